From an optimization exercise on the open Yosys and OpenROAD flow, aimed at small area; shortcuts taken in it are not production practice. RTL that was checked went through simulation tests only; none was proved equivalent to the original. The runs stand in the order in which they began. Some may have run side by side, so a run need not build on the results above it, and the first need not be the original design. The series may have gaps, and a smaller design here may also do less where the tests do not look. No functional check of the RTL was part of runs 2 to 4 and 8.

===== run.sh =====
#!/bin/bash
# synth_recipe.tcl (not shown) runs the flow's synth.tcl, then flattens the netlist and writes it again
# the make line also repeats each setting of config.mk as NAME=value (left out here)
make -C /OpenROAD-flow-scripts/flow DESIGN_CONFIG=/design/flow/config.mk WORK_HOME=/design/flow/orfs CLKGATE_MAP_FILE= SYNTH_SCRIPT=/design/flow/synth_recipe.tcl finish

===== config.mk =====
export PLATFORM = sky130hd
export DESIGN_NAME = iir_top
export DESIGN_NICKNAME = iir_top
export VERILOG_FILES = /design/flow/design.v
export SDC_FILE = /design/flow/constraint.sdc
export NUM_CORES = 4
export LEC_CHECK = 0
export CAP_MARGIN = 20
export CORE_MARGIN = 2
export CORE_UTILIZATION = 40
export SLEW_MARGIN = 20

===== constraint.sdc =====
create_clock -name core_clock -period 45.0 [get_ports {clock}]
set_input_delay 9.0000 -clock core_clock [delete_from_list [all_inputs] [get_ports {clock}]]
set_output_delay 9.0000 -clock core_clock [all_outputs]
set_load 0.01 [all_outputs]

===== design.v =====
module iir_filter
    #(
        parameter NB_SAMPLE     = 9,   
        parameter NBF_SAMPLE    = 7,   
        parameter NB_COEFF      = 15,  
        parameter NBF_COEFF     = 13,  
        parameter N_COEFFS      = 3    
    )
    ( 
        output signed [NB_SAMPLE - 1 : 0]     o_sample,   
        input signed [NB_SAMPLE - 1 : 0] 	    i_sample,   
        input [NB_COEFF*N_COEFFS - 1 : 0]     i_coeffsB,  
        input [NB_COEFF*(N_COEFFS-1) - 1 : 0] i_coeffsA,  
        input 				                i_reset,    
        input 				                clock       
    );
    localparam NB_DOTB  = NB_SAMPLE  + NB_COEFF;    
    localparam NBF_DOTB = NBF_SAMPLE + NBF_COEFF;   
    localparam NB_ADDB  = NB_DOTB   + 2;            
    localparam NBF_ADDB = NBF_DOTB;                 
    localparam NB_DOTA  = NB_ADDB  + NB_COEFF;      
    localparam NBF_DOTA = NBF_ADDB + NBF_COEFF;     
    localparam NB_ADDA  = NB_DOTA  + 2;             
    localparam NBF_ADDA = NBF_DOTA;                 
    localparam NBI_ADDA = NB_ADDA - NBF_ADDA;       
    localparam NB_SAMPLEA  = NB_ADDB;               
    localparam NBF_SAMPLEA = NBF_ADDB;              
    localparam NBI_SAMPLEA = NB_SAMPLEA - NBF_SAMPLEA;  
    localparam NB_SAT     = NBI_ADDA-NBI_SAMPLEA;    
    localparam NBI_SAMPLE = NB_SAMPLE - NBF_SAMPLE;  
    localparam NB_SAT_OUT = NBI_ADDA-NBI_SAMPLE;     
    wire signed [NB_COEFF   - 1 : 0] coeffa [N_COEFFS - 1 : 1];     
    wire signed [NB_COEFF   - 1 : 0] coeffb [N_COEFFS - 1 : 0];     
    wire signed [NB_DOTB    - 1 : 0] dotb   [N_COEFFS - 1 : 0];     
    wire signed [NB_DOTA    - 1 : 0] dota   [N_COEFFS - 1 : 1];     
    wire signed [NB_ADDB    - 1 : 0] addb;                          
    wire signed [NB_ADDA    - 1 : 0] adda;                          
    wire signed [NB_SAMPLEA - 1 : 0] adda_trunc;                    
    wire signed [NB_DOTA    - 1 : 0] addbExpand;                    
    reg signed [NB_SAMPLE  - 1 : 0] r_sampleb [N_COEFFS - 1 : 1];   
    reg signed [NB_SAMPLEA - 1 : 0] r_samplea [N_COEFFS - 1 : 1];   
    generate
        genvar 			    ptrCoeffa;
        genvar 			    ptrCoeffb;
        for(ptrCoeffb=0;ptrCoeffb<N_COEFFS;ptrCoeffb=ptrCoeffb+1)begin:cb
	        assign coeffb[ptrCoeffb] = i_coeffsB[(ptrCoeffb+1)*NB_COEFF -1 -: NB_COEFF];
        end
        for(ptrCoeffa=0;ptrCoeffa<N_COEFFS-1;ptrCoeffa=ptrCoeffa+1)begin:ca
	        assign coeffa[ptrCoeffa+1] = i_coeffsA[(ptrCoeffa+1)*NB_COEFF -1 -: NB_COEFF];
        end
    endgenerate
    assign dotb[0] = coeffb[0] * i_sample;
    assign dotb[1] = coeffb[1] * r_sampleb[1];
    assign dotb[2] = coeffb[2] * r_sampleb[2];
    assign addb = dotb[0] + dotb[1] + dotb[2];
    always @(posedge clock) begin: regB
        if(i_reset) begin
            r_sampleb[1] <= {NB_SAMPLE{1'b0}};
            r_sampleb[2] <= {NB_SAMPLE{1'b0}};
        end
        else begin
            r_sampleb[1] <= i_sample;
            r_sampleb[2] <= r_sampleb[1];
        end       
    end
    assign dota[1] = coeffa[1] * r_samplea[1];
    assign dota[2] = coeffa[2] * r_samplea[2];
    assign addbExpand = $signed({{NBI_ADDA-NBI_SAMPLEA{addb[NB_ADDB-1]}},addb,{NBF_ADDA-NBF_SAMPLEA{1'b0}}});
    assign adda       = addbExpand - dota[1] - dota[2];
    assign adda_trunc = ( ~|adda[NB_ADDA-1 -: NB_SAT+1] || &adda[NB_ADDA-1 -: NB_SAT+1]) ? adda[NB_ADDA-(NBI_ADDA-NBI_SAMPLEA) - 1 -: NB_SAMPLEA] :
                        (adda[NB_ADDA-1]) ? {{1'b1},{NB_SAMPLEA-1{1'b0}}} : {{1'b0},{NB_SAMPLEA-1{1'b1}}};
    always @(posedge clock) begin: regA
        if(i_reset) begin
            r_samplea[1] <= {NB_SAMPLEA{1'b0}};
            r_samplea[2] <= {NB_SAMPLEA{1'b0}};
        end
        else begin
            r_samplea[1] <= adda_trunc;
            r_samplea[2] <= r_samplea[1];
        end       
    end
    assign o_sample   = ( ~|adda[NB_ADDA-1 -: NB_SAT_OUT+1] || &adda[NB_ADDA-1 -: NB_SAT+1]) ? adda[NB_ADDA-(NBI_ADDA-NBI_SAMPLE) - 1 -: NB_SAMPLE] :
                        (adda[NB_ADDA-1]) ? {{1'b1},{NB_SAMPLE-1{1'b0}}} : {{1'b0},{NB_SAMPLE-1{1'b1}}};
endmodule
module iir_top
    #(
        parameter NB_SAMPLE     = 9,   
        parameter NBF_SAMPLE    = 7,   
        parameter NB_COEFF      = 15,  
        parameter NBF_COEFF     = 13,  
        parameter N_COEFFS      = 3    
    )
    (
        output signed [NB_SAMPLE - 1 : 0] o_sample,  
        input signed  [NB_SAMPLE - 1 : 0] i_sample,  
        input                             i_reset,   
        input                             clock      
    );
   wire signed [NB_SAMPLE - 1 : 0] 	  w_sec1_to_sec2;  
   wire signed [NB_SAMPLE - 1 : 0] 	  w_sec2_to_sec3;  
   wire [NB_COEFF*N_COEFFS - 1 : 0] 	  coeffSec1B;  
   wire [NB_COEFF*(N_COEFFS-1) - 1 : 0]   coeffSec1A;  
   wire [NB_COEFF*N_COEFFS - 1 : 0] 	  coeffSec2B;  
   wire [NB_COEFF*(N_COEFFS-1) - 1 : 0]   coeffSec2A;  
   wire [NB_COEFF*N_COEFFS - 1 : 0] 	  coeffSec3B;  
   wire [NB_COEFF*(N_COEFFS-1) - 1 : 0]   coeffSec3A;  
assign coeffSec1B = {15'h002B,15'h0056,15'h002B};
assign coeffSec1A = {15'h1DA6,15'h4306};
assign coeffSec2B = {15'h0028,15'h0050,15'h0028};
assign coeffSec2A = {15'h19F6,15'h46AB};
assign coeffSec3B = {15'h0027,15'h004E,15'h0027};
assign coeffSec3A = {15'h1807,15'h4895};
    iir_filter
        #(
            .NB_SAMPLE     (NB_SAMPLE),
            .NBF_SAMPLE    (NBF_SAMPLE),
            .NB_COEFF      (NB_COEFF),
            .NBF_COEFF     (NBF_COEFF),
            .N_COEFFS      (N_COEFFS)
        )
        u_iir_filter_sec1
        ( 
            .o_sample (w_sec1_to_sec2),
            .i_sample (i_sample),
            .i_coeffsB(coeffSec1B),
            .i_coeffsA(coeffSec1A),
            .i_reset  (i_reset),
            .clock    (clock)
        );
    iir_filter
        #(
            .NB_SAMPLE     (NB_SAMPLE),
            .NBF_SAMPLE    (NBF_SAMPLE),
            .NB_COEFF      (NB_COEFF),
            .NBF_COEFF     (NBF_COEFF),
            .N_COEFFS      (N_COEFFS)
        )
        u_iir_filter_sec2
        ( 
            .o_sample (w_sec2_to_sec3),
            .i_sample (w_sec1_to_sec2),
	        .i_coeffsB(coeffSec2B),
	        .i_coeffsA(coeffSec2A),
            .i_reset  (i_reset),
            .clock    (clock)
        );
    iir_filter
        #(
            .NB_SAMPLE     (NB_SAMPLE),
            .NBF_SAMPLE    (NBF_SAMPLE),
            .NB_COEFF      (NB_COEFF),
            .NBF_COEFF     (NBF_COEFF),
            .N_COEFFS      (N_COEFFS)
        )
        u_iir_filter_sec3
        ( 
            .o_sample (o_sample),
            .i_sample (w_sec2_to_sec3),
            .i_coeffsB(coeffSec3B),
            .i_coeffsA(coeffSec3A),
            .i_reset  (i_reset),
            .clock    (clock)
        );
endmodule

==> summary.txt, run 1 <==
status=complete, no violations; Worst Path Max Fanout=7; minimum clock period=43.74 ns; DRT Wirelength=139.2 mm; GR Util All Layers=18.61%; xor and xnor fraction of the mapped netlist area=4.925%; final std cells w/o fill=8867; vias per inst=4.777; Die H=396.4 µm; gr ovfl total=0; largest net degree at the start of global routing=85; leading area contributor after synthesis=fa_1; syn_area_per_cell=9.462 µm²; Distinct cells, synth=93; Starting Density=40.40%; max incr delay on CP=0.54 ns; P&R area growth vs syn=10.55%; initial antenna violation count=0; crit share post-route=97.20%; 1st-pass router iterations=7; simple-gate area share of the yosys netlist=5.748%; Final Skew=0.01681 ns; Max-Cap Viols=0; Max-slew headroom=28.95%; post-DP HPWL=123.7 mm; Synth Area in Adders=61.14%; final hold violations=0; commonest cells in the netlist=inv_1, ha_1, fa_1; cts bufs inserted=31; worst-margin pin slew=1.039 ns; Post-synth EDFFs=0; # DRC=0; most common cell in the netlist=inv_1; Clk pin slew, worst setup/hold paths=0.07 ns; placed cells=8800; CP arrival=34.74 ns; cell area after synthesis=0.06158 mm²; setup_tns=0 ns; fillers=14754; Fmax=22.86 MHz; CTS Sinks=210; critical path's slowest cell=fa_1; Setup crit end kind=output port; fin. max-slew vios=0; ys flop type=dfxtp_1; layout cell share with drive strength beyond 1=7.606%; top cells by area, synth=fa_1, ha_1, inv_1, dfxtp_1, xnor2_1; Setup CP Type=in2out; register area=0.004204 mm²; clock tree from TritonCTS=built; # rows=143; Core Box Area=0.1524 mm²; Post-Synthesis Cells=6508; Post-Syn Nets=8875; CP dominant cell by count=fa_1; clk root buf=clkbuf_16; fin area=0.06808 mm²; Multi-input gate area=0.05047 mm²; Post-Place Cell Area=0.06636 mm²; Vias=42362; worst hold-check path type=reg2reg; I/O Buffers=19; Die Area=0.1571 mm²; crit path launch type=input port; final setup violation count=0; post-route ant nets=0; clk buf depth=3; WL/cell=15.70 µm; hold buffers post-CTS=0; Clock Latency Late Sink=0.64 ns; first-pass GRT wire length=238.0 mm; Yosys top cell area share=35.40%; FFs w/ async S/R, synth=0%; R2R depth=116; antenna cell count=0; mux contribution to synthesized area=0.4368%; starting DRC count in detailed routing=1768; largest family of logic cells by synthesized area=adder cells; Syn. warnings=3; H-tree depth=1; complex-gate fraction of the synthesized area=8.763%; # IOs=20; cell count of the worst hold path=1; chip width=396.4 µm; Seq/Total Area, Yosys=6.827%; synthesized flop and latch total=210; fin util=44.66%; CP required=36.00 ns; vias in the first global route=46498; Nets=9182; Placer Congestion=0.8987
timing repair:
item                                    CTS  global route
endpoints found under the setup margin    9             9
pin swaps                                 4            50
setup buffers                             2            10
resized for setup                        26           110
gates cloned                              0             0
critical path: cells and delay by family:
| kind | cells | cell delay [ns] |
|---|---|---|
| fa+ha+maj | 33 | 13.98 |
| mux | 1 | 0.30 |
| buf+inv | 30 | 3.51 |
| compound gates | 35 | 6.07 |
| xor+xnor | 4 | 0.59 |
| simple gates | 9 | 1.24 |
routing by layer:
metal	vias up	wire length, µm	global-route usage [%]
met5	-	0	0
li1	20830	-	-
met3	124	4446	1.603
met2	513	64020	30.34
met4	0	2629	3.571
met1	20895	68130	27.05
metrics by stage:
step / setup WS, ns / hold WS, ns
after floorplan: 1.333 / 0.4571
after global routing: -0.1700 / 0.5126
after global placement: -0.06488 / 0.4912
after detailed placement: -0.4997 / 0.4976
after CTS: 0.008200 / 0.5027
final: 1.259 / 0.5014
sequential cells by signal (all words and copies together) (netlist names):
signal,count
u_iir_filter_sec1.r_samplea,52
u_iir_filter_sec2.r_samplea,52
u_iir_filter_sec3.r_samplea,52
u_iir_filter_sec1.r_sampleb,18
u_iir_filter_sec2.r_sampleb,18
u_iir_filter_sec3.r_sampleb,18
path summary, 6_finish.rpt:
check	startpoint	end	slack, ns
setup / recovery	i_sample[6]	o_sample[5]	1.26
hold / removal	u_iir_filter_sec2.r_sampleb[1][7]	u_iir_filter_sec2.r_sampleb[2][7]	0.50
setup reg to reg	u_iir_filter_sec1.r_sampleb[1][5]	u_iir_filter_sec3.r_samplea[1][2]	16.18
hold reg to reg	u_iir_filter_sec2.r_sampleb[1][7]	u_iir_filter_sec2.r_sampleb[2][7]	0.50
logic make-up (layout without fill, tap and decap cells):
group | count (synthesis) | in the layout
fa+ha+maj | 2356 | 2356
buf+inv | 1989 | 2318
compound gates | 840 | 840
simple gates | 745 | 745
xor+xnor | 342 | 342
flops | 210 | 210
mux | 26 | 26
cell type report:
class,count,share of cell area (%)
clock buffers,40,1.263
clock inverters,15,0.2830
inverters,1929,10.64
multi-input cells,4309,74.13
flip-flops and latches,210,6.175
well taps,2030,3.731
repair buffers,334,3.782
placed cells by master, fill, tap and decap left out, drive strengths merged, types with 8 or more instances in the layout:
cell	synthesis	routed
o211ai	19	19
a21boi	17	17
a2111oi	13	13
o21bai	55	55
a31oi	14	14
xnor2	231	231
nor2	258	258
fa	1089	1089
a211o	14	14
inv	1927	1931
and2	12	12
ha	1267	1267
a31o	8	8
or2	16	16
o21a	32	32
nor3	39	39
dlymetal6s2s	0	9
nand2	172	172
a21oi	275	275
nand2b	31	31
nor2b	67	67
buf	18	316
a211oi	23	23
clkbuf	42	42
a21o	93	93
dfxtp	210	210
xor2	111	111
and3	22	22
o22ai	10	10
nand3	62	62
mux2i	19	19
o31ai	9	9
nand4	20	20
o21ai	192	192
or3	14	14
Power of run 1 is left out: the tool's default activity adds up to more than one toggle a clock period on the data nets, which glitch-free logic cannot reach.
==> run 2: too many edits to list; what changed since run 1 <==
design.v: 164 -> 1993 lines; modules unchanged: 0
  iir_sec1: new, 735 lines, shown in part
  iir_sec2: new, 627 lines, not shown
  iir_sec3: new, 597 lines, not shown
  iir_top: edited, 80 -> 34 lines
  removed: iir_filter
==> module iir_sec1 as of run 2, first 9 of 735 lines <==
module iir_sec1 (
    input  [8:0]   x0,
    input  [8:0]   x1,
    input  [8:0]   x2,
    input  [23:0]  y1,
    input  [23:0]  y2,
    output [23:0]  y0,
    output [8:0]   o
);
==> module iir_top as of run 2 <==
module iir_top
    (
        output signed [8:0] o_sample,
        input  signed [8:0] i_sample,
        input               i_reset,
        input               clock
    );
    reg  [8:0]  x1, x2;
    reg  [23:0] ya1, ya2;
    reg  [22:0] yb1, yb2, yc1, yc2;
    wire [23:0] ya0;
    wire [22:0] yb0, yc0;
    wire [8:0]  oa, ob;
    wire [8:0]  oa1 = (~ya1[23] & |ya1[22:21]) ? 9'h0FF : ya1[21:13];
    wire [8:0]  oa2 = (~ya2[23] & |ya2[22:21]) ? 9'h0FF : ya2[21:13];
    wire [8:0]  ob1 = (~yb1[22] & yb1[21]) ? 9'h0FF : yb1[21:13];
    wire [8:0]  ob2 = (~yb2[22] & yb2[21]) ? 9'h0FF : yb2[21:13];
    iir_sec1 u_sec1 (.x0(i_sample), .x1(x1),  .x2(x2),  .y1(ya1), .y2(ya2), .y0(ya0), .o(oa));
    iir_sec2 u_sec2 (.x0(oa),       .x1(oa1), .x2(oa2), .y1(yb1), .y2(yb2), .y0(yb0), .o(ob));
    iir_sec3 u_sec3 (.x0(ob),       .x1(ob1), .x2(ob2), .y1(yc1), .y2(yc2), .y0(yc0), .o(o_sample));
    always @(posedge clock) begin
        if (i_reset) begin
            x1  <= 9'd0;  x2  <= 9'd0;
            ya1 <= 24'd0; ya2 <= 24'd0;
            yb1 <= 23'd0; yb2 <= 23'd0;
            yc1 <= 23'd0; yc2 <= 23'd0;
        end else begin
            x1  <= i_sample; x2 <= x1;
            ya1 <= ya0; ya2 <= ya1;
            yb1 <= yb0; yb2 <= yb1;
            yc1 <= yc0; yc2 <= yc1;
        end
    end
endmodule
==> summary.txt, run 2 <==
status=complete, no violations; final hold violations=0 (unchanged); hold buffers post-CTS=0 (unchanged); initial antenna violation count=0 (unchanged); most frequent cells in the layout=inv_1, fa_1, dfxtp_1, nor2_1, ha_1; Max-slew headroom=44.56% (+16 points); Distinct cells, synth=40 (-57%); CTS Sinks=158 (-25%); worst hold-check path type=reg2reg; P&R area growth vs syn=6.767%; post-route ant nets=0 (unchanged); Clk pin slew, worst setup/hold paths=0.07 ns (about the same); hold_sp=ya1[23]; max incr delay on CP=0.59 ns (+0.05 ns); hold_ws=0.5936 ns (+0.09222 ns); first-pass GRT wire length=98.12 mm (-59%); PostCTS Resize Cnt=0 (-100%); crit path launch type=input port; Die Area=0.06756 mm² (-57%); R2R depth=115 (-0.86%); Max-Cap Viols=0 (unchanged); minimum clock period=39.63 ns (-4.113 ns); Setup crit end kind=output port; CP arrival=30.63 ns (-4.11 ns); M1 wire length=24.77 mm (-64%); Post-Synthesis Cells=2275 (-65%); largest net degree at the start of global routing=95 (+12%); post-DP HPWL=54.05 mm (-56%); WL/cell=19.02 µm (+21%); synthesized flop and latch total=158 (-25%); Bufs and invs on worst path=29 (-3.3%); Post-CTS Setup Repair Bufs=0 (-2); Vias=14479 (-66%); antenna cell count=0 (unchanged); # IOs=20 (unchanged); gr ovfl total=0 (unchanged); Crit path depth=104 (-7.1%); chip width=259.9 µm (-34%); Starting Density=40.57% (+0.17 points); FFs w/ async S/R, synth=0% (unchanged); I/O Buffers=19 (unchanged); layout cell share with drive strength beyond 1=1.861% (-5.7 points); # rows=93 (-35%); Worst Path Max Fanout=9 (+2); GR Util All Layers=19.78% (+1.2 points); Fmax=25.23 MHz (+10%); top cells by area, synth=fa_1, inv_1, dfxtp_1, ha_1, nor2_1; Seq/Total Area, Yosys=12.07% (+5.2 points); Yosys top cell area share=65.79% (+30 points); fin. max-slew vios=0 (unchanged); setup slack, reg-to-reg=20.95 ns (+4.77 ns); CP dominant cell by count=fa_1; Nets=3248 (-65%); Placer Congestion=0.9019 (+0.36%); cts bufs inserted=17 (-45%); setup_tns=0 ns (unchanged); RSZ-0062 raised after global routing=no; final setup violation count=0 (unchanged); worst r2r src=ya2[0]; Die H=259.9 µm (-34%); metal2 WL=31.63 mm (-51%); DRT Wirelength=60.20 mm (-57%); critical path launch point=i_sample[1]; most common cell in the netlist=inv_1; leading area contributor after synthesis=fa_1; starting DRC count in detailed routing=759 (-57%); vias per inst=4.575 (-4.2%); Setup CP Type=in2out; clk buf depth=2 (-1); clock tree from TritonCTS=built; fillers=6088 (-59%); vias in the first global route=17434 (-63%); 1st-pass router iterations=4 (-3); syn_area_per_cell=11.52 µm² (+22%); ys flop type=dfxtp_1; critical path's top delay family=adder cells; cell count of the worst hold path=2 (+1); Clock Latency Late Sink=0.50 ns (-0.14 ns); fin util=43.31% (-1.3 points); Final Skew=0.01625 ns (-0.0005573 ns); worst-margin pin slew=0.8316 ns (-0.2072 ns); top flop regs=ya1 x24, ya2 x24; H-tree depth=4 (+3); cell area after synthesis=0.02620 mm² (-57%); most common cell after layout, fill and taps aside=inv_1; Post-Syn Nets=3226 (-64%); Syn. warnings=1 (-2); Core Box Area=0.06458 mm² (-58%); Post-synth EDFFs=0 (unchanged); DR top layer=met4; # DRC=0 (unchanged); CP required=36.00 ns (about the same); met3 WL post-DR=2.915 mm (-34%); clk root buf=clkbuf_16; critical path's slowest cell=clkdlybuf4s50_1; crit share post-route=88.06% (-9.1 points); commonest cells in the netlist=inv_1, fa_1, dfxtp_1
## run 2: final timing paths
check	end
worst max-delay path	o_sample[0]
worst min-delay path	ya2[23]
worst max register to register	yc1[21]
worst min register to register	ya2[23]
## run 2: worst min-delay path: stages (launching register included)
cell and delay [ns]:
dfxtp_1 0.38, inv_1 0.12, nor2_1 0.05
## run 2: kinds of logic after synthesis
family / after synthesis / share of synthesized area [%]
flops: 158 / 12.07
compound gates: 31 / 0.7976
xor+xnor: 12 / 0.4585
simple gates: 246 / 4.255
buf+inv: 883 / 12.66
fa+ha+maj: 945 / 69.76
## run 2: routing by layer
layer  up-vias  track usage [%]
li1       6142                -
met1      7983            26.24
met2       301            34.19
met3        53            3.294
met4         0            4.342
met5         -                0
## run 2: stage by stage
step                area [µm²]  worst slack [ns]  cells
finish                   27970             5.372   3165
global route             27970             3.960   3165
CTS                      27970             5.177   3165
detailed placement       27400             5.246   3133
global placement         27400             5.570   3133
floorplan                26200             7.832   2275
## run 2: area by class of cell
cell class                      count  area (µm²)  area share [%]
Tap cell                          855        1070           3.824
Sequential cell                   158        3163           11.31
Clock inverter                     12       112.6          0.4026
Timing Repair Buffer               20       198.9          0.7112
Multi-Input combinational cell   1234       19720           70.50
Inverter                          866        3251           11.62
Clock buffer                       20       456.7           1.633
Power of run 2 is left out for the same reason.
==> run 3: too many edits to list; what changed since run 2 <==
design.v: 1993 -> 1143 lines; modules unchanged: 0
  iir_fa: new, 4 lines
  iir_sec1: edited, 735 -> 390 lines, shown in part
  iir_sec2: edited, 627 -> 340 lines, not shown
  iir_sec3: edited, 597 -> 370 lines, not shown
  iir_top: edited, 34 -> 39 lines
==> module iir_fa as of run 3 <==
module iir_fa (input a, input b, input c, output s, output co);
    assign s = a ^ b ^ c;
    assign co = (a & b) | (c & (a ^ b));
endmodule
==> module iir_sec1 as of run 3, first 27 of 390 lines <==
module iir_sec1 (
    input  [8:0]   x0,
    input  [8:0]   x1,
    input  [8:0]   x2,
    input  [23:0]  y1,
    input  [23:0]  y2,
    output [23:0]  y0,
    output [8:0]   o
);
    wire [10:0] t;
    wire [24:0] v1;
    wire [27:0] v2;
    wire n1, n2, n3, n4, n5, n6, n7, n8, n9, n10, n11, n12, n13, n14, n15, n16;
    wire n17, n18, n19, n20, n21, n22, n23, n24, n25, n26, n27, n28, n29, n30, n31, n32;
    wire n33, n34, n35, n36, n37, n38, n39, n40, n41, n42, n43, n44, n45, n46, n47, n48;
    wire n49, n50, n51, n52, n53, n54, n55, n56, n57, n58, n59, n60, n61, n62, n63, n64;
    wire n65, n66, n67, n68, n69, n70, n71, n72, n73, n74, n75, n76, n77, n78, n79, n80;
    wire n81, n82, n83, n84, n85, n86, n87, n88, n89, n90, n91, n92, n93, n94, n95, n96;
    wire n97, n98, n99, n100, n101, n102, n103, n104, n105, n106, n107, n108, n109, n110, n111, n112;
    wire n113, n114, n115, n116, n117, n118, n119, n120, n121, n122, n123, n124, n125, n126, n127, n128;
    wire n129, n130, n131, n132, n133, n134, n135, n136, n137, n138, n139, n140, n141, n142, n143, n144;
    wire n145, n146, n147, n148, n149, n150, n151, n152, n153, n154, n155, n156, n157, n158, n159, n160;
    wire n161, n162, n163, n164, n165, n166, n167, n168, n169, n170, n171, n172, n173, n174, n175, n176;
    wire n177, n178, n179, n180, n181, n182, n183, n184, n185, n186, n187, n188, n189, n190, n191, n192;
    wire n193, n194, n195, n196, n197, n198, n199, n200, n201, n202, n203, n204, n205, n206, n207, n208;
    wire n209, n210, n211, n212, n213, n214, n215, n216, n217, n218, n219, n220, n221, n222, n223, n224;
    wire n225, n226, n227, n228, n229, n230, n231, n232, n233, n234, n235, n236, n237, n238, n239, n240;
==> module iir_top as of run 3 <==
module iir_top
    (
        output signed [8:0] o_sample,
        input  signed [8:0] i_sample,
        input               i_reset,
        input               clock
    );
    reg  [8:0]  x1, x2;
    reg  [23:0] ya1;
    reg  [23:0] ya2;
    wire [23:0] ya0;
    reg  [22:0] yb1;
    reg  [22:0] yb2;
    wire [22:0] yb0;
    reg  [22:0] yc1;
    reg  [22:0] yc2;
    wire [22:0] yc0;
    wire [8:0]  oa, ob;
    wire [8:0]  oa1 = (~ya1[23] & |ya1[22:21]) ? 9'h0FF : ya1[21:13];
    wire [8:0]  oa2 = (~ya2[23] & |ya2[22:21]) ? 9'h0FF : ya2[21:13];
    wire [8:0]  ob1 = (~yb1[22] & |yb1[21:21]) ? 9'h0FF : yb1[21:13];
    wire [8:0]  ob2 = (~yb2[22] & |yb2[21:21]) ? 9'h0FF : yb2[21:13];
    iir_sec1 u_sec1 (.x0(i_sample), .x1(x1), .x2(x2), .y1(ya1), .y2(ya2), .y0(ya0), .o(oa));
    iir_sec2 u_sec2 (.x0(oa), .x1(oa1), .x2(oa2), .y1(yb1), .y2(yb2), .y0(yb0), .o(ob));
    iir_sec3 u_sec3 (.x0(ob), .x1(ob1), .x2(ob2), .y1(yc1), .y2(yc2), .y0(yc0), .o(o_sample));
    always @(posedge clock) begin
        if (i_reset) begin
            x1 <= 9'd0; x2 <= 9'd0;
            ya1 <= 24'd0; ya2 <= 24'd0;
            yb1 <= 23'd0; yb2 <= 23'd0;
            yc1 <= 23'd0; yc2 <= 23'd0;
        end else begin
            x1 <= i_sample; x2 <= x1;
            ya1 <= ya0; ya2 <= ya1;
            yb1 <= yb0; yb2 <= yb1;
            yc1 <= yc0; yc2 <= yc1;
        end
    end
endmodule
--- a/config.mk
+++ b/config.mk
@@ -9,3 +9,5 @@
 export CORE_MARGIN = 2
 export CORE_UTILIZATION = 40
 export SLEW_MARGIN = 20
+export SYNTH_HIERARCHICAL = 1
+export SYNTH_MINIMUM_KEEP_SIZE = 0
==> summary.txt, run 3 <==
fillers=4632 (-24%); Die Area=0.05525 mm² (-18%); max incr delay on CP=0.54 ns (-0.05 ns); synthesized flop and latch total=158 (unchanged); largest net degree at the start of global routing=80 (-16%); final hold violations=0 (unchanged); top flop regs=ya1 x24, ya2 x24; final worst setup slack=-3.421 ns (-8.792 ns); crit share post-route=107.6% (+20 points); WL/cell=18.81 µm (-1.1%); syn_area_per_cell=14.12 µm² (+23%); top cells by area, synth=fa_1, dfxtp_1, ha_1, nor2b_1, inv_1; antenna cell count=0 (unchanged); Max-Cap Viols=0 (unchanged); Multi-input gate area=0.01758 mm² (-11%); RSZ-0062 raised after global routing=yes; # DRC=0 (unchanged); clk buf depth=2 (unchanged); Die H=235.1 µm (-9.6%); Seq/Total Area, Yosys=14.81% (+2.7 points); ys flop type=dfxtp_1; register area=0.003163 mm² (unchanged); vias per inst=4.715 (+3.1%); most common cell after layout, fill and taps aside=fa_1; Syn. warnings=7 (+6); worst hold-check path type=reg2reg; Post-Syn Nets=2316 (-28%); Bufs and invs on worst path=14 (-52%); DRT Wirelength=44.03 mm (-27%); Post-Synthesis Cells=1512 (-34%); CTS Sinks=158 (unchanged); leading area contributor after synthesis=fa_1; chip width=235.1 µm (-9.6%); critical path's slowest cell=fa_2; I/O Buffers=19 (unchanged); hold_ws=0.4667 ns (-0.1269 ns); Vias=11037 (-24%); status=failed layout checks; Placer Congestion=0.8637 (-4.2%); Violated Checks=setup timing; most frequent cells in the layout=fa_1, inv_1, nor2b_1, dfxtp_1, buf_4; critical path's top delay family=adder cells; 1st-pass router iterations=7 (+3); Starting Density=40.55% (about the same); fin. max-slew vios=0 (unchanged); most common cell in the netlist=fa_1; FFs w/ async S/R, synth=0% (unchanged); starting DRC count in detailed routing=474 (-38%); minimum clock period=48.42 ns (+8.792 ns); Fmax=20.65 MHz (-18%); Setup CP Type=in2out; # rows=84 (-9.7%); cell area after synthesis=0.02135 mm² (-18%); gr ovfl total=0 (unchanged); clock tree from TritonCTS=built; post-DP HPWL=40.25 mm (-26%); Max-slew headroom=35.68% (-8.9 points); clk root buf=clkbuf_16; Yosys top cell area share=64.87% (-0.92 points); Setup crit end kind=output port; CP dominant cell by count=fa_2; initial antenna violation count=0 (unchanged); final setup violation count=9 (+9); Worst Path Max Fanout=5 (-4); Nets=2444 (-25%); commonest cells in the netlist=fa_1, inv_1, nor2b_1; Core Box Area=0.05266 mm² (-18%); Clock Latency Late Sink=0.46 ns (-0.04 ns); Distinct cells, synth=47 (+18%); Post-synth EDFFs=0 (unchanged); P&R area growth vs syn=12.99%; first-pass GRT wire length=74.35 mm (-24%); H-tree depth=4 (unchanged); vias in the first global route=13221 (-24%); cts bufs inserted=17 (unchanged); post-route ant nets=0 (unchanged); # IOs=20 (unchanged); CP required=36.00 ns (about the same); layout cell share with drive strength beyond 1=17.36% (+16 points); Final Skew=0.01324 ns (-0.003014 ns); crit path launch type=input port; Clk pin slew, worst setup/hold paths=0.06 ns (about the same); GR Util All Layers=17.69% (-2.1 points); CP arrival=39.42 ns (+8.79 ns); worst-margin pin slew=0.9648 ns (+0.1332 ns)
[run 3: cell count changes in the layout (fill, tap and decap cells not counted), sizes merged, moves of 22 or more]
| cell | before | now |
|---|---|---|
| inv | 868 | 235 |
| fa | 861 | 692 |
| nor2 | 124 | 3 |
| buf | 2 | 119 |
| nor2b | 50 | 166 |
| nand2b | 8 | 59 |
| nand2 | 49 | 5 |
| ha | 79 | 101 |
[run 3: cells by family after synthesis]
family / Yosys count / synth area share [%]
AO/OA/AOI/OAI: 34 / 1.365
flip-flops: 158 / 14.81
XOR/XNOR: 12 / 0.4922
buffers and inverters: 250 / 4.541
AND/OR/NAND/NOR: 254 / 7.441
adder cells (fa/ha/maj): 804 / 71.35
[run 3: per-module statistics from Yosys, one instance, submodules excluded]
module | copies in the design | cells | cell area (µm²)
iir_top | 1 | 373 | 4502
iir_sec3 | 1 | 155 | 1066
iir_sec1 | 1 | 179 | 1189
iir_sec2 | 1 | 116 | 804.5
iir_fa | 689 | 1 | 20.02
[run 3: metrics by stage]
stage,utilization [%],cell area [µm²],instances,TNS (ns),worst slack [ns]
after global placement,44.22,23290,2292,-38.06,-4.253
after global routing,45.82,24130,2341,-37.02,-4.191
after floorplan,-,21650,1512,-25.07,-2.805
after detailed placement,44.22,23290,2292,-41.45,-4.637
final,45.82,24130,2341,-30.10,-3.421
after CTS,45.65,24040,2337,-30.94,-3.505
[run 3: worst reg2reg max path: cells and delay by family (launching register included)]
family,cells,cell delay [ns]
adders and majority gates,92,35.24
buffers and inverters,13,0.85
and+or+nand+nor,6,0.83
xor gates and xnor gates,4,0.69
DFF,1,0.32
[run 3: final timing paths]
check / from / slack [ns] / depth (start not counted) / end
max: i_sample[1] / -3.42 / 100 / o_sample[4]
min: x1[7] / 0.47 / 1 / x2[7]
max reg2reg: ya1[0] / 6.93 / 115 / yc1[22]
min reg2reg: x1[7] / 0.47 / 1 / x2[7]
[run 3: timing repair]
action	4_1_cts	5_1_grt
buffers inserted	13	5
pin swaps	22	3
setup endpoints to repair	9	9
hold endpoints to repair	0	0
gates resized for setup	62	11
hold buffers	0	0
[run 3: cell type report]
cell class	instances	share of cell area [%]
timing repair buffer	126	4.211
multi-input combinational	1104	72.84
tap	688	3.568
clock inverter	15	0.8608
sequential	158	13.11
inverter	233	3.646
clock buffer	17	1.763
[run 3: routing by layer]
| metal | vias up | global-route usage [%] | share of wire, % |
|---|---|---|---|
| met5 | - | 0 | 0 |
| met2 | 136 | 28.16 | 49 |
| met1 | 6099 | 25.99 | 47 |
| li1 | 4761 | - | - |
| met3 | 41 | 1.962 | 2.9 |
| met4 | 0 | 4.680 | 1.7 |
Power of run 3 is left out for the same reason.
==> run 4: too many edits to list; what changed since run 3 <==
design.v: 1143 -> 1201 lines; modules unchanged: 1
  iir_sec1: edited, 390 -> 413 lines, shown in part
  iir_sec2: edited, 340 -> 360 lines, not shown
  iir_sec3: edited, 370 -> 391 lines, not shown
  iir_top: edited, 39 -> 33 lines
==> module iir_sec1 as of run 4, first 25 of 413 lines <==
module iir_sec1 (
    input  [8:0]   x0,
    input  [8:0]   x1,
    input  [8:0]   x2,
    input  [23:0]  y1,
    input  [23:0]  y2,
    output [23:0]  y0,
    output [8:0]   o
);
    wire n1, n2, n3, n4, n5, n6, n7, n8, n9, n10, n11, n12, n13, n14, n15, n16;
    wire n17, n18, n19, n20, n21, n22, n23, n24, n25, n26, n27, n28, n29, n30, n31, n32;
    wire n33, n34, n35, n36, n37, n38, n39, n40, n41, n42, n43, n44, n45, n46, n47, n48;
    wire n49, n50, n51, n52, n53, n54, n55, n56, n57, n58, n59, n60, n61, n62, n63, n64;
    wire n65, n66, n67, n68, n69, n70, n71, n72, n73, n74, n75, n76, n77, n78, n79, n80;
    wire n81, n82, n83, n84, n85, n86, n87, n88, n89, n90, n91, n92, n93, n94, n95, n96;
    wire n97, n98, n99, n100, n101, n102, n103, n104, n105, n106, n107, n108, n109, n110, n111, n112;
    wire n113, n114, n115, n116, n117, n118, n119, n120, n121, n122, n123, n124, n125, n126, n127, n128;
    wire n129, n130, n131, n132, n133, n134, n135, n136, n137, n138, n139, n140, n141, n142, n143, n144;
    wire n145, n146, n147, n148, n149, n150, n151, n152, n153, n154, n155, n156, n157, n158, n159, n160;
    wire n161, n162, n163, n164, n165, n166, n167, n168, n169, n170, n171, n172, n173, n174, n175, n176;
    wire n177, n178, n179, n180, n181, n182, n183, n184, n185, n186, n187, n188, n189, n190, n191, n192;
    wire n193, n194, n195, n196, n197, n198, n199, n200, n201, n202, n203, n204, n205, n206, n207, n208;
    wire n209, n210, n211, n212, n213, n214, n215, n216, n217, n218, n219, n220, n221, n222, n223, n224;
    wire n225, n226, n227, n228, n229, n230, n231, n232, n233, n234, n235, n236, n237, n238, n239, n240;
    wire n241, n242, n243, n244, n245, n246, n247, n248, n249, n250, n251, n252, n253, n254, n255, n256;
==> module iir_top as of run 4 <==
module iir_top
    (
        output signed [8:0] o_sample,
        input  signed [8:0] i_sample,
        input               i_reset,
        input               clock
    );
    reg  [8:0]  x1n, x2;
    reg  [23:0] ya1, ya2;
    wire [23:0] ya0;
    reg  [22:0] yb1, yb2;
    wire [22:0] yb0;
    reg  [22:0] yc1, yc2;
    wire [22:0] yc0;
    wire [8:0]  oa, ob, oa1, oa2, ob1, ob2;
    assign oa1 = (~~ya1[23] & (~ya1[21] | ya1[22])) ? 9'h0FF : {~ya1[21], ~ya1[20], ya1[19], ya1[18], ya1[17], ya1[16], ya1[15], ya1[14], ~ya1[13]};
    assign oa2 = (~ya2[23] & (ya2[21] | ~ya2[22])) ? 9'h0FF : {ya2[21], ya2[20], ~ya2[19], ~ya2[18], ~ya2[17], ~ya2[16], ~ya2[15], ~ya2[14], ya2[13]};
    assign ob1 = (~yb1[22] & (~yb1[21])) ? 9'h0FF : {~yb1[21], ~yb1[20], ~yb1[19], ~yb1[18], yb1[17], yb1[16], yb1[15], yb1[14], yb1[13]};
    assign ob2 = (~~yb2[22] & (yb2[21])) ? 9'h0FF : {yb2[21], yb2[20], yb2[19], yb2[18], ~yb2[17], ~yb2[16], ~yb2[15], ~yb2[14], ~yb2[13]};
    iir_sec1 u_sec1 (.x0(i_sample), .x1(x1n), .x2(x2), .y1(ya1), .y2(ya2), .y0(ya0), .o(oa));
    iir_sec2 u_sec2 (.x0(oa), .x1(oa1), .x2(oa2), .y1(yb1), .y2(yb2), .y0(yb0), .o(ob));
    iir_sec3 u_sec3 (.x0(ob), .x1(ob1), .x2(ob2), .y1(yc1), .y2(yc2), .y0(yc0), .o(o_sample));
    always @(posedge clock) begin
        x1n <= i_reset ? 9'h1FF : ~i_sample;
        x2  <= i_reset ? 9'h000 : ~x1n;
        ya1 <= i_reset ? 24'b101100000011101110000010 : (ya0 ^ 24'b101011111111111111111111);
        ya2 <= i_reset ? 24'b010011111100010001111101 : ~ya1;
        yb1 <= i_reset ? 23'b01111000001111111111111 : (yb0 ^ 23'b00001011101111111111101);
        yb2 <= i_reset ? 23'b10000111110000000000000 : ~yb1;
        yc1 <= i_reset ? 23'b11000100011110101010000 : (yc0 ^ 23'b11111101111111111111110);
        yc2 <= i_reset ? 23'b00111011100001010101111 : ~yc1;
    end
endmodule
==> summary.txt, run 4 <==
chip width=239.4 µm (+1.8%); Distinct cells, synth=46 (-2.1%); final worst setup slack=6.604 ns (+10.02 ns); clk buf depth=2 (unchanged); crit path launch type=input port; 1st-pass router iterations=5 (-2); layout cell share with drive strength beyond 1=3.333% (-14 points); worst-margin pin slew=0.9549 ns (-0.009869 ns); Setup CP Type=in2out; setup slack, reg-to-reg=16.95 ns (+10.02 ns); Starting Density=40.37% (-0.18 points); initial antenna violation count=0 (unchanged); RSZ-0062 raised after global routing=no; Nets=2479 (+1.4%); P&R area growth vs syn=4.642%; Max-slew headroom=36.34% (+0.66 points); hold buffers post-CTS=0 (unchanged); final setup violation count=0 (-9); setup_tns=0 ns (+30.10 ns); post-route ant nets=0 (unchanged); final hold violations=0 (unchanged); CP dominant cell by count=fa_1; CTS Sinks=158 (unchanged); fin. max-slew vios=0 (unchanged); # rows=86 (+2.4%); status=complete, no violations; DRT Wirelength=44.82 mm (+1.8%); Yosys top cell area share=62.89% (-2.0 points); clock tree from TritonCTS=built; hold_ws=0.4102 ns (-0.05657 ns); cell area after synthesis=0.02216 mm² (+3.8%); Placer Congestion=0.8700 (+0.73%); Fmax=26.04 MHz (+26%); CP required=36.00 ns (about the same); syn_area_per_cell=12.91 µm² (-8.6%); Post-Syn Nets=2528 (+9.2%); Worst Path Max Fanout=8 (+3); met2 usage in global routing=33.33% (+5.2 points); max incr delay on CP=0.65 ns (+0.11 ns); Max-Cap Viols=0 (unchanged); fillers=5110 (+10%); antenna cell count=0 (unchanged); met1 usage=21.48% (-4.5 points); # DRC=0 (unchanged); most frequent cells in the layout=fa_1, inv_1, dfxtp_1, ha_1, nand2b_1; Die Area=0.05729 mm² (+3.7%); H-tree depth=4 (unchanged); Final Skew=0.01150 ns (-0.001734 ns); Post-CTS Setup Repair Bufs=0 (-13); Clk pin slew, worst setup/hold paths=0.07 ns (about the same); vias per inst=4.731 (+0.35%); worst hold-check path type=reg2reg; Post-Synthesis Cells=1716 (+13%); Setup crit end kind=output port; critical path's slowest cell=clkdlybuf4s50_1; CP arrival=29.40 ns (-10.02 ns); GR Util All Layers=18.09% (+0.40 points); commonest cells in the netlist=fa_1, inv_1, dfxtp_1; largest net degree at the start of global routing=98 (+23%); cts bufs inserted=17 (unchanged); synthesized flop and latch total=158 (unchanged); crit share post-route=85.32% (-22 points); starting DRC count in detailed routing=414 (-13%); Die H=239.4 µm (+1.8%); Core Box Area=0.05488 mm² (+4.2%); gr ovfl total=0 (unchanged); Post-synth EDFFs=0 (unchanged); GR Layer Usage met3=2.847% (+0.88 points); # IOs=20 (unchanged); busiest layer in global routing=met2; critical path's top delay family=adder cells; top flop regs=ya1 x24, ya2 x24; minimum clock period=38.40 ns (-10.02 ns); FFs w/ async S/R, synth=0% (unchanged); most common cell after layout, fill and taps aside=fa_1; Seq/Total Area, Yosys=14.28% (-0.54 points); Clock Latency Late Sink=0.48 ns (+0.02 ns); vias in the first global route=14349 (+8.5%); WL/cell=18.80 µm (about the same); top cells by area, synth=fa_1, dfxtp_1, inv_1, ha_1, nand2b_1; I/O Buffers=19 (unchanged); Syn. warnings=7 (unchanged); leading area contributor after synthesis=fa_1; PostCTS Resize Cnt=0 (-100%); DP Worst Slack=6.498 ns (+11.13 ns); clk root buf=clkbuf_16; most common cell in the netlist=fa_1; first-pass GRT wire length=76.74 mm (+3.2%); post-DP HPWL=40.43 mm (+0.45%); Bufs and invs on worst path=19 (+5); ys flop type=dfxtp_1; Vias=11279 (+2.2%)
-- run 4: cell count changes in the layout (fill, tap and decap cells not counted), moves of 11 or more --
cell and change:
fa_2 -79, nor2_1 +78, buf_4 -101, buf_6 -11, nand2_1 +24, fa_1 +83
nor2b_1 -151, clkdlybuf4s50_1 +12, inv_1 +139, nand2b_1 +46
-- run 4: metrics by stage --
step | utilization (%) | instance area [µm²] | cells
final | 42.25 | 23180 | 2384
after floorplan | - | 22160 | 1716
after detailed placement | 41.19 | 22600 | 2352
after global placement | 41.19 | 22600 | 2352
after CTS | 42.25 | 23180 | 2384
after global routing | 42.25 | 23180 | 2384
-- run 4: layout make-up --
class	count	area (µm²)	share of cell area [%]
Clock inverter	13	130.1	0.5613
Clock buffer	19	452.9	1.954
Inverter	362	1359	5.861
Multi-Input combinational cell	1108	17000	73.34
Tap cell	704	880.8	3.799
Sequential cell	158	3163	13.64
Timing Repair Buffer	20	195.2	0.8419
-- run 4: worst reg2reg max path, delay by kind of cell, from the launching register on --
family / cells / cell delay, ns
adder cells (fa/ha/maj): 84 / 24.99
buffers and inverters: 19 / 1.13
AND/OR/NAND/NOR: 4 / 0.71
flip-flops: 1 / 0.46
XOR/XNOR: 2 / 0.35
AO/OA/AOI/OAI: 1 / 0.32
-- run 4: logic make-up after synthesis --
family,count (synthesis),synth area share (%)
AO/OA/AOI/OAI,54,1.739
AND/OR/NAND/NOR,240,5.602
flip-flops,158,14.28
buffers and inverters,450,8.979
adder cells (fa/ha/maj),809,69.21
XOR/XNOR,5,0.1977
-- run 4: Yosys stat by module, one instance, submodules excluded --
| module | cell area, µm² | flops+latches |
|---|---|---|
| iir_top | 4304 | 158 |
| iir_sec3 | 1418 | 0 |
| iir_sec1 | 1476 | 0 |
| iir_fa | 20.02 | 0 |
| iir_sec2 | 1025 | 0 |
-- run 4: final timing paths --
kind / startpoint / to / depth (start not counted)
worst max-delay path: i_sample[2] / o_sample[6] / 89
worst min-delay path: x1n[2] / x2[2] / 1
worst max register to register: ya2[0] / yc1[22] / 110
worst min register to register: x1n[2] / x2[2] / 1
-- run 4: per-layer routing --
layer | part of all wire [%] | wire length [µm] | up-vias
met4 | 2.5 | 1134 | 0
met3 | 2.7 | 1227 | 62
met5 | 0 | 0 | -
li1 | - | - | 4837
met2 | 56 | 24940 | 145
met1 | 39 | 17520 | 6235
Power of run 4 is left out for the same reason.
--- run 5: outline of the changes from run 4 ---
design.v: 1201 -> 1131 lines; modules unchanged: 1
  iir_inv: new, 3 lines
  iir_sec1: edited, 413 -> 387 lines, shown in part
  iir_sec2: edited, 360 -> 336 lines, not shown
  iir_sec3: edited, 391 -> 366 lines
  iir_top: edited, 33 -> 35 lines
==> module iir_inv as of run 5 <==
module iir_inv (input a, output y);
    assign y = ~a;
endmodule
==> module iir_sec1, changes in run 5, first 30 of 512 lines <==
@@ -40,10 +40,8 @@
     wire n481, n482, n483, n484, n485, n486, n487, n488, n489, n490, n491, n492, n493, n494, n495, n496;
     wire n497, n498, n499, n500, n501, n502, n503, n504, n505, n506, n507, n508, n509, n510, n511, n512;
     wire n513, n514, n515, n516, n517, n518, n519, n520, n521, n522, n523, n524, n525, n526, n527, n528;
-    wire n529, n530, n531, n532, n533, n534, n535, n536, n537, n538, n539, n540, n541, n542, n543, n544;
-    wire n545, n546, n547, n548, n549, n550, n551, n552, n553, n554, n555, n556, n557, n558, n559, n560;
-    wire n561, n562, n563, n564, n565, n566, n567, n568, n569, n570, n571, n572, n573, n574, n575, n576;
-    wire n577, n578;
+    wire n529, n530, n532, n534, n536, n538, n540, n542, n544, n546, n548, n550, n552, n554, n556, n558;
+    wire n560, n562, n564, n566, n568, n570, n572, n574, n576, n578;
     assign n1 = x1[7] ^ x2[8];
     assign n2 = x1[7] & x2[8];
     assign n3 = x1[0] ^ x2[1];
@@ -57,8 +55,8 @@
     assign n17 = n1 ^ n16;
     assign n18 = ~n1 & n16;
     iir_fa un20 (.a(x1[8]), .b(~n2), .c(n18), .s(n19), .co(n20));
-    assign n21 = y1[22] ^ y1[23];
-    assign n22 = y1[22] | y1[23];
+    assign n21 = y1[23] ^ y1[22];
+    assign n22 = y1[23] | ~y1[22];
     assign n23 = y1[0] ^ y1[1];
     assign n24 = y1[0] & ~y1[1];
     iir_fa un26 (.a(~y1[1]), .b(y1[2]), .c(n24), .s(n25), .co(n26));
@@ -69,9 +67,9 @@
     iir_fa un36 (.a(y1[6]), .b(~y1[7]), .c(n34), .s(n35), .co(n36));
     iir_fa un38 (.a(y1[7]), .b(y1[8]), .c(~n36), .s(n37), .co(n38));
     iir_fa un40 (.a(y1[8]), .b(y1[9]), .c(n38), .s(n39), .co(n40));
-    iir_fa un42 (.a(y1[9]), .b(~y1[10]), .c(n40), .s(n41), .co(n42));
-    iir_fa un44 (.a(~y1[10]), .b(y1[11]), .c(n42), .s(n43), .co(n44));
==> module iir_sec3, changes in run 5 <==
@@ -38,10 +38,8 @@
     wire n449, n450, n451, n452, n453, n454, n455, n456, n457, n458, n459, n460, n461, n462, n463, n464;
     wire n465, n466, n467, n468, n469, n470, n471, n472, n473, n474, n475, n476, n477, n478, n479, n480;
     wire n481, n482, n483, n484, n485, n486, n487, n488, n489, n490, n491, n492, n493, n494, n495, n496;
-    wire n497, n498, n499, n500, n501, n502, n503, n504, n505, n506, n507, n508, n509, n510, n511, n512;
-    wire n513, n514, n515, n516, n517, n518, n519, n520, n521, n522, n523, n524, n525, n526, n527, n528;
-    wire n529, n530, n531, n532, n533, n534, n535, n536, n537, n538, n539, n540, n541, n542, n543, n544;
-    wire n545, n546, n547, n548;
+    wire n497, n498, n499, n500, n501, n502, n504, n506, n508, n510, n512, n514, n516, n518, n520, n522;
+    wire n524, n526, n528, n530, n532, n534, n536, n538, n540, n542, n544, n546, n548;
     assign n1 = x1[7] ^ x2[8];
     assign n2 = x1[7] | ~x2[8];
     assign n3 = x1[0] ^ x2[1];
@@ -328,64 +326,41 @@
     assign n500 = (n160 & ~n162) | (n499 & (n160 | ~n162));
     assign n501 = ~n172 & n500;
     assign n502 = (n180 & ~n182) | (n501 & (n180 | ~n182));
-    iir_fa un504 (.a(n194), .b(~x0[0]), .c(n502), .s(n503), .co(n504));
-    iir_fa un506 (.a(n208), .b(x0[1]), .c(~n504), .s(n505), .co(n506));
-    iir_fa un508 (.a(n222), .b(x0[2]), .c(n506), .s(n507), .co(n508));
-    iir_fa un510 (.a(n436), .b(~x0[0]), .c(n508), .s(n509), .co(n510));
-    assign n511 = n458 ^ n510;
+    iir_fa un504 (.a(n194), .b(~x0[0]), .c(n502), .s(y0[0]), .co(n504));
+    iir_fa un506 (.a(n208), .b(x0[1]), .c(~n504), .s(y0[1]), .co(n506));
+    iir_fa un508 (.a(n222), .b(x0[2]), .c(n506), .s(y0[2]), .co(n508));
+    iir_fa un510 (.a(n436), .b(~x0[0]), .c(n508), .s(y0[3]), .co(n510));
+    assign y0[4] = n458 ^ n510;
     assign n512 = n458 | n510;
-    iir_fa un514 (.a(n459), .b(n460), .c(n512), .s(n513), .co(n514));
-    assign n515 = n470 ^ n514;
+    iir_fa un514 (.a(n459), .b(n460), .c(n512), .s(y0[5]), .co(n514));
+    assign y0[6] = n470 ^ n514;
     assign n516 = n470 | n514;
-    iir_fa un518 (.a(n471), .b(n472), .c(n516), .s(n517), .co(n518));
-    assign n519 = n478 ^ n518;
+    iir_fa un518 (.a(n471), .b(n472), .c(n516), .s(y0[7]), .co(n518));
+    assign y0[8] = n478 ^ n518;
     assign n520 = n478 | n518;
-    iir_fa un522 (.a(n479), .b(~n474), .c(n520), .s(n521), .co(n522));
-    iir_fa un524 (.a(n475), .b(n468), .c(~n522), .s(n523), .co(n524));
-    assign n525 = n476 ^ n524;
+    iir_fa un522 (.a(n479), .b(~n474), .c(n520), .s(y0[9]), .co(n522));
+    iir_fa un524 (.a(n475), .b(n468), .c(~n522), .s(y0[10]), .co(n524));
+    assign y0[11] = n476 ^ n524;
     assign n526 = n476 & n524;
-    assign n527 = n480 ^ n526;
+    assign y0[12] = n480 ^ n526;
     assign n528 = n480 & n526;
-    assign n529 = n482 ^ n528;
+    assign y0[13] = n482 ^ n528;
     assign n530 = n482 & n528;
-    assign n531 = n484 ^ n530;
+    assign y0[14] = n484 ^ n530;
     assign n532 = ~n484 & n530;
-    assign n533 = n486 ^ n532;
+    assign y0[15] = n486 ^ n532;
     assign n534 = ~n486 & n532;
-    assign n535 = n488 ^ n534;
+    assign y0[16] = n488 ^ n534;
     assign n536 = n488 & n534;
-    iir_fa un538 (.a(n489), .b(n420), .c(n536), .s(n537), .co(n538));
-    assign n539 = n424 ^ n538;
+    iir_fa un538 (.a(n489), .b(n420), .c(n536), .s(y0[17]), .co(n538));
+    assign y0[18] = n424 ^ n538;
     assign n540 = ~n424 & n538;
-    assign n541 = n428 ^ n540;
+    assign y0[19] = n428 ^ n540;
     assign n542 = ~n428 & n540;
-    assign n543 = n432 ^ n542;
+    assign y0[20] = n432 ^ n542;
     assign n544 = ~n432 & n542;
-    iir_fa un546 (.a(~n433), .b(n434), .c(n544), .s(n545), .co(n546));
-    iir_fa un548 (.a(~n73), .b(n435), .c(n546), .s(n547), .co(n548));
-    assign y0[0] = n503;
-    assign y0[1] = n505;
-    assign y0[2] = n507;
-    assign y0[3] = n509;
-    assign y0[4] = n511;
-    assign y0[5] = n513;
-    assign y0[6] = n515;
-    assign y0[7] = n517;
-    assign y0[8] = n519;
-    assign y0[9] = n521;
-    assign y0[10] = n523;
-    assign y0[11] = n525;
-    assign y0[12] = n527;
-    assign y0[13] = n529;
-    assign y0[14] = n531;
-    assign y0[15] = n533;
-    assign y0[16] = n535;
-    assign y0[17] = n537;
-    assign y0[18] = n539;
-    assign y0[19] = n541;
-    assign y0[20] = n543;
-    assign y0[21] = n545;
-    assign y0[22] = n547;
+    iir_fa un546 (.a(~n433), .b(n434), .c(n544), .s(y0[21]), .co(n546));
+    iir_fa un548 (.a(~n73), .b(n435), .c(n546), .s(y0[22]), .co(n548));
     wire sat = (~y0[22] & (y0[21]));
     assign o = sat ? 9'h0FF : {y0[21], ~y0[20], ~y0[19], ~y0[18], y0[17], y0[16], ~y0[15], ~y0[14], y0[13]};
 endmodule
==> module iir_top as of run 5 <==
module iir_top
    (
        output signed [8:0] o_sample,
        input  signed [8:0] i_sample,
        input               i_reset,
        input               clock
    );
    reg  [8:0]  x1n, x2;
    reg  [23:0] ya1, ya2;
    wire [23:0] ya0;
    reg  [22:0] yb1, yb2;
    wire [22:0] yb0;
    reg  [22:0] yc1, yc2;
    wire [22:0] yc0;
    wire [8:0]  oa, ob, oa1, oa2, ob1, ob2;
    assign oa1 = (~~ya1[23] & (~ya1[21] | ~ya1[22])) ? 9'h0FF : {~ya1[21], ya1[20], ya1[19], ya1[18], ya1[17], ya1[16], ya1[15], ya1[14], ~ya1[13]};
    assign oa2 = (~ya2[23] & (ya2[21] | ya2[22])) ? 9'h0FF : {ya2[21], ~ya2[20], ~ya2[19], ~ya2[18], ~ya2[17], ~ya2[16], ~ya2[15], ~ya2[14], ya2[13]};
    assign ob1 = (~yb1[22] & (yb1[21])) ? 9'h0FF : {yb1[21], yb1[20], yb1[19], yb1[18], yb1[17], yb1[16], yb1[15], yb1[14], yb1[13]};
    assign ob2 = (~~yb2[22] & (~yb2[21])) ? 9'h0FF : {~yb2[21], ~yb2[20], ~yb2[19], ~yb2[18], ~yb2[17], ~yb2[16], ~yb2[15], ~yb2[14], ~yb2[13]};
    iir_sec1 u_sec1 (.x0(i_sample), .x1(x1n), .x2(x2), .y1(ya1), .y2(ya2), .y0(ya0), .o(oa));
    iir_sec2 u_sec2 (.x0(oa), .x1(oa1), .x2(oa2), .y1(yb1), .y2(yb2), .y0(yb0), .o(ob));
    iir_sec3 u_sec3 (.x0(ob), .x1(ob1), .x2(ob2), .y1(yc1), .y2(yc2), .y0(yc0), .o(o_sample));
    wire rstn;
    iir_inv u_rstn (.a(i_reset), .y(rstn));
    always @(posedge clock) begin
        x1n <= ~({9{rstn}} & i_sample);
        x2  <= ~({9{i_reset}} | x1n);
        ya1 <= (24'b111000000011011110000010 & ~({24{rstn}} & ~(ya0 ^ 24'b111111111111001111111111))) | (~24'b111000000011011110000010 & ~({24{i_reset}} | ~(ya0 ^ 24'b111111111111001111111111)));
        ya2 <= (24'b000111111100100001111101 & ~({24{rstn}} & ya1)) | (~24'b000111111100100001111101 & ~({24{i_reset}} | ya1));
        yb1 <= (23'b00000000000000000000000 & ~({23{rstn}} & ~(yb0 ^ 23'b10000111100000000000000))) | (~23'b00000000000000000000000 & ~({23{i_reset}} | ~(yb0 ^ 23'b10000111100000000000000)));
        yb2 <= (23'b11111111111111111111111 & ~({23{rstn}} & yb1)) | (~23'b11111111111111111111111 & ~({23{i_reset}} | yb1));
        yc1 <= (23'b11000100011110101010000 & ~({23{rstn}} & ~(yc0 ^ 23'b11111101111111111111110))) | (~23'b11000100011110101010000 & ~({23{i_reset}} | ~(yc0 ^ 23'b11111101111111111111110)));
        yc2 <= (23'b00111011100001010101111 & ~({23{rstn}} & yc1)) | (~23'b00111011100001010101111 & ~({23{i_reset}} | yc1));
    end
endmodule
==> summary.txt, run 5 <==
fin. max-slew vios=0 (unchanged); hold_sp=x1n[4]; simple-gate area share of the yosys netlist=5.510% (-0.092 points); gr ovfl total=0 (unchanged); # rows=84 (-2.3%); Seq/Total Area, Yosys=14.74% (+0.46 points); first-pass GRT wire length=78.54 mm (+2.3%); mux contribution to synthesized area=0% (unchanged); post-route ant nets=0 (unchanged); CP required=36.00 ns (about the same); ys flop type=dfxtp_1; status=complete, no violations; most common cell after layout, fill and taps aside=fa_1; Syn. warnings=7 (unchanged); chip width=235.6 µm (-1.6%); most common cell in the netlist=fa_1; Clk pin slew, worst setup/hold paths=0.07 ns (about the same); clk buf depth=2 (unchanged); clock tree from TritonCTS=built; commonest cells in the netlist=fa_1, inv_1, dfxtp_1; complex-gate fraction of the synthesized area=1.417% (-0.32 points); R2R depth=113 (+2.7%); vias per inst=4.762 (+0.65%); minimum clock period=39.46 ns (+1.066 ns); synthesized flop and latch total=158 (unchanged); I/O Buffers=19 (unchanged); cell count of the worst hold path=1 (unchanged); Nets=2470 (-0.36%); Yosys top cell area share=64.93% (+2.0 points); worst hold-check path type=reg2reg; most frequent cells in the layout=fa_1, inv_1, dfxtp_1, nand2_1, ha_1; Core Box Area=0.05276 mm² (-3.9%); syn_area_per_cell=13.11 µm² (+1.5%); Fmax=25.34 MHz (-2.7%); largest family of logic cells by synthesized area=adder cells; Post-Syn Nets=2449 (-3.1%); top cells by area, synth=fa_1, dfxtp_1, inv_1, ha_1, nand2_1; placed cells=2327 (-1.1%); Vias=11233 (-0.41%); Starting Density=40.67% (+0.30 points); PostCTS Resize Cnt=0 (unchanged); GR Util All Layers=18.81% (+0.72 points); layout cell share with drive strength beyond 1=3.232% (-0.10 points); Crit path depth=115 (+29%); DRT Wirelength=46.48 mm (+3.7%); vias in the first global route=14202 (-1.0%); Placer Congestion=0.8619 (-0.93%); RSZ-0062 raised after global routing=no; starting DRC count in detailed routing=424 (+2.4%); CP dominant cell by count=fa_1; initial antenna violation count=0 (unchanged); CTS Sinks=158 (unchanged); Post-synth EDFFs=0 (unchanged); H-tree depth=4 (unchanged); Setup CP Type=reg2out; Worst Path Max Fanout=8 (unchanged); Die H=235.6 µm (-1.6%); Max-slew headroom=45.33% (+9.0 points); FFs w/ async S/R, synth=0% (unchanged); clk root buf=clkbuf_16; Max-Cap Viols=0 (unchanged); WL/cell=19.70 µm (+4.8%); P&R area growth vs syn=7.196%; Clock Latency Late Sink=0.45 ns (-0.03 ns); final setup violation count=0 (unchanged); worst r2r src=ya1[1]; setup slack, reg-to-reg=15.68 ns (-1.27 ns); # DRC=0 (unchanged); Post-Place Cell Area=0.02239 mm² (-0.94%); critical path's top delay family=adder cells; critical path's slowest cell=clkdlybuf4s50_1; Distinct cells, synth=50 (+8.7%); # IOs=20 (unchanged); cell area after synthesis=0.02146 mm² (-3.2%); largest net degree at the start of global routing=65 (-34%); antenna cell count=0 (unchanged); post-DP HPWL=41.47 mm (+2.6%); crit share post-route=87.69% (+2.4 points); Synth Area in Adders=71.35% (+2.1 points); setup_tns=0 ns (unchanged); fin area=0.02300 mm² (-0.79%); final std cells w/o fill=2359 (-1.0%); hold buffers post-CTS=0 (unchanged); cts bufs inserted=17 (unchanged); Post-Synthesis Cells=1637 (-4.6%); Post-CTS Setup Repair Bufs=0 (unchanged); max incr delay on CP=0.54 ns (-0.11 ns); hold path endpoint=x2[4]; CP arrival=30.46 ns (+1.06 ns); 1st-pass router iterations=4 (-1); RR Endpoint=yc1[22]; xor and xnor fraction of the mapped netlist area=0.2041% (+0.0064 points); leading area contributor after synthesis=fa_1; worst-margin pin slew=0.8200 ns (-0.1349 ns); Die Area=0.05551 mm² (-3.1%); crit path launch type=flip-flop; Setup crit end kind=output port; top flop regs=ya1 x24, ya2 x24; final hold violations=0 (unchanged); Bufs and invs on worst path=22 (+3); Final Skew=0.01472 ns (+0.003211 ns)
[run 5: worst reg2reg max path: cells and delay by family, from the launching register on]
kind                       cells  cell delay (ns)
buffers and inverters         21             1.26
and+or+nand+nor                4             0.63
DFF                            1             0.39
AOI/OAI and AO/OA              1             0.34
adders and majority gates     85            26.06
xor gates and xnor gates       2             0.45
[run 5: cell type report]
cell class	instances	area [µm²]
flip-flops and latches	158	3163
inverters	352	1321
well taps	688	860.8
fillers	4856	29760
repair buffers	21	202.7
clock inverters	14	183.9
multi-input cells	1108	16840
clock buffers	18	429.2
[run 5: cells by family after synthesis]
| kind of cell | after synthesis |
|---|---|
| XOR/XNOR | 5 |
| buffers and inverters | 371 |
| AND/OR/NAND/NOR | 261 |
| adder cells (fa/ha/maj) | 807 |
| flip-flops | 158 |
| AO/OA/AOI/OAI | 35 |
[run 5: metrics by stage]
step | setup WS (ns) | utilization, % | hold slack, ns
global route | 4.118 | 43.60 | 0.4292
finish | 5.538 | 43.60 | 0.4013
detailed placement | 5.606 | 42.44 | 0.3942
global placement | 6.215 | 42.44 | 0.3911
CTS | 5.312 | 43.60 | 0.4052
floorplan | 8.234 | - | 0.3833
[run 5: per-module statistics from Yosys, one instance, submodules excluded]
module    cell area (µm²)  flip-flops and latches
iir_fa              20.02                       0
iir_inv             3.754                       0
iir_sec1             1300                       0
iir_sec2            819.5                       0
iir_sec3             1244                       0
iir_top              4158                     158
[run 5: metal layers]
| metal | routed length, µm | up-vias | GRT usage (%) | part of all wire [%] |
|---|---|---|---|---|
| li1 | - | 4813 | - | - |
| met4 | 1081 | 0 | 5.096 | 2.3 |
| met5 | 0 | - | 0 | 0 |
| met3 | 1282 | 56 | 2.498 | 2.8 |
| met2 | 26310 | 188 | 35.01 | 57 |
| met1 | 17810 | 6176 | 22.84 | 38 |
[run 5: how the worst max path moves through the flow]
stage	slack (ns)	to	from
after global routing	4.12	o_sample[7]	ya1[1]
final	5.54	o_sample[7]	ya1[1]
after CTS	5.31	o_sample[7]	ya1[1]
after detailed placement	5.61	o_sample[7]	i_sample[2]
after floorplan	8.23	o_sample[0]	ya1[1]
after global placement	6.21	o_sample[7]	i_sample[2]
Power of run 5 is left out for the same reason.
==> run 6: changes to the inputs <==
--- a/config.mk
+++ b/config.mk
@@ -8,6 +8,7 @@
 export CAP_MARGIN = 20
 export CORE_MARGIN = 2
 export CORE_UTILIZATION = 40
+export CTS_BUF_LIST = sky130_fd_sc_hd__clkbuf_8
 export SLEW_MARGIN = 20
 export SYNTH_HIERARCHICAL = 1
 export SYNTH_MINIMUM_KEEP_SIZE = 0
==> summary.txt, run 6 <==
Worst Setup EP=o_sample[7]; R2R depth=113 (unchanged); worst-margin pin slew=0.8407 ns (+0.02068 ns); simple-gate area share of the yosys netlist=5.510% (unchanged); Clk pin slew, worst setup/hold paths=0.10 ns (+0.03 ns); most frequent cells in the layout=fa_1, inv_1, dfxtp_1, nand2_1, ha_1; antenna cell count=0 (unchanged); Setup crit end kind=output port; Post-synth EDFFs=0 (unchanged); Syn. warnings=7 (unchanged); P&R area growth vs syn=6.303%; final worst setup slack=5.482 ns (-0.05559 ns); DRT Wirelength=46.06 mm (-0.91%); CTS Sinks=158 (unchanged); critical path launch point=ya1[1]; hold_ws=0.4060 ns (+0.004688 ns); clk root buf=clkbuf_8; post-DP HPWL=41.47 mm (unchanged); setup_tns=0 ns (unchanged); hold buffers post-CTS=0 (unchanged); synthesized flop and latch total=158 (unchanged); RR Endpoint=yc1[22]; Setup CP Type=reg2out; # IOs=20 (unchanged); gr ovfl total=0 (unchanged); fin. max-slew vios=0 (unchanged); Synth Area in Adders=71.35% (unchanged); DP Worst Slack=5.606 ns (unchanged); Worst Path Max Fanout=8 (unchanged); largest family of logic cells by synthesized area=adder cells; ys flop type=dfxtp_1; vias per inst=4.742 (-0.42%); 1st-pass router iterations=5 (+1); cell area after synthesis=0.02146 mm² (unchanged); complex-gate fraction of the synthesized area=1.417% (unchanged); Starting Density=40.67% (unchanged); Post-Syn Nets=2449 (unchanged); FFs w/ async S/R, synth=0% (unchanged); crit path launch type=flip-flop; Post-CTS Setup Repair Bufs=0 (unchanged); Die Area=0.05551 mm² (unchanged); CP required=36.00 ns (about the same); register area=0.003163 mm² (unchanged); layout cell share with drive strength beyond 1=3.232% (unchanged); mux contribution to synthesized area=0% (unchanged); PostCTS Resize Cnt=0 (unchanged); # rows=84 (unchanged); Multi-input gate area=0.01684 mm² (unchanged); GR Util All Layers=18.65% (-0.15 points); WL/cell=19.52 µm (-0.91%); most common cell after layout, fill and taps aside=fa_1; top cells by area, synth=fa_1, dfxtp_1, inv_1, ha_1, nand2_1; initial antenna violation count=0 (unchanged); final setup violation count=0 (unchanged); most common cell in the netlist=fa_1; Yosys top cell area share=64.93% (unchanged); top flop regs=ya1 x24, ya2 x24; syn_area_per_cell=13.11 µm² (unchanged); xor and xnor fraction of the mapped netlist area=0.2041% (unchanged); Seq/Total Area, Yosys=14.74% (unchanged); setup slack, reg-to-reg=15.68 ns (about the same); status=complete, no violations; CP dominant cell by count=fa_1; minimum clock period=39.52 ns (+0.05559 ns); Nets=2470 (unchanged); vias in the first global route=14139 (-0.44%); largest net degree at the start of global routing=65 (unchanged); worst r2r src=ya1[1]; I/O Buffers=19 (unchanged); chip width=235.6 µm (unchanged); final hold violations=0 (unchanged); leading area contributor after synthesis=fa_1; crit share post-route=87.82% (+0.12 points); critical path's slowest cell=clkdlybuf4s50_1; # DRC=0 (unchanged); Final Skew=0.01722 ns (+0.002500 ns); max incr delay on CP=0.54 ns (about the same); Max-Cap Viols=0 (unchanged); Post-Synthesis Cells=1637 (unchanged); CP arrival=30.52 ns (+0.06 ns); H-tree depth=4 (unchanged); Distinct cells, synth=50 (unchanged); Core Box Area=0.05276 mm² (unchanged); cts bufs inserted=17 (unchanged); starting DRC count in detailed routing=522 (+23%); Fmax=25.31 MHz (-0.14%); worst hold-check path type=reg2reg; Max-slew headroom=43.95% (-1.4 points); RSZ-0062 raised after global routing=no; Placer Congestion=0.8619 (unchanged); Clock Latency Late Sink=0.50 ns (+0.05 ns); Die H=235.6 µm (unchanged); commonest cells in the netlist=fa_1, inv_1, dfxtp_1; post-route ant nets=0 (unchanged); clock tree from TritonCTS=built; first-pass GRT wire length=78.01 mm (-0.68%); clk buf depth=2 (unchanged); Vias=11186 (-0.42%); fillers=4879 (+0.47%)
-- run 6: worst min-delay path by stage --
stage               cells past startpoint       to  slack [ns]    start
floorplan                               1  yc2[19]        0.38  yc1[19]
finish                                  1    x2[4]        0.41   x1n[4]
global placement                        1    x2[5]        0.39   x1n[5]
global route                            1    x2[3]        0.43   x1n[3]
CTS                                     1    x2[4]        0.41   x1n[4]
detailed placement                      1    x2[4]        0.39   x1n[4]
-- run 6: cell type report --
class                           instances  share of cell area [%]
Timing Repair Buffer                   21                  0.8886
Clock buffer                           17                   1.026
Sequential cell                       158                   13.87
Inverter                              352                   5.792
Tap cell                              688                   3.774
Clock inverter                         15                  0.8228
Multi-Input combinational cell       1108                   73.83
-- run 6: cell families after synthesis --
group,count (synthesis)
DFF,158
and+or+nand+nor,261
xor gates and xnor gates,5
AOI/OAI and AO/OA,35
buffers and inverters,371
adders and majority gates,807
-- run 6: worst max-delay path, delay by kind of cell, from the launching register on --
kind | cells | cell delay [ns]
DFF | 1 | 0.40
AOI/OAI and AO/OA | 1 | 0.34
xor gates and xnor gates | 2 | 0.45
buffers and inverters | 22 | 1.83
adders and majority gates | 85 | 26.03
and+or+nand+nor | 5 | 0.97
-- run 6: per-stage QoR --
stage	instances	area, µm²	util, %
6_report	2359	22810	43.23
5_1_grt	2359	22810	43.23
4_1_cts	2359	22810	43.23
3_5_place_dp	2327	22390	42.44
3_3_place_gp	2327	22390	42.44
2_1_floorplan	1637	21460	-
-- run 6: Yosys stat by module, one instance, submodules excluded --
module / area (µm²) / times used / flops+latches / cells inside
iir_top: 4158 / 1 / 158 / 375
iir_sec3: 1244 / 1 / 0 / 210
iir_sec2: 819.5 / 1 / 0 / 133
iir_fa: 20.02 / 696 / 0 / 1
iir_inv: 3.754 / 1 / 0 / 1
iir_sec1: 1300 / 1 / 0 / 222
-- run 6: layer usage --
layer  routed length, µm  up-vias  track usage [%]
met5                   0        -                0
met4                1077        0            4.825
met3                1130       61            2.533
met2               25900      161            34.71
met1               17950     6158            22.73
li1                    -     4806                -
Power of run 6 is left out for the same reason.
## Run 7: large edit since run 6, in outline
design.v: 1131 -> 1095 lines; modules unchanged: 2
  iir_sec1: edited, 387 -> 358 lines, shown in part
  iir_sec2: edited, 336 -> 336 lines, not shown
  iir_sec3: edited, 366 -> 359 lines, not shown
  iir_top: edited, 35 -> 35 lines
==> module iir_sec1, changes in run 7, first 29 of 617 lines <==
@@ -37,11 +37,8 @@
     wire n433, n434, n435, n436, n437, n438, n439, n440, n441, n442, n443, n444, n445, n446, n447, n448;
     wire n449, n450, n451, n452, n453, n454, n455, n456, n457, n458, n459, n460, n461, n462, n463, n464;
     wire n465, n466, n467, n468, n469, n470, n471, n472, n473, n474, n475, n476, n477, n478, n479, n480;
-    wire n481, n482, n483, n484, n485, n486, n487, n488, n489, n490, n491, n492, n493, n494, n495, n496;
-    wire n497, n498, n499, n500, n501, n502, n503, n504, n505, n506, n507, n508, n509, n510, n511, n512;
-    wire n513, n514, n515, n516, n517, n518, n519, n520, n521, n522, n523, n524, n525, n526, n527, n528;
-    wire n529, n530, n532, n534, n536, n538, n540, n542, n544, n546, n548, n550, n552, n554, n556, n558;
-    wire n560, n562, n564, n566, n568, n570, n572, n574, n576, n578;
+    wire n482, n484, n486, n488, n490, n492, n494, n496, n498, n500, n502, n504, n506, n508, n510, n512;
+    wire n514, n516, n518, n520, n522, n524, n526, n528;
     assign n1 = x1[7] ^ x2[8];
     assign n2 = x1[7] & x2[8];
     assign n3 = x1[0] ^ x2[1];
@@ -55,333 +52,307 @@
     assign n17 = n1 ^ n16;
     assign n18 = ~n1 & n16;
     iir_fa un20 (.a(x1[8]), .b(~n2), .c(n18), .s(n19), .co(n20));
-    assign n21 = y1[23] ^ y1[22];
-    assign n22 = y1[23] | ~y1[22];
+    assign n21 = y1[22] ^ y1[23];
+    assign n22 = y1[22] | ~y1[23];
     assign n23 = y1[0] ^ y1[1];
-    assign n24 = y1[0] & ~y1[1];
-    iir_fa un26 (.a(~y1[1]), .b(y1[2]), .c(n24), .s(n25), .co(n26));
+    assign n24 = y1[0] & y1[1];
+    iir_fa un26 (.a(y1[1]), .b(y1[2]), .c(n24), .s(n25), .co(n26));
     iir_fa un28 (.a(y1[2]), .b(y1[3]), .c(n26), .s(n27), .co(n28));
     iir_fa un30 (.a(y1[3]), .b(y1[4]), .c(n28), .s(n29), .co(n30));
==> module iir_top as of run 7 <==
module iir_top
    (
        output signed [8:0] o_sample,
        input  signed [8:0] i_sample,
        input               i_reset,
        input               clock
    );
    reg  [8:0]  x1n, x2;
    reg  [23:0] ya1, ya2;
    wire [23:0] ya0;
    reg  [22:0] yb1, yb2;
    wire [22:0] yb0;
    reg  [22:0] yc1, yc2;
    wire [22:0] yc0;
    wire [8:0]  oa, ob, oa1, oa2, ob1, ob2;
    assign oa1 = (~ya1[23] & (ya1[21] | ya1[22])) ? 9'h0FF : {ya1[21], ya1[20], ya1[19], ya1[18], ya1[17], ya1[16], ya1[15], ya1[14], ya1[13]};
    assign oa2 = (~~ya2[23] & (~ya2[21] | ~ya2[22])) ? 9'h0FF : {~ya2[21], ~ya2[20], ~ya2[19], ~ya2[18], ~ya2[17], ~ya2[16], ~ya2[15], ~ya2[14], ~ya2[13]};
    assign ob1 = (~yb1[22] & (~yb1[21])) ? 9'h0FF : {~yb1[21], ~yb1[20], ~yb1[19], yb1[18], ~yb1[17], ~yb1[16], ~yb1[15], ~yb1[14], ~yb1[13]};
    assign ob2 = (~~yb2[22] & (yb2[21])) ? 9'h0FF : {yb2[21], yb2[20], yb2[19], ~yb2[18], yb2[17], yb2[16], yb2[15], yb2[14], yb2[13]};
    iir_sec1 u_sec1 (.x0(i_sample), .x1(x1n), .x2(x2), .y1(ya1), .y2(ya2), .y0(ya0), .o(oa));
    iir_sec2 u_sec2 (.x0(oa), .x1(oa1), .x2(oa2), .y1(yb1), .y2(yb2), .y0(yb0), .o(ob));
    iir_sec3 u_sec3 (.x0(ob), .x1(ob1), .x2(ob2), .y1(yc1), .y2(yc2), .y0(yc0), .o(o_sample));
    wire rstn;
    iir_inv u_rstn (.a(i_reset), .y(rstn));
    always @(posedge clock) begin
        x1n <= ~({9{rstn}} & i_sample);
        x2  <= ~({9{i_reset}} | x1n);
        ya1 <= (24'b000000000000000000000000 & ~({24{rstn}} & ~(ya0 ^ 24'b011100110011011110111101))) | (~24'b000000000000000000000000 & ~({24{i_reset}} | ~(ya0 ^ 24'b011100110011011110111101)));
        ya2 <= (24'b111111111111111111111111 & ~({24{rstn}} & ya1)) | (~24'b111111111111111111111111 & ~({24{i_reset}} | ya1));
        yb1 <= (23'b01110111111111111111101 & ~({23{rstn}} & ~(yb0 ^ 23'b00111100011111111111111))) | (~23'b01110111111111111111101 & ~({23{i_reset}} | ~(yb0 ^ 23'b00111100011111111111111)));
        yb2 <= (23'b10001000000000000000010 & ~({23{rstn}} & yb1)) | (~23'b10001000000000000000010 & ~({23{i_reset}} | yb1));
        yc1 <= (23'b11011111111111111001000 & ~({23{rstn}} & ~(yc0 ^ 23'b00100111111111110011111))) | (~23'b11011111111111111001000 & ~({23{i_reset}} | ~(yc0 ^ 23'b00100111111111110011111)));
        yc2 <= (23'b00100000000000000110111 & ~({23{rstn}} & yc1)) | (~23'b00100000000000000110111 & ~({23{i_reset}} | yc1));
    end
endmodule
--- a/config.mk
+++ b/config.mk
@@ -7,7 +7,7 @@
 export LEC_CHECK = 0
 export CAP_MARGIN = 20
 export CORE_MARGIN = 2
-export CORE_UTILIZATION = 40
+export CORE_UTILIZATION = 65
 export CTS_BUF_LIST = sky130_fd_sc_hd__clkbuf_8
 export SLEW_MARGIN = 20
 export SYNTH_HIERARCHICAL = 1
==> summary.txt, run 7 <==
minimum clock period=43.85 ns (+4.328 ns); most frequent cells in the layout=fa_1, inv_1, dfxtp_1, ha_1, nand2_1; CP required=36.00 ns (about the same); Clk pin slew, worst setup/hold paths=0.09 ns (about the same); status=complete, no violations; top flop regs=ya1 x24, ya2 x24; # rows=65 (-23%); hold path endpoint=x2[0]; Setup CP Type=in2out; cell count of the worst hold path=1 (unchanged); Seq/Total Area, Yosys=15.34% (+0.60 points); RSZ-0062 raised after global routing=no; post-DP HPWL=37.61 mm (-9.3%); setup_tns=0 ns (unchanged); FFs w/ async S/R, synth=0% (unchanged); RR Endpoint=yc1[22]; Core Box Area=0.03139 mm² (-40%); layout cell share with drive strength beyond 1=3.945% (+0.71 points); first-pass GRT wire length=71.42 mm (-8.4%); Max-slew headroom=27.42% (-17 points); post-route ant nets=0 (unchanged); Max-Cap Viols=0 (unchanged); clk buf depth=2 (unchanged); ys flop type=dfxtp_1; clock tree from TritonCTS=built; setup slack, reg-to-reg=12.97 ns (-2.71 ns); initial antenna violation count=1 (+1); Vias=10781 (-3.6%); Final Skew=0.02464 ns (+0.007423 ns); antenna cell count=0 (unchanged); Die Area=0.03316 mm² (-40%); Nets=2362 (-4.4%); WL/cell=20.95 µm (+7.3%); top cells by area, synth=fa_1, dfxtp_1, ha_1, inv_1, nand2_1; # DRC=0 (unchanged); largest net degree at the start of global routing=80 (+23%); Distinct cells, synth=50 (unchanged); leading area contributor after synthesis=fa_1; commonest cells in the netlist=fa_1, inv_1, dfxtp_1; Placer Congestion=0.9017 (+4.6%); Worst Path Max Fanout=8 (unchanged); hold_ws=0.4094 ns (+0.003436 ns); Post-synth EDFFs=0 (unchanged); most common cell in the netlist=fa_1; gr ovfl total=0 (unchanged); CP dominant cell by count=fa_1; Clock Latency Late Sink=0.50 ns (about the same); CTS Sinks=158 (unchanged); P&R area growth vs syn=4.672%; Die H=182.1 µm (-23%); CP arrival=34.85 ns (+4.33 ns); synthesized flop and latch total=158 (unchanged); Post-Syn Nets=2341 (-4.4%); Syn. warnings=7 (unchanged); starting DRC count in detailed routing=678 (+30%); most common cell after layout, fill and taps aside=fa_1; DRT Wirelength=41.88 mm (-9.1%); Post-Synthesis Cells=1563 (-4.5%); cell area after synthesis=0.02062 mm² (-3.9%); syn_area_per_cell=13.19 µm² (+0.64%); crit path launch type=input port; cts bufs inserted=17 (unchanged); Post-CTS Setup Repair Bufs=0 (unchanged); final setup violation count=0 (unchanged); hold_sp=x1n[0]; Setup crit end kind=output port; I/O Buffers=19 (unchanged); fin. max-slew vios=0 (unchanged); worst hold-check path type=reg2reg; worst r2r src=ya2[0]; final hold violations=0 (unchanged); chip width=182.1 µm (-23%); max incr delay on CP=0.67 ns (+0.13 ns); vias in the first global route=12798 (-9.5%); clk root buf=clkbuf_8; H-tree depth=4 (unchanged); worst-margin pin slew=1.089 ns (+0.2480 ns); critical path's slowest cell=fa_1; GR Util All Layers=29.54% (+11 points); Fmax=22.81 MHz (-9.9%); # IOs=20 (unchanged); vias per inst=5.393 (+14%); crit share post-route=97.43% (+9.6 points); 1st-pass router iterations=5 (unchanged); Starting Density=65.68% (+25 points); R2R depth=103 (-8.8%); Yosys top cell area share=63.69% (-1.2 points)
-- run 7: cell types whose count changed in the layout (fill, tap and decap cells not counted), sizes merged, moves of 6 or more --
cell    before  now
inv        358  313
fa         696  656
nand2b      31   43
nand2      115  105
o21ai        2    9
ha         105  111
or2          7    1
-- run 7: Yosys stat by module, one instance, submodules excluded --
module	flops+latches	times used	cells inside	cell area (µm²)
iir_top	158	1	375	4218
iir_sec1	0	1	204	1247
iir_inv	0	1	1	3.754
iir_sec2	0	1	137	828.3
iir_sec3	0	1	190	1190
iir_fa	0	656	1	20.02
-- run 7: critical path, delay by kind of cell --
kind                       cells  cell delay [ns]
xor gates and xnor gates       2             0.27
buffers and inverters         12             1.56
AOI/OAI and AO/OA              1             0.32
adders and majority gates     72            22.89
and+or+nand+nor                5             0.76
-- run 7: how the worst max path moves through the flow --
stage / startpoint / endpoint / slack [ns]
3_3_place_gp: i_sample[0] / o_sample[2] / 1.15
2_1_floorplan: i_sample[0] / o_sample[0] / 3.24
3_5_place_dp: i_sample[0] / o_sample[2] / 0.67
4_1_cts: i_sample[0] / o_sample[2] / 0.65
6_report: i_sample[0] / o_sample[2] / 1.15
5_1_grt: i_sample[0] / o_sample[2] / 0.02
-- run 7: cell families after synthesis --
group,count (synthesis),share of synthesized area [%]
AND/OR/NAND/NOR,256,5.850
adder cells (fa/ha/maj),771,70.64
flip-flops,158,15.34
AO/OA/AOI/OAI,43,1.505
buffers and inverters,331,6.499
XOR/XNOR,4,0.1699
-- run 7: repair_timing --
| action | CTS | global route |
|---|---|---|
| gates resized for setup | 0 | 3 |
| hold buffers | 0 | 0 |
| setup endpoints to repair | 0 | 9 |
-- run 7: layer usage --
layer / up-vias / share of wire (%) / GRT usage [%] / routed length [µm]
li1: 4629 / - / - / -
met1: 5879 / 46 / 46.47 / 19470
met2: 240 / 46 / 43.25 / 19210
met3: 33 / 6.5 / 7.264 / 2737
met4: 0 / 1.1 / 5.355 / 461
met5: - / 0 / 0 / 0
-- run 7: final cells by class --
type | count | area (µm²)
timing repair buffer | 21 | 202.7
tap | 402 | 503.0
multi-input combinational | 1074 | 16130
inverter | 312 | 1172
clock buffer | 18 | 247.7
clock inverter | 14 | 168.9
sequential | 158 | 3163
fill | 2318 | 9809
-- run 7: through the flow --
step / setup slack [ns] / instances / area [µm²] / util [%]
final: 1.155 / 1999 / 21580 / 68.75
after global routing: 0.01749 / 1999 / 21580 / 68.75
after CTS: 0.6512 / 1999 / 21570 / 68.72
after detailed placement: 0.6662 / 1967 / 21160 / 67.40
after global placement: 1.150 / 1967 / 21160 / 67.40
after floorplan: 3.242 / 1563 / 20620 / -
Power of run 7 is left out for the same reason.
==> run 8: changes to the inputs <==
==> design.v (replaced) <==
module iir_inv (input a, output y);
    assign y = ~a;
endmodule
module iir_fa (input a, input b, input c, output s, output co);
    assign s = a ^ b ^ c;
    assign co = (a & b) | (c & (a ^ b));
endmodule
module iir_sec1 (
    input  [8:0]   x0,
    input  [8:0]   x1,
    input  [8:0]   x2,
    input  [23:0]  y1,
    input  [23:0]  y2,
    output [23:0]  y0,
    output [8:0]   o
);
    wire n1, n2, n3, n4, n5, n6, n7, n8, n9, n10, n11, n12, n13, n14, n15, n16;
    wire n17, n18, n19, n20, n21, n22, n23, n24, n25, n26, n27, n28, n29, n30, n31, n32;
    wire n33, n34, n35, n36, n37, n38, n39, n40, n41, n42, n43, n44, n45, n46, n47, n48;
    wire n49, n50, n51, n52, n53, n54, n55, n56, n57, n58, n59, n60, n61, n62, n63, n64;
    wire n65, n66, n67, n68, n69, n70, n71, n72, n73, n74, n75, n76, n77, n78, n79, n80;
    wire n81, n82, n83, n84, n85, n86, n87, n88, n89, n90, n91, n92, n93, n94, n95, n96;
    wire n97, n98, n99, n100, n101, n102, n103, n104, n105, n106, n107, n108, n109, n110, n111, n112;
    wire n113, n114, n115, n116, n117, n118, n119, n120, n121, n122, n123, n124, n125, n126, n127, n128;
    wire n129, n130, n131, n132, n133, n134, n135, n136, n137, n138, n139, n140, n141, n142, n143, n144;
    wire n145, n146, n147, n148, n149, n150, n151, n152, n153, n154, n155, n156, n157, n158, n159, n160;
    wire n161, n162, n163, n164, n165, n166, n167, n168, n169, n170, n171, n172, n173, n174, n175, n176;
    wire n177, n178, n179, n180, n181, n182, n183, n184, n185, n186, n187, n188, n189, n190, n191, n192;
    wire n193, n194, n195, n196, n197, n198, n199, n200, n201, n202, n203, n204, n205, n206, n207, n208;
    wire n209, n210, n211, n212, n213, n214, n215, n216, n217, n218, n219, n220, n221, n222, n223, n224;
    wire n225, n226, n227, n228, n229, n230, n231, n232, n233, n234, n235, n236, n237, n238, n239, n240;
    wire n241, n242, n243, n244, n245, n246, n247, n248, n249, n250, n251, n252, n253, n254, n255, n256;
    wire n257, n258, n259, n260, n261, n262, n263, n264, n265, n266, n267, n268, n269, n270, n271, n272;
    wire n273, n274, n275, n276, n277, n278, n279, n280, n281, n282, n283, n284, n285, n286, n287, n288;
    wire n289, n290, n291, n292, n293, n294, n295, n296, n297, n298, n299, n300, n301, n302, n303, n304;
    wire n305, n306, n307, n308, n309, n310, n311, n312, n313, n314, n315, n316, n317, n318, n319, n320;
    wire n321, n322, n323, n324, n325, n326, n327, n328, n329, n330, n331, n332, n333, n334, n335, n336;
    wire n337, n338, n339, n340, n341, n342, n343, n344, n345, n346, n347, n348, n349, n350, n351, n352;
    wire n353, n354, n355, n356, n357, n358, n359, n360, n361, n362, n363, n364, n365, n366, n367, n368;
    wire n369, n370, n371, n372, n373, n374, n375, n376, n377, n378, n379, n380, n381, n382, n383, n384;
    wire n385, n386, n387, n388, n389, n390, n391, n392, n393, n394, n395, n396, n397, n398, n399, n400;
    wire n401, n402, n403, n404, n405, n406, n407, n408, n409, n410, n411, n412, n413, n414, n415, n416;
    wire n417, n418, n419, n420, n421, n422, n423, n424, n425, n426, n427, n428, n429, n430, n431, n432;
    wire n433, n434, n435, n436, n437, n438, n439, n440, n441, n442, n443, n444, n445, n446, n447, n448;
    wire n449, n450, n451, n452, n453, n454, n455, n456, n457, n458, n459, n460, n461, n462, n463, n464;
    wire n465, n466, n467, n468, n469, n470, n471, n472, n473, n474, n475, n476, n477, n478, n479, n480;
    wire n482, n484, n486, n488, n490, n492, n494, n496, n498, n500, n502, n504, n506, n508, n510, n512;
    wire n514, n516, n518, n520, n522, n524, n526, n528;
    assign n1 = x1[7] ^ x2[8];
    assign n2 = x1[7] & x2[8];
    assign n3 = x1[0] ^ x2[1];
    assign n4 = ~x1[0] & x2[1];
    iir_fa un6 (.a(~x1[1]), .b(x2[2]), .c(n4), .s(n5), .co(n6));
    iir_fa un8 (.a(~x1[2]), .b(x2[3]), .c(n6), .s(n7), .co(n8));
    iir_fa un10 (.a(~x1[3]), .b(x2[4]), .c(n8), .s(n9), .co(n10));
    iir_fa un12 (.a(~x1[4]), .b(x2[5]), .c(n10), .s(n11), .co(n12));
    iir_fa un14 (.a(~x1[5]), .b(x2[6]), .c(n12), .s(n13), .co(n14));
    iir_fa un16 (.a(~x1[6]), .b(x2[7]), .c(n14), .s(n15), .co(n16));
    assign n17 = n1 ^ n16;
    assign n18 = ~n1 & n16;
    iir_fa un20 (.a(x1[8]), .b(~n2), .c(n18), .s(n19), .co(n20));
    assign n21 = y1[22] ^ y1[23];
    assign n22 = y1[22] | ~y1[23];
    assign n23 = y1[0] ^ y1[1];
    assign n24 = y1[0] & y1[1];
    iir_fa un26 (.a(y1[1]), .b(y1[2]), .c(n24), .s(n25), .co(n26));
    iir_fa un28 (.a(y1[2]), .b(y1[3]), .c(n26), .s(n27), .co(n28));
    iir_fa un30 (.a(y1[3]), .b(y1[4]), .c(n28), .s(n29), .co(n30));
    iir_fa un32 (.a(y1[4]), .b(y1[5]), .c(n30), .s(n31), .co(n32));
    iir_fa un34 (.a(y1[5]), .b(y1[6]), .c(n32), .s(n33), .co(n34));
    iir_fa un36 (.a(y1[6]), .b(y1[7]), .c(n34), .s(n35), .co(n36));
    iir_fa un38 (.a(y1[7]), .b(y1[8]), .c(n36), .s(n37), .co(n38));
    iir_fa un40 (.a(y1[8]), .b(y1[9]), .c(n38), .s(n39), .co(n40));
    iir_fa un42 (.a(y1[9]), .b(y1[10]), .c(n40), .s(n41), .co(n42));
    iir_fa un44 (.a(y1[10]), .b(y1[11]), .c(n42), .s(n43), .co(n44));
    iir_fa un46 (.a(y1[11]), .b(y1[12]), .c(n44), .s(n45), .co(n46));
    iir_fa un48 (.a(y1[12]), .b(y1[13]), .c(n46), .s(n47), .co(n48));
    iir_fa un50 (.a(y1[13]), .b(y1[14]), .c(n48), .s(n49), .co(n50));
    iir_fa un52 (.a(y1[14]), .b(y1[15]), .c(n50), .s(n51), .co(n52));
    iir_fa un54 (.a(y1[15]), .b(y1[16]), .c(n52), .s(n53), .co(n54));
    iir_fa un56 (.a(y1[16]), .b(y1[17]), .c(n54), .s(n55), .co(n56));
    iir_fa un58 (.a(y1[17]), .b(y1[18]), .c(n56), .s(n57), .co(n58));
    iir_fa un60 (.a(y1[18]), .b(y1[19]), .c(n58), .s(n59), .co(n60));
    iir_fa un62 (.a(y1[19]), .b(y1[20]), .c(n60), .s(n61), .co(n62));
    iir_fa un64 (.a(y1[20]), .b(y1[21]), .c(n62), .s(n63), .co(n64));
    iir_fa un66 (.a(y1[21]), .b(y1[22]), .c(n64), .s(n65), .co(n66));
    assign n67 = n21 ^ n66;
    assign n68 = n21 & n66;
    iir_fa un70 (.a(~y1[23]), .b(n22), .c(n68), .s(n69), .co(n70));
    assign n71 = y2[19] ^ y2[23];
    assign n72 = y2[19] & y2[23];
    assign n73 = y2[20] ^ n72;
    assign n74 = y2[20] & n72;
    assign n75 = y2[21] ^ n74;
    assign n76 = y2[21] & n74;
    assign n77 = y2[22] ^ n76;
    assign n78 = y2[22] & n76;
    assign n79 = y2[1] ^ y2[0];
    assign n80 = y2[1] & y2[0];
    assign n81 = y2[2] ^ n80;
    assign n82 = y2[2] & n80;
    assign n83 = y2[3] ^ n82;
    assign n84 = y2[3] & n82;
    iir_fa un86 (.a(~y2[0]), .b(y2[4]), .c(n84), .s(n85), .co(n86));
    iir_fa un88 (.a(~y2[1]), .b(y2[5]), .c(n86), .s(n87), .co(n88));
    iir_fa un90 (.a(~y2[2]), .b(y2[6]), .c(n88), .s(n89), .co(n90));
    iir_fa un92 (.a(~y2[3]), .b(y2[7]), .c(n90), .s(n91), .co(n92));
    iir_fa un94 (.a(~y2[4]), .b(y2[8]), .c(n92), .s(n93), .co(n94));
    iir_fa un96 (.a(~y2[5]), .b(y2[9]), .c(n94), .s(n95), .co(n96));
    iir_fa un98 (.a(~y2[6]), .b(y2[10]), .c(n96), .s(n97), .co(n98));
    iir_fa un100 (.a(~y2[7]), .b(y2[11]), .c(n98), .s(n99), .co(n100));
    iir_fa un102 (.a(~y2[8]), .b(y2[12]), .c(n100), .s(n101), .co(n102));
    iir_fa un104 (.a(~y2[9]), .b(y2[13]), .c(n102), .s(n103), .co(n104));
    iir_fa un106 (.a(~y2[10]), .b(y2[14]), .c(n104), .s(n105), .co(n106));
    iir_fa un108 (.a(~y2[11]), .b(y2[15]), .c(n106), .s(n107), .co(n108));
    iir_fa un110 (.a(~y2[12]), .b(y2[16]), .c(n108), .s(n109), .co(n110));
    iir_fa un112 (.a(~y2[13]), .b(y2[17]), .c(n110), .s(n111), .co(n112));
    iir_fa un114 (.a(~y2[14]), .b(y2[18]), .c(n112), .s(n113), .co(n114));
    iir_fa un116 (.a(~y2[15]), .b(y2[19]), .c(n114), .s(n115), .co(n116));
    iir_fa un118 (.a(~y2[16]), .b(y2[20]), .c(n116), .s(n117), .co(n118));
    iir_fa un120 (.a(~y2[17]), .b(y2[21]), .c(n118), .s(n119), .co(n120));
    iir_fa un122 (.a(~y2[18]), .b(y2[22]), .c(n120), .s(n121), .co(n122));
    assign n123 = n71 ^ n122;
    assign n124 = ~n71 & n122;
    assign n125 = n73 ^ n124;
    assign n126 = ~n73 & n124;
    assign n127 = n75 ^ n126;
    assign n128 = ~n75 & n126;
    assign n129 = n77 ^ n128;
    assign n130 = ~n77 & n128;
    iir_fa un132 (.a(y2[23]), .b(~n78), .c(n130), .s(n131), .co(n132));
    assign n133 = n17 ^ x0[8];
    assign n134 = n17 & x0[8];
    assign n135 = n19 ^ n134;
    assign n136 = n19 | ~n134;
    assign n137 = x2[0] ^ x0[0];
    assign n138 = x2[0] & x0[0];
    iir_fa un140 (.a(~n3), .b(x0[1]), .c(n138), .s(n139), .co(n140));
    iir_fa un142 (.a(n5), .b(x0[2]), .c(n140), .s(n141), .co(n142));
    iir_fa un144 (.a(n7), .b(x0[3]), .c(n142), .s(n143), .co(n144));
    iir_fa un146 (.a(n9), .b(x0[4]), .c(n144), .s(n145), .co(n146));
    iir_fa un148 (.a(n11), .b(x0[5]), .c(n146), .s(n147), .co(n148));
    iir_fa un150 (.a(n13), .b(x0[6]), .c(n148), .s(n149), .co(n150));
    iir_fa un152 (.a(n15), .b(x0[7]), .c(n150), .s(n151), .co(n152));
    assign n153 = n133 ^ n152;
    assign n154 = ~n133 & n152;
    assign n155 = n135 ^ n154;
    assign n156 = n135 & n154;
    iir_fa un158 (.a(n20), .b(n136), .c(n156), .s(n157), .co(n158));
    assign n159 = n23 ^ n79;
    assign n160 = n23 & n79;
    iir_fa un162 (.a(y2[0]), .b(n81), .c(n160), .s(n161), .co(n162));
    iir_fa un164 (.a(n83), .b(n162), .c(n27), .s(n163), .co(n164));
    iir_fa un166 (.a(n85), .b(n164), .c(n29), .s(n165), .co(n166));
    iir_fa un168 (.a(n87), .b(n31), .c(n166), .s(n167), .co(n168));
    iir_fa un170 (.a(n89), .b(n33), .c(n168), .s(n169), .co(n170));
    assign n171 = y1[0] ^ n91;
    assign n172 = y1[0] & n91;
    iir_fa un174 (.a(n171), .b(n35), .c(n170), .s(n173), .co(n174));
    assign n175 = n23 ^ n172;
    assign n176 = n23 & n172;
    iir_fa un178 (.a(n93), .b(n175), .c(n37), .s(n177), .co(n178));
    iir_fa un180 (.a(y2[0]), .b(n89), .c(~n174), .s(n179), .co(n180));
    iir_fa un182 (.a(n79), .b(n25), .c(n176), .s(n181), .co(n182));
    iir_fa un184 (.a(n95), .b(n181), .c(n39), .s(n183), .co(n184));
    iir_fa un186 (.a(n91), .b(~n178), .c(n180), .s(n185), .co(n186));
    iir_fa un188 (.a(n81), .b(n27), .c(n182), .s(n187), .co(n188));
    iir_fa un190 (.a(n97), .b(n187), .c(n41), .s(n189), .co(n190));
    iir_fa un192 (.a(n93), .b(~n184), .c(n186), .s(n191), .co(n192));
    iir_fa un194 (.a(n83), .b(n29), .c(n188), .s(n193), .co(n194));
    iir_fa un196 (.a(n99), .b(n193), .c(n43), .s(n195), .co(n196));
    iir_fa un198 (.a(n95), .b(~n190), .c(n192), .s(n197), .co(n198));
    assign n199 = n85 ^ n31;
    assign n200 = n85 & n31;
    iir_fa un202 (.a(n199), .b(n194), .c(n101), .s(n201), .co(n202));
    iir_fa un204 (.a(n45), .b(n196), .c(n201), .s(n203), .co(n204));
    iir_fa un206 (.a(n97), .b(n198), .c(~n203), .s(n205), .co(n206));
    iir_fa un208 (.a(n87), .b(n200), .c(n33), .s(n207), .co(n208));
    iir_fa un210 (.a(n207), .b(n103), .c(n202), .s(n209), .co(n210));
    iir_fa un212 (.a(n47), .b(n204), .c(n209), .s(n211), .co(n212));
    iir_fa un214 (.a(y1[0]), .b(n99), .c(n206), .s(n213), .co(n214));
    assign n215 = n89 ^ n35;
    assign n216 = n89 & n35;
    iir_fa un218 (.a(n208), .b(n215), .c(n105), .s(n217), .co(n218));
    iir_fa un220 (.a(n210), .b(n49), .c(n212), .s(n219), .co(n220));
    iir_fa un222 (.a(y1[1]), .b(n101), .c(n214), .s(n221), .co(n222));
    iir_fa un224 (.a(n217), .b(n219), .c(~n221), .s(n223), .co(n224));
    iir_fa un226 (.a(n91), .b(n216), .c(n37), .s(n225), .co(n226));
    iir_fa un228 (.a(n225), .b(n107), .c(n218), .s(n227), .co(n228));
    iir_fa un230 (.a(n51), .b(n220), .c(n227), .s(n229), .co(n230));
    iir_fa un232 (.a(y1[2]), .b(n103), .c(n222), .s(n231), .co(n232));
    iir_fa un234 (.a(n229), .b(~n231), .c(n224), .s(n233), .co(n234));
    assign n235 = n93 ^ n39;
    assign n236 = n93 & n39;
    iir_fa un238 (.a(n226), .b(n235), .c(n109), .s(n237), .co(n238));
    iir_fa un240 (.a(n228), .b(n53), .c(n230), .s(n239), .co(n240));
    iir_fa un242 (.a(y1[3]), .b(n105), .c(n232), .s(n241), .co(n242));
    iir_fa un244 (.a(n237), .b(n239), .c(n234), .s(n243), .co(n244));
    iir_fa un246 (.a(n95), .b(n236), .c(n41), .s(n245), .co(n246));
    iir_fa un248 (.a(n245), .b(n111), .c(n238), .s(n247), .co(n248));
    iir_fa un250 (.a(n55), .b(n240), .c(n247), .s(n249), .co(n250));
    iir_fa un252 (.a(y1[4]), .b(n107), .c(n242), .s(n251), .co(n252));
    iir_fa un254 (.a(n249), .b(~n251), .c(n244), .s(n253), .co(n254));
    iir_fa un256 (.a(n97), .b(n43), .c(n246), .s(n255), .co(n256));
    iir_fa un258 (.a(n255), .b(n113), .c(n248), .s(n257), .co(n258));
    iir_fa un260 (.a(n57), .b(n250), .c(n257), .s(n259), .co(n260));
    iir_fa un262 (.a(y1[5]), .b(n109), .c(n252), .s(n261), .co(n262));
    iir_fa un264 (.a(n259), .b(~n261), .c(n254), .s(n263), .co(n264));
    iir_fa un266 (.a(n99), .b(n45), .c(n256), .s(n265), .co(n266));
    iir_fa un268 (.a(n265), .b(n115), .c(n258), .s(n267), .co(n268));
    iir_fa un270 (.a(n59), .b(n260), .c(n267), .s(n269), .co(n270));
    iir_fa un272 (.a(y1[6]), .b(n111), .c(n262), .s(n271), .co(n272));
    iir_fa un274 (.a(n269), .b(~n271), .c(n264), .s(n273), .co(n274));
    iir_fa un276 (.a(n101), .b(n47), .c(n266), .s(n275), .co(n276));
    iir_fa un278 (.a(n275), .b(n117), .c(n268), .s(n277), .co(n278));
    iir_fa un280 (.a(n61), .b(n270), .c(n277), .s(n279), .co(n280));
    iir_fa un282 (.a(y1[7]), .b(n113), .c(n272), .s(n281), .co(n282));
    iir_fa un284 (.a(n279), .b(~n281), .c(n274), .s(n283), .co(n284));
    iir_fa un286 (.a(n103), .b(n49), .c(n276), .s(n285), .co(n286));
    iir_fa un288 (.a(n285), .b(n119), .c(n278), .s(n287), .co(n288));
    iir_fa un290 (.a(n63), .b(n287), .c(n280), .s(n289), .co(n290));
    iir_fa un292 (.a(y1[8]), .b(n115), .c(n282), .s(n291), .co(n292));
    iir_fa un294 (.a(n289), .b(~n291), .c(n284), .s(n293), .co(n294));
    iir_fa un296 (.a(n105), .b(n51), .c(n286), .s(n295), .co(n296));
    iir_fa un298 (.a(n295), .b(n121), .c(n288), .s(n297), .co(n298));
    iir_fa un300 (.a(n65), .b(n297), .c(n290), .s(n299), .co(n300));
    iir_fa un302 (.a(y1[9]), .b(n117), .c(n292), .s(n301), .co(n302));
    iir_fa un304 (.a(n299), .b(~n301), .c(n294), .s(n303), .co(n304));
    assign n305 = n107 ^ n53;
    assign n306 = n107 & n53;
    iir_fa un308 (.a(y1[10]), .b(n119), .c(n123), .s(n307), .co(n308));
    iir_fa un310 (.a(n296), .b(n305), .c(n298), .s(n309), .co(n310));
    iir_fa un312 (.a(n67), .b(n309), .c(n300), .s(n311), .co(n312));
    iir_fa un314 (.a(n307), .b(~n311), .c(n302), .s(n313), .co(n314));
    iir_fa un316 (.a(n109), .b(n306), .c(n55), .s(n315), .co(n316));
    iir_fa un318 (.a(y1[11]), .b(n121), .c(n125), .s(n317), .co(n318));
    iir_fa un320 (.a(n308), .b(n317), .c(n69), .s(n319), .co(n320));
    iir_fa un322 (.a(n315), .b(n310), .c(n312), .s(n321), .co(n322));
    iir_fa un324 (.a(n319), .b(~n321), .c(n314), .s(n323), .co(n324));
    iir_fa un326 (.a(n111), .b(n57), .c(n316), .s(n325), .co(n326));
    iir_fa un328 (.a(y1[12]), .b(n127), .c(n318), .s(n327), .co(n328));
    iir_fa un330 (.a(n325), .b(n123), .c(n322), .s(n329), .co(n330));
    iir_fa un332 (.a(n327), .b(n320), .c(n324), .s(n331), .co(n332));
    assign n333 = n113 ^ n59;
    assign n334 = n113 & n59;
    iir_fa un336 (.a(n326), .b(n333), .c(n125), .s(n335), .co(n336));
    iir_fa un338 (.a(y1[13]), .b(n129), .c(n328), .s(n337), .co(n338));
    iir_fa un340 (.a(n335), .b(~n337), .c(n330), .s(n339), .co(n340));
    assign n341 = n115 ^ n334;
    assign n342 = n115 & n334;
    iir_fa un344 (.a(n61), .b(n341), .c(n127), .s(n343), .co(n344));
    iir_fa un346 (.a(y1[14]), .b(n131), .c(n338), .s(n345), .co(n346));
    iir_fa un348 (.a(n336), .b(n343), .c(n340), .s(n347), .co(n348));
    iir_fa un350 (.a(n117), .b(n342), .c(n63), .s(n349), .co(n350));
    iir_fa un352 (.a(n349), .b(n129), .c(n344), .s(n351), .co(n352));
    iir_fa un354 (.a(y1[15]), .b(~n351), .c(n346), .s(n353), .co(n354));
    assign n355 = n119 ^ n65;
    assign n356 = n119 & n65;
    iir_fa un358 (.a(n350), .b(n355), .c(n131), .s(n357), .co(n358));
    iir_fa un360 (.a(~y1[16]), .b(n352), .c(n357), .s(n359), .co(n360));
    iir_fa un362 (.a(n121), .b(n67), .c(n356), .s(n361), .co(n362));
    iir_fa un364 (.a(n361), .b(n358), .c(n360), .s(n363), .co(n364));
    iir_fa un366 (.a(y1[18]), .b(n123), .c(n69), .s(n365), .co(n366));
    iir_fa un368 (.a(n362), .b(~n365), .c(n364), .s(n367), .co(n368));
    assign n369 = y1[19] ^ n125;
    assign n370 = y1[19] | n125;
    iir_fa un372 (.a(n369), .b(~n366), .c(n368), .s(n371), .co(n372));
    assign n373 = y1[20] ^ n127;
    assign n374 = y1[20] | n127;
    iir_fa un376 (.a(~n370), .b(n373), .c(n372), .s(n375), .co(n376));
    assign n377 = y1[21] ^ n129;
    assign n378 = y1[21] | n129;
    iir_fa un380 (.a(~n374), .b(n377), .c(n376), .s(n379), .co(n380));
    iir_fa un382 (.a(y1[22]), .b(n378), .c(n131), .s(n381), .co(n382));
    iir_fa un384 (.a(n211), .b(~n213), .c(n139), .s(n383), .co(n384));
    iir_fa un386 (.a(n223), .b(n137), .c(n141), .s(n385), .co(n386));
    iir_fa un388 (.a(n233), .b(n139), .c(n143), .s(n387), .co(n388));
    iir_fa un390 (.a(n243), .b(n137), .c(n141), .s(n389), .co(n390));
    iir_fa un392 (.a(n253), .b(n139), .c(n143), .s(n391), .co(n392));
    iir_fa un394 (.a(n263), .b(n141), .c(n145), .s(n393), .co(n394));
    iir_fa un396 (.a(n273), .b(n143), .c(n147), .s(n395), .co(n396));
    iir_fa un398 (.a(n283), .b(n145), .c(n149), .s(n397), .co(n398));
    iir_fa un400 (.a(n293), .b(n147), .c(n151), .s(n399), .co(n400));
    iir_fa un402 (.a(n303), .b(n149), .c(n157), .s(n401), .co(n402));
    iir_fa un404 (.a(n304), .b(n151), .c(n155), .s(n403), .co(n404));
    iir_fa un406 (.a(n313), .b(n147), .c(~n158), .s(n405), .co(n406));
    iir_fa un408 (.a(n323), .b(n149), .c(n153), .s(n407), .co(n408));
    iir_fa un410 (.a(n329), .b(n155), .c(n158), .s(n409), .co(n410));
    iir_fa un412 (.a(n339), .b(n153), .c(n157), .s(n411), .co(n412));
    iir_fa un414 (.a(n345), .b(~n347), .c(n155), .s(n413), .co(n414));
    iir_fa un416 (.a(n353), .b(~n348), .c(n157), .s(n415), .co(n416));
    iir_fa un418 (.a(~n359), .b(n354), .c(n158), .s(n417), .co(n418));
    iir_fa un420 (.a(n389), .b(n388), .c(n145), .s(n419), .co(n420));
    iir_fa un422 (.a(n390), .b(n391), .c(n147), .s(n421), .co(n422));
    iir_fa un424 (.a(n392), .b(n393), .c(n149), .s(n423), .co(n424));
    iir_fa un426 (.a(n394), .b(n395), .c(n151), .s(n425), .co(n426));
    iir_fa un428 (.a(~n141), .b(n396), .c(n397), .s(n427), .co(n428));
    iir_fa un430 (.a(n398), .b(n155), .c(n399), .s(n429), .co(n430));
    iir_fa un432 (.a(n145), .b(n153), .c(~n400), .s(n431), .co(n432));
    iir_fa un434 (.a(n403), .b(n402), .c(~n405), .s(n433), .co(n434));
    iir_fa un436 (.a(~n407), .b(n404), .c(n157), .s(n435), .co(n436));
    iir_fa un438 (.a(n331), .b(n151), .c(n408), .s(n437), .co(n438));
    iir_fa un440 (.a(~n332), .b(n410), .c(n411), .s(n439), .co(n440));
    iir_fa un442 (.a(n158), .b(~n413), .c(n412), .s(n441), .co(n442));
    iir_fa un444 (.a(y1[17]), .b(~n363), .c(n418), .s(n443), .co(n444));
    iir_fa un446 (.a(~n137), .b(n422), .c(n423), .s(n445), .co(n446));
    iir_fa un448 (.a(~n139), .b(n424), .c(n425), .s(n447), .co(n448));
    iir_fa un450 (.a(~n153), .b(n426), .c(n427), .s(n449), .co(n450));
    iir_fa un452 (.a(~n143), .b(n428), .c(n429), .s(n451), .co(n452));
    iir_fa un454 (.a(n430), .b(~n431), .c(n401), .s(n453), .co(n454));
    iir_fa un456 (.a(~n406), .b(n435), .c(n434), .s(n455), .co(n456));
    iir_fa un458 (.a(~n437), .b(n436), .c(n409), .s(n457), .co(n458));
    iir_fa un460 (.a(n414), .b(n415), .c(~n442), .s(n459), .co(n460));
    iir_fa un462 (.a(~n432), .b(n454), .c(n433), .s(n461), .co(n462));
    iir_fa un464 (.a(~n438), .b(n458), .c(n439), .s(n463), .co(n464));
    iir_fa un466 (.a(n416), .b(n417), .c(n460), .s(n465), .co(n466));
    iir_fa un468 (.a(n440), .b(n441), .c(n464), .s(n467), .co(n468));
    assign n469 = ~y1[0] & y2[0];
    assign n470 = ~n159 & n469;
    assign n471 = (n25 & n161) | (~n470 & (n25 | n161));
    assign n472 = (~n79 & n163) | (n471 & (~n79 | n163));
    assign n473 = (~n81 & n165) | (n472 & (~n81 | n165));
    assign n474 = (~n83 & n167) | (n473 & (~n83 | n167));
    assign n475 = (~n85 & n169) | (n474 & (~n85 | n169));
    assign n476 = (~n87 & n173) | (n475 & (~n87 | n173));
    assign n477 = (n177 & ~n179) | (n476 & (n177 | ~n179));
    assign n478 = (n183 & ~n185) | (n477 & (n183 | ~n185));
    assign n479 = (n189 & ~n191) | (n478 & (n189 | ~n191));
    assign n480 = (n195 & ~n197) | (n479 & (n195 | ~n197));
    iir_fa un482 (.a(~n205), .b(n137), .c(n480), .s(y0[0]), .co(n482));
    assign y0[1] = n383 ^ n482;
    assign n484 = n383 | n482;
    iir_fa un486 (.a(n384), .b(n385), .c(n484), .s(y0[2]), .co(n486));
    iir_fa un488 (.a(n386), .b(n387), .c(n486), .s(y0[3]), .co(n488));
    iir_fa un490 (.a(n419), .b(~n241), .c(n488), .s(y0[4]), .co(n490));
    iir_fa un492 (.a(n420), .b(n421), .c(n490), .s(y0[5]), .co(n492));
    assign y0[6] = n445 ^ n492;
    assign n494 = n445 | n492;
    iir_fa un496 (.a(n446), .b(n447), .c(n494), .s(y0[7]), .co(n496));
    iir_fa un498 (.a(n448), .b(n449), .c(n496), .s(y0[8]), .co(n498));
    iir_fa un500 (.a(n450), .b(n451), .c(n498), .s(y0[9]), .co(n500));
    iir_fa un502 (.a(n452), .b(n453), .c(n500), .s(y0[10]), .co(n502));
    assign y0[11] = n461 ^ n502;
    assign n504 = n461 | n502;
    iir_fa un506 (.a(n462), .b(n455), .c(n504), .s(y0[12]), .co(n506));
    iir_fa un508 (.a(n456), .b(n457), .c(n506), .s(y0[13]), .co(n508));
    assign y0[14] = n463 ^ n508;
    assign n510 = n463 | n508;
    assign y0[15] = n467 ^ n510;
    assign n512 = n467 | n510;
    iir_fa un514 (.a(n468), .b(~n459), .c(n512), .s(y0[16]), .co(n514));
    assign y0[17] = n465 ^ n514;
    assign n516 = n465 & ~n514;
    iir_fa un518 (.a(n466), .b(n443), .c(n516), .s(y0[18]), .co(n518));
    iir_fa un520 (.a(n444), .b(~n367), .c(n518), .s(y0[19]), .co(n520));
    assign y0[20] = n371 ^ n520;
    assign n522 = ~n371 & n520;
    assign y0[21] = n375 ^ n522;
    assign n524 = ~n375 & n522;
    assign y0[22] = n379 ^ n524;
    assign n526 = ~n379 & n524;
    iir_fa un528 (.a(~n380), .b(n381), .c(n526), .s(y0[23]), .co(n528));
    wire sat = (~y0[23] & (~y0[21] | ~y0[22]));
    assign o = sat ? 9'h0FF : {~y0[21], ~y0[20], y0[19], y0[18], ~y0[17], ~y0[16], y0[15], y0[14], ~y0[13]};
endmodule
module iir_sec2 (
    input  [8:0]   x0,
    input  [8:0]   x1,
    input  [8:0]   x2,
    input  [22:0]  y1,
    input  [22:0]  y2,
    output [22:0]  y0,
    output [8:0]   o
);
    wire n1, n2, n3, n4, n5, n6, n7, n8, n9, n10, n11, n12, n13, n14, n15, n16;
    wire n17, n18, n19, n20, n21, n22, n23, n24, n25, n26, n27, n28, n29, n30, n31, n32;
    wire n33, n34, n35, n36, n37, n38, n39, n40, n41, n42, n43, n44, n45, n46, n47, n48;
    wire n49, n50, n51, n52, n53, n54, n55, n56, n57, n58, n59, n60, n61, n62, n63, n64;
    wire n65, n66, n67, n68, n69, n70, n71, n72, n73, n74, n75, n76, n77, n78, n79, n80;
    wire n81, n82, n83, n84, n85, n86, n87, n88, n89, n90, n91, n92, n93, n94, n95, n96;
    wire n97, n98, n99, n100, n101, n102, n103, n104, n105, n106, n107, n108, n109, n110, n111, n112;
    wire n113, n114, n115, n116, n117, n118, n119, n120, n121, n122, n123, n124, n125, n126, n127, n128;
    wire n129, n130, n131, n132, n133, n134, n135, n136, n137, n138, n139, n140, n141, n142, n143, n144;
    wire n145, n146, n147, n148, n149, n150, n151, n152, n153, n154, n155, n156, n157, n158, n159, n160;
    wire n161, n162, n163, n164, n165, n166, n167, n168, n169, n170, n171, n172, n173, n174, n175, n176;
    wire n177, n178, n179, n180, n181, n182, n183, n184, n185, n186, n187, n188, n189, n190, n191, n192;
    wire n193, n194, n195, n196, n197, n198, n199, n200, n201, n202, n203, n204, n205, n206, n207, n208;
    wire n209, n210, n211, n212, n213, n214, n215, n216, n217, n218, n219, n220, n221, n222, n223, n224;
    wire n225, n226, n227, n228, n229, n230, n231, n232, n233, n234, n235, n236, n237, n238, n239, n240;
    wire n241, n242, n243, n244, n245, n246, n247, n248, n249, n250, n251, n252, n253, n254, n255, n256;
    wire n257, n258, n259, n260, n261, n262, n263, n264, n265, n266, n267, n268, n269, n270, n271, n272;
    wire n273, n274, n275, n276, n277, n278, n279, n280, n281, n282, n283, n284, n285, n286, n287, n288;
    wire n289, n290, n291, n292, n293, n294, n295, n296, n297, n298, n299, n300, n301, n302, n303, n304;
    wire n305, n306, n307, n308, n309, n310, n311, n312, n313, n314, n315, n316, n317, n318, n319, n320;
    wire n321, n322, n323, n324, n325, n326, n327, n328, n329, n330, n331, n332, n333, n334, n335, n336;
    wire n337, n338, n339, n340, n341, n342, n343, n344, n345, n346, n347, n348, n349, n350, n351, n352;
    wire n353, n354, n355, n356, n357, n358, n359, n360, n361, n362, n363, n364, n365, n366, n367, n368;
    wire n369, n370, n371, n372, n373, n374, n375, n376, n377, n378, n379, n380, n381, n382, n383, n384;
    wire n385, n386, n387, n388, n389, n390, n391, n392, n393, n394, n395, n396, n397, n398, n399, n400;
    wire n401, n402, n403, n404, n405, n406, n407, n408, n409, n410, n411, n412, n413, n414, n415, n416;
    wire n417, n418, n419, n420, n421, n422, n423, n424, n425, n426, n427, n428, n429, n430, n431, n432;
    wire n433, n434, n435, n436, n437, n438, n439, n440, n441, n442, n443, n444, n445, n446, n447, n448;
    wire n449, n450, n451, n452, n453, n454, n455, n456, n457, n458, n459, n460, n461, n462, n463, n464;
    wire n465, n466, n467, n468, n469, n470, n471, n472, n473, n474, n475, n476, n477, n478, n479, n480;
    wire n482, n484, n486, n488, n490, n492, n494, n496, n498, n500, n502, n504, n506, n508, n510, n512;
    wire n514, n516, n518, n520, n522, n524;
    assign n1 = x1[7] ^ x2[8];
    assign n2 = x1[7] | ~x2[8];
    assign n3 = x1[0] ^ x2[1];
    assign n4 = x1[0] & x2[1];
    iir_fa un6 (.a(x1[1]), .b(x2[2]), .c(n4), .s(n5), .co(n6));
    iir_fa un8 (.a(x1[2]), .b(x2[3]), .c(n6), .s(n7), .co(n8));
    iir_fa un10 (.a(x1[3]), .b(x2[4]), .c(n8), .s(n9), .co(n10));
    iir_fa un12 (.a(x1[4]), .b(x2[5]), .c(n10), .s(n11), .co(n12));
    iir_fa un14 (.a(x1[5]), .b(x2[6]), .c(n12), .s(n13), .co(n14));
    iir_fa un16 (.a(x1[6]), .b(x2[7]), .c(n14), .s(n15), .co(n16));
    assign n17 = n1 ^ n16;
    assign n18 = n1 & n16;
    iir_fa un20 (.a(~x1[8]), .b(n2), .c(n18), .s(n19), .co(n20));
    assign n21 = y1[21] ^ y1[22];
    assign n22 = y1[21] & y1[22];
    assign n23 = y1[0] ^ y1[1];
    assign n24 = y1[0] | y1[1];
    iir_fa un26 (.a(y1[1]), .b(y1[2]), .c(n24), .s(n25), .co(n26));
    iir_fa un28 (.a(y1[2]), .b(y1[3]), .c(n26), .s(n27), .co(n28));
    iir_fa un30 (.a(y1[3]), .b(y1[4]), .c(n28), .s(n29), .co(n30));
    iir_fa un32 (.a(y1[4]), .b(y1[5]), .c(n30), .s(n31), .co(n32));
    iir_fa un34 (.a(y1[5]), .b(y1[6]), .c(n32), .s(n33), .co(n34));
    iir_fa un36 (.a(y1[6]), .b(y1[7]), .c(n34), .s(n35), .co(n36));
    iir_fa un38 (.a(y1[7]), .b(y1[8]), .c(n36), .s(n37), .co(n38));
    iir_fa un40 (.a(y1[8]), .b(y1[9]), .c(n38), .s(n39), .co(n40));
    iir_fa un42 (.a(y1[9]), .b(y1[10]), .c(n40), .s(n41), .co(n42));
    iir_fa un44 (.a(y1[10]), .b(y1[11]), .c(n42), .s(n43), .co(n44));
    iir_fa un46 (.a(y1[11]), .b(y1[12]), .c(n44), .s(n45), .co(n46));
    iir_fa un48 (.a(y1[12]), .b(y1[13]), .c(n46), .s(n47), .co(n48));
    iir_fa un50 (.a(y1[13]), .b(y1[14]), .c(n48), .s(n49), .co(n50));
    iir_fa un52 (.a(y1[14]), .b(y1[15]), .c(n50), .s(n51), .co(n52));
    iir_fa un54 (.a(y1[15]), .b(y1[16]), .c(n52), .s(n53), .co(n54));
    iir_fa un56 (.a(y1[16]), .b(y1[17]), .c(n54), .s(n55), .co(n56));
    iir_fa un58 (.a(y1[17]), .b(y1[18]), .c(n56), .s(n57), .co(n58));
    iir_fa un60 (.a(y1[18]), .b(y1[19]), .c(n58), .s(n59), .co(n60));
    iir_fa un62 (.a(y1[19]), .b(y1[20]), .c(n60), .s(n61), .co(n62));
    iir_fa un64 (.a(y1[20]), .b(y1[21]), .c(n62), .s(n63), .co(n64));
    assign n65 = n21 ^ n64;
    assign n66 = n21 | n64;
    iir_fa un68 (.a(y1[22]), .b(n22), .c(n66), .s(n67), .co(n68));
    assign n69 = y2[20] ^ y2[22];
    assign n70 = y2[20] | y2[22];
    assign n71 = y2[21] ^ n70;
    assign n72 = y2[21] | n70;
    assign n73 = y2[0] ^ y2[2];
    assign n74 = y2[0] & y2[2];
    iir_fa un76 (.a(y2[1]), .b(y2[3]), .c(n74), .s(n75), .co(n76));
    iir_fa un78 (.a(y2[2]), .b(y2[4]), .c(n76), .s(n77), .co(n78));
    iir_fa un80 (.a(y2[3]), .b(y2[5]), .c(n78), .s(n79), .co(n80));
    iir_fa un82 (.a(y2[4]), .b(y2[6]), .c(n80), .s(n81), .co(n82));
    iir_fa un84 (.a(y2[5]), .b(y2[7]), .c(n82), .s(n83), .co(n84));
    iir_fa un86 (.a(y2[6]), .b(y2[8]), .c(n84), .s(n85), .co(n86));
    iir_fa un88 (.a(y2[7]), .b(y2[9]), .c(n86), .s(n87), .co(n88));
    iir_fa un90 (.a(y2[8]), .b(y2[10]), .c(n88), .s(n89), .co(n90));
    iir_fa un92 (.a(y2[9]), .b(y2[11]), .c(n90), .s(n91), .co(n92));
    iir_fa un94 (.a(y2[10]), .b(y2[12]), .c(n92), .s(n93), .co(n94));
    iir_fa un96 (.a(y2[11]), .b(y2[13]), .c(n94), .s(n95), .co(n96));
    iir_fa un98 (.a(y2[12]), .b(y2[14]), .c(n96), .s(n97), .co(n98));
    iir_fa un100 (.a(y2[13]), .b(y2[15]), .c(n98), .s(n99), .co(n100));
    iir_fa un102 (.a(y2[14]), .b(y2[16]), .c(n100), .s(n101), .co(n102));
    iir_fa un104 (.a(y2[15]), .b(y2[17]), .c(n102), .s(n103), .co(n104));
    iir_fa un106 (.a(y2[16]), .b(y2[18]), .c(n104), .s(n105), .co(n106));
    iir_fa un108 (.a(y2[17]), .b(y2[19]), .c(n106), .s(n107), .co(n108));
    iir_fa un110 (.a(y2[18]), .b(y2[20]), .c(n108), .s(n109), .co(n110));
    iir_fa un112 (.a(y2[19]), .b(y2[21]), .c(n110), .s(n111), .co(n112));
    assign n113 = n69 ^ n112;
    assign n114 = ~n69 & n112;
    assign n115 = n71 ^ n114;
    assign n116 = ~n71 & n114;
    iir_fa un118 (.a(y2[22]), .b(n72), .c(n116), .s(n117), .co(n118));
    assign n119 = n17 ^ x0[8];
    assign n120 = n17 | ~x0[8];
    assign n121 = n19 ^ n120;
    assign n122 = n19 | n120;
    assign n123 = x2[0] ^ x0[0];
    assign n124 = x2[0] & x0[0];
    iir_fa un126 (.a(n3), .b(x0[1]), .c(n124), .s(n125), .co(n126));
    iir_fa un128 (.a(n5), .b(x0[2]), .c(n126), .s(n127), .co(n128));
    iir_fa un130 (.a(n7), .b(x0[3]), .c(n128), .s(n129), .co(n130));
    iir_fa un132 (.a(n9), .b(x0[4]), .c(n130), .s(n131), .co(n132));
    iir_fa un134 (.a(n11), .b(x0[5]), .c(n132), .s(n133), .co(n134));
    iir_fa un136 (.a(n13), .b(x0[6]), .c(n134), .s(n135), .co(n136));
    iir_fa un138 (.a(n15), .b(x0[7]), .c(n136), .s(n137), .co(n138));
    assign n139 = n119 ^ n138;
    assign n140 = n119 & n138;
    assign n141 = n121 ^ n140;
    assign n142 = ~n121 & n140;
    iir_fa un144 (.a(n20), .b(n122), .c(n142), .s(n143), .co(n144));
    iir_fa un146 (.a(~y1[0]), .b(n73), .c(n27), .s(n145), .co(n146));
    iir_fa un148 (.a(n23), .b(n75), .c(n146), .s(n147), .co(n148));
    iir_fa un150 (.a(n77), .b(n148), .c(n31), .s(n149), .co(n150));
    assign n151 = y1[0] ^ n79;
    assign n152 = y1[0] | n79;
    iir_fa un154 (.a(n27), .b(n151), .c(~n33), .s(n153), .co(n154));
    iir_fa un156 (.a(n152), .b(n81), .c(n35), .s(n155), .co(n156));
    iir_fa un158 (.a(n23), .b(n29), .c(n154), .s(n157), .co(n158));
    iir_fa un160 (.a(n25), .b(n83), .c(n37), .s(n159), .co(n160));
    iir_fa un162 (.a(n31), .b(~n156), .c(n158), .s(n161), .co(n162));
    iir_fa un164 (.a(y1[0]), .b(n27), .c(n85), .s(n163), .co(n164));
    iir_fa un166 (.a(n163), .b(n39), .c(n160), .s(n165), .co(n166));
    iir_fa un168 (.a(y2[0]), .b(n33), .c(n162), .s(n167), .co(n168));
    assign n169 = y2[1] ^ n23;
    assign n170 = y2[1] & n23;
    iir_fa un172 (.a(n29), .b(n87), .c(n164), .s(n171), .co(n172));
    iir_fa un174 (.a(n171), .b(n41), .c(n166), .s(n173), .co(n174));
    iir_fa un176 (.a(n169), .b(n35), .c(n168), .s(n175), .co(n176));
    iir_fa un178 (.a(n73), .b(n170), .c(n37), .s(n177), .co(n178));
    iir_fa un180 (.a(n25), .b(n31), .c(n89), .s(n179), .co(n180));
    iir_fa un182 (.a(n172), .b(n179), .c(n43), .s(n181), .co(n182));
    iir_fa un184 (.a(n177), .b(~n174), .c(n176), .s(n183), .co(n184));
    assign n185 = y2[0] ^ n75;
    assign n186 = y2[0] & n75;
    iir_fa un188 (.a(n185), .b(n39), .c(n178), .s(n187), .co(n188));
    iir_fa un190 (.a(n27), .b(n33), .c(n91), .s(n189), .co(n190));
    iir_fa un192 (.a(n180), .b(n189), .c(n45), .s(n191), .co(n192));
    iir_fa un194 (.a(n187), .b(~n182), .c(n184), .s(n193), .co(n194));
    iir_fa un196 (.a(y2[1]), .b(n186), .c(n77), .s(n195), .co(n196));
    iir_fa un198 (.a(n195), .b(n41), .c(n188), .s(n197), .co(n198));
    iir_fa un200 (.a(n29), .b(n35), .c(n93), .s(n199), .co(n200));
    iir_fa un202 (.a(n190), .b(n199), .c(n47), .s(n201), .co(n202));
    iir_fa un204 (.a(n197), .b(~n192), .c(n194), .s(n203), .co(n204));
    iir_fa un206 (.a(y1[0]), .b(y2[2]), .c(n196), .s(n205), .co(n206));
    iir_fa un208 (.a(n79), .b(n205), .c(n43), .s(n207), .co(n208));
    iir_fa un210 (.a(n31), .b(n37), .c(n95), .s(n209), .co(n210));
    iir_fa un212 (.a(n200), .b(n209), .c(n49), .s(n211), .co(n212));
    iir_fa un214 (.a(n198), .b(n207), .c(n204), .s(n213), .co(n214));
    iir_fa un216 (.a(n202), .b(n211), .c(~n213), .s(n215), .co(n216));
    iir_fa un218 (.a(y1[1]), .b(y2[3]), .c(n206), .s(n217), .co(n218));
    iir_fa un220 (.a(n81), .b(n217), .c(n45), .s(n219), .co(n220));
    iir_fa un222 (.a(n33), .b(n39), .c(n97), .s(n221), .co(n222));
    iir_fa un224 (.a(n210), .b(n221), .c(n51), .s(n223), .co(n224));
    iir_fa un226 (.a(n208), .b(n219), .c(n214), .s(n225), .co(n226));
    iir_fa un228 (.a(n212), .b(n223), .c(n216), .s(n227), .co(n228));
    iir_fa un230 (.a(y1[2]), .b(y2[4]), .c(n218), .s(n229), .co(n230));
    iir_fa un232 (.a(n83), .b(n229), .c(n47), .s(n231), .co(n232));
    iir_fa un234 (.a(n35), .b(n41), .c(n99), .s(n233), .co(n234));
    iir_fa un236 (.a(n222), .b(n233), .c(n53), .s(n235), .co(n236));
    iir_fa un238 (.a(n220), .b(n231), .c(n226), .s(n237), .co(n238));
    iir_fa un240 (.a(n224), .b(n235), .c(n228), .s(n239), .co(n240));
    iir_fa un242 (.a(y1[3]), .b(y2[5]), .c(n230), .s(n241), .co(n242));
    iir_fa un244 (.a(n85), .b(n241), .c(n49), .s(n243), .co(n244));
    iir_fa un246 (.a(n37), .b(n43), .c(n101), .s(n245), .co(n246));
    iir_fa un248 (.a(n234), .b(n245), .c(n55), .s(n247), .co(n248));
    iir_fa un250 (.a(n232), .b(n243), .c(n238), .s(n249), .co(n250));
    iir_fa un252 (.a(n236), .b(n247), .c(n240), .s(n251), .co(n252));
    iir_fa un254 (.a(y1[4]), .b(y2[6]), .c(n242), .s(n253), .co(n254));
    iir_fa un256 (.a(n87), .b(n253), .c(n51), .s(n255), .co(n256));
    iir_fa un258 (.a(n39), .b(n45), .c(n103), .s(n257), .co(n258));
    iir_fa un260 (.a(n246), .b(n257), .c(n57), .s(n259), .co(n260));
    iir_fa un262 (.a(n244), .b(n255), .c(n250), .s(n261), .co(n262));
    iir_fa un264 (.a(n248), .b(n259), .c(n252), .s(n263), .co(n264));
    iir_fa un266 (.a(y1[5]), .b(y2[7]), .c(n254), .s(n265), .co(n266));
    iir_fa un268 (.a(n89), .b(n265), .c(n53), .s(n267), .co(n268));
    iir_fa un270 (.a(n41), .b(n47), .c(n105), .s(n269), .co(n270));
    iir_fa un272 (.a(n258), .b(n269), .c(n59), .s(n271), .co(n272));
    iir_fa un274 (.a(n256), .b(n267), .c(n262), .s(n273), .co(n274));
    iir_fa un276 (.a(n260), .b(n271), .c(n264), .s(n275), .co(n276));
    iir_fa un278 (.a(y1[6]), .b(y2[8]), .c(n91), .s(n277), .co(n278));
    iir_fa un280 (.a(n266), .b(n277), .c(n55), .s(n279), .co(n280));
    iir_fa un282 (.a(n43), .b(n49), .c(n107), .s(n281), .co(n282));
    iir_fa un284 (.a(n270), .b(n281), .c(n61), .s(n283), .co(n284));
    iir_fa un286 (.a(n268), .b(n279), .c(n274), .s(n285), .co(n286));
    iir_fa un288 (.a(n272), .b(n283), .c(n276), .s(n287), .co(n288));
    iir_fa un290 (.a(y1[7]), .b(y2[9]), .c(n93), .s(n289), .co(n290));
    iir_fa un292 (.a(n278), .b(n289), .c(n57), .s(n291), .co(n292));
    iir_fa un294 (.a(n45), .b(n51), .c(n109), .s(n293), .co(n294));
    iir_fa un296 (.a(n282), .b(n293), .c(n63), .s(n295), .co(n296));
    iir_fa un298 (.a(n280), .b(n291), .c(n286), .s(n297), .co(n298));
    iir_fa un300 (.a(n284), .b(n295), .c(n288), .s(n299), .co(n300));
    iir_fa un302 (.a(y1[8]), .b(y2[10]), .c(n95), .s(n301), .co(n302));
    iir_fa un304 (.a(n290), .b(n301), .c(n59), .s(n303), .co(n304));
    iir_fa un306 (.a(n47), .b(n53), .c(n111), .s(n305), .co(n306));
    iir_fa un308 (.a(n292), .b(n303), .c(n65), .s(n307), .co(n308));
    iir_fa un310 (.a(n294), .b(n305), .c(n296), .s(n309), .co(n310));
    iir_fa un312 (.a(n298), .b(n307), .c(~n309), .s(n311), .co(n312));
    assign n313 = y1[9] ^ y2[11];
    assign n314 = y1[9] & y2[11];
    iir_fa un316 (.a(n313), .b(n97), .c(n302), .s(n315), .co(n316));
    iir_fa un318 (.a(n315), .b(n61), .c(n304), .s(n317), .co(n318));
    iir_fa un320 (.a(n49), .b(n55), .c(n306), .s(n319), .co(n320));
    iir_fa un322 (.a(n113), .b(n317), .c(n308), .s(n321), .co(n322));
    iir_fa un324 (.a(n67), .b(n321), .c(n312), .s(n323), .co(n324));
    iir_fa un326 (.a(n319), .b(n310), .c(~n323), .s(n325), .co(n326));
    assign n327 = y1[10] ^ y2[12];
    assign n328 = y1[10] & y2[12];
    iir_fa un330 (.a(n314), .b(n327), .c(n99), .s(n329), .co(n330));
    iir_fa un332 (.a(n316), .b(n329), .c(n63), .s(n331), .co(n332));
    iir_fa un334 (.a(n51), .b(n57), .c(n320), .s(n333), .co(n334));
    iir_fa un336 (.a(n115), .b(n318), .c(n331), .s(n335), .co(n336));
    iir_fa un338 (.a(n335), .b(n322), .c(n324), .s(n337), .co(n338));
    iir_fa un340 (.a(n333), .b(~n337), .c(n326), .s(n339), .co(n340));
    iir_fa un342 (.a(y1[11]), .b(y2[13]), .c(n328), .s(n341), .co(n342));
    iir_fa un344 (.a(n341), .b(n101), .c(n330), .s(n343), .co(n344));
    iir_fa un346 (.a(n53), .b(n59), .c(n65), .s(n345), .co(n346));
    iir_fa un348 (.a(n343), .b(n332), .c(n117), .s(n347), .co(n348));
    iir_fa un350 (.a(n336), .b(n347), .c(n338), .s(n349), .co(n350));
    iir_fa un352 (.a(n345), .b(n334), .c(n340), .s(n351), .co(n352));
    iir_fa un354 (.a(y1[12]), .b(y2[14]), .c(n342), .s(n353), .co(n354));
    iir_fa un356 (.a(n353), .b(n103), .c(n344), .s(n355), .co(n356));
    iir_fa un358 (.a(n55), .b(n61), .c(n346), .s(n357), .co(n358));
    iir_fa un360 (.a(n355), .b(n348), .c(n350), .s(n359), .co(n360));
    iir_fa un362 (.a(n67), .b(n357), .c(n352), .s(n361), .co(n362));
    iir_fa un364 (.a(y1[13]), .b(y2[15]), .c(n354), .s(n363), .co(n364));
    iir_fa un366 (.a(n363), .b(n105), .c(n356), .s(n365), .co(n366));
    iir_fa un368 (.a(n57), .b(n63), .c(n358), .s(n367), .co(n368));
    iir_fa un370 (.a(n365), .b(~n367), .c(n360), .s(n369), .co(n370));
    assign n371 = y1[14] ^ y2[16];
    assign n372 = y1[14] & y2[16];
    iir_fa un374 (.a(n371), .b(n364), .c(n107), .s(n373), .co(n374));
    iir_fa un376 (.a(n366), .b(n373), .c(n65), .s(n375), .co(n376));
    iir_fa un378 (.a(n59), .b(~n375), .c(n368), .s(n377), .co(n378));
    assign n379 = y1[15] ^ y2[17];
    assign n380 = y1[15] & y2[17];
    iir_fa un382 (.a(n372), .b(n379), .c(n109), .s(n381), .co(n382));
    iir_fa un384 (.a(n374), .b(n381), .c(n376), .s(n383), .co(n384));
    iir_fa un386 (.a(~n61), .b(n67), .c(n383), .s(n385), .co(n386));
    iir_fa un388 (.a(y1[16]), .b(y2[18]), .c(n380), .s(n387), .co(n388));
    iir_fa un390 (.a(n387), .b(n111), .c(n382), .s(n389), .co(n390));
    iir_fa un392 (.a(n389), .b(n384), .c(n386), .s(n391), .co(n392));
    assign n393 = y1[17] ^ y2[19];
    assign n394 = y1[17] & y2[19];
    iir_fa un396 (.a(n393), .b(n388), .c(n390), .s(n395), .co(n396));
    iir_fa un398 (.a(n65), .b(n395), .c(n392), .s(n397), .co(n398));
    iir_fa un400 (.a(y1[18]), .b(y2[20]), .c(n394), .s(n399), .co(n400));
    iir_fa un402 (.a(n399), .b(n396), .c(n67), .s(n401), .co(n402));
    iir_fa un404 (.a(~n115), .b(n401), .c(n398), .s(n403), .co(n404));
    iir_fa un406 (.a(y1[19]), .b(y2[21]), .c(n400), .s(n405), .co(n406));
    iir_fa un408 (.a(n405), .b(n402), .c(n404), .s(n407), .co(n408));
    iir_fa un410 (.a(y1[20]), .b(y2[22]), .c(n406), .s(n409), .co(n410));
    assign n411 = y1[21] ^ n410;
    assign n412 = y1[21] & n410;
    iir_fa un414 (.a(~n237), .b(n239), .c(n123), .s(n413), .co(n414));
    iir_fa un416 (.a(~n249), .b(n251), .c(n125), .s(n415), .co(n416));
    iir_fa un418 (.a(n263), .b(n123), .c(n127), .s(n417), .co(n418));
    iir_fa un420 (.a(n275), .b(n125), .c(n129), .s(n419), .co(n420));
    iir_fa un422 (.a(n287), .b(n127), .c(n131), .s(n421), .co(n422));
    iir_fa un424 (.a(n299), .b(n129), .c(n133), .s(n423), .co(n424));
    iir_fa un426 (.a(n300), .b(n131), .c(n135), .s(n425), .co(n426));
    iir_fa un428 (.a(n325), .b(n133), .c(n137), .s(n427), .co(n428));
    iir_fa un430 (.a(n339), .b(n135), .c(n139), .s(n429), .co(n430));
    iir_fa un432 (.a(~n349), .b(n351), .c(n137), .s(n431), .co(n432));
    iir_fa un434 (.a(n361), .b(n139), .c(n143), .s(n433), .co(n434));
    iir_fa un436 (.a(n369), .b(~n362), .c(n141), .s(n435), .co(n436));
    iir_fa un438 (.a(n377), .b(~n370), .c(n143), .s(n437), .co(n438));
    iir_fa un440 (.a(~n385), .b(n378), .c(n144), .s(n439), .co(n440));
    iir_fa un442 (.a(~n261), .b(n416), .c(n417), .s(n441), .co(n442));
    iir_fa un444 (.a(~n273), .b(n418), .c(n419), .s(n443), .co(n444));
    iir_fa un446 (.a(~n285), .b(n420), .c(n421), .s(n445), .co(n446));
    iir_fa un448 (.a(~n297), .b(n422), .c(n423), .s(n447), .co(n448));
    iir_fa un450 (.a(~n311), .b(n424), .c(n425), .s(n449), .co(n450));
    iir_fa un452 (.a(~n141), .b(n431), .c(n430), .s(n451), .co(n452));
    iir_fa un454 (.a(~n359), .b(n432), .c(n433), .s(n453), .co(n454));
    iir_fa un456 (.a(n144), .b(~n435), .c(n434), .s(n455), .co(n456));
    iir_fa un458 (.a(n63), .b(~n391), .c(n440), .s(n457), .co(n458));
    iir_fa un460 (.a(n426), .b(n450), .c(n427), .s(n459), .co(n460));
    iir_fa un462 (.a(~n436), .b(n437), .c(n456), .s(n461), .co(n462));
    iir_fa un464 (.a(n113), .b(~n397), .c(n458), .s(n463), .co(n464));
    iir_fa un466 (.a(n428), .b(n429), .c(n460), .s(n465), .co(n466));
    iir_fa un468 (.a(n438), .b(n439), .c(n462), .s(n467), .co(n468));
    assign n469 = (~n23 & y2[0]) | (y1[0] & (~n23 | y2[0]));
    assign n470 = (n25 & y2[1]) | (n469 & (n25 | y2[1]));
    assign n471 = n145 & n470;
    assign n472 = (n29 & n147) | (n471 & (n29 | n147));
    assign n473 = (~n25 & n149) | (n472 & (~n25 | n149));
    assign n474 = (n150 & ~n153) | (n473 & (n150 | ~n153));
    assign n475 = (n155 & ~n157) | (n474 & (n155 | ~n157));
    assign n476 = (n159 & ~n161) | (n475 & (n159 | ~n161));
    assign n477 = (n165 & ~n167) | (n476 & (n165 | ~n167));
    assign n478 = (n173 & ~n175) | (n477 & (n173 | ~n175));
    assign n479 = (n181 & ~n183) | (n478 & (n181 | ~n183));
    assign n480 = (n191 & ~n193) | (n479 & (n191 | ~n193));
    iir_fa un482 (.a(n201), .b(~n203), .c(n480), .s(y0[0]), .co(n482));
    assign y0[1] = n215 ^ n482;
    assign n484 = n215 & n482;
    iir_fa un486 (.a(~n225), .b(n227), .c(n484), .s(y0[2]), .co(n486));
    assign y0[3] = n413 ^ n486;
    assign n488 = n413 & n486;
    iir_fa un490 (.a(n414), .b(n415), .c(n488), .s(y0[4]), .co(n490));
    assign y0[5] = n441 ^ n490;
    assign n492 = n441 & n490;
    iir_fa un494 (.a(n442), .b(n443), .c(n492), .s(y0[6]), .co(n494));
    iir_fa un496 (.a(n444), .b(n445), .c(n494), .s(y0[7]), .co(n496));
    iir_fa un498 (.a(n446), .b(n447), .c(n496), .s(y0[8]), .co(n498));
    iir_fa un500 (.a(n448), .b(n449), .c(n498), .s(y0[9]), .co(n500));
    assign y0[10] = n459 ^ n500;
    assign n502 = n459 & n500;
    assign y0[11] = n465 ^ n502;
    assign n504 = n465 & n502;
    iir_fa un506 (.a(n466), .b(n451), .c(n504), .s(y0[12]), .co(n506));
    iir_fa un508 (.a(n452), .b(n453), .c(n506), .s(y0[13]), .co(n508));
    iir_fa un510 (.a(n454), .b(n455), .c(n508), .s(y0[14]), .co(n510));
    assign y0[15] = n461 ^ n510;
    assign n512 = n461 & n510;
    assign y0[16] = n467 ^ n512;
    assign n514 = n467 & n512;
    iir_fa un516 (.a(n468), .b(n457), .c(n514), .s(y0[17]), .co(n516));
    assign y0[18] = n463 ^ n516;
    assign n518 = n463 & n516;
    iir_fa un520 (.a(n464), .b(~n403), .c(n518), .s(y0[19]), .co(n520));
    iir_fa un522 (.a(n117), .b(~n407), .c(n520), .s(y0[20]), .co(n522));
    iir_fa un524 (.a(n408), .b(n409), .c(~n522), .s(y0[21]), .co(n524));
    assign y0[22] = n411 ^ n524;
    wire sat = (~y0[22] & (~y0[21]));
    assign o = sat ? 9'h0FF : {~y0[21], y0[20], y0[19], y0[18], y0[17], y0[16], y0[15], y0[14], y0[13]};
endmodule
module iir_sec3 (
    input  [8:0]   x0,
    input  [8:0]   x1,
    input  [8:0]   x2,
    input  [22:0]  y1,
    input  [22:0]  y2,
    output [22:0]  y0,
    output [8:0]   o
);
    wire n1, n2, n3, n4, n5, n6, n7, n8, n9, n10, n11, n12, n13, n14, n15, n16;
    wire n17, n18, n19, n20, n21, n22, n23, n24, n25, n26, n27, n28, n29, n30, n31, n32;
    wire n33, n34, n35, n36, n37, n38, n39, n40, n41, n42, n43, n44, n45, n46, n47, n48;
    wire n49, n50, n51, n52, n53, n54, n55, n56, n57, n58, n59, n60, n61, n62, n63, n64;
    wire n65, n66, n67, n68, n69, n70, n71, n72, n73, n74, n75, n76, n77, n78, n79, n80;
    wire n81, n82, n83, n84, n85, n86, n87, n88, n89, n90, n91, n92, n93, n94, n95, n96;
    wire n97, n98, n99, n100, n101, n102, n103, n104, n105, n106, n107, n108, n109, n110, n111, n112;
    wire n113, n114, n115, n116, n117, n118, n119, n120, n121, n122, n123, n124, n125, n126, n127, n128;
    wire n129, n130, n131, n132, n133, n134, n135, n136, n137, n138, n139, n140, n141, n142, n143, n144;
    wire n145, n146, n147, n148, n149, n150, n151, n152, n153, n154, n155, n156, n157, n158, n159, n160;
    wire n161, n162, n163, n164, n165, n166, n167, n168, n169, n170, n171, n172, n173, n174, n175, n176;
    wire n177, n178, n179, n180, n181, n182, n183, n184, n185, n186, n187, n188, n189, n190, n191, n192;
    wire n193, n194, n195, n196, n197, n198, n199, n200, n201, n202, n203, n204, n205, n206, n207, n208;
    wire n209, n210, n211, n212, n213, n214, n215, n216, n217, n218, n219, n220, n221, n222, n223, n224;
    wire n225, n226, n227, n228, n229, n230, n231, n232, n233, n234, n235, n236, n237, n238, n239, n240;
    wire n241, n242, n243, n244, n245, n246, n247, n248, n249, n250, n251, n252, n253, n254, n255, n256;
    wire n257, n258, n259, n260, n261, n262, n263, n264, n265, n266, n267, n268, n269, n270, n271, n272;
    wire n273, n274, n275, n276, n277, n278, n279, n280, n281, n282, n283, n284, n285, n286, n287, n288;
    wire n289, n290, n291, n292, n293, n294, n295, n296, n297, n298, n299, n300, n301, n302, n303, n304;
    wire n305, n306, n307, n308, n309, n310, n311, n312, n313, n314, n315, n316, n317, n318, n319, n320;
    wire n321, n322, n323, n324, n325, n326, n327, n328, n329, n330, n331, n332, n333, n334, n335, n336;
    wire n337, n338, n339, n340, n341, n342, n343, n344, n345, n346, n347, n348, n349, n350, n351, n352;
    wire n353, n354, n355, n356, n357, n358, n359, n360, n361, n362, n363, n364, n365, n366, n367, n368;
    wire n369, n370, n371, n372, n373, n374, n375, n376, n377, n378, n379, n380, n381, n382, n383, n384;
    wire n385, n386, n387, n388, n389, n390, n391, n392, n393, n394, n395, n396, n397, n398, n399, n400;
    wire n401, n402, n403, n404, n405, n406, n407, n408, n409, n410, n411, n412, n413, n414, n415, n416;
    wire n417, n418, n419, n420, n421, n422, n423, n424, n425, n426, n427, n428, n429, n430, n431, n432;
    wire n433, n434, n435, n436, n437, n438, n439, n440, n441, n442, n443, n444, n445, n446, n447, n448;
    wire n449, n450, n451, n452, n453, n454, n455, n456, n457, n458, n459, n460, n461, n462, n463, n464;
    wire n465, n466, n467, n468, n469, n470, n471, n472, n473, n474, n476, n478, n480, n482, n484, n486;
    wire n488, n490, n492, n494, n496, n498, n500, n502, n504, n506, n508, n510, n512, n514, n516, n518;
    assign n1 = x1[7] ^ x2[8];
    assign n2 = x1[7] | ~x2[8];
    assign n3 = x1[0] ^ x2[1];
    assign n4 = x1[0] & x2[1];
    iir_fa un6 (.a(x1[1]), .b(x2[2]), .c(n4), .s(n5), .co(n6));
    iir_fa un8 (.a(x1[2]), .b(x2[3]), .c(n6), .s(n7), .co(n8));
    iir_fa un10 (.a(x1[3]), .b(x2[4]), .c(n8), .s(n9), .co(n10));
    iir_fa un12 (.a(x1[4]), .b(x2[5]), .c(n10), .s(n11), .co(n12));
    iir_fa un14 (.a(x1[5]), .b(x2[6]), .c(n12), .s(n13), .co(n14));
    iir_fa un16 (.a(x1[6]), .b(x2[7]), .c(n14), .s(n15), .co(n16));
    assign n17 = n1 ^ n16;
    assign n18 = n1 & n16;
    iir_fa un20 (.a(~x1[8]), .b(n2), .c(n18), .s(n19), .co(n20));
    assign n21 = y1[19] ^ y1[22];
    assign n22 = y1[19] & y1[22];
    assign n23 = y1[20] ^ n22;
    assign n24 = y1[20] & n22;
    assign n25 = y1[21] ^ n24;
    assign n26 = y1[21] & n24;
    assign n27 = y1[1] ^ y1[0];
    assign n28 = ~y1[1] & y1[0];
    assign n29 = y1[2] ^ n28;
    assign n30 = ~y1[2] & n28;
    iir_fa un32 (.a(~y1[0]), .b(y1[3]), .c(n30), .s(n31), .co(n32));
    iir_fa un34 (.a(y1[1]), .b(~y1[4]), .c(n32), .s(n33), .co(n34));
    iir_fa un36 (.a(y1[2]), .b(y1[5]), .c(n34), .s(n35), .co(n36));
    iir_fa un38 (.a(y1[3]), .b(y1[6]), .c(~n36), .s(n37), .co(n38));
    iir_fa un40 (.a(y1[4]), .b(y1[7]), .c(~n38), .s(n39), .co(n40));
    iir_fa un42 (.a(~y1[5]), .b(y1[8]), .c(n40), .s(n41), .co(n42));
    iir_fa un44 (.a(y1[6]), .b(y1[9]), .c(n42), .s(n43), .co(n44));
    iir_fa un46 (.a(~y1[7]), .b(y1[10]), .c(n44), .s(n45), .co(n46));
    iir_fa un48 (.a(~y1[8]), .b(y1[11]), .c(n46), .s(n47), .co(n48));
    iir_fa un50 (.a(~y1[9]), .b(y1[12]), .c(n48), .s(n49), .co(n50));
    iir_fa un52 (.a(~y1[10]), .b(y1[13]), .c(n50), .s(n51), .co(n52));
    iir_fa un54 (.a(~y1[11]), .b(y1[14]), .c(n52), .s(n53), .co(n54));
    iir_fa un56 (.a(~y1[12]), .b(y1[15]), .c(n54), .s(n55), .co(n56));
    iir_fa un58 (.a(~y1[13]), .b(y1[16]), .c(n56), .s(n57), .co(n58));
    iir_fa un60 (.a(~y1[14]), .b(y1[17]), .c(n58), .s(n59), .co(n60));
    iir_fa un62 (.a(~y1[15]), .b(y1[18]), .c(n60), .s(n61), .co(n62));
    iir_fa un64 (.a(~y1[16]), .b(y1[19]), .c(n62), .s(n63), .co(n64));
    iir_fa un66 (.a(~y1[17]), .b(y1[20]), .c(n64), .s(n65), .co(n66));
    iir_fa un68 (.a(~y1[18]), .b(y1[21]), .c(n66), .s(n67), .co(n68));
    assign n69 = n21 ^ n68;
    assign n70 = ~n21 & n68;
    assign n71 = n23 ^ n70;
    assign n72 = ~n23 & n70;
    assign n73 = n25 ^ n72;
    assign n74 = n17 ^ x0[8];
    assign n75 = n17 | ~x0[8];
    assign n76 = n19 ^ n75;
    assign n77 = n19 | n75;
    assign n78 = x2[0] ^ x0[0];
    assign n79 = x2[0] & x0[0];
    iir_fa un81 (.a(n3), .b(x0[1]), .c(n79), .s(n80), .co(n81));
    iir_fa un83 (.a(n5), .b(x0[2]), .c(n81), .s(n82), .co(n83));
    iir_fa un85 (.a(n7), .b(x0[3]), .c(n83), .s(n84), .co(n85));
    iir_fa un87 (.a(n9), .b(x0[4]), .c(n85), .s(n86), .co(n87));
    iir_fa un89 (.a(n11), .b(x0[5]), .c(n87), .s(n88), .co(n89));
    iir_fa un91 (.a(n13), .b(x0[6]), .c(n89), .s(n90), .co(n91));
    iir_fa un93 (.a(n15), .b(x0[7]), .c(n91), .s(n92), .co(n93));
    assign n94 = n74 ^ n93;
    assign n95 = n74 & n93;
    assign n96 = n76 ^ n95;
    assign n97 = ~n76 & n95;
    iir_fa un99 (.a(n20), .b(n77), .c(n97), .s(n98), .co(n99));
    assign n100 = y2[2] ^ n29;
    assign n101 = y2[2] & n29;
    assign n102 = y2[0] ^ n101;
    assign n103 = y2[0] & n101;
    iir_fa un105 (.a(y2[3]), .b(n27), .c(n31), .s(n104), .co(n105));
    iir_fa un107 (.a(y2[1]), .b(n29), .c(n33), .s(n106), .co(n107));
    iir_fa un109 (.a(y2[4]), .b(n103), .c(~n105), .s(n108), .co(n109));
    iir_fa un111 (.a(y2[5]), .b(y2[2]), .c(n35), .s(n110), .co(n111));
    iir_fa un113 (.a(n31), .b(~n107), .c(n109), .s(n112), .co(n113));
    iir_fa un115 (.a(y2[6]), .b(y2[3]), .c(n33), .s(n114), .co(n115));
    iir_fa un117 (.a(n114), .b(n37), .c(n113), .s(n116), .co(n117));
    iir_fa un119 (.a(y1[0]), .b(y2[7]), .c(y2[4]), .s(n118), .co(n119));
    assign n120 = n35 ^ n115;
    assign n121 = n35 & n115;
    iir_fa un123 (.a(~n118), .b(n120), .c(n117), .s(n122), .co(n123));
    iir_fa un125 (.a(y1[1]), .b(y2[5]), .c(n121), .s(n124), .co(n125));
    iir_fa un127 (.a(y2[8]), .b(n119), .c(n37), .s(n126), .co(n127));
    iir_fa un129 (.a(n124), .b(~n126), .c(n123), .s(n128), .co(n129));
    iir_fa un131 (.a(y2[9]), .b(y2[6]), .c(n127), .s(n130), .co(n131));
    iir_fa un133 (.a(y1[2]), .b(n125), .c(n39), .s(n132), .co(n133));
    iir_fa un135 (.a(~n130), .b(n132), .c(n129), .s(n134), .co(n135));
    iir_fa un137 (.a(y1[3]), .b(y2[10]), .c(n131), .s(n136), .co(n137));
    iir_fa un139 (.a(y2[7]), .b(n41), .c(n133), .s(n138), .co(n139));
    iir_fa un141 (.a(~n136), .b(n138), .c(n135), .s(n140), .co(n141));
    iir_fa un143 (.a(y1[4]), .b(y1[0]), .c(y2[8]), .s(n142), .co(n143));
    iir_fa un145 (.a(y2[11]), .b(y2[0]), .c(n137), .s(n144), .co(n145));
    iir_fa un147 (.a(n142), .b(n43), .c(n139), .s(n146), .co(n147));
    iir_fa un149 (.a(~n144), .b(n146), .c(n141), .s(n148), .co(n149));
    iir_fa un151 (.a(y2[9]), .b(y2[1]), .c(n27), .s(n150), .co(n151));
    iir_fa un153 (.a(y1[5]), .b(y2[12]), .c(n145), .s(n152), .co(n153));
    iir_fa un155 (.a(n143), .b(n150), .c(n45), .s(n154), .co(n155));
    iir_fa un157 (.a(n147), .b(n154), .c(n149), .s(n156), .co(n157));
    iir_fa un159 (.a(n152), .b(n49), .c(~n156), .s(n158), .co(n159));
    iir_fa un161 (.a(y1[6]), .b(y2[10]), .c(y2[2]), .s(n160), .co(n161));
    iir_fa un163 (.a(y2[0]), .b(n29), .c(n160), .s(n162), .co(n163));
    iir_fa un165 (.a(n151), .b(n162), .c(n155), .s(n164), .co(n165));
    iir_fa un167 (.a(n47), .b(n164), .c(n157), .s(n166), .co(n167));
    iir_fa un169 (.a(y2[13]), .b(n153), .c(n51), .s(n168), .co(n169));
    iir_fa un171 (.a(~n166), .b(n159), .c(n168), .s(n170), .co(n171));
    iir_fa un173 (.a(y1[7]), .b(y2[14]), .c(y2[3]), .s(n172), .co(n173));
    assign n174 = y2[11] ^ n161;
    assign n175 = y2[11] & n161;
    iir_fa un177 (.a(y2[1]), .b(n172), .c(n31), .s(n176), .co(n177));
    iir_fa un179 (.a(n174), .b(n163), .c(n165), .s(n178), .co(n179));
    iir_fa un181 (.a(n49), .b(n178), .c(n167), .s(n180), .co(n181));
    iir_fa un183 (.a(n176), .b(n53), .c(n169), .s(n182), .co(n183));
    iir_fa un185 (.a(~n180), .b(n171), .c(n182), .s(n184), .co(n185));
    iir_fa un187 (.a(y1[8]), .b(y2[15]), .c(y2[2]), .s(n186), .co(n187));
    iir_fa un189 (.a(y2[12]), .b(y2[4]), .c(n175), .s(n188), .co(n189));
    iir_fa un191 (.a(n173), .b(n186), .c(n33), .s(n190), .co(n191));
    iir_fa un193 (.a(n188), .b(n179), .c(n51), .s(n192), .co(n193));
    iir_fa un195 (.a(n177), .b(n190), .c(n55), .s(n194), .co(n195));
    iir_fa un197 (.a(n183), .b(n185), .c(n194), .s(n196), .co(n197));
    iir_fa un199 (.a(n192), .b(n181), .c(~n196), .s(n198), .co(n199));
    iir_fa un201 (.a(y1[9]), .b(y2[16]), .c(y2[5]), .s(n200), .co(n201));
    iir_fa un203 (.a(y2[13]), .b(y2[3]), .c(n189), .s(n202), .co(n203));
    iir_fa un205 (.a(n187), .b(n200), .c(n35), .s(n204), .co(n205));
    iir_fa un207 (.a(n202), .b(n53), .c(n193), .s(n206), .co(n207));
    iir_fa un209 (.a(n191), .b(n204), .c(n57), .s(n208), .co(n209));
    iir_fa un211 (.a(n195), .b(n197), .c(n208), .s(n210), .co(n211));
    iir_fa un213 (.a(n206), .b(~n210), .c(n199), .s(n212), .co(n213));
    iir_fa un215 (.a(y1[10]), .b(y2[17]), .c(y2[4]), .s(n214), .co(n215));
    iir_fa un217 (.a(y2[14]), .b(y2[6]), .c(n203), .s(n216), .co(n217));
    iir_fa un219 (.a(n201), .b(n214), .c(n205), .s(n218), .co(n219));
    iir_fa un221 (.a(n216), .b(n37), .c(n55), .s(n220), .co(n221));
    iir_fa un223 (.a(n218), .b(n59), .c(n209), .s(n222), .co(n223));
    iir_fa un225 (.a(n207), .b(n220), .c(n213), .s(n224), .co(n225));
    iir_fa un227 (.a(n211), .b(n222), .c(~n224), .s(n226), .co(n227));
    iir_fa un229 (.a(y1[11]), .b(y2[18]), .c(y2[7]), .s(n228), .co(n229));
    iir_fa un231 (.a(y2[15]), .b(y2[5]), .c(n217), .s(n230), .co(n231));
    iir_fa un233 (.a(n215), .b(n228), .c(n219), .s(n232), .co(n233));
    iir_fa un235 (.a(n230), .b(n57), .c(n221), .s(n234), .co(n235));
    iir_fa un237 (.a(n39), .b(n232), .c(n61), .s(n236), .co(n237));
    iir_fa un239 (.a(n223), .b(n236), .c(n227), .s(n238), .co(n239));
    iir_fa un241 (.a(n234), .b(n225), .c(~n238), .s(n240), .co(n241));
    iir_fa un243 (.a(y1[12]), .b(y2[19]), .c(y2[8]), .s(n242), .co(n243));
    iir_fa un245 (.a(y2[6]), .b(n229), .c(n242), .s(n244), .co(n245));
    iir_fa un247 (.a(n244), .b(n233), .c(n41), .s(n246), .co(n247));
    iir_fa un249 (.a(y2[16]), .b(n231), .c(n59), .s(n248), .co(n249));
    iir_fa un251 (.a(n246), .b(n63), .c(n237), .s(n250), .co(n251));
    iir_fa un253 (.a(n235), .b(n248), .c(n241), .s(n252), .co(n253));
    iir_fa un255 (.a(n250), .b(n239), .c(~n252), .s(n254), .co(n255));
    iir_fa un257 (.a(y1[13]), .b(y2[20]), .c(y2[9]), .s(n256), .co(n257));
    iir_fa un259 (.a(n243), .b(n256), .c(n245), .s(n258), .co(n259));
    iir_fa un261 (.a(n258), .b(n43), .c(n247), .s(n260), .co(n261));
    iir_fa un263 (.a(y2[17]), .b(y2[7]), .c(n61), .s(n262), .co(n263));
    iir_fa un265 (.a(n260), .b(n65), .c(n251), .s(n264), .co(n265));
    iir_fa un267 (.a(n249), .b(n262), .c(n253), .s(n266), .co(n267));
    iir_fa un269 (.a(n264), .b(~n266), .c(n255), .s(n268), .co(n269));
    iir_fa un271 (.a(y1[14]), .b(y2[21]), .c(y2[10]), .s(n270), .co(n271));
    iir_fa un273 (.a(n257), .b(n270), .c(n259), .s(n272), .co(n273));
    iir_fa un275 (.a(n272), .b(n45), .c(n261), .s(n274), .co(n275));
    iir_fa un277 (.a(y2[18]), .b(y2[8]), .c(n63), .s(n276), .co(n277));
    iir_fa un279 (.a(n274), .b(n67), .c(n265), .s(n278), .co(n279));
    iir_fa un281 (.a(n263), .b(n276), .c(n267), .s(n280), .co(n281));
    iir_fa un283 (.a(n278), .b(~n280), .c(n269), .s(n282), .co(n283));
    assign n284 = y2[22] ^ y2[19];
    assign n285 = y2[22] & y2[19];
    iir_fa un287 (.a(y1[15]), .b(y2[11]), .c(n271), .s(n286), .co(n287));
    iir_fa un289 (.a(n286), .b(n273), .c(n47), .s(n288), .co(n289));
    iir_fa un291 (.a(y2[9]), .b(n284), .c(n65), .s(n290), .co(n291));
    iir_fa un293 (.a(n277), .b(n290), .c(n69), .s(n292), .co(n293));
    iir_fa un295 (.a(n275), .b(n288), .c(n279), .s(n294), .co(n295));
    iir_fa un297 (.a(n292), .b(~n294), .c(n281), .s(n296), .co(n297));
    assign n298 = y2[20] ^ y2[10];
    assign n299 = y2[20] & y2[10];
    iir_fa un301 (.a(y1[16]), .b(y2[12]), .c(n287), .s(n300), .co(n301));
    iir_fa un303 (.a(n300), .b(n49), .c(n289), .s(n302), .co(n303));
    iir_fa un305 (.a(n285), .b(n298), .c(n67), .s(n304), .co(n305));
    iir_fa un307 (.a(n291), .b(n71), .c(n304), .s(n306), .co(n307));
    iir_fa un309 (.a(n293), .b(n306), .c(n297), .s(n308), .co(n309));
    iir_fa un311 (.a(n302), .b(n295), .c(~n308), .s(n310), .co(n311));
    assign n312 = y2[21] ^ y2[11];
    assign n313 = y2[21] & y2[11];
    iir_fa un315 (.a(y1[17]), .b(y2[13]), .c(n301), .s(n314), .co(n315));
    iir_fa un317 (.a(n314), .b(n51), .c(n303), .s(n316), .co(n317));
    iir_fa un319 (.a(n299), .b(n312), .c(n305), .s(n318), .co(n319));
    iir_fa un321 (.a(n316), .b(n69), .c(n73), .s(n320), .co(n321));
    iir_fa un323 (.a(n307), .b(n318), .c(n309), .s(n322), .co(n323));
    iir_fa un325 (.a(n320), .b(~n322), .c(n311), .s(n324), .co(n325));
    iir_fa un327 (.a(y1[18]), .b(y2[22]), .c(y2[14]), .s(n326), .co(n327));
    assign n328 = y2[12] ^ n313;
    assign n329 = y2[12] & n313;
    iir_fa un331 (.a(n326), .b(n315), .c(n53), .s(n330), .co(n331));
    iir_fa un333 (.a(n317), .b(n330), .c(n71), .s(n332), .co(n333));
    iir_fa un335 (.a(n328), .b(n319), .c(n323), .s(n334), .co(n335));
    iir_fa un337 (.a(n332), .b(n321), .c(n325), .s(n336), .co(n337));
    iir_fa un339 (.a(y1[19]), .b(y2[15]), .c(n327), .s(n338), .co(n339));
    assign n340 = y2[13] ^ n329;
    assign n341 = y2[13] & n329;
    iir_fa un343 (.a(n338), .b(n55), .c(n331), .s(n342), .co(n343));
    iir_fa un345 (.a(n340), .b(n73), .c(n335), .s(n344), .co(n345));
    iir_fa un347 (.a(n342), .b(n333), .c(n337), .s(n346), .co(n347));
    assign n348 = y2[14] ^ n341;
    assign n349 = y2[14] & n341;
    iir_fa un351 (.a(y1[20]), .b(y2[16]), .c(n339), .s(n350), .co(n351));
    iir_fa un353 (.a(n350), .b(n57), .c(n343), .s(n352), .co(n353));
    iir_fa un355 (.a(n348), .b(~n352), .c(n345), .s(n354), .co(n355));
    iir_fa un357 (.a(y1[21]), .b(y2[17]), .c(n351), .s(n356), .co(n357));
    iir_fa un359 (.a(n356), .b(n59), .c(n353), .s(n358), .co(n359));
    iir_fa un361 (.a(y2[15]), .b(n349), .c(n355), .s(n360), .co(n361));
    assign n362 = y1[22] ^ y2[16];
    assign n363 = y1[22] & y2[16];
    iir_fa un365 (.a(y2[18]), .b(n357), .c(n61), .s(n364), .co(n365));
    iir_fa un367 (.a(~n362), .b(n359), .c(n364), .s(n366), .co(n367));
    iir_fa un369 (.a(y2[19]), .b(n63), .c(n365), .s(n368), .co(n369));
    iir_fa un371 (.a(y2[17]), .b(n363), .c(~n367), .s(n370), .co(n371));
    iir_fa un373 (.a(y2[20]), .b(n65), .c(n369), .s(n372), .co(n373));
    assign n374 = y2[18] ^ n371;
    assign n375 = y2[18] & n371;
    iir_fa un377 (.a(y2[21]), .b(n67), .c(n373), .s(n376), .co(n377));
    assign n378 = y2[19] ^ n375;
    assign n379 = y2[19] & n375;
    iir_fa un381 (.a(y2[22]), .b(y2[20]), .c(n69), .s(n380), .co(n381));
    iir_fa un383 (.a(~n377), .b(n380), .c(n379), .s(n382), .co(n383));
    assign n384 = y2[21] ^ n71;
    assign n385 = y2[21] & n71;
    iir_fa un387 (.a(n381), .b(n384), .c(n383), .s(n386), .co(n387));
    assign n388 = n385 ^ n387;
    assign n389 = n385 & n387;
    iir_fa un391 (.a(y2[22]), .b(n73), .c(~n388), .s(n390), .co(n391));
    iir_fa un393 (.a(n212), .b(~n78), .c(n84), .s(n392), .co(n393));
    iir_fa un395 (.a(n226), .b(n80), .c(~n86), .s(n394), .co(n395));
    iir_fa un397 (.a(~n240), .b(n78), .c(n82), .s(n396), .co(n397));
    iir_fa un399 (.a(n254), .b(n80), .c(n84), .s(n398), .co(n399));
    iir_fa un401 (.a(n268), .b(n82), .c(n86), .s(n400), .co(n401));
    iir_fa un403 (.a(n282), .b(n84), .c(n88), .s(n402), .co(n403));
    iir_fa un405 (.a(n283), .b(n86), .c(n90), .s(n404), .co(n405));
    iir_fa un407 (.a(n310), .b(n88), .c(n92), .s(n406), .co(n407));
    iir_fa un409 (.a(n324), .b(n90), .c(n94), .s(n408), .co(n409));
    iir_fa un411 (.a(~n334), .b(n336), .c(n92), .s(n410), .co(n411));
    iir_fa un413 (.a(n346), .b(n94), .c(n98), .s(n412), .co(n413));
    iir_fa un415 (.a(n354), .b(~n347), .c(n96), .s(n414), .co(n415));
    iir_fa un417 (.a(n358), .b(~n360), .c(n98), .s(n416), .co(n417));
    iir_fa un419 (.a(n366), .b(~n361), .c(n99), .s(n418), .co(n419));
    iir_fa un421 (.a(n396), .b(~n88), .c(n395), .s(n420), .co(n421));
    iir_fa un423 (.a(n397), .b(n398), .c(~n90), .s(n422), .co(n423));
    iir_fa un425 (.a(n399), .b(n400), .c(~n92), .s(n424), .co(n425));
    iir_fa un427 (.a(n401), .b(n402), .c(~n94), .s(n426), .co(n427));
    iir_fa un429 (.a(n403), .b(n404), .c(n96), .s(n428), .co(n429));
    iir_fa un431 (.a(n405), .b(n406), .c(~n98), .s(n430), .co(n431));
    iir_fa un433 (.a(n407), .b(n408), .c(~n99), .s(n432), .co(n433));
    iir_fa un435 (.a(~n96), .b(n410), .c(n409), .s(n434), .co(n435));
    iir_fa un437 (.a(~n344), .b(n411), .c(n412), .s(n436), .co(n437));
    iir_fa un439 (.a(n99), .b(~n414), .c(n413), .s(n438), .co(n439));
    iir_fa un441 (.a(n368), .b(~n370), .c(n419), .s(n440), .co(n441));
    iir_fa un443 (.a(~n296), .b(n427), .c(n428), .s(n442), .co(n443));
    iir_fa un445 (.a(~n415), .b(n416), .c(n439), .s(n444), .co(n445));
    iir_fa un447 (.a(n372), .b(~n374), .c(n441), .s(n446), .co(n447));
    iir_fa un449 (.a(n429), .b(n443), .c(n430), .s(n448), .co(n449));
    iir_fa un451 (.a(n417), .b(n418), .c(n445), .s(n450), .co(n451));
    iir_fa un453 (.a(n376), .b(~n378), .c(n447), .s(n452), .co(n453));
    iir_fa un455 (.a(n431), .b(n432), .c(n449), .s(n454), .co(n455));
    iir_fa un457 (.a(n434), .b(n433), .c(n455), .s(n456), .co(n457));
    iir_fa un459 (.a(n435), .b(n436), .c(n457), .s(n458), .co(n459));
    iir_fa un461 (.a(n437), .b(n438), .c(n459), .s(n460), .co(n461));
    assign n462 = ~y1[0] & y2[0];
    assign n463 = (n27 & y2[1]) | (~n462 & (n27 | y2[1]));
    assign n464 = (~y1[0] & n100) | (n463 & (~y1[0] | n100));
    assign n465 = (n102 & ~n104) | (n464 & (n102 | ~n104));
    assign n466 = (~n106 & n108) | (n465 & (~n106 | n108));
    assign n467 = (~n110 & n112) | (n466 & (~n110 | n112));
    assign n468 = (~n111 & n116) | (n467 & (~n111 | n116));
    assign n469 = (~n39 & n122) | (n468 & (~n39 | n122));
    assign n470 = (~n41 & n128) | (n469 & (~n41 | n128));
    assign n471 = (~n43 & n134) | (n470 & (~n43 | n134));
    assign n472 = (~n45 & n140) | (n471 & (~n45 | n140));
    assign n473 = (~n47 & n148) | (n472 & (~n47 | n148));
    assign n474 = n158 & ~n473;
    iir_fa un476 (.a(n170), .b(~n78), .c(n474), .s(y0[0]), .co(n476));
    iir_fa un478 (.a(n184), .b(~n80), .c(n476), .s(y0[1]), .co(n478));
    iir_fa un480 (.a(n198), .b(n82), .c(~n478), .s(y0[2]), .co(n480));
    assign y0[3] = n392 ^ n480;
    assign n482 = n392 | n480;
    iir_fa un484 (.a(n393), .b(~n394), .c(n482), .s(y0[4]), .co(n484));
    assign y0[5] = n420 ^ n484;
    assign n486 = n420 & ~n484;
    iir_fa un488 (.a(n421), .b(n422), .c(n486), .s(y0[6]), .co(n488));
    iir_fa un490 (.a(n423), .b(n424), .c(n488), .s(y0[7]), .co(n490));
    iir_fa un492 (.a(n425), .b(n426), .c(n490), .s(y0[8]), .co(n492));
    assign y0[9] = n442 ^ n492;
    assign n494 = n442 & n492;
    assign y0[10] = n448 ^ n494;
    assign n496 = n448 & n494;
    assign y0[11] = n454 ^ n496;
    assign n498 = n454 & n496;
    assign y0[12] = n456 ^ n498;
    assign n500 = n456 & n498;
    assign y0[13] = n458 ^ n500;
    assign n502 = n458 & n500;
    assign y0[14] = n460 ^ n502;
    assign n504 = n460 & n502;
    iir_fa un506 (.a(n461), .b(n444), .c(n504), .s(y0[15]), .co(n506));
    assign y0[16] = n450 ^ n506;
    assign n508 = n450 & n506;
    iir_fa un510 (.a(n451), .b(n440), .c(n508), .s(y0[17]), .co(n510));
    assign y0[18] = n446 ^ n510;
    assign n512 = n446 & n510;
    assign y0[19] = n452 ^ n512;
    assign n514 = n452 & n512;
    iir_fa un516 (.a(n453), .b(~n382), .c(n514), .s(y0[20]), .co(n516));
    assign y0[21] = n386 ^ n516;
    assign n518 = ~n386 & n516;
    assign y0[22] = n390 ^ n518;
    wire sat = (~y0[22] & (~y0[21]));
    assign o = sat ? 9'h0FF : {~y0[21], y0[20], y0[19], y0[18], y0[17], y0[16], y0[15], y0[14], y0[13]};
endmodule
module iir_top
    (
        output signed [8:0] o_sample,
        input  signed [8:0] i_sample,
        input               i_reset,
        input               clock
    );
    reg  [8:0]  x1n, x2;
    reg  [23:0] ya1, ya2;
    wire [23:0] ya0;
    reg  [22:0] yb1, yb2;
    wire [22:0] yb0;
    reg  [22:0] yc1, yc2;
    wire [22:0] yc0;
    wire [8:0]  oa, ob, oa1, oa2, ob1, ob2;
    assign oa1 = (~ya1[23] & (ya1[21] | ya1[22])) ? 9'h0FF : {ya1[21], ya1[20], ya1[19], ya1[18], ya1[17], ya1[16], ya1[15], ya1[14], ya1[13]};
    assign oa2 = (~~ya2[23] & (~ya2[21] | ~ya2[22])) ? 9'h0FF : {~ya2[21], ~ya2[20], ~ya2[19], ~ya2[18], ~ya2[17], ~ya2[16], ~ya2[15], ~ya2[14], ~ya2[13]};
    assign ob1 = (~yb1[22] & (~yb1[21])) ? 9'h0FF : {~yb1[21], ~yb1[20], ~yb1[19], ~yb1[18], ~yb1[17], ~yb1[16], ~yb1[15], ~yb1[14], ~yb1[13]};
    assign ob2 = (~~yb2[22] & (yb2[21])) ? 9'h0FF : {yb2[21], yb2[20], yb2[19], yb2[18], yb2[17], yb2[16], yb2[15], yb2[14], yb2[13]};
    iir_sec1 u_sec1 (.x0(i_sample), .x1(x1n), .x2(x2), .y1(ya1), .y2(ya2), .y0(ya0), .o(oa));
    iir_sec2 u_sec2 (.x0(oa), .x1(oa1), .x2(oa2), .y1(yb1), .y2(yb2), .y0(yb0), .o(ob));
    iir_sec3 u_sec3 (.x0(ob), .x1(ob1), .x2(ob2), .y1(yc1), .y2(yc2), .y0(yc0), .o(o_sample));
    wire rstn;
    iir_inv u_rstn (.a(i_reset), .y(rstn));
    always @(posedge clock) begin
        x1n <= ~({9{rstn}} & i_sample);
        x2  <= ~({9{i_reset}} | x1n);
        ya1 <= (24'b000000000000000000000000 & ~({24{rstn}} & ~(ya0 ^ 24'b011100110011011110111101))) | (~24'b000000000000000000000000 & ~({24{i_reset}} | ~(ya0 ^ 24'b011100110011011110111101)));
        ya2 <= (24'b111111111111111111111111 & ~({24{rstn}} & ya1)) | (~24'b111111111111111111111111 & ~({24{i_reset}} | ya1));
        yb1 <= (23'b01111111111111111111111 & ~({23{rstn}} & ~(yb0 ^ 23'b00111111111111111111111))) | (~23'b01111111111111111111111 & ~({23{i_reset}} | ~(yb0 ^ 23'b00111111111111111111111)));
        yb2 <= (23'b10000000000000000000000 & ~({23{rstn}} & yb1)) | (~23'b10000000000000000000000 & ~({23{i_reset}} | yb1));
        yc1 <= (23'b11111111111111110101001 & ~({23{rstn}} & ~(yc0 ^ 23'b10111111111111110011101))) | (~23'b11111111111111110101001 & ~({23{i_reset}} | ~(yc0 ^ 23'b10111111111111110011101)));
        yc2 <= (23'b00000000000000001010110 & ~({23{rstn}} & yc1)) | (~23'b00000000000000001010110 & ~({23{i_reset}} | yc1));
    end
endmodule
==> summary.txt, run 8 <==
status=complete, no violations; final hold violations=0 (unchanged); gr ovfl total=0 (unchanged); cell area after synthesis=0.02039 mm² (-1.1%); clock tree from TritonCTS=built; hold buffers post-CTS=0 (unchanged); Clk pin slew, worst setup/hold paths=0.09 ns (about the same); crit share post-route=97.84% (+0.40 points); # DRC=0 (unchanged); DRT Wirelength=42.90 mm (+2.4%); initial antenna violation count=0 (-1); clk buf depth=2 (unchanged); WL/cell=21.58 µm (+3.0%); most common cell in the netlist=fa_1; final setup violation count=0 (unchanged); Max-Cap Viols=0 (unchanged); Die Area=0.03280 mm² (-1.1%); commonest cells in the netlist=fa_1, inv_1, dfxtp_1; setup_tns=0 ns (unchanged); Multi-input gate area=0.01606 mm² (-0.38%); cts bufs inserted=17 (unchanged); antenna cell count=0 (unchanged); Vias=10788 (+0.065%); Post-Syn Nets=2314 (-1.2%); Die H=181.1 µm (-0.54%); Setup CP Type=in2out; syn_area_per_cell=13.24 µm² (+0.37%); clk root buf=clkbuf_8; Max-slew headroom=33.17% (+5.8 points); FFs w/ async S/R, synth=0% (unchanged); CP required=36.00 ns (about the same); Clock Latency Late Sink=0.49 ns (about the same); Yosys top cell area share=63.52% (-0.17 points); worst hold-check path type=reg2reg; Distinct cells, synth=48 (-4.0%); top flop regs=ya1 x24, ya2 x24; fin. max-slew vios=0 (unchanged); Starting Density=66.32% (+0.63 points); starting DRC count in detailed routing=554 (-18%); I/O Buffers=19 (unchanged); largest net degree at the start of global routing=80 (unchanged); leading area contributor after synthesis=fa_1; layout cell share with drive strength beyond 1=6.784% (+2.8 points); minimum clock period=44.03 ns (+0.1819 ns); Syn. warnings=7 (unchanged); Post-Synthesis Cells=1540 (-1.5%); max incr delay on CP=0.55 ns (-0.12 ns); Nets=2354 (-0.34%); Core Box Area=0.03075 mm² (-2.0%); vias per inst=5.427 (+0.62%); ys flop type=dfxtp_1; critical path's slowest cell=fa_1; Seq/Total Area, Yosys=15.51% (+0.17 points); Setup crit end kind=output port; crit path launch type=input port; # rows=64 (-1.5%); CP arrival=35.03 ns (+0.18 ns); post-route ant nets=0 (unchanged); fillers=2269 (-2.1%); post-DP HPWL=38.06 mm (+1.2%); P&R area growth vs syn=5.485%; Worst Path Max Fanout=8 (unchanged); synthesized flop and latch total=158 (unchanged); GR Util All Layers=30.13% (+0.59 points); Final Skew=0.01294 ns (-0.01170 ns); Placer Congestion=0.9146 (+1.4%); Post-synth EDFFs=0 (unchanged); Fmax=22.71 MHz (-0.41%); CP dominant cell by count=fa_1; # IOs=20 (unchanged); most frequent cells in the layout=fa_1, inv_1, dfxtp_1, ha_1, nand2_1; vias in the first global route=12790 (-0.063%); most common cell after layout, fill and taps aside=fa_1; H-tree depth=4 (unchanged); first-pass GRT wire length=72.37 mm (+1.3%); top cells by area, synth=fa_1, dfxtp_1, ha_1, inv_1, nand2_1; worst-margin pin slew=1.002 ns (-0.08638 ns); 1st-pass router iterations=5 (unchanged); chip width=181.1 µm (-0.54%); CTS Sinks=158 (unchanged); register area=0.003163 mm² (unchanged)
run 8: cell types whose count changed after synthesis, sizes merged, moves of 3 or more:
cell and change:
a22oi -5, fa -9, ha +5, inv -19, maj3 +3, nand2b -7
nor2b +6, or2 +8, or2b -3
run 8: logic make-up (layout without fill, tap and decap cells):
| kind of cell | Yosys count | after routing | synth area share [%] |
|---|---|---|---|
| flip-flops | 158 | 158 | 15.51 |
| AO/OA/AOI/OAI | 39 | 39 | 1.307 |
| buffers and inverters | 313 | 365 | 6.136 |
| AND/OR/NAND/NOR | 253 | 253 | 5.737 |
| multiplexers | 1 | 1 | 0.04909 |
| XOR/XNOR | 6 | 6 | 0.2577 |
| adder cells (fa/ha/maj) | 770 | 770 | 71.00 |
run 8: final timing paths:
check	endpoint	cells after the start	start	slack (ns)
worst min-delay path	x2[6]	1	x1n[6]	0.41
worst min register to register	x2[6]	1	x1n[6]	0.41
worst max register to register	yc1[21]	103	ya2[0]	11.81
worst max-delay path	o_sample[6]	93	i_sample[0]	0.97
run 8: metal layers:
metal / track usage [%] / vias to the layer above / share of wire (%)
li1: - / 4608 / -
met1: 42.86 / 5859 / 41
met2: 49.20 / 270 / 51
met3: 5.866 / 51 / 5.4
met4: 7.024 / 0 / 1.9
met5: 0 / - / 0
run 8: critical path: cells and delay by family:
kind            cells  cell delay [ns]
simple gates        5             0.65
xor+xnor            3             0.48
buf+inv            10             1.25
fa+ha+maj          74            23.45
compound gates      1             0.14
run 8: per-stage QoR:
stage	cell area, µm²	hold slack, ns	std cells	utilization [%]	setup slack [ns]
after floorplan	20390	0.3856	1540	-	1.428
after global placement	21040	0.3886	1950	68.41	0.1605
after detailed placement	21040	0.3919	1950	68.41	-0.4715
after CTS	21400	0.4064	1983	69.60	0.01415
after global routing	21510	0.4245	1988	69.95	-0.02498
final	21510	0.4069	1988	69.95	0.9727
run 8: cell type report:
type,instances,share of cell area (%)
Tap cell,396,2.303
Timing Repair Buffer,41,1.576
Clock inverter,12,0.4014
Inverter,293,5.119
Clock buffer,19,1.216
Sequential cell,158,14.70
Multi-Input combinational cell,1069,74.68
run 8: Yosys stat by module, one instance, submodules excluded:
module / cell area, µm² / copies in the design / cells inside
iir_top: 4155 / 1 / 376
iir_sec1: 1247 / 1 / 204
iir_sec3: 1150 / 1 / 180
iir_sec2: 883.3 / 1 / 132
iir_fa: 20.02 / 647 / 1
iir_inv: 3.754 / 1 / 1
run 8: timing repair:
| item | 4_1_cts | 5_1_grt |
|---|---|---|
| resized for setup | 14 | 29 |
| hold endpoints to repair | 0 | 0 |
| gates cloned | 0 | 0 |
| setup endpoints to repair | 9 | 9 |
| buffers inserted | 2 | 5 |
| pin swaps | 3 | 12 |
Power of run 8 is left out for the same reason.
==> run 9: changes to the inputs <==
--- a/design.v
+++ b/design.v
@@ -401,9 +401,9 @@
     wire n417, n418, n419, n420, n421, n422, n423, n424, n425, n426, n427, n428, n429, n430, n431, n432;
     wire n433, n434, n435, n436, n437, n438, n439, n440, n441, n442, n443, n444, n445, n446, n447, n448;
     wire n449, n450, n451, n452, n453, n454, n455, n456, n457, n458, n459, n460, n461, n462, n463, n464;
-    wire n465, n466, n467, n468, n469, n470, n471, n472, n473, n474, n475, n476, n477, n478, n479, n480;
-    wire n482, n484, n486, n488, n490, n492, n494, n496, n498, n500, n502, n504, n506, n508, n510, n512;
-    wire n514, n516, n518, n520, n522, n524;
+    wire n465, n466, n467, n468, n469, n470, n471, n472, n473, n474, n475, n476, n477, n478, n480, n482;
+    wire n484, n486, n488, n490, n492, n494, n496, n498, n500, n502, n504, n506, n508, n510, n512, n514;
+    wire n516, n518, n520, n522;
     assign n1 = x1[7] ^ x2[8];
     assign n2 = x1[7] | ~x2[8];
     assign n3 = x1[0] ^ x2[1];
@@ -420,9 +420,9 @@
     assign n21 = y1[21] ^ y1[22];
     assign n22 = y1[21] & y1[22];
     assign n23 = y1[0] ^ y1[1];
-    assign n24 = y1[0] | y1[1];
-    iir_fa un26 (.a(y1[1]), .b(y1[2]), .c(n24), .s(n25), .co(n26));
-    iir_fa un28 (.a(y1[2]), .b(y1[3]), .c(n26), .s(n27), .co(n28));
+    assign n24 = ~y1[0] & y1[1];
+    iir_fa un26 (.a(y1[1]), .b(~y1[2]), .c(n24), .s(n25), .co(n26));
+    iir_fa un28 (.a(y1[2]), .b(y1[3]), .c(~n26), .s(n27), .co(n28));
     iir_fa un30 (.a(y1[3]), .b(y1[4]), .c(n28), .s(n29), .co(n30));
     iir_fa un32 (.a(y1[4]), .b(y1[5]), .c(n30), .s(n31), .co(n32));
     iir_fa un34 (.a(y1[5]), .b(y1[6]), .c(n32), .s(n33), .co(n34));
@@ -437,8 +437,8 @@
     iir_fa un52 (.a(y1[14]), .b(y1[15]), .c(n50), .s(n51), .co(n52));
     iir_fa un54 (.a(y1[15]), .b(y1[16]), .c(n52), .s(n53), .co(n54));
     iir_fa un56 (.a(y1[16]), .b(y1[17]), .c(n54), .s(n55), .co(n56));
-    iir_fa un58 (.a(y1[17]), .b(y1[18]), .c(n56), .s(n57), .co(n58));
-    iir_fa un60 (.a(y1[18]), .b(y1[19]), .c(n58), .s(n59), .co(n60));
+    iir_fa un58 (.a(y1[17]), .b(~y1[18]), .c(n56), .s(n57), .co(n58));
+    iir_fa un60 (.a(~y1[18]), .b(y1[19]), .c(n58), .s(n59), .co(n60));
     iir_fa un62 (.a(y1[19]), .b(y1[20]), .c(n60), .s(n61), .co(n62));
     iir_fa un64 (.a(y1[20]), .b(y1[21]), .c(n62), .s(n63), .co(n64));
     assign n65 = n21 ^ n64;
@@ -450,7 +450,7 @@
     assign n72 = y2[21] | n70;
     assign n73 = y2[0] ^ y2[2];
     assign n74 = y2[0] & y2[2];
-    iir_fa un76 (.a(y2[1]), .b(y2[3]), .c(n74), .s(n75), .co(n76));
+    iir_fa un76 (.a(~y2[1]), .b(y2[3]), .c(n74), .s(n75), .co(n76));
     iir_fa un78 (.a(y2[2]), .b(y2[4]), .c(n76), .s(n77), .co(n78));
     iir_fa un80 (.a(y2[3]), .b(y2[5]), .c(n78), .s(n79), .co(n80));
     iir_fa un82 (.a(y2[4]), .b(y2[6]), .c(n80), .s(n81), .co(n82));
@@ -465,249 +465,239 @@
     iir_fa un100 (.a(y2[13]), .b(y2[15]), .c(n98), .s(n99), .co(n100));
     iir_fa un102 (.a(y2[14]), .b(y2[16]), .c(n100), .s(n101), .co(n102));
     iir_fa un104 (.a(y2[15]), .b(y2[17]), .c(n102), .s(n103), .co(n104));
-    iir_fa un106 (.a(y2[16]), .b(y2[18]), .c(n104), .s(n105), .co(n106));
+    iir_fa un106 (.a(y2[16]), .b(~y2[18]), .c(n104), .s(n105), .co(n106));
     iir_fa un108 (.a(y2[17]), .b(y2[19]), .c(n106), .s(n107), .co(n108));
-    iir_fa un110 (.a(y2[18]), .b(y2[20]), .c(n108), .s(n109), .co(n110));
+    iir_fa un110 (.a(~y2[18]), .b(y2[20]), .c(n108), .s(n109), .co(n110));
     iir_fa un112 (.a(y2[19]), .b(y2[21]), .c(n110), .s(n111), .co(n112));
     assign n113 = n69 ^ n112;
     assign n114 = ~n69 & n112;
     assign n115 = n71 ^ n114;
     assign n116 = ~n71 & n114;
     iir_fa un118 (.a(y2[22]), .b(n72), .c(n116), .s(n117), .co(n118));
-    assign n119 = n17 ^ x0[8];
-    assign n120 = n17 | ~x0[8];
-    assign n121 = n19 ^ n120;
-    assign n122 = n19 | n120;
-    assign n123 = x2[0] ^ x0[0];
-    assign n124 = x2[0] & x0[0];
-    iir_fa un126 (.a(n3), .b(x0[1]), .c(n124), .s(n125), .co(n126));
-    iir_fa un128 (.a(n5), .b(x0[2]), .c(n126), .s(n127), .co(n128));
-    iir_fa un130 (.a(n7), .b(x0[3]), .c(n128), .s(n129), .co(n130));
-    iir_fa un132 (.a(n9), .b(x0[4]), .c(n130), .s(n131), .co(n132));
-    iir_fa un134 (.a(n11), .b(x0[5]), .c(n132), .s(n133), .co(n134));
-    iir_fa un136 (.a(n13), .b(x0[6]), .c(n134), .s(n135), .co(n136));
-    iir_fa un138 (.a(n15), .b(x0[7]), .c(n136), .s(n137), .co(n138));
-    assign n139 = n119 ^ n138;
-    assign n140 = n119 & n138;
-    assign n141 = n121 ^ n140;
-    assign n142 = ~n121 & n140;
-    iir_fa un144 (.a(n20), .b(n122), .c(n142), .s(n143), .co(n144));
-    iir_fa un146 (.a(~y1[0]), .b(n73), .c(n27), .s(n145), .co(n146));
-    iir_fa un148 (.a(n23), .b(n75), .c(n146), .s(n147), .co(n148));
-    iir_fa un150 (.a(n77), .b(n148), .c(n31), .s(n149), .co(n150));
-    assign n151 = y1[0] ^ n79;
-    assign n152 = y1[0] | n79;
-    iir_fa un154 (.a(n27), .b(n151), .c(~n33), .s(n153), .co(n154));
-    iir_fa un156 (.a(n152), .b(n81), .c(n35), .s(n155), .co(n156));
-    iir_fa un158 (.a(n23), .b(n29), .c(n154), .s(n157), .co(n158));
-    iir_fa un160 (.a(n25), .b(n83), .c(n37), .s(n159), .co(n160));
-    iir_fa un162 (.a(n31), .b(~n156), .c(n158), .s(n161), .co(n162));
-    iir_fa un164 (.a(y1[0]), .b(n27), .c(n85), .s(n163), .co(n164));
-    iir_fa un166 (.a(n163), .b(n39), .c(n160), .s(n165), .co(n166));
-    iir_fa un168 (.a(y2[0]), .b(n33), .c(n162), .s(n167), .co(n168));
-    assign n169 = y2[1] ^ n23;
-    assign n170 = y2[1] & n23;
-    iir_fa un172 (.a(n29), .b(n87), .c(n164), .s(n171), .co(n172));
-    iir_fa un174 (.a(n171), .b(n41), .c(n166), .s(n173), .co(n174));
-    iir_fa un176 (.a(n169), .b(n35), .c(n168), .s(n175), .co(n176));
-    iir_fa un178 (.a(n73), .b(n170), .c(n37), .s(n177), .co(n178));
-    iir_fa un180 (.a(n25), .b(n31), .c(n89), .s(n179), .co(n180));
-    iir_fa un182 (.a(n172), .b(n179), .c(n43), .s(n181), .co(n182));
-    iir_fa un184 (.a(n177), .b(~n174), .c(n176), .s(n183), .co(n184));
-    assign n185 = y2[0] ^ n75;
-    assign n186 = y2[0] & n75;
-    iir_fa un188 (.a(n185), .b(n39), .c(n178), .s(n187), .co(n188));
-    iir_fa un190 (.a(n27), .b(n33), .c(n91), .s(n189), .co(n190));
-    iir_fa un192 (.a(n180), .b(n189), .c(n45), .s(n191), .co(n192));
-    iir_fa un194 (.a(n187), .b(~n182), .c(n184), .s(n193), .co(n194));
-    iir_fa un196 (.a(y2[1]), .b(n186), .c(n77), .s(n195), .co(n196));
-    iir_fa un198 (.a(n195), .b(n41), .c(n188), .s(n197), .co(n198));
-    iir_fa un200 (.a(n29), .b(n35), .c(n93), .s(n199), .co(n200));
-    iir_fa un202 (.a(n190), .b(n199), .c(n47), .s(n201), .co(n202));
-    iir_fa un204 (.a(n197), .b(~n192), .c(n194), .s(n203), .co(n204));
-    iir_fa un206 (.a(y1[0]), .b(y2[2]), .c(n196), .s(n205), .co(n206));
-    iir_fa un208 (.a(n79), .b(n205), .c(n43), .s(n207), .co(n208));
-    iir_fa un210 (.a(n31), .b(n37), .c(n95), .s(n209), .co(n210));
-    iir_fa un212 (.a(n200), .b(n209), .c(n49), .s(n211), .co(n212));
-    iir_fa un214 (.a(n198), .b(n207), .c(n204), .s(n213), .co(n214));
-    iir_fa un216 (.a(n202), .b(n211), .c(~n213), .s(n215), .co(n216));
-    iir_fa un218 (.a(y1[1]), .b(y2[3]), .c(n206), .s(n217), .co(n218));
-    iir_fa un220 (.a(n81), .b(n217), .c(n45), .s(n219), .co(n220));
-    iir_fa un222 (.a(n33), .b(n39), .c(n97), .s(n221), .co(n222));
-    iir_fa un224 (.a(n210), .b(n221), .c(n51), .s(n223), .co(n224));
-    iir_fa un226 (.a(n208), .b(n219), .c(n214), .s(n225), .co(n226));
-    iir_fa un228 (.a(n212), .b(n223), .c(n216), .s(n227), .co(n228));
-    iir_fa un230 (.a(y1[2]), .b(y2[4]), .c(n218), .s(n229), .co(n230));
-    iir_fa un232 (.a(n83), .b(n229), .c(n47), .s(n231), .co(n232));
-    iir_fa un234 (.a(n35), .b(n41), .c(n99), .s(n233), .co(n234));
-    iir_fa un236 (.a(n222), .b(n233), .c(n53), .s(n235), .co(n236));
-    iir_fa un238 (.a(n220), .b(n231), .c(n226), .s(n237), .co(n238));
-    iir_fa un240 (.a(n224), .b(n235), .c(n228), .s(n239), .co(n240));
-    iir_fa un242 (.a(y1[3]), .b(y2[5]), .c(n230), .s(n241), .co(n242));
-    iir_fa un244 (.a(n85), .b(n241), .c(n49), .s(n243), .co(n244));
-    iir_fa un246 (.a(n37), .b(n43), .c(n101), .s(n245), .co(n246));
-    iir_fa un248 (.a(n234), .b(n245), .c(n55), .s(n247), .co(n248));
-    iir_fa un250 (.a(n232), .b(n243), .c(n238), .s(n249), .co(n250));
-    iir_fa un252 (.a(n236), .b(n247), .c(n240), .s(n251), .co(n252));
-    iir_fa un254 (.a(y1[4]), .b(y2[6]), .c(n242), .s(n253), .co(n254));
-    iir_fa un256 (.a(n87), .b(n253), .c(n51), .s(n255), .co(n256));
-    iir_fa un258 (.a(n39), .b(n45), .c(n103), .s(n257), .co(n258));
-    iir_fa un260 (.a(n246), .b(n257), .c(n57), .s(n259), .co(n260));
-    iir_fa un262 (.a(n244), .b(n255), .c(n250), .s(n261), .co(n262));
-    iir_fa un264 (.a(n248), .b(n259), .c(n252), .s(n263), .co(n264));
-    iir_fa un266 (.a(y1[5]), .b(y2[7]), .c(n254), .s(n265), .co(n266));
-    iir_fa un268 (.a(n89), .b(n265), .c(n53), .s(n267), .co(n268));
-    iir_fa un270 (.a(n41), .b(n47), .c(n105), .s(n269), .co(n270));
-    iir_fa un272 (.a(n258), .b(n269), .c(n59), .s(n271), .co(n272));
-    iir_fa un274 (.a(n256), .b(n267), .c(n262), .s(n273), .co(n274));
-    iir_fa un276 (.a(n260), .b(n271), .c(n264), .s(n275), .co(n276));
-    iir_fa un278 (.a(y1[6]), .b(y2[8]), .c(n91), .s(n277), .co(n278));
-    iir_fa un280 (.a(n266), .b(n277), .c(n55), .s(n279), .co(n280));
-    iir_fa un282 (.a(n43), .b(n49), .c(n107), .s(n281), .co(n282));
-    iir_fa un284 (.a(n270), .b(n281), .c(n61), .s(n283), .co(n284));
-    iir_fa un286 (.a(n268), .b(n279), .c(n274), .s(n285), .co(n286));
-    iir_fa un288 (.a(n272), .b(n283), .c(n276), .s(n287), .co(n288));
-    iir_fa un290 (.a(y1[7]), .b(y2[9]), .c(n93), .s(n289), .co(n290));
-    iir_fa un292 (.a(n278), .b(n289), .c(n57), .s(n291), .co(n292));
-    iir_fa un294 (.a(n45), .b(n51), .c(n109), .s(n293), .co(n294));
-    iir_fa un296 (.a(n282), .b(n293), .c(n63), .s(n295), .co(n296));
-    iir_fa un298 (.a(n280), .b(n291), .c(n286), .s(n297), .co(n298));
-    iir_fa un300 (.a(n284), .b(n295), .c(n288), .s(n299), .co(n300));
-    iir_fa un302 (.a(y1[8]), .b(y2[10]), .c(n95), .s(n301), .co(n302));
-    iir_fa un304 (.a(n290), .b(n301), .c(n59), .s(n303), .co(n304));
-    iir_fa un306 (.a(n47), .b(n53), .c(n111), .s(n305), .co(n306));
-    iir_fa un308 (.a(n292), .b(n303), .c(n65), .s(n307), .co(n308));
-    iir_fa un310 (.a(n294), .b(n305), .c(n296), .s(n309), .co(n310));
-    iir_fa un312 (.a(n298), .b(n307), .c(~n309), .s(n311), .co(n312));
-    assign n313 = y1[9] ^ y2[11];
-    assign n314 = y1[9] & y2[11];
-    iir_fa un316 (.a(n313), .b(n97), .c(n302), .s(n315), .co(n316));
-    iir_fa un318 (.a(n315), .b(n61), .c(n304), .s(n317), .co(n318));
-    iir_fa un320 (.a(n49), .b(n55), .c(n306), .s(n319), .co(n320));
-    iir_fa un322 (.a(n113), .b(n317), .c(n308), .s(n321), .co(n322));
-    iir_fa un324 (.a(n67), .b(n321), .c(n312), .s(n323), .co(n324));
-    iir_fa un326 (.a(n319), .b(n310), .c(~n323), .s(n325), .co(n326));
-    assign n327 = y1[10] ^ y2[12];
-    assign n328 = y1[10] & y2[12];
-    iir_fa un330 (.a(n314), .b(n327), .c(n99), .s(n329), .co(n330));
-    iir_fa un332 (.a(n316), .b(n329), .c(n63), .s(n331), .co(n332));
-    iir_fa un334 (.a(n51), .b(n57), .c(n320), .s(n333), .co(n334));
-    iir_fa un336 (.a(n115), .b(n318), .c(n331), .s(n335), .co(n336));
-    iir_fa un338 (.a(n335), .b(n322), .c(n324), .s(n337), .co(n338));
-    iir_fa un340 (.a(n333), .b(~n337), .c(n326), .s(n339), .co(n340));
-    iir_fa un342 (.a(y1[11]), .b(y2[13]), .c(n328), .s(n341), .co(n342));
-    iir_fa un344 (.a(n341), .b(n101), .c(n330), .s(n343), .co(n344));
-    iir_fa un346 (.a(n53), .b(n59), .c(n65), .s(n345), .co(n346));
-    iir_fa un348 (.a(n343), .b(n332), .c(n117), .s(n347), .co(n348));
-    iir_fa un350 (.a(n336), .b(n347), .c(n338), .s(n349), .co(n350));
-    iir_fa un352 (.a(n345), .b(n334), .c(n340), .s(n351), .co(n352));
-    iir_fa un354 (.a(y1[12]), .b(y2[14]), .c(n342), .s(n353), .co(n354));
-    iir_fa un356 (.a(n353), .b(n103), .c(n344), .s(n355), .co(n356));
-    iir_fa un358 (.a(n55), .b(n61), .c(n346), .s(n357), .co(n358));
-    iir_fa un360 (.a(n355), .b(n348), .c(n350), .s(n359), .co(n360));
-    iir_fa un362 (.a(n67), .b(n357), .c(n352), .s(n361), .co(n362));
-    iir_fa un364 (.a(y1[13]), .b(y2[15]), .c(n354), .s(n363), .co(n364));
-    iir_fa un366 (.a(n363), .b(n105), .c(n356), .s(n365), .co(n366));
-    iir_fa un368 (.a(n57), .b(n63), .c(n358), .s(n367), .co(n368));
-    iir_fa un370 (.a(n365), .b(~n367), .c(n360), .s(n369), .co(n370));
-    assign n371 = y1[14] ^ y2[16];
-    assign n372 = y1[14] & y2[16];
-    iir_fa un374 (.a(n371), .b(n364), .c(n107), .s(n373), .co(n374));
-    iir_fa un376 (.a(n366), .b(n373), .c(n65), .s(n375), .co(n376));
-    iir_fa un378 (.a(n59), .b(~n375), .c(n368), .s(n377), .co(n378));
-    assign n379 = y1[15] ^ y2[17];
-    assign n380 = y1[15] & y2[17];
-    iir_fa un382 (.a(n372), .b(n379), .c(n109), .s(n381), .co(n382));
-    iir_fa un384 (.a(n374), .b(n381), .c(n376), .s(n383), .co(n384));
-    iir_fa un386 (.a(~n61), .b(n67), .c(n383), .s(n385), .co(n386));
-    iir_fa un388 (.a(y1[16]), .b(y2[18]), .c(n380), .s(n387), .co(n388));
-    iir_fa un390 (.a(n387), .b(n111), .c(n382), .s(n389), .co(n390));
-    iir_fa un392 (.a(n389), .b(n384), .c(n386), .s(n391), .co(n392));
-    assign n393 = y1[17] ^ y2[19];
-    assign n394 = y1[17] & y2[19];
-    iir_fa un396 (.a(n393), .b(n388), .c(n390), .s(n395), .co(n396));
-    iir_fa un398 (.a(n65), .b(n395), .c(n392), .s(n397), .co(n398));
-    iir_fa un400 (.a(y1[18]), .b(y2[20]), .c(n394), .s(n399), .co(n400));
-    iir_fa un402 (.a(n399), .b(n396), .c(n67), .s(n401), .co(n402));
-    iir_fa un404 (.a(~n115), .b(n401), .c(n398), .s(n403), .co(n404));
-    iir_fa un406 (.a(y1[19]), .b(y2[21]), .c(n400), .s(n405), .co(n406));
-    iir_fa un408 (.a(n405), .b(n402), .c(n404), .s(n407), .co(n408));
-    iir_fa un410 (.a(y1[20]), .b(y2[22]), .c(n406), .s(n409), .co(n410));
-    assign n411 = y1[21] ^ n410;
-    assign n412 = y1[21] & n410;
-    iir_fa un414 (.a(~n237), .b(n239), .c(n123), .s(n413), .co(n414));
-    iir_fa un416 (.a(~n249), .b(n251), .c(n125), .s(n415), .co(n416));
-    iir_fa un418 (.a(n263), .b(n123), .c(n127), .s(n417), .co(n418));
-    iir_fa un420 (.a(n275), .b(n125), .c(n129), .s(n419), .co(n420));
-    iir_fa un422 (.a(n287), .b(n127), .c(n131), .s(n421), .co(n422));
-    iir_fa un424 (.a(n299), .b(n129), .c(n133), .s(n423), .co(n424));
-    iir_fa un426 (.a(n300), .b(n131), .c(n135), .s(n425), .co(n426));
-    iir_fa un428 (.a(n325), .b(n133), .c(n137), .s(n427), .co(n428));
-    iir_fa un430 (.a(n339), .b(n135), .c(n139), .s(n429), .co(n430));
-    iir_fa un432 (.a(~n349), .b(n351), .c(n137), .s(n431), .co(n432));
-    iir_fa un434 (.a(n361), .b(n139), .c(n143), .s(n433), .co(n434));
-    iir_fa un436 (.a(n369), .b(~n362), .c(n141), .s(n435), .co(n436));
-    iir_fa un438 (.a(n377), .b(~n370), .c(n143), .s(n437), .co(n438));
-    iir_fa un440 (.a(~n385), .b(n378), .c(n144), .s(n439), .co(n440));
-    iir_fa un442 (.a(~n261), .b(n416), .c(n417), .s(n441), .co(n442));
-    iir_fa un444 (.a(~n273), .b(n418), .c(n419), .s(n443), .co(n444));
-    iir_fa un446 (.a(~n285), .b(n420), .c(n421), .s(n445), .co(n446));
-    iir_fa un448 (.a(~n297), .b(n422), .c(n423), .s(n447), .co(n448));
-    iir_fa un450 (.a(~n311), .b(n424), .c(n425), .s(n449), .co(n450));
-    iir_fa un452 (.a(~n141), .b(n431), .c(n430), .s(n451), .co(n452));
-    iir_fa un454 (.a(~n359), .b(n432), .c(n433), .s(n453), .co(n454));
-    iir_fa un456 (.a(n144), .b(~n435), .c(n434), .s(n455), .co(n456));
-    iir_fa un458 (.a(n63), .b(~n391), .c(n440), .s(n457), .co(n458));
-    iir_fa un460 (.a(n426), .b(n450), .c(n427), .s(n459), .co(n460));
-    iir_fa un462 (.a(~n436), .b(n437), .c(n456), .s(n461), .co(n462));
-    iir_fa un464 (.a(n113), .b(~n397), .c(n458), .s(n463), .co(n464));
-    iir_fa un466 (.a(n428), .b(n429), .c(n460), .s(n465), .co(n466));
-    iir_fa un468 (.a(n438), .b(n439), .c(n462), .s(n467), .co(n468));
-    assign n469 = (~n23 & y2[0]) | (y1[0] & (~n23 | y2[0]));
-    assign n470 = (n25 & y2[1]) | (n469 & (n25 | y2[1]));
-    assign n471 = n145 & n470;
-    assign n472 = (n29 & n147) | (n471 & (n29 | n147));
-    assign n473 = (~n25 & n149) | (n472 & (~n25 | n149));
-    assign n474 = (n150 & ~n153) | (n473 & (n150 | ~n153));
-    assign n475 = (n155 & ~n157) | (n474 & (n155 | ~n157));
-    assign n476 = (n159 & ~n161) | (n475 & (n159 | ~n161));
-    assign n477 = (n165 & ~n167) | (n476 & (n165 | ~n167));
-    assign n478 = (n173 & ~n175) | (n477 & (n173 | ~n175));
-    assign n479 = (n181 & ~n183) | (n478 & (n181 | ~n183));
-    assign n480 = (n191 & ~n193) | (n479 & (n191 | ~n193));
-    iir_fa un482 (.a(n201), .b(~n203), .c(n480), .s(y0[0]), .co(n482));
-    assign y0[1] = n215 ^ n482;
-    assign n484 = n215 & n482;
-    iir_fa un486 (.a(~n225), .b(n227), .c(n484), .s(y0[2]), .co(n486));
-    assign y0[3] = n413 ^ n486;
-    assign n488 = n413 & n486;
-    iir_fa un490 (.a(n414), .b(n415), .c(n488), .s(y0[4]), .co(n490));
-    assign y0[5] = n441 ^ n490;
-    assign n492 = n441 & n490;
-    iir_fa un494 (.a(n442), .b(n443), .c(n492), .s(y0[6]), .co(n494));
-    iir_fa un496 (.a(n444), .b(n445), .c(n494), .s(y0[7]), .co(n496));
-    iir_fa un498 (.a(n446), .b(n447), .c(n496), .s(y0[8]), .co(n498));
-    iir_fa un500 (.a(n448), .b(n449), .c(n498), .s(y0[9]), .co(n500));
-    assign y0[10] = n459 ^ n500;
-    assign n502 = n459 & n500;
-    assign y0[11] = n465 ^ n502;
-    assign n504 = n465 & n502;
-    iir_fa un506 (.a(n466), .b(n451), .c(n504), .s(y0[12]), .co(n506));
-    iir_fa un508 (.a(n452), .b(n453), .c(n506), .s(y0[13]), .co(n508));
-    iir_fa un510 (.a(n454), .b(n455), .c(n508), .s(y0[14]), .co(n510));
-    assign y0[15] = n461 ^ n510;
-    assign n512 = n461 & n510;
-    assign y0[16] = n467 ^ n512;
-    assign n514 = n467 & n512;
-    iir_fa un516 (.a(n468), .b(n457), .c(n514), .s(y0[17]), .co(n516));
-    assign y0[18] = n463 ^ n516;
-    assign n518 = n463 & n516;
-    iir_fa un520 (.a(n464), .b(~n403), .c(n518), .s(y0[19]), .co(n520));
-    iir_fa un522 (.a(n117), .b(~n407), .c(n520), .s(y0[20]), .co(n522));
-    iir_fa un524 (.a(n408), .b(n409), .c(~n522), .s(y0[21]), .co(n524));
-    assign y0[22] = n411 ^ n524;
+    iir_fa un120 (.a(~y1[0]), .b(n73), .c(n27), .s(n119), .co(n120));
+    iir_fa un122 (.a(n75), .b(n120), .c(n29), .s(n121), .co(n122));
+    iir_fa un124 (.a(n25), .b(n77), .c(n31), .s(n123), .co(n124));
+    assign n125 = y1[0] ^ n79;
+    assign n126 = y1[0] | n79;
+    iir_fa un128 (.a(n27), .b(n125), .c(~n33), .s(n127), .co(n128));
+    iir_fa un130 (.a(n23), .b(n126), .c(n81), .s(n129), .co(n130));
+    iir_fa un132 (.a(~n29), .b(n129), .c(n35), .s(n131), .co(n132));
+    iir_fa un134 (.a(n83), .b(n130), .c(n37), .s(n133), .co(n134));
+    iir_fa un136 (.a(n25), .b(n31), .c(~n132), .s(n135), .co(n136));
+    iir_fa un138 (.a(y1[0]), .b(n27), .c(n85), .s(n137), .co(n138));
+    iir_fa un140 (.a(n137), .b(n39), .c(n134), .s(n139), .co(n140));
+    iir_fa un142 (.a(y2[0]), .b(n33), .c(n136), .s(n141), .co(n142));
+    iir_fa un144 (.a(y2[1]), .b(n23), .c(n29), .s(n143), .co(n144));
+    iir_fa un146 (.a(n143), .b(n87), .c(n138), .s(n145), .co(n146));
+    iir_fa un148 (.a(n145), .b(n41), .c(n140), .s(n147), .co(n148));
+    assign n149 = n35 ^ n142;
+    assign n150 = n35 & n142;
+    iir_fa un152 (.a(n73), .b(n25), .c(n37), .s(n151), .co(n152));
+    iir_fa un154 (.a(n31), .b(n144), .c(n89), .s(n153), .co(n154));
+    iir_fa un156 (.a(n146), .b(n153), .c(n43), .s(n155), .co(n156));
+    iir_fa un158 (.a(n151), .b(n150), .c(~n148), .s(n157), .co(n158));
+    assign n159 = y2[0] ^ n75;
+    assign n160 = y2[0] & n75;
+    iir_fa un162 (.a(n159), .b(n39), .c(n152), .s(n161), .co(n162));
+    iir_fa un164 (.a(n27), .b(n33), .c(n91), .s(n163), .co(n164));
+    iir_fa un166 (.a(n154), .b(n163), .c(n45), .s(n165), .co(n166));
+    iir_fa un168 (.a(n161), .b(~n156), .c(n158), .s(n167), .co(n168));
+    iir_fa un170 (.a(y2[1]), .b(n29), .c(n35), .s(n169), .co(n170));
+    iir_fa un172 (.a(n160), .b(n77), .c(n41), .s(n171), .co(n172));
+    iir_fa un174 (.a(n169), .b(n93), .c(n164), .s(n173), .co(n174));
+    iir_fa un176 (.a(n173), .b(n47), .c(n166), .s(n175), .co(n176));
+    iir_fa un178 (.a(n162), .b(n171), .c(n168), .s(n177), .co(n178));
+    iir_fa un180 (.a(y1[0]), .b(y2[2]), .c(n79), .s(n179), .co(n180));
+    iir_fa un182 (.a(n31), .b(n37), .c(n170), .s(n181), .co(n182));
+    iir_fa un184 (.a(n179), .b(n172), .c(n43), .s(n183), .co(n184));
+    iir_fa un186 (.a(n181), .b(n95), .c(n174), .s(n185), .co(n186));
+    iir_fa un188 (.a(n185), .b(n49), .c(n176), .s(n187), .co(n188));
+    iir_fa un190 (.a(n183), .b(n178), .c(~n187), .s(n189), .co(n190));
+    iir_fa un192 (.a(y2[3]), .b(n81), .c(n180), .s(n191), .co(n192));
+    iir_fa un194 (.a(y1[1]), .b(n33), .c(n39), .s(n193), .co(n194));
+    iir_fa un196 (.a(n191), .b(n45), .c(n184), .s(n195), .co(n196));
+    iir_fa un198 (.a(n182), .b(n193), .c(n97), .s(n197), .co(n198));
+    iir_fa un200 (.a(n186), .b(n197), .c(n51), .s(n199), .co(n200));
+    iir_fa un202 (.a(~n195), .b(n188), .c(n199), .s(n201), .co(n202));
+    iir_fa un204 (.a(y1[2]), .b(y2[4]), .c(n83), .s(n203), .co(n204));
+    iir_fa un206 (.a(x2[0]), .b(n35), .c(n41), .s(n205), .co(n206));
+    iir_fa un208 (.a(n192), .b(n203), .c(n47), .s(n207), .co(n208));
+    iir_fa un210 (.a(n194), .b(n205), .c(n99), .s(n209), .co(n210));
+    iir_fa un212 (.a(n198), .b(n209), .c(n53), .s(n211), .co(n212));
+    iir_fa un214 (.a(n200), .b(n202), .c(n211), .s(n213), .co(n214));
+    iir_fa un216 (.a(n196), .b(n207), .c(~n213), .s(n215), .co(n216));
+    iir_fa un218 (.a(y1[3]), .b(y2[5]), .c(n85), .s(n217), .co(n218));
+    iir_fa un220 (.a(n3), .b(n37), .c(n206), .s(n219), .co(n220));
+    iir_fa un222 (.a(n204), .b(n217), .c(n49), .s(n221), .co(n222));
+    iir_fa un224 (.a(n43), .b(n219), .c(n101), .s(n223), .co(n224));
+    iir_fa un226 (.a(n210), .b(n223), .c(n55), .s(n225), .co(n226));
+    iir_fa un228 (.a(n212), .b(n214), .c(n225), .s(n227), .co(n228));
+    iir_fa un230 (.a(n208), .b(n221), .c(n216), .s(n229), .co(n230));
+    iir_fa un232 (.a(y1[4]), .b(y2[6]), .c(n87), .s(n231), .co(n232));
+    iir_fa un234 (.a(x2[0]), .b(n5), .c(n39), .s(n233), .co(n234));
+    iir_fa un236 (.a(n233), .b(n220), .c(n45), .s(n235), .co(n236));
+    iir_fa un238 (.a(n218), .b(n231), .c(n51), .s(n237), .co(n238));
+    iir_fa un240 (.a(n235), .b(n103), .c(n224), .s(n239), .co(n240));
+    iir_fa un242 (.a(n239), .b(n57), .c(n226), .s(n241), .co(n242));
+    iir_fa un244 (.a(n222), .b(n237), .c(n230), .s(n243), .co(n244));
+    iir_fa un246 (.a(n228), .b(n241), .c(~n243), .s(n245), .co(n246));
+    iir_fa un248 (.a(y1[5]), .b(y2[7]), .c(n89), .s(n247), .co(n248));
+    iir_fa un250 (.a(n3), .b(n7), .c(n41), .s(n249), .co(n250));
+    iir_fa un252 (.a(n234), .b(n249), .c(n47), .s(n251), .co(n252));
+    iir_fa un254 (.a(n232), .b(n247), .c(n53), .s(n253), .co(n254));
+    iir_fa un256 (.a(n236), .b(n251), .c(n105), .s(n255), .co(n256));
+    iir_fa un258 (.a(n240), .b(n255), .c(n59), .s(n257), .co(n258));
+    iir_fa un260 (.a(n238), .b(n253), .c(n244), .s(n259), .co(n260));
+    iir_fa un262 (.a(n242), .b(n257), .c(n246), .s(n261), .co(n262));
+    iir_fa un264 (.a(y1[6]), .b(y2[8]), .c(n91), .s(n263), .co(n264));
+    iir_fa un266 (.a(n5), .b(n9), .c(n250), .s(n265), .co(n266));
+    iir_fa un268 (.a(n43), .b(n265), .c(n49), .s(n267), .co(n268));
+    iir_fa un270 (.a(n248), .b(n263), .c(n55), .s(n269), .co(n270));
+    iir_fa un272 (.a(n252), .b(n267), .c(n107), .s(n271), .co(n272));
+    iir_fa un274 (.a(n256), .b(n271), .c(n61), .s(n273), .co(n274));
+    iir_fa un276 (.a(n254), .b(n269), .c(n260), .s(n275), .co(n276));
+    iir_fa un278 (.a(n258), .b(n273), .c(n262), .s(n277), .co(n278));
+    iir_fa un280 (.a(y1[7]), .b(y2[9]), .c(n93), .s(n279), .co(n280));
+    iir_fa un282 (.a(n7), .b(n11), .c(n266), .s(n281), .co(n282));
+    iir_fa un284 (.a(n45), .b(n281), .c(n51), .s(n283), .co(n284));
+    iir_fa un286 (.a(n264), .b(n279), .c(n57), .s(n285), .co(n286));
+    iir_fa un288 (.a(n268), .b(n283), .c(n109), .s(n287), .co(n288));
+    iir_fa un290 (.a(n272), .b(n287), .c(n63), .s(n289), .co(n290));
+    iir_fa un292 (.a(n270), .b(n285), .c(n276), .s(n291), .co(n292));
+    iir_fa un294 (.a(n274), .b(n289), .c(n278), .s(n293), .co(n294));
+    iir_fa un296 (.a(y1[8]), .b(y2[10]), .c(n95), .s(n295), .co(n296));
+    iir_fa un298 (.a(n9), .b(n13), .c(n282), .s(n297), .co(n298));
+    iir_fa un300 (.a(n47), .b(n297), .c(n53), .s(n299), .co(n300));
+    iir_fa un302 (.a(n280), .b(n295), .c(n59), .s(n301), .co(n302));
+    iir_fa un304 (.a(n284), .b(n299), .c(n111), .s(n303), .co(n304));
+    iir_fa un306 (.a(n286), .b(n301), .c(n65), .s(n305), .co(n306));
+    iir_fa un308 (.a(n288), .b(n303), .c(n290), .s(n307), .co(n308));
+    iir_fa un310 (.a(n305), .b(~n307), .c(n292), .s(n309), .co(n310));
+    assign n311 = y1[9] ^ y2[11];
+    assign n312 = y1[9] & y2[11];
+    iir_fa un314 (.a(n311), .b(n97), .c(n296), .s(n313), .co(n314));
+    iir_fa un316 (.a(n11), .b(n15), .c(n298), .s(n315), .co(n316));
+    iir_fa un318 (.a(n49), .b(n315), .c(n55), .s(n317), .co(n318));
+    iir_fa un320 (.a(n313), .b(n61), .c(n302), .s(n319), .co(n320));
+    iir_fa un322 (.a(n300), .b(n317), .c(n304), .s(n321), .co(n322));
+    iir_fa un324 (.a(n113), .b(n319), .c(n306), .s(n323), .co(n324));
+    iir_fa un326 (.a(n67), .b(n323), .c(n310), .s(n325), .co(n326));
+    iir_fa un328 (.a(n321), .b(n308), .c(~n325), .s(n327), .co(n328));
+    iir_fa un330 (.a(y1[10]), .b(y2[12]), .c(n312), .s(n329), .co(n330));
+    iir_fa un332 (.a(n329), .b(n99), .c(n314), .s(n331), .co(n332));
+    iir_fa un334 (.a(n13), .b(n17), .c(n316), .s(n333), .co(n334));
+    iir_fa un336 (.a(n51), .b(n333), .c(n57), .s(n335), .co(n336));
+    iir_fa un338 (.a(n331), .b(n115), .c(n63), .s(n337), .co(n338));
+    iir_fa un340 (.a(n318), .b(n335), .c(n322), .s(n339), .co(n340));
+    iir_fa un342 (.a(n320), .b(n337), .c(n324), .s(n341), .co(n342));
+    iir_fa un344 (.a(~n339), .b(n341), .c(n326), .s(n343), .co(n344));
+    iir_fa un346 (.a(y1[11]), .b(y2[13]), .c(n330), .s(n345), .co(n346));
+    iir_fa un348 (.a(n345), .b(n101), .c(n332), .s(n347), .co(n348));
+    iir_fa un350 (.a(n15), .b(n19), .c(n334), .s(n349), .co(n350));
+    iir_fa un352 (.a(n53), .b(n349), .c(n59), .s(n351), .co(n352));
+    iir_fa un354 (.a(n336), .b(n351), .c(n65), .s(n353), .co(n354));
+    iir_fa un356 (.a(n347), .b(n117), .c(n338), .s(n355), .co(n356));
+    iir_fa un358 (.a(n355), .b(n342), .c(n344), .s(n357), .co(n358));
+    iir_fa un360 (.a(n353), .b(n340), .c(~n357), .s(n359), .co(n360));
+    iir_fa un362 (.a(y1[12]), .b(y2[14]), .c(n346), .s(n361), .co(n362));
+    iir_fa un364 (.a(n361), .b(n103), .c(n348), .s(n363), .co(n364));
+    iir_fa un366 (.a(n17), .b(n20), .c(n350), .s(n365), .co(n366));
+    iir_fa un368 (.a(n55), .b(n365), .c(n61), .s(n367), .co(n368));
+    iir_fa un370 (.a(n352), .b(n367), .c(n354), .s(n369), .co(n370));
+    iir_fa un372 (.a(n363), .b(n356), .c(n358), .s(n371), .co(n372));
+    iir_fa un374 (.a(n67), .b(n369), .c(n360), .s(n373), .co(n374));
+    iir_fa un376 (.a(y1[13]), .b(y2[15]), .c(n362), .s(n375), .co(n376));
+    iir_fa un378 (.a(n375), .b(n105), .c(n364), .s(n377), .co(n378));
+    iir_fa un380 (.a(n19), .b(n366), .c(n57), .s(n379), .co(n380));
+    iir_fa un382 (.a(n379), .b(n63), .c(n368), .s(n381), .co(n382));
+    iir_fa un384 (.a(n381), .b(n370), .c(n374), .s(n383), .co(n384));
+    iir_fa un386 (.a(n377), .b(n372), .c(~n383), .s(n385), .co(n386));
+    iir_fa un388 (.a(y1[14]), .b(y2[16]), .c(n376), .s(n387), .co(n388));
+    iir_fa un390 (.a(n387), .b(n107), .c(n378), .s(n389), .co(n390));
+    iir_fa un392 (.a(n20), .b(n59), .c(n380), .s(n391), .co(n392));
+    iir_fa un394 (.a(n391), .b(n382), .c(n384), .s(n393), .co(n394));
+    iir_fa un396 (.a(n389), .b(n65), .c(n386), .s(n395), .co(n396));
+    iir_fa un398 (.a(y1[15]), .b(y2[17]), .c(n388), .s(n397), .co(n398));
+    iir_fa un400 (.a(n397), .b(n109), .c(n390), .s(n399), .co(n400));
+    iir_fa un402 (.a(n61), .b(n392), .c(n394), .s(n401), .co(n402));
+    iir_fa un404 (.a(n399), .b(n67), .c(n396), .s(n403), .co(n404));
+    assign n405 = y1[16] ^ n398;
+    assign n406 = y1[16] & n398;
+    iir_fa un408 (.a(n405), .b(n111), .c(n400), .s(n407), .co(n408));
+    iir_fa un410 (.a(y2[18]), .b(n63), .c(n402), .s(n409), .co(n410));
+    iir_fa un412 (.a(n407), .b(~n409), .c(n404), .s(n411), .co(n412));
+    assign n413 = y1[17] ^ y2[19];
+    assign n414 = y1[17] & y2[19];
+    iir_fa un416 (.a(n413), .b(n406), .c(n408), .s(n415), .co(n416));
+    iir_fa un418 (.a(n65), .b(n415), .c(n412), .s(n417), .co(n418));
+    iir_fa un420 (.a(n113), .b(n410), .c(~n417), .s(n419), .co(n420));
+    iir_fa un422 (.a(y2[20]), .b(n414), .c(n416), .s(n421), .co(n422));
+    iir_fa un424 (.a(n67), .b(n421), .c(n418), .s(n423), .co(n424));
+    iir_fa un426 (.a(y1[18]), .b(n115), .c(n420), .s(n425), .co(n426));
+    iir_fa un428 (.a(y1[19]), .b(y2[21]), .c(n422), .s(n427), .co(n428));
+    iir_fa un430 (.a(~n117), .b(n427), .c(n424), .s(n429), .co(n430));
+    iir_fa un432 (.a(y1[20]), .b(y2[22]), .c(n428), .s(n431), .co(n432));
+    assign n433 = y1[21] ^ n432;
+    assign n434 = y1[21] & n432;
+    iir_fa un436 (.a(n227), .b(~n229), .c(x0[1]), .s(n435), .co(n436));
+    iir_fa un438 (.a(n245), .b(x0[2]), .c(x0[0]), .s(n437), .co(n438));
+    iir_fa un440 (.a(n261), .b(x0[3]), .c(x0[1]), .s(n439), .co(n440));
+    iir_fa un442 (.a(n277), .b(x0[4]), .c(x0[2]), .s(n441), .co(n442));
+    iir_fa un444 (.a(n293), .b(x0[5]), .c(x0[3]), .s(n443), .co(n444));
+    iir_fa un446 (.a(n294), .b(x0[6]), .c(x0[4]), .s(n445), .co(n446));
+    iir_fa un448 (.a(n327), .b(x0[7]), .c(x0[5]), .s(n447), .co(n448));
+    iir_fa un450 (.a(n343), .b(~n328), .c(x0[8]), .s(n449), .co(n450));
+    iir_fa un452 (.a(n371), .b(~n373), .c(x0[8]), .s(n451), .co(n452));
+    iir_fa un454 (.a(~n259), .b(n438), .c(n439), .s(n453), .co(n454));
+    iir_fa un456 (.a(~n275), .b(n440), .c(n441), .s(n455), .co(n456));
+    iir_fa un458 (.a(~n291), .b(n442), .c(n443), .s(n457), .co(n458));
+    iir_fa un460 (.a(~n309), .b(n444), .c(n445), .s(n459), .co(n460));
+    iir_fa un462 (.a(x0[6]), .b(n448), .c(~n449), .s(n461), .co(n462));
+    iir_fa un464 (.a(n359), .b(x0[7]), .c(~n450), .s(n463), .co(n464));
+    iir_fa un466 (.a(n446), .b(n447), .c(n460), .s(n465), .co(n466));
+    assign n467 = (n23 & y2[0]) | (y1[0] & (n23 | y2[0]));
+    assign n468 = (n25 & y2[1]) | (~n467 & (n25 | y2[1]));
+    assign n469 = n119 & ~n468;
+    assign n470 = (~n23 & n121) | (n469 & (~n23 | n121));
+    assign n471 = (n122 & n123) | (n470 & (n122 | n123));
+    assign n472 = (n124 & ~n127) | (n471 & (n124 | ~n127));
+    assign n473 = (~n128 & n131) | (n472 & (~n128 | n131));
+    assign n474 = (n133 & ~n135) | (n473 & (n133 | ~n135));
+    assign n475 = (n139 & ~n141) | (n474 & (n139 | ~n141));
+    assign n476 = (n147 & ~n149) | (n475 & (n147 | ~n149));
+    assign n477 = (n155 & ~n157) | (n476 & (n155 | ~n157));
+    assign n478 = (n165 & ~n167) | (n477 & (n165 | ~n167));
+    iir_fa un480 (.a(n175), .b(~n177), .c(n478), .s(y0[0]), .co(n480));
+    assign y0[1] = n189 ^ n480;
+    assign n482 = ~n189 & n480;
+    iir_fa un484 (.a(~n190), .b(n201), .c(n482), .s(y0[2]), .co(n484));
+    iir_fa un486 (.a(~n215), .b(x0[0]), .c(n484), .s(y0[3]), .co(n486));
+    assign y0[4] = n435 ^ n486;
+    assign n488 = n435 & n486;
+    iir_fa un490 (.a(n436), .b(n437), .c(n488), .s(y0[5]), .co(n490));
+    assign y0[6] = n453 ^ n490;
+    assign n492 = n453 & n490;
+    iir_fa un494 (.a(n454), .b(n455), .c(n492), .s(y0[7]), .co(n494));
+    iir_fa un496 (.a(n456), .b(n457), .c(n494), .s(y0[8]), .co(n496));
+    iir_fa un498 (.a(n458), .b(n459), .c(n496), .s(y0[9]), .co(n498));
+    assign y0[10] = n465 ^ n498;
+    assign n500 = n465 & n498;
+    iir_fa un502 (.a(n466), .b(n461), .c(n500), .s(y0[11]), .co(n502));
+    iir_fa un504 (.a(n462), .b(n463), .c(n502), .s(y0[12]), .co(n504));
+    iir_fa un506 (.a(n464), .b(~n451), .c(n504), .s(y0[13]), .co(n506));
+    iir_fa un508 (.a(n452), .b(n385), .c(~n506), .s(y0[14]), .co(n508));
+    iir_fa un510 (.a(~n393), .b(n395), .c(n508), .s(y0[15]), .co(n510));
+    iir_fa un512 (.a(~n401), .b(n403), .c(n510), .s(y0[16]), .co(n512));
+    assign y0[17] = n411 ^ n512;
+    assign n514 = n411 | n512;
+    assign y0[18] = n419 ^ n514;
+    assign n516 = n419 & ~n514;
+    iir_fa un518 (.a(~n423), .b(n425), .c(n516), .s(y0[19]), .co(n518));
+    iir_fa un520 (.a(n426), .b(~n429), .c(n518), .s(y0[20]), .co(n520));
+    iir_fa un522 (.a(n430), .b(n431), .c(~n520), .s(y0[21]), .co(n522));
+    assign y0[22] = n433 ^ n522;
     wire sat = (~y0[22] & (~y0[21]));
-    assign o = sat ? 9'h0FF : {~y0[21], y0[20], y0[19], y0[18], y0[17], y0[16], y0[15], y0[14], y0[13]};
+    assign o = sat ? 9'h0FF : {~y0[21], y0[20], y0[19], ~y0[18], y0[17], ~y0[16], ~y0[15], ~y0[14], y0[13]};
 endmodule
 module iir_sec3 (
     input  [8:0]   x0,
@@ -1078,8 +1068,8 @@
     wire [8:0]  oa, ob, oa1, oa2, ob1, ob2;
     assign oa1 = (~ya1[23] & (ya1[21] | ya1[22])) ? 9'h0FF : {ya1[21], ya1[20], ya1[19], ya1[18], ya1[17], ya1[16], ya1[15], ya1[14], ya1[13]};
     assign oa2 = (~~ya2[23] & (~ya2[21] | ~ya2[22])) ? 9'h0FF : {~ya2[21], ~ya2[20], ~ya2[19], ~ya2[18], ~ya2[17], ~ya2[16], ~ya2[15], ~ya2[14], ~ya2[13]};
-    assign ob1 = (~yb1[22] & (~yb1[21])) ? 9'h0FF : {~yb1[21], ~yb1[20], ~yb1[19], ~yb1[18], ~yb1[17], ~yb1[16], ~yb1[15], ~yb1[14], ~yb1[13]};
-    assign ob2 = (~~yb2[22] & (yb2[21])) ? 9'h0FF : {yb2[21], yb2[20], yb2[19], yb2[18], yb2[17], yb2[16], yb2[15], yb2[14], yb2[13]};
+    assign ob1 = (~yb1[22] & (~yb1[21])) ? 9'h0FF : {~yb1[21], ~yb1[20], ~yb1[19], yb1[18], ~yb1[17], ~yb1[16], ~yb1[15], ~yb1[14], ~yb1[13]};
+    assign ob2 = (~~yb2[22] & (yb2[21])) ? 9'h0FF : {yb2[21], yb2[20], yb2[19], ~yb2[18], yb2[17], yb2[16], yb2[15], yb2[14], yb2[13]};
     iir_sec1 u_sec1 (.x0(i_sample), .x1(x1n), .x2(x2), .y1(ya1), .y2(ya2), .y0(ya0), .o(oa));
     iir_sec2 u_sec2 (.x0(oa), .x1(oa1), .x2(oa2), .y1(yb1), .y2(yb2), .y0(yb0), .o(ob));
     iir_sec3 u_sec3 (.x0(ob), .x1(ob1), .x2(ob2), .y1(yc1), .y2(yc2), .y0(yc0), .o(o_sample));
@@ -1090,8 +1080,8 @@
         x2  <= ~({9{i_reset}} | x1n);
         ya1 <= (24'b000000000000000000000000 & ~({24{rstn}} & ~(ya0 ^ 24'b011100110011011110111101))) | (~24'b000000000000000000000000 & ~({24{i_reset}} | ~(ya0 ^ 24'b011100110011011110111101)));
         ya2 <= (24'b111111111111111111111111 & ~({24{rstn}} & ya1)) | (~24'b111111111111111111111111 & ~({24{i_reset}} | ya1));
-        yb1 <= (23'b01111111111111111111111 & ~({23{rstn}} & ~(yb0 ^ 23'b00111111111111111111111))) | (~23'b01111111111111111111111 & ~({23{i_reset}} | ~(yb0 ^ 23'b00111111111111111111111)));
-        yb2 <= (23'b10000000000000000000000 & ~({23{rstn}} & yb1)) | (~23'b10000000000000000000000 & ~({23{i_reset}} | yb1));
+        yb1 <= (23'b01110111111111111111101 & ~({23{rstn}} & ~(yb0 ^ 23'b00111100011111111111111))) | (~23'b01110111111111111111101 & ~({23{i_reset}} | ~(yb0 ^ 23'b00111100011111111111111)));
+        yb2 <= (23'b10001000000000000000010 & ~({23{rstn}} & yb1)) | (~23'b10001000000000000000010 & ~({23{i_reset}} | yb1));
         yc1 <= (23'b11111111111111110101001 & ~({23{rstn}} & ~(yc0 ^ 23'b10111111111111110011101))) | (~23'b11111111111111110101001 & ~({23{i_reset}} | ~(yc0 ^ 23'b10111111111111110011101)));
         yc2 <= (23'b00000000000000001010110 & ~({23{rstn}} & yc1)) | (~23'b00000000000000001010110 & ~({23{i_reset}} | yc1));
     end
==> summary.txt, run 9 <==
final setup violation count=0 (unchanged); CP dominant cell by count=fa_1; met1 usage=37.73% (-5.1 points); top cells by area, synth=fa_1, dfxtp_1, ha_1, inv_1, nand2_1; top flop regs=ya1 x24, ya2 x24; Post-synth EDFFs=0 (unchanged); Distinct cells, synth=47 (-2.1%); I/O Buffers=19 (unchanged); Post-Place Cell Area=0.02106 mm² (about the same); Yosys top cell area share=63.91% (+0.40 points); Vias=10664 (-1.1%); final hold violations=0 (unchanged); initial antenna violation count=0 (unchanged); Final Skew=0.01444 ns (+0.001506 ns); met2 usage in global routing=51.16% (+2.0 points); Max-Cap Viols=0 (unchanged); chip width=181.7 µm (+0.30%); most common cell after layout, fill and taps aside=fa_1; crit share post-route=96.86% (-0.98 points); layout cell share with drive strength beyond 1=3.357% (-3.4 points); H-tree depth=4 (unchanged); # rows=65 (+1.6%); leading area contributor after synthesis=fa_1; DRT Wirelength=40.49 mm (-5.6%); worst r2r src=ya2[0]; CP arrival=34.58 ns (-0.45 ns); Clock Latency Late Sink=0.49 ns (about the same); worst hold-check path type=reg2reg; status=complete, no violations; GR Util All Layers=28.88% (-1.3 points); P&R area growth vs syn=4.653%; GR Layer Usage met3=4.091% (-1.8 points); cts bufs inserted=17 (unchanged); worst-margin pin slew=0.8265 ns (-0.1759 ns); ys flop type=dfxtp_1; Die Area=0.03300 mm² (+0.60%); commonest cells in the netlist=fa_1, inv_1, dfxtp_1; max incr delay on CP=0.63 ns (+0.08 ns); # DRC=0 (unchanged); CP required=36.00 ns (about the same); DP Worst Slack=1.088 ns (+1.559 ns); vias in the first global route=13244 (+3.5%); minimum clock period=43.58 ns (-0.4424 ns); Placer Congestion=0.8698 (-4.9%); 1st-pass router iterations=4 (-1); fin area=0.02147 mm² (-0.19%); clk root buf=clkbuf_8; Max-slew headroom=44.90% (+12 points); WL/cell=20.44 µm (-5.3%); Post-Synthesis Cells=1548 (+0.52%); Syn. warnings=7 (unchanged); most common cell in the netlist=fa_1; Seq/Total Area, Yosys=15.42% (-0.094 points); Core Box Area=0.03131 mm² (+1.8%); crit path launch type=input port; CTS Sinks=158 (unchanged); # IOs=20 (unchanged); largest net degree at the start of global routing=56 (-30%); synthesized flop and latch total=158 (unchanged); FFs w/ async S/R, synth=0% (unchanged); gr ovfl total=0 (unchanged); Starting Density=65.52% (-0.79 points); final worst setup slack=1.415 ns (+0.4424 ns); clock tree from TritonCTS=built; cell area after synthesis=0.02052 mm² (+0.61%); Post-Syn Nets=2321 (+0.30%); Setup CP Type=in2out; critical path's slowest cell=fa_2; busiest layer in global routing=met2; first-pass GRT wire length=70.19 mm (-3.0%); fin. max-slew vios=0 (unchanged); antenna cell count=0 (unchanged); critical path launch point=i_sample[0]; most frequent cells in the layout=fa_1, inv_1, dfxtp_1, ha_1, nand2_1; Clk pin slew, worst setup/hold paths=0.08 ns (about the same); clk buf depth=2 (unchanged); Nets=2342 (-0.51%); Die H=181.7 µm (+0.30%); Fmax=22.94 MHz (+1.0%); Worst Path Max Fanout=8 (unchanged); hold buffers post-CTS=0 (unchanged); Setup crit end kind=output port; RSZ-0062 raised after global routing=no; fillers=2328 (+2.6%); vias per inst=5.383 (-0.80%); syn_area_per_cell=13.25 µm² (about the same); starting DRC count in detailed routing=404 (-27%); post-DP HPWL=36.63 mm (-3.7%); hold_sp=x1n[0]; setup_tns=0 ns (unchanged); post-route ant nets=0 (unchanged)
-- run 9: kinds of logic (layout without fill, tap and decap cells) --
group | after synthesis | after routing | share of synthesized area, %
buffers and inverters | 319 | 350 | 6.294
adders and majority gates | 770 | 770 | 70.86
AOI/OAI and AO/OA | 40 | 40 | 1.476
xor gates and xnor gates | 6 | 6 | 0.2561
DFF | 158 | 158 | 15.42
and+or+nand+nor | 255 | 255 | 5.696
-- run 9: worst max-delay path: cells and delay by family --
family,cells,cell delay (ns)
compound gates,1,0.29
xor+xnor,3,0.43
fa+ha+maj,71,22.47
buf+inv,12,1.63
simple gates,5,0.71
-- run 9: repair_timing --
| item | 4_1_cts | 5_1_grt |
|---|---|---|
| gates resized for setup | 0 | 3 |
| endpoints found under the setup margin | 0 | 9 |
| setup buffers | 0 | 0 |
-- run 9: layer usage --
| metal | vias to the layer above | part of all wire, % |
|---|---|---|
| li1 | 4598 | - |
| met1 | 5881 | 40 |
| met2 | 126 | 55 |
| met3 | 59 | 2.5 |
| met4 | 0 | 2.7 |
| met5 | - | 0 |
-- run 9: worst paths after layout --
path                 end  slack [ns]  cells past startpoint
max reg2reg      yc1[22]       13.02                    102
max          o_sample[0]        1.42                     92
min                x2[0]        0.40                      1
min reg2reg        x2[0]        0.40                      1
-- run 9: Yosys stat by module, one instance, submodules excluded --
| module | copies in the design | flip-flops and latches | cells inside | area, µm² |
|---|---|---|---|---|
| iir_inv | 1 | 0 | 1 | 3.754 |
| iir_top | 1 | 158 | 375 | 4180 |
| iir_sec1 | 1 | 0 | 204 | 1247 |
| iir_sec3 | 1 | 0 | 176 | 1144 |
| iir_sec2 | 1 | 0 | 137 | 828.3 |
| iir_fa | 655 | 0 | 1 | 20.02 |
-- run 9: final cells by class --
type / count / area (µm²) / share of cell area (%)
inverter: 300 / 1127 / 5.251
multi-input combinational: 1071 / 16070 / 74.85
clock inverter: 12 / 172.7 / 0.8042
sequential: 158 / 3163 / 14.73
tap: 402 / 503.0 / 2.343
clock buffer: 17 / 234.0 / 1.090
timing repair buffer: 21 / 200.2 / 0.9324
-- run 9: metrics by stage --
step           hold WS, ns  util (%)  cells
4_1_cts             0.4042     68.54   1981
5_1_grt             0.4155     68.57   1981
2_1_floorplan       0.3856         -   1548
6_report            0.4015     68.57   1981
3_5_place_dp        0.3935     67.24   1952
3_3_place_gp        0.3891     67.24   1952
Power of run 9 is left out for the same reason.
==> run 10: changes to the inputs <==
==> design.v (replaced) <==
module iir_inv (input a, output y);
    assign y = ~a;
endmodule
module iir_fa (input a, input b, input c, output s, output co);
    assign s = a ^ b ^ c;
    assign co = (a & b) | (c & (a ^ b));
endmodule
module iir_sec1 (
    input  [8:0]   x0,
    input  [8:0]   x1,
    input  [8:0]   x2,
    input  [23:0]  y1,
    input  [23:0]  y2,
    output [23:0]  y0,
    output [8:0]   o
);
    wire n1, n2, n3, n4, n5, n6, n7, n8, n9, n10, n11, n12, n13, n14, n15, n16;
    wire n17, n18, n19, n20, n21, n22, n23, n24, n25, n26, n27, n28, n29, n30, n31, n32;
    wire n33, n34, n35, n36, n37, n38, n39, n40, n41, n42, n43, n44, n45, n46, n47, n48;
    wire n49, n50, n51, n52, n53, n54, n55, n56, n57, n58, n59, n60, n61, n62, n63, n64;
    wire n65, n66, n67, n68, n69, n70, n71, n72, n73, n74, n75, n76, n77, n78, n79, n80;
    wire n81, n82, n83, n84, n85, n86, n87, n88, n89, n90, n91, n92, n93, n94, n95, n96;
    wire n97, n98, n99, n100, n101, n102, n103, n104, n105, n106, n107, n108, n109, n110, n111, n112;
    wire n113, n114, n115, n116, n117, n118, n119, n120, n121, n122, n123, n124, n125, n126, n127, n128;
    wire n129, n130, n131, n132, n133, n134, n135, n136, n137, n138, n139, n140, n141, n142, n143, n144;
    wire n145, n146, n147, n148, n149, n150, n151, n152, n153, n154, n155, n156, n157, n158, n159, n160;
    wire n161, n162, n163, n164, n165, n166, n167, n168, n169, n170, n171, n172, n173, n174, n175, n176;
    wire n177, n178, n179, n180, n181, n182, n183, n184, n185, n186, n187, n188, n189, n190, n191, n192;
    wire n193, n194, n195, n196, n197, n198, n199, n200, n201, n202, n203, n204, n205, n206, n207, n208;
    wire n209, n210, n211, n212, n213, n214, n215, n216, n217, n218, n219, n220, n221, n222, n223, n224;
    wire n225, n226, n227, n228, n229, n230, n231, n232, n233, n234, n235, n236, n237, n238, n239, n240;
    wire n241, n242, n243, n244, n245, n246, n247, n248, n249, n250, n251, n252, n253, n254, n255, n256;
    wire n257, n258, n259, n260, n261, n262, n263, n264, n265, n266, n267, n268, n269, n270, n271, n272;
    wire n273, n274, n275, n276, n277, n278, n279, n280, n281, n282, n283, n284, n285, n286, n287, n288;
    wire n289, n290, n291, n292, n293, n294, n295, n296, n297, n298, n299, n300, n301, n302, n303, n304;
    wire n305, n306, n307, n308, n309, n310, n311, n312, n313, n314, n315, n316, n317, n318, n319, n320;
    wire n321, n322, n323, n324, n325, n326, n327, n328, n329, n330, n331, n332, n333, n334, n335, n336;
    wire n337, n338, n339, n340, n341, n342, n343, n344, n345, n346, n347, n348, n349, n350, n351, n352;
    wire n353, n354, n355, n356, n357, n358, n359, n360, n361, n362, n363, n364, n365, n366, n367, n368;
    wire n369, n370, n371, n372, n373, n374, n375, n376, n377, n378, n379, n380, n381, n382, n383, n384;
    wire n385, n386, n387, n388, n389, n390, n391, n392, n393, n394, n395, n396, n397, n398, n399, n400;
    wire n401, n402, n403, n404, n405, n406, n407, n408, n409, n410, n411, n412, n413, n414, n415, n416;
    wire n417, n418, n419, n420, n421, n422, n423, n424, n425, n426, n427, n428, n429, n430, n431, n432;
    wire n433, n434, n435, n436, n437, n438, n439, n440, n441, n442, n443, n444, n445, n446, n447, n448;
    wire n449, n450, n451, n452, n453, n454, n455, n456, n457, n458, n459, n460, n461, n462, n463, n464;
    wire n465, n466, n467, n468, n469, n470, n471, n472, n473, n474, n475, n476, n477, n478, n479, n480;
    wire n482, n484, n486, n488, n490, n492, n494, n496, n498, n500, n502, n504, n506, n508, n510, n512;
    wire n514, n516, n518, n520, n522, n524, n526, n528;
    assign n1 = x1[7] ^ x2[8];
    assign n2 = x1[7] & x2[8];
    assign n3 = x1[0] ^ x2[1];
    assign n4 = ~x1[0] & x2[1];
    iir_fa un6 (.a(~x1[1]), .b(x2[2]), .c(n4), .s(n5), .co(n6));
    iir_fa un8 (.a(~x1[2]), .b(x2[3]), .c(n6), .s(n7), .co(n8));
    iir_fa un10 (.a(~x1[3]), .b(x2[4]), .c(n8), .s(n9), .co(n10));
    iir_fa un12 (.a(~x1[4]), .b(x2[5]), .c(n10), .s(n11), .co(n12));
    iir_fa un14 (.a(~x1[5]), .b(x2[6]), .c(n12), .s(n13), .co(n14));
    iir_fa un16 (.a(~x1[6]), .b(x2[7]), .c(n14), .s(n15), .co(n16));
    assign n17 = n1 ^ n16;
    assign n18 = ~n1 & n16;
    iir_fa un20 (.a(x1[8]), .b(~n2), .c(n18), .s(n19), .co(n20));
    assign n21 = y1[22] ^ y1[23];
    assign n22 = y1[22] | ~y1[23];
    assign n23 = y1[0] ^ y1[1];
    assign n24 = y1[0] & y1[1];
    iir_fa un26 (.a(y1[1]), .b(y1[2]), .c(n24), .s(n25), .co(n26));
    iir_fa un28 (.a(y1[2]), .b(y1[3]), .c(n26), .s(n27), .co(n28));
    iir_fa un30 (.a(y1[3]), .b(y1[4]), .c(n28), .s(n29), .co(n30));
    iir_fa un32 (.a(y1[4]), .b(y1[5]), .c(n30), .s(n31), .co(n32));
    iir_fa un34 (.a(y1[5]), .b(y1[6]), .c(n32), .s(n33), .co(n34));
    iir_fa un36 (.a(y1[6]), .b(y1[7]), .c(n34), .s(n35), .co(n36));
    iir_fa un38 (.a(y1[7]), .b(y1[8]), .c(n36), .s(n37), .co(n38));
    iir_fa un40 (.a(y1[8]), .b(y1[9]), .c(n38), .s(n39), .co(n40));
    iir_fa un42 (.a(y1[9]), .b(y1[10]), .c(n40), .s(n41), .co(n42));
    iir_fa un44 (.a(y1[10]), .b(y1[11]), .c(n42), .s(n43), .co(n44));
    iir_fa un46 (.a(y1[11]), .b(y1[12]), .c(n44), .s(n45), .co(n46));
    iir_fa un48 (.a(y1[12]), .b(y1[13]), .c(n46), .s(n47), .co(n48));
    iir_fa un50 (.a(y1[13]), .b(y1[14]), .c(n48), .s(n49), .co(n50));
    iir_fa un52 (.a(y1[14]), .b(y1[15]), .c(n50), .s(n51), .co(n52));
    iir_fa un54 (.a(y1[15]), .b(y1[16]), .c(n52), .s(n53), .co(n54));
    iir_fa un56 (.a(y1[16]), .b(y1[17]), .c(n54), .s(n55), .co(n56));
    iir_fa un58 (.a(y1[17]), .b(y1[18]), .c(n56), .s(n57), .co(n58));
    iir_fa un60 (.a(y1[18]), .b(y1[19]), .c(n58), .s(n59), .co(n60));
    iir_fa un62 (.a(y1[19]), .b(y1[20]), .c(n60), .s(n61), .co(n62));
    iir_fa un64 (.a(y1[20]), .b(y1[21]), .c(n62), .s(n63), .co(n64));
    iir_fa un66 (.a(y1[21]), .b(y1[22]), .c(n64), .s(n65), .co(n66));
    assign n67 = n21 ^ n66;
    assign n68 = n21 & n66;
    iir_fa un70 (.a(~y1[23]), .b(n22), .c(n68), .s(n69), .co(n70));
    assign n71 = y2[19] ^ y2[23];
    assign n72 = y2[19] & y2[23];
    assign n73 = y2[20] ^ n72;
    assign n74 = y2[20] & n72;
    assign n75 = y2[21] ^ n74;
    assign n76 = y2[21] & n74;
    assign n77 = y2[22] ^ n76;
    assign n78 = y2[22] & n76;
    assign n79 = y2[0] ^ y2[4];
    assign n80 = ~y2[0] & y2[4];
    iir_fa un82 (.a(~y2[1]), .b(y2[5]), .c(n80), .s(n81), .co(n82));
    iir_fa un84 (.a(~y2[2]), .b(y2[6]), .c(n82), .s(n83), .co(n84));
    iir_fa un86 (.a(~y2[3]), .b(y2[7]), .c(n84), .s(n85), .co(n86));
    iir_fa un88 (.a(~y2[4]), .b(y2[8]), .c(n86), .s(n87), .co(n88));
    iir_fa un90 (.a(~y2[5]), .b(y2[9]), .c(n88), .s(n89), .co(n90));
    iir_fa un92 (.a(~y2[6]), .b(y2[10]), .c(n90), .s(n91), .co(n92));
    iir_fa un94 (.a(~y2[7]), .b(y2[11]), .c(n92), .s(n93), .co(n94));
    iir_fa un96 (.a(~y2[8]), .b(y2[12]), .c(n94), .s(n95), .co(n96));
    iir_fa un98 (.a(~y2[9]), .b(y2[13]), .c(n96), .s(n97), .co(n98));
    iir_fa un100 (.a(~y2[10]), .b(y2[14]), .c(n98), .s(n99), .co(n100));
    iir_fa un102 (.a(~y2[11]), .b(y2[15]), .c(n100), .s(n101), .co(n102));
    iir_fa un104 (.a(~y2[12]), .b(y2[16]), .c(n102), .s(n103), .co(n104));
    iir_fa un106 (.a(~y2[13]), .b(y2[17]), .c(n104), .s(n105), .co(n106));
    iir_fa un108 (.a(~y2[14]), .b(y2[18]), .c(n106), .s(n107), .co(n108));
    iir_fa un110 (.a(~y2[15]), .b(y2[19]), .c(n108), .s(n109), .co(n110));
    iir_fa un112 (.a(~y2[16]), .b(y2[20]), .c(n110), .s(n111), .co(n112));
    iir_fa un114 (.a(~y2[17]), .b(y2[21]), .c(n112), .s(n113), .co(n114));
    iir_fa un116 (.a(~y2[18]), .b(y2[22]), .c(n114), .s(n115), .co(n116));
    assign n117 = n71 ^ n116;
    assign n118 = ~n71 & n116;
    assign n119 = n73 ^ n118;
    assign n120 = ~n73 & n118;
    assign n121 = n75 ^ n120;
    assign n122 = ~n75 & n120;
    assign n123 = n77 ^ n122;
    assign n124 = ~n77 & n122;
    iir_fa un126 (.a(y2[23]), .b(~n78), .c(n124), .s(n125), .co(n126));
    assign n127 = n17 ^ x0[8];
    assign n128 = n17 & x0[8];
    assign n129 = n19 ^ n128;
    assign n130 = n19 | ~n128;
    assign n131 = x2[0] ^ x0[0];
    assign n132 = x2[0] & x0[0];
    iir_fa un134 (.a(~n3), .b(x0[1]), .c(n132), .s(n133), .co(n134));
    iir_fa un136 (.a(n5), .b(x0[2]), .c(n134), .s(n135), .co(n136));
    iir_fa un138 (.a(n7), .b(x0[3]), .c(n136), .s(n137), .co(n138));
    iir_fa un140 (.a(n9), .b(x0[4]), .c(n138), .s(n139), .co(n140));
    iir_fa un142 (.a(n11), .b(x0[5]), .c(n140), .s(n141), .co(n142));
    iir_fa un144 (.a(n13), .b(x0[6]), .c(n142), .s(n143), .co(n144));
    iir_fa un146 (.a(n15), .b(x0[7]), .c(n144), .s(n145), .co(n146));
    assign n147 = n127 ^ n146;
    assign n148 = ~n127 & n146;
    assign n149 = n129 ^ n148;
    assign n150 = n129 & n148;
    iir_fa un152 (.a(n20), .b(n130), .c(n150), .s(n151), .co(n152));
    assign n153 = y1[0] ^ y2[0];
    assign n154 = y1[0] & y2[0];
    iir_fa un156 (.a(y2[1]), .b(n23), .c(n154), .s(n155), .co(n156));
    assign n157 = y2[2] ^ n156;
    assign n158 = y2[2] & n156;
    iir_fa un160 (.a(~y2[0]), .b(n25), .c(n157), .s(n159), .co(n160));
    iir_fa un162 (.a(y2[3]), .b(n158), .c(n27), .s(n161), .co(n162));
    iir_fa un164 (.a(~y2[1]), .b(n160), .c(n161), .s(n163), .co(n164));
    iir_fa un166 (.a(n162), .b(n29), .c(n164), .s(n165), .co(n166));
    iir_fa un168 (.a(y2[2]), .b(n79), .c(~n165), .s(n167), .co(n168));
    iir_fa un170 (.a(n81), .b(n31), .c(n166), .s(n169), .co(n170));
    iir_fa un172 (.a(y2[3]), .b(~n169), .c(n168), .s(n171), .co(n172));
    iir_fa un174 (.a(n79), .b(n83), .c(n33), .s(n173), .co(n174));
    iir_fa un176 (.a(n170), .b(n173), .c(~n172), .s(n175), .co(n176));
    assign n177 = y1[0] ^ n85;
    assign n178 = y1[0] & n85;
    iir_fa un180 (.a(n177), .b(n35), .c(n174), .s(n179), .co(n180));
    iir_fa un182 (.a(~n81), .b(n179), .c(n176), .s(n181), .co(n182));
    iir_fa un184 (.a(y2[0]), .b(n23), .c(n178), .s(n183), .co(n184));
    iir_fa un186 (.a(n87), .b(n183), .c(n37), .s(n185), .co(n186));
    iir_fa un188 (.a(n180), .b(n185), .c(n182), .s(n187), .co(n188));
    iir_fa un190 (.a(y2[1]), .b(n25), .c(n184), .s(n189), .co(n190));
    iir_fa un192 (.a(n89), .b(n189), .c(n39), .s(n191), .co(n192));
    iir_fa un194 (.a(n186), .b(n191), .c(n188), .s(n193), .co(n194));
    iir_fa un196 (.a(y2[2]), .b(n27), .c(n190), .s(n195), .co(n196));
    iir_fa un198 (.a(n91), .b(n195), .c(n41), .s(n197), .co(n198));
    iir_fa un200 (.a(n192), .b(n197), .c(n194), .s(n199), .co(n200));
    iir_fa un202 (.a(y2[3]), .b(n29), .c(n196), .s(n201), .co(n202));
    iir_fa un204 (.a(n93), .b(n201), .c(n43), .s(n203), .co(n204));
    iir_fa un206 (.a(n198), .b(n203), .c(n200), .s(n205), .co(n206));
    assign n207 = n31 ^ n202;
    assign n208 = n31 & n202;
    iir_fa un210 (.a(n95), .b(n207), .c(n45), .s(n209), .co(n210));
    iir_fa un212 (.a(n204), .b(n209), .c(n206), .s(n211), .co(n212));
    iir_fa un214 (.a(n79), .b(n91), .c(~n211), .s(n213), .co(n214));
    iir_fa un216 (.a(n81), .b(n33), .c(n208), .s(n215), .co(n216));
    iir_fa un218 (.a(n97), .b(n215), .c(n47), .s(n217), .co(n218));
    iir_fa un220 (.a(n210), .b(n217), .c(n212), .s(n219), .co(n220));
    iir_fa un222 (.a(y1[0]), .b(n93), .c(n214), .s(n221), .co(n222));
    assign n223 = n83 ^ n35;
    assign n224 = n83 & n35;
    iir_fa un226 (.a(n223), .b(n216), .c(n99), .s(n225), .co(n226));
    iir_fa un228 (.a(n225), .b(n49), .c(n218), .s(n227), .co(n228));
    iir_fa un230 (.a(y1[1]), .b(n95), .c(n222), .s(n229), .co(n230));
    iir_fa un232 (.a(n227), .b(n220), .c(~n229), .s(n231), .co(n232));
    iir_fa un234 (.a(n85), .b(n224), .c(n37), .s(n233), .co(n234));
    iir_fa un236 (.a(n233), .b(n101), .c(n226), .s(n235), .co(n236));
    iir_fa un238 (.a(n235), .b(n51), .c(n228), .s(n237), .co(n238));
    iir_fa un240 (.a(y1[2]), .b(n97), .c(n230), .s(n239), .co(n240));
    iir_fa un242 (.a(n237), .b(~n239), .c(n232), .s(n241), .co(n242));
    assign n243 = n87 ^ n39;
    assign n244 = n87 & n39;
    iir_fa un246 (.a(n234), .b(n243), .c(n103), .s(n245), .co(n246));
    iir_fa un248 (.a(n236), .b(n245), .c(n53), .s(n247), .co(n248));
    iir_fa un250 (.a(y1[3]), .b(n99), .c(n240), .s(n249), .co(n250));
    iir_fa un252 (.a(n238), .b(n247), .c(n242), .s(n251), .co(n252));
    iir_fa un254 (.a(n89), .b(n244), .c(n41), .s(n253), .co(n254));
    iir_fa un256 (.a(n253), .b(n105), .c(n246), .s(n255), .co(n256));
    iir_fa un258 (.a(n255), .b(n55), .c(n248), .s(n257), .co(n258));
    iir_fa un260 (.a(y1[4]), .b(n101), .c(n250), .s(n259), .co(n260));
    iir_fa un262 (.a(n257), .b(~n259), .c(n252), .s(n261), .co(n262));
    iir_fa un264 (.a(n91), .b(n43), .c(n254), .s(n263), .co(n264));
    iir_fa un266 (.a(n263), .b(n107), .c(n256), .s(n265), .co(n266));
    iir_fa un268 (.a(n265), .b(n57), .c(n258), .s(n267), .co(n268));
    iir_fa un270 (.a(y1[5]), .b(n103), .c(n260), .s(n269), .co(n270));
    iir_fa un272 (.a(n267), .b(~n269), .c(n262), .s(n271), .co(n272));
    iir_fa un274 (.a(n93), .b(n45), .c(n264), .s(n273), .co(n274));
    iir_fa un276 (.a(n273), .b(n109), .c(n266), .s(n275), .co(n276));
    iir_fa un278 (.a(n275), .b(n59), .c(n268), .s(n277), .co(n278));
    iir_fa un280 (.a(y1[6]), .b(n105), .c(n270), .s(n279), .co(n280));
    iir_fa un282 (.a(n277), .b(~n279), .c(n272), .s(n281), .co(n282));
    iir_fa un284 (.a(n95), .b(n47), .c(n274), .s(n283), .co(n284));
    iir_fa un286 (.a(n283), .b(n111), .c(n276), .s(n285), .co(n286));
    iir_fa un288 (.a(n285), .b(n61), .c(n278), .s(n287), .co(n288));
    iir_fa un290 (.a(y1[7]), .b(n107), .c(n280), .s(n289), .co(n290));
    iir_fa un292 (.a(n287), .b(~n289), .c(n282), .s(n291), .co(n292));
    iir_fa un294 (.a(n97), .b(n49), .c(n284), .s(n293), .co(n294));
    iir_fa un296 (.a(n293), .b(n113), .c(n286), .s(n295), .co(n296));
    iir_fa un298 (.a(n295), .b(n63), .c(n288), .s(n297), .co(n298));
    iir_fa un300 (.a(y1[8]), .b(n109), .c(n290), .s(n299), .co(n300));
    iir_fa un302 (.a(n297), .b(~n299), .c(n292), .s(n301), .co(n302));
    iir_fa un304 (.a(n99), .b(n51), .c(n294), .s(n303), .co(n304));
    iir_fa un306 (.a(n303), .b(n115), .c(n296), .s(n305), .co(n306));
    iir_fa un308 (.a(n305), .b(n65), .c(n298), .s(n307), .co(n308));
    iir_fa un310 (.a(y1[9]), .b(n111), .c(n300), .s(n309), .co(n310));
    iir_fa un312 (.a(n307), .b(~n309), .c(n302), .s(n311), .co(n312));
    assign n313 = n101 ^ n53;
    assign n314 = n101 & n53;
    iir_fa un316 (.a(y1[10]), .b(n113), .c(n117), .s(n315), .co(n316));
    iir_fa un318 (.a(n304), .b(n313), .c(n306), .s(n317), .co(n318));
    iir_fa un320 (.a(n317), .b(n67), .c(n308), .s(n319), .co(n320));
    iir_fa un322 (.a(n315), .b(~n319), .c(n310), .s(n321), .co(n322));
    iir_fa un324 (.a(n103), .b(n314), .c(n55), .s(n323), .co(n324));
    iir_fa un326 (.a(y1[11]), .b(n115), .c(n119), .s(n325), .co(n326));
    iir_fa un328 (.a(n316), .b(n325), .c(n69), .s(n327), .co(n328));
    iir_fa un330 (.a(n323), .b(n318), .c(n320), .s(n329), .co(n330));
    iir_fa un332 (.a(n327), .b(~n329), .c(n322), .s(n331), .co(n332));
    iir_fa un334 (.a(n105), .b(n57), .c(n324), .s(n333), .co(n334));
    iir_fa un336 (.a(y1[12]), .b(n121), .c(n326), .s(n335), .co(n336));
    iir_fa un338 (.a(n333), .b(n117), .c(n330), .s(n337), .co(n338));
    iir_fa un340 (.a(n335), .b(n328), .c(n332), .s(n339), .co(n340));
    assign n341 = n107 ^ n59;
    assign n342 = n107 & n59;
    iir_fa un344 (.a(n334), .b(n341), .c(n119), .s(n343), .co(n344));
    iir_fa un346 (.a(y1[13]), .b(n123), .c(n336), .s(n345), .co(n346));
    iir_fa un348 (.a(n343), .b(~n345), .c(n338), .s(n347), .co(n348));
    assign n349 = n109 ^ n342;
    assign n350 = n109 & n342;
    iir_fa un352 (.a(n61), .b(n349), .c(n121), .s(n351), .co(n352));
    iir_fa un354 (.a(y1[14]), .b(n125), .c(n346), .s(n353), .co(n354));
    iir_fa un356 (.a(n344), .b(n351), .c(n348), .s(n355), .co(n356));
    iir_fa un358 (.a(n111), .b(n350), .c(n63), .s(n357), .co(n358));
    iir_fa un360 (.a(n123), .b(n352), .c(n357), .s(n359), .co(n360));
    iir_fa un362 (.a(y1[15]), .b(~n359), .c(n354), .s(n361), .co(n362));
    assign n363 = n113 ^ n65;
    assign n364 = n113 & n65;
    iir_fa un366 (.a(n358), .b(n125), .c(n363), .s(n365), .co(n366));
    iir_fa un368 (.a(~y1[16]), .b(n360), .c(n365), .s(n367), .co(n368));
    iir_fa un370 (.a(n115), .b(n67), .c(n364), .s(n369), .co(n370));
    iir_fa un372 (.a(n366), .b(n369), .c(n368), .s(n371), .co(n372));
    iir_fa un374 (.a(y1[18]), .b(n117), .c(n69), .s(n373), .co(n374));
    iir_fa un376 (.a(n370), .b(~n373), .c(n372), .s(n375), .co(n376));
    assign n377 = y1[19] ^ n119;
    assign n378 = y1[19] | n119;
    iir_fa un380 (.a(n377), .b(~n374), .c(n376), .s(n379), .co(n380));
    assign n381 = y1[20] ^ n121;
    assign n382 = y1[20] | n121;
    iir_fa un384 (.a(~n378), .b(n381), .c(n380), .s(n383), .co(n384));
    assign n385 = y1[21] ^ n123;
    assign n386 = y1[21] | n123;
    iir_fa un388 (.a(~n382), .b(n385), .c(n384), .s(n387), .co(n388));
    iir_fa un390 (.a(y1[22]), .b(n386), .c(n125), .s(n389), .co(n390));
    iir_fa un392 (.a(n219), .b(~n221), .c(n133), .s(n391), .co(n392));
    iir_fa un394 (.a(n231), .b(n131), .c(n135), .s(n393), .co(n394));
    iir_fa un396 (.a(n241), .b(n133), .c(n137), .s(n395), .co(n396));
    iir_fa un398 (.a(n251), .b(n131), .c(n135), .s(n397), .co(n398));
    iir_fa un400 (.a(n261), .b(n133), .c(n137), .s(n399), .co(n400));
    iir_fa un402 (.a(n271), .b(n135), .c(n139), .s(n401), .co(n402));
    iir_fa un404 (.a(n281), .b(n137), .c(n141), .s(n403), .co(n404));
    iir_fa un406 (.a(n291), .b(n139), .c(n143), .s(n405), .co(n406));
    iir_fa un408 (.a(n301), .b(n141), .c(n145), .s(n407), .co(n408));
    iir_fa un410 (.a(n311), .b(n143), .c(n151), .s(n409), .co(n410));
    iir_fa un412 (.a(n312), .b(n145), .c(n149), .s(n411), .co(n412));
    iir_fa un414 (.a(n321), .b(n141), .c(~n152), .s(n413), .co(n414));
    iir_fa un416 (.a(n331), .b(n143), .c(n147), .s(n415), .co(n416));
    iir_fa un418 (.a(n337), .b(n149), .c(n152), .s(n417), .co(n418));
    iir_fa un420 (.a(n347), .b(n147), .c(n151), .s(n419), .co(n420));
    iir_fa un422 (.a(n353), .b(~n355), .c(n149), .s(n421), .co(n422));
    iir_fa un424 (.a(n361), .b(~n356), .c(n151), .s(n423), .co(n424));
    iir_fa un426 (.a(n362), .b(~n367), .c(n152), .s(n425), .co(n426));
    iir_fa un428 (.a(n397), .b(n396), .c(n139), .s(n427), .co(n428));
    iir_fa un430 (.a(n398), .b(n399), .c(n141), .s(n429), .co(n430));
    iir_fa un432 (.a(n400), .b(n401), .c(n143), .s(n431), .co(n432));
    iir_fa un434 (.a(n402), .b(n403), .c(n145), .s(n433), .co(n434));
    iir_fa un436 (.a(~n135), .b(n404), .c(n405), .s(n435), .co(n436));
    iir_fa un438 (.a(n406), .b(n149), .c(n407), .s(n437), .co(n438));
    iir_fa un440 (.a(n139), .b(n147), .c(~n408), .s(n439), .co(n440));
    iir_fa un442 (.a(n411), .b(n410), .c(~n413), .s(n441), .co(n442));
    iir_fa un444 (.a(~n415), .b(n412), .c(n151), .s(n443), .co(n444));
    iir_fa un446 (.a(n339), .b(n145), .c(n416), .s(n445), .co(n446));
    iir_fa un448 (.a(~n340), .b(n418), .c(n419), .s(n447), .co(n448));
    iir_fa un450 (.a(n152), .b(~n421), .c(n420), .s(n449), .co(n450));
    iir_fa un452 (.a(y1[17]), .b(~n371), .c(n426), .s(n451), .co(n452));
    iir_fa un454 (.a(~n131), .b(n430), .c(n431), .s(n453), .co(n454));
    iir_fa un456 (.a(~n133), .b(n432), .c(n433), .s(n455), .co(n456));
    iir_fa un458 (.a(~n147), .b(n434), .c(n435), .s(n457), .co(n458));
    iir_fa un460 (.a(~n137), .b(n436), .c(n437), .s(n459), .co(n460));
    iir_fa un462 (.a(n438), .b(~n439), .c(n409), .s(n461), .co(n462));
    iir_fa un464 (.a(~n414), .b(n443), .c(n442), .s(n463), .co(n464));
    iir_fa un466 (.a(~n445), .b(n444), .c(n417), .s(n465), .co(n466));
    iir_fa un468 (.a(n422), .b(n423), .c(~n450), .s(n467), .co(n468));
    iir_fa un470 (.a(~n440), .b(n462), .c(n441), .s(n469), .co(n470));
    iir_fa un472 (.a(~n446), .b(n466), .c(n447), .s(n471), .co(n472));
    iir_fa un474 (.a(n424), .b(n425), .c(n468), .s(n473), .co(n474));
    iir_fa un476 (.a(n448), .b(n449), .c(n472), .s(n475), .co(n476));
    assign n477 = n83 & ~n187;
    assign n478 = (n85 & ~n193) | (n477 & (n85 | ~n193));
    assign n479 = (n87 & ~n199) | (n478 & (n87 | ~n199));
    assign n480 = (n89 & ~n205) | (n479 & (n89 | ~n205));
    iir_fa un482 (.a(n213), .b(~n131), .c(n480), .s(y0[0]), .co(n482));
    assign y0[1] = n391 ^ n482;
    assign n484 = ~n391 & n482;
    iir_fa un486 (.a(n392), .b(n393), .c(~n484), .s(y0[2]), .co(n486));
    iir_fa un488 (.a(n394), .b(n395), .c(n486), .s(y0[3]), .co(n488));
    iir_fa un490 (.a(n427), .b(~n249), .c(n488), .s(y0[4]), .co(n490));
    iir_fa un492 (.a(n428), .b(n429), .c(n490), .s(y0[5]), .co(n492));
    assign y0[6] = n453 ^ n492;
    assign n494 = n453 | n492;
    iir_fa un496 (.a(n454), .b(n455), .c(n494), .s(y0[7]), .co(n496));
    iir_fa un498 (.a(n456), .b(n457), .c(n496), .s(y0[8]), .co(n498));
    iir_fa un500 (.a(n458), .b(n459), .c(n498), .s(y0[9]), .co(n500));
    iir_fa un502 (.a(n460), .b(n461), .c(n500), .s(y0[10]), .co(n502));
    assign y0[11] = n469 ^ n502;
    assign n504 = n469 | n502;
    iir_fa un506 (.a(n470), .b(n463), .c(n504), .s(y0[12]), .co(n506));
    iir_fa un508 (.a(n464), .b(n465), .c(n506), .s(y0[13]), .co(n508));
    assign y0[14] = n471 ^ n508;
    assign n510 = n471 | n508;
    assign y0[15] = n475 ^ n510;
    assign n512 = n475 | n510;
    iir_fa un514 (.a(n476), .b(~n467), .c(n512), .s(y0[16]), .co(n514));
    assign y0[17] = n473 ^ n514;
    assign n516 = n473 & ~n514;
    iir_fa un518 (.a(n474), .b(n451), .c(n516), .s(y0[18]), .co(n518));
    iir_fa un520 (.a(n452), .b(~n375), .c(n518), .s(y0[19]), .co(n520));
    assign y0[20] = n379 ^ n520;
    assign n522 = ~n379 & n520;
    assign y0[21] = n383 ^ n522;
    assign n524 = ~n383 & n522;
    assign y0[22] = n387 ^ n524;
    assign n526 = ~n387 & n524;
    iir_fa un528 (.a(~n388), .b(n389), .c(n526), .s(y0[23]), .co(n528));
    wire sat = (~y0[23] & (~y0[21] | ~y0[22]));
    assign o = sat ? 9'h0FF : {~y0[21], ~y0[20], y0[19], y0[18], ~y0[17], ~y0[16], y0[15], y0[14], ~y0[13]};
endmodule
module iir_sec2 (
    input  [8:0]   x0,
    input  [8:0]   x1,
    input  [8:0]   x2,
    input  [22:0]  y1,
    input  [22:0]  y2,
    output [22:0]  y0,
    output [8:0]   o
);
    wire n1, n2, n3, n4, n5, n6, n7, n8, n9, n10, n11, n12, n13, n14, n15, n16;
    wire n17, n18, n19, n20, n21, n22, n23, n24, n25, n26, n27, n28, n29, n30, n31, n32;
    wire n33, n34, n35, n36, n37, n38, n39, n40, n41, n42, n43, n44, n45, n46, n47, n48;
    wire n49, n50, n51, n52, n53, n54, n55, n56, n57, n58, n59, n60, n61, n62, n63, n64;
    wire n65, n66, n67, n68, n69, n70, n71, n72, n73, n74, n75, n76, n77, n78, n79, n80;
    wire n81, n82, n83, n84, n85, n86, n87, n88, n89, n90, n91, n92, n93, n94, n95, n96;
    wire n97, n98, n99, n100, n101, n102, n103, n104, n105, n106, n107, n108, n109, n110, n111, n112;
    wire n113, n114, n115, n116, n117, n118, n119, n120, n121, n122, n123, n124, n125, n126, n127, n128;
    wire n129, n130, n131, n132, n133, n134, n135, n136, n137, n138, n139, n140, n141, n142, n143, n144;
    wire n145, n146, n147, n148, n149, n150, n151, n152, n153, n154, n155, n156, n157, n158, n159, n160;
    wire n161, n162, n163, n164, n165, n166, n167, n168, n169, n170, n171, n172, n173, n174, n175, n176;
    wire n177, n178, n179, n180, n181, n182, n183, n184, n185, n186, n187, n188, n189, n190, n191, n192;
    wire n193, n194, n195, n196, n197, n198, n199, n200, n201, n202, n203, n204, n205, n206, n207, n208;
    wire n209, n210, n211, n212, n213, n214, n215, n216, n217, n218, n219, n220, n221, n222, n223, n224;
    wire n225, n226, n227, n228, n229, n230, n231, n232, n233, n234, n235, n236, n237, n238, n239, n240;
    wire n241, n242, n243, n244, n245, n246, n247, n248, n249, n250, n251, n252, n253, n254, n255, n256;
    wire n257, n258, n259, n260, n261, n262, n263, n264, n265, n266, n267, n268, n269, n270, n271, n272;
    wire n273, n274, n275, n276, n277, n278, n279, n280, n281, n282, n283, n284, n285, n286, n287, n288;
    wire n289, n290, n291, n292, n293, n294, n295, n296, n297, n298, n299, n300, n301, n302, n303, n304;
    wire n305, n306, n307, n308, n309, n310, n311, n312, n313, n314, n315, n316, n317, n318, n319, n320;
    wire n321, n322, n323, n324, n325, n326, n327, n328, n329, n330, n331, n332, n333, n334, n335, n336;
    wire n337, n338, n339, n340, n341, n342, n343, n344, n345, n346, n347, n348, n349, n350, n351, n352;
    wire n353, n354, n355, n356, n357, n358, n359, n360, n361, n362, n363, n364, n365, n366, n367, n368;
    wire n369, n370, n371, n372, n373, n374, n375, n376, n377, n378, n379, n380, n381, n382, n383, n384;
    wire n385, n386, n387, n388, n389, n390, n391, n392, n393, n394, n395, n396, n397, n398, n399, n400;
    wire n401, n402, n403, n404, n405, n406, n407, n408, n409, n410, n411, n412, n413, n414, n415, n416;
    wire n417, n418, n419, n420, n421, n422, n423, n424, n425, n426, n427, n428, n429, n430, n431, n432;
    wire n433, n434, n435, n436, n437, n438, n439, n440, n441, n442, n443, n444, n445, n446, n447, n448;
    wire n449, n450, n451, n452, n453, n454, n455, n456, n457, n458, n459, n460, n461, n462, n463, n464;
    wire n465, n466, n467, n468, n469, n470, n471, n472, n473, n474, n475, n476, n477, n478, n480, n482;
    wire n484, n486, n488, n490, n492, n494, n496, n498, n500, n502, n504, n506, n508, n510, n512, n514;
    wire n516, n518, n520, n522;
    assign n1 = x1[7] ^ x2[8];
    assign n2 = x1[7] | ~x2[8];
    assign n3 = x1[0] ^ x2[1];
    assign n4 = x1[0] & x2[1];
    iir_fa un6 (.a(x1[1]), .b(x2[2]), .c(n4), .s(n5), .co(n6));
    iir_fa un8 (.a(x1[2]), .b(x2[3]), .c(n6), .s(n7), .co(n8));
    iir_fa un10 (.a(x1[3]), .b(x2[4]), .c(n8), .s(n9), .co(n10));
    iir_fa un12 (.a(x1[4]), .b(x2[5]), .c(n10), .s(n11), .co(n12));
    iir_fa un14 (.a(x1[5]), .b(x2[6]), .c(n12), .s(n13), .co(n14));
    iir_fa un16 (.a(x1[6]), .b(x2[7]), .c(n14), .s(n15), .co(n16));
    assign n17 = n1 ^ n16;
    assign n18 = n1 & n16;
    iir_fa un20 (.a(~x1[8]), .b(n2), .c(n18), .s(n19), .co(n20));
    assign n21 = y1[21] ^ y1[22];
    assign n22 = y1[21] & y1[22];
    assign n23 = y1[0] ^ y1[1];
    assign n24 = ~y1[0] & y1[1];
    iir_fa un26 (.a(y1[1]), .b(~y1[2]), .c(n24), .s(n25), .co(n26));
    iir_fa un28 (.a(y1[2]), .b(y1[3]), .c(~n26), .s(n27), .co(n28));
    iir_fa un30 (.a(y1[3]), .b(y1[4]), .c(n28), .s(n29), .co(n30));
    iir_fa un32 (.a(y1[4]), .b(y1[5]), .c(n30), .s(n31), .co(n32));
    iir_fa un34 (.a(y1[5]), .b(y1[6]), .c(n32), .s(n33), .co(n34));
    iir_fa un36 (.a(y1[6]), .b(y1[7]), .c(n34), .s(n35), .co(n36));
    iir_fa un38 (.a(y1[7]), .b(y1[8]), .c(n36), .s(n37), .co(n38));
    iir_fa un40 (.a(y1[8]), .b(y1[9]), .c(n38), .s(n39), .co(n40));
    iir_fa un42 (.a(y1[9]), .b(y1[10]), .c(n40), .s(n41), .co(n42));
    iir_fa un44 (.a(y1[10]), .b(y1[11]), .c(n42), .s(n43), .co(n44));
    iir_fa un46 (.a(y1[11]), .b(y1[12]), .c(n44), .s(n45), .co(n46));
    iir_fa un48 (.a(y1[12]), .b(y1[13]), .c(n46), .s(n47), .co(n48));
    iir_fa un50 (.a(y1[13]), .b(y1[14]), .c(n48), .s(n49), .co(n50));
    iir_fa un52 (.a(y1[14]), .b(y1[15]), .c(n50), .s(n51), .co(n52));
    iir_fa un54 (.a(y1[15]), .b(y1[16]), .c(n52), .s(n53), .co(n54));
    iir_fa un56 (.a(y1[16]), .b(y1[17]), .c(n54), .s(n55), .co(n56));
    iir_fa un58 (.a(y1[17]), .b(~y1[18]), .c(n56), .s(n57), .co(n58));
    iir_fa un60 (.a(~y1[18]), .b(y1[19]), .c(n58), .s(n59), .co(n60));
    iir_fa un62 (.a(y1[19]), .b(y1[20]), .c(n60), .s(n61), .co(n62));
    iir_fa un64 (.a(y1[20]), .b(y1[21]), .c(n62), .s(n63), .co(n64));
    assign n65 = n21 ^ n64;
    assign n66 = n21 | n64;
    iir_fa un68 (.a(y1[22]), .b(n22), .c(n66), .s(n67), .co(n68));
    assign n69 = y2[20] ^ y2[22];
    assign n70 = y2[20] | y2[22];
    assign n71 = y2[21] ^ n70;
    assign n72 = y2[21] | n70;
    assign n73 = y2[0] ^ y2[2];
    assign n74 = y2[0] & y2[2];
    iir_fa un76 (.a(~y2[1]), .b(y2[3]), .c(n74), .s(n75), .co(n76));
    iir_fa un78 (.a(y2[2]), .b(y2[4]), .c(n76), .s(n77), .co(n78));
    iir_fa un80 (.a(y2[3]), .b(y2[5]), .c(n78), .s(n79), .co(n80));
    iir_fa un82 (.a(y2[4]), .b(y2[6]), .c(n80), .s(n81), .co(n82));
    iir_fa un84 (.a(y2[5]), .b(y2[7]), .c(n82), .s(n83), .co(n84));
    iir_fa un86 (.a(y2[6]), .b(y2[8]), .c(n84), .s(n85), .co(n86));
    iir_fa un88 (.a(y2[7]), .b(y2[9]), .c(n86), .s(n87), .co(n88));
    iir_fa un90 (.a(y2[8]), .b(y2[10]), .c(n88), .s(n89), .co(n90));
    iir_fa un92 (.a(y2[9]), .b(y2[11]), .c(n90), .s(n91), .co(n92));
    iir_fa un94 (.a(y2[10]), .b(y2[12]), .c(n92), .s(n93), .co(n94));
    iir_fa un96 (.a(y2[11]), .b(y2[13]), .c(n94), .s(n95), .co(n96));
    iir_fa un98 (.a(y2[12]), .b(y2[14]), .c(n96), .s(n97), .co(n98));
    iir_fa un100 (.a(y2[13]), .b(y2[15]), .c(n98), .s(n99), .co(n100));
    iir_fa un102 (.a(y2[14]), .b(y2[16]), .c(n100), .s(n101), .co(n102));
    iir_fa un104 (.a(y2[15]), .b(y2[17]), .c(n102), .s(n103), .co(n104));
    iir_fa un106 (.a(y2[16]), .b(~y2[18]), .c(n104), .s(n105), .co(n106));
    iir_fa un108 (.a(y2[17]), .b(y2[19]), .c(n106), .s(n107), .co(n108));
    iir_fa un110 (.a(~y2[18]), .b(y2[20]), .c(n108), .s(n109), .co(n110));
    iir_fa un112 (.a(y2[19]), .b(y2[21]), .c(n110), .s(n111), .co(n112));
    assign n113 = n69 ^ n112;
    assign n114 = ~n69 & n112;
    assign n115 = n71 ^ n114;
    assign n116 = ~n71 & n114;
    iir_fa un118 (.a(y2[22]), .b(n72), .c(n116), .s(n117), .co(n118));
    iir_fa un120 (.a(~y1[0]), .b(n73), .c(n27), .s(n119), .co(n120));
    iir_fa un122 (.a(n75), .b(n120), .c(n29), .s(n121), .co(n122));
    iir_fa un124 (.a(n25), .b(n77), .c(n31), .s(n123), .co(n124));
    assign n125 = y1[0] ^ n79;
    assign n126 = y1[0] | n79;
    iir_fa un128 (.a(n27), .b(n125), .c(~n33), .s(n127), .co(n128));
    iir_fa un130 (.a(n23), .b(n126), .c(n81), .s(n129), .co(n130));
    iir_fa un132 (.a(~n29), .b(n129), .c(n35), .s(n131), .co(n132));
    iir_fa un134 (.a(n83), .b(n130), .c(n37), .s(n133), .co(n134));
    iir_fa un136 (.a(n25), .b(n31), .c(~n132), .s(n135), .co(n136));
    iir_fa un138 (.a(y1[0]), .b(n27), .c(n85), .s(n137), .co(n138));
    iir_fa un140 (.a(n137), .b(n39), .c(n134), .s(n139), .co(n140));
    iir_fa un142 (.a(y2[0]), .b(n33), .c(n136), .s(n141), .co(n142));
    iir_fa un144 (.a(y2[1]), .b(n23), .c(n29), .s(n143), .co(n144));
    iir_fa un146 (.a(n143), .b(n87), .c(n138), .s(n145), .co(n146));
    iir_fa un148 (.a(n145), .b(n41), .c(n140), .s(n147), .co(n148));
    assign n149 = n35 ^ n142;
    assign n150 = n35 & n142;
    iir_fa un152 (.a(n73), .b(n25), .c(n37), .s(n151), .co(n152));
    iir_fa un154 (.a(n31), .b(n144), .c(n89), .s(n153), .co(n154));
    iir_fa un156 (.a(n146), .b(n153), .c(n43), .s(n155), .co(n156));
    iir_fa un158 (.a(n151), .b(n150), .c(~n148), .s(n157), .co(n158));
    assign n159 = y2[0] ^ n75;
    assign n160 = y2[0] & n75;
    iir_fa un162 (.a(n159), .b(n39), .c(n152), .s(n161), .co(n162));
    iir_fa un164 (.a(n27), .b(n33), .c(n91), .s(n163), .co(n164));
    iir_fa un166 (.a(n154), .b(n163), .c(n45), .s(n165), .co(n166));
    iir_fa un168 (.a(n161), .b(~n156), .c(n158), .s(n167), .co(n168));
    iir_fa un170 (.a(y2[1]), .b(n29), .c(n35), .s(n169), .co(n170));
    iir_fa un172 (.a(n160), .b(n77), .c(n41), .s(n171), .co(n172));
    iir_fa un174 (.a(n169), .b(n93), .c(n164), .s(n173), .co(n174));
    iir_fa un176 (.a(n173), .b(n47), .c(n166), .s(n175), .co(n176));
    iir_fa un178 (.a(n162), .b(n171), .c(n168), .s(n177), .co(n178));
    iir_fa un180 (.a(y1[0]), .b(y2[2]), .c(n79), .s(n179), .co(n180));
    iir_fa un182 (.a(n31), .b(n37), .c(n170), .s(n181), .co(n182));
    iir_fa un184 (.a(n179), .b(n172), .c(n43), .s(n183), .co(n184));
    iir_fa un186 (.a(n181), .b(n95), .c(n174), .s(n185), .co(n186));
    iir_fa un188 (.a(n185), .b(n49), .c(n176), .s(n187), .co(n188));
    iir_fa un190 (.a(n183), .b(n178), .c(~n187), .s(n189), .co(n190));
    iir_fa un192 (.a(y2[3]), .b(n81), .c(n180), .s(n191), .co(n192));
    iir_fa un194 (.a(y1[1]), .b(n33), .c(n39), .s(n193), .co(n194));
    iir_fa un196 (.a(n191), .b(n45), .c(n184), .s(n195), .co(n196));
    iir_fa un198 (.a(n182), .b(n193), .c(n97), .s(n197), .co(n198));
    iir_fa un200 (.a(n186), .b(n197), .c(n51), .s(n199), .co(n200));
    iir_fa un202 (.a(~n195), .b(n188), .c(n199), .s(n201), .co(n202));
    iir_fa un204 (.a(y1[2]), .b(y2[4]), .c(n83), .s(n203), .co(n204));
    iir_fa un206 (.a(x2[0]), .b(n35), .c(n41), .s(n205), .co(n206));
    iir_fa un208 (.a(n192), .b(n203), .c(n47), .s(n207), .co(n208));
    iir_fa un210 (.a(n194), .b(n205), .c(n99), .s(n209), .co(n210));
    iir_fa un212 (.a(n198), .b(n209), .c(n53), .s(n211), .co(n212));
    iir_fa un214 (.a(n200), .b(n202), .c(n211), .s(n213), .co(n214));
    iir_fa un216 (.a(n196), .b(n207), .c(~n213), .s(n215), .co(n216));
    iir_fa un218 (.a(y1[3]), .b(y2[5]), .c(n85), .s(n217), .co(n218));
    iir_fa un220 (.a(n3), .b(n37), .c(n206), .s(n219), .co(n220));
    iir_fa un222 (.a(n204), .b(n217), .c(n49), .s(n221), .co(n222));
    iir_fa un224 (.a(n43), .b(n219), .c(n101), .s(n223), .co(n224));
    iir_fa un226 (.a(n210), .b(n223), .c(n55), .s(n225), .co(n226));
    iir_fa un228 (.a(n212), .b(n214), .c(n225), .s(n227), .co(n228));
    iir_fa un230 (.a(n208), .b(n221), .c(n216), .s(n229), .co(n230));
    iir_fa un232 (.a(y1[4]), .b(y2[6]), .c(n87), .s(n231), .co(n232));
    iir_fa un234 (.a(x2[0]), .b(n5), .c(n39), .s(n233), .co(n234));
    iir_fa un236 (.a(n233), .b(n220), .c(n45), .s(n235), .co(n236));
    iir_fa un238 (.a(n218), .b(n231), .c(n51), .s(n237), .co(n238));
    iir_fa un240 (.a(n235), .b(n103), .c(n224), .s(n239), .co(n240));
    iir_fa un242 (.a(n239), .b(n57), .c(n226), .s(n241), .co(n242));
    iir_fa un244 (.a(n222), .b(n237), .c(n230), .s(n243), .co(n244));
    iir_fa un246 (.a(n228), .b(n241), .c(~n243), .s(n245), .co(n246));
    iir_fa un248 (.a(y1[5]), .b(y2[7]), .c(n89), .s(n247), .co(n248));
    iir_fa un250 (.a(n3), .b(n7), .c(n41), .s(n249), .co(n250));
    iir_fa un252 (.a(n234), .b(n249), .c(n47), .s(n251), .co(n252));
    iir_fa un254 (.a(n232), .b(n247), .c(n53), .s(n253), .co(n254));
    iir_fa un256 (.a(n236), .b(n251), .c(n105), .s(n255), .co(n256));
    iir_fa un258 (.a(n240), .b(n255), .c(n59), .s(n257), .co(n258));
    iir_fa un260 (.a(n238), .b(n253), .c(n244), .s(n259), .co(n260));
    iir_fa un262 (.a(n242), .b(n257), .c(n246), .s(n261), .co(n262));
    iir_fa un264 (.a(y1[6]), .b(y2[8]), .c(n91), .s(n263), .co(n264));
    iir_fa un266 (.a(n5), .b(n9), .c(n250), .s(n265), .co(n266));
    iir_fa un268 (.a(n43), .b(n265), .c(n49), .s(n267), .co(n268));
    iir_fa un270 (.a(n248), .b(n263), .c(n55), .s(n269), .co(n270));
    iir_fa un272 (.a(n252), .b(n267), .c(n107), .s(n271), .co(n272));
    iir_fa un274 (.a(n256), .b(n271), .c(n61), .s(n273), .co(n274));
    iir_fa un276 (.a(n254), .b(n269), .c(n260), .s(n275), .co(n276));
    iir_fa un278 (.a(n258), .b(n273), .c(n262), .s(n277), .co(n278));
    iir_fa un280 (.a(y1[7]), .b(y2[9]), .c(n93), .s(n279), .co(n280));
    iir_fa un282 (.a(n7), .b(n11), .c(n266), .s(n281), .co(n282));
    iir_fa un284 (.a(n45), .b(n281), .c(n51), .s(n283), .co(n284));
    iir_fa un286 (.a(n264), .b(n279), .c(n57), .s(n285), .co(n286));
    iir_fa un288 (.a(n268), .b(n283), .c(n109), .s(n287), .co(n288));
    iir_fa un290 (.a(n272), .b(n287), .c(n63), .s(n289), .co(n290));
    iir_fa un292 (.a(n270), .b(n285), .c(n276), .s(n291), .co(n292));
    iir_fa un294 (.a(n274), .b(n289), .c(n278), .s(n293), .co(n294));
    iir_fa un296 (.a(y1[8]), .b(y2[10]), .c(n95), .s(n295), .co(n296));
    iir_fa un298 (.a(n9), .b(n13), .c(n282), .s(n297), .co(n298));
    iir_fa un300 (.a(n47), .b(n297), .c(n53), .s(n299), .co(n300));
    iir_fa un302 (.a(n280), .b(n295), .c(n59), .s(n301), .co(n302));
    iir_fa un304 (.a(n284), .b(n299), .c(n111), .s(n303), .co(n304));
    iir_fa un306 (.a(n286), .b(n301), .c(n65), .s(n305), .co(n306));
    iir_fa un308 (.a(n288), .b(n303), .c(n290), .s(n307), .co(n308));
    iir_fa un310 (.a(n305), .b(~n307), .c(n292), .s(n309), .co(n310));
    assign n311 = y1[9] ^ y2[11];
    assign n312 = y1[9] & y2[11];
    iir_fa un314 (.a(n311), .b(n97), .c(n296), .s(n313), .co(n314));
    iir_fa un316 (.a(n11), .b(n15), .c(n298), .s(n315), .co(n316));
    iir_fa un318 (.a(n49), .b(n315), .c(n55), .s(n317), .co(n318));
    iir_fa un320 (.a(n313), .b(n61), .c(n302), .s(n319), .co(n320));
    iir_fa un322 (.a(n300), .b(n317), .c(n304), .s(n321), .co(n322));
    iir_fa un324 (.a(n113), .b(n319), .c(n306), .s(n323), .co(n324));
    iir_fa un326 (.a(n67), .b(n323), .c(n310), .s(n325), .co(n326));
    iir_fa un328 (.a(n321), .b(n308), .c(~n325), .s(n327), .co(n328));
    iir_fa un330 (.a(y1[10]), .b(y2[12]), .c(n312), .s(n329), .co(n330));
    iir_fa un332 (.a(n329), .b(n99), .c(n314), .s(n331), .co(n332));
    iir_fa un334 (.a(n13), .b(n17), .c(n316), .s(n333), .co(n334));
    iir_fa un336 (.a(n51), .b(n333), .c(n57), .s(n335), .co(n336));
    iir_fa un338 (.a(n331), .b(n115), .c(n63), .s(n337), .co(n338));
    iir_fa un340 (.a(n318), .b(n335), .c(n322), .s(n339), .co(n340));
    iir_fa un342 (.a(n320), .b(n337), .c(n324), .s(n341), .co(n342));
    iir_fa un344 (.a(~n339), .b(n341), .c(n326), .s(n343), .co(n344));
    iir_fa un346 (.a(y1[11]), .b(y2[13]), .c(n330), .s(n345), .co(n346));
    iir_fa un348 (.a(n345), .b(n101), .c(n332), .s(n347), .co(n348));
    iir_fa un350 (.a(n15), .b(n19), .c(n334), .s(n349), .co(n350));
    iir_fa un352 (.a(n53), .b(n349), .c(n59), .s(n351), .co(n352));
    iir_fa un354 (.a(n336), .b(n351), .c(n65), .s(n353), .co(n354));
    iir_fa un356 (.a(n347), .b(n117), .c(n338), .s(n355), .co(n356));
    iir_fa un358 (.a(n355), .b(n342), .c(n344), .s(n357), .co(n358));
    iir_fa un360 (.a(n353), .b(n340), .c(~n357), .s(n359), .co(n360));
    iir_fa un362 (.a(y1[12]), .b(y2[14]), .c(n346), .s(n361), .co(n362));
    iir_fa un364 (.a(n361), .b(n103), .c(n348), .s(n363), .co(n364));
    iir_fa un366 (.a(n17), .b(n20), .c(n350), .s(n365), .co(n366));
    iir_fa un368 (.a(n55), .b(n365), .c(n61), .s(n367), .co(n368));
    iir_fa un370 (.a(n352), .b(n367), .c(n354), .s(n369), .co(n370));
    iir_fa un372 (.a(n363), .b(n356), .c(n358), .s(n371), .co(n372));
    iir_fa un374 (.a(n67), .b(n369), .c(n360), .s(n373), .co(n374));
    iir_fa un376 (.a(y1[13]), .b(y2[15]), .c(n362), .s(n375), .co(n376));
    iir_fa un378 (.a(n375), .b(n105), .c(n364), .s(n377), .co(n378));
    iir_fa un380 (.a(n19), .b(n366), .c(n57), .s(n379), .co(n380));
    iir_fa un382 (.a(n379), .b(n63), .c(n368), .s(n381), .co(n382));
    iir_fa un384 (.a(n381), .b(n370), .c(n374), .s(n383), .co(n384));
    iir_fa un386 (.a(n377), .b(n372), .c(~n383), .s(n385), .co(n386));
    iir_fa un388 (.a(y1[14]), .b(y2[16]), .c(n376), .s(n387), .co(n388));
    iir_fa un390 (.a(n387), .b(n107), .c(n378), .s(n389), .co(n390));
    iir_fa un392 (.a(n20), .b(n59), .c(n380), .s(n391), .co(n392));
    iir_fa un394 (.a(n391), .b(n382), .c(n384), .s(n393), .co(n394));
    iir_fa un396 (.a(n389), .b(n65), .c(n386), .s(n395), .co(n396));
    iir_fa un398 (.a(y1[15]), .b(y2[17]), .c(n388), .s(n397), .co(n398));
    iir_fa un400 (.a(n397), .b(n109), .c(n390), .s(n399), .co(n400));
    iir_fa un402 (.a(n61), .b(n392), .c(n394), .s(n401), .co(n402));
    iir_fa un404 (.a(n399), .b(n67), .c(n396), .s(n403), .co(n404));
    assign n405 = y1[16] ^ n398;
    assign n406 = y1[16] & n398;
    iir_fa un408 (.a(n405), .b(n111), .c(n400), .s(n407), .co(n408));
    iir_fa un410 (.a(y2[18]), .b(n63), .c(n402), .s(n409), .co(n410));
    iir_fa un412 (.a(n407), .b(~n409), .c(n404), .s(n411), .co(n412));
    assign n413 = y1[17] ^ y2[19];
    assign n414 = y1[17] & y2[19];
    iir_fa un416 (.a(n413), .b(n406), .c(n408), .s(n415), .co(n416));
    iir_fa un418 (.a(n65), .b(n415), .c(n412), .s(n417), .co(n418));
    iir_fa un420 (.a(n113), .b(n410), .c(~n417), .s(n419), .co(n420));
    iir_fa un422 (.a(y2[20]), .b(n414), .c(n416), .s(n421), .co(n422));
    iir_fa un424 (.a(n67), .b(n421), .c(n418), .s(n423), .co(n424));
    iir_fa un426 (.a(y1[18]), .b(n115), .c(n420), .s(n425), .co(n426));
    iir_fa un428 (.a(y1[19]), .b(y2[21]), .c(n422), .s(n427), .co(n428));
    iir_fa un430 (.a(~n117), .b(n427), .c(n424), .s(n429), .co(n430));
    iir_fa un432 (.a(y1[20]), .b(y2[22]), .c(n428), .s(n431), .co(n432));
    assign n433 = y1[21] ^ n432;
    assign n434 = y1[21] & n432;
    iir_fa un436 (.a(n227), .b(~n229), .c(x0[1]), .s(n435), .co(n436));
    iir_fa un438 (.a(n245), .b(x0[2]), .c(x0[0]), .s(n437), .co(n438));
    iir_fa un440 (.a(n261), .b(x0[3]), .c(x0[1]), .s(n439), .co(n440));
    iir_fa un442 (.a(n277), .b(x0[4]), .c(x0[2]), .s(n441), .co(n442));
    iir_fa un444 (.a(n293), .b(x0[5]), .c(x0[3]), .s(n443), .co(n444));
    iir_fa un446 (.a(n294), .b(x0[6]), .c(x0[4]), .s(n445), .co(n446));
    iir_fa un448 (.a(n327), .b(x0[7]), .c(x0[5]), .s(n447), .co(n448));
    iir_fa un450 (.a(n343), .b(~n328), .c(x0[8]), .s(n449), .co(n450));
    iir_fa un452 (.a(n371), .b(~n373), .c(x0[8]), .s(n451), .co(n452));
    iir_fa un454 (.a(~n259), .b(n438), .c(n439), .s(n453), .co(n454));
    iir_fa un456 (.a(~n275), .b(n440), .c(n441), .s(n455), .co(n456));
    iir_fa un458 (.a(~n291), .b(n442), .c(n443), .s(n457), .co(n458));
    iir_fa un460 (.a(~n309), .b(n444), .c(n445), .s(n459), .co(n460));
    iir_fa un462 (.a(x0[6]), .b(n448), .c(~n449), .s(n461), .co(n462));
    iir_fa un464 (.a(n359), .b(x0[7]), .c(~n450), .s(n463), .co(n464));
    iir_fa un466 (.a(n446), .b(n447), .c(n460), .s(n465), .co(n466));
    assign n467 = (n23 & y2[0]) | (y1[0] & (n23 | y2[0]));
    assign n468 = (n25 & y2[1]) | (~n467 & (n25 | y2[1]));
    assign n469 = n119 & ~n468;
    assign n470 = (~n23 & n121) | (n469 & (~n23 | n121));
    assign n471 = (n122 & n123) | (n470 & (n122 | n123));
    assign n472 = (n124 & ~n127) | (n471 & (n124 | ~n127));
    assign n473 = (~n128 & n131) | (n472 & (~n128 | n131));
    assign n474 = (n133 & ~n135) | (n473 & (n133 | ~n135));
    assign n475 = (n139 & ~n141) | (n474 & (n139 | ~n141));
    assign n476 = (n147 & ~n149) | (n475 & (n147 | ~n149));
    assign n477 = (n155 & ~n157) | (n476 & (n155 | ~n157));
    assign n478 = (n165 & ~n167) | (n477 & (n165 | ~n167));
    iir_fa un480 (.a(n175), .b(~n177), .c(n478), .s(y0[0]), .co(n480));
    assign y0[1] = n189 ^ n480;
    assign n482 = ~n189 & n480;
    iir_fa un484 (.a(~n190), .b(n201), .c(n482), .s(y0[2]), .co(n484));
    iir_fa un486 (.a(~n215), .b(x0[0]), .c(n484), .s(y0[3]), .co(n486));
    assign y0[4] = n435 ^ n486;
    assign n488 = n435 & n486;
    iir_fa un490 (.a(n436), .b(n437), .c(n488), .s(y0[5]), .co(n490));
    assign y0[6] = n453 ^ n490;
    assign n492 = n453 & n490;
    iir_fa un494 (.a(n454), .b(n455), .c(n492), .s(y0[7]), .co(n494));
    iir_fa un496 (.a(n456), .b(n457), .c(n494), .s(y0[8]), .co(n496));
    iir_fa un498 (.a(n458), .b(n459), .c(n496), .s(y0[9]), .co(n498));
    assign y0[10] = n465 ^ n498;
    assign n500 = n465 & n498;
    iir_fa un502 (.a(n466), .b(n461), .c(n500), .s(y0[11]), .co(n502));
    iir_fa un504 (.a(n462), .b(n463), .c(n502), .s(y0[12]), .co(n504));
    iir_fa un506 (.a(n464), .b(~n451), .c(n504), .s(y0[13]), .co(n506));
    iir_fa un508 (.a(n452), .b(n385), .c(~n506), .s(y0[14]), .co(n508));
    iir_fa un510 (.a(~n393), .b(n395), .c(n508), .s(y0[15]), .co(n510));
    iir_fa un512 (.a(~n401), .b(n403), .c(n510), .s(y0[16]), .co(n512));
    assign y0[17] = n411 ^ n512;
    assign n514 = n411 | n512;
    assign y0[18] = n419 ^ n514;
    assign n516 = n419 & ~n514;
    iir_fa un518 (.a(~n423), .b(n425), .c(n516), .s(y0[19]), .co(n518));
    iir_fa un520 (.a(n426), .b(~n429), .c(n518), .s(y0[20]), .co(n520));
    iir_fa un522 (.a(n430), .b(n431), .c(~n520), .s(y0[21]), .co(n522));
    assign y0[22] = n433 ^ n522;
    wire sat = (~y0[22] & (~y0[21]));
    assign o = sat ? 9'h0FF : {~y0[21], y0[20], y0[19], ~y0[18], y0[17], ~y0[16], ~y0[15], ~y0[14], y0[13]};
endmodule
module iir_sec3 (
    input  [8:0]   x0,
    input  [8:0]   x1,
    input  [8:0]   x2,
    input  [22:0]  y1,
    input  [22:0]  y2,
    output [22:0]  y0,
    output [8:0]   o
);
    wire n1, n2, n3, n4, n5, n6, n7, n8, n9, n10, n11, n12, n13, n14, n15, n16;
    wire n17, n18, n19, n20, n21, n22, n23, n24, n25, n26, n27, n28, n29, n30, n31, n32;
    wire n33, n34, n35, n36, n37, n38, n39, n40, n41, n42, n43, n44, n45, n46, n47, n48;
    wire n49, n50, n51, n52, n53, n54, n55, n56, n57, n58, n59, n60, n61, n62, n63, n64;
    wire n65, n66, n67, n68, n69, n70, n71, n72, n73, n74, n75, n76, n77, n78, n79, n80;
    wire n81, n82, n83, n84, n85, n86, n87, n88, n89, n90, n91, n92, n93, n94, n95, n96;
    wire n97, n98, n99, n100, n101, n102, n103, n104, n105, n106, n107, n108, n109, n110, n111, n112;
    wire n113, n114, n115, n116, n117, n118, n119, n120, n121, n122, n123, n124, n125, n126, n127, n128;
    wire n129, n130, n131, n132, n133, n134, n135, n136, n137, n138, n139, n140, n141, n142, n143, n144;
    wire n145, n146, n147, n148, n149, n150, n151, n152, n153, n154, n155, n156, n157, n158, n159, n160;
    wire n161, n162, n163, n164, n165, n166, n167, n168, n169, n170, n171, n172, n173, n174, n175, n176;
    wire n177, n178, n179, n180, n181, n182, n183, n184, n185, n186, n187, n188, n189, n190, n191, n192;
    wire n193, n194, n195, n196, n197, n198, n199, n200, n201, n202, n203, n204, n205, n206, n207, n208;
    wire n209, n210, n211, n212, n213, n214, n215, n216, n217, n218, n219, n220, n221, n222, n223, n224;
    wire n225, n226, n227, n228, n229, n230, n231, n232, n233, n234, n235, n236, n237, n238, n239, n240;
    wire n241, n242, n243, n244, n245, n246, n247, n248, n249, n250, n251, n252, n253, n254, n255, n256;
    wire n257, n258, n259, n260, n261, n262, n263, n264, n265, n266, n267, n268, n269, n270, n271, n272;
    wire n273, n274, n275, n276, n277, n278, n279, n280, n281, n282, n283, n284, n285, n286, n287, n288;
    wire n289, n290, n291, n292, n293, n294, n295, n296, n297, n298, n299, n300, n301, n302, n303, n304;
    wire n305, n306, n307, n308, n309, n310, n311, n312, n313, n314, n315, n316, n317, n318, n319, n320;
    wire n321, n322, n323, n324, n325, n326, n327, n328, n329, n330, n331, n332, n333, n334, n335, n336;
    wire n337, n338, n339, n340, n341, n342, n343, n344, n345, n346, n347, n348, n349, n350, n351, n352;
    wire n353, n354, n355, n356, n357, n358, n359, n360, n361, n362, n363, n364, n365, n366, n367, n368;
    wire n369, n370, n371, n372, n373, n374, n375, n376, n377, n378, n379, n380, n381, n382, n383, n384;
    wire n385, n386, n387, n388, n389, n390, n391, n392, n393, n394, n395, n396, n397, n398, n399, n400;
    wire n401, n402, n403, n404, n405, n406, n407, n408, n409, n410, n411, n412, n413, n414, n415, n416;
    wire n417, n418, n419, n420, n421, n422, n423, n424, n425, n426, n427, n428, n429, n430, n431, n432;
    wire n433, n434, n435, n436, n437, n438, n439, n440, n441, n442, n443, n444, n445, n446, n447, n448;
    wire n449, n450, n451, n452, n453, n454, n455, n456, n457, n458, n459, n460, n461, n462, n463, n464;
    wire n465, n466, n467, n468, n469, n470, n471, n472, n473, n474, n476, n478, n480, n482, n484, n486;
    wire n488, n490, n492, n494, n496, n498, n500, n502, n504, n506, n508, n510, n512, n514, n516, n518;
    assign n1 = x1[7] ^ x2[8];
    assign n2 = x1[7] | ~x2[8];
    assign n3 = x1[0] ^ x2[1];
    assign n4 = x1[0] & x2[1];
    iir_fa un6 (.a(x1[1]), .b(x2[2]), .c(n4), .s(n5), .co(n6));
    iir_fa un8 (.a(x1[2]), .b(x2[3]), .c(n6), .s(n7), .co(n8));
    iir_fa un10 (.a(x1[3]), .b(x2[4]), .c(n8), .s(n9), .co(n10));
    iir_fa un12 (.a(x1[4]), .b(x2[5]), .c(n10), .s(n11), .co(n12));
    iir_fa un14 (.a(x1[5]), .b(x2[6]), .c(n12), .s(n13), .co(n14));
    iir_fa un16 (.a(x1[6]), .b(x2[7]), .c(n14), .s(n15), .co(n16));
    assign n17 = n1 ^ n16;
    assign n18 = n1 & n16;
    iir_fa un20 (.a(~x1[8]), .b(n2), .c(n18), .s(n19), .co(n20));
    assign n21 = y1[22] ^ y1[19];
    assign n22 = y1[22] | ~y1[19];
    assign n23 = y1[20] ^ n22;
    assign n24 = ~y1[20] | n22;
    assign n25 = y1[21] ^ n24;
    assign n26 = ~y1[21] | n24;
    assign n27 = y1[0] ^ y1[3];
    assign n28 = y1[0] & ~y1[3];
    iir_fa un30 (.a(y1[1]), .b(y1[4]), .c(n28), .s(n29), .co(n30));
    iir_fa un32 (.a(y1[2]), .b(y1[5]), .c(n30), .s(n31), .co(n32));
    iir_fa un34 (.a(y1[3]), .b(y1[6]), .c(n32), .s(n33), .co(n34));
    iir_fa un36 (.a(~y1[4]), .b(y1[7]), .c(n34), .s(n35), .co(n36));
    iir_fa un38 (.a(~y1[5]), .b(y1[8]), .c(n36), .s(n37), .co(n38));
    iir_fa un40 (.a(~y1[6]), .b(y1[9]), .c(n38), .s(n39), .co(n40));
    iir_fa un42 (.a(~y1[7]), .b(y1[10]), .c(n40), .s(n41), .co(n42));
    iir_fa un44 (.a(~y1[8]), .b(y1[11]), .c(n42), .s(n43), .co(n44));
    iir_fa un46 (.a(~y1[9]), .b(y1[12]), .c(n44), .s(n45), .co(n46));
    iir_fa un48 (.a(~y1[10]), .b(y1[13]), .c(n46), .s(n47), .co(n48));
    iir_fa un50 (.a(~y1[11]), .b(y1[14]), .c(n48), .s(n49), .co(n50));
    iir_fa un52 (.a(~y1[12]), .b(y1[15]), .c(n50), .s(n51), .co(n52));
    iir_fa un54 (.a(~y1[13]), .b(y1[16]), .c(n52), .s(n53), .co(n54));
    iir_fa un56 (.a(~y1[14]), .b(y1[17]), .c(n54), .s(n55), .co(n56));
    iir_fa un58 (.a(~y1[15]), .b(y1[18]), .c(n56), .s(n57), .co(n58));
    iir_fa un60 (.a(~y1[16]), .b(y1[19]), .c(n58), .s(n59), .co(n60));
    iir_fa un62 (.a(~y1[17]), .b(y1[20]), .c(n60), .s(n61), .co(n62));
    iir_fa un64 (.a(~y1[18]), .b(y1[21]), .c(n62), .s(n63), .co(n64));
    assign n65 = n21 ^ n64;
    assign n66 = n21 & n64;
    assign n67 = n23 ^ n66;
    assign n68 = n23 & n66;
    assign n69 = n25 ^ n68;
    assign n70 = n17 ^ x0[8];
    assign n71 = n17 | ~x0[8];
    assign n72 = n19 ^ n71;
    assign n73 = n19 | n71;
    assign n74 = x2[0] ^ x0[0];
    assign n75 = x2[0] & x0[0];
    iir_fa un77 (.a(n3), .b(x0[1]), .c(n75), .s(n76), .co(n77));
    iir_fa un79 (.a(n5), .b(x0[2]), .c(n77), .s(n78), .co(n79));
    iir_fa un81 (.a(n7), .b(x0[3]), .c(n79), .s(n80), .co(n81));
    iir_fa un83 (.a(n9), .b(x0[4]), .c(n81), .s(n82), .co(n83));
    iir_fa un85 (.a(n11), .b(x0[5]), .c(n83), .s(n84), .co(n85));
    iir_fa un87 (.a(n13), .b(x0[6]), .c(n85), .s(n86), .co(n87));
    iir_fa un89 (.a(n15), .b(x0[7]), .c(n87), .s(n88), .co(n89));
    assign n90 = n70 ^ n89;
    assign n91 = n70 & n89;
    assign n92 = n72 ^ n91;
    assign n93 = ~n72 & n91;
    iir_fa un95 (.a(n20), .b(n73), .c(n93), .s(n94), .co(n95));
    assign n96 = y1[0] ^ y2[0];
    assign n97 = y1[0] & y2[0];
    iir_fa un99 (.a(y1[1]), .b(y2[1]), .c(n97), .s(n98), .co(n99));
    iir_fa un101 (.a(y1[2]), .b(y2[2]), .c(n99), .s(n100), .co(n101));
    assign n102 = y2[3] ^ n27;
    assign n103 = y2[3] & n27;
    iir_fa un105 (.a(y1[1]), .b(y2[0]), .c(~n102), .s(n104), .co(n105));
    iir_fa un107 (.a(y1[2]), .b(y2[4]), .c(y2[1]), .s(n106), .co(n107));
    iir_fa un109 (.a(n106), .b(n29), .c(n105), .s(n108), .co(n109));
    iir_fa un111 (.a(y2[5]), .b(y2[2]), .c(n27), .s(n110), .co(n111));
    iir_fa un113 (.a(n107), .b(n110), .c(n31), .s(n112), .co(n113));
    iir_fa un115 (.a(y2[6]), .b(y2[3]), .c(n111), .s(n114), .co(n115));
    iir_fa un117 (.a(n114), .b(n113), .c(n33), .s(n116), .co(n117));
    assign n118 = y1[0] ^ y2[4];
    assign n119 = y1[0] & y2[4];
    iir_fa un121 (.a(y2[7]), .b(n115), .c(n35), .s(n120), .co(n121));
    iir_fa un123 (.a(n118), .b(n31), .c(~n117), .s(n122), .co(n123));
    iir_fa un125 (.a(y1[1]), .b(y2[5]), .c(n119), .s(n124), .co(n125));
    iir_fa un127 (.a(y2[8]), .b(n37), .c(n121), .s(n126), .co(n127));
    iir_fa un129 (.a(n124), .b(n33), .c(n123), .s(n128), .co(n129));
    iir_fa un131 (.a(y1[2]), .b(y2[6]), .c(n125), .s(n130), .co(n131));
    iir_fa un133 (.a(y2[9]), .b(n39), .c(n127), .s(n132), .co(n133));
    iir_fa un135 (.a(n130), .b(n35), .c(n129), .s(n134), .co(n135));
    iir_fa un137 (.a(y1[3]), .b(y2[7]), .c(n131), .s(n136), .co(n137));
    iir_fa un139 (.a(y2[10]), .b(n41), .c(n133), .s(n138), .co(n139));
    iir_fa un141 (.a(n136), .b(n37), .c(n135), .s(n140), .co(n141));
    assign n142 = y1[0] ^ y2[8];
    assign n143 = y1[0] & y2[8];
    iir_fa un145 (.a(y2[0]), .b(n142), .c(n137), .s(n144), .co(n145));
    iir_fa un147 (.a(y1[4]), .b(y2[11]), .c(n43), .s(n146), .co(n147));
    iir_fa un149 (.a(n144), .b(n39), .c(n141), .s(n148), .co(n149));
    iir_fa un151 (.a(n139), .b(n146), .c(~n148), .s(n150), .co(n151));
    iir_fa un153 (.a(y1[1]), .b(y2[9]), .c(y2[1]), .s(n152), .co(n153));
    iir_fa un155 (.a(n143), .b(n152), .c(n145), .s(n154), .co(n155));
    iir_fa un157 (.a(y1[5]), .b(y2[12]), .c(n45), .s(n156), .co(n157));
    iir_fa un159 (.a(n154), .b(n41), .c(n149), .s(n158), .co(n159));
    iir_fa un161 (.a(n147), .b(n156), .c(n151), .s(n160), .co(n161));
    iir_fa un163 (.a(y1[6]), .b(y2[13]), .c(y2[0]), .s(n162), .co(n163));
    iir_fa un165 (.a(y1[2]), .b(y2[10]), .c(y2[2]), .s(n164), .co(n165));
    iir_fa un167 (.a(n153), .b(n164), .c(n155), .s(n166), .co(n167));
    iir_fa un169 (.a(n162), .b(n47), .c(n157), .s(n168), .co(n169));
    iir_fa un171 (.a(n166), .b(n43), .c(n159), .s(n170), .co(n171));
    iir_fa un173 (.a(n168), .b(~n170), .c(n161), .s(n172), .co(n173));
    assign n174 = y2[11] ^ y2[3];
    assign n175 = y2[11] & y2[3];
    iir_fa un177 (.a(y1[7]), .b(y2[14]), .c(y2[1]), .s(n176), .co(n177));
    iir_fa un179 (.a(n27), .b(n174), .c(n165), .s(n178), .co(n179));
    iir_fa un181 (.a(n178), .b(n167), .c(n45), .s(n180), .co(n181));
    iir_fa un183 (.a(n163), .b(n176), .c(n49), .s(n182), .co(n183));
    iir_fa un185 (.a(n169), .b(n182), .c(n173), .s(n184), .co(n185));
    iir_fa un187 (.a(n180), .b(n171), .c(~n184), .s(n186), .co(n187));
    iir_fa un189 (.a(y1[8]), .b(y2[15]), .c(y2[4]), .s(n188), .co(n189));
    iir_fa un191 (.a(y2[2]), .b(n177), .c(n188), .s(n190), .co(n191));
    iir_fa un193 (.a(y2[12]), .b(n175), .c(n179), .s(n192), .co(n193));
    iir_fa un195 (.a(n192), .b(n47), .c(n181), .s(n194), .co(n195));
    iir_fa un197 (.a(n29), .b(n190), .c(n51), .s(n196), .co(n197));
    iir_fa un199 (.a(n183), .b(n196), .c(n185), .s(n198), .co(n199));
    iir_fa un201 (.a(n194), .b(~n198), .c(n187), .s(n200), .co(n201));
    iir_fa un203 (.a(y1[9]), .b(y2[16]), .c(y2[5]), .s(n202), .co(n203));
    iir_fa un205 (.a(y2[3]), .b(n189), .c(n202), .s(n204), .co(n205));
    iir_fa un207 (.a(n191), .b(n204), .c(n31), .s(n206), .co(n207));
    iir_fa un209 (.a(y2[13]), .b(n193), .c(n49), .s(n208), .co(n209));
    iir_fa un211 (.a(n206), .b(n53), .c(n197), .s(n210), .co(n211));
    iir_fa un213 (.a(n195), .b(n208), .c(n201), .s(n212), .co(n213));
    iir_fa un215 (.a(n210), .b(n199), .c(~n212), .s(n214), .co(n215));
    iir_fa un217 (.a(y1[10]), .b(y2[17]), .c(y2[6]), .s(n216), .co(n217));
    iir_fa un219 (.a(n203), .b(n216), .c(n205), .s(n218), .co(n219));
    iir_fa un221 (.a(n218), .b(n207), .c(n33), .s(n220), .co(n221));
    iir_fa un223 (.a(y2[14]), .b(y2[4]), .c(n51), .s(n222), .co(n223));
    iir_fa un225 (.a(n220), .b(n55), .c(n211), .s(n224), .co(n225));
    iir_fa un227 (.a(n209), .b(n222), .c(n213), .s(n226), .co(n227));
    iir_fa un229 (.a(n224), .b(~n226), .c(n215), .s(n228), .co(n229));
    iir_fa un231 (.a(y1[11]), .b(y2[18]), .c(y2[7]), .s(n230), .co(n231));
    iir_fa un233 (.a(n217), .b(n230), .c(n219), .s(n232), .co(n233));
    iir_fa un235 (.a(n232), .b(n35), .c(n221), .s(n234), .co(n235));
    iir_fa un237 (.a(y2[15]), .b(y2[5]), .c(n53), .s(n236), .co(n237));
    iir_fa un239 (.a(n234), .b(n57), .c(n225), .s(n238), .co(n239));
    iir_fa un241 (.a(n223), .b(n236), .c(n227), .s(n240), .co(n241));
    iir_fa un243 (.a(n238), .b(~n240), .c(n229), .s(n242), .co(n243));
    iir_fa un245 (.a(y1[12]), .b(y2[19]), .c(y2[8]), .s(n244), .co(n245));
    iir_fa un247 (.a(n231), .b(n244), .c(n233), .s(n246), .co(n247));
    iir_fa un249 (.a(n246), .b(n37), .c(n235), .s(n248), .co(n249));
    iir_fa un251 (.a(y2[16]), .b(y2[6]), .c(n55), .s(n250), .co(n251));
    iir_fa un253 (.a(n248), .b(n59), .c(n239), .s(n252), .co(n253));
    iir_fa un255 (.a(n237), .b(n250), .c(n241), .s(n254), .co(n255));
    iir_fa un257 (.a(n252), .b(~n254), .c(n243), .s(n256), .co(n257));
    iir_fa un259 (.a(y1[13]), .b(y2[20]), .c(y2[9]), .s(n258), .co(n259));
    iir_fa un261 (.a(n245), .b(n258), .c(n247), .s(n260), .co(n261));
    iir_fa un263 (.a(n260), .b(n39), .c(n249), .s(n262), .co(n263));
    iir_fa un265 (.a(y2[17]), .b(y2[7]), .c(n57), .s(n264), .co(n265));
    iir_fa un267 (.a(n262), .b(n61), .c(n253), .s(n266), .co(n267));
    iir_fa un269 (.a(n251), .b(n264), .c(n255), .s(n268), .co(n269));
    iir_fa un271 (.a(n266), .b(~n268), .c(n257), .s(n270), .co(n271));
    iir_fa un273 (.a(y1[14]), .b(y2[21]), .c(y2[10]), .s(n272), .co(n273));
    iir_fa un275 (.a(n259), .b(n272), .c(n261), .s(n274), .co(n275));
    iir_fa un277 (.a(n274), .b(n41), .c(n263), .s(n276), .co(n277));
    iir_fa un279 (.a(y2[18]), .b(y2[8]), .c(n59), .s(n278), .co(n279));
    iir_fa un281 (.a(n276), .b(n63), .c(n267), .s(n280), .co(n281));
    iir_fa un283 (.a(n265), .b(n278), .c(n269), .s(n282), .co(n283));
    iir_fa un285 (.a(n280), .b(~n282), .c(n271), .s(n284), .co(n285));
    assign n286 = y2[19] ^ y2[9];
    assign n287 = y2[19] & y2[9];
    iir_fa un289 (.a(y1[15]), .b(y2[22]), .c(y2[11]), .s(n288), .co(n289));
    iir_fa un291 (.a(n273), .b(n288), .c(n275), .s(n290), .co(n291));
    iir_fa un293 (.a(n290), .b(n43), .c(n277), .s(n292), .co(n293));
    iir_fa un295 (.a(n286), .b(n61), .c(n279), .s(n294), .co(n295));
    iir_fa un297 (.a(n292), .b(n65), .c(n281), .s(n296), .co(n297));
    iir_fa un299 (.a(n294), .b(~n296), .c(n283), .s(n298), .co(n299));
    assign n300 = y2[20] ^ y2[10];
    assign n301 = y2[20] & y2[10];
    iir_fa un303 (.a(y1[16]), .b(y2[12]), .c(n289), .s(n302), .co(n303));
    iir_fa un305 (.a(n302), .b(n291), .c(n45), .s(n304), .co(n305));
    iir_fa un307 (.a(n287), .b(n300), .c(n63), .s(n306), .co(n307));
    iir_fa un309 (.a(n293), .b(n304), .c(n67), .s(n308), .co(n309));
    iir_fa un311 (.a(n295), .b(n306), .c(n299), .s(n310), .co(n311));
    iir_fa un313 (.a(n297), .b(n308), .c(~n310), .s(n312), .co(n313));
    assign n314 = y2[21] ^ y2[11];
    assign n315 = y2[21] & y2[11];
    iir_fa un317 (.a(y1[17]), .b(y2[13]), .c(n303), .s(n316), .co(n317));
    iir_fa un319 (.a(n316), .b(n47), .c(n305), .s(n318), .co(n319));
    iir_fa un321 (.a(n301), .b(n314), .c(n65), .s(n320), .co(n321));
    iir_fa un323 (.a(n307), .b(n69), .c(n320), .s(n322), .co(n323));
    iir_fa un325 (.a(n318), .b(n309), .c(n313), .s(n324), .co(n325));
    iir_fa un327 (.a(n322), .b(n311), .c(~n324), .s(n326), .co(n327));
    assign n328 = y2[22] ^ y2[12];
    assign n329 = y2[22] & y2[12];
    iir_fa un331 (.a(y1[18]), .b(y2[14]), .c(n317), .s(n330), .co(n331));
    iir_fa un333 (.a(n330), .b(n49), .c(n319), .s(n332), .co(n333));
    iir_fa un335 (.a(n315), .b(n328), .c(n67), .s(n334), .co(n335));
    iir_fa un337 (.a(n321), .b(n334), .c(n323), .s(n336), .co(n337));
    iir_fa un339 (.a(n332), .b(~n336), .c(n325), .s(n338), .co(n339));
    assign n340 = y2[13] ^ n329;
    assign n341 = y2[13] & n329;
    iir_fa un343 (.a(y1[19]), .b(y2[15]), .c(n331), .s(n342), .co(n343));
    iir_fa un345 (.a(n342), .b(n51), .c(n333), .s(n344), .co(n345));
    iir_fa un347 (.a(n340), .b(n335), .c(n337), .s(n346), .co(n347));
    iir_fa un349 (.a(n344), .b(n69), .c(n339), .s(n348), .co(n349));
    assign n350 = y2[14] ^ n341;
    assign n351 = y2[14] & n341;
    iir_fa un353 (.a(y1[20]), .b(y2[16]), .c(n343), .s(n352), .co(n353));
    iir_fa un355 (.a(n352), .b(n53), .c(n345), .s(n354), .co(n355));
    iir_fa un357 (.a(n350), .b(~n354), .c(n347), .s(n356), .co(n357));
    iir_fa un359 (.a(y1[21]), .b(y2[17]), .c(n353), .s(n358), .co(n359));
    iir_fa un361 (.a(n358), .b(n55), .c(n355), .s(n360), .co(n361));
    iir_fa un363 (.a(y2[15]), .b(n351), .c(n357), .s(n362), .co(n363));
    iir_fa un365 (.a(y1[22]), .b(y2[18]), .c(n359), .s(n364), .co(n365));
    iir_fa un367 (.a(n364), .b(n57), .c(n361), .s(n366), .co(n367));
    assign n368 = y2[16] ^ n363;
    assign n369 = y2[16] & n363;
    iir_fa un371 (.a(y2[19]), .b(n365), .c(n59), .s(n370), .co(n371));
    iir_fa un373 (.a(~y2[17]), .b(n367), .c(n370), .s(n372), .co(n373));
    assign n374 = y2[20] ^ n61;
    assign n375 = y2[20] | n61;
    iir_fa un377 (.a(y2[18]), .b(~n371), .c(n374), .s(n376), .co(n377));
    iir_fa un379 (.a(y2[21]), .b(n375), .c(n63), .s(n378), .co(n379));
    assign n380 = y2[19] ^ n377;
    assign n381 = y2[19] & n377;
    iir_fa un383 (.a(y2[22]), .b(n65), .c(n379), .s(n382), .co(n383));
    iir_fa un385 (.a(y2[20]), .b(n381), .c(~n382), .s(n384), .co(n385));
    assign n386 = y2[21] ^ n385;
    assign n387 = y2[21] & n385;
    iir_fa un389 (.a(n67), .b(n383), .c(~n386), .s(n388), .co(n389));
    assign n390 = y2[22] ^ n69;
    assign n391 = y2[22] & n69;
    iir_fa un393 (.a(n390), .b(n387), .c(~n389), .s(n392), .co(n393));
    iir_fa un395 (.a(n214), .b(n74), .c(~n80), .s(n394), .co(n395));
    iir_fa un397 (.a(n228), .b(n76), .c(~n82), .s(n396), .co(n397));
    iir_fa un399 (.a(n242), .b(n74), .c(n78), .s(n398), .co(n399));
    iir_fa un401 (.a(n256), .b(n76), .c(n80), .s(n400), .co(n401));
    iir_fa un403 (.a(n270), .b(n78), .c(n82), .s(n402), .co(n403));
    iir_fa un405 (.a(n284), .b(n80), .c(n84), .s(n404), .co(n405));
    iir_fa un407 (.a(n285), .b(n82), .c(n86), .s(n406), .co(n407));
    iir_fa un409 (.a(n312), .b(n84), .c(n88), .s(n408), .co(n409));
    iir_fa un411 (.a(~n326), .b(n86), .c(n90), .s(n410), .co(n411));
    iir_fa un413 (.a(n338), .b(~n327), .c(n88), .s(n412), .co(n413));
    iir_fa un415 (.a(n348), .b(n90), .c(n94), .s(n414), .co(n415));
    iir_fa un417 (.a(n356), .b(~n349), .c(n92), .s(n416), .co(n417));
    iir_fa un419 (.a(n360), .b(~n362), .c(n94), .s(n418), .co(n419));
    iir_fa un421 (.a(n366), .b(~n368), .c(n95), .s(n420), .co(n421));
    iir_fa un423 (.a(n398), .b(~n84), .c(n397), .s(n422), .co(n423));
    iir_fa un425 (.a(n399), .b(n400), .c(~n86), .s(n424), .co(n425));
    iir_fa un427 (.a(n401), .b(n402), .c(~n88), .s(n426), .co(n427));
    iir_fa un429 (.a(n403), .b(n404), .c(~n90), .s(n428), .co(n429));
    iir_fa un431 (.a(n405), .b(n406), .c(n92), .s(n430), .co(n431));
    iir_fa un433 (.a(n407), .b(n408), .c(~n94), .s(n432), .co(n433));
    iir_fa un435 (.a(n409), .b(n410), .c(~n95), .s(n434), .co(n435));
    iir_fa un437 (.a(~n92), .b(n412), .c(n411), .s(n436), .co(n437));
    iir_fa un439 (.a(~n346), .b(n413), .c(n414), .s(n438), .co(n439));
    iir_fa un441 (.a(n95), .b(~n416), .c(n415), .s(n440), .co(n441));
    iir_fa un443 (.a(n372), .b(~n369), .c(n421), .s(n442), .co(n443));
    iir_fa un445 (.a(~n298), .b(n429), .c(n430), .s(n444), .co(n445));
    iir_fa un447 (.a(~n417), .b(n418), .c(n441), .s(n446), .co(n447));
    iir_fa un449 (.a(n373), .b(~n376), .c(n443), .s(n448), .co(n449));
    iir_fa un451 (.a(n431), .b(n445), .c(n432), .s(n450), .co(n451));
    iir_fa un453 (.a(n419), .b(n420), .c(n447), .s(n452), .co(n453));
    iir_fa un455 (.a(n378), .b(~n380), .c(n449), .s(n454), .co(n455));
    iir_fa un457 (.a(n433), .b(n434), .c(n451), .s(n456), .co(n457));
    iir_fa un459 (.a(n436), .b(n435), .c(n457), .s(n458), .co(n459));
    iir_fa un461 (.a(n437), .b(n438), .c(n459), .s(n460), .co(n461));
    iir_fa un463 (.a(n439), .b(n440), .c(n461), .s(n462), .co(n463));
    assign n464 = y1[0] & ~n100;
    assign n465 = (~n101 & n104) | (n464 & (~n101 | n104));
    assign n466 = (~n103 & n108) | (n465 & (~n103 | n108));
    assign n467 = (n109 & n112) | (n466 & (n109 | n112));
    assign n468 = (~n29 & n116) | (n467 & (~n29 | n116));
    assign n469 = (n120 & ~n122) | (n468 & (n120 | ~n122));
    assign n470 = (n126 & ~n128) | (n469 & (n126 | ~n128));
    assign n471 = (n132 & ~n134) | (n470 & (n132 | ~n134));
    assign n472 = (n138 & ~n140) | (n471 & (n138 | ~n140));
    assign n473 = n150 & n472;
    assign n474 = (~n158 & n160) | (n473 & (~n158 | n160));
    iir_fa un476 (.a(n172), .b(~n74), .c(n474), .s(y0[0]), .co(n476));
    iir_fa un478 (.a(n186), .b(n76), .c(~n476), .s(y0[1]), .co(n478));
    iir_fa un480 (.a(n200), .b(n78), .c(n478), .s(y0[2]), .co(n480));
    assign y0[3] = n394 ^ n480;
    assign n482 = n394 & ~n480;
    iir_fa un484 (.a(n395), .b(n396), .c(n482), .s(y0[4]), .co(n484));
    assign y0[5] = n422 ^ n484;
    assign n486 = n422 & n484;
    iir_fa un488 (.a(n423), .b(n424), .c(n486), .s(y0[6]), .co(n488));
    iir_fa un490 (.a(n425), .b(n426), .c(n488), .s(y0[7]), .co(n490));
    iir_fa un492 (.a(n427), .b(n428), .c(n490), .s(y0[8]), .co(n492));
    assign y0[9] = n444 ^ n492;
    assign n494 = n444 & n492;
    assign y0[10] = n450 ^ n494;
    assign n496 = n450 & n494;
    assign y0[11] = n456 ^ n496;
    assign n498 = n456 & n496;
    assign y0[12] = n458 ^ n498;
    assign n500 = n458 & n498;
    assign y0[13] = n460 ^ n500;
    assign n502 = n460 & n500;
    assign y0[14] = n462 ^ n502;
    assign n504 = n462 & n502;
    iir_fa un506 (.a(n463), .b(n446), .c(n504), .s(y0[15]), .co(n506));
    assign y0[16] = n452 ^ n506;
    assign n508 = n452 & n506;
    iir_fa un510 (.a(n453), .b(n442), .c(n508), .s(y0[17]), .co(n510));
    assign y0[18] = n448 ^ n510;
    assign n512 = n448 & n510;
    assign y0[19] = n454 ^ n512;
    assign n514 = n454 & n512;
    iir_fa un516 (.a(n455), .b(~n384), .c(n514), .s(y0[20]), .co(n516));
    assign y0[21] = n388 ^ n516;
    assign n518 = n388 & n516;
    assign y0[22] = n392 ^ n518;
    wire sat = (~~y0[22] & (y0[21]));
    assign o = sat ? 9'h0FF : {y0[21], y0[20], y0[19], y0[18], y0[17], y0[16], y0[15], y0[14], y0[13]};
endmodule
module iir_top
    (
        output signed [8:0] o_sample,
        input  signed [8:0] i_sample,
        input               i_reset,
        input               clock
    );
    reg  [8:0]  x1n, x2;
    reg  [23:0] ya1, ya2;
    wire [23:0] ya0;
    reg  [22:0] yb1, yb2;
    wire [22:0] yb0;
    reg  [22:0] yc1, yc2;
    wire [22:0] yc0;
    wire [8:0]  oa, ob, oa1, oa2, ob1, ob2;
    assign oa1 = (~ya1[23] & (ya1[21] | ya1[22])) ? 9'h0FF : {ya1[21], ya1[20], ya1[19], ya1[18], ya1[17], ya1[16], ya1[15], ya1[14], ya1[13]};
    assign oa2 = (~~ya2[23] & (~ya2[21] | ~ya2[22])) ? 9'h0FF : {~ya2[21], ~ya2[20], ~ya2[19], ~ya2[18], ~ya2[17], ~ya2[16], ~ya2[15], ~ya2[14], ~ya2[13]};
    assign ob1 = (~yb1[22] & (~yb1[21])) ? 9'h0FF : {~yb1[21], ~yb1[20], ~yb1[19], yb1[18], ~yb1[17], ~yb1[16], ~yb1[15], ~yb1[14], ~yb1[13]};
    assign ob2 = (~~yb2[22] & (yb2[21])) ? 9'h0FF : {yb2[21], yb2[20], yb2[19], ~yb2[18], yb2[17], yb2[16], yb2[15], yb2[14], yb2[13]};
    iir_sec1 u_sec1 (.x0(i_sample), .x1(x1n), .x2(x2), .y1(ya1), .y2(ya2), .y0(ya0), .o(oa));
    iir_sec2 u_sec2 (.x0(oa), .x1(oa1), .x2(oa2), .y1(yb1), .y2(yb2), .y0(yb0), .o(ob));
    iir_sec3 u_sec3 (.x0(ob), .x1(ob1), .x2(ob2), .y1(yc1), .y2(yc2), .y0(yc0), .o(o_sample));
    wire rstn;
    iir_inv u_rstn (.a(i_reset), .y(rstn));
    always @(posedge clock) begin
        x1n <= ~({9{rstn}} & i_sample);
        x2  <= ~({9{i_reset}} | x1n);
        ya1 <= (24'b000000000000000000000000 & ~({24{rstn}} & ~(ya0 ^ 24'b011100110011011110111110))) | (~24'b000000000000000000000000 & ~({24{i_reset}} | ~(ya0 ^ 24'b011100110011011110111110)));
        ya2 <= (24'b111111111111111111111111 & ~({24{rstn}} & ya1)) | (~24'b111111111111111111111111 & ~({24{i_reset}} | ya1));
        yb1 <= (23'b01110111111111111111101 & ~({23{rstn}} & ~(yb0 ^ 23'b00111100011111111111111))) | (~23'b01110111111111111111101 & ~({23{i_reset}} | ~(yb0 ^ 23'b00111100011111111111111)));
        yb2 <= (23'b10001000000000000000010 & ~({23{rstn}} & yb1)) | (~23'b10001000000000000000010 & ~({23{i_reset}} | yb1));
        yc1 <= (23'b01111111111111111110000 & ~({23{rstn}} & ~(yc0 ^ 23'b11111111111111111111110))) | (~23'b01111111111111111110000 & ~({23{i_reset}} | ~(yc0 ^ 23'b11111111111111111111110)));
        yc2 <= (23'b10000000000000000001111 & ~({23{rstn}} & yc1)) | (~23'b10000000000000000001111 & ~({23{i_reset}} | yc1));
    end
endmodule
==> summary.txt, run 10 <==
Setup CP Type=in2out; fin area=0.02133 mm² (-0.65%); Final Skew=0.01501 ns (+0.0005686 ns); max incr delay on CP=0.64 ns (about the same); 1st-pass router iterations=6 (+2); cts bufs inserted=17 (unchanged); FFs w/ async S/R, synth=0% (unchanged); Setup crit end kind=output port; crit share post-route=97.07% (+0.21 points); Post-Syn Nets=2286 (-1.5%); GR Util All Layers=29.00% (+0.13 points); cell area after synthesis=0.02040 mm² (-0.54%); gr ovfl total=0 (unchanged); busiest layer in global routing=met2; Post-synth EDFFs=0 (unchanged); final setup violation count=0 (unchanged); synthesized flop and latch total=158 (unchanged); Syn. warnings=7 (unchanged); GR Layer Usage met3=5.080% (+0.99 points); H-tree depth=4 (unchanged); vias per inst=5.431 (+0.88%); clk buf depth=2 (unchanged); most common cell after layout, fill and taps aside=fa_1; Fmax=22.89 MHz (-0.22%); Distinct cells, synth=49 (+4.3%); clk root buf=clkbuf_8; # rows=64 (-1.5%); crit path launch type=input port; Die H=181.2 µm (-0.27%); CP dominant cell by count=fa_1; top cells by area, synth=fa_1, dfxtp_1, ha_1, inv_1, nand2_1; top flop regs=ya1 x24, ya2 x24; vias in the first global route=12960 (-2.1%); Clock Latency Late Sink=0.47 ns (-0.02 ns); Die Area=0.03282 mm² (-0.53%); met2 usage in global routing=50.62% (-0.54 points); # IOs=20 (unchanged); chip width=181.2 µm (-0.27%); I/O Buffers=19 (unchanged); clock tree from TritonCTS=built; critical path's slowest cell=fa_2; final hold violations=0 (unchanged); first-pass GRT wire length=69.89 mm (-0.42%); layout cell share with drive strength beyond 1=3.764% (+0.41 points); largest net degree at the start of global routing=81 (+45%); DRT Wirelength=40.50 mm (about the same); RSZ-0062 raised after global routing=no; syn_area_per_cell=13.51 µm² (+2.0%); worst-margin pin slew=1.003 ns (+0.1769 ns); status=complete, no violations; Nets=2307 (-1.5%); Placer Congestion=0.8555 (-1.6%); post-DP HPWL=36.42 mm (-0.58%); minimum clock period=43.68 ns (+0.09581 ns); CP required=36.00 ns (about the same); fin. max-slew vios=0 (unchanged); Yosys top cell area share=64.95% (+1.0 points); Max-Cap Viols=0 (unchanged); CP arrival=34.68 ns (+0.10 ns); antenna cell count=0 (unchanged); P&R area growth vs syn=4.544%; ys flop type=dfxtp_1; Max-slew headroom=33.11% (-12 points); met1 usage=37.89% (+0.16 points); most common cell in the netlist=fa_1; Post-Place Cell Area=0.02095 mm² (-0.51%); # DRC=0 (unchanged); commonest cells in the netlist=fa_1, inv_1, dfxtp_1; Clk pin slew, worst setup/hold paths=0.08 ns (about the same); fillers=2310 (-0.77%); Core Box Area=0.03075 mm² (-1.8%); WL/cell=20.91 µm (+2.3%); Vias=10519 (-1.4%); Worst Path Max Fanout=8 (unchanged); post-route ant nets=0 (unchanged); starting DRC count in detailed routing=414 (+2.5%); Starting Density=66.36% (+0.83 points); CTS Sinks=158 (unchanged); most frequent cells in the layout=fa_1, inv_1, dfxtp_1, ha_1, nand2_1; Post-Synthesis Cells=1510 (-2.5%); hold_ws=0.4087 ns (+0.007257 ns); Seq/Total Area, Yosys=15.50% (+0.084 points); initial antenna violation count=0 (unchanged); setup_tns=0 ns (unchanged); leading area contributor after synthesis=fa_1; worst hold-check path type=reg2reg
run 10: final cells by class:
class / instances / area, µm² / share of cell area, %
clock inverters: 11 / 120.1 / 0.5631
clock buffers: 18 / 247.7 / 1.161
multi-input cells: 1051 / 16050 / 75.22
inverters: 282 / 1059 / 4.962
well taps: 396 / 495.5 / 2.323
repair buffers: 21 / 200.2 / 0.9385
flip-flops and latches: 158 / 3163 / 14.83
run 10: logic make-up (layout without fill, tap and decap cells):
logic type	after synthesis	after routing	share of synthesized area, %
buffers and inverters	301	332	5.930
and+or+nand+nor	245	245	5.439
xor gates and xnor gates	6	6	0.2575
adders and majority gates	771	771	71.59
DFF	158	158	15.50
AOI/OAI and AO/OA	28	28	1.226
muxes	1	1	0.05518
run 10: through the flow:
| stage | setup slack (ns) | utilization [%] | std cells |
|---|---|---|---|
| after floorplan | 3.297 | - | 1510 |
| after global placement | 1.456 | 68.13 | 1908 |
| after detailed placement | 0.9359 | 68.13 | 1908 |
| after CTS | 0.8976 | 69.32 | 1937 |
| after global routing | 0.05200 | 69.37 | 1937 |
| final | 1.319 | 69.37 | 1937 |
run 10: per-layer routing:
layer | up-vias | wire length, µm
met3 | 73 | 1793
li1 | 4457 | -
met4 | 0 | 1135
met1 | 5815 | 15330
met5 | - | 0
met2 | 174 | 22230
run 10: Yosys stat by module (local to each module, per instance):
module / cells / times used
iir_top: 375 / 1
iir_sec2: 132 / 1
iir_sec3: 163 / 1
iir_sec1: 177 / 1
iir_fa: 1 / 662
iir_inv: 1 / 1
run 10: worst max-delay path, delay by kind of cell:
kind / cells / cell delay (ns)
buf+inv: 11 / 1.60
fa+ha+maj: 71 / 22.55
compound gates: 1 / 0.33
simple gates: 5 / 0.72
xor+xnor: 3 / 0.48
run 10: worst paths after layout:
| check | startpoint | endpoint | slack, ns | depth (start not counted) |
|---|---|---|---|---|
| setup / recovery | i_sample[0] | o_sample[0] | 1.32 | 91 |
| setup reg to reg | ya1[0] | yc1[22] | 12.50 | 105 |
| hold / removal | x1n[4] | x2[4] | 0.41 | 1 |
| hold reg to reg | x1n[4] | x2[4] | 0.41 | 1 |
run 10: what timing repair did:
| action | CTS | global route |
|---|---|---|
| endpoints found under the hold margin | 0 | 0 |
| endpoints found under the setup margin | 0 | 8 |
| hold buffers | 0 | 0 |
| buffers inserted | 0 | 0 |
| gates resized for setup | 0 | 4 |
Power of run 10 is left out for the same reason.
==> run 11: changes to the inputs <==
--- a/design.v
+++ b/design.v
@@ -49,8 +49,8 @@
     assign n1 = x1[7] ^ x2[8];
     assign n2 = x1[7] & x2[8];
     assign n3 = x1[0] ^ x2[1];
-    assign n4 = ~x1[0] & x2[1];
-    iir_fa un6 (.a(~x1[1]), .b(x2[2]), .c(n4), .s(n5), .co(n6));
+    assign n4 = x1[0] | x2[1];
+    iir_fa un6 (.a(x1[1]), .b(x2[2]), .c(~n4), .s(n5), .co(n6));
     iir_fa un8 (.a(~x1[2]), .b(x2[3]), .c(n6), .s(n7), .co(n8));
     iir_fa un10 (.a(~x1[3]), .b(x2[4]), .c(n8), .s(n9), .co(n10));
     iir_fa un12 (.a(~x1[4]), .b(x2[5]), .c(n10), .s(n11), .co(n12));
@@ -60,7 +60,7 @@
     assign n18 = ~n1 & n16;
     iir_fa un20 (.a(x1[8]), .b(~n2), .c(n18), .s(n19), .co(n20));
     assign n21 = y1[22] ^ y1[23];
-    assign n22 = y1[22] | ~y1[23];
+    assign n22 = y1[22] | y1[23];
     assign n23 = y1[0] ^ y1[1];
     assign n24 = y1[0] & y1[1];
     iir_fa un26 (.a(y1[1]), .b(y1[2]), .c(n24), .s(n25), .co(n26));
@@ -85,8 +85,8 @@
     iir_fa un64 (.a(y1[20]), .b(y1[21]), .c(n62), .s(n63), .co(n64));
     iir_fa un66 (.a(y1[21]), .b(y1[22]), .c(n64), .s(n65), .co(n66));
     assign n67 = n21 ^ n66;
-    assign n68 = n21 & n66;
-    iir_fa un70 (.a(~y1[23]), .b(n22), .c(n68), .s(n69), .co(n70));
+    assign n68 = ~n21 & n66;
+    iir_fa un70 (.a(y1[23]), .b(n22), .c(n68), .s(n69), .co(n70));
     assign n71 = y2[19] ^ y2[23];
     assign n72 = y2[19] & y2[23];
     assign n73 = y2[20] ^ n72;
@@ -98,8 +98,8 @@
     assign n79 = y2[0] ^ y2[4];
     assign n80 = ~y2[0] & y2[4];
     iir_fa un82 (.a(~y2[1]), .b(y2[5]), .c(n80), .s(n81), .co(n82));
-    iir_fa un84 (.a(~y2[2]), .b(y2[6]), .c(n82), .s(n83), .co(n84));
-    iir_fa un86 (.a(~y2[3]), .b(y2[7]), .c(n84), .s(n85), .co(n86));
+    iir_fa un84 (.a(y2[2]), .b(y2[6]), .c(n82), .s(n83), .co(n84));
+    iir_fa un86 (.a(y2[3]), .b(y2[7]), .c(n84), .s(n85), .co(n86));
     iir_fa un88 (.a(~y2[4]), .b(y2[8]), .c(n86), .s(n87), .co(n88));
     iir_fa un90 (.a(~y2[5]), .b(y2[9]), .c(n88), .s(n89), .co(n90));
     iir_fa un92 (.a(~y2[6]), .b(y2[10]), .c(n90), .s(n91), .co(n92));
@@ -130,7 +130,7 @@
     assign n130 = n19 | ~n128;
     assign n131 = x2[0] ^ x0[0];
     assign n132 = x2[0] & x0[0];
-    iir_fa un134 (.a(~n3), .b(x0[1]), .c(n132), .s(n133), .co(n134));
+    iir_fa un134 (.a(n3), .b(x0[1]), .c(n132), .s(n133), .co(n134));
     iir_fa un136 (.a(n5), .b(x0[2]), .c(n134), .s(n135), .co(n136));
     iir_fa un138 (.a(n7), .b(x0[3]), .c(n136), .s(n137), .co(n138));
     iir_fa un140 (.a(n9), .b(x0[4]), .c(n138), .s(n139), .co(n140));
@@ -145,17 +145,17 @@
     assign n153 = y1[0] ^ y2[0];
     assign n154 = y1[0] & y2[0];
     iir_fa un156 (.a(y2[1]), .b(n23), .c(n154), .s(n155), .co(n156));
-    assign n157 = y2[2] ^ n156;
-    assign n158 = y2[2] & n156;
-    iir_fa un160 (.a(~y2[0]), .b(n25), .c(n157), .s(n159), .co(n160));
-    iir_fa un162 (.a(y2[3]), .b(n158), .c(n27), .s(n161), .co(n162));
-    iir_fa un164 (.a(~y2[1]), .b(n160), .c(n161), .s(n163), .co(n164));
-    iir_fa un166 (.a(n162), .b(n29), .c(n164), .s(n165), .co(n166));
-    iir_fa un168 (.a(y2[2]), .b(n79), .c(~n165), .s(n167), .co(n168));
-    iir_fa un170 (.a(n81), .b(n31), .c(n166), .s(n169), .co(n170));
-    iir_fa un172 (.a(y2[3]), .b(~n169), .c(n168), .s(n171), .co(n172));
+    assign n157 = n156 ^ n25;
+    assign n158 = n156 & n25;
+    iir_fa un160 (.a(y2[2]), .b(y2[0]), .c(~n157), .s(n159), .co(n160));
+    iir_fa un162 (.a(y2[3]), .b(y2[1]), .c(n160), .s(n161), .co(n162));
+    iir_fa un164 (.a(n158), .b(n27), .c(~n161), .s(n163), .co(n164));
+    iir_fa un166 (.a(y2[2]), .b(n29), .c(n164), .s(n165), .co(n166));
+    iir_fa un168 (.a(n79), .b(n162), .c(~n165), .s(n167), .co(n168));
+    iir_fa un170 (.a(y2[3]), .b(n81), .c(n31), .s(n169), .co(n170));
+    iir_fa un172 (.a(n169), .b(n166), .c(~n168), .s(n171), .co(n172));
     iir_fa un174 (.a(n79), .b(n83), .c(n33), .s(n173), .co(n174));
-    iir_fa un176 (.a(n170), .b(n173), .c(~n172), .s(n175), .co(n176));
+    iir_fa un176 (.a(n170), .b(n173), .c(n172), .s(n175), .co(n176));
     assign n177 = y1[0] ^ n85;
     assign n178 = y1[0] & n85;
     iir_fa un180 (.a(n177), .b(n35), .c(n174), .s(n179), .co(n180));
@@ -166,27 +166,27 @@
     iir_fa un190 (.a(y2[1]), .b(n25), .c(n184), .s(n189), .co(n190));
     iir_fa un192 (.a(n89), .b(n189), .c(n39), .s(n191), .co(n192));
     iir_fa un194 (.a(n186), .b(n191), .c(n188), .s(n193), .co(n194));
-    iir_fa un196 (.a(y2[2]), .b(n27), .c(n190), .s(n195), .co(n196));
-    iir_fa un198 (.a(n91), .b(n195), .c(n41), .s(n197), .co(n198));
-    iir_fa un200 (.a(n192), .b(n197), .c(n194), .s(n199), .co(n200));
-    iir_fa un202 (.a(y2[3]), .b(n29), .c(n196), .s(n201), .co(n202));
-    iir_fa un204 (.a(n93), .b(n201), .c(n43), .s(n203), .co(n204));
-    iir_fa un206 (.a(n198), .b(n203), .c(n200), .s(n205), .co(n206));
-    assign n207 = n31 ^ n202;
-    assign n208 = n31 & n202;
-    iir_fa un210 (.a(n95), .b(n207), .c(n45), .s(n209), .co(n210));
-    iir_fa un212 (.a(n204), .b(n209), .c(n206), .s(n211), .co(n212));
-    iir_fa un214 (.a(n79), .b(n91), .c(~n211), .s(n213), .co(n214));
+    iir_fa un196 (.a(n27), .b(n190), .c(n91), .s(n195), .co(n196));
+    iir_fa un198 (.a(n195), .b(n41), .c(n192), .s(n197), .co(n198));
+    iir_fa un200 (.a(y2[2]), .b(n87), .c(~n197), .s(n199), .co(n200));
+    iir_fa un202 (.a(n29), .b(n93), .c(n196), .s(n201), .co(n202));
+    iir_fa un204 (.a(n201), .b(n43), .c(n198), .s(n203), .co(n204));
+    iir_fa un206 (.a(y2[3]), .b(n89), .c(n200), .s(n205), .co(n206));
+    assign n207 = n31 ^ n95;
+    assign n208 = n31 & n95;
+    iir_fa un210 (.a(n202), .b(n207), .c(n45), .s(n209), .co(n210));
+    iir_fa un212 (.a(n79), .b(n91), .c(n206), .s(n211), .co(n212));
+    iir_fa un214 (.a(n204), .b(n209), .c(~n211), .s(n213), .co(n214));
     iir_fa un216 (.a(n81), .b(n33), .c(n208), .s(n215), .co(n216));
     iir_fa un218 (.a(n97), .b(n215), .c(n47), .s(n217), .co(n218));
-    iir_fa un220 (.a(n210), .b(n217), .c(n212), .s(n219), .co(n220));
-    iir_fa un222 (.a(y1[0]), .b(n93), .c(n214), .s(n221), .co(n222));
+    iir_fa un220 (.a(y1[0]), .b(n93), .c(n212), .s(n219), .co(n220));
+    iir_fa un222 (.a(n210), .b(n217), .c(n214), .s(n221), .co(n222));
     assign n223 = n83 ^ n35;
     assign n224 = n83 & n35;
     iir_fa un226 (.a(n223), .b(n216), .c(n99), .s(n225), .co(n226));
     iir_fa un228 (.a(n225), .b(n49), .c(n218), .s(n227), .co(n228));
-    iir_fa un230 (.a(y1[1]), .b(n95), .c(n222), .s(n229), .co(n230));
-    iir_fa un232 (.a(n227), .b(n220), .c(~n229), .s(n231), .co(n232));
+    iir_fa un230 (.a(y1[1]), .b(n95), .c(n220), .s(n229), .co(n230));
+    iir_fa un232 (.a(n227), .b(~n229), .c(n222), .s(n231), .co(n232));
     iir_fa un234 (.a(n85), .b(n224), .c(n37), .s(n233), .co(n234));
     iir_fa un236 (.a(n233), .b(n101), .c(n226), .s(n235), .co(n236));
     iir_fa un238 (.a(n235), .b(n51), .c(n228), .s(n237), .co(n238));
@@ -232,13 +232,13 @@
     assign n314 = n101 & n53;
     iir_fa un316 (.a(y1[10]), .b(n113), .c(n117), .s(n315), .co(n316));
     iir_fa un318 (.a(n304), .b(n313), .c(n306), .s(n317), .co(n318));
-    iir_fa un320 (.a(n317), .b(n67), .c(n308), .s(n319), .co(n320));
-    iir_fa un322 (.a(n315), .b(~n319), .c(n310), .s(n321), .co(n322));
+    iir_fa un320 (.a(n315), .b(n67), .c(n310), .s(n319), .co(n320));
+    iir_fa un322 (.a(n317), .b(n308), .c(n312), .s(n321), .co(n322));
     iir_fa un324 (.a(n103), .b(n314), .c(n55), .s(n323), .co(n324));
     iir_fa un326 (.a(y1[11]), .b(n115), .c(n119), .s(n325), .co(n326));
     iir_fa un328 (.a(n316), .b(n325), .c(n69), .s(n327), .co(n328));
-    iir_fa un330 (.a(n323), .b(n318), .c(n320), .s(n329), .co(n330));
-    iir_fa un332 (.a(n327), .b(~n329), .c(n322), .s(n331), .co(n332));
+    iir_fa un330 (.a(n323), .b(n318), .c(n322), .s(n329), .co(n330));
+    iir_fa un332 (.a(n327), .b(n320), .c(~n329), .s(n331), .co(n332));
     iir_fa un334 (.a(n105), .b(n57), .c(n324), .s(n333), .co(n334));
     iir_fa un336 (.a(y1[12]), .b(n121), .c(n326), .s(n335), .co(n336));
     iir_fa un338 (.a(n333), .b(n117), .c(n330), .s(n337), .co(n338));
@@ -260,21 +260,21 @@
     assign n364 = n113 & n65;
     iir_fa un366 (.a(n358), .b(n125), .c(n363), .s(n365), .co(n366));
     iir_fa un368 (.a(~y1[16]), .b(n360), .c(n365), .s(n367), .co(n368));
-    iir_fa un370 (.a(n115), .b(n67), .c(n364), .s(n369), .co(n370));
-    iir_fa un372 (.a(n366), .b(n369), .c(n368), .s(n371), .co(n372));
+    iir_fa un370 (.a(n115), .b(n364), .c(n366), .s(n369), .co(n370));
+    iir_fa un372 (.a(y1[17]), .b(n67), .c(~n368), .s(n371), .co(n372));
     iir_fa un374 (.a(y1[18]), .b(n117), .c(n69), .s(n373), .co(n374));
-    iir_fa un376 (.a(n370), .b(~n373), .c(n372), .s(n375), .co(n376));
+    iir_fa un376 (.a(~n370), .b(n373), .c(n372), .s(n375), .co(n376));
     assign n377 = y1[19] ^ n119;
     assign n378 = y1[19] | n119;
-    iir_fa un380 (.a(n377), .b(~n374), .c(n376), .s(n379), .co(n380));
+    iir_fa un380 (.a(~n377), .b(n374), .c(n376), .s(n379), .co(n380));
     assign n381 = y1[20] ^ n121;
     assign n382 = y1[20] | n121;
-    iir_fa un384 (.a(~n378), .b(n381), .c(n380), .s(n383), .co(n384));
+    iir_fa un384 (.a(n378), .b(~n381), .c(n380), .s(n383), .co(n384));
     assign n385 = y1[21] ^ n123;
     assign n386 = y1[21] | n123;
-    iir_fa un388 (.a(~n382), .b(n385), .c(n384), .s(n387), .co(n388));
+    iir_fa un388 (.a(n382), .b(~n385), .c(n384), .s(n387), .co(n388));
     iir_fa un390 (.a(y1[22]), .b(n386), .c(n125), .s(n389), .co(n390));
-    iir_fa un392 (.a(n219), .b(~n221), .c(n133), .s(n391), .co(n392));
+    iir_fa un392 (.a(~n219), .b(n221), .c(n133), .s(n391), .co(n392));
     iir_fa un394 (.a(n231), .b(n131), .c(n135), .s(n393), .co(n394));
     iir_fa un396 (.a(n241), .b(n133), .c(n137), .s(n395), .co(n396));
     iir_fa un398 (.a(n251), .b(n131), .c(n135), .s(n397), .co(n398));
@@ -284,8 +284,8 @@
     iir_fa un406 (.a(n291), .b(n139), .c(n143), .s(n405), .co(n406));
     iir_fa un408 (.a(n301), .b(n141), .c(n145), .s(n407), .co(n408));
     iir_fa un410 (.a(n311), .b(n143), .c(n151), .s(n409), .co(n410));
-    iir_fa un412 (.a(n312), .b(n145), .c(n149), .s(n411), .co(n412));
-    iir_fa un414 (.a(n321), .b(n141), .c(~n152), .s(n413), .co(n414));
+    iir_fa un412 (.a(n321), .b(n145), .c(n149), .s(n411), .co(n412));
+    iir_fa un414 (.a(n319), .b(n141), .c(~n152), .s(n413), .co(n414));
     iir_fa un416 (.a(n331), .b(n143), .c(n147), .s(n415), .co(n416));
     iir_fa un418 (.a(n337), .b(n149), .c(n152), .s(n417), .co(n418));
     iir_fa un420 (.a(n347), .b(n147), .c(n151), .s(n419), .co(n420));
@@ -304,7 +304,7 @@
     iir_fa un446 (.a(n339), .b(n145), .c(n416), .s(n445), .co(n446));
     iir_fa un448 (.a(~n340), .b(n418), .c(n419), .s(n447), .co(n448));
     iir_fa un450 (.a(n152), .b(~n421), .c(n420), .s(n449), .co(n450));
-    iir_fa un452 (.a(y1[17]), .b(~n371), .c(n426), .s(n451), .co(n452));
+    iir_fa un452 (.a(~n369), .b(n371), .c(n426), .s(n451), .co(n452));
     iir_fa un454 (.a(~n131), .b(n430), .c(n431), .s(n453), .co(n454));
     iir_fa un456 (.a(~n133), .b(n432), .c(n433), .s(n455), .co(n456));
     iir_fa un458 (.a(~n147), .b(n434), .c(n435), .s(n457), .co(n458));
@@ -319,12 +319,12 @@
     iir_fa un476 (.a(n448), .b(n449), .c(n472), .s(n475), .co(n476));
     assign n477 = n83 & ~n187;
     assign n478 = (n85 & ~n193) | (n477 & (n85 | ~n193));
-    assign n479 = (n87 & ~n199) | (n478 & (n87 | ~n199));
-    assign n480 = (n89 & ~n205) | (n479 & (n89 | ~n205));
-    iir_fa un482 (.a(n213), .b(~n131), .c(n480), .s(y0[0]), .co(n482));
+    assign n479 = (~n194 & n199) | (n478 & (~n194 | n199));
+    assign n480 = (~n203 & n205) | (n479 & (~n203 | n205));
+    iir_fa un482 (.a(n213), .b(n131), .c(~n480), .s(y0[0]), .co(n482));
     assign y0[1] = n391 ^ n482;
-    assign n484 = ~n391 & n482;
-    iir_fa un486 (.a(n392), .b(n393), .c(~n484), .s(y0[2]), .co(n486));
+    assign n484 = n391 | n482;
+    iir_fa un486 (.a(n392), .b(n393), .c(n484), .s(y0[2]), .co(n486));
     iir_fa un488 (.a(n394), .b(n395), .c(n486), .s(y0[3]), .co(n488));
     iir_fa un490 (.a(n427), .b(~n249), .c(n488), .s(y0[4]), .co(n490));
     iir_fa un492 (.a(n428), .b(n429), .c(n490), .s(y0[5]), .co(n492));
@@ -346,16 +346,16 @@
     assign y0[17] = n473 ^ n514;
     assign n516 = n473 & ~n514;
     iir_fa un518 (.a(n474), .b(n451), .c(n516), .s(y0[18]), .co(n518));
-    iir_fa un520 (.a(n452), .b(~n375), .c(n518), .s(y0[19]), .co(n520));
+    iir_fa un520 (.a(n452), .b(n375), .c(n518), .s(y0[19]), .co(n520));
     assign y0[20] = n379 ^ n520;
-    assign n522 = ~n379 & n520;
+    assign n522 = n379 & n520;
     assign y0[21] = n383 ^ n522;
-    assign n524 = ~n383 & n522;
+    assign n524 = n383 & n522;
     assign y0[22] = n387 ^ n524;
-    assign n526 = ~n387 & n524;
-    iir_fa un528 (.a(~n388), .b(n389), .c(n526), .s(y0[23]), .co(n528));
-    wire sat = (~y0[23] & (~y0[21] | ~y0[22]));
-    assign o = sat ? 9'h0FF : {~y0[21], ~y0[20], y0[19], y0[18], ~y0[17], ~y0[16], y0[15], y0[14], ~y0[13]};
+    assign n526 = n387 & n524;
+    iir_fa un528 (.a(n388), .b(n389), .c(n526), .s(y0[23]), .co(n528));
+    wire sat = (~y0[23] & (y0[21] | y0[22]));
+    assign o = sat ? 9'h0FF : {y0[21], y0[20], y0[19], y0[18], ~y0[17], ~y0[16], y0[15], y0[14], ~y0[13]};
 endmodule
 module iir_sec2 (
     input  [8:0]   x0,
@@ -414,7 +414,7 @@
     assign n21 = y1[21] ^ y1[22];
     assign n22 = y1[21] & y1[22];
     assign n23 = y1[0] ^ y1[1];
-    assign n24 = ~y1[0] & y1[1];
+    assign n24 = y1[0] & y1[1];
     iir_fa un26 (.a(y1[1]), .b(~y1[2]), .c(n24), .s(n25), .co(n26));
     iir_fa un28 (.a(y1[2]), .b(y1[3]), .c(~n26), .s(n27), .co(n28));
     iir_fa un30 (.a(y1[3]), .b(y1[4]), .c(n28), .s(n29), .co(n30));
@@ -431,8 +431,8 @@
     iir_fa un52 (.a(y1[14]), .b(y1[15]), .c(n50), .s(n51), .co(n52));
     iir_fa un54 (.a(y1[15]), .b(y1[16]), .c(n52), .s(n53), .co(n54));
     iir_fa un56 (.a(y1[16]), .b(y1[17]), .c(n54), .s(n55), .co(n56));
-    iir_fa un58 (.a(y1[17]), .b(~y1[18]), .c(n56), .s(n57), .co(n58));
-    iir_fa un60 (.a(~y1[18]), .b(y1[19]), .c(n58), .s(n59), .co(n60));
+    iir_fa un58 (.a(y1[17]), .b(y1[18]), .c(n56), .s(n57), .co(n58));
+    iir_fa un60 (.a(y1[18]), .b(y1[19]), .c(n58), .s(n59), .co(n60));
     iir_fa un62 (.a(y1[19]), .b(y1[20]), .c(n60), .s(n61), .co(n62));
     iir_fa un64 (.a(y1[20]), .b(y1[21]), .c(n62), .s(n63), .co(n64));
     assign n65 = n21 ^ n64;
@@ -441,10 +441,10 @@
     assign n69 = y2[20] ^ y2[22];
     assign n70 = y2[20] | y2[22];
     assign n71 = y2[21] ^ n70;
-    assign n72 = y2[21] | n70;
+    assign n72 = ~y2[21] | n70;
     assign n73 = y2[0] ^ y2[2];
-    assign n74 = y2[0] & y2[2];
-    iir_fa un76 (.a(~y2[1]), .b(y2[3]), .c(n74), .s(n75), .co(n76));
+    assign n74 = ~y2[0] & y2[2];
+    iir_fa un76 (.a(y2[1]), .b(y2[3]), .c(n74), .s(n75), .co(n76));
     iir_fa un78 (.a(y2[2]), .b(y2[4]), .c(n76), .s(n77), .co(n78));
     iir_fa un80 (.a(y2[3]), .b(y2[5]), .c(n78), .s(n79), .co(n80));
     iir_fa un82 (.a(y2[4]), .b(y2[6]), .c(n80), .s(n81), .co(n82));
@@ -459,73 +459,73 @@
     iir_fa un100 (.a(y2[13]), .b(y2[15]), .c(n98), .s(n99), .co(n100));
     iir_fa un102 (.a(y2[14]), .b(y2[16]), .c(n100), .s(n101), .co(n102));
     iir_fa un104 (.a(y2[15]), .b(y2[17]), .c(n102), .s(n103), .co(n104));
-    iir_fa un106 (.a(y2[16]), .b(~y2[18]), .c(n104), .s(n105), .co(n106));
+    iir_fa un106 (.a(y2[16]), .b(y2[18]), .c(n104), .s(n105), .co(n106));
     iir_fa un108 (.a(y2[17]), .b(y2[19]), .c(n106), .s(n107), .co(n108));
-    iir_fa un110 (.a(~y2[18]), .b(y2[20]), .c(n108), .s(n109), .co(n110));
-    iir_fa un112 (.a(y2[19]), .b(y2[21]), .c(n110), .s(n111), .co(n112));
+    iir_fa un110 (.a(y2[18]), .b(y2[20]), .c(n108), .s(n109), .co(n110));
+    iir_fa un112 (.a(y2[19]), .b(~y2[21]), .c(n110), .s(n111), .co(n112));
     assign n113 = n69 ^ n112;
     assign n114 = ~n69 & n112;
     assign n115 = n71 ^ n114;
-    assign n116 = ~n71 & n114;
+    assign n116 = n71 & n114;
     iir_fa un118 (.a(y2[22]), .b(n72), .c(n116), .s(n117), .co(n118));
-    iir_fa un120 (.a(~y1[0]), .b(n73), .c(n27), .s(n119), .co(n120));
-    iir_fa un122 (.a(n75), .b(n120), .c(n29), .s(n121), .co(n122));
-    iir_fa un124 (.a(n25), .b(n77), .c(n31), .s(n123), .co(n124));
-    assign n125 = y1[0] ^ n79;
-    assign n126 = y1[0] | n79;
-    iir_fa un128 (.a(n27), .b(n125), .c(~n33), .s(n127), .co(n128));
-    iir_fa un130 (.a(n23), .b(n126), .c(n81), .s(n129), .co(n130));
-    iir_fa un132 (.a(~n29), .b(n129), .c(n35), .s(n131), .co(n132));
-    iir_fa un134 (.a(n83), .b(n130), .c(n37), .s(n133), .co(n134));
-    iir_fa un136 (.a(n25), .b(n31), .c(~n132), .s(n135), .co(n136));
-    iir_fa un138 (.a(y1[0]), .b(n27), .c(n85), .s(n137), .co(n138));
-    iir_fa un140 (.a(n137), .b(n39), .c(n134), .s(n139), .co(n140));
-    iir_fa un142 (.a(y2[0]), .b(n33), .c(n136), .s(n141), .co(n142));
-    iir_fa un144 (.a(y2[1]), .b(n23), .c(n29), .s(n143), .co(n144));
-    iir_fa un146 (.a(n143), .b(n87), .c(n138), .s(n145), .co(n146));
-    iir_fa un148 (.a(n145), .b(n41), .c(n140), .s(n147), .co(n148));
-    assign n149 = n35 ^ n142;
-    assign n150 = n35 & n142;
-    iir_fa un152 (.a(n73), .b(n25), .c(n37), .s(n151), .co(n152));
-    iir_fa un154 (.a(n31), .b(n144), .c(n89), .s(n153), .co(n154));
-    iir_fa un156 (.a(n146), .b(n153), .c(n43), .s(n155), .co(n156));
-    iir_fa un158 (.a(n151), .b(n150), .c(~n148), .s(n157), .co(n158));
-    assign n159 = y2[0] ^ n75;
-    assign n160 = y2[0] & n75;
-    iir_fa un162 (.a(n159), .b(n39), .c(n152), .s(n161), .co(n162));
-    iir_fa un164 (.a(n27), .b(n33), .c(n91), .s(n163), .co(n164));
-    iir_fa un166 (.a(n154), .b(n163), .c(n45), .s(n165), .co(n166));
-    iir_fa un168 (.a(n161), .b(~n156), .c(n158), .s(n167), .co(n168));
-    iir_fa un170 (.a(y2[1]), .b(n29), .c(n35), .s(n169), .co(n170));
-    iir_fa un172 (.a(n160), .b(n77), .c(n41), .s(n171), .co(n172));
+    iir_fa un120 (.a(y1[0]), .b(~n73), .c(n27), .s(n119), .co(n120));
+    iir_fa un122 (.a(n23), .b(n75), .c(n120), .s(n121), .co(n122));
+    iir_fa un124 (.a(n25), .b(n77), .c(n122), .s(n123), .co(n124));
+    assign n125 = y1[0] ^ n27;
+    assign n126 = y1[0] & n27;
+    iir_fa un128 (.a(n79), .b(n124), .c(n33), .s(n127), .co(n128));
+    iir_fa un130 (.a(n23), .b(n126), .c(n29), .s(n129), .co(n130));
+    iir_fa un132 (.a(n81), .b(n35), .c(n128), .s(n131), .co(n132));
+    iir_fa un134 (.a(n25), .b(n31), .c(n130), .s(n133), .co(n134));
+    iir_fa un136 (.a(n83), .b(n37), .c(n132), .s(n135), .co(n136));
+    iir_fa un138 (.a(y1[0]), .b(n33), .c(n134), .s(n137), .co(n138));
+    iir_fa un140 (.a(y2[0]), .b(n27), .c(n85), .s(n139), .co(n140));
+    iir_fa un142 (.a(n139), .b(n39), .c(n136), .s(n141), .co(n142));
+    assign n143 = y2[1] ^ n23;
+    assign n144 = y2[1] & n23;
+    iir_fa un146 (.a(n143), .b(n35), .c(n138), .s(n145), .co(n146));
+    iir_fa un148 (.a(n29), .b(n87), .c(n140), .s(n147), .co(n148));
+    iir_fa un150 (.a(n147), .b(n41), .c(n142), .s(n149), .co(n150));
+    iir_fa un152 (.a(n144), .b(n25), .c(n37), .s(n151), .co(n152));
+    iir_fa un154 (.a(n73), .b(n31), .c(n89), .s(n153), .co(n154));
+    iir_fa un156 (.a(n148), .b(n153), .c(n43), .s(n155), .co(n156));
+    iir_fa un158 (.a(n146), .b(n151), .c(~n150), .s(n157), .co(n158));
+    iir_fa un160 (.a(y2[0]), .b(n27), .c(n33), .s(n159), .co(n160));
+    assign n161 = n75 ^ n39;
+    assign n162 = n75 & n39;
+    iir_fa un164 (.a(n159), .b(n91), .c(n154), .s(n163), .co(n164));
+    iir_fa un166 (.a(n163), .b(n45), .c(n156), .s(n165), .co(n166));
+    iir_fa un168 (.a(n152), .b(n161), .c(n158), .s(n167), .co(n168));
+    iir_fa un170 (.a(n29), .b(n35), .c(n160), .s(n169), .co(n170));
+    iir_fa un172 (.a(y2[1]), .b(n77), .c(n162), .s(n171), .co(n172));
     iir_fa un174 (.a(n169), .b(n93), .c(n164), .s(n173), .co(n174));
     iir_fa un176 (.a(n173), .b(n47), .c(n166), .s(n175), .co(n176));
-    iir_fa un178 (.a(n162), .b(n171), .c(n168), .s(n177), .co(n178));
-    iir_fa un180 (.a(y1[0]), .b(y2[2]), .c(n79), .s(n179), .co(n180));
-    iir_fa un182 (.a(n31), .b(n37), .c(n170), .s(n181), .co(n182));
-    iir_fa un184 (.a(n179), .b(n172), .c(n43), .s(n183), .co(n184));
-    iir_fa un186 (.a(n181), .b(n95), .c(n174), .s(n185), .co(n186));
-    iir_fa un188 (.a(n185), .b(n49), .c(n176), .s(n187), .co(n188));
-    iir_fa un190 (.a(n183), .b(n178), .c(~n187), .s(n189), .co(n190));
-    iir_fa un192 (.a(y2[3]), .b(n81), .c(n180), .s(n191), .co(n192));
-    iir_fa un194 (.a(y1[1]), .b(n33), .c(n39), .s(n193), .co(n194));
-    iir_fa un196 (.a(n191), .b(n45), .c(n184), .s(n195), .co(n196));
-    iir_fa un198 (.a(n182), .b(n193), .c(n97), .s(n197), .co(n198));
-    iir_fa un200 (.a(n186), .b(n197), .c(n51), .s(n199), .co(n200));
-    iir_fa un202 (.a(~n195), .b(n188), .c(n199), .s(n201), .co(n202));
+    iir_fa un178 (.a(n41), .b(n171), .c(n168), .s(n177), .co(n178));
+    iir_fa un180 (.a(y1[0]), .b(n31), .c(n37), .s(n179), .co(n180));
+    iir_fa un182 (.a(y2[2]), .b(n79), .c(n172), .s(n181), .co(n182));
+    iir_fa un184 (.a(n170), .b(n179), .c(n95), .s(n183), .co(n184));
+    iir_fa un186 (.a(n174), .b(n183), .c(n49), .s(n185), .co(n186));
+    iir_fa un188 (.a(n43), .b(n181), .c(n178), .s(n187), .co(n188));
+    iir_fa un190 (.a(n176), .b(n185), .c(~n187), .s(n189), .co(n190));
+    iir_fa un192 (.a(y1[1]), .b(n33), .c(n39), .s(n191), .co(n192));
+    iir_fa un194 (.a(y2[3]), .b(n81), .c(n182), .s(n193), .co(n194));
+    iir_fa un196 (.a(n180), .b(n191), .c(n97), .s(n195), .co(n196));
+    iir_fa un198 (.a(n184), .b(n195), .c(n51), .s(n197), .co(n198));
+    iir_fa un200 (.a(n45), .b(n193), .c(n188), .s(n199), .co(n200));
+    iir_fa un202 (.a(n186), .b(n197), .c(n190), .s(n201), .co(n202));
     iir_fa un204 (.a(y1[2]), .b(y2[4]), .c(n83), .s(n203), .co(n204));
     iir_fa un206 (.a(x2[0]), .b(n35), .c(n41), .s(n205), .co(n206));
-    iir_fa un208 (.a(n192), .b(n203), .c(n47), .s(n207), .co(n208));
-    iir_fa un210 (.a(n194), .b(n205), .c(n99), .s(n209), .co(n210));
-    iir_fa un212 (.a(n198), .b(n209), .c(n53), .s(n211), .co(n212));
-    iir_fa un214 (.a(n200), .b(n202), .c(n211), .s(n213), .co(n214));
-    iir_fa un216 (.a(n196), .b(n207), .c(~n213), .s(n215), .co(n216));
+    iir_fa un208 (.a(n203), .b(n194), .c(n47), .s(n207), .co(n208));
+    iir_fa un210 (.a(n192), .b(n205), .c(n99), .s(n209), .co(n210));
+    iir_fa un212 (.a(n196), .b(n209), .c(n53), .s(n211), .co(n212));
+    iir_fa un214 (.a(n198), .b(n211), .c(n202), .s(n213), .co(n214));
+    iir_fa un216 (.a(n207), .b(n200), .c(~n213), .s(n215), .co(n216));
     iir_fa un218 (.a(y1[3]), .b(y2[5]), .c(n85), .s(n217), .co(n218));
     iir_fa un220 (.a(n3), .b(n37), .c(n206), .s(n219), .co(n220));
     iir_fa un222 (.a(n204), .b(n217), .c(n49), .s(n221), .co(n222));
     iir_fa un224 (.a(n43), .b(n219), .c(n101), .s(n223), .co(n224));
     iir_fa un226 (.a(n210), .b(n223), .c(n55), .s(n225), .co(n226));
-    iir_fa un228 (.a(n212), .b(n214), .c(n225), .s(n227), .co(n228));
+    iir_fa un228 (.a(n212), .b(n225), .c(n214), .s(n227), .co(n228));
     iir_fa un230 (.a(n208), .b(n221), .c(n216), .s(n229), .co(n230));
     iir_fa un232 (.a(y1[4]), .b(y2[6]), .c(n87), .s(n231), .co(n232));
     iir_fa un234 (.a(x2[0]), .b(n5), .c(n39), .s(n233), .co(n234));
@@ -534,7 +534,7 @@
     iir_fa un240 (.a(n235), .b(n103), .c(n224), .s(n239), .co(n240));
     iir_fa un242 (.a(n239), .b(n57), .c(n226), .s(n241), .co(n242));
     iir_fa un244 (.a(n222), .b(n237), .c(n230), .s(n243), .co(n244));
-    iir_fa un246 (.a(n228), .b(n241), .c(~n243), .s(n245), .co(n246));
+    iir_fa un246 (.a(n241), .b(n228), .c(~n243), .s(n245), .co(n246));
     iir_fa un248 (.a(y1[5]), .b(y2[7]), .c(n89), .s(n247), .co(n248));
     iir_fa un250 (.a(n3), .b(n7), .c(n41), .s(n249), .co(n250));
     iir_fa un252 (.a(n234), .b(n249), .c(n47), .s(n251), .co(n252));
@@ -581,31 +581,31 @@
     iir_fa un332 (.a(n329), .b(n99), .c(n314), .s(n331), .co(n332));
     iir_fa un334 (.a(n13), .b(n17), .c(n316), .s(n333), .co(n334));
     iir_fa un336 (.a(n51), .b(n333), .c(n57), .s(n335), .co(n336));
-    iir_fa un338 (.a(n331), .b(n115), .c(n63), .s(n337), .co(n338));
-    iir_fa un340 (.a(n318), .b(n335), .c(n322), .s(n339), .co(n340));
-    iir_fa un342 (.a(n320), .b(n337), .c(n324), .s(n341), .co(n342));
-    iir_fa un344 (.a(~n339), .b(n341), .c(n326), .s(n343), .co(n344));
+    iir_fa un338 (.a(n318), .b(n335), .c(n115), .s(n337), .co(n338));
+    iir_fa un340 (.a(n331), .b(n63), .c(n320), .s(n339), .co(n340));
+    iir_fa un342 (.a(n339), .b(n324), .c(n326), .s(n341), .co(n342));
+    iir_fa un344 (.a(n322), .b(n337), .c(n328), .s(n343), .co(n344));
     iir_fa un346 (.a(y1[11]), .b(y2[13]), .c(n330), .s(n345), .co(n346));
     iir_fa un348 (.a(n345), .b(n101), .c(n332), .s(n347), .co(n348));
     iir_fa un350 (.a(n15), .b(n19), .c(n334), .s(n349), .co(n350));
     iir_fa un352 (.a(n53), .b(n349), .c(n59), .s(n351), .co(n352));
     iir_fa un354 (.a(n336), .b(n351), .c(n65), .s(n353), .co(n354));
-    iir_fa un356 (.a(n347), .b(n117), .c(n338), .s(n355), .co(n356));
-    iir_fa un358 (.a(n355), .b(n342), .c(n344), .s(n357), .co(n358));
-    iir_fa un360 (.a(n353), .b(n340), .c(~n357), .s(n359), .co(n360));
+    iir_fa un356 (.a(n347), .b(n117), .c(n340), .s(n355), .co(n356));
+    iir_fa un358 (.a(n338), .b(n353), .c(n344), .s(n357), .co(n358));
+    iir_fa un360 (.a(n355), .b(n342), .c(~n357), .s(n359), .co(n360));
     iir_fa un362 (.a(y1[12]), .b(y2[14]), .c(n346), .s(n361), .co(n362));
     iir_fa un364 (.a(n361), .b(n103), .c(n348), .s(n363), .co(n364));
     iir_fa un366 (.a(n17), .b(n20), .c(n350), .s(n365), .co(n366));
     iir_fa un368 (.a(n55), .b(n365), .c(n61), .s(n367), .co(n368));
     iir_fa un370 (.a(n352), .b(n367), .c(n354), .s(n369), .co(n370));
-    iir_fa un372 (.a(n363), .b(n356), .c(n358), .s(n371), .co(n372));
-    iir_fa un374 (.a(n67), .b(n369), .c(n360), .s(n373), .co(n374));
+    iir_fa un372 (.a(n67), .b(n369), .c(n358), .s(n371), .co(n372));
+    iir_fa un374 (.a(n363), .b(n356), .c(n360), .s(n373), .co(n374));
     iir_fa un376 (.a(y1[13]), .b(y2[15]), .c(n362), .s(n375), .co(n376));
     iir_fa un378 (.a(n375), .b(n105), .c(n364), .s(n377), .co(n378));
     iir_fa un380 (.a(n19), .b(n366), .c(n57), .s(n379), .co(n380));
     iir_fa un382 (.a(n379), .b(n63), .c(n368), .s(n381), .co(n382));
-    iir_fa un384 (.a(n381), .b(n370), .c(n374), .s(n383), .co(n384));
-    iir_fa un386 (.a(n377), .b(n372), .c(~n383), .s(n385), .co(n386));
+    iir_fa un384 (.a(n381), .b(n370), .c(n372), .s(n383), .co(n384));
+    iir_fa un386 (.a(n377), .b(~n383), .c(n374), .s(n385), .co(n386));
     iir_fa un388 (.a(y1[14]), .b(y2[16]), .c(n376), .s(n387), .co(n388));
     iir_fa un390 (.a(n387), .b(n107), .c(n378), .s(n389), .co(n390));
     iir_fa un392 (.a(n20), .b(n59), .c(n380), .s(n391), .co(n392));
@@ -615,21 +615,21 @@
     iir_fa un400 (.a(n397), .b(n109), .c(n390), .s(n399), .co(n400));
     iir_fa un402 (.a(n61), .b(n392), .c(n394), .s(n401), .co(n402));
     iir_fa un404 (.a(n399), .b(n67), .c(n396), .s(n403), .co(n404));
-    assign n405 = y1[16] ^ n398;
-    assign n406 = y1[16] & n398;
-    iir_fa un408 (.a(n405), .b(n111), .c(n400), .s(n407), .co(n408));
-    iir_fa un410 (.a(y2[18]), .b(n63), .c(n402), .s(n409), .co(n410));
-    iir_fa un412 (.a(n407), .b(~n409), .c(n404), .s(n411), .co(n412));
+    assign n405 = y1[16] ^ y2[18];
+    assign n406 = y1[16] & y2[18];
+    iir_fa un408 (.a(n405), .b(n398), .c(n111), .s(n407), .co(n408));
+    iir_fa un410 (.a(n400), .b(n407), .c(n404), .s(n409), .co(n410));
+    iir_fa un412 (.a(n63), .b(n402), .c(~n409), .s(n411), .co(n412));
     assign n413 = y1[17] ^ y2[19];
     assign n414 = y1[17] & y2[19];
-    iir_fa un416 (.a(n413), .b(n406), .c(n408), .s(n415), .co(n416));
-    iir_fa un418 (.a(n65), .b(n415), .c(n412), .s(n417), .co(n418));
-    iir_fa un420 (.a(n113), .b(n410), .c(~n417), .s(n419), .co(n420));
-    iir_fa un422 (.a(y2[20]), .b(n414), .c(n416), .s(n421), .co(n422));
-    iir_fa un424 (.a(n67), .b(n421), .c(n418), .s(n423), .co(n424));
-    iir_fa un426 (.a(y1[18]), .b(n115), .c(n420), .s(n425), .co(n426));
-    iir_fa un428 (.a(y1[19]), .b(y2[21]), .c(n422), .s(n427), .co(n428));
-    iir_fa un430 (.a(~n117), .b(n427), .c(n424), .s(n429), .co(n430));
+    iir_fa un416 (.a(n406), .b(n413), .c(n408), .s(n415), .co(n416));
+    iir_fa un418 (.a(n65), .b(n415), .c(n410), .s(n417), .co(n418));
+    iir_fa un420 (.a(n113), .b(~n417), .c(n412), .s(n419), .co(n420));
+    iir_fa un422 (.a(y1[18]), .b(y2[20]), .c(n414), .s(n421), .co(n422));
+    iir_fa un424 (.a(n421), .b(n115), .c(n416), .s(n423), .co(n424));
+    iir_fa un426 (.a(n67), .b(n423), .c(n418), .s(n425), .co(n426));
+    iir_fa un428 (.a(y1[19]), .b(n422), .c(n424), .s(n427), .co(n428));
+    iir_fa un430 (.a(y2[21]), .b(n117), .c(~n427), .s(n429), .co(n430));
     iir_fa un432 (.a(y1[20]), .b(y2[22]), .c(n428), .s(n431), .co(n432));
     assign n433 = y1[21] ^ n432;
     assign n434 = y1[21] & n432;
@@ -640,31 +640,31 @@
     iir_fa un444 (.a(n293), .b(x0[5]), .c(x0[3]), .s(n443), .co(n444));
     iir_fa un446 (.a(n294), .b(x0[6]), .c(x0[4]), .s(n445), .co(n446));
     iir_fa un448 (.a(n327), .b(x0[7]), .c(x0[5]), .s(n447), .co(n448));
-    iir_fa un450 (.a(n343), .b(~n328), .c(x0[8]), .s(n449), .co(n450));
-    iir_fa un452 (.a(n371), .b(~n373), .c(x0[8]), .s(n451), .co(n452));
+    iir_fa un450 (.a(n341), .b(~n343), .c(x0[8]), .s(n449), .co(n450));
+    iir_fa un452 (.a(~n371), .b(n373), .c(x0[8]), .s(n451), .co(n452));
     iir_fa un454 (.a(~n259), .b(n438), .c(n439), .s(n453), .co(n454));
     iir_fa un456 (.a(~n275), .b(n440), .c(n441), .s(n455), .co(n456));
     iir_fa un458 (.a(~n291), .b(n442), .c(n443), .s(n457), .co(n458));
     iir_fa un460 (.a(~n309), .b(n444), .c(n445), .s(n459), .co(n460));
     iir_fa un462 (.a(x0[6]), .b(n448), .c(~n449), .s(n461), .co(n462));
-    iir_fa un464 (.a(n359), .b(x0[7]), .c(~n450), .s(n463), .co(n464));
+    iir_fa un464 (.a(n359), .b(~x0[7]), .c(n450), .s(n463), .co(n464));
     iir_fa un466 (.a(n446), .b(n447), .c(n460), .s(n465), .co(n466));
     assign n467 = (n23 & y2[0]) | (y1[0] & (n23 | y2[0]));
-    assign n468 = (n25 & y2[1]) | (~n467 & (n25 | y2[1]));
+    assign n468 = (n25 & ~y2[1]) | (n467 & (n25 | ~y2[1]));
     assign n469 = n119 & ~n468;
-    assign n470 = (~n23 & n121) | (n469 & (~n23 | n121));
-    assign n471 = (n122 & n123) | (n470 & (n122 | n123));
-    assign n472 = (n124 & ~n127) | (n471 & (n124 | ~n127));
-    assign n473 = (~n128 & n131) | (n472 & (~n128 | n131));
-    assign n474 = (n133 & ~n135) | (n473 & (n133 | ~n135));
-    assign n475 = (n139 & ~n141) | (n474 & (n139 | ~n141));
-    assign n476 = (n147 & ~n149) | (n475 & (n147 | ~n149));
+    assign n470 = (n29 & n121) | (n469 & (n29 | n121));
+    assign n471 = (n31 & n123) | (n470 & (n31 | n123));
+    assign n472 = (~n125 & n127) | (n471 & (~n125 | n127));
+    assign n473 = (~n129 & n131) | (n472 & (~n129 | n131));
+    assign n474 = (~n133 & n135) | (n473 & (~n133 | n135));
+    assign n475 = (~n137 & n141) | (n474 & (~n137 | n141));
+    assign n476 = (~n145 & n149) | (n475 & (~n145 | n149));
     assign n477 = (n155 & ~n157) | (n476 & (n155 | ~n157));
     assign n478 = (n165 & ~n167) | (n477 & (n165 | ~n167));
     iir_fa un480 (.a(n175), .b(~n177), .c(n478), .s(y0[0]), .co(n480));
     assign y0[1] = n189 ^ n480;
-    assign n482 = ~n189 & n480;
-    iir_fa un484 (.a(~n190), .b(n201), .c(n482), .s(y0[2]), .co(n484));
+    assign n482 = n189 & n480;
+    iir_fa un484 (.a(~n199), .b(n201), .c(n482), .s(y0[2]), .co(n484));
     iir_fa un486 (.a(~n215), .b(x0[0]), .c(n484), .s(y0[3]), .co(n486));
     assign y0[4] = n435 ^ n486;
     assign n488 = n435 & n486;
@@ -677,21 +677,21 @@
     assign y0[10] = n465 ^ n498;
     assign n500 = n465 & n498;
     iir_fa un502 (.a(n466), .b(n461), .c(n500), .s(y0[11]), .co(n502));
-    iir_fa un504 (.a(n462), .b(n463), .c(n502), .s(y0[12]), .co(n504));
-    iir_fa un506 (.a(n464), .b(~n451), .c(n504), .s(y0[13]), .co(n506));
-    iir_fa un508 (.a(n452), .b(n385), .c(~n506), .s(y0[14]), .co(n508));
+    iir_fa un504 (.a(n462), .b(~n463), .c(n502), .s(y0[12]), .co(n504));
+    iir_fa un506 (.a(n464), .b(n451), .c(~n504), .s(y0[13]), .co(n506));
+    iir_fa un508 (.a(n452), .b(n385), .c(n506), .s(y0[14]), .co(n508));
     iir_fa un510 (.a(~n393), .b(n395), .c(n508), .s(y0[15]), .co(n510));
     iir_fa un512 (.a(~n401), .b(n403), .c(n510), .s(y0[16]), .co(n512));
     assign y0[17] = n411 ^ n512;
-    assign n514 = n411 | n512;
+    assign n514 = n411 & ~n512;
     assign y0[18] = n419 ^ n514;
-    assign n516 = n419 & ~n514;
-    iir_fa un518 (.a(~n423), .b(n425), .c(n516), .s(y0[19]), .co(n518));
-    iir_fa un520 (.a(n426), .b(~n429), .c(n518), .s(y0[20]), .co(n520));
-    iir_fa un522 (.a(n430), .b(n431), .c(~n520), .s(y0[21]), .co(n522));
+    assign n516 = n419 & n514;
+    iir_fa un518 (.a(n420), .b(~n425), .c(n516), .s(y0[19]), .co(n518));
+    iir_fa un520 (.a(~n426), .b(n429), .c(n518), .s(y0[20]), .co(n520));
+    iir_fa un522 (.a(n430), .b(~n431), .c(n520), .s(y0[21]), .co(n522));
     assign y0[22] = n433 ^ n522;
-    wire sat = (~y0[22] & (~y0[21]));
-    assign o = sat ? 9'h0FF : {~y0[21], y0[20], y0[19], ~y0[18], y0[17], ~y0[16], ~y0[15], ~y0[14], y0[13]};
+    wire sat = (y0[22] & (y0[21]));
+    assign o = sat ? 9'h0FF : {y0[21], y0[20], y0[19], y0[18], ~y0[17], ~y0[16], ~y0[15], ~y0[14], ~y0[13]};
 endmodule
 module iir_sec3 (
     input  [8:0]   x0,
@@ -746,19 +746,19 @@
     assign n17 = n1 ^ n16;
     assign n18 = n1 & n16;
     iir_fa un20 (.a(~x1[8]), .b(n2), .c(n18), .s(n19), .co(n20));
-    assign n21 = y1[22] ^ y1[19];
-    assign n22 = y1[22] | ~y1[19];
+    assign n21 = y1[19] ^ y1[22];
+    assign n22 = y1[19] & y1[22];
     assign n23 = y1[20] ^ n22;
-    assign n24 = ~y1[20] | n22;
+    assign n24 = y1[20] & n22;
     assign n25 = y1[21] ^ n24;
-    assign n26 = ~y1[21] | n24;
+    assign n26 = y1[21] & n24;
     assign n27 = y1[0] ^ y1[3];
     assign n28 = y1[0] & ~y1[3];
     iir_fa un30 (.a(y1[1]), .b(y1[4]), .c(n28), .s(n29), .co(n30));
-    iir_fa un32 (.a(y1[2]), .b(y1[5]), .c(n30), .s(n31), .co(n32));
+    iir_fa un32 (.a(y1[2]), .b(~y1[5]), .c(n30), .s(n31), .co(n32));
     iir_fa un34 (.a(y1[3]), .b(y1[6]), .c(n32), .s(n33), .co(n34));
     iir_fa un36 (.a(~y1[4]), .b(y1[7]), .c(n34), .s(n35), .co(n36));
-    iir_fa un38 (.a(~y1[5]), .b(y1[8]), .c(n36), .s(n37), .co(n38));
+    iir_fa un38 (.a(y1[5]), .b(y1[8]), .c(n36), .s(n37), .co(n38));
     iir_fa un40 (.a(~y1[6]), .b(y1[9]), .c(n38), .s(n39), .co(n40));
     iir_fa un42 (.a(~y1[7]), .b(y1[10]), .c(n40), .s(n41), .co(n42));
     iir_fa un44 (.a(~y1[8]), .b(y1[11]), .c(n42), .s(n43), .co(n44));
@@ -773,9 +773,9 @@
     iir_fa un62 (.a(~y1[17]), .b(y1[20]), .c(n60), .s(n61), .co(n62));
     iir_fa un64 (.a(~y1[18]), .b(y1[21]), .c(n62), .s(n63), .co(n64));
     assign n65 = n21 ^ n64;
-    assign n66 = n21 & n64;
+    assign n66 = ~n21 & n64;
     assign n67 = n23 ^ n66;
-    assign n68 = n23 & n66;
+    assign n68 = ~n23 & n66;
     assign n69 = n25 ^ n68;
     assign n70 = n17 ^ x0[8];
     assign n71 = n17 | ~x0[8];
@@ -821,45 +821,45 @@
     iir_fa un137 (.a(y1[3]), .b(y2[7]), .c(n131), .s(n136), .co(n137));
     iir_fa un139 (.a(y2[10]), .b(n41), .c(n133), .s(n138), .co(n139));
     iir_fa un141 (.a(n136), .b(n37), .c(n135), .s(n140), .co(n141));
-    assign n142 = y1[0] ^ y2[8];
-    assign n143 = y1[0] & y2[8];
-    iir_fa un145 (.a(y2[0]), .b(n142), .c(n137), .s(n144), .co(n145));
-    iir_fa un147 (.a(y1[4]), .b(y2[11]), .c(n43), .s(n146), .co(n147));
-    iir_fa un149 (.a(n144), .b(n39), .c(n141), .s(n148), .co(n149));
-    iir_fa un151 (.a(n139), .b(n146), .c(~n148), .s(n150), .co(n151));
-    iir_fa un153 (.a(y1[1]), .b(y2[9]), .c(y2[1]), .s(n152), .co(n153));
-    iir_fa un155 (.a(n143), .b(n152), .c(n145), .s(n154), .co(n155));
-    iir_fa un157 (.a(y1[5]), .b(y2[12]), .c(n45), .s(n156), .co(n157));
-    iir_fa un159 (.a(n154), .b(n41), .c(n149), .s(n158), .co(n159));
+    assign n142 = y1[0] ^ y2[11];
+    assign n143 = y1[0] & y2[11];
+    iir_fa un145 (.a(y2[8]), .b(y2[0]), .c(n142), .s(n144), .co(n145));
+    iir_fa un147 (.a(n144), .b(n137), .c(n39), .s(n146), .co(n147));
+    iir_fa un149 (.a(y1[4]), .b(n43), .c(n139), .s(n148), .co(n149));
+    iir_fa un151 (.a(n146), .b(n141), .c(~n148), .s(n150), .co(n151));
+    iir_fa un153 (.a(y1[5]), .b(y1[1]), .c(y2[9]), .s(n152), .co(n153));
+    iir_fa un155 (.a(y2[1]), .b(n143), .c(n152), .s(n154), .co(n155));
+    iir_fa un157 (.a(n145), .b(n154), .c(n41), .s(n156), .co(n157));
+    iir_fa un159 (.a(y2[12]), .b(n45), .c(n149), .s(n158), .co(n159));
     iir_fa un161 (.a(n147), .b(n156), .c(n151), .s(n160), .co(n161));
     iir_fa un163 (.a(y1[6]), .b(y2[13]), .c(y2[0]), .s(n162), .co(n163));
     iir_fa un165 (.a(y1[2]), .b(y2[10]), .c(y2[2]), .s(n164), .co(n165));
     iir_fa un167 (.a(n153), .b(n164), .c(n155), .s(n166), .co(n167));
-    iir_fa un169 (.a(n162), .b(n47), .c(n157), .s(n168), .co(n169));
-    iir_fa un171 (.a(n166), .b(n43), .c(n159), .s(n170), .co(n171));
+    iir_fa un169 (.a(n166), .b(n43), .c(n157), .s(n168), .co(n169));
+    iir_fa un171 (.a(n162), .b(n47), .c(n159), .s(n170), .co(n171));
     iir_fa un173 (.a(n168), .b(~n170), .c(n161), .s(n172), .co(n173));
-    assign n174 = y2[11] ^ y2[3];
-    assign n175 = y2[11] & y2[3];
-    iir_fa un177 (.a(y1[7]), .b(y2[14]), .c(y2[1]), .s(n176), .co(n177));
-    iir_fa un179 (.a(n27), .b(n174), .c(n165), .s(n178), .co(n179));
-    iir_fa un181 (.a(n178), .b(n167), .c(n45), .s(n180), .co(n181));
-    iir_fa un183 (.a(n163), .b(n176), .c(n49), .s(n182), .co(n183));
-    iir_fa un185 (.a(n169), .b(n182), .c(n173), .s(n184), .co(n185));
-    iir_fa un187 (.a(n180), .b(n171), .c(~n184), .s(n186), .co(n187));
+    iir_fa un175 (.a(y1[7]), .b(y2[14]), .c(y2[11]), .s(n174), .co(n175));
+    assign n176 = y2[3] ^ n27;
+    assign n177 = y2[3] & n27;
+    iir_fa un179 (.a(y2[1]), .b(n163), .c(n174), .s(n178), .co(n179));
+    iir_fa un181 (.a(n165), .b(n176), .c(n167), .s(n180), .co(n181));
+    iir_fa un183 (.a(n180), .b(n45), .c(n169), .s(n182), .co(n183));
+    iir_fa un185 (.a(n178), .b(n49), .c(n171), .s(n184), .co(n185));
+    iir_fa un187 (.a(n182), .b(~n184), .c(n173), .s(n186), .co(n187));
     iir_fa un189 (.a(y1[8]), .b(y2[15]), .c(y2[4]), .s(n188), .co(n189));
-    iir_fa un191 (.a(y2[2]), .b(n177), .c(n188), .s(n190), .co(n191));
-    iir_fa un193 (.a(y2[12]), .b(n175), .c(n179), .s(n192), .co(n193));
-    iir_fa un195 (.a(n192), .b(n47), .c(n181), .s(n194), .co(n195));
-    iir_fa un197 (.a(n29), .b(n190), .c(n51), .s(n196), .co(n197));
-    iir_fa un199 (.a(n183), .b(n196), .c(n185), .s(n198), .co(n199));
-    iir_fa un201 (.a(n194), .b(~n198), .c(n187), .s(n200), .co(n201));
+    iir_fa un191 (.a(y2[2]), .b(n175), .c(n188), .s(n190), .co(n191));
+    iir_fa un193 (.a(n29), .b(n179), .c(n190), .s(n192), .co(n193));
+    iir_fa un195 (.a(y2[12]), .b(n177), .c(n181), .s(n194), .co(n195));
+    iir_fa un197 (.a(n194), .b(n47), .c(n183), .s(n196), .co(n197));
+    iir_fa un199 (.a(n192), .b(n51), .c(n185), .s(n198), .co(n199));
+    iir_fa un201 (.a(n196), .b(~n198), .c(n187), .s(n200), .co(n201));
     iir_fa un203 (.a(y1[9]), .b(y2[16]), .c(y2[5]), .s(n202), .co(n203));
     iir_fa un205 (.a(y2[3]), .b(n189), .c(n202), .s(n204), .co(n205));
     iir_fa un207 (.a(n191), .b(n204), .c(n31), .s(n206), .co(n207));
-    iir_fa un209 (.a(y2[13]), .b(n193), .c(n49), .s(n208), .co(n209));
-    iir_fa un211 (.a(n206), .b(n53), .c(n197), .s(n210), .co(n211));
-    iir_fa un213 (.a(n195), .b(n208), .c(n201), .s(n212), .co(n213));
-    iir_fa un215 (.a(n210), .b(n199), .c(~n212), .s(n214), .co(n215));
+    iir_fa un209 (.a(y2[13]), .b(n195), .c(n49), .s(n208), .co(n209));
+    iir_fa un211 (.a(n193), .b(n206), .c(n53), .s(n210), .co(n211));
+    iir_fa un213 (.a(n197), .b(n208), .c(n201), .s(n212), .co(n213));
+    iir_fa un215 (.a(n199), .b(n210), .c(~n212), .s(n214), .co(n215));
     iir_fa un217 (.a(y1[10]), .b(y2[17]), .c(y2[6]), .s(n216), .co(n217));
     iir_fa un219 (.a(n203), .b(n216), .c(n205), .s(n218), .co(n219));
     iir_fa un221 (.a(n218), .b(n207), .c(n33), .s(n220), .co(n221));
@@ -895,85 +895,85 @@
     iir_fa un281 (.a(n276), .b(n63), .c(n267), .s(n280), .co(n281));
     iir_fa un283 (.a(n265), .b(n278), .c(n269), .s(n282), .co(n283));
     iir_fa un285 (.a(n280), .b(~n282), .c(n271), .s(n284), .co(n285));
-    assign n286 = y2[19] ^ y2[9];
-    assign n287 = y2[19] & y2[9];
-    iir_fa un289 (.a(y1[15]), .b(y2[22]), .c(y2[11]), .s(n288), .co(n289));
-    iir_fa un291 (.a(n273), .b(n288), .c(n275), .s(n290), .co(n291));
+    assign n286 = y2[22] ^ y2[19];
+    assign n287 = y2[22] & y2[19];
+    iir_fa un289 (.a(y2[11]), .b(y2[9]), .c(n286), .s(n288), .co(n289));
+    iir_fa un291 (.a(y1[15]), .b(n273), .c(n275), .s(n290), .co(n291));
     iir_fa un293 (.a(n290), .b(n43), .c(n277), .s(n292), .co(n293));
-    iir_fa un295 (.a(n286), .b(n61), .c(n279), .s(n294), .co(n295));
-    iir_fa un297 (.a(n292), .b(n65), .c(n281), .s(n296), .co(n297));
-    iir_fa un299 (.a(n294), .b(~n296), .c(n283), .s(n298), .co(n299));
+    iir_fa un295 (.a(n288), .b(n61), .c(n279), .s(n294), .co(n295));
+    iir_fa un297 (.a(n294), .b(n65), .c(n283), .s(n296), .co(n297));
+    iir_fa un299 (.a(n292), .b(n281), .c(n285), .s(n298), .co(n299));
     assign n300 = y2[20] ^ y2[10];
     assign n301 = y2[20] & y2[10];
-    iir_fa un303 (.a(y1[16]), .b(y2[12]), .c(n289), .s(n302), .co(n303));
-    iir_fa un305 (.a(n302), .b(n291), .c(n45), .s(n304), .co(n305));
-    iir_fa un307 (.a(n287), .b(n300), .c(n63), .s(n306), .co(n307));
-    iir_fa un309 (.a(n293), .b(n304), .c(n67), .s(n308), .co(n309));
-    iir_fa un311 (.a(n295), .b(n306), .c(n299), .s(n310), .co(n311));
-    iir_fa un313 (.a(n297), .b(n308), .c(~n310), .s(n312), .co(n313));
-    assign n314 = y2[21] ^ y2[11];
-    assign n315 = y2[21] & y2[11];
-    iir_fa un317 (.a(y1[17]), .b(y2[13]), .c(n303), .s(n316), .co(n317));
-    iir_fa un319 (.a(n316), .b(n47), .c(n305), .s(n318), .co(n319));
-    iir_fa un321 (.a(n301), .b(n314), .c(n65), .s(n320), .co(n321));
-    iir_fa un323 (.a(n307), .b(n69), .c(n320), .s(n322), .co(n323));
-    iir_fa un325 (.a(n318), .b(n309), .c(n313), .s(n324), .co(n325));
+    iir_fa un303 (.a(n287), .b(n300), .c(n289), .s(n302), .co(n303));
+    iir_fa un305 (.a(y1[16]), .b(y2[12]), .c(n291), .s(n304), .co(n305));
+    iir_fa un307 (.a(n304), .b(n45), .c(n293), .s(n306), .co(n307));
+    iir_fa un309 (.a(n302), .b(n63), .c(n295), .s(n308), .co(n309));
+    iir_fa un311 (.a(n67), .b(n308), .c(n297), .s(n310), .co(n311));
+    iir_fa un313 (.a(n306), .b(~n310), .c(n299), .s(n312), .co(n313));
+    iir_fa un315 (.a(y1[17]), .b(y2[13]), .c(y2[11]), .s(n314), .co(n315));
+    assign n316 = y2[21] ^ n301;
+    assign n317 = y2[21] & n301;
+    iir_fa un319 (.a(n314), .b(n305), .c(n47), .s(n318), .co(n319));
+    iir_fa un321 (.a(n307), .b(n318), .c(n65), .s(n320), .co(n321));
+    iir_fa un323 (.a(n316), .b(n303), .c(n309), .s(n322), .co(n323));
+    iir_fa un325 (.a(n69), .b(n320), .c(n313), .s(n324), .co(n325));
     iir_fa un327 (.a(n322), .b(n311), .c(~n324), .s(n326), .co(n327));
-    assign n328 = y2[22] ^ y2[12];
-    assign n329 = y2[22] & y2[12];
-    iir_fa un331 (.a(y1[18]), .b(y2[14]), .c(n317), .s(n330), .co(n331));
-    iir_fa un333 (.a(n330), .b(n49), .c(n319), .s(n332), .co(n333));
-    iir_fa un335 (.a(n315), .b(n328), .c(n67), .s(n334), .co(n335));
-    iir_fa un337 (.a(n321), .b(n334), .c(n323), .s(n336), .co(n337));
-    iir_fa un339 (.a(n332), .b(~n336), .c(n325), .s(n338), .co(n339));
-    assign n340 = y2[13] ^ n329;
-    assign n341 = y2[13] & n329;
-    iir_fa un343 (.a(y1[19]), .b(y2[15]), .c(n331), .s(n342), .co(n343));
-    iir_fa un345 (.a(n342), .b(n51), .c(n333), .s(n344), .co(n345));
-    iir_fa un347 (.a(n340), .b(n335), .c(n337), .s(n346), .co(n347));
-    iir_fa un349 (.a(n344), .b(n69), .c(n339), .s(n348), .co(n349));
-    assign n350 = y2[14] ^ n341;
-    assign n351 = y2[14] & n341;
-    iir_fa un353 (.a(y1[20]), .b(y2[16]), .c(n343), .s(n352), .co(n353));
-    iir_fa un355 (.a(n352), .b(n53), .c(n345), .s(n354), .co(n355));
-    iir_fa un357 (.a(n350), .b(~n354), .c(n347), .s(n356), .co(n357));
-    iir_fa un359 (.a(y1[21]), .b(y2[17]), .c(n353), .s(n358), .co(n359));
+    iir_fa un329 (.a(y1[18]), .b(y2[22]), .c(y2[14]), .s(n328), .co(n329));
+    assign n330 = y2[12] ^ n317;
+    assign n331 = y2[12] & n317;
+    iir_fa un333 (.a(n315), .b(n328), .c(n49), .s(n332), .co(n333));
+    iir_fa un335 (.a(n319), .b(n332), .c(n67), .s(n334), .co(n335));
+    iir_fa un337 (.a(n321), .b(n334), .c(n325), .s(n336), .co(n337));
+    iir_fa un339 (.a(n330), .b(n323), .c(n327), .s(n338), .co(n339));
+    iir_fa un341 (.a(y1[19]), .b(y2[15]), .c(n329), .s(n340), .co(n341));
+    assign n342 = y2[13] ^ n331;
+    assign n343 = y2[13] & n331;
+    iir_fa un345 (.a(n340), .b(n51), .c(n333), .s(n344), .co(n345));
+    iir_fa un347 (.a(n344), .b(n335), .c(n337), .s(n346), .co(n347));
+    iir_fa un349 (.a(n342), .b(n69), .c(n339), .s(n348), .co(n349));
+    iir_fa un351 (.a(y1[20]), .b(y2[16]), .c(n341), .s(n350), .co(n351));
+    assign n352 = y2[14] ^ n343;
+    assign n353 = y2[14] & n343;
+    iir_fa un355 (.a(n350), .b(n53), .c(n345), .s(n354), .co(n355));
+    iir_fa un357 (.a(~n352), .b(n354), .c(n347), .s(n356), .co(n357));
+    iir_fa un359 (.a(y1[21]), .b(y2[17]), .c(n351), .s(n358), .co(n359));
     iir_fa un361 (.a(n358), .b(n55), .c(n355), .s(n360), .co(n361));
-    iir_fa un363 (.a(y2[15]), .b(n351), .c(n357), .s(n362), .co(n363));
-    iir_fa un365 (.a(y1[22]), .b(y2[18]), .c(n359), .s(n364), .co(n365));
-    iir_fa un367 (.a(n364), .b(n57), .c(n361), .s(n366), .co(n367));
-    assign n368 = y2[16] ^ n363;
-    assign n369 = y2[16] & n363;
-    iir_fa un371 (.a(y2[19]), .b(n365), .c(n59), .s(n370), .co(n371));
-    iir_fa un373 (.a(~y2[17]), .b(n367), .c(n370), .s(n372), .co(n373));
-    assign n374 = y2[20] ^ n61;
-    assign n375 = y2[20] | n61;
-    iir_fa un377 (.a(y2[18]), .b(~n371), .c(n374), .s(n376), .co(n377));
-    iir_fa un379 (.a(y2[21]), .b(n375), .c(n63), .s(n378), .co(n379));
+    iir_fa un363 (.a(y2[15]), .b(n353), .c(~n360), .s(n362), .co(n363));
+    assign n364 = y1[22] ^ y2[16];
+    assign n365 = y1[22] & y2[16];
+    iir_fa un367 (.a(y2[18]), .b(n359), .c(n57), .s(n366), .co(n367));
+    iir_fa un369 (.a(~n364), .b(n361), .c(n366), .s(n368), .co(n369));
+    iir_fa un371 (.a(y2[19]), .b(n59), .c(n367), .s(n370), .co(n371));
+    iir_fa un373 (.a(y2[17]), .b(n365), .c(~n369), .s(n372), .co(n373));
+    iir_fa un375 (.a(y2[20]), .b(n61), .c(n371), .s(n374), .co(n375));
+    assign n376 = y2[18] ^ n373;
+    assign n377 = y2[18] & n373;
+    iir_fa un379 (.a(y2[21]), .b(n63), .c(n375), .s(n378), .co(n379));
     assign n380 = y2[19] ^ n377;
     assign n381 = y2[19] & n377;
-    iir_fa un383 (.a(y2[22]), .b(n65), .c(n379), .s(n382), .co(n383));
-    iir_fa un385 (.a(y2[20]), .b(n381), .c(~n382), .s(n384), .co(n385));
-    assign n386 = y2[21] ^ n385;
-    assign n387 = y2[21] & n385;
-    iir_fa un389 (.a(n67), .b(n383), .c(~n386), .s(n388), .co(n389));
-    assign n390 = y2[22] ^ n69;
-    assign n391 = y2[22] & n69;
-    iir_fa un393 (.a(n390), .b(n387), .c(~n389), .s(n392), .co(n393));
+    iir_fa un383 (.a(y2[22]), .b(y2[20]), .c(n65), .s(n382), .co(n383));
+    iir_fa un385 (.a(~n379), .b(n381), .c(n382), .s(n384), .co(n385));
+    assign n386 = y2[21] ^ n67;
+    assign n387 = y2[21] & n67;
+    iir_fa un389 (.a(n383), .b(n386), .c(n385), .s(n388), .co(n389));
+    assign n390 = n387 ^ n389;
+    assign n391 = n387 & n389;
+    iir_fa un393 (.a(y2[22]), .b(n69), .c(~n390), .s(n392), .co(n393));
     iir_fa un395 (.a(n214), .b(n74), .c(~n80), .s(n394), .co(n395));
     iir_fa un397 (.a(n228), .b(n76), .c(~n82), .s(n396), .co(n397));
     iir_fa un399 (.a(n242), .b(n74), .c(n78), .s(n398), .co(n399));
     iir_fa un401 (.a(n256), .b(n76), .c(n80), .s(n400), .co(n401));
     iir_fa un403 (.a(n270), .b(n78), .c(n82), .s(n402), .co(n403));
     iir_fa un405 (.a(n284), .b(n80), .c(n84), .s(n404), .co(n405));
-    iir_fa un407 (.a(n285), .b(n82), .c(n86), .s(n406), .co(n407));
+    iir_fa un407 (.a(n298), .b(n82), .c(n86), .s(n406), .co(n407));
     iir_fa un409 (.a(n312), .b(n84), .c(n88), .s(n408), .co(n409));
     iir_fa un411 (.a(~n326), .b(n86), .c(n90), .s(n410), .co(n411));
-    iir_fa un413 (.a(n338), .b(~n327), .c(n88), .s(n412), .co(n413));
-    iir_fa un415 (.a(n348), .b(n90), .c(n94), .s(n414), .co(n415));
-    iir_fa un417 (.a(n356), .b(~n349), .c(n92), .s(n416), .co(n417));
-    iir_fa un419 (.a(n360), .b(~n362), .c(n94), .s(n418), .co(n419));
-    iir_fa un421 (.a(n366), .b(~n368), .c(n95), .s(n420), .co(n421));
+    iir_fa un413 (.a(n336), .b(~n338), .c(n88), .s(n412), .co(n413));
+    iir_fa un415 (.a(n346), .b(n90), .c(n94), .s(n414), .co(n415));
+    iir_fa un417 (.a(~n356), .b(n349), .c(n92), .s(n416), .co(n417));
+    iir_fa un419 (.a(~n362), .b(n357), .c(n94), .s(n418), .co(n419));
+    iir_fa un421 (.a(~n363), .b(n368), .c(n95), .s(n420), .co(n421));
     iir_fa un423 (.a(n398), .b(~n84), .c(n397), .s(n422), .co(n423));
     iir_fa un425 (.a(n399), .b(n400), .c(~n86), .s(n424), .co(n425));
     iir_fa un427 (.a(n401), .b(n402), .c(~n88), .s(n426), .co(n427));
@@ -982,12 +982,12 @@
     iir_fa un433 (.a(n407), .b(n408), .c(~n94), .s(n432), .co(n433));
     iir_fa un435 (.a(n409), .b(n410), .c(~n95), .s(n434), .co(n435));
     iir_fa un437 (.a(~n92), .b(n412), .c(n411), .s(n436), .co(n437));
-    iir_fa un439 (.a(~n346), .b(n413), .c(n414), .s(n438), .co(n439));
+    iir_fa un439 (.a(~n348), .b(n413), .c(n414), .s(n438), .co(n439));
     iir_fa un441 (.a(n95), .b(~n416), .c(n415), .s(n440), .co(n441));
-    iir_fa un443 (.a(n372), .b(~n369), .c(n421), .s(n442), .co(n443));
-    iir_fa un445 (.a(~n298), .b(n429), .c(n430), .s(n444), .co(n445));
+    iir_fa un443 (.a(n370), .b(~n372), .c(n421), .s(n442), .co(n443));
+    iir_fa un445 (.a(~n296), .b(n429), .c(n430), .s(n444), .co(n445));
     iir_fa un447 (.a(~n417), .b(n418), .c(n441), .s(n446), .co(n447));
-    iir_fa un449 (.a(n373), .b(~n376), .c(n443), .s(n448), .co(n449));
+    iir_fa un449 (.a(n374), .b(~n376), .c(n443), .s(n448), .co(n449));
     iir_fa un451 (.a(n431), .b(n445), .c(n432), .s(n450), .co(n451));
     iir_fa un453 (.a(n419), .b(n420), .c(n447), .s(n452), .co(n453));
     iir_fa un455 (.a(n378), .b(~n380), .c(n449), .s(n454), .co(n455));
@@ -1004,10 +1004,10 @@
     assign n470 = (n126 & ~n128) | (n469 & (n126 | ~n128));
     assign n471 = (n132 & ~n134) | (n470 & (n132 | ~n134));
     assign n472 = (n138 & ~n140) | (n471 & (n138 | ~n140));
-    assign n473 = n150 & n472;
-    assign n474 = (~n158 & n160) | (n473 & (~n158 | n160));
-    iir_fa un476 (.a(n172), .b(~n74), .c(n474), .s(y0[0]), .co(n476));
-    iir_fa un478 (.a(n186), .b(n76), .c(~n476), .s(y0[1]), .co(n478));
+    assign n473 = ~n150 & n472;
+    assign n474 = (n158 & ~n160) | (n473 & (n158 | ~n160));
+    iir_fa un476 (.a(n172), .b(n74), .c(~n474), .s(y0[0]), .co(n476));
+    iir_fa un478 (.a(n186), .b(n76), .c(n476), .s(y0[1]), .co(n478));
     iir_fa un480 (.a(n200), .b(n78), .c(n478), .s(y0[2]), .co(n480));
     assign y0[3] = n394 ^ n480;
     assign n482 = n394 & ~n480;
@@ -1039,10 +1039,10 @@
     assign n514 = n454 & n512;
     iir_fa un516 (.a(n455), .b(~n384), .c(n514), .s(y0[20]), .co(n516));
     assign y0[21] = n388 ^ n516;
-    assign n518 = n388 & n516;
+    assign n518 = ~n388 & n516;
     assign y0[22] = n392 ^ n518;
-    wire sat = (~~y0[22] & (y0[21]));
-    assign o = sat ? 9'h0FF : {y0[21], y0[20], y0[19], y0[18], y0[17], y0[16], y0[15], y0[14], y0[13]};
+    wire sat = (~y0[22] & (~y0[21]));
+    assign o = sat ? 9'h0FF : {~y0[21], y0[20], y0[19], y0[18], y0[17], y0[16], y0[15], y0[14], y0[13]};
 endmodule
 module iir_top
     (
@@ -1059,23 +1059,23 @@
     reg  [22:0] yc1, yc2;
     wire [22:0] yc0;
     wire [8:0]  oa, ob, oa1, oa2, ob1, ob2;
-    assign oa1 = (~ya1[23] & (ya1[21] | ya1[22])) ? 9'h0FF : {ya1[21], ya1[20], ya1[19], ya1[18], ya1[17], ya1[16], ya1[15], ya1[14], ya1[13]};
-    assign oa2 = (~~ya2[23] & (~ya2[21] | ~ya2[22])) ? 9'h0FF : {~ya2[21], ~ya2[20], ~ya2[19], ~ya2[18], ~ya2[17], ~ya2[16], ~ya2[15], ~ya2[14], ~ya2[13]};
-    assign ob1 = (~yb1[22] & (~yb1[21])) ? 9'h0FF : {~yb1[21], ~yb1[20], ~yb1[19], yb1[18], ~yb1[17], ~yb1[16], ~yb1[15], ~yb1[14], ~yb1[13]};
-    assign ob2 = (~~yb2[22] & (yb2[21])) ? 9'h0FF : {yb2[21], yb2[20], yb2[19], ~yb2[18], yb2[17], yb2[16], yb2[15], yb2[14], yb2[13]};
+    assign oa1 = (ya1[23] & (ya1[21] | ya1[22])) ? 9'h0FF : {ya1[21], ya1[20], ya1[19], ya1[18], ya1[17], ya1[16], ya1[15], ya1[14], ya1[13]};
+    assign oa2 = (ya2[23] & (~ya2[21] | ~ya2[22])) ? 9'h0FF : {~ya2[21], ~ya2[20], ~ya2[19], ~ya2[18], ~ya2[17], ~ya2[16], ~ya2[15], ~ya2[14], ~ya2[13]};
+    assign ob1 = (~yb1[22] & (~yb1[21])) ? 9'h0FF : {~yb1[21], ~yb1[20], ~yb1[19], ~yb1[18], ~yb1[17], ~yb1[16], ~yb1[15], ~yb1[14], ~yb1[13]};
+    assign ob2 = (yb2[22] & (~yb2[21])) ? 9'h0FF : {~yb2[21], yb2[20], yb2[19], yb2[18], yb2[17], yb2[16], yb2[15], yb2[14], yb2[13]};
     iir_sec1 u_sec1 (.x0(i_sample), .x1(x1n), .x2(x2), .y1(ya1), .y2(ya2), .y0(ya0), .o(oa));
     iir_sec2 u_sec2 (.x0(oa), .x1(oa1), .x2(oa2), .y1(yb1), .y2(yb2), .y0(yb0), .o(ob));
     iir_sec3 u_sec3 (.x0(ob), .x1(ob1), .x2(ob2), .y1(yc1), .y2(yc2), .y0(yc0), .o(o_sample));
     wire rstn;
     iir_inv u_rstn (.a(i_reset), .y(rstn));
     always @(posedge clock) begin
-        x1n <= ~({9{rstn}} & i_sample);
-        x2  <= ~({9{i_reset}} | x1n);
-        ya1 <= (24'b000000000000000000000000 & ~({24{rstn}} & ~(ya0 ^ 24'b011100110011011110111110))) | (~24'b000000000000000000000000 & ~({24{i_reset}} | ~(ya0 ^ 24'b011100110011011110111110)));
-        ya2 <= (24'b111111111111111111111111 & ~({24{rstn}} & ya1)) | (~24'b111111111111111111111111 & ~({24{i_reset}} | ya1));
-        yb1 <= (23'b01110111111111111111101 & ~({23{rstn}} & ~(yb0 ^ 23'b00111100011111111111111))) | (~23'b01110111111111111111101 & ~({23{i_reset}} | ~(yb0 ^ 23'b00111100011111111111111)));
-        yb2 <= (23'b10001000000000000000010 & ~({23{rstn}} & yb1)) | (~23'b10001000000000000000010 & ~({23{i_reset}} | yb1));
-        yc1 <= (23'b01111111111111111110000 & ~({23{rstn}} & ~(yc0 ^ 23'b11111111111111111111110))) | (~23'b01111111111111111110000 & ~({23{i_reset}} | ~(yc0 ^ 23'b11111111111111111111110)));
-        yc2 <= (23'b10000000000000000001111 & ~({23{rstn}} & yc1)) | (~23'b10000000000000000001111 & ~({23{i_reset}} | yc1));
+        x1n <= (9'b111111101 & ~({9{rstn}} & ~(i_sample ^ 9'b111111101))) | (~9'b111111101 & ~({9{i_reset}} | ~(i_sample ^ 9'b111111101)));
+        x2 <= (9'b000000010 & ~({9{rstn}} & ~(x1n ^ 9'b111111111))) | (~9'b000000010 & ~({9{i_reset}} | ~(x1n ^ 9'b111111111)));
+        ya1 <= (24'b100000000000000000000000 & ~({24{rstn}} & ~(ya0 ^ 24'b100000110011011110111101))) | (~24'b100000000000000000000000 & ~({24{i_reset}} | ~(ya0 ^ 24'b100000110011011110111101)));
+        ya2 <= (24'b111111111111111111110011 & ~({24{rstn}} & ~(ya1 ^ 24'b011111111111111111110011))) | (~24'b111111111111111111110011 & ~({24{i_reset}} | ~(ya1 ^ 24'b011111111111111111110011)));
+        yb1 <= (23'b01111111111111111111100 & ~({23{rstn}} & ~(yb0 ^ 23'b11111000001111111111100))) | (~23'b01111111111111111111100 & ~({23{i_reset}} | ~(yb0 ^ 23'b11111000001111111111100)));
+        yb2 <= (23'b11000000000000000000001 & ~({23{rstn}} & ~(yb1 ^ 23'b10111111111111111111101))) | (~23'b11000000000000000000001 & ~({23{i_reset}} | ~(yb1 ^ 23'b10111111111111111111101)));
+        yc1 <= (23'b11111111111111111010000 & ~({23{rstn}} & ~(yc0 ^ 23'b10111111111111111011111))) | (~23'b11111111111111111010000 & ~({23{i_reset}} | ~(yc0 ^ 23'b10111111111111111011111)));
+        yc2 <= (23'b00000000000100000001111 & ~({23{rstn}} & ~(yc1 ^ 23'b11111111111011111011111))) | (~23'b00000000000100000001111 & ~({23{i_reset}} | ~(yc1 ^ 23'b11111111111011111011111)));
     end
 endmodule
==> summary.txt, run 11 <==
syn_area_per_cell=13.66 µm² (+1.1%); first-pass GRT wire length=72.37 mm (+3.5%); Post-Synthesis Cells=1487 (-1.5%); vias per inst=5.458 (+0.51%); Distinct cells, synth=41 (-16%); Placer Congestion=0.8877 (+3.8%); fin. max-slew vios=0 (unchanged); GR Util All Layers=30.16% (+1.2 points); Setup CP Type=in2out; most common cell after layout, fill and taps aside=fa_1; most common cell in the netlist=fa_1; largest net degree at the start of global routing=68 (-16%); clk buf depth=2 (unchanged); clk root buf=clkbuf_8; Final Skew=0.01742 ns (+0.002411 ns); setup_tns=0 ns (unchanged); Die H=180.8 µm (-0.20%); Seq/Total Area, Yosys=15.57% (+0.065 points); worst hold-check path type=reg2reg; FFs w/ async S/R, synth=0% (unchanged); Nets=2284 (-1.0%); I/O Buffers=19 (unchanged); vias in the first global route=12833 (-0.98%); leading area contributor after synthesis=fa_1; # IOs=20 (unchanged); # rows=64 (unchanged); Worst Path Max Fanout=8 (unchanged); 1st-pass router iterations=4 (-2); max incr delay on CP=0.63 ns (about the same); metal2 WL=23.31 mm (+4.8%); Clock Latency Late Sink=0.49 ns (+0.02 ns); CP required=36.00 ns (about the same); Yosys top cell area share=65.22% (+0.27 points); DR top layer=met4; Vias=10458 (-0.58%); fillers=2227 (-3.6%); cts bufs inserted=17 (unchanged); minimum clock period=43.80 ns (+0.1151 ns); WL/cell=22.23 µm (+6.4%); P&R area growth vs syn=4.618% (about the same); synthesized flop and latch total=158 (unchanged); status=complete, no violations; hold buffers post-CTS=0 (unchanged); starting DRC count in detailed routing=440 (+6.3%); CP arrival=34.80 ns (+0.12 ns); R2R depth=104 (-0.95%); layout cell share with drive strength beyond 1=3.816% (+0.052 points); gr ovfl total=0 (unchanged); hold_sp=x1n[4]; fin area=0.02126 mm² (-0.35%); initial antenna violation count=0 (unchanged); Starting Density=66.25% (-0.10 points); clock tree from TritonCTS=built; cell area after synthesis=0.02032 mm² (-0.42%); critical path's slowest cell=fa_2; antenna cell count=0 (unchanged); commonest cells in the netlist=fa_1, inv_1, dfxtp_1; RSZ-0062 raised after global routing=no; Max-slew headroom=44.02% (+11 points); RR Endpoint=yc1[22]; post-route ant nets=0 (unchanged); # DRC=0 (unchanged); Post-synth EDFFs=0 (unchanged); Setup crit end kind=output port; most frequent cells in the layout=fa_1, inv_1, dfxtp_1, ha_1, nand2_1; Max-Cap Viols=0 (unchanged); chip width=180.8 µm (-0.20%); Core Box Area=0.03067 mm² (-0.26%); met3 WL post-DR=1.431 mm (-20%); CP dominant cell by count=fa_1; hold path endpoint=x2[4]; H-tree depth=4 (unchanged); Fmax=22.83 MHz (-0.26%); Syn. warnings=7 (unchanged); worst-margin pin slew=0.8397 ns (-0.1637 ns); DRT Wirelength=42.60 mm (+5.2%); final hold violations=0 (unchanged); Post-Syn Nets=2262 (-1.0%); top cells by area, synth=fa_1, dfxtp_1, ha_1, inv_1, nand2_1; cell count of the worst hold path=1 (unchanged); post-DP HPWL=37.95 mm (+4.2%); top flop regs=ya1 x24, ya2 x24; final setup violation count=0 (unchanged); ys flop type=dfxtp_1; crit share post-route=97.32% (+0.26 points); worst r2r src=ya1[0]; crit path launch type=input port; CTS Sinks=158 (unchanged); Clk pin slew, worst setup/hold paths=0.09 ns (about the same); Die Area=0.03269 mm² (-0.41%); M1 wire length=16.17 mm (+5.4%); setup slack, reg-to-reg=12.09 ns (-0.41 ns); Post-Place Cell Area=0.02088 mm² (-0.35%)
==> run 11: cell types whose count changed after synthesis, moves of 6 or more <==
cell      change
nand2b_1     +10
nor2b_1       +8
nor2_1       -11
nand2_2       +6
nand2_1      -10
inv_1        -17
==> run 11: Yosys stat by module, one instance, submodules excluded <==
module | times used | cells | cell area (µm²)
iir_sec2 | 1 | 118 | 755.7
iir_inv | 1 | 1 | 3.754
iir_sec1 | 1 | 174 | 1059
iir_top | 1 | 375 | 4198
iir_sec3 | 1 | 157 | 1051
iir_fa | 662 | 1 | 20.02
==> run 11: stage by stage <==
step           hold WS [ns]  cells  setup WS (ns)  utilization [%]
2_1_floorplan        0.3856   1487          3.297                -
5_1_grt              0.4288   1916        0.03059            69.31
4_1_cts              0.3995   1916          1.008            69.30
3_3_place_gp         0.3902   1886          1.377            68.06
6_report             0.4021   1916          1.204            69.31
3_5_place_dp         0.3945   1886         0.9154            68.06
==> run 11: worst max-delay path by stage <==
stage,startpoint,endpoint,slack (ns)
floorplan,i_sample[0],o_sample[0],3.30
global placement,i_sample[0],o_sample[7],1.38
detailed placement,i_sample[0],o_sample[2],0.92
CTS,i_sample[0],o_sample[7],1.01
global route,i_sample[0],o_sample[2],0.03
finish,i_sample[0],o_sample[2],1.20
==> run 11: cells by family after synthesis <==
family	Yosys count	synth area share, %
buffers and inverters	280	5.548
AOI/OAI and AO/OA	26	0.9853
and+or+nand+nor	244	5.653
adders and majority gates	772	71.94
muxes	1	0.04926
xor gates and xnor gates	6	0.2586
DFF	158	15.57
==> run 11: repair_timing <==
item | in CTS | in global routing
buffers inserted | 0 | 0
gates resized for setup | 0 | 1
setup endpoints to repair | 0 | 7
hold endpoints to repair | 0 | 0
==> run 11: metal layers <==
layer	global-route usage, %	up-vias
met1	38.90	5759
met5	0	-
met4	11.48	0
met2	52.40	205
li1	-	4407
met3	4.414	87
==> run 11: area by class of cell <==
cell class	count	area (µm²)	area share (%)
sequential	158	3163	14.88
timing repair buffer	22	207.7	0.9770
tap	396	495.5	2.331
inverter	261	979.7	4.609
multi-input combinational	1049	16030	75.41
clock inverter	11	118.9	0.5592
clock buffer	19	261.5	1.230
==> run 11: critical path, delay by kind of cell <==
kind                     cells  cell delay (ns)
AO/OA/AOI/OAI                1             0.32
XOR/XNOR                     3             0.49
adder cells (fa/ha/maj)     71            22.59
buffers and inverters       11             1.55
AND/OR/NAND/NOR              5             0.82
Power of run 11 is left out for the same reason.
## Run 12: large edit since run 11, in outline
design.v: 1081 -> 1084 lines; modules unchanged: 2
  iir_x2: new, 3 lines
  iir_sec1: edited, 352 -> 352 lines, shown in part
  iir_sec2: edited, 336 -> 336 lines, not shown
  iir_sec3: edited, 351 -> 351 lines, not shown
  iir_top: edited, 35 -> 35 lines
==> module iir_x2 as of run 12 <==
module iir_x2 (input a, input b, output y);
    assign y = a ^ b;
endmodule
==> module iir_sec1, changes in run 12, first 34 of 547 lines <==
@@ -39,35 +39,35 @@
     wire n465, n466, n467, n468, n469, n470, n471, n472, n473, n474, n475, n476, n477, n478, n479, n480;
     wire n482, n484, n486, n488, n490, n492, n494, n496, n498, n500, n502, n504, n506, n508, n510, n512;
     wire n514, n516, n518, n520, n522, n524, n526, n528;
-    assign n1 = x1[7] ^ x2[8];
-    assign n2 = x1[7] & x2[8];
-    assign n3 = x1[0] ^ x2[1];
-    assign n4 = x1[0] | x2[1];
-    iir_fa un6 (.a(x1[1]), .b(x2[2]), .c(~n4), .s(n5), .co(n6));
+    iir_x2 un1 (.a(x1[7]), .b(x2[8]), .y(n1));
+    assign n2 = ~(x1[7] & x2[8]);
+    iir_x2 un3 (.a(x1[0]), .b(x2[1]), .y(n3));
+    assign n4 = ~(x1[0] | x2[1]);
+    iir_fa un6 (.a(x1[1]), .b(x2[2]), .c(n4), .s(n5), .co(n6));
     iir_fa un8 (.a(~x1[2]), .b(x2[3]), .c(n6), .s(n7), .co(n8));
     iir_fa un10 (.a(~x1[3]), .b(x2[4]), .c(n8), .s(n9), .co(n10));
     iir_fa un12 (.a(~x1[4]), .b(x2[5]), .c(n10), .s(n11), .co(n12));
     iir_fa un14 (.a(~x1[5]), .b(x2[6]), .c(n12), .s(n13), .co(n14));
     iir_fa un16 (.a(~x1[6]), .b(x2[7]), .c(n14), .s(n15), .co(n16));
-    assign n17 = n1 ^ n16;
+    iir_x2 un17 (.a(n1), .b(n16), .y(n17));
     assign n18 = ~n1 & n16;
-    iir_fa un20 (.a(x1[8]), .b(~n2), .c(n18), .s(n19), .co(n20));
-    assign n21 = y1[22] ^ y1[23];
-    assign n22 = y1[22] | y1[23];
-    assign n23 = y1[0] ^ y1[1];
-    assign n24 = y1[0] & y1[1];
-    iir_fa un26 (.a(y1[1]), .b(y1[2]), .c(n24), .s(n25), .co(n26));
+    iir_fa un20 (.a(x1[8]), .b(n2), .c(n18), .s(n19), .co(n20));
+    iir_x2 un21 (.a(y1[22]), .b(y1[23]), .y(n21));
+    assign n22 = ~(y1[22] & y1[23]);
+    iir_x2 un23 (.a(y1[0]), .b(y1[1]), .y(n23));
+    assign n24 = y1[0] & ~y1[1];
+    iir_fa un26 (.a(y1[1]), .b(y1[2]), .c(~n24), .s(n25), .co(n26));
==> module iir_top as of run 12 <==
module iir_top
    (
        output signed [8:0] o_sample,
        input  signed [8:0] i_sample,
        input               i_reset,
        input               clock
    );
    reg  [8:0]  x1n, x2;
    reg  [23:0] ya1, ya2;
    wire [23:0] ya0;
    reg  [22:0] yb1, yb2;
    wire [22:0] yb0;
    reg  [22:0] yc1, yc2;
    wire [22:0] yc0;
    wire [8:0]  oa, ob, oa1, oa2, ob1, ob2;
    assign oa1 = (~ya1[23] & (~ya1[21] | ~ya1[22])) ? 9'h0FF : {~ya1[21], ~ya1[20], ~ya1[19], ~ya1[18], ~ya1[17], ~ya1[16], ~ya1[15], ~ya1[14], ~ya1[13]};
    assign oa2 = (~ya2[23] & (ya2[21] | ya2[22])) ? 9'h0FF : {ya2[21], ~ya2[20], ya2[19], ya2[18], ya2[17], ya2[16], ya2[15], ya2[14], ya2[13]};
    assign ob1 = (~yb1[22] & (yb1[21])) ? 9'h0FF : {yb1[21], yb1[20], yb1[19], yb1[18], yb1[17], yb1[16], yb1[15], yb1[14], yb1[13]};
    assign ob2 = (yb2[22] & (~yb2[21])) ? 9'h0FF : {~yb2[21], yb2[20], ~yb2[19], ~yb2[18], ~yb2[17], ~yb2[16], ~yb2[15], ~yb2[14], ~yb2[13]};
    iir_sec1 u_sec1 (.x0(i_sample), .x1(x1n), .x2(x2), .y1(ya1), .y2(ya2), .y0(ya0), .o(oa));
    iir_sec2 u_sec2 (.x0(oa), .x1(oa1), .x2(oa2), .y1(yb1), .y2(yb2), .y0(yb0), .o(ob));
    iir_sec3 u_sec3 (.x0(ob), .x1(ob1), .x2(ob2), .y1(yc1), .y2(yc2), .y0(yc0), .o(o_sample));
    wire rstn;
    iir_inv u_rstn (.a(i_reset), .y(rstn));
    always @(posedge clock) begin
        x1n <= (9'b111111101 & ~({9{rstn}} & ~(i_sample ^ 9'b111111101))) | (~9'b111111101 & ~({9{i_reset}} | ~(i_sample ^ 9'b111111101)));
        x2 <= (9'b000000010 & ~({9{rstn}} & ~(x1n ^ 9'b111111111))) | (~9'b000000010 & ~({9{i_reset}} | ~(x1n ^ 9'b111111111)));
        ya1 <= (24'b011111111111000000011110 & ~({24{rstn}} & ~(ya0 ^ 24'b001111110111111110100011))) | (~24'b011111111111000000011110 & ~({24{i_reset}} | ~(ya0 ^ 24'b001111110111111110100011)));
        ya2 <= (24'b000100000000111111100001 & ~({24{rstn}} & ~(ya1 ^ 24'b011011111111111111111111))) | (~24'b000100000000111111100001 & ~({24{i_reset}} | ~(ya1 ^ 24'b011011111111111111111111)));
        yb1 <= (23'b00000000000000000000000 & ~({23{rstn}} & ~(yb0 ^ 23'b10001011110000000000010))) | (~23'b00000000000000000000000 & ~({23{i_reset}} | ~(yb0 ^ 23'b10001011110000000000010)));
        yb2 <= (23'b11011111111111111111111 & ~({23{rstn}} & ~(yb1 ^ 23'b11011111111111111111111))) | (~23'b11011111111111111111111 & ~({23{i_reset}} | ~(yb1 ^ 23'b11011111111111111111111)));
        yc1 <= (23'b00001111010101111001010 & ~({23{rstn}} & ~(yc0 ^ 23'b11011111111111111011101))) | (~23'b00001111010101111001010 & ~({23{i_reset}} | ~(yc0 ^ 23'b11011111111111111011101)));
        yc2 <= (23'b10110000101000000010101 & ~({23{rstn}} & ~(yc1 ^ 23'b10111111111101111011111))) | (~23'b10110000101000000010101 & ~({23{i_reset}} | ~(yc1 ^ 23'b10111111111101111011111)));
    end
endmodule
==> summary.txt, run 12 <==
Fmax=23.39 MHz (+2.5%); CTS Sinks=158 (unchanged); Syn. warnings=7 (unchanged); fillers=2248 (+0.94%); FFs w/ async S/R, synth=0% (unchanged); Clk pin slew, worst setup/hold paths=0.09 ns (about the same); Core Box Area=0.03051 mm² (-0.52%); status=complete, no violations; first-pass GRT wire length=72.26 mm (-0.14%); worst-margin pin slew=0.9460 ns (+0.1063 ns); cts bufs inserted=17 (unchanged); cell area after synthesis=0.02007 mm² (-1.2%); Clock Latency Late Sink=0.49 ns (about the same); most frequent cells in the layout=fa_1, inv_1, dfxtp_1, nand2_1, xor2_1; CP dominant cell by count=fa_1; chip width=179.7 µm (-0.59%); Distinct cells, synth=35 (-15%); clk root buf=clkbuf_8; Max-slew headroom=36.93% (-7.1 points); 1st-pass router iterations=5 (+1); PostCTS Resize Cnt=0 (unchanged); hold buffers post-CTS=0 (unchanged); Nets=2191 (-4.1%); Setup CP Type=in2out; Vias=10484 (+0.25%); post-route ant nets=0 (unchanged); fin. max-slew vios=0 (unchanged); synthesized flop and latch total=158 (unchanged); commonest cells in the netlist=fa_1, inv_1, dfxtp_1; RSZ-0062 raised after global routing=no; setup_tns=0 ns (unchanged); Die H=179.7 µm (-0.59%); Post-CTS Setup Repair Bufs=0 (unchanged); top flop regs=ya1 x24, ya2 x24; starting DRC count in detailed routing=510 (+16%); Worst Path Max Fanout=8 (unchanged); crit share post-route=94.99% (-2.3 points); setup slack, reg-to-reg=12.47 ns (+0.38 ns); leading area contributor after synthesis=fa_1; # DRC=0 (unchanged); H-tree depth=4 (unchanged); Yosys top cell area share=66.02% (+0.80 points); RR Endpoint=yc1[22]; GR Util All Layers=30.33% (+0.17 points); Die Area=0.03230 mm² (-1.2%); CP arrival=33.75 ns (-1.05 ns); Worst Setup EP=o_sample[4]; gr ovfl total=0 (unchanged); # IOs=20 (unchanged); CP required=36.00 ns (about the same); initial antenna violation count=0 (unchanged); R2R depth=99 (-4.8%); Setup crit end kind=output port; Post-Syn Nets=2169 (-4.1%); # rows=64 (unchanged); placed cells=1895 (+0.48%); worst r2r src=ya1[0]; ys flop type=dfxtp_1; DRT Wirelength=42.57 mm (about the same); vias in the first global route=12828 (-0.039%); Final Skew=0.02132 ns (+0.003900 ns); Post-Synthesis Cells=1496 (+0.61%); largest net degree at the start of global routing=76 (+12%); most common cell after layout, fill and taps aside=fa_1; Seq/Total Area, Yosys=15.76% (+0.19 points); Post-synth EDFFs=0 (unchanged); I/O Buffers=19 (unchanged); critical path launch point=i_sample[0]; worst hold-check path type=reg2reg; crit path launch type=input port; top cells by area, synth=fa_1, dfxtp_1, xor2_1, inv_1, nand2_1; P&R area growth vs syn=4.662% (about the same); clk buf depth=2 (unchanged); final setup violation count=0 (unchanged); Starting Density=65.79% (-0.46 points); hold_sp=x1n[3]; antenna cell count=0 (unchanged); critical path's slowest cell=fa_1; Max-Cap Viols=0 (unchanged); minimum clock period=42.75 ns (-1.051 ns); post-DP HPWL=37.56 mm (-1.0%); clock tree from TritonCTS=built; layout cell share with drive strength beyond 1=3.723% (-0.093 points); max incr delay on CP=0.56 ns (-0.07 ns); vias per inst=5.441 (-0.32%); most common cell in the netlist=fa_1; WL/cell=22.09 µm (-0.65%); syn_area_per_cell=13.42 µm² (-1.8%); Placer Congestion=0.9159 (+3.2%); final std cells w/o fill=1927 (+0.57%); final hold violations=0 (unchanged)
## run 12: cell types whose count changed in the layout (fill, tap and decap cells not counted), moves of 11 or more
cell     previous run  this run
inv_1             260       175
nor2b_1            23        42
xor2_1              1       109
or2_2               1        12
ha_1              102         0
nand2_1            91       142
## run 12: per-layer routing
metal  global-route usage, %  up-vias  part of all wire, %
li1                        -     4424                    -
met1                   38.73     5794                   37
met2                   54.53      193                   57
met3                   4.538       73                  3.2
met4                   8.683        0                  2.9
met5                       0        -                    0
## run 12: kinds of logic (layout without fill, tap and decap cells)
logic type,Yosys count,in the layout,share of synthesized area (%)
simple gates,344,344,7.991
buf+inv,194,229,4.164
flops,158,158,15.76
compound gates,21,21,0.8788
xor+xnor,109,109,4.756
fa+ha+maj,670,670,66.45
## run 12: layout make-up
| class | count | area, µm² | area share (%) |
|---|---|---|---|
| Clock buffer | 18 | 247.7 | 1.179 |
| Clock inverter | 14 | 165.2 | 0.7861 |
| Inverter | 176 | 660.6 | 3.145 |
| Multi-Input combinational cell | 1144 | 16070 | 76.51 |
| Sequential cell | 158 | 3163 | 15.06 |
| Tap cell | 396 | 495.5 | 2.358 |
| Timing Repair Buffer | 21 | 202.7 | 0.9648 |
## run 12: through the flow
| step | util [%] | worst slack, ns | hold WS, ns | area, µm² |
|---|---|---|---|---|
| global route | 68.86 | 0.9372 | 0.4354 | 21010 |
| detailed placement | 67.51 | 2.122 | 0.3962 | 20600 |
| global placement | 67.51 | 2.607 | 0.3941 | 20600 |
| CTS | 68.86 | 2.149 | 0.4092 | 21010 |
| floorplan | - | 4.501 | 0.3856 | 20070 |
| finish | 68.86 | 2.255 | 0.4102 | 21010 |
## run 12: how the worst min path moves through the flow
stage	end	cells past startpoint	slack, ns
2_1_floorplan	x2[2]	1	0.39
3_3_place_gp	x2[2]	1	0.39
3_5_place_dp	x2[3]	1	0.40
4_1_cts	x2[3]	1	0.41
5_1_grt	x2[2]	1	0.44
6_report	x2[3]	1	0.41
## run 12: critical path, delay by kind of cell
kind / cells / cell delay [ns]
AO/OA/AOI/OAI: 1 / 0.42
XOR/XNOR: 3 / 0.76
AND/OR/NAND/NOR: 23 / 3.72
adder cells (fa/ha/maj): 48 / 18.67
buffers and inverters: 4 / 1.12
## run 12: modules after synthesis (local to each module, per instance)
module    copies in the design  area [µm²]
iir_inv                      1       3.754
iir_sec1                     1       574.3
iir_sec3                     1       581.8
iir_x2                     109       8.758
iir_sec2                     1       478.0
iir_top                      1        4228
iir_fa                     662       20.02
Power of run 12 is left out for the same reason.

==> static timing again, ports no longer ideal <==
How much do the figures lean on ideal ports? The routed layouts below were timed once more, with nothing changed but the port constraints. Step 1 sets driving cells, clkbuf_16 on the clock port and buf_2 on the other inputs (assumed; they add their load-dependent delay and slew). Step 2 moves the port delays by t, midway between the first and last clock arrival at a register: inputs arrive t later, outputs are due t later. That takes back most of the time a late clock gives input paths. Slacks: ideal / step 1 / step 2; pairs: ideal / step 1.
run	t (ns)	setup slack, ns	worst hold slack (ns)	latest minus earliest clock arrival (ns)	worst register clock-pin slew, ns
run 1	0.694	1.259 / 1.231 / 1.231	0.501 / 0.501 / 0.501	0.016 / 0.017	0.08 / 0.08
run 2	0.554	5.371 / 5.344 / 5.344	0.594 / 0.594 / 0.594	0.016 / 0.017	0.08 / 0.08
run 3	0.508	-3.420 / -3.459 / -3.459	0.467 / 0.467 / 0.467	0.013 / 0.013	0.07 / 0.07
run 4	0.532	6.604 / 6.580 / 6.580	0.410 / 0.410 / 0.410	0.012 / 0.011	0.07 / 0.07
run 5	0.494	5.538 / 5.488 / 5.823	0.401 / 0.401 / 0.401	0.015 / 0.015	0.07 / 0.07
run 6	0.534	5.482 / 5.436 / 5.835	0.406 / 0.406 / 0.406	0.017 / 0.017	0.10 / 0.10
run 7	0.536	1.155 / 1.133 / 1.133	0.409 / 0.409 / 0.409	0.025 / 0.025	0.10 / 0.10
run 8	0.533	0.973 / 0.952 / 0.952	0.407 / 0.407 / 0.407	0.014 / 0.014	0.10 / 0.10
run 9	0.528	1.415 / 1.393 / 1.393	0.401 / 0.401 / 0.401	0.015 / 0.015	0.09 / 0.09
run 10	0.514	1.319 / 1.298 / 1.298	0.409 / 0.409 / 0.409	0.015 / 0.015	0.09 / 0.09
run 11	0.536	1.204 / 1.183 / 1.183	0.402 / 0.402 / 0.402	0.018 / 0.017	0.10 / 0.10
run 12	0.536	2.255 / 2.233 / 2.233	0.410 / 0.410 / 0.410	0.022 / 0.021	0.11 / 0.11
For run 3, which loses most, drivers alone change the setup slack by -0.039 ns; drivers and shift together by -0.039 ns.
